From an optimization exercise on the open Yosys and OpenROAD flow, aimed at small area, a short achievable clock period and few clock cycles; shortcuts taken in it are not production practice.
At most, simulation tests tie the RTL to the original design; equivalence was not proved.
The runs stand in the order in which they began. Some may have run side by side, so a run need not build on the results above it, and the first need not be the original design.
Some runs may be left out. An edit can pass the tests and still lose a function that they never use.
Function not checked in runs 2, 16, 18, 21, 23, 24 and 33: the RTL went through the layout flow alone.

<file path="design/flow/config.mk">
export PLATFORM = sky130hd
export DESIGN_NAME = fir_filter
export DESIGN_NICKNAME = fir_filter
export VERILOG_FILES = /design/flow/design.v
export SDC_FILE = /design/flow/constraint.sdc
export NUM_CORES = 4
export LEC_CHECK = 0
export CAP_MARGIN = 20
export CORE_MARGIN = 2
export CORE_UTILIZATION = 40
export PLACE_DENSITY = 0.6
export SLEW_MARGIN = 20
</file>
<file path="design/flow/constraint.sdc">
create_clock -name core_clock -period 11.0 [get_ports {clk}]
set_input_delay 2.2000 -clock core_clock [delete_from_list [all_inputs] [get_ports {clk}]]
set_output_delay 2.2000 -clock core_clock [all_outputs]
set_load 0.01 [all_outputs]
</file>
<file path="design/flow/design.v">
module fir_filter #(
    parameter DATA_WIDTH = 16,
    parameter TAPS = 16
)(
    input wire clk,
    input wire reset,
    input wire start_fir,                  
    input wire [1:0] filter_mode,          
    input wire [TAPS*DATA_WIDTH-1:0] input_buffer,  
    output reg signed [DATA_WIDTH-1:0] fir_output,
    output reg fir_done
);
    reg signed [DATA_WIDTH-1:0] coeffs [0:TAPS-1];
    reg [$clog2(TAPS):0] tap_ptr;
    reg signed [2*DATA_WIDTH-1:0] acc;
    reg fir_active;
    wire signed [DATA_WIDTH-1:0] sample = input_buffer[tap_ptr[$clog2(TAPS)-1:0]*DATA_WIDTH +: DATA_WIDTH];
    wire signed [2*DATA_WIDTH-1:0] acc_next = acc + sample * coeffs[tap_ptr[$clog2(TAPS)-1:0]];
    integer i;
    always @(*) begin
        case (filter_mode)
            2'b00: begin
                coeffs[0]  =  12'sd100;  coeffs[1]  =  12'sd200;
                coeffs[2]  =  12'sd400;  coeffs[3]  =  12'sd600;
                coeffs[4]  =  12'sd800;  coeffs[5]  =  12'sd1000;
                coeffs[6]  =  12'sd1200; coeffs[7]  =  12'sd1400;
                coeffs[8]  =  12'sd1400; coeffs[9]  =  12'sd1200;
                coeffs[10] =  12'sd1000; coeffs[11] =  12'sd800;
                coeffs[12] =  12'sd600;  coeffs[13] =  12'sd400;
                coeffs[14] =  12'sd200;  coeffs[15] =  12'sd100;
            end
            2'b01: begin
                coeffs[0]  = -12'sd100;  coeffs[1]  = -12'sd200;
                coeffs[2]  = -12'sd300;  coeffs[3]  = -12'sd400;
                coeffs[4]  = -12'sd500;  coeffs[5]  = -12'sd600;
                coeffs[6]  = -12'sd700;  coeffs[7]  =  12'sd808;
                coeffs[8]  =  12'sd808;  coeffs[9]  = -12'sd700;
                coeffs[10] = -12'sd600;  coeffs[11] = -12'sd500;
                coeffs[12] = -12'sd400;  coeffs[13] = -12'sd300;
                coeffs[14] = -12'sd200;  coeffs[15] = -12'sd100;
            end
            2'b10: begin
                coeffs[0]  =  12'sd0;    coeffs[1]  =  12'sd100;
                coeffs[2]  =  12'sd200;  coeffs[3]  =  12'sd400;
                coeffs[4]  =  12'sd600;  coeffs[5]  =  12'sd800;
                coeffs[6]  =  12'sd1000; coeffs[7]  = -12'sd1200;
                coeffs[8]  = -12'sd1200; coeffs[9]  =  12'sd1000;
                coeffs[10] =  12'sd800;  coeffs[11] =  12'sd600;
                coeffs[12] =  12'sd400;  coeffs[13] =  12'sd200;
                coeffs[14] =  12'sd100;  coeffs[15] =  12'sd0;
            end
            default: begin
                for (i = 0; i < TAPS; i = i + 1)
                    coeffs[i] = 12'sd0;
            end
        endcase
    end
    always @(posedge clk or posedge reset) begin
        if (reset) begin
            tap_ptr    <= 0;
            acc        <= 0;
            fir_output <= 0;
            fir_done   <= 0;
            fir_active <= 0;
        end else begin
            if (start_fir && !fir_active) begin
                fir_active <= 1;
                tap_ptr    <= 0;
                acc        <= 0;
                fir_done   <= 0;
            end else if (fir_active) begin
                acc <= acc_next;
                tap_ptr <= tap_ptr + 1;
                if (tap_ptr == TAPS - 1) begin
                    fir_output <= acc_next >>> 12;  
                    fir_done   <= 1;
                    fir_active <= 0;
                end
            end else begin
                fir_done <= 0;
            end
        end
    end
endmodule
</file>
<file path="design/flow/run.sh">
#!/bin/bash
# synth_recipe.tcl (not shown) runs the flow's synth.tcl, then flattens the netlist and writes it again
# the make line also repeats each setting of config.mk as NAME=value (left out here)
make -C /OpenROAD-flow-scripts/flow DESIGN_CONFIG=/design/flow/config.mk WORK_HOME=/design/flow/orfs CLKGATE_MAP_FILE= SYNTH_SCRIPT=/design/flow/synth_recipe.tcl finish
</file>
==> run notes, run 1 <==
- The run finished with no timing, DRC or antenna violations.
- The internal reg-to-reg setup slack is 2.00 ns.
- The post-synthesis area per instance is 9.58 um^2.
- The final routed wirelength across all metal layers is 41.7 mm.
- The final hold violation count came to 0.
- The clock arrives with 0.0132 ns of skew.
- The number of flip-flops and latches in the synthesized netlist is 49.
- From synthesis to final layout, the design area changed by 25.6%.
- The element type at the critical path start is an input pin.
- The number of nets with antenna violations after routing is 0.
- Of all cell types, the one taking the most synthesized area is fa_1.
- The global-route wire length before repair is 63.6 mm.
- The initial antenna violation count was 6.
- For the worst-skew pair, the clock arrives at the later sink with an insertion delay of 0.30 ns.
- The quantity of I/O buffers inserted on ports is 277.
- After layout, the worst setup slack is 1.11 ns.
- By area the synthesized netlist is led by fa_1 (32%), mux4_2 (12%), ha_1 (11%), dfrtp_1 (9.5%), inv_1 (8.6%).
- The number of top-level design ports is 278.
- Adding up every negative setup slack in the final design gives 0 ns.
- The worst hold path class is reg -> reg.
- Setup repair after global routing left no endpoint under its margin.
- The worst slack at placement is 0.872 ns.
- At the end of routability-driven placement, the weighted congestion stood at 0.940.
- After clock tree synthesis, the setup repair step added 0 buffers.
- The HPWL reported at the end of detailed placement is 37.0 mm.
- After clock tree synthesis, the repair step resized 0 gates.
- The first detailed-routing pass ran for 5 iterations.
- The number of DRC violations after detailed routing is 0.
- For hold timing, the worst endpoint is fir_done$_DFFE_PP0P_.
- Entering global routing, the biggest net connects 63 pins.
- After synthesis, the largest area contributor takes up 31.6% of total cell area.
- By startpoint and endpoint, the worst setup path is classified as in -> reg.
- Measured against its own limit, the worst slew margin works out to 32.0%.
- In the final routed layout, each cell accounts on average for 20.9 um.
- Global routing used 25.1% of the available tracks across all layers.
- STA classifies the critical path endpoint as a flop.
- The start point of the worst min-delay path is fir_done$_DFFE_PP0P_.
- The maximum level of the CTS H-tree is 2.
- The critical path startpoint is filter_mode[1].
- For this run, the top clock speed supported by timing is 101 MHz.
- Counting flops with a built-in enable in the synthesized netlist gives 0.
- The die outline height is 184 um.
- The number of instances on the worst hold path is 1.
- For this block, the via count after detailed routing is 10515.
- Counting cells, the worst reg-to-reg path comes to 27.
- After clock tree synthesis, the clock-pin slew on the worst setup and hold paths is 0.07 ns.
- The count of endpoints failing setup in the final report is 0.
- For this block, the initial DRC count from the detailed router was 623.
- The final net count is 2167.
- The number of CTS-inserted buffers is 5.
- The number of core rows is 65.
- Of all nets on the critical path, the largest fanout is 16.
- The count of distinct cell types in the synthesized netlist is 56.
- The dominant cell by count in the synthesized netlist is inv_1.
- Synthesis produced a netlist whose cell count is 1349.
- In this run the critical register-to-register path is captured at fir_output[14]$_DFFE_PP0P_.
- The final critical-path share of the clock period is 89.9%.
- The per-cell via count in the routed design is 5.27.
- The via count of the first global-routing pass is 11299.
- From left edge to right edge, the die measures 184 um.
- The number of slew-limit violations in the final report is 0.
- The TritonCTS clock tree is built.
- The mapped netlist covers 12900 um^2.
- STA puts the critical path data required time at 11.18 ns.
- CTS placed an instance of clkbuf_16 at the clock tree root.
- The count of synthesis-stage warnings from yosys is 2.
- The predominant post-synthesis flop cell is dfrtp_1.
- The total area inside the core boundary comes to 31700 um^2.
- The number of hold buffers added after CTS was 0.
- The die covers 33800 um^2.
- The time the final worst path needs with I/O delays and setup is 9.89 ns.
- Cells with a size suffix above 1 make up 8.54% of the layout.
- The max-capacitance violation count is 0.
- The starting density of the core is 40.7%.
- STA puts the critical path data arrival time at 10.07 ns.
- For this run, asynchronously set or reset flops after synthesis account for 100%.
- The clock sink total is 49.
- After synthesis, the most frequently instantiated cells are inv_1 (296), fa_1 (204), nor2_1 (124).
- At the pin with the least slew margin, the transition time is 1.02 ns.
- The total global routing overflow is 0.
- The sequential element share of the synthesized area is 9.49%.
- The buffer levels on the longest clock path is 2.
- The worst flop-to-flop path startpoint is tap_ptr[0]$_DFFE_PP0P_.
## through the flow
stage | hold slack [ns] | util (%) | instances | cell area, um^2
after global placement | 0.464 | 50.6 | 1985 | 16100
after floorplan | 0.470 | - | 1349 | 12900
after global routing | 0.509 | 51.1 | 1995 | 16200
final | 0.479 | 51.2 | 1997 | 16200
after CTS | 0.483 | 51.1 | 1993 | 16200
after detailed placement | 0.468 | 50.6 | 1985 | 16100
## worst max path at each step
stage | to | slack [ns] | cells past startpoint
after global placement | fir_output[14]$_DFFE_PP0P_ | 1.02 | 28
after floorplan | fir_output[14]$_DFFE_PP0P_ | 2.00 | 29
after CTS | fir_output[14]$_DFFE_PP0P_ | 1.17 | 28
after detailed placement | fir_output[14]$_DFFE_PP0P_ | 0.87 | 28
final | fir_output[14]$_DFFE_PP0P_ | 1.11 | 28
after global routing | fir_output[14]$_DFFE_PP0P_ | 0.76 | 28
## critical path, stage by stage
cell	delay (ns)
clkdlybuf4s50_1	0.53
inv_1	0.10
ha_1	0.31
nor2_1	0.13
nor2_1	0.11
a222oi_1	0.33
a32o_1	0.71
nor2_1	0.16
fa_1	0.56
inv_1	0.05
fa_1	0.46
fa_1	0.50
fa_1	0.54
inv_1	0.05
fa_1	0.48
inv_1	0.05
fa_1	0.50
inv_1	0.05
ha_1	0.34
a21o_1	0.19
a21o_1	0.17
a21o_1	0.20
nand4_1	0.12
nand3_1	0.14
o21a_1	0.26
o211a_1	0.24
or3_1	0.33
a41o_1	0.24
## layer usage
layer	track usage, %	vias to the layer above	share of wire, %
met5	0	-	0.10
met2	47.2	341	54
met4	7.39	8	3.2
li1	-	4812	-
met1	29.5	5292	38
met3	3.80	62	5.2
## logic make-up after synthesis
kind of cell,Yosys count,share of synthesized area [%]
DFF,49,9.49
AOI/OAI and AO/OA,156,8.16
muxes,111,15.2
adders and majority gates,315,42.4
and+or+nand+nor,317,11.0
xor gates and xnor gates,44,2.98
buffers and inverters,357,10.8
## final cells by class
type	instances	area [um^2]
tap	402	503
clock buffer	8	146
antenna	3	7.51
timing repair buffer	293	2900
fill	2966	15500
multi-input combinational	943	10300
sequential	49	1230
inverter	299	1120
## cells in the final DEF, fill, tap and decap left out, types with 13 or more instances in the layout
cell	netlist	layout
mux2i_1	19	18
dfrtp_1	49	44
o21ai_1	16	16
nand2b_1	37	37
xnor2_1	38	38
ha_1	111	111
inv_1	296	295
mux4_2	66	66
nor2_1	124	124
fa_1	204	204
a21oi_1	29	29
buf_4	3	15
nand2_1	99	99
o21ai_0	30	30
and2_1	13	13
a21o_1	17	17
mux2_2	26	26
clkdlybuf4s50_1	0	277
## registers in the layout, summed over array words and instances (netlist names)
| register | cells |
|---|---|
| fir_done | 1 |
| acc | 26 |
| fir_output | 16 |
| tap_ptr | 5 |
| fir_active | 1 |
Testbench counts, summed over its fixed seeds: cycles 17,416.
Power of run 1 is not shown: default switching activity piles up to over one toggle a cycle in this logic, so the estimate is an artifact.
==> inputs of run 2 (changes only) <==
==> design/flow/design.v (replaced) <==
module fir_filter #(
    parameter DATA_WIDTH = 16,
    parameter TAPS = 16
)(
    input wire clk,
    input wire reset,
    input wire start_fir,
    input wire [1:0] filter_mode,
    input wire [TAPS*DATA_WIDTH-1:0] input_buffer,
    output reg signed [DATA_WIDTH-1:0] fir_output,
    output reg fir_done
);
    wire m0 = filter_mode == 2'd0;
    wire m1 = filter_mode == 2'd1;
    wire m2 = filter_mode == 2'd2;
    wire m3 = filter_mode == 2'd3;
    wire [16:0] p0 = {input_buffer[15], input_buffer[15:0]} + {input_buffer[255], input_buffer[255:240]};
    wire [16:0] p1 = {input_buffer[31], input_buffer[31:16]} + {input_buffer[239], input_buffer[239:224]};
    wire [16:0] p2 = {input_buffer[47], input_buffer[47:32]} + {input_buffer[223], input_buffer[223:208]};
    wire [16:0] p3 = {input_buffer[63], input_buffer[63:48]} + {input_buffer[207], input_buffer[207:192]};
    wire [16:0] p4 = {input_buffer[79], input_buffer[79:64]} + {input_buffer[191], input_buffer[191:176]};
    wire [16:0] p5 = {input_buffer[95], input_buffer[95:80]} + {input_buffer[175], input_buffer[175:160]};
    wire [16:0] p6 = {input_buffer[111], input_buffer[111:96]} + {input_buffer[159], input_buffer[159:144]};
    wire [16:0] p7 = {input_buffer[127], input_buffer[127:112]} + {input_buffer[143], input_buffer[143:128]};
    wire g1;
    wire g2;
    wire g3;
    wire g4;
    wire g5;
    wire g6;
    wire g7;
    wire g8;
    wire g9;
    wire g10;
    wire g11;
    wire g12;
    wire g13;
    wire g14;
    wire g15;
    wire g16;
    wire g17;
    wire g18;
    wire g19;
    wire g20;
    wire g21;
    wire g22;
    wire g23;
    wire g24;
    wire g25;
    wire g26;
    wire g27;
    wire g28;
    wire g29;
    wire g30;
    wire g31;
    wire g32;
    wire g33;
    wire g34;
    wire g35;
    wire g36;
    wire g37;
    wire g38;
    wire g39;
    wire g40;
    wire g41;
    wire g42;
    wire g43;
    wire g44;
    wire g45;
    wire g46;
    wire g47;
    wire g48;
    wire g49;
    wire g50;
    wire g51;
    wire g52;
    wire g53;
    wire g54;
    wire g55;
    wire g56;
    wire g57;
    wire g58;
    wire g59;
    wire g60;
    wire g61;
    wire g62;
    wire g63;
    wire g64;
    wire g65;
    wire g66;
    wire g67;
    wire g68;
    wire g69;
    wire g70;
    wire g71;
    wire g72;
    wire g73;
    wire g74;
    wire g75;
    wire g76;
    wire g77;
    wire g78;
    wire g79;
    wire g80;
    wire g81;
    wire g82;
    wire g83;
    wire g84;
    wire g85;
    wire g86;
    wire g87;
    wire g88;
    wire g89;
    wire g90;
    wire g91;
    wire g92;
    wire g93;
    wire g94;
    wire g95;
    wire g96;
    wire g97;
    wire g98;
    wire g99;
    wire g100;
    wire g101;
    wire g102;
    wire g103;
    wire g104;
    wire g105;
    wire g106;
    wire g107;
    wire g108;
    wire g109;
    wire g110;
    wire g111;
    wire g112;
    wire g113;
    wire g114;
    wire g115;
    wire g116;
    wire g117;
    wire g118;
    wire g119;
    wire g120;
    wire g121;
    wire g122;
    wire g123;
    wire g124;
    wire g125;
    wire g126;
    wire g127;
    wire g128;
    wire g129;
    wire g130;
    wire g131;
    wire g132;
    wire g133;
    wire g134;
    wire g135;
    wire g136;
    wire g137;
    wire g138;
    wire g139;
    wire g140;
    wire g141;
    wire g142;
    wire g143;
    wire g144;
    wire g145;
    wire g146;
    wire g147;
    wire g148;
    wire g149;
    wire g150;
    wire g151;
    wire g152;
    wire g153;
    wire g154;
    wire g155;
    wire g156;
    wire g157;
    wire g158;
    wire g159;
    wire g160;
    wire g161;
    wire g162;
    wire g163;
    wire g164;
    wire g165;
    wire g166;
    wire g167;
    wire g168;
    wire g169;
    wire g170;
    wire g171;
    wire g172;
    wire g173;
    wire g174;
    wire g175;
    wire g176;
    wire g177;
    wire g178;
    wire g179;
    wire g180;
    wire g181;
    wire g182;
    wire g183;
    wire g184;
    wire g185;
    wire g186;
    wire g187;
    wire g188;
    wire g189;
    wire g190;
    wire g191;
    wire g192;
    wire g193;
    wire g194;
    wire g195;
    wire g196;
    wire g197;
    wire g198;
    wire g199;
    wire g200;
    wire g201;
    wire g202;
    wire g203;
    wire g204;
    wire g205;
    wire g206;
    wire g207;
    wire g208;
    wire g209;
    wire g210;
    wire g211;
    wire k212;
    wire k213;
    wire k214;
    wire k215;
    wire bs216;
    wire bc217;
    wire bs218;
    wire bc219;
    wire bs220;
    wire bc221;
    wire bs222;
    wire bc223;
    wire bs224;
    wire bc225;
    wire bs226;
    wire bc227;
    wire bs228;
    wire bc229;
    wire bs230;
    wire bc231;
    wire bs232;
    wire bc233;
    wire bs234;
    wire bc235;
    wire bs236;
    wire bc237;
    wire bs238;
    wire bc239;
    wire bs240;
    wire bc241;
    wire bs242;
    wire bc243;
    wire bs244;
    wire bc245;
    wire bs246;
    wire bc247;
    wire bs248;
    wire bc249;
    wire bs250;
    wire bc251;
    wire bs252;
    wire bc253;
    wire bs254;
    wire bc255;
    wire bs256;
    wire bc257;
    wire bs258;
    wire bc259;
    wire bs260;
    wire bc261;
    wire bs262;
    wire bc263;
    wire bs264;
    wire bc265;
    wire bs266;
    wire bc267;
    wire bs268;
    wire bc269;
    wire bs270;
    wire bc271;
    wire bs272;
    wire bc273;
    wire bs274;
    wire bc275;
    wire bs276;
    wire bc277;
    wire bs278;
    wire bc279;
    wire bs280;
    wire bc281;
    wire bs282;
    wire bc283;
    wire bs284;
    wire bc285;
    wire bs286;
    wire bc287;
    wire bs288;
    wire bc289;
    wire bs290;
    wire bc291;
    wire bs292;
    wire bc293;
    wire bs294;
    wire bc295;
    wire bs296;
    wire bc297;
    wire bs298;
    wire bc299;
    wire bs300;
    wire bc301;
    wire bs302;
    wire bc303;
    wire bs304;
    wire bc305;
    wire bs306;
    wire bc307;
    wire bs308;
    wire bc309;
    wire bs310;
    wire bc311;
    wire bs312;
    wire bc313;
    wire bs314;
    wire bc315;
    wire bs316;
    wire bc317;
    wire bs318;
    wire bc319;
    wire bs320;
    wire bc321;
    wire bs322;
    wire bc323;
    wire bs324;
    wire bc325;
    wire bs326;
    wire bc327;
    wire bs328;
    wire bc329;
    wire bs330;
    wire bc331;
    wire bs332;
    wire bc333;
    wire bs334;
    wire bc335;
    wire bs336;
    wire bc337;
    wire bs338;
    wire bc339;
    wire bs340;
    wire bc341;
    wire bs342;
    wire bc343;
    wire bs344;
    wire bc345;
    wire bs346;
    wire bc347;
    wire bs348;
    wire bc349;
    wire bs350;
    wire bc351;
    wire bs352;
    wire bc353;
    wire bs354;
    wire bc355;
    wire bs356;
    wire bc357;
    wire bs358;
    wire bc359;
    wire bs360;
    wire bc361;
    wire bs362;
    wire bc363;
    wire bs364;
    wire bc365;
    wire bs366;
    wire bc367;
    wire bs368;
    wire bc369;
    wire bs370;
    wire bc371;
    wire bs372;
    wire bc373;
    wire bs374;
    wire bc375;
    wire bs376;
    wire bc377;
    wire bs378;
    wire bc379;
    wire bs380;
    wire bc381;
    wire bs382;
    wire bc383;
    wire bs384;
    wire bc385;
    wire bs386;
    wire bc387;
    wire bs388;
    wire bc389;
    wire bs390;
    wire bc391;
    wire bs392;
    wire bc393;
    wire bs394;
    wire bc395;
    wire bs396;
    wire bc397;
    wire bs398;
    wire bc399;
    wire bs400;
    wire bc401;
    wire bs402;
    wire bc403;
    wire bs404;
    wire bc405;
    wire bs406;
    wire bc407;
    wire bs408;
    wire bc409;
    wire bs410;
    wire bc411;
    wire bs412;
    wire bc413;
    wire bs414;
    wire bc415;
    wire bs416;
    wire bc417;
    wire bs418;
    wire bc419;
    wire bs420;
    wire bc421;
    wire bs422;
    wire bc423;
    wire bs424;
    wire bc425;
    wire bs426;
    wire bc427;
    wire bs428;
    wire bc429;
    wire bs430;
    wire bc431;
    wire bs432;
    wire bc433;
    wire bs434;
    wire bc435;
    wire bs436;
    wire bc437;
    wire bs438;
    wire bc439;
    wire bs440;
    wire bc441;
    wire bs442;
    wire bc443;
    wire bs444;
    wire bc445;
    wire bs446;
    wire bc447;
    wire bs448;
    wire bc449;
    wire bs450;
    wire bc451;
    wire bs452;
    wire bc453;
    wire bs454;
    wire bc455;
    wire bs456;
    wire bc457;
    wire bs458;
    wire bc459;
    wire bs460;
    wire bc461;
    wire bs462;
    wire bc463;
    wire bs464;
    wire bc465;
    wire bs466;
    wire bc467;
    wire bs468;
    wire bc469;
    wire bs470;
    wire bc471;
    wire bs472;
    wire bc473;
    wire bs474;
    wire bc475;
    wire bs476;
    wire bc477;
    wire bs478;
    wire bc479;
    wire bs480;
    wire bc481;
    wire bs482;
    wire bc483;
    wire bs484;
    wire bc485;
    wire bs486;
    wire bc487;
    wire bs488;
    wire bc489;
    wire bs490;
    wire bc491;
    wire bs492;
    wire bc493;
    wire bs494;
    wire bc495;
    wire bs496;
    wire bc497;
    wire bs498;
    wire bc499;
    wire bs500;
    wire bc501;
    wire bs502;
    wire bc503;
    wire bs504;
    wire bc505;
    wire bs506;
    wire bc507;
    wire bs508;
    wire bc509;
    wire bs510;
    wire bc511;
    wire bs512;
    wire bc513;
    wire bs514;
    wire bc515;
    wire bs516;
    wire bc517;
    wire bs518;
    wire bc519;
    wire bs520;
    wire bc521;
    wire bs522;
    wire bc523;
    wire bs524;
    wire bc525;
    wire bs526;
    wire bc527;
    wire bs528;
    wire bc529;
    wire bs530;
    wire bc531;
    wire bs532;
    wire bc533;
    wire bs534;
    wire bc535;
    wire bs536;
    wire bc537;
    wire bs538;
    wire bc539;
    wire bs540;
    wire bc541;
    wire bs542;
    wire bc543;
    wire bs544;
    wire bc545;
    wire bs546;
    wire bc547;
    wire bs548;
    wire bc549;
    wire bs550;
    wire bc551;
    wire bs552;
    wire bc553;
    wire bs554;
    wire bc555;
    wire bs556;
    wire bc557;
    wire bs558;
    wire bc559;
    wire bs560;
    wire bc561;
    wire bs562;
    wire bc563;
    wire bs564;
    wire bc565;
    wire bs566;
    wire bc567;
    wire bs568;
    wire bc569;
    wire bs570;
    wire bc571;
    wire bs572;
    wire bc573;
    wire bs574;
    wire bc575;
    wire bs576;
    wire bc577;
    wire bs578;
    wire bc579;
    wire bs580;
    wire bc581;
    wire bs582;
    wire bc583;
    wire bs584;
    wire bc585;
    wire bs586;
    wire bc587;
    wire bs588;
    wire bc589;
    wire bs590;
    wire bc591;
    wire bs592;
    wire bc593;
    wire bs594;
    wire bc595;
    wire bs596;
    wire bc597;
    wire bs598;
    wire bc599;
    wire h600;
    wire h601;
    wire h602;
    wire h603;
    wire h604;
    wire h605;
    wire h606;
    wire h607;
    wire h608;
    wire h609;
    wire h610;
    wire h611;
    wire h612;
    wire h613;
    wire h614;
    wire h615;
    wire h616;
    wire cs617;
    wire cc618;
    wire cs619;
    wire cc620;
    wire cs621;
    wire cc622;
    wire cs623;
    wire cc624;
    wire cs625;
    wire cc626;
    wire cs627;
    wire cc628;
    wire cs629;
    wire cc630;
    wire cs631;
    wire cc632;
    wire cs633;
    wire cc634;
    wire cs635;
    wire cc636;
    wire cs637;
    wire cc638;
    wire cs639;
    wire cc640;
    wire cs641;
    wire cc642;
    wire cs643;
    wire cc644;
    wire cs645;
    wire cc646;
    wire cs647;
    wire cc648;
    wire cs649;
    wire cc650;
    wire cs651;
    wire cc652;
    wire cs653;
    wire cc654;
    wire cs655;
    wire cc656;
    wire cs657;
    wire cc658;
    wire cs659;
    wire cc660;
    wire cs661;
    wire cc662;
    wire cs663;
    wire cc664;
    wire cs665;
    wire cc666;
    wire cs667;
    wire cc668;
    wire cs669;
    wire cc670;
    wire cs671;
    wire cc672;
    wire cs673;
    wire cc674;
    wire cs675;
    wire cc676;
    wire cs677;
    wire cc678;
    wire cs679;
    wire cc680;
    wire cs681;
    wire cc682;
    wire cs683;
    wire cc684;
    wire cs685;
    wire cc686;
    wire cs687;
    wire cc688;
    wire cs689;
    wire cc690;
    wire cs691;
    wire cc692;
    wire cs693;
    wire cc694;
    wire cs695;
    wire cc696;
    wire cs697;
    wire cc698;
    wire cs699;
    wire cc700;
    wire cs701;
    wire cc702;
    wire cs703;
    wire cc704;
    wire cs705;
    wire cc706;
    wire cs707;
    wire cc708;
    wire cs709;
    wire cc710;
    wire cs711;
    wire cc712;
    wire cs713;
    wire cc714;
    wire cs715;
    wire cc716;
    wire cs717;
    wire cc718;
    wire cs719;
    wire cc720;
    wire cs721;
    wire cc722;
    wire cs723;
    wire cc724;
    wire cs725;
    wire cc726;
    wire cs727;
    wire cc728;
    wire cs729;
    wire cc730;
    wire cs731;
    wire cc732;
    wire cs733;
    wire cc734;
    wire cs735;
    wire cc736;
    wire cs737;
    wire cc738;
    wire cs739;
    wire cc740;
    wire cs741;
    wire cc742;
    wire cs743;
    wire cc744;
    wire cs745;
    wire cc746;
    wire cs747;
    wire cc748;
    wire cs749;
    wire cc750;
    wire cs751;
    wire cc752;
    wire cs753;
    wire cc754;
    wire cs755;
    wire cc756;
    wire cs757;
    wire cc758;
    wire cs759;
    wire cc760;
    wire cs761;
    wire cc762;
    wire cs763;
    wire cc764;
    wire cs765;
    wire cc766;
    wire cs767;
    wire cc768;
    wire cs769;
    wire cc770;
    wire cs771;
    wire cc772;
    wire cs773;
    wire cc774;
    wire cs775;
    wire cc776;
    wire cs777;
    wire cc778;
    wire cs779;
    wire cc780;
    wire cs781;
    wire cc782;
    wire cs783;
    wire cc784;
    wire cs785;
    wire cc786;
    wire cs787;
    wire cc788;
    wire cs789;
    wire cc790;
    wire cs791;
    wire cc792;
    wire cs793;
    wire cc794;
    wire cs795;
    wire cc796;
    wire cs797;
    wire cc798;
    wire cs799;
    wire cc800;
    wire cs801;
    wire cc802;
    wire cs803;
    wire cc804;
    wire cs805;
    wire cc806;
    wire cs807;
    wire cc808;
    wire cs809;
    wire cc810;
    wire cs811;
    wire cc812;
    wire cs813;
    wire cc814;
    wire cs815;
    wire cc816;
    wire cs817;
    wire cc818;
    wire cs819;
    wire cc820;
    wire cs821;
    wire cc822;
    wire cs823;
    wire cc824;
    wire cs825;
    wire cc826;
    wire cs827;
    wire cc828;
    wire cs829;
    wire cc830;
    wire cs831;
    wire cc832;
    wire cs833;
    wire cc834;
    wire cs835;
    wire cc836;
    wire cs837;
    wire cc838;
    wire cs839;
    wire cc840;
    wire cs841;
    wire cc842;
    wire cs843;
    wire cc844;
    wire cs845;
    wire cc846;
    wire cs847;
    wire cc848;
    wire cs849;
    wire cc850;
    wire cs851;
    wire cc852;
    wire cs853;
    wire cc854;
    assign g1 = (m0 & p0[0]) | (m1 & ~p0[0]) | (m2 & p1[0]);
    assign g2 = (m0 & p0[1]) | (m1 & ~p0[1]) | (m2 & p1[1]);
    assign g3 = (m0 & p0[2]) | (m1 & ~p0[2]) | (m2 & p1[2]);
    assign g4 = (m0 & p0[3]) | (m1 & ~p0[3]) | (m2 & p1[3]);
    assign g5 = (m0 & p0[4]) | (m1 & ~p0[4]) | (m2 & p1[4]);
    assign g6 = (m0 & p0[5]) | (m1 & ~p0[5]) | (m2 & p1[5]);
    assign g7 = (m0 & p0[6]) | (m1 & ~p0[6]) | (m2 & p1[6]);
    assign g8 = (m0 & p0[7]) | (m1 & ~p0[7]) | (m2 & p1[7]);
    assign g9 = (m0 & p0[8]) | (m1 & ~p0[8]) | (m2 & p1[8]);
    assign g10 = (m0 & p0[9]) | (m1 & ~p0[9]) | (m2 & p1[9]);
    assign g11 = (m0 & p0[10]) | (m1 & ~p0[10]) | (m2 & p1[10]);
    assign g12 = (m0 & p0[11]) | (m1 & ~p0[11]) | (m2 & p1[11]);
    assign g13 = (m0 & p0[12]) | (m1 & ~p0[12]) | (m2 & p1[12]);
    assign g14 = (m0 & p0[13]) | (m1 & ~p0[13]) | (m2 & p1[13]);
    assign g15 = (m0 & p0[14]) | (m1 & ~p0[14]) | (m2 & p1[14]);
    assign g16 = (m0 & p0[15]) | (m1 & ~p0[15]) | (m2 & p1[15]);
    assign g17 = ~((m0 & p0[16]) | (m1 & ~p0[16]) | (m2 & p1[16]));
    assign g18 = (m0 & p1[0]) | (m1 & ~p1[0]) | (m2 & p4[0]);
    assign g19 = (m0 & p1[1]) | (m1 & ~p1[1]) | (m2 & p4[1]);
    assign g20 = (m0 & p1[2]) | (m1 & ~p1[2]) | (m2 & p4[2]);
    assign g21 = (m0 & p1[3]) | (m1 & ~p1[3]) | (m2 & p4[3]);
    assign g22 = (m0 & p1[4]) | (m1 & ~p1[4]) | (m2 & p4[4]);
    assign g23 = (m0 & p1[5]) | (m1 & ~p1[5]) | (m2 & p4[5]);
    assign g24 = (m0 & p1[6]) | (m1 & ~p1[6]) | (m2 & p4[6]);
    assign g25 = (m0 & p1[7]) | (m1 & ~p1[7]) | (m2 & p4[7]);
    assign g26 = (m0 & p1[8]) | (m1 & ~p1[8]) | (m2 & p4[8]);
    assign g27 = (m0 & p1[9]) | (m1 & ~p1[9]) | (m2 & p4[9]);
    assign g28 = (m0 & p1[10]) | (m1 & ~p1[10]) | (m2 & p4[10]);
    assign g29 = (m0 & p1[11]) | (m1 & ~p1[11]) | (m2 & p4[11]);
    assign g30 = (m0 & p1[12]) | (m1 & ~p1[12]) | (m2 & p4[12]);
    assign g31 = (m0 & p1[13]) | (m1 & ~p1[13]) | (m2 & p4[13]);
    assign g32 = (m0 & p1[14]) | (m1 & ~p1[14]) | (m2 & p4[14]);
    assign g33 = (m0 & p1[15]) | (m1 & ~p1[15]) | (m2 & p4[15]);
    assign g34 = ~((m0 & p1[16]) | (m1 & ~p1[16]) | (m2 & p4[16]));
    assign g35 = (m1 & ~p4[0]);
    assign g36 = (m0 & p3[0]) | (m1 & ~p4[1]) | (m2 & p6[0]);
    assign g37 = (m0 & p3[1]) | (m1 & ~p4[2]) | (m2 & p6[1]);
    assign g38 = (m0 & p3[2]) | (m1 & ~p4[3]) | (m2 & p6[2]);
    assign g39 = (m0 & p3[3]) | (m1 & ~p4[4]) | (m2 & p6[3]);
    assign g40 = (m0 & p3[4]) | (m1 & ~p4[5]) | (m2 & p6[4]);
    assign g41 = (m0 & p3[5]) | (m1 & ~p4[6]) | (m2 & p6[5]);
    assign g42 = (m0 & p3[6]) | (m1 & ~p4[7]) | (m2 & p6[6]);
    assign g43 = (m0 & p3[7]) | (m1 & ~p4[8]) | (m2 & p6[7]);
    assign g44 = (m0 & p3[8]) | (m1 & ~p4[9]) | (m2 & p6[8]);
    assign g45 = (m0 & p3[9]) | (m1 & ~p4[10]) | (m2 & p6[9]);
    assign g46 = (m0 & p3[10]) | (m1 & ~p4[11]) | (m2 & p6[10]);
    assign g47 = (m0 & p3[11]) | (m1 & ~p4[12]) | (m2 & p6[11]);
    assign g48 = (m0 & p3[12]) | (m1 & ~p4[13]) | (m2 & p6[12]);
    assign g49 = (m0 & p3[13]) | (m1 & ~p4[14]) | (m2 & p6[13]);
    assign g50 = (m0 & p3[14]) | (m1 & ~p4[15]) | (m2 & p6[14]);
    assign g51 = (m0 & p3[15]) | (m1 & ~p4[16]) | (m2 & p6[15]);
    assign g52 = ~((m0 & p3[16]) | (m1 & ~p4[16]) | (m2 & p6[16]));
    assign g53 = (m0 & p5[0]) | (m1 & ~p5[0]) | (m2 & p2[0]);
    assign g54 = (m0 & p5[1]) | (m1 & ~p5[1]) | (m2 & p2[1]);
    assign g55 = (m0 & p5[2]) | (m1 & ~p5[2]) | (m2 & p2[2]);
    assign g56 = (m0 & p5[3]) | (m1 & ~p5[3]) | (m2 & p2[3]);
    assign g57 = (m0 & p5[4]) | (m1 & ~p5[4]) | (m2 & p2[4]);
    assign g58 = (m0 & p5[5]) | (m1 & ~p5[5]) | (m2 & p2[5]);
    assign g59 = (m0 & p5[6]) | (m1 & ~p5[6]) | (m2 & p2[6]);
    assign g60 = (m0 & p5[7]) | (m1 & ~p5[7]) | (m2 & p2[7]);
    assign g61 = (m0 & p5[8]) | (m1 & ~p5[8]) | (m2 & p2[8]);
    assign g62 = (m0 & p5[9]) | (m1 & ~p5[9]) | (m2 & p2[9]);
    assign g63 = (m0 & p5[10]) | (m1 & ~p5[10]) | (m2 & p2[10]);
    assign g64 = (m0 & p5[11]) | (m1 & ~p5[11]) | (m2 & p2[11]);
    assign g65 = (m0 & p5[12]) | (m1 & ~p5[12]) | (m2 & p2[12]);
    assign g66 = (m0 & p5[13]) | (m1 & ~p5[13]) | (m2 & p2[13]);
    assign g67 = (m0 & p5[14]) | (m1 & ~p5[14]) | (m2 & p2[14]);
    assign g68 = (m0 & p5[15]) | (m1 & ~p5[15]) | (m2 & p2[15]);
    assign g69 = ~((m0 & p5[16]) | (m1 & ~p5[16]) | (m2 & p2[16]));
    assign g70 = (m1 & p2[0]);
    assign g71 = (m0 & ~p7[0]) | (m1 & p2[1]);
    assign g72 = (m0 & ~p7[1]) | (m1 & p2[2]);
    assign g73 = (m0 & ~p7[2]) | (m1 & p2[3]);
    assign g74 = (m0 & ~p7[3]) | (m1 & p2[4]);
    assign g75 = (m0 & ~p7[4]) | (m1 & p2[5]);
    assign g76 = (m0 & ~p7[5]) | (m1 & p2[6]);
    assign g77 = (m0 & ~p7[6]) | (m1 & p2[7]);
    assign g78 = (m0 & ~p7[7]) | (m1 & p2[8]);
    assign g79 = (m0 & ~p7[8]) | (m1 & p2[9]);
    assign g80 = (m0 & ~p7[9]) | (m1 & p2[10]);
    assign g81 = (m0 & ~p7[10]) | (m1 & p2[11]);
    assign g82 = (m0 & ~p7[11]) | (m1 & p2[12]);
    assign g83 = (m0 & ~p7[12]) | (m1 & p2[13]);
    assign g84 = (m0 & ~p7[13]) | (m1 & p2[14]);
    assign g85 = (m0 & ~p7[14]) | (m1 & p2[15]);
    assign g86 = (m0 & ~p7[15]) | (m1 & p2[16]);
    assign g87 = ~((m0 & ~p7[16]) | (m1 & p2[16]));
    assign g88 = (m0 & p2[0]) | (m1 & ~p2[0]) | (m2 & p7[0]);
    assign g89 = (m0 & p2[1]) | (m1 & ~p2[1]) | (m2 & p7[1]);
    assign g90 = (m0 & p2[2]) | (m1 & ~p2[2]) | (m2 & p7[2]);
    assign g91 = (m0 & p2[3]) | (m1 & ~p2[3]) | (m2 & p7[3]);
    assign g92 = (m0 & p2[4]) | (m1 & ~p2[4]) | (m2 & p7[4]);
    assign g93 = (m0 & p2[5]) | (m1 & ~p2[5]) | (m2 & p7[5]);
    assign g94 = (m0 & p2[6]) | (m1 & ~p2[6]) | (m2 & p7[6]);
    assign g95 = (m0 & p2[7]) | (m1 & ~p2[7]) | (m2 & p7[7]);
    assign g96 = (m0 & p2[8]) | (m1 & ~p2[8]) | (m2 & p7[8]);
    assign g97 = (m0 & p2[9]) | (m1 & ~p2[9]) | (m2 & p7[9]);
    assign g98 = (m0 & p2[10]) | (m1 & ~p2[10]) | (m2 & p7[10]);
    assign g99 = (m0 & p2[11]) | (m1 & ~p2[11]) | (m2 & p7[11]);
    assign g100 = (m0 & p2[12]) | (m1 & ~p2[12]) | (m2 & p7[12]);
    assign g101 = (m0 & p2[13]) | (m1 & ~p2[13]) | (m2 & p7[13]);
    assign g102 = (m0 & p2[14]) | (m1 & ~p2[14]) | (m2 & p7[14]);
    assign g103 = (m0 & p2[15]) | (m1 & ~p2[15]) | (m2 & p7[15]);
    assign g104 = ~((m0 & p2[16]) | (m1 & ~p2[16]) | (m2 & p7[16]));
    assign g105 = (m0 & p3[0]) | (m1 & ~p3[0]) | (m2 & p3[0]);
    assign g106 = (m0 & p3[1]) | (m1 & ~p3[1]) | (m2 & p3[1]);
    assign g107 = (m0 & p3[2]) | (m1 & ~p3[2]) | (m2 & p3[2]);
    assign g108 = (m0 & p3[3]) | (m1 & ~p3[3]) | (m2 & p3[3]);
    assign g109 = (m0 & p3[4]) | (m1 & ~p3[4]) | (m2 & p3[4]);
    assign g110 = (m0 & p3[5]) | (m1 & ~p3[5]) | (m2 & p3[5]);
    assign g111 = (m0 & p3[6]) | (m1 & ~p3[6]) | (m2 & p3[6]);
    assign g112 = (m0 & p3[7]) | (m1 & ~p3[7]) | (m2 & p3[7]);
    assign g113 = (m0 & p3[8]) | (m1 & ~p3[8]) | (m2 & p3[8]);
    assign g114 = (m0 & p3[9]) | (m1 & ~p3[9]) | (m2 & p3[9]);
    assign g115 = (m0 & p3[10]) | (m1 & ~p3[10]) | (m2 & p3[10]);
    assign g116 = (m0 & p3[11]) | (m1 & ~p3[11]) | (m2 & p3[11]);
    assign g117 = (m0 & p3[12]) | (m1 & ~p3[12]) | (m2 & p3[12]);
    assign g118 = (m0 & p3[13]) | (m1 & ~p3[13]) | (m2 & p3[13]);
    assign g119 = (m0 & p3[14]) | (m1 & ~p3[14]) | (m2 & p3[14]);
    assign g120 = (m0 & p3[15]) | (m1 & ~p3[15]) | (m2 & p3[15]);
    assign g121 = ~((m0 & p3[16]) | (m1 & ~p3[16]) | (m2 & p3[16]));
    assign g122 = (m0 & p6[0]) | (m1 & ~p5[0]);
    assign g123 = (m0 & p6[1]) | (m1 & ~p5[1]);
    assign g124 = (m0 & p6[2]) | (m1 & ~p5[2]);
    assign g125 = (m0 & p6[3]) | (m1 & ~p5[3]);
    assign g126 = (m0 & p6[4]) | (m1 & ~p5[4]);
    assign g127 = (m0 & p6[5]) | (m1 & ~p5[5]);
    assign g128 = (m0 & p6[6]) | (m1 & ~p5[6]);
    assign g129 = (m0 & p6[7]) | (m1 & ~p5[7]);
    assign g130 = (m0 & p6[8]) | (m1 & ~p5[8]);
    assign g131 = (m0 & p6[9]) | (m1 & ~p5[9]);
    assign g132 = (m0 & p6[10]) | (m1 & ~p5[10]);
    assign g133 = (m0 & p6[11]) | (m1 & ~p5[11]);
    assign g134 = (m0 & p6[12]) | (m1 & ~p5[12]);
    assign g135 = (m0 & p6[13]) | (m1 & ~p5[13]);
    assign g136 = (m0 & p6[14]) | (m1 & ~p5[14]);
    assign g137 = (m0 & p6[15]) | (m1 & ~p5[15]);
    assign g138 = ~((m0 & p6[16]) | (m1 & ~p5[16]));
    assign g139 = (m1 & ~p4[0]) | (m2 & p4[0]);
    assign g140 = (m0 & p4[0]) | (m1 & ~p4[1]) | (m2 & p4[1]);
    assign g141 = (m0 & p4[1]) | (m1 & ~p4[2]) | (m2 & p4[2]);
    assign g142 = (m0 & p4[2]) | (m1 & ~p4[3]) | (m2 & p4[3]);
    assign g143 = (m0 & p4[3]) | (m1 & ~p4[4]) | (m2 & p4[4]);
    assign g144 = (m0 & p4[4]) | (m1 & ~p4[5]) | (m2 & p4[5]);
    assign g145 = (m0 & p4[5]) | (m1 & ~p4[6]) | (m2 & p4[6]);
    assign g146 = (m0 & p4[6]) | (m1 & ~p4[7]) | (m2 & p4[7]);
    assign g147 = (m0 & p4[7]) | (m1 & ~p4[8]) | (m2 & p4[8]);
    assign g148 = (m0 & p4[8]) | (m1 & ~p4[9]) | (m2 & p4[9]);
    assign g149 = (m0 & p4[9]) | (m1 & ~p4[10]) | (m2 & p4[10]);
    assign g150 = (m0 & p4[10]) | (m1 & ~p4[11]) | (m2 & p4[11]);
    assign g151 = (m0 & p4[11]) | (m1 & ~p4[12]) | (m2 & p4[12]);
    assign g152 = (m0 & p4[12]) | (m1 & ~p4[13]) | (m2 & p4[13]);
    assign g153 = (m0 & p4[13]) | (m1 & ~p4[14]) | (m2 & p4[14]);
    assign g154 = (m0 & p4[14]) | (m1 & ~p4[15]) | (m2 & p4[15]);
    assign g155 = (m0 & p4[15]) | (m1 & ~p4[16]) | (m2 & p4[16]);
    assign g156 = ~((m0 & p4[16]) | (m1 & ~p4[16]) | (m2 & p4[16]));
    assign g157 = (m0 & p5[0]) | (m1 & p7[0]) | (m2 & p5[0]);
    assign g158 = (m0 & p5[1]) | (m1 & p7[1]) | (m2 & p5[1]);
    assign g159 = (m0 & p5[2]) | (m1 & p7[2]) | (m2 & p5[2]);
    assign g160 = (m0 & p5[3]) | (m1 & p7[3]) | (m2 & p5[3]);
    assign g161 = (m0 & p5[4]) | (m1 & p7[4]) | (m2 & p5[4]);
    assign g162 = (m0 & p5[5]) | (m1 & p7[5]) | (m2 & p5[5]);
    assign g163 = (m0 & p5[6]) | (m1 & p7[6]) | (m2 & p5[6]);
    assign g164 = (m0 & p5[7]) | (m1 & p7[7]) | (m2 & p5[7]);
    assign g165 = (m0 & p5[8]) | (m1 & p7[8]) | (m2 & p5[8]);
    assign g166 = (m0 & p5[9]) | (m1 & p7[9]) | (m2 & p5[9]);
    assign g167 = (m0 & p5[10]) | (m1 & p7[10]) | (m2 & p5[10]);
    assign g168 = (m0 & p5[11]) | (m1 & p7[11]) | (m2 & p5[11]);
    assign g169 = (m0 & p5[12]) | (m1 & p7[12]) | (m2 & p5[12]);
    assign g170 = (m0 & p5[13]) | (m1 & p7[13]) | (m2 & p5[13]);
    assign g171 = (m0 & p5[14]) | (m1 & p7[14]) | (m2 & p5[14]);
    assign g172 = (m0 & p5[15]) | (m1 & p7[15]) | (m2 & p5[15]);
    assign g173 = ~((m0 & p5[16]) | (m1 & p7[16]) | (m2 & p5[16]));
    assign g174 = (m0 & p6[0]) | (m1 & ~p6[0]) | (m2 & p6[0]);
    assign g175 = (m0 & p6[1]) | (m1 & ~p6[1]) | (m2 & p6[1]);
    assign g176 = (m0 & p6[2]) | (m1 & ~p6[2]) | (m2 & p6[2]);
    assign g177 = (m0 & p6[3]) | (m1 & ~p6[3]) | (m2 & p6[3]);
    assign g178 = (m0 & p6[4]) | (m1 & ~p6[4]) | (m2 & p6[4]);
    assign g179 = (m0 & p6[5]) | (m1 & ~p6[5]) | (m2 & p6[5]);
    assign g180 = (m0 & p6[6]) | (m1 & ~p6[6]) | (m2 & p6[6]);
    assign g181 = (m0 & p6[7]) | (m1 & ~p6[7]) | (m2 & p6[7]);
    assign g182 = (m0 & p6[8]) | (m1 & ~p6[8]) | (m2 & p6[8]);
    assign g183 = (m0 & p6[9]) | (m1 & ~p6[9]) | (m2 & p6[9]);
    assign g184 = (m0 & p6[10]) | (m1 & ~p6[10]) | (m2 & p6[10]);
    assign g185 = (m0 & p6[11]) | (m1 & ~p6[11]) | (m2 & p6[11]);
    assign g186 = (m0 & p6[12]) | (m1 & ~p6[12]) | (m2 & p6[12]);
    assign g187 = (m0 & p6[13]) | (m1 & ~p6[13]) | (m2 & p6[13]);
    assign g188 = (m0 & p6[14]) | (m1 & ~p6[14]) | (m2 & p6[14]);
    assign g189 = (m0 & p6[15]) | (m1 & ~p6[15]) | (m2 & p6[15]);
    assign g190 = ~((m0 & p6[16]) | (m1 & ~p6[16]) | (m2 & p6[16]));
    assign g191 = (m1 & p6[0]);
    assign g192 = (m1 & p6[1]);
    assign g193 = (m1 & p6[2]);
    assign g194 = (m1 & p6[3]);
    assign g195 = (m0 & p7[0]) | (m1 & p6[4]) | (m2 & ~p7[0]);
    assign g196 = (m0 & p7[1]) | (m1 & p6[5]) | (m2 & ~p7[1]);
    assign g197 = (m0 & p7[2]) | (m1 & p6[6]) | (m2 & ~p7[2]);
    assign g198 = (m0 & p7[3]) | (m1 & p6[7]) | (m2 & ~p7[3]);
    assign g199 = (m0 & p7[4]) | (m1 & p6[8]) | (m2 & ~p7[4]);
    assign g200 = (m0 & p7[5]) | (m1 & p6[9]) | (m2 & ~p7[5]);
    assign g201 = (m0 & p7[6]) | (m1 & p6[10]) | (m2 & ~p7[6]);
    assign g202 = (m0 & p7[7]) | (m1 & p6[11]) | (m2 & ~p7[7]);
    assign g203 = (m0 & p7[8]) | (m1 & p6[12]) | (m2 & ~p7[8]);
    assign g204 = (m0 & p7[9]) | (m1 & p6[13]) | (m2 & ~p7[9]);
    assign g205 = (m0 & p7[10]) | (m1 & p6[14]) | (m2 & ~p7[10]);
    assign g206 = (m0 & p7[11]) | (m1 & p6[15]) | (m2 & ~p7[11]);
    assign g207 = (m0 & p7[12]) | (m1 & p6[16]) | (m2 & ~p7[12]);
    assign g208 = (m0 & p7[13]) | (m1 & p6[16]) | (m2 & ~p7[13]);
    assign g209 = (m0 & p7[14]) | (m1 & p6[16]) | (m2 & ~p7[14]);
    assign g210 = (m0 & p7[15]) | (m1 & p6[16]) | (m2 & ~p7[15]);
    assign g211 = ~((m0 & p7[16]) | (m1 & p6[16]) | (m2 & ~p7[16]));
    assign k212 = m0 | m1;
    assign k213 = m1;
    assign k214 = m1;
    assign k215 = m1 | m2;
    fir_fa u_bs216 (.a(g3), .b(g19), .c(g37), .s(bs216), .co(bc217));
    fir_fa u_bs218 (.a(g4), .b(g20), .c(g38), .s(bs218), .co(bc219));
    fir_fa u_bs220 (.a(g55), .b(g73), .c(g89), .s(bs220), .co(bc221));
    fir_ha u_bs222 (.a(g106), .b(g123), .s(bs222), .co(bc223));
    fir_fa u_bs224 (.a(g5), .b(g21), .c(g39), .s(bs224), .co(bc225));
    fir_fa u_bs226 (.a(g56), .b(g74), .c(g90), .s(bs226), .co(bc227));
    fir_fa u_bs228 (.a(g107), .b(g124), .c(g141), .s(bs228), .co(bc229));
    fir_ha u_bs230 (.a(g158), .b(g175), .s(bs230), .co(bc231));
    fir_fa u_bs232 (.a(g6), .b(g22), .c(g40), .s(bs232), .co(bc233));
    fir_fa u_bs234 (.a(g57), .b(g75), .c(g91), .s(bs234), .co(bc235));
    fir_fa u_bs236 (.a(g108), .b(g125), .c(g142), .s(bs236), .co(bc237));
    fir_ha u_bs238 (.a(g159), .b(g176), .s(bs238), .co(bc239));
    fir_fa u_bs240 (.a(g7), .b(g23), .c(g41), .s(bs240), .co(bc241));
    fir_fa u_bs242 (.a(g58), .b(g76), .c(g92), .s(bs242), .co(bc243));
    fir_fa u_bs244 (.a(g109), .b(g126), .c(g143), .s(bs244), .co(bc245));
    fir_ha u_bs246 (.a(g160), .b(g177), .s(bs246), .co(bc247));
    fir_fa u_bs248 (.a(g8), .b(g24), .c(g42), .s(bs248), .co(bc249));
    fir_fa u_bs250 (.a(g59), .b(g77), .c(g93), .s(bs250), .co(bc251));
    fir_fa u_bs252 (.a(g110), .b(g127), .c(g144), .s(bs252), .co(bc253));
    fir_ha u_bs254 (.a(g161), .b(g178), .s(bs254), .co(bc255));
    fir_fa u_bs256 (.a(g9), .b(g25), .c(g43), .s(bs256), .co(bc257));
    fir_fa u_bs258 (.a(g60), .b(g78), .c(g94), .s(bs258), .co(bc259));
    fir_fa u_bs260 (.a(g111), .b(g128), .c(g145), .s(bs260), .co(bc261));
    fir_ha u_bs262 (.a(g162), .b(g179), .s(bs262), .co(bc263));
    fir_fa u_bs264 (.a(g10), .b(g26), .c(g44), .s(bs264), .co(bc265));
    fir_fa u_bs266 (.a(g61), .b(g79), .c(g95), .s(bs266), .co(bc267));
    fir_fa u_bs268 (.a(g112), .b(g129), .c(g146), .s(bs268), .co(bc269));
    fir_ha u_bs270 (.a(g163), .b(g180), .s(bs270), .co(bc271));
    fir_fa u_bs272 (.a(g11), .b(g27), .c(g45), .s(bs272), .co(bc273));
    fir_fa u_bs274 (.a(g62), .b(g80), .c(g96), .s(bs274), .co(bc275));
    fir_fa u_bs276 (.a(g113), .b(g130), .c(g147), .s(bs276), .co(bc277));
    fir_ha u_bs278 (.a(g164), .b(g181), .s(bs278), .co(bc279));
    fir_fa u_bs280 (.a(g12), .b(g28), .c(g46), .s(bs280), .co(bc281));
    fir_fa u_bs282 (.a(g63), .b(g81), .c(g97), .s(bs282), .co(bc283));
    fir_fa u_bs284 (.a(g114), .b(g131), .c(g148), .s(bs284), .co(bc285));
    fir_ha u_bs286 (.a(g165), .b(g182), .s(bs286), .co(bc287));
    fir_fa u_bs288 (.a(g13), .b(g29), .c(g47), .s(bs288), .co(bc289));
    fir_fa u_bs290 (.a(g64), .b(g82), .c(g98), .s(bs290), .co(bc291));
    fir_fa u_bs292 (.a(g115), .b(g132), .c(g149), .s(bs292), .co(bc293));
    fir_ha u_bs294 (.a(g166), .b(g183), .s(bs294), .co(bc295));
    fir_fa u_bs296 (.a(g14), .b(g30), .c(g48), .s(bs296), .co(bc297));
    fir_fa u_bs298 (.a(g65), .b(g83), .c(g99), .s(bs298), .co(bc299));
    fir_fa u_bs300 (.a(g116), .b(g133), .c(g150), .s(bs300), .co(bc301));
    fir_ha u_bs302 (.a(g167), .b(g184), .s(bs302), .co(bc303));
    fir_fa u_bs304 (.a(g15), .b(g31), .c(g49), .s(bs304), .co(bc305));
    fir_fa u_bs306 (.a(g66), .b(g84), .c(g100), .s(bs306), .co(bc307));
    fir_fa u_bs308 (.a(g117), .b(g134), .c(g151), .s(bs308), .co(bc309));
    fir_ha u_bs310 (.a(g168), .b(g185), .s(bs310), .co(bc311));
    fir_fa u_bs312 (.a(g16), .b(g32), .c(g50), .s(bs312), .co(bc313));
    fir_fa u_bs314 (.a(g67), .b(g85), .c(g101), .s(bs314), .co(bc315));
    fir_fa u_bs316 (.a(g118), .b(g135), .c(g152), .s(bs316), .co(bc317));
    fir_ha u_bs318 (.a(g169), .b(g186), .s(bs318), .co(bc319));
    fir_fa u_bs320 (.a(g17), .b(g33), .c(g51), .s(bs320), .co(bc321));
    fir_fa u_bs322 (.a(g68), .b(g86), .c(g102), .s(bs322), .co(bc323));
    fir_fa u_bs324 (.a(g119), .b(g136), .c(g153), .s(bs324), .co(bc325));
    fir_fa u_bs326 (.a(g170), .b(g187), .c(g207), .s(bs326), .co(bc327));
    fir_fa u_bs328 (.a(g34), .b(g52), .c(g69), .s(bs328), .co(bc329));
    fir_fa u_bs330 (.a(g87), .b(g103), .c(g120), .s(bs330), .co(bc331));
    fir_fa u_bs332 (.a(g137), .b(g154), .c(g171), .s(bs332), .co(bc333));
    fir_ha u_bs334 (.a(g188), .b(g208), .s(bs334), .co(bc335));
    fir_fa u_bs336 (.a(g104), .b(g121), .c(g138), .s(bs336), .co(bc337));
    fir_ha u_bs338 (.a(g2), .b(g18), .s(bs338), .co(bc339));
    fir_fa u_bs340 (.a(g54), .b(g72), .c(g88), .s(bs340), .co(bc341));
    fir_fa u_bs342 (.a(g105), .b(g122), .c(g139), .s(bs342), .co(bc343));
    fir_fa u_bs344 (.a(g140), .b(g157), .c(g174), .s(bs344), .co(bc345));
    fir_fa u_bs346 (.a(g194), .b(k214), .c(bs218), .s(bs346), .co(bc347));
    fir_ha u_bs348 (.a(bs220), .b(bs222), .s(bs348), .co(bc349));
    fir_fa u_bs350 (.a(g195), .b(k215), .c(bs224), .s(bs350), .co(bc351));
    fir_fa u_bs352 (.a(bs226), .b(bs228), .c(bs230), .s(bs352), .co(bc353));
    fir_fa u_bs354 (.a(bc219), .b(bc221), .c(bc223), .s(bs354), .co(bc355));
    fir_fa u_bs356 (.a(g196), .b(bs232), .c(bs234), .s(bs356), .co(bc357));
    fir_fa u_bs358 (.a(bs236), .b(bs238), .c(bc225), .s(bs358), .co(bc359));
    fir_fa u_bs360 (.a(bc227), .b(bc229), .c(bc231), .s(bs360), .co(bc361));
    fir_fa u_bs362 (.a(g197), .b(bs240), .c(bs242), .s(bs362), .co(bc363));
    fir_fa u_bs364 (.a(bs244), .b(bs246), .c(bc233), .s(bs364), .co(bc365));
    fir_fa u_bs366 (.a(bc235), .b(bc237), .c(bc239), .s(bs366), .co(bc367));
    fir_fa u_bs368 (.a(g198), .b(bs248), .c(bs250), .s(bs368), .co(bc369));
    fir_fa u_bs370 (.a(bs252), .b(bs254), .c(bc241), .s(bs370), .co(bc371));
    fir_fa u_bs372 (.a(bc243), .b(bc245), .c(bc247), .s(bs372), .co(bc373));
    fir_fa u_bs374 (.a(g199), .b(bs256), .c(bs258), .s(bs374), .co(bc375));
    fir_fa u_bs376 (.a(bs260), .b(bs262), .c(bc249), .s(bs376), .co(bc377));
    fir_fa u_bs378 (.a(bc251), .b(bc253), .c(bc255), .s(bs378), .co(bc379));
    fir_fa u_bs380 (.a(g200), .b(bs264), .c(bs266), .s(bs380), .co(bc381));
    fir_fa u_bs382 (.a(bs268), .b(bs270), .c(bc257), .s(bs382), .co(bc383));
    fir_fa u_bs384 (.a(bc259), .b(bc261), .c(bc263), .s(bs384), .co(bc385));
    fir_fa u_bs386 (.a(g201), .b(bs272), .c(bs274), .s(bs386), .co(bc387));
    fir_fa u_bs388 (.a(bs276), .b(bs278), .c(bc265), .s(bs388), .co(bc389));
    fir_fa u_bs390 (.a(bc267), .b(bc269), .c(bc271), .s(bs390), .co(bc391));
    fir_fa u_bs392 (.a(g202), .b(bs280), .c(bs282), .s(bs392), .co(bc393));
    fir_fa u_bs394 (.a(bs284), .b(bs286), .c(bc273), .s(bs394), .co(bc395));
    fir_fa u_bs396 (.a(bc275), .b(bc277), .c(bc279), .s(bs396), .co(bc397));
    fir_fa u_bs398 (.a(g203), .b(bs288), .c(bs290), .s(bs398), .co(bc399));
    fir_fa u_bs400 (.a(bs292), .b(bs294), .c(bc281), .s(bs400), .co(bc401));
    fir_fa u_bs402 (.a(bc283), .b(bc285), .c(bc287), .s(bs402), .co(bc403));
    fir_fa u_bs404 (.a(g204), .b(bs296), .c(bs298), .s(bs404), .co(bc405));
    fir_fa u_bs406 (.a(bs300), .b(bs302), .c(bc289), .s(bs406), .co(bc407));
    fir_fa u_bs408 (.a(bc291), .b(bc293), .c(bc295), .s(bs408), .co(bc409));
    fir_fa u_bs410 (.a(g205), .b(bs304), .c(bs306), .s(bs410), .co(bc411));
    fir_fa u_bs412 (.a(bs308), .b(bs310), .c(bc297), .s(bs412), .co(bc413));
    fir_fa u_bs414 (.a(bc299), .b(bc301), .c(bc303), .s(bs414), .co(bc415));
    fir_fa u_bs416 (.a(g206), .b(bs312), .c(bs314), .s(bs416), .co(bc417));
    fir_fa u_bs418 (.a(bs316), .b(bs318), .c(bc305), .s(bs418), .co(bc419));
    fir_fa u_bs420 (.a(bc307), .b(bc309), .c(bc311), .s(bs420), .co(bc421));
    fir_fa u_bs422 (.a(1'b1), .b(bs320), .c(bs322), .s(bs422), .co(bc423));
    fir_fa u_bs424 (.a(bs324), .b(bs326), .c(bc313), .s(bs424), .co(bc425));
    fir_fa u_bs426 (.a(bc315), .b(bc317), .c(bc319), .s(bs426), .co(bc427));
    fir_fa u_bs428 (.a(1'b1), .b(bs328), .c(bs330), .s(bs428), .co(bc429));
    fir_fa u_bs430 (.a(bs332), .b(bs334), .c(bc321), .s(bs430), .co(bc431));
    fir_fa u_bs432 (.a(bc323), .b(bc325), .c(bc327), .s(bs432), .co(bc433));
    fir_fa u_bs434 (.a(g155), .b(g172), .c(g189), .s(bs434), .co(bc435));
    fir_fa u_bs436 (.a(g209), .b(bs336), .c(bc329), .s(bs436), .co(bc437));
    fir_fa u_bs438 (.a(bc331), .b(bc333), .c(bc335), .s(bs438), .co(bc439));
    fir_fa u_bs440 (.a(g156), .b(g173), .c(g190), .s(bs440), .co(bc441));
    fir_fa u_bs442 (.a(g36), .b(g53), .c(g71), .s(bs442), .co(bc443));
    fir_fa u_bs444 (.a(g193), .b(k213), .c(bs216), .s(bs444), .co(bc445));
    fir_ha u_bs446 (.a(bs340), .b(bs342), .s(bs446), .co(bc447));
    fir_fa u_bs448 (.a(bc217), .b(bs344), .c(bs346), .s(bs448), .co(bc449));
    fir_fa u_bs450 (.a(bs348), .b(bc341), .c(bc343), .s(bs450), .co(bc451));
    fir_fa u_bs452 (.a(bs350), .b(bs352), .c(bs354), .s(bs452), .co(bc453));
    fir_fa u_bs454 (.a(bc345), .b(bc347), .c(bc349), .s(bs454), .co(bc455));
    fir_fa u_bs456 (.a(bs356), .b(bs358), .c(bs360), .s(bs456), .co(bc457));
    fir_fa u_bs458 (.a(bc351), .b(bc353), .c(bc355), .s(bs458), .co(bc459));
    fir_fa u_bs460 (.a(bs362), .b(bs364), .c(bs366), .s(bs460), .co(bc461));
    fir_fa u_bs462 (.a(bc357), .b(bc359), .c(bc361), .s(bs462), .co(bc463));
    fir_fa u_bs464 (.a(bs368), .b(bs370), .c(bs372), .s(bs464), .co(bc465));
    fir_fa u_bs466 (.a(bc363), .b(bc365), .c(bc367), .s(bs466), .co(bc467));
    fir_fa u_bs468 (.a(bs374), .b(bs376), .c(bs378), .s(bs468), .co(bc469));
    fir_fa u_bs470 (.a(bc369), .b(bc371), .c(bc373), .s(bs470), .co(bc471));
    fir_fa u_bs472 (.a(bs380), .b(bs382), .c(bs384), .s(bs472), .co(bc473));
    fir_fa u_bs474 (.a(bc375), .b(bc377), .c(bc379), .s(bs474), .co(bc475));
    fir_fa u_bs476 (.a(bs386), .b(bs388), .c(bs390), .s(bs476), .co(bc477));
    fir_fa u_bs478 (.a(bc381), .b(bc383), .c(bc385), .s(bs478), .co(bc479));
    fir_fa u_bs480 (.a(bs392), .b(bs394), .c(bs396), .s(bs480), .co(bc481));
    fir_fa u_bs482 (.a(bc387), .b(bc389), .c(bc391), .s(bs482), .co(bc483));
    fir_fa u_bs484 (.a(bs398), .b(bs400), .c(bs402), .s(bs484), .co(bc485));
    fir_fa u_bs486 (.a(bc393), .b(bc395), .c(bc397), .s(bs486), .co(bc487));
    fir_fa u_bs488 (.a(bs404), .b(bs406), .c(bs408), .s(bs488), .co(bc489));
    fir_fa u_bs490 (.a(bc399), .b(bc401), .c(bc403), .s(bs490), .co(bc491));
    fir_fa u_bs492 (.a(bs410), .b(bs412), .c(bs414), .s(bs492), .co(bc493));
    fir_fa u_bs494 (.a(bc405), .b(bc407), .c(bc409), .s(bs494), .co(bc495));
    fir_fa u_bs496 (.a(bs416), .b(bs418), .c(bs420), .s(bs496), .co(bc497));
    fir_fa u_bs498 (.a(bc411), .b(bc413), .c(bc415), .s(bs498), .co(bc499));
    fir_fa u_bs500 (.a(bs422), .b(bs424), .c(bs426), .s(bs500), .co(bc501));
    fir_fa u_bs502 (.a(bc417), .b(bc419), .c(bc421), .s(bs502), .co(bc503));
    fir_fa u_bs504 (.a(bs428), .b(bs430), .c(bs432), .s(bs504), .co(bc505));
    fir_fa u_bs506 (.a(bc423), .b(bc425), .c(bc427), .s(bs506), .co(bc507));
    fir_fa u_bs508 (.a(bs434), .b(bs436), .c(bs438), .s(bs508), .co(bc509));
    fir_fa u_bs510 (.a(bc429), .b(bc431), .c(bc433), .s(bs510), .co(bc511));
    fir_fa u_bs512 (.a(g210), .b(bc337), .c(bs440), .s(bs512), .co(bc513));
    fir_fa u_bs514 (.a(bc435), .b(bc437), .c(bc439), .s(bs514), .co(bc515));
    fir_ha u_bs516 (.a(g1), .b(g35), .s(bs516), .co(bc517));
    fir_fa u_bs518 (.a(g192), .b(k212), .c(bs338), .s(bs518), .co(bc519));
    fir_fa u_bs520 (.a(bc339), .b(bs444), .c(bs446), .s(bs520), .co(bc521));
    fir_fa u_bs522 (.a(bs448), .b(bs450), .c(bc445), .s(bs522), .co(bc523));
    fir_fa u_bs524 (.a(bs452), .b(bs454), .c(bc449), .s(bs524), .co(bc525));
    fir_fa u_bs526 (.a(bs456), .b(bs458), .c(bc453), .s(bs526), .co(bc527));
    fir_fa u_bs528 (.a(bs460), .b(bs462), .c(bc457), .s(bs528), .co(bc529));
    fir_fa u_bs530 (.a(bs464), .b(bs466), .c(bc461), .s(bs530), .co(bc531));
    fir_fa u_bs532 (.a(bs468), .b(bs470), .c(bc465), .s(bs532), .co(bc533));
    fir_fa u_bs534 (.a(bs472), .b(bs474), .c(bc469), .s(bs534), .co(bc535));
    fir_fa u_bs536 (.a(bs476), .b(bs478), .c(bc473), .s(bs536), .co(bc537));
    fir_fa u_bs538 (.a(bs480), .b(bs482), .c(bc477), .s(bs538), .co(bc539));
    fir_fa u_bs540 (.a(bs484), .b(bs486), .c(bc481), .s(bs540), .co(bc541));
    fir_fa u_bs542 (.a(bs488), .b(bs490), .c(bc485), .s(bs542), .co(bc543));
    fir_fa u_bs544 (.a(bs492), .b(bs494), .c(bc489), .s(bs544), .co(bc545));
    fir_fa u_bs546 (.a(bs496), .b(bs498), .c(bc493), .s(bs546), .co(bc547));
    fir_fa u_bs548 (.a(bs500), .b(bs502), .c(bc497), .s(bs548), .co(bc549));
    fir_fa u_bs550 (.a(bs504), .b(bs506), .c(bc501), .s(bs550), .co(bc551));
    fir_fa u_bs552 (.a(bs508), .b(bs510), .c(bc505), .s(bs552), .co(bc553));
    fir_fa u_bs554 (.a(bs512), .b(bs514), .c(bc509), .s(bs554), .co(bc555));
    fir_fa u_bs556 (.a(g211), .b(bc441), .c(bc513), .s(bs556), .co(bc557));
    fir_ha u_bs558 (.a(g70), .b(g191), .s(bs558), .co(bc559));
    fir_fa u_bs560 (.a(bs442), .b(bs518), .c(bc517), .s(bs560), .co(bc561));
    fir_fa u_bs562 (.a(bc443), .b(bs520), .c(bc519), .s(bs562), .co(bc563));
    fir_fa u_bs564 (.a(bc447), .b(bs522), .c(bc521), .s(bs564), .co(bc565));
    fir_fa u_bs566 (.a(bc451), .b(bs524), .c(bc523), .s(bs566), .co(bc567));
    fir_fa u_bs568 (.a(bc455), .b(bs526), .c(bc525), .s(bs568), .co(bc569));
    fir_fa u_bs570 (.a(bc459), .b(bs528), .c(bc527), .s(bs570), .co(bc571));
    fir_fa u_bs572 (.a(bc463), .b(bs530), .c(bc529), .s(bs572), .co(bc573));
    fir_fa u_bs574 (.a(bc467), .b(bs532), .c(bc531), .s(bs574), .co(bc575));
    fir_fa u_bs576 (.a(bc471), .b(bs534), .c(bc533), .s(bs576), .co(bc577));
    fir_fa u_bs578 (.a(bc475), .b(bs536), .c(bc535), .s(bs578), .co(bc579));
    fir_fa u_bs580 (.a(bc479), .b(bs538), .c(bc537), .s(bs580), .co(bc581));
    fir_fa u_bs582 (.a(bc483), .b(bs540), .c(bc539), .s(bs582), .co(bc583));
    fir_fa u_bs584 (.a(bc487), .b(bs542), .c(bc541), .s(bs584), .co(bc585));
    fir_fa u_bs586 (.a(bc491), .b(bs544), .c(bc543), .s(bs586), .co(bc587));
    fir_fa u_bs588 (.a(bc495), .b(bs546), .c(bc545), .s(bs588), .co(bc589));
    fir_fa u_bs590 (.a(bc499), .b(bs548), .c(bc547), .s(bs590), .co(bc591));
    fir_fa u_bs592 (.a(bc503), .b(bs550), .c(bc549), .s(bs592), .co(bc593));
    fir_fa u_bs594 (.a(bc507), .b(bs552), .c(bc551), .s(bs594), .co(bc595));
    fir_fa u_bs596 (.a(bc511), .b(bs554), .c(bc553), .s(bs596), .co(bc597));
    fir_fa u_bs598 (.a(bc515), .b(bs556), .c(bc555), .s(bs598), .co(bc599));
    assign h600 = (m1 & p7[0]);
    assign h601 = (m1 & p7[1]);
    assign h602 = (m1 & p7[2]);
    assign h603 = (m1 & p7[3]);
    assign h604 = (m1 & p7[4]);
    assign h605 = (m1 & p7[5]);
    assign h606 = (m1 & p7[6]);
    assign h607 = (m1 & p7[7]);
    assign h608 = (m1 & p7[8]);
    assign h609 = (m1 & p7[9]);
    assign h610 = (m1 & p7[10]);
    assign h611 = (m1 & p7[11]);
    assign h612 = (m1 & p7[12]);
    assign h613 = (m1 & p7[13]);
    assign h614 = (m1 & p7[14]);
    assign h615 = (m1 & p7[15]);
    assign h616 = ~(m1 & p7[16]);
    fir_ha u_cs617 (.a(bs566), .b(bs560), .s(cs617), .co(cc618));
    fir_fa u_cs619 (.a(bs568), .b(bs562), .c(bs560), .s(cs619), .co(cc620));
    fir_fa u_cs621 (.a(bs570), .b(bs564), .c(bs562), .s(cs621), .co(cc622));
    fir_fa u_cs623 (.a(bs572), .b(bs566), .c(bs564), .s(cs623), .co(cc624));
    fir_fa u_cs625 (.a(bs574), .b(bs568), .c(bs566), .s(cs625), .co(cc626));
    fir_fa u_cs627 (.a(bs576), .b(bs570), .c(bs568), .s(cs627), .co(cc628));
    fir_fa u_cs629 (.a(bs578), .b(bs572), .c(bs570), .s(cs629), .co(cc630));
    fir_fa u_cs631 (.a(bs580), .b(bs574), .c(bs572), .s(cs631), .co(cc632));
    fir_fa u_cs633 (.a(bs582), .b(bs576), .c(bs574), .s(cs633), .co(cc634));
    fir_fa u_cs635 (.a(bs584), .b(bs578), .c(bs576), .s(cs635), .co(cc636));
    fir_fa u_cs637 (.a(bs586), .b(bs580), .c(bs578), .s(cs637), .co(cc638));
    fir_fa u_cs639 (.a(bs588), .b(bs582), .c(bs580), .s(cs639), .co(cc640));
    fir_fa u_cs641 (.a(bs590), .b(bs584), .c(bs582), .s(cs641), .co(cc642));
    fir_fa u_cs643 (.a(bs592), .b(bs586), .c(bs584), .s(cs643), .co(cc644));
    fir_ha u_cs645 (.a(bc591), .b(bc585), .s(cs645), .co(cc646));
    fir_fa u_cs647 (.a(bs594), .b(bs588), .c(bs586), .s(cs647), .co(cc648));
    fir_ha u_cs649 (.a(bc593), .b(bc587), .s(cs649), .co(cc650));
    fir_fa u_cs651 (.a(bs596), .b(bs590), .c(bs588), .s(cs651), .co(cc652));
    fir_ha u_cs653 (.a(bc595), .b(bc589), .s(cs653), .co(cc654));
    fir_fa u_cs655 (.a(bs598), .b(bs592), .c(bs590), .s(cs655), .co(cc656));
    fir_ha u_cs657 (.a(bc597), .b(bc591), .s(cs657), .co(cc658));
    fir_fa u_cs659 (.a(bc557), .b(bs594), .c(bs592), .s(cs659), .co(cc660));
    fir_ha u_cs661 (.a(bc599), .b(bc593), .s(cs661), .co(cc662));
    fir_fa u_cs663 (.a(1'b1), .b(bs596), .c(bs594), .s(cs663), .co(cc664));
    fir_ha u_cs665 (.a(1'b1), .b(bs598), .s(cs665), .co(cc666));
    fir_ha u_cs667 (.a(1'b1), .b(bc557), .s(cs667), .co(cc668));
    fir_ha u_cs669 (.a(bs564), .b(bs516), .s(cs669), .co(cc670));
    fir_fa u_cs671 (.a(bs516), .b(bc565), .c(bc559), .s(cs671), .co(cc672));
    fir_ha u_cs673 (.a(bs558), .b(h603), .s(cs673), .co(cc674));
    fir_fa u_cs675 (.a(bc567), .b(bc561), .c(bc559), .s(cs675), .co(cc676));
    fir_fa u_cs677 (.a(h604), .b(cs619), .c(cc618), .s(cs677), .co(cc678));
    fir_fa u_cs679 (.a(bc569), .b(bc563), .c(bc561), .s(cs679), .co(cc680));
    fir_fa u_cs681 (.a(h605), .b(cs621), .c(cc620), .s(cs681), .co(cc682));
    fir_fa u_cs683 (.a(bc571), .b(bc565), .c(bc563), .s(cs683), .co(cc684));
    fir_fa u_cs685 (.a(h606), .b(cs623), .c(cc622), .s(cs685), .co(cc686));
    fir_fa u_cs687 (.a(bc573), .b(bc567), .c(bc565), .s(cs687), .co(cc688));
    fir_fa u_cs689 (.a(h607), .b(cs625), .c(cc624), .s(cs689), .co(cc690));
    fir_fa u_cs691 (.a(bc575), .b(bc569), .c(bc567), .s(cs691), .co(cc692));
    fir_fa u_cs693 (.a(h608), .b(cs627), .c(cc626), .s(cs693), .co(cc694));
    fir_fa u_cs695 (.a(bc577), .b(bc571), .c(bc569), .s(cs695), .co(cc696));
    fir_fa u_cs697 (.a(h609), .b(cs629), .c(cc628), .s(cs697), .co(cc698));
    fir_fa u_cs699 (.a(bc579), .b(bc573), .c(bc571), .s(cs699), .co(cc700));
    fir_fa u_cs701 (.a(h610), .b(cs631), .c(cc630), .s(cs701), .co(cc702));
    fir_fa u_cs703 (.a(bc581), .b(bc575), .c(bc573), .s(cs703), .co(cc704));
    fir_fa u_cs705 (.a(h611), .b(cs633), .c(cc632), .s(cs705), .co(cc706));
    fir_fa u_cs707 (.a(bc583), .b(bc577), .c(bc575), .s(cs707), .co(cc708));
    fir_fa u_cs709 (.a(h612), .b(cs635), .c(cc634), .s(cs709), .co(cc710));
    fir_fa u_cs711 (.a(bc585), .b(bc579), .c(bc577), .s(cs711), .co(cc712));
    fir_fa u_cs713 (.a(h613), .b(cs637), .c(cc636), .s(cs713), .co(cc714));
    fir_fa u_cs715 (.a(bc587), .b(bc581), .c(bc579), .s(cs715), .co(cc716));
    fir_fa u_cs717 (.a(h614), .b(cs639), .c(cc638), .s(cs717), .co(cc718));
    fir_fa u_cs719 (.a(bc589), .b(bc583), .c(bc581), .s(cs719), .co(cc720));
    fir_fa u_cs721 (.a(h615), .b(cs641), .c(cc640), .s(cs721), .co(cc722));
    fir_fa u_cs723 (.a(bc583), .b(h616), .c(1'b1), .s(cs723), .co(cc724));
    fir_fa u_cs725 (.a(cs643), .b(cs645), .c(cc642), .s(cs725), .co(cc726));
    fir_fa u_cs727 (.a(bc585), .b(1'b1), .c(cs647), .s(cs727), .co(cc728));
    fir_fa u_cs729 (.a(cs649), .b(cc644), .c(cc646), .s(cs729), .co(cc730));
    fir_fa u_cs731 (.a(bc587), .b(1'b1), .c(cs651), .s(cs731), .co(cc732));
    fir_fa u_cs733 (.a(cs653), .b(cc648), .c(cc650), .s(cs733), .co(cc734));
    fir_fa u_cs735 (.a(bc589), .b(1'b1), .c(cs655), .s(cs735), .co(cc736));
    fir_fa u_cs737 (.a(cs657), .b(cc652), .c(cc654), .s(cs737), .co(cc738));
    fir_fa u_cs739 (.a(bc591), .b(1'b1), .c(cs659), .s(cs739), .co(cc740));
    fir_fa u_cs741 (.a(cs661), .b(cc656), .c(cc658), .s(cs741), .co(cc742));
    fir_fa u_cs743 (.a(bc595), .b(bc593), .c(1'b1), .s(cs743), .co(cc744));
    fir_fa u_cs745 (.a(cs663), .b(cc660), .c(cc662), .s(cs745), .co(cc746));
    fir_fa u_cs747 (.a(bs596), .b(bc597), .c(bc595), .s(cs747), .co(cc748));
    fir_fa u_cs749 (.a(1'b1), .b(cs665), .c(cc664), .s(cs749), .co(cc750));
    fir_fa u_cs751 (.a(bs598), .b(bc599), .c(bc597), .s(cs751), .co(cc752));
    fir_fa u_cs753 (.a(1'b1), .b(cs667), .c(cc666), .s(cs753), .co(cc754));
    fir_fa u_cs755 (.a(1'b1), .b(1'b1), .c(bc557), .s(cs755), .co(cc756));
    fir_fa u_cs757 (.a(bc599), .b(1'b1), .c(cc668), .s(cs757), .co(cc758));
    fir_ha u_cs759 (.a(bc563), .b(bs558), .s(cs759), .co(cc760));
    fir_fa u_cs761 (.a(cs617), .b(cs671), .c(cs673), .s(cs761), .co(cc762));
    fir_fa u_cs763 (.a(cs675), .b(cs677), .c(cc672), .s(cs763), .co(cc764));
    fir_fa u_cs765 (.a(cs679), .b(cs681), .c(cc676), .s(cs765), .co(cc766));
    fir_fa u_cs767 (.a(cs683), .b(cs685), .c(cc680), .s(cs767), .co(cc768));
    fir_fa u_cs769 (.a(cs687), .b(cs689), .c(cc684), .s(cs769), .co(cc770));
    fir_fa u_cs771 (.a(cs691), .b(cs693), .c(cc688), .s(cs771), .co(cc772));
    fir_fa u_cs773 (.a(cs695), .b(cs697), .c(cc692), .s(cs773), .co(cc774));
    fir_fa u_cs775 (.a(cs699), .b(cs701), .c(cc696), .s(cs775), .co(cc776));
    fir_fa u_cs777 (.a(cs703), .b(cs705), .c(cc700), .s(cs777), .co(cc778));
    fir_fa u_cs779 (.a(cs707), .b(cs709), .c(cc704), .s(cs779), .co(cc780));
    fir_fa u_cs781 (.a(cs711), .b(cs713), .c(cc708), .s(cs781), .co(cc782));
    fir_fa u_cs783 (.a(cs715), .b(cs717), .c(cc712), .s(cs783), .co(cc784));
    fir_fa u_cs785 (.a(cs719), .b(cs721), .c(cc716), .s(cs785), .co(cc786));
    fir_fa u_cs787 (.a(cs723), .b(cs725), .c(cc720), .s(cs787), .co(cc788));
    fir_fa u_cs789 (.a(cs727), .b(cs729), .c(cc724), .s(cs789), .co(cc790));
    fir_fa u_cs791 (.a(cs731), .b(cs733), .c(cc728), .s(cs791), .co(cc792));
    fir_fa u_cs793 (.a(cs735), .b(cs737), .c(cc732), .s(cs793), .co(cc794));
    fir_fa u_cs795 (.a(cs739), .b(cs741), .c(cc736), .s(cs795), .co(cc796));
    fir_fa u_cs797 (.a(cs743), .b(cs745), .c(cc740), .s(cs797), .co(cc798));
    fir_fa u_cs799 (.a(cs747), .b(cs749), .c(cc744), .s(cs799), .co(cc800));
    fir_fa u_cs801 (.a(cs751), .b(cs753), .c(cc748), .s(cs801), .co(cc802));
    fir_fa u_cs803 (.a(cs755), .b(cs757), .c(cc752), .s(cs803), .co(cc804));
    fir_ha u_cs805 (.a(bs560), .b(bc559), .s(cs805), .co(cc806));
    fir_fa u_cs807 (.a(bs562), .b(bc561), .c(h601), .s(cs807), .co(cc808));
    fir_fa u_cs809 (.a(h602), .b(cs669), .c(cs759), .s(cs809), .co(cc810));
    fir_fa u_cs811 (.a(cc670), .b(cs761), .c(cc760), .s(cs811), .co(cc812));
    fir_fa u_cs813 (.a(cc674), .b(cs763), .c(cc762), .s(cs813), .co(cc814));
    fir_fa u_cs815 (.a(cc678), .b(cs765), .c(cc764), .s(cs815), .co(cc816));
    fir_fa u_cs817 (.a(cc682), .b(cs767), .c(cc766), .s(cs817), .co(cc818));
    fir_fa u_cs819 (.a(cc686), .b(cs769), .c(cc768), .s(cs819), .co(cc820));
    fir_fa u_cs821 (.a(cc690), .b(cs771), .c(cc770), .s(cs821), .co(cc822));
    fir_fa u_cs823 (.a(cc694), .b(cs773), .c(cc772), .s(cs823), .co(cc824));
    fir_fa u_cs825 (.a(cc698), .b(cs775), .c(cc774), .s(cs825), .co(cc826));
    fir_fa u_cs827 (.a(cc702), .b(cs777), .c(cc776), .s(cs827), .co(cc828));
    fir_fa u_cs829 (.a(cc706), .b(cs779), .c(cc778), .s(cs829), .co(cc830));
    fir_fa u_cs831 (.a(cc710), .b(cs781), .c(cc780), .s(cs831), .co(cc832));
    fir_fa u_cs833 (.a(cc714), .b(cs783), .c(cc782), .s(cs833), .co(cc834));
    fir_fa u_cs835 (.a(cc718), .b(cs785), .c(cc784), .s(cs835), .co(cc836));
    fir_fa u_cs837 (.a(cc722), .b(cs787), .c(cc786), .s(cs837), .co(cc838));
    fir_fa u_cs839 (.a(cc726), .b(cs789), .c(cc788), .s(cs839), .co(cc840));
    fir_fa u_cs841 (.a(cc730), .b(cs791), .c(cc790), .s(cs841), .co(cc842));
    fir_fa u_cs843 (.a(cc734), .b(cs793), .c(cc792), .s(cs843), .co(cc844));
    fir_fa u_cs845 (.a(cc738), .b(cs795), .c(cc794), .s(cs845), .co(cc846));
    fir_fa u_cs847 (.a(cc742), .b(cs797), .c(cc796), .s(cs847), .co(cc848));
    fir_fa u_cs849 (.a(cc746), .b(cs799), .c(cc798), .s(cs849), .co(cc850));
    fir_fa u_cs851 (.a(cc750), .b(cs801), .c(cc800), .s(cs851), .co(cc852));
    fir_fa u_cs853 (.a(cc754), .b(cs803), .c(cc802), .s(cs853), .co(cc854));
    wire [25:0] z = {cs853, cs851, cs849, cs847, cs845, cs843, cs841, cs839, cs837, cs835, cs833, cs831, cs829, cs827, cs825, cs823, cs821, cs819, cs817, cs815, cs813, cs811, cs809, cs807, h600, bs516} + {cc852, cc850, cc848, cc846, cc844, cc842, cc840, cc838, cc836, cc834, cc832, cc830, cc828, cc826, cc824, cc822, cc820, cc818, cc816, cc814, cc812, cc810, cc808, cc806, cs805, bs558};
    always @(posedge clk or posedge reset) begin
        if (reset) fir_done <= 1'b0;
        else fir_done <= start_fir;
    end
    always @(posedge clk) fir_output <= z[25:10];
endmodule
module fir_fa (input wire a, input wire b, input wire c, output wire s, output wire co);
    assign s = a ^ b ^ c;
    assign co = (a & b) | (a & c) | (b & c);
endmodule
module fir_ha (input wire a, input wire b, output wire s, output wire co);
    assign s = a ^ b;
    assign co = a & b;
endmodule
--- a/design/flow/config.mk
+++ b/design/flow/config.mk
@@ -10,3 +10,5 @@
 export CORE_UTILIZATION = 40
 export PLACE_DENSITY = 0.6
 export SLEW_MARGIN = 20
+export SYNTH_HIERARCHICAL = 1
+export SYNTH_MINIMUM_KEEP_SIZE = 0
==> run 2 against run 1 <==
- die area grew 26%
- largest cell class unchanged
- wire length is 42% higher
- still clean on timing, DRC and antenna
- non-clock buffer count is 369 higher
==> run notes, run 2 <==
- The run finished with no timing, DRC or antenna violations.
- The number of buffers added to fix hold violations after cts is 0 (unchanged).
- The final net count is 3166 (+46%).
- The kind of cell adding the most delay to the critical path is adder cells.
- The most numerous cell type found on the critical path is fa_2.
- The pin count of the biggest net entering global routing came to 95 (+51%).
- The library cell used most frequently in the layout, excluding fill and tap cells, is buf_4.
- The portion of synthesized cell area occupied by the leading cell type is 35.3% (+3.7 points).
- The count of distinct cell types in the synthesized netlist came to 86 (+54%).
- The library cells used most frequently in the layout, excluding fill and tap cells, are buf_4 (373), clkdlybuf4s50_1 (257), fa_1 (250), nand2_1 (178), ha_1 (162).
- The element type at the critical path start is an input pin.
- The total routing resource utilization after global routing is 27.9% (+2.7 points).
- The post-route non-filler standard cell count came to 2962 (+48%).
- The CTS clock-pin slew for the worst setup and hold paths is 0.05 ns (-0.02 ns).
- The starting density of the core is 40.3% (-0.45 points).
- The number of inserted diodes is 0 (-3).
- The slew of the pin with the lowest slew margin is 0.671 ns (-0.349 ns).
- The final critical-path share of the clock period was 98.2% (+8.3 points).
- The worst slew margin relative to its limit was 55.0% (+23 points).
- The TritonCTS clock tree is built.
- The sequential element share of the synthesized area was 2.11% (-7.4 points).
- The predominant post-synthesis flop cell is dfxtp_1.
- STA classifies the critical path endpoint as a flop.
- The number of core rows is 74 (+14%).
- The detailed-route wire length per cell is 19.9 um (-4.4%).
- The final-layout setup total negative slack is 0 ns (unchanged).
- The per-cell via count in the routed design is 5.51 (+4.7%).
- The core footprint is 40600 um^2 (+28%).
- The maximum level of the CTS H-tree was 1 (-1).
- The worst-path maximum fanout was 3 (-13).
- The filler cell count in the final layout is 3693 (+25%).
- The via count of the first global-routing pass is 16941 (+50%).
- The final hold violation count is 0 (unchanged).
- The initial antenna violation count is 0 (-6).
- The time the final worst path needs with I/O delays and setup is 10.81 ns (+0.913 ns).
- The total global routing overflow is 0 (unchanged).
- The arrival time of data at the critical path endpoint is 10.98 ns (+0.91 ns).
- The dominant cell by count in the synthesized netlist is fa_1.
- The global-route wire length before repair is 91.9 mm (+45%).
- The count of synthesis-stage warnings from yosys is 7 (+5).
- The post-synthesis area per instance is 8.99 um^2 (-6.2%).
- The count of endpoints failing setup in the final report is 0 (unchanged).
- The number of flip-flops and latches in the synthesized netlist is 17 (-65%).
- The netlist area before placement is 16300 um^2 (+26%).
- The path class of the tightest hold or removal check is in -> async.
- The number of cells after detailed placement is 2928 (+48%).
- The largest registers in the layout are fir_output (16), fir_done (1).
- The count of routing violations after the opening detailed-route iteration is 884 (+42%).
- The worst setup path is of the in -> reg kind.
- The layout cell share with drive strength beyond 1 is 23.8% (+15 points).
- The via count was 16335 (+55%).
- The floorplan die width is 206 um (+12%).
- The number of nets with antenna violations after routing is 0 (unchanged).
- Ranked by total cell area, the synthesized netlist is headed by fa_1 (35%), ha_1 (14%), nand2_1 (4.1%), xnor2_1 (3.7%), a21oi_1 (3.2%).
- The number of detailed-routing iterations run before antenna repair is 6 (+1).
- The area enclosed by the die boundary is 42500 um^2 (+26%).
- The final routed wirelength across all metal layers is 59.0 mm (+42%).
- The buffer levels on the longest clock path is 2 (unchanged).
- The critical path required time was 11.17 ns (about the same).
- The fmax is 92.5 MHz (-8.4%).
- The final weighted congestion in routability-driven placement is 0.921 (-2.0%).
- The largest incremental delay on the critical path was 0.59 ns (-0.12 ns).
- The flip-flop count of the largest register after layout came to 16 (-38%).
- The post-synthesis cell count is 1818 (+35%).
- The number of top-level design ports is 278 (unchanged).
- The clock sink total is 17 (-65%).
- The share of async-settable or async-resettable flops after synthesis is 5.88% (-94 points).
- The post-synthesis to final-layout area growth is 44.5%.
- The number of slew-limit violations in the final report is 0 (unchanged).
- The HPWL reported at the end of detailed placement was 50.9 mm (+38%).
- The number of CTS-inserted buffers is 3 (-2).
- The register with the highest flop count is fir_output.
- The quantity of I/O buffers inserted on ports is 277 (unchanged).
- The die outline height was 206 um (+12%).
- The number of buffer and inverter instances along the worst setup path is 4 (-2).
- The number of flops mapped to enable cells by yosys is 0 (unchanged).
- CTS placed an instance of clkbuf_16 at the clock tree root.
- The max-capacitance violation count is 0 (unchanged).
- Counting instances in the post-synthesis netlist gives the leading cell types as fa_1 (288), ha_1 (186), nand2_1 (180).
- The number of DRC violations after detailed routing is 0 (unchanged).
- fa_1 takes more of the synthesized area than any other cell.
- The slowest library cell on the worst path is fa_2.
run 2: cell count changes after synthesis, moves of 42 or more:
cell / change
dfrtp_1: -48
a221o_1: +42
mux4_2: -66
a21oi_1: +74
nand2_1: +81
ha_1: +75
o211ai_1: +47
fa_1: +84
inv_1: -215
o21ai_0: +59
run 2: what timing repair did:
item,4_1_cts,5_1_grt
setup buffers,5,29
setup endpoints to repair,10,14
gates resized for setup,45,190
pin swaps,46,222
gates cloned,0,0
endpoints found under the hold margin,0,0
run 2: cell type report:
cell class | instances | area (um^2) | share of cell area (%)
multi-input combinational | 1664 | 16400 | 69.5
inverter | 83 | 312 | 1.32
timing repair buffer | 662 | 5800 | 24.6
sequential | 17 | 345 | 1.46
tap | 532 | 666 | 2.82
clock buffer | 4 | 78.8 | 0.334
run 2: Yosys stat by module, one instance, submodules excluded:
module      copies in the design  area (um^2)  flip-flops and latches  cells
fir_filter                     1        10300                      17   1507
fir_fa                       280         20.0                       0      1
fir_ha                        31         12.5                       0      1
run 2: routing by layer:
metal	vias to the layer above	GRT usage [%]	routed length (um)
met5	-	0	0
met4	0	5.99	1830
met3	71	2.73	2920
met2	472	50.1	29500
met1	7997	36.2	24800
li1	7795	-	-
run 2: worst paths after layout:
path | slack (ns) | from | depth (start not counted) | end
min | 2.09 | reset | 2 | fir_done$_DFF_PP0_
max in group asynchronous | 8.83 | reset | 2 | fir_done$_DFF_PP0_
max | 0.19 | input_buffer[50] | 31 | fir_output[10]$_DFF_P_
min in group core_clock | 2.40 | start_fir | 1 | fir_done$_DFF_PP0_
run 2: kinds of logic (layout without fill, tap and decap cells):
family / Yosys count / count (layout) / synth area share [%]
AOI/OAI and AO/OA: 550 / 550 / 24.0
and+or+nand+nor: 505 / 505 / 14.3
adders and majority gates: 474 / 474 / 49.5
buffers and inverters: 152 / 749 / 3.50
xor gates and xnor gates: 106 / 106 / 5.68
DFF: 17 / 17 / 2.11
muxes: 13 / 13 / 0.796
other: 1 / 16 / 0.0230
run 2: metrics by stage:
stage                     hold slack, ns  setup slack, ns  util (%)  area, um^2
after CTS                           2.08         0.000673      55.8       22600
after floorplan                     1.93            0.512         -       16400
after detailed placement            2.36           -0.551      55.0       22300
after global routing                2.11          -0.0346      58.2       23600
after global placement              2.34           -0.456      55.0       22300
final                               2.09            0.193      58.2       23600
Power of run 2 is left out for the same reason.
## Run 3: large edit since run 2, in outline
design/flow/design.v: 1436 -> 2457 lines; modules unchanged: 2
  fir_filter: edited, 1428 -> 2449 lines, shown in part
==> module fir_filter, changes in run 3, first 18 of 3425 lines <==
@@ -14,14 +14,22 @@
     wire m1 = filter_mode == 2'd1;
     wire m2 = filter_mode == 2'd2;
     wire m3 = filter_mode == 2'd3;
-    wire [16:0] p0 = {input_buffer[15], input_buffer[15:0]} + {input_buffer[255], input_buffer[255:240]};
-    wire [16:0] p1 = {input_buffer[31], input_buffer[31:16]} + {input_buffer[239], input_buffer[239:224]};
-    wire [16:0] p2 = {input_buffer[47], input_buffer[47:32]} + {input_buffer[223], input_buffer[223:208]};
-    wire [16:0] p3 = {input_buffer[63], input_buffer[63:48]} + {input_buffer[207], input_buffer[207:192]};
-    wire [16:0] p4 = {input_buffer[79], input_buffer[79:64]} + {input_buffer[191], input_buffer[191:176]};
-    wire [16:0] p5 = {input_buffer[95], input_buffer[95:80]} + {input_buffer[175], input_buffer[175:160]};
-    wire [16:0] p6 = {input_buffer[111], input_buffer[111:96]} + {input_buffer[159], input_buffer[159:144]};
-    wire [16:0] p7 = {input_buffer[127], input_buffer[127:112]} + {input_buffer[143], input_buffer[143:128]};
+    wire [15:0] x0 = input_buffer[15:0];
+    wire [15:0] x1 = input_buffer[31:16];
+    wire [15:0] x2 = input_buffer[47:32];
+    wire [15:0] x3 = input_buffer[63:48];
+    wire [15:0] x4 = input_buffer[79:64];
+    wire [15:0] x5 = input_buffer[95:80];
==> run 3 against run 2 <==
- still clean on timing, DRC and antenna
- count of clock-buffer cells in the layout is 1 lower
- wire length rose by 5.7%
- sequential share of layout area up 0.088 points
- synthesized cell count decreased by 5.8%
- sequential cell count unchanged
- core utilization is 4.9 points lower
- via count decreased by 8.3%
- area after synthesis rose by 3.3%
- first-iteration DRC count up 49%
- setup slack better by 0.047 ns
- hold slack better by 0.021 ns
- die area increased by 3.2%
- critical endpoint is now fir_output[12]$_DFF_P_
- largest cell class unchanged
==> run notes, run 3 <==
- The flip-flop count of the largest register after layout is 16 (unchanged).
- The post-synthesis cell count is 1713 (-5.8%).
- Tracing the worst setup path back leads to its startpoint at filter_mode[0].
- The number of top-level design ports is 278 (unchanged).
- The netlist area before placement is 16900 um^2 (+3.3%).
- The pin count of the biggest net entering global routing is 35 (-63%).
- The number of inserted diodes is 0 (unchanged).
- The total global routing overflow is 0 (unchanged).
- The CTS clock-pin slew for the worst setup and hold paths is 0.05 ns (about the same).
- In this run the worst setup path terminates at fir_output[12]$_DFF_P_.
- The number of flip-flops and latches in the synthesized netlist came to 17 (unchanged).
- By area the synthesized netlist is led by fa_1 (57%), nand2_1 (8.0%), o211ai_1 (4.5%), ha_1 (4.4%), a21oi_1 (2.4%).
- The worst setup path is launched from an input pin.
- Of all cell types, the one taking the most synthesized area is fa_1.
- The final weighted congestion in routability-driven placement was 0.921 (unchanged).
- The portion of synthesized cell area occupied by the leading cell type was 57.2% (+22 points).
- The total routing resource utilization after global routing was 29.2% (+1.3 points).
- The number of core rows is 75 (+1.4%).
- The filler cell count in the final layout is 3784 (+2.5%).
- The cell sitting at the root of the clock tree is a clkbuf_16.
- The capturing element type of the critical path is a flop.
- The final-layout setup total negative slack is 0 ns (unchanged).
- The arrival time of data at the critical path endpoint is 10.90 ns (-0.08 ns).
- The quantity of I/O buffers inserted on ports is 277 (unchanged).
- The initial antenna violation count came to 2 (+2).
- The layout cell share with drive strength beyond 1 is 13.5% (-10 points).
- The detailed-route wire length per cell came to 23.4 um (+17%).
- The number of buffers added to fix hold violations after cts is 0 (unchanged).
- The maximum level of the CTS H-tree is 1 (unchanged).
- The sequential element share of the synthesized area is 2.05% (-0.067 points).
- The worst slew margin relative to its limit came to 61.0% (+6.0 points).
- The HPWL reported at the end of detailed placement is 55.3 mm (+8.6%).
- The fmax is 92.9 MHz (+0.44%).
- The share of async-settable or async-resettable flops after synthesis is 5.88% (unchanged).
- The number of detailed-routing iterations run before antenna repair was 9 (+3).
- The worst hold path class is in -> async.
- The die outline height was 209 um (+1.6%).
- Compared with the post-synthesis result, the final layout area differs by 32.0%.
- The number of CTS-inserted buffers was 3 (unchanged).
- The per-cell via count in the routed design is 5.61 (+1.8%).
- The count of distinct cell types in the synthesized netlist came to 55 (-36%).
- The largest registers in the layout are fir_output (16), fir_done (1).
- The clock sink total was 17 (unchanged).
- The time the final worst path needs with I/O delays and setup was 10.76 ns (-0.0471 ns).
- The number of DRC violations after detailed routing is 0 (unchanged).
- The critical path is of the in -> reg type.
- The core footprint is 41800 um^2 (+3.0%).
- The max-capacitance violation count is 0 (unchanged).
- The via count was 14986 (-8.3%).
- TritonCTS built the clock tree.
- Leaving out fill and tap cells, the most frequent cell in the layout is fa_1.
- The via count of the first global-routing pass is 16555 (-2.3%).
- The post-synthesis area per instance is 9.85 um^2 (+9.6%).
- fir_output holds more flip-flops than any other register.
- The global-route wire length before repair came to 97.1 mm (+5.6%).
- The floorplan die width is 209 um (+1.6%).
- The number of nets with antenna violations after routing was 0 (unchanged).
- Among all cell types in the netlist, the one instantiated most often is fa_1.
- Among all flip-flop cells after synthesis, the most frequent one is dfxtp_1.
- The worst-path maximum fanout was 18 (+15).
- The final net count is 2934 (-7.3%).
- The flow ran to the end and the layout has no timing, DRC or antenna violations.
- The count of routing violations after the opening detailed-route iteration is 1319 (+49%).
- After synthesis, the most frequently instantiated cells are fa_1 (482), nand2_1 (361), o211ai_1 (102).
- The final critical-path share of the clock period is 97.8% (-0.43 points).
- The number of slew-limit violations in the final report was 0 (unchanged).
- The count of endpoints failing setup in the final report is 0 (unchanged).
- The buffer levels on the longest clock path is 2 (unchanged).
- The worst hold slack after final layout is 2.11 ns (+0.0212 ns).
- Leaving out fill and tap cells, the most frequent cells in the layout are fa_1 (472), nand2_1 (361), clkdlybuf4s50_1 (276), buf_4 (205), o211ai_1 (102).
- The number of flops mapped to enable cells by yosys is 0 (unchanged).
- The area enclosed by the die boundary is 43800 um^2 (+3.2%).
- The critical path required time is 11.14 ns (-0.03 ns).
- The final hold violation count is 0 (unchanged).
- The starting density of the core was 40.4% (+0.11 points).
- The final routed wirelength across all metal layers is 62.4 mm (+5.7%).
- The count of synthesis-stage warnings from yosys was 7 (unchanged).
- The slew of the pin with the lowest slew margin is 0.586 ns (-0.0850 ns).
-- run 3: changes by cell type in the layout (fill, tap and decap cells not counted), moves of 51 or more --
cell and delta:
o211ai_1 +54, nand2_1 +183, buf_4 -168, ha_1 -111, fa_1 +222, inv_1 -51
-- run 3: worst min path at each step --
stage / depth (start not counted) / to / from
global route: 2 / fir_done$_DFF_PP0_ / reset
floorplan: 1 / fir_done$_DFF_PP0_ / reset
CTS: 2 / fir_done$_DFF_PP0_ / reset
global placement: 2 / fir_done$_DFF_PP0_ / reset
finish: 2 / fir_done$_DFF_PP0_ / reset
detailed placement: 2 / fir_done$_DFF_PP0_ / reset
-- run 3: metal layers --
metal	routed length, um	up-vias	track usage (%)
li1	-	6670	-
met1	24500	7467	38.3
met2	31400	703	50.9
met3	4430	142	3.79
met4	2030	4	8.42
met5	18	-	0
-- run 3: modules after synthesis, one instance, submodules excluded --
module	cells	times used
fir_filter	1199	1
fir_ha	1	32
fir_fa	1	482
-- run 3: cell type report --
class / count / area (um^2) / area share (%)
Timing Repair Buffer: 503 / 4720 / 21.2
Sequential cell: 17 / 345 / 1.55
Multi-Input combinational cell: 1581 / 16400 / 73.4
Clock inverter: 1 / 5.00 / 0.0225
Tap cell: 539 / 674 / 3.03
Inverter: 26 / 98.8 / 0.444
Clock buffer: 3 / 75.1 / 0.337
-- run 3: critical path: stages --
cell and delay (ns):
clkdlybuf4s50_1 0.50, inv_2 0.08, ha_4 0.24, buf_12 0.15
nor2_4 0.14, buf_12 0.22, a21oi_1 0.11, fa_1 0.57
fa_1 0.46, fa_1 0.57, fa_1 0.46, fa_1 0.52
fa_1 0.58, fa_1 0.52, buf_4 0.19, fa_1 0.51
fa_1 0.45, fa_1 0.57, fa_1 0.44, ha_1 0.36
nand3_1 0.13, nand4bb_2 0.36, a311oi_2 0.34, a211oi_2 0.09
xnor2_1 0.13
-- run 3: repair_timing --
item	CTS	global route
gates resized for setup	8	45
pin swaps	2	30
setup buffers	0	2
setup endpoints to repair	8	14
-- run 3: kinds of logic after synthesis --
logic type                 after synthesis  synth area share, %
muxes                                    6                0.356
other                                    1               0.0222
and+or+nand+nor                        650                 17.0
xor gates and xnor gates                16                0.831
adders and majority gates              541                 61.6
AOI/OAI and AO/OA                      352                 15.1
buffers and inverters                  130                 3.01
DFF                                     17                 2.05
-- run 3: metrics by stage --
step / instance area, um^2 / setup slack [ns] / util, % / cells
floorplan: 16900 / 0.513 / - / 1728
global placement: 21900 / -0.274 / 52.5 / 2664
detailed placement: 21900 / -0.388 / 52.5 / 2664
CTS: 22000 / 0.00365 / 52.8 / 2668
global route: 22300 / -0.0260 / 53.3 / 2670
finish: 22300 / 0.240 / 53.3 / 2670
Testbench counts for the RTL of run 3, summed over its fixed seeds: cycles 1,032.
Power of run 3 is left out for the same reason.
==> inputs of run 4 (changes only) <==
--- a/design/flow/config.mk
+++ b/design/flow/config.mk
@@ -5,10 +5,11 @@
 export SDC_FILE = /design/flow/constraint.sdc
 export NUM_CORES = 4
 export LEC_CHECK = 0
-export CAP_MARGIN = 20
+export CAP_MARGIN = 0
 export CORE_MARGIN = 2
 export CORE_UTILIZATION = 40
+export GPL_TIMING_DRIVEN = 0
 export PLACE_DENSITY = 0.6
-export SLEW_MARGIN = 20
+export SLEW_MARGIN = 0
 export SYNTH_HIERARCHICAL = 1
 export SYNTH_MINIMUM_KEEP_SIZE = 0
==> run 4 against run 3 <==
- core utilization is 2.1 points lower
- sequential cell count stayed put
- critical path depth stayed put
- design area is 4.0% lower
- maximum frequency hardly changed
- synthesized cell count stayed put
- wire length is 35% higher
==> run notes, run 4 <==
- The time the final worst path needs with I/O delays and setup is 10.75 ns (-0.00672 ns).
- The final critical-path share of the clock period was 97.8% (about the same).
- The critical path start-end classification is in -> reg.
- The count of endpoints failing setup in the final report is 0 (unchanged).
- The buffer levels on the longest clock path came to 2 (unchanged).
- The number of DRC violations after detailed routing came to 0 (unchanged).
- The share of the core filled with cells is 51.2% (-2.1 points).
- The max-capacitance violation count is 0 (unchanged).
- The quantity of I/O buffers inserted on ports is 277 (unchanged).
- The worst slew margin relative to its limit is 39.1% (-22 points).
- The number of nets with antenna violations after routing was 0 (unchanged).
- The total routing resource utilization after global routing is 38.9% (+9.6 points).
- The pin count of the biggest net entering global routing came to 11 (-69%).
- The layout cell share with drive strength beyond 1 was 8.73% (-4.8 points).
- The synthesized-area fraction occupied by adder cells came to 61.6% (unchanged).
- The worst setup path is launched from an input pin.
- The clock sink total is 17 (unchanged).
- The HPWL reported at the end of detailed placement came to 69.6 mm (+26%).
- The via count of the first global-routing pass came to 16814 (+1.6%).
- The post-synthesis to final-layout area growth is 26.7%.
- The share of async-settable or async-resettable flops after synthesis came to 5.88% (unchanged).
- The final hold violation count is 0 (unchanged).
- The sequential element share of the synthesized area is 2.05% (unchanged).
- The flow ran to the end and the layout has no timing, DRC or antenna violations.
- The count of routing violations after the opening detailed-route iteration is 2152 (+63%).
- The library cell used most frequently in the layout, excluding fill and tap cells, is fa_1.
- The slowest library cell on the worst path is fa_1.
- The arrival time of data at the critical path endpoint is 10.88 ns (-0.02 ns).
- The kind of cell with the highest combined delay along the critical path is adder cells.
- The floorplan die width was 209 um (unchanged).
- The synthesized-area fraction occupied by ao, oa, aoi and oai cells came to 15.1% (unchanged).
- The area enclosed by the die boundary is 43800 um^2 (unchanged).
- In the layout the commonest cells are fa_1 (455), nand2_1 (361), clkdlybuf4s50_1 (275), o211ai_1 (102), nor2_1 (83).
- The final net count is 2819 (-3.9%).
- The slew of the pin with the lowest slew margin is 0.913 ns (+0.327 ns).
- The worst-path maximum fanout is 10 (-8).
- The cell seen most often among critical-path stages is fa_1.
- The register with the highest flop count is fir_output.
- The number of buffer and inverter instances along the worst setup path is 5 (unchanged).
- The number of flip-flops and latches in the synthesized netlist is 17 (unchanged).
- The post-synthesis share of cell area spent on and, or, nand and nor gates came to 17.0% (unchanged).
- The starting density of the core came to 40.4% (unchanged).
- The post-synthesis share of cell area spent on xor and xnor gates is 0.831% (unchanged).
- The final routed wirelength across all metal layers is 84.1 mm (+35%).
- The CTS clock-pin slew for the worst setup and hold paths is 0.05 ns (about the same).
- The fmax is 93.0 MHz (about the same).
- Among all cell types in the netlist, the one instantiated most often is fa_1.
- The critical path required time is 11.13 ns (about the same).
- The largest registers in the layout are fir_output (16), fir_done (1).
- The per-cell via count in the routed design is 6.23 (+11%).
- For this run, the leading register cell type out of synthesis is dfxtp_1.
- The initial antenna violation count is 0 (-2).
- The cell chosen for the clock root is clkbuf_16.
- The count of synthesis-stage warnings from yosys was 7 (unchanged).
- The number of CTS-inserted buffers came to 3 (unchanged).
- The biggest area contributor in the post-synthesis netlist is fa_1.
- Ranked by total cell area, the synthesized netlist is headed by fa_1 (57%), nand2_1 (8.0%), o211ai_1 (4.5%), ha_1 (4.4%), a21oi_1 (2.4%).
- TritonCTS built the clock tree.
- The number of flops mapped to enable cells by yosys was 0 (unchanged).
- The detailed-route wire length per cell came to 32.9 um (+41%).
- The count of distinct cell types in the synthesized netlist came to 55 (unchanged).
- The commonest cells after synthesis are fa_1 (482), nand2_1 (361), o211ai_1 (102).
- The largest family of logic cells by synthesized area is adder cells.
- The post-synthesis area per instance is 9.85 um^2 (unchanged).
- The path class of the tightest hold or removal check is in -> async.
- The total global routing overflow was 0 (unchanged).
- The via count came to 15925 (+6.3%).
- The final weighted congestion in routability-driven placement is 0.987 (+7.2%).
- The number of buffers added to fix hold violations after cts came to 0 (unchanged).
- The netlist area before placement is 16900 um^2 (unchanged).
- The global-route wire length before repair is 119 mm (+23%).
- The largest incremental delay on the critical path was 0.61 ns (+0.03 ns).
- The portion of synthesized cell area occupied by the leading cell type is 57.2% (unchanged).
- The core footprint is 41800 um^2 (unchanged).
- The die outline height is 209 um (unchanged).
- The number of top-level design ports was 278 (unchanged).
- The number of detailed-routing iterations run before antenna repair is 8 (-1).
- The number of slew-limit violations in the final report is 0 (unchanged).
- The number of core rows is 75 (unchanged).
- The post-synthesis cell count was 1713 (unchanged).
- STA classifies the critical path endpoint as a flop.
- The maximum level of the CTS H-tree was 1 (unchanged).
- The mux cell area share after synthesis is 0.356% (unchanged).
- The flip-flop count of the largest register after layout is 16 (unchanged).
[run 4: cell counts after synthesis]
No cell type changed its count.
[run 4: layer usage]
metal | vias to the layer above | share of wire (%) | track usage [%] | wire length (um)
met1 | 8017 | 37 | 51.2 | 31500
met3 | 265 | 13 | 11.8 | 10700
met4 | 0 | 5.8 | 18.1 | 4860
li1 | 6438 | - | - | -
met5 | - | 0 | 0 | 0
met2 | 1205 | 44 | 59.1 | 37100
[run 4: kinds of logic (layout without fill, tap and decap cells)]
family,count (synthesis),in the layout
buffers and inverters,130,418
other,1,18
xor gates and xnor gates,16,16
adders and majority gates,541,541
AOI/OAI and AO/OA,352,352
and+or+nand+nor,650,650
muxes,6,6
DFF,17,17
[run 4: cell type report]
| class | count | area, um^2 |
|---|---|---|
| Buffer | 102 | 956 |
| Inverter | 26 | 103 |
| Multi-Input combinational cell | 1581 | 16400 |
| Clock buffer | 4 | 78.8 |
| Fill cell | 3833 | 20400 |
| Timing Repair Buffer | 286 | 2860 |
| Sequential cell | 17 | 345 |
| Tap cell | 539 | 674 |
| Antenna cell | 2 | 5.00 |
[run 4: Yosys stat by module, one instance, submodules excluded]
module,cell area (um^2),cells
fir_ha,12.5,1
fir_fa,20.0,1
fir_filter,6820,1199
[run 4: path summary, 6_finish.rpt]
path / start / to / slack (ns) / depth (start not counted)
max in group asynchronous: reset / fir_done$_DFF_PP0_ / 8.82 / 2
min: reset / fir_done$_DFF_PP0_ / 2.09 / 2
max: filter_mode[0] / fir_output[12]$_DFF_P_ / 0.25 / 25
min in group core_clock: start_fir / fir_done$_DFF_PP0_ / 2.39 / 1
[run 4: per-stage QoR]
step           instances  setup TNS, ns  setup WS [ns]  hold slack [ns]  instance area [um^2]
2_1_floorplan       1728              0          0.513             1.93                 16900
3_3_place_gp        2544         -25.06          -1.76             2.34                 20400
3_5_place_dp        2544         -26.72          -1.86             2.35                 20400
4_1_cts             2552              0         0.0234             2.09                 21300
5_1_grt             2555        -0.0139        -0.0139             2.10                 21400
6_report            2557              0          0.247             2.09                 21400
[run 4: timing repair]
action / 4_1_cts / 5_1_grt
setup endpoints to repair: 16 / 14
resized for setup: 262 / 30
setup buffers: 6 / 3
pin swaps: 64 / 30
Power of run 4 is left out for the same reason.
==> inputs of run 5 (changes only) <==
==> design/flow/flow/run.sh (new file) <==
#!/bin/bash
# The standard layout (standard.sh), with smaller port buffers and power
# recovery (downsizing of gates off the critical paths) after global routing.
set -uo pipefail
bash standard.sh "BUFFER_PORTS_ARGS=-buffer_cell sky130_fd_sc_hd__buf_1" RECOVER_POWER=100 finish > standard_make.log 2>&1
==> design/flow/standard.sh (new file) <==
#!/bin/bash
# synth_recipe.tcl (not shown) runs the flow's synth.tcl, then flattens the netlist and writes it again
# the make line also repeats each setting of config.mk as NAME=value (left out here)
make -C /OpenROAD-flow-scripts/flow DESIGN_CONFIG=/design/flow/config.mk WORK_HOME=/design/flow/orfs CLKGATE_MAP_FILE= SYNTH_SCRIPT=/design/flow/synth_recipe.tcl "${@:-finish}"
removed: design/flow/run.sh
==> run 5 against run 4 <==
- largest cell class unchanged
- first-iteration DRC count fell by 0.51%
- area after synthesis did not move
- critical path depth did not move
- still clean
==> run notes, run 5 <==
- The number of detailed-routing iterations run before antenna repair was 8 (unchanged).
- The predominant post-synthesis flop cell is dfxtp_1.
- STA classifies the critical path endpoint as a flop.
- The synthesized-area fraction occupied by adder cells was 61.6% (unchanged).
- The area enclosed by the die boundary came to 43800 um^2 (unchanged).
- The number of buffer and inverter instances along the worst setup path is 5 (unchanged).
- The final critical-path share of the clock period came to 98.3% (+0.57 points).
- The count of endpoints failing setup in the final report is 0 (unchanged).
- The maximum level of the CTS H-tree came to 1 (unchanged).
- The detailed-route wire length per cell was 31.2 um (-5.3%).
- The CTS clock-pin slew for the worst setup and hold paths is 0.05 ns (about the same).
- The die outline height came to 209 um (unchanged).
- The largest incremental delay on the critical path came to 0.60 ns (about the same).
- The number of top-level design ports is 278 (unchanged).
- The final-layout setup total negative slack is 0 ns (unchanged).
- The initial antenna violation count came to 1 (+1).
- The number of core rows is 75 (unchanged).
- The cell that appears most often on the critical path is fa_1.
- The fmax is 92.5 MHz (-0.58%).
- The portion of synthesized cell area occupied by the leading cell type is 57.2% (unchanged).
- The post-synthesis share of cell area spent on and, or, nand and nor gates is 17.0% (unchanged).
- The clock sink total is 17 (unchanged).
- The flip-flop count of the largest register after layout is 16 (unchanged).
- The per-cell via count in the routed design is 6.28 (+0.78%).
- The number of inserted diodes came to 0 (-2).
- The commonest non-fill, non-tap cell in the layout is fa_1.
- The pin count of the biggest net entering global routing is 20 (+9).
- The cell sitting at the root of the clock tree is a clkbuf_16.
- The commonest cells after synthesis are fa_1 (482), nand2_1 (361), o211ai_1 (102).
- The max-capacitance violation count was 0 (unchanged).
- The slew of the pin with the lowest slew margin was 1.07 ns (+0.158 ns).
- The kind of cell with the highest combined delay along the critical path is adder cells.
- The quantity of I/O buffers inserted on ports is 277 (unchanged).
- The number of DRC violations after detailed routing is 0 (unchanged).
- The sequential element share of the synthesized area is 2.05% (unchanged).
- The starting density of the core was 40.4% (unchanged).
- The floorplan die width is 209 um (unchanged).
- The time the final worst path needs with I/O delays and setup came to 10.82 ns (+0.0626 ns).
- The number of nets with antenna violations after routing is 0 (unchanged).
- The netlist area before placement is 16900 um^2 (unchanged).
- The share of async-settable or async-resettable flops after synthesis was 5.88% (unchanged).
- The number of flip-flops and latches in the synthesized netlist is 17 (unchanged).
- Yosys attributes the largest share of cell area to fa_1 (57%), nand2_1 (8.0%), o211ai_1 (4.5%), ha_1 (4.4%), a21oi_1 (2.4%).
- The number of buffers added to fix hold violations after cts is 0 (unchanged).
- The worst hold path class is in -> async.
- The total routing resource utilization after global routing is 36.5% (-2.4 points).
- The final net count is 2812 (-0.25%).
- In the layout the commonest cells are fa_1 (466), nand2_1 (361), buf_1 (275), o211ai_1 (102), nor2_1 (84).
- The number of slew-limit violations in the final report is 0 (unchanged).
- After synthesis, the largest family of logic cells by area is adder cells.
- The HPWL reported at the end of detailed placement is 66.0 mm (-5.2%).
- The count of distinct cell types in the synthesized netlist is 55 (unchanged).
- Of all cell types, the one taking the most synthesized area is fa_1.
- The layout cell share with drive strength beyond 1 is 8.01% (-0.72 points).
- The critical path required time is 11.17 ns (+0.04 ns).
- The post-synthesis cell count is 1713 (unchanged).
- The count of routing violations after the opening detailed-route iteration is 2141 (-0.51%).
- By startpoint and endpoint, the worst setup path is classified as in -> reg.
- Yosys instantiated no cell more often than fa_1.
- The via count came to 15992 (+0.42%).
- The total global routing overflow was 0 (unchanged).
- The final weighted congestion in routability-driven placement is 1.01 (+2.7%).
- The arrival time of data at the critical path endpoint came to 10.99 ns (+0.11 ns).
- The worst-path maximum fanout was 10 (unchanged).
- The largest registers in the layout are fir_output (16), fir_done (1).
- The TritonCTS clock tree is built.
- The post-synthesis area per instance came to 9.85 um^2 (unchanged).
- The run finished with no timing, DRC or antenna violations.
- The count of synthesis-stage warnings from yosys is 7 (unchanged).
- The synthesized-area fraction occupied by ao, oa, aoi and oai cells is 15.1% (unchanged).
- The number of flops mapped to enable cells by yosys came to 0 (unchanged).
- The worst slew margin relative to its limit is 28.6% (-11 points).
- The final routed wirelength across all metal layers is 79.4 mm (-5.6%).
- The core footprint is 41800 um^2 (unchanged).
- The number of CTS-inserted buffers was 3 (unchanged).
- The global-route wire length before repair is 113 mm (-5.4%).
- The via count of the first global-routing pass was 16855 (+0.24%).
- The buffer levels on the longest clock path was 2 (unchanged).
- The element type at the critical path start is an input pin.
- fir_output holds more flip-flops than any other register.
- The post-synthesis share of cell area spent on xor and xnor gates is 0.831% (unchanged).
- The final hold violation count is 0 (unchanged).
- The mux cell area share after synthesis was 0.356% (unchanged).
- On the critical path, the stage with the largest delay is an instance of fa_1.
- From synthesis to final layout, the design area changed by 14.6%.
[run 5: layout make-up]
class,instances,area (um^2)
plain buffers,101,726
multi-input cells,1581,16300
repair buffers,280,1060
clock inverters,1,5.00
fillers,4084,22400
inverters,26,103
flip-flops and latches,17,345
well taps,539,674
clock buffers,3,75.1
[run 5: per-module statistics from Yosys (local to each module, per instance)]
module / cells / area [um^2]
fir_filter: 1199 / 6820
fir_fa: 1 / 20.0
fir_ha: 1 / 12.5
[run 5: metrics by stage]
| stage | area (um^2) | std cells | worst slack (ns) | utilization, % | hold WS, ns |
|---|---|---|---|---|---|
| global route | 19300 | 2548 | -0.0365 | 46.3 | 1.76 |
| global placement | 18600 | 2544 | -1.63 | 44.6 | 2.01 |
| floorplan | 16900 | 1728 | 0.513 | - | 1.93 |
| detailed placement | 18600 | 2544 | -1.48 | 44.6 | 2.01 |
| CTS | 19100 | 2548 | 0.000878 | 45.8 | 1.75 |
| finish | 19300 | 2548 | 0.184 | 46.3 | 1.75 |
[run 5: logic make-up after synthesis]
group | Yosys count
XOR/XNOR | 16
adder cells (fa/ha/maj) | 541
buffers and inverters | 130
AO/OA/AOI/OAI | 352
flip-flops | 17
other | 1
multiplexers | 6
AND/OR/NAND/NOR | 650
[run 5: timing repair]
action | 4_1_cts | 5_1_grt
setup endpoints to repair | 16 | 15
gates resized for setup | 186 | 84
buffers inserted | 2 | 1
hold endpoints to repair | 0 | 0
pin swaps | 12 | 32
gates cloned | 0 | 0
[run 5: how the worst max path moves through the flow]
stage	startpoint	end	slack, ns	cells after the start
floorplan	filter_mode[1]	fir_output[9]$_DFF_P_	0.51	25
global placement	filter_mode[0]	fir_output[15]$_DFF_P_	-1.63	24
detailed placement	filter_mode[1]	fir_output[15]$_DFF_P_	-1.48	26
CTS	filter_mode[1]	fir_output[12]$_DFF_P_	0.0009	26
global route	filter_mode[0]	fir_output[10]$_DFF_P_	-0.04	25
finish	filter_mode[0]	fir_output[14]$_DFF_P_	0.18	25
[run 5: per-layer routing]
layer / global-route usage (%) / share of wire (%) / vias to the layer above
li1: - / - / 6411
met1: 46.7 / 36 / 8041
met2: 55.5 / 44 / 1249
met3: 12.8 / 14 / 289
met4: 17.3 / 6.0 / 2
met5: 0 / 0.016 / -
Power of run 5 is left out for the same reason.
==> run 6: too many edits to list; what changed since run 5 <==
design/flow/design.v: 2457 -> 2429 lines; modules unchanged: 2
  fir_filter: edited, 2449 -> 2421 lines, shown in part
==> module fir_filter, changes in run 6, first 74 of 1143 lines <==
@@ -30,6 +30,52 @@
     wire [15:0] x13 = input_buffer[223:208];
     wire [15:0] x14 = input_buffer[239:224];
     wire [15:0] x15 = input_buffer[255:240];
+    reg r0_0;
+    reg r0_1;
+    reg r0_2;
+    reg r0_3;
+    reg r0_4;
+    reg r0_5;
+    reg r0_6;
+    reg r0_7;
+    reg r0_8;
+    reg r0_9;
+    reg r0_10;
+    reg r0_11;
+    reg r0_12;
+    reg r0_13;
+    reg r0_14;
+    reg r0_15;
+    reg r0_16;
+    reg r0_17;
+    reg r0_18;
+    reg r0_19;
+    reg r0_20;
+    reg r0_21;
+    reg r1_0;
+    reg r1_1;
+    reg r1_2;
+    reg r1_3;
+    reg r1_4;
+    reg r1_5;
+    reg r1_6;
+    reg r1_7;
+    reg r1_8;
+    reg r1_9;
+    reg r1_10;
+    reg r1_11;
+    reg r1_12;
+    reg r1_13;
+    reg r1_14;
+    reg r1_15;
+    reg r1_16;
+    reg r1_17;
+    reg r1_18;
+    reg r1_19;
+    reg r1_20;
+    reg r1_21;
+    reg r1_22;
+    reg [16:0] r_eg;
     wire g1;
     wire g2;
     wire g3;
@@ -1194,38 +1240,38 @@
     wire bc1162;
     wire bs1163;
     wire bc1164;
-    wire h1165;
-    wire h1166;
-    wire h1167;
-    wire h1168;
-    wire h1169;
-    wire h1170;
-    wire h1171;
-    wire h1172;
-    wire h1173;
-    wire h1174;
-    wire h1175;
-    wire h1176;
-    wire h1177;
-    wire h1178;
-    wire h1179;
-    wire h1180;
-    wire h1181;
==> run 6 against run 5 <==
- the layout now fails its checks (capacitance limit, slew limit)
- non-clock buffer count stayed put
- count of clock-buffer cells in the layout is 6 higher
- first-iteration DRC count is 4.8% higher
- largest cell class unchanged
- highest routed layer is now met4
==> run notes, run 6 <==
- The clock sink total is 63 (+46).
- The layout cell share with drive strength beyond 1 was 1.09% (-6.9 points).
- The CTS clock-pin slew for the worst setup and hold paths is 0.06 ns (about the same).
- Setup repair after global routing left no endpoint under its margin.
- The die outline height is 215 um (+2.9%).
- The library cell used most frequently in the layout, excluding fill and tap cells, is fa_1.
- The sequential element share of the synthesized area is 7.08% (+5.0 points).
- The portion of synthesized cell area occupied by the leading cell type is 51.5% (-5.7 points).
- STA classifies the critical path startpoint as an input pin.
- The total global routing overflow is 0 (unchanged).
- After synthesis, the largest family of logic cells by area is adder cells.
- fa_1 is the most common cell in the netlist.
- The max-capacitance violation count is 1 (+1).
- The synthesized-area fraction occupied by adder cells is 56.9% (-4.6 points).
- The count of synthesis-stage warnings from yosys is 7 (unchanged).
- The time the final worst path needs with I/O delays and setup is 8.59 ns (-2.23 ns).
- The number of DRC violations after detailed routing came to 0 (unchanged).
- The met3 layer wire length in the routed design came to 10.1 mm (-10%).
- The final routed wirelength across all metal layers came to 81.3 mm (+2.4%).
- On the critical path, the stage with the largest delay is an instance of clkbuf_1.
- The initial antenna violation count is 5 (+4).
- The quantity of gates resized following cts is 0 (-100%).
- The critical path start-end classification is in -> reg.
- The maximum level of the CTS H-tree is 3 (+2).
- The fmax is 116 MHz (+26%).
- The post-route non-filler standard cell count is 2708 (+6.3%).
- The number of nets with antenna violations after routing came to 0 (unchanged).
- The predominant post-synthesis flop cell is dfxtp_1.
- The area enclosed by the die boundary is 46400 um^2 (+5.9%).
- The worst slew margin relative to its limit is -3.00% (-32 points).
- The count of endpoints failing setup in the final report came to 0 (unchanged).
- The count of routing violations after the opening detailed-route iteration is 2243 (+4.8%).
- The final-layout setup total negative slack is 0 ns (unchanged).
- The number of flops mapped to enable cells by yosys came to 0 (unchanged).
- The run finished, with violations left.
- The worst-path maximum fanout is 10 (unchanged).
- The detailed-route wire length per cell is 30.0 um (-3.6%).
- The TritonCTS clock tree is built.
- The cell chosen for the clock root is clkbuf_16.
- The number of detailed-routing iterations run before antenna repair is 7 (-1).
- The worst hold path class is in -> async.
- The top cell types in the final layout, fill and taps aside, are fa_1 (460), nand2_1 (371), buf_1 (285), o211ai_1 (103), nor2_1 (98).
- The register cell area after layout is 1270 um^2 (+270%).
- The HPWL reported at the end of detailed placement came to 66.6 mm (+0.92%).
- The number of buffer and inverter instances along the worst setup path came to 6 (+1).
- The number of core rows came to 77 (+2.7%).
- The buffer levels on the longest clock path is 2 (unchanged).
- The number of stages on the worst setup path came to 16 (-36%).
- The number of top-level design ports is 278 (unchanged).
- The floorplan die width is 215 um (+2.9%).
- The top metal layer carrying routed signals is met4.
- The share of async-settable or async-resettable flops after synthesis was 1.59% (-4.3 points).
- The filler cell count in the final layout is 4335 (+6.1%).
- The synthesized-area fraction occupied by ao, oa, aoi and oai cells is 15.7% (+0.59 points).
- The starting density of the core is 40.5% (+0.050 points).
- The largest incremental delay on the critical path is 1.01 ns (+0.41 ns).
- The number of cells after detailed placement came to 2686 (+5.6%).
- The count of distinct cell types in the synthesized netlist is 54 (-1.8%).
- The register with the highest flop count is r_eg.
- The violated checks flagged are capacitance limit, slew limit.
- The via count of the first global-routing pass is 17507 (+3.9%).
- Traced cell by cell, the critical path runs through buf_1 > inv_1 > ha_1 > clkbuf_1 > clkbuf_1 > clkbuf_1 > clkbuf_1 > nand2_1 > nand3_1 > fa_1 > fa_1 > fa_1 > fa_1 > fa_1 > fa_1 > fa_1.
- The number of buffers added to fix hold violations after cts is 0 (unchanged).
- The last element of the critical path is r0_13$_DFF_P_.
- The number of slew-limit violations in the final report is 13 (+13).
- The capturing element type of the critical path is a flop.
- In this design, the largest share of critical-path delay is due to adder cells.
- The post-synthesis cell type with the largest combined area is fa_1.
- The final weighted congestion in routability-driven placement was 1.02 (+0.20%).
- The commonest cells after synthesis are fa_1 (460), nand2_1 (371), o211ai_1 (103).
- The final critical-path share of the clock period came to 78.1% (-20 points).
- The quantity of I/O buffers inserted on ports is 277 (unchanged).
- The slew of the pin with the lowest slew margin was 1.54 ns (+0.474 ns).
- The post-synthesis area per instance is 9.88 um^2 (+0.29%).
- The cell seen most often among critical-path stages is fa_1.
- The post-synthesis share of cell area spent on xor and xnor gates was 1.03% (+0.20 points).
- The netlist area before placement is 17900 um^2 (+6.0%).
- The number of setup buffers added after CTS is 0 (-2).
- By area the synthesized netlist is led by fa_1 (51%), nand2_1 (7.8%), dfxtp_1 (6.9%), ha_1 (5.5%), o211ai_1 (4.3%).
- The placement-stage cell area came to 19700 um^2 (+5.6%).
- The summed area of non-filler cells in the final layout is 20000 um^2 (+3.5%).
- The total routing resource utilization after global routing is 35.4% (-1.1 points).
- The flip-flop count of the largest register after layout came to 17 (+1).
- The final net count is 2904 (+3.3%).
- The post-synthesis share of cell area spent on and, or, nand and nor gates is 15.8% (-1.2 points).
- The mux cell area share after synthesis is 0.448% (+0.092 points).
- The number of flip-flops and latches in the synthesized netlist is 63 (+46).
- The per-cell via count in the routed design came to 6.18 (-1.5%).
- The global-route wire length before repair came to 117 mm (+3.8%).
- The footprint of the multi-input gates is 16100 um^2 (-1.6%).
- The pin count of the biggest net entering global routing came to 14 (-30%).
- The number of CTS-inserted buffers is 9 (+6).
- The post-synthesis to final-layout area growth is 11.8%.
- The worst hold slack after final layout came to 1.66 ns (-0.0927 ns).
- The core footprint is 44200 um^2 (+5.9%).
- The arrival time of data at the critical path endpoint came to 8.77 ns (-2.22 ns).
- The post-synthesis cell count came to 1811 (+5.7%).
- The final hold violation count is 0 (unchanged).
- The routed metal-1 wire length came to 30.3 mm (+6.0%).
- The critical path startpoint is filter_mode[0].
- The critical path required time came to 11.18 ns (about the same).
- The via count is 16748 (+4.7%).
- The detailed-routed wire length on met2 is 36.3 mm (+4.4%).
run 6: cell count changes after synthesis, sizes merged, moves of 14 or more:
cell / change
dfxtp: +46
a22o: +14
ha: +19
a211o: -15
and2: -26
fa: -22
run 6: layout make-up:
| type | instances | area share [%] |
|---|---|---|
| clock inverter | 7 | 0.500 |
| tap | 592 | 3.70 |
| timing repair buffer | 277 | 5.20 |
| sequential | 63 | 6.33 |
| inverter | 33 | 0.619 |
| multi-input combinational | 1617 | 80.4 |
| buffer | 104 | 2.04 |
| antenna | 6 | 0.0751 |
| clock buffer | 9 | 1.13 |
run 6: worst min-delay path by stage:
stage	to	slack (ns)	cells past startpoint
floorplan	fir_done$_DFF_PP0_	1.93	1
finish	fir_done$_DFF_PP0_	1.66	2
global placement	fir_done$_DFF_PP0_	2.01	2
global route	fir_done$_DFF_PP0_	1.66	2
detailed placement	fir_done$_DFF_PP0_	2.01	2
CTS	fir_done$_DFF_PP0_	1.65	2
run 6: per-layer routing:
| layer | track usage [%] | vias up |
|---|---|---|
| li1 | - | 6817 |
| met1 | 46.6 | 8416 |
| met2 | 54.3 | 1264 |
| met3 | 9.42 | 251 |
| met4 | 17.1 | 0 |
| met5 | 0 | - |
run 6: cell families (layout without fill, tap and decap cells):
family,Yosys count,in the layout
xor gates and xnor gates,21,21
muxes,8,8
and+or+nand+nor,651,651
adders and majority gates,538,538
AOI/OAI and AO/OA,392,392
buffers and inverters,137,430
DFF,63,63
other,1,13
run 6: per-module statistics from Yosys (local to each module, per instance):
module / flip-flops and latches / area [um^2]
fir_filter: 63 / 8260
fir_fa: 0 / 20.0
fir_ha: 0 / 12.5
run 6: stage by stage:
step	setup WS, ns	utilization (%)
final	2.41	45.2
after detailed placement	2.30	44.5
after global routing	2.34	45.2
after global placement	2.37	44.5
after CTS	2.64	45.3
after floorplan	3.88	-
Testbench counts for the RTL of run 6, summed over its fixed seeds: cycles 1,032.
Power of run 6 is left out for the same reason.
==> inputs of run 7 (changes only) <==
--- a/design/flow/config.mk
+++ b/design/flow/config.mk
@@ -5,11 +5,12 @@
 export SDC_FILE = /design/flow/constraint.sdc
 export NUM_CORES = 4
 export LEC_CHECK = 0
-export CAP_MARGIN = 0
+export CAP_MARGIN = 20
 export CORE_MARGIN = 2
 export CORE_UTILIZATION = 40
 export GPL_TIMING_DRIVEN = 0
 export PLACE_DENSITY = 0.6
-export SLEW_MARGIN = 0
+export SETUP_SLACK_MARGIN = 4.0
+export SLEW_MARGIN = 20
 export SYNTH_HIERARCHICAL = 1
 export SYNTH_MINIMUM_KEEP_SIZE = 0
==> run 7 against run 6 <==
- now clean on timing, DRC and antenna
- count of clock-buffer cells in the layout is the same
- first-iteration DRC count up 11%
- design area increased by 4.5%
- wire length is essentially flat
- die area stayed put
- area after synthesis stayed put
- largest cell class unchanged
- maximum frequency grew 0.35%
- core utilization up 2.1 points
==> run notes, run 7 <==
- The flow ran to the end and the layout has no timing, DRC or antenna violations.
- The critical path required time is 11.17 ns (about the same).
- The final hold violation count is 0 (unchanged).
- Leaving out fill and tap cells, the most frequent cells in the layout are fa_1 (448), nand2_1 (371), buf_1 (272), o211ai_1 (103), nor2_1 (97).
- The portion of synthesized cell area occupied by the leading cell type is 51.5% (unchanged).
- The netlist area before placement is 17900 um^2 (unchanged).
- The max-capacitance violation count came to 0 (-1).
- The arrival time of data at the critical path endpoint came to 8.73 ns (-0.04 ns).
- The fmax is 117 MHz (+0.35%).
- The worst hold path class is in -> async.
- The final critical-path share of the clock period is 77.8% (-0.27 points).
- The sequential element share of the synthesized area came to 7.08% (unchanged).
- The TritonCTS clock tree is built.
- The global-route wire length before repair came to 117 mm (about the same).
- The critical path goes through clkbuf_1 > clkinvlp_2 > ha_1 > clkbuf_1 > clkbuf_1 > clkbuf_1 > a222oi_1 > fa_1 > fa_1 > fa_2 > fa_1 > fa_1 > fa_1 > fa_1.
- The count of distinct cell types in the synthesized netlist was 54 (unchanged).
- The number of detailed-routing iterations run before antenna repair is 8 (+1).
- The number of DRC violations after detailed routing is 0 (unchanged).
- The final routed wirelength across all metal layers is 81.3 mm (about the same).
- The quantity of I/O buffers inserted on ports came to 277 (unchanged).
- The pin count of the biggest net entering global routing is 14 (unchanged).
- The HPWL reported at the end of detailed placement came to 66.4 mm (-0.33%).
- The slowest library cell on the worst path is clkbuf_1.
- The clock sink total was 63 (unchanged).
- After synthesis, the most frequently instantiated cells are fa_1 (460), nand2_1 (371), o211ai_1 (103).
- The total global routing overflow is 0 (unchanged).
- The number of slew-limit violations in the final report is 0 (-13).
- The number of flops mapped to enable cells by yosys is 0 (unchanged).
- The critical path start-end classification is in -> reg.
- Counting stages on the worst path, the most repeated cell is fa_1.
- The initial antenna violation count came to 3 (-2).
- The register with the highest flop count is r_eg.
- The per-cell via count in the routed design is 6.22 (+0.64%).
- The element type at the critical path start is an input pin.
- The post-synthesis to final-layout area growth is 16.9%.
- The total routing resource utilization after global routing is 35.2% (-0.15 points).
- The core footprint is 44200 um^2 (unchanged).
- The dominant cell by count in the synthesized netlist is fa_1.
- The CTS clock-pin slew for the worst setup and hold paths is 0.06 ns (about the same).
- The final weighted congestion in routability-driven placement came to 0.971 (-4.5%).
- The buffer levels on the longest clock path came to 2 (unchanged).
- The count of routing violations after the opening detailed-route iteration came to 2479 (+11%).
- The via count of the first global-routing pass is 17685 (+1.0%).
- The final-layout setup total negative slack was 0 ns (unchanged).
- In this run the clock root is driven by a clkbuf_16.
- The count of endpoints failing setup in the final report is 0 (unchanged).
- Sorting the synthesized cells by area gives the leading types as fa_1 (51%), nand2_1 (7.8%), dfxtp_1 (6.9%), ha_1 (5.5%), o211ai_1 (4.3%).
- The detailed-route wire length per cell was 29.9 um (-0.24%).
- The commonest non-fill, non-tap cell in the layout is fa_1.
- The time the final worst path needs with I/O delays and setup is 8.56 ns (-0.0300 ns).
- The die outline height was 215 um (unchanged).
- The floorplan die width is 215 um (unchanged).
- The layout cell share with drive strength beyond 1 is 7.89% (+6.8 points).
- The number of flip-flops and latches in the synthesized netlist is 63 (unchanged).
- The worst-path maximum fanout is 10 (unchanged).
- The post-synthesis cell type with the largest combined area is fa_1.
- The capturing element type of the critical path is a flop.
- The worst slew margin relative to its limit is 26.1% (+29 points).
- The number of buffers added to fix hold violations after cts was 0 (unchanged).
- The area enclosed by the die boundary is 46400 um^2 (unchanged).
- The number of core rows was 77 (unchanged).
- In the synthesized netlist the dominant register cell turns out to be dfxtp_1.
- The number of top-level design ports is 278 (unchanged).
- The maximum level of the CTS H-tree is 3 (unchanged).
- The count of synthesis-stage warnings from yosys is 7 (unchanged).
- Setup repair after global routing could not meet its margin everywhere.
- The starting density of the core is 40.5% (unchanged).
- The post-synthesis cell count is 1811 (unchanged).
- The share of async-settable or async-resettable flops after synthesis is 1.59% (unchanged).
- The flip-flop count of the largest register after layout is 17 (unchanged).
- The largest incremental delay on the critical path came to 0.79 ns (-0.22 ns).
- The number of CTS-inserted buffers is 9 (unchanged).
- The final net count is 2911 (+0.24%).
- The number of nets with antenna violations after routing was 0 (unchanged).
- The slew of the pin with the lowest slew margin is 1.11 ns (-0.436 ns).
- The via count was 16898 (+0.90%).
- The post-synthesis area per instance is 9.88 um^2 (unchanged).
## run 7: cell counts after synthesis
Identical to the previous run, type by type.
## run 7: cells by family (layout without fill, tap and decap cells)
kind of cell             Yosys count  after routing  synth area share (%)
adder cells (fa/ha/maj)          538            538                  56.9
other                              1             13                0.0210
AO/OA/AOI/OAI                    392            392                  15.7
flip-flops                        63             63                  7.08
XOR/XNOR                          21             21                  1.03
multiplexers                       8              8                 0.448
AND/OR/NAND/NOR                  651            651                  15.8
buffers and inverters            137            437                  2.97
## run 7: what timing repair did
action,4_1_cts,5_1_grt
hold endpoints to repair,0,0
cloned,0,0
buffers inserted,0,7
gates resized for setup,269,115
setup endpoints to repair,41,37
pin swaps,66,47
## run 7: layout make-up
type	count	area [um^2]
well taps	592	741
clock buffers	9	225
inverters	33	126
repair buffers	284	1100
flip-flops and latches	63	1290
fillers	4262	23300
diodes	6	15.0
multi-input cells	1617	16300
clock inverters	7	77.6
plain buffers	104	1080
## run 7: per-module statistics from Yosys, one instance, submodules excluded
| module | area (um^2) | flip-flops and latches | cells inside | copies in the design |
|---|---|---|---|---|
| fir_filter | 8260 | 63 | 1317 | 1 |
| fir_fa | 20.0 | 0 | 1 | 459 |
| fir_ha | 12.5 | 0 | 1 | 35 |
## run 7: metrics by stage
step / utilization (%) / hold WS (ns) / std cells / area, um^2 / setup WS [ns]
floorplan: - / 1.93 / 1817 / 17900 / 4.00
global route: 47.3 / 1.64 / 2711 / 20900 / 2.43
detailed placement: 44.6 / 2.01 / 2686 / 19700 / 2.41
CTS: 47.0 / 1.64 / 2702 / 20800 / 3.96
global placement: 44.6 / 2.01 / 2686 / 19700 / 2.45
finish: 47.3 / 1.65 / 2715 / 20900 / 2.44
## run 7: critical path, delay by kind of cell
family | cells | cell delay, ns
adders and majority gates | 8 | 4.11
buffers and inverters | 5 | 2.18
AOI/OAI and AO/OA | 1 | 0.23
## run 7: worst max path at each step
stage                   start            end  slack, ns  cells past startpoint
2_1_floorplan  filter_mode[1]   r0_4$_DFF_P_       4.00                     14
3_3_place_gp   filter_mode[1]  r0_13$_DFF_P_       2.45                     14
3_5_place_dp   filter_mode[1]  r0_13$_DFF_P_       2.41                     14
4_1_cts        filter_mode[1]  r0_15$_DFF_P_       3.96                     14
5_1_grt        filter_mode[1]   r0_6$_DFF_P_       2.43                     15
6_report       filter_mode[1]  r0_16$_DFF_P_       2.44                     14
## run 7: layer usage
layer	global-route usage (%)	wire, um
met4	16.3	4660
met5	0	0
met2	53.2	35700
met1	45.9	29800
met3	11.7	11100
Power of run 7 is left out for the same reason.
==> inputs of run 8 (changes only) <==
--- a/design/flow/design.v
+++ b/design/flow/design.v
@@ -51,7 +51,6 @@
     reg r0_18;
     reg r0_19;
     reg r0_20;
-    reg r0_21;
     reg r1_0;
     reg r1_1;
     reg r1_2;
@@ -74,7 +73,28 @@
     reg r1_19;
     reg r1_20;
     reg r1_21;
-    reg r1_22;
+    reg r2_0;
+    reg r2_1;
+    reg r2_2;
+    reg r2_3;
+    reg r2_4;
+    reg r2_5;
+    reg r2_6;
+    reg r2_7;
+    reg r2_8;
+    reg r2_9;
+    reg r2_10;
+    reg r2_11;
+    reg r2_12;
+    reg r2_13;
+    reg r2_14;
+    reg r2_15;
+    reg r2_16;
+    reg r2_17;
+    reg r2_18;
+    reg r2_19;
+    reg r2_20;
+    reg r2_21;
     reg [16:0] r_eg;
     wire g1;
     wire g2;
@@ -1198,50 +1218,50 @@
     wire bc1120;
     wire bs1121;
     wire bc1122;
-    wire bs1123;
-    wire bc1124;
-    wire bs1125;
-    wire bc1126;
-    wire bs1127;
-    wire bc1128;
-    wire bs1129;
-    wire bc1130;
-    wire bs1131;
-    wire bc1132;
-    wire bs1133;
-    wire bc1134;
-    wire bs1135;
-    wire bc1136;
-    wire bs1137;
-    wire bc1138;
-    wire bs1139;
-    wire bc1140;
-    wire bs1141;
-    wire bc1142;
-    wire bs1143;
-    wire bc1144;
-    wire bs1145;
-    wire bc1146;
-    wire bs1147;
-    wire bc1148;
-    wire bs1149;
-    wire bc1150;
-    wire bs1151;
-    wire bc1152;
-    wire bs1153;
-    wire bc1154;
-    wire bs1155;
-    wire bc1156;
-    wire bs1157;
-    wire bc1158;
-    wire bs1159;
-    wire bc1160;
-    wire bs1161;
-    wire bc1162;
-    wire bs1163;
-    wire bc1164;
-    wire bs1165;
-    wire bc1166;
+    wire cs1123;
+    wire cc1124;
+    wire cs1125;
+    wire cc1126;
+    wire cs1127;
+    wire cc1128;
+    wire cs1129;
+    wire cc1130;
+    wire cs1131;
+    wire cc1132;
+    wire cs1133;
+    wire cc1134;
+    wire cs1135;
+    wire cc1136;
+    wire cs1137;
+    wire cc1138;
+    wire cs1139;
+    wire cc1140;
+    wire cs1141;
+    wire cc1142;
+    wire cs1143;
+    wire cc1144;
+    wire cs1145;
+    wire cc1146;
+    wire cs1147;
+    wire cc1148;
+    wire cs1149;
+    wire cc1150;
+    wire cs1151;
+    wire cc1152;
+    wire cs1153;
+    wire cc1154;
+    wire cs1155;
+    wire cc1156;
+    wire cs1157;
+    wire cc1158;
+    wire cs1159;
+    wire cc1160;
+    wire cs1161;
+    wire cc1162;
+    wire cs1163;
+    wire cc1164;
+    wire cs1165;
+    wire cc1166;
     wire cs1167;
     wire cc1168;
     wire cs1169;
@@ -1466,6 +1486,90 @@
     wire cc1388;
     wire cs1389;
     wire cc1390;
+    wire cs1391;
+    wire cc1392;
+    wire cs1393;
+    wire cc1394;
+    wire cs1395;
+    wire cc1396;
+    wire cs1397;
+    wire cc1398;
+    wire cs1399;
+    wire cc1400;
+    wire cs1401;
+    wire cc1402;
+    wire cs1403;
+    wire cc1404;
+    wire cs1405;
+    wire cc1406;
+    wire cs1407;
+    wire cc1408;
+    wire cs1409;
+    wire cc1410;
+    wire cs1411;
+    wire cc1412;
+    wire cs1413;
+    wire cc1414;
+    wire cs1415;
+    wire cc1416;
+    wire cs1417;
+    wire cc1418;
+    wire cs1419;
+    wire cc1420;
+    wire cs1421;
+    wire cc1422;
+    wire cs1423;
+    wire cc1424;
+    wire cs1425;
+    wire cc1426;
+    wire cs1427;
+    wire cc1428;
+    wire cs1429;
+    wire cc1430;
+    wire cs1431;
+    wire cc1432;
+    wire cs1433;
+    wire cc1434;
+    wire cs1435;
+    wire cc1436;
+    wire cs1437;
+    wire cc1438;
+    wire cs1439;
+    wire cc1440;
+    wire cs1441;
+    wire cc1442;
+    wire cs1443;
+    wire cc1444;
+    wire cs1445;
+    wire cc1446;
+    wire cs1447;
+    wire cc1448;
+    wire cs1449;
+    wire cc1450;
+    wire cs1451;
+    wire cc1452;
+    wire cs1453;
+    wire cc1454;
+    wire cs1455;
+    wire cc1456;
+    wire cs1457;
+    wire cc1458;
+    wire cs1459;
+    wire cc1460;
+    wire cs1461;
+    wire cc1462;
+    wire cs1463;
+    wire cc1464;
+    wire cs1465;
+    wire cc1466;
+    wire cs1467;
+    wire cc1468;
+    wire cs1469;
+    wire cc1470;
+    wire cs1471;
+    wire cc1472;
+    wire cs1473;
+    wire cc1474;
     assign g1 = (m0 & x0[0]) | (m1 & ~x0[0]) | (m2 & x1[0]);
     assign g2 = (m0 & x0[1]) | (m1 & ~x0[1]) | (m2 & x1[1]);
     assign g3 = (m0 & x0[2]) | (m1 & ~x0[2]) | (m2 & x1[2]);
@@ -2228,193 +2332,255 @@
     fir_fa u_bs1117 (.a(bs1071), .b(bs1073), .c(bc1068), .s(bs1117), .co(bc1118));
     fir_fa u_bs1119 (.a(bs1075), .b(bs1077), .c(bc1072), .s(bs1119), .co(bc1120));
     fir_fa u_bs1121 (.a(bc1000), .b(bs1079), .c(bc1076), .s(bs1121), .co(bc1122));
-    fir_ha u_bs1123 (.a(bs889), .b(bs1001), .s(bs1123), .co(bc1124));
-    fir_fa u_bs1125 (.a(bc1002), .b(bs1083), .c(bc1082), .s(bs1125), .co(bc1126));
-    fir_fa u_bs1127 (.a(bc1006), .b(bs1085), .c(bc1084), .s(bs1127), .co(bc1128));
-    fir_fa u_bs1129 (.a(bc1010), .b(bs1087), .c(bc1086), .s(bs1129), .co(bc1130));
-    fir_fa u_bs1131 (.a(bc1014), .b(bs1089), .c(bc1088), .s(bs1131), .co(bc1132));
-    fir_fa u_bs1133 (.a(bc1018), .b(bs1091), .c(bc1090), .s(bs1133), .co(bc1134));
-    fir_fa u_bs1135 (.a(bc1022), .b(bs1093), .c(bc1092), .s(bs1135), .co(bc1136));
-    fir_fa u_bs1137 (.a(bc1026), .b(bs1095), .c(bc1094), .s(bs1137), .co(bc1138));
-    fir_fa u_bs1139 (.a(bc1030), .b(bs1097), .c(bc1096), .s(bs1139), .co(bc1140));
-    fir_fa u_bs1141 (.a(bc1034), .b(bs1099), .c(bc1098), .s(bs1141), .co(bc1142));
-    fir_fa u_bs1143 (.a(bc1038), .b(bs1101), .c(bc1100), .s(bs1143), .co(bc1144));
-    fir_fa u_bs1145 (.a(bc1042), .b(bs1103), .c(bc1102), .s(bs1145), .co(bc1146));
-    fir_fa u_bs1147 (.a(bc1046), .b(bs1105), .c(bc1104), .s(bs1147), .co(bc1148));
-    fir_fa u_bs1149 (.a(bc1050), .b(bs1107), .c(bc1106), .s(bs1149), .co(bc1150));
-    fir_fa u_bs1151 (.a(bc1054), .b(bs1109), .c(bc1108), .s(bs1151), .co(bc1152));
-    fir_fa u_bs1153 (.a(bc1058), .b(bs1111), .c(bc1110), .s(bs1153), .co(bc1154));
-    fir_fa u_bs1155 (.a(bc1062), .b(bs1113), .c(bc1112), .s(bs1155), .co(bc1156));
-    fir_fa u_bs1157 (.a(bc1066), .b(bs1115), .c(bc1114), .s(bs1157), .co(bc1158));
-    fir_fa u_bs1159 (.a(bc1070), .b(bs1117), .c(bc1116), .s(bs1159), .co(bc1160));
-    fir_fa u_bs1161 (.a(bc1074), .b(bs1119), .c(bc1118), .s(bs1161), .co(bc1162));
-    fir_fa u_bs1163 (.a(bc1078), .b(bs1121), .c(bc1120), .s(bs1163), .co(bc1164));
-    fir_fa u_bs1165 (.a(1'b1), .b(bc1080), .c(bc1122), .s(bs1165), .co(bc1166));
     wire [16:0] p7e = {x7[15], x7} + {x8[15], x8};
     wire [16:0] eg = {17{m1}} & p7e;
-    fir_ha u_cs1167 (.a(r0_4), .b(r0_1), .s(cs1167), .co(cc1168));
-    fir_fa u_cs1169 (.a(r0_5), .b(r0_2), .c(r0_1), .s(cs1169), .co(cc1170));
-    fir_fa u_cs1171 (.a(r0_6), .b(r0_3), .c(r0_2), .s(cs1171), .co(cc1172));
-    fir_fa u_cs1173 (.a(r0_7), .b(r0_4), .c(r0_3), .s(cs1173), .co(cc1174));
-    fir_fa u_cs1175 (.a(r0_8), .b(r0_5), .c(r0_4), .s(cs1175), .co(cc1176));
-    fir_fa u_cs1177 (.a(r0_9), .b(r0_6), .c(r0_5), .s(cs1177), .co(cc1178));
-    fir_fa u_cs1179 (.a(r0_10), .b(r0_7), .c(r0_6), .s(cs1179), .co(cc1180));
-    fir_fa u_cs1181 (.a(r0_11), .b(r0_8), .c(r0_7), .s(cs1181), .co(cc1182));
-    fir_fa u_cs1183 (.a(r0_12), .b(r0_9), .c(r0_8), .s(cs1183), .co(cc1184));
-    fir_fa u_cs1185 (.a(r0_13), .b(r0_10), .c(r0_9), .s(cs1185), .co(cc1186));
-    fir_fa u_cs1187 (.a(r0_14), .b(r0_11), .c(r0_10), .s(cs1187), .co(cc1188));
-    fir_fa u_cs1189 (.a(r0_15), .b(r0_12), .c(r0_11), .s(cs1189), .co(cc1190));
-    fir_fa u_cs1191 (.a(r0_16), .b(r0_13), .c(r0_12), .s(cs1191), .co(cc1192));
-    fir_fa u_cs1193 (.a(r0_17), .b(r0_14), .c(r0_13), .s(cs1193), .co(cc1194));
-    fir_ha u_cs1195 (.a(r0_18), .b(r0_15), .s(cs1195), .co(cc1196));
-    fir_ha u_cs1197 (.a(r0_19), .b(r0_16), .s(cs1197), .co(cc1198));
-    fir_ha u_cs1199 (.a(r0_20), .b(r0_17), .s(cs1199), .co(cc1200));
-    fir_ha u_cs1201 (.a(r0_21), .b(r0_18), .s(cs1201), .co(cc1202));
-    fir_ha u_cs1203 (.a(1'b1), .b(r0_19), .s(cs1203), .co(cc1204));
-    fir_ha u_cs1205 (.a(r0_3), .b(r0_0), .s(cs1205), .co(cc1206));
-    fir_fa u_cs1207 (.a(r0_0), .b(r1_4), .c(r1_1), .s(cs1207), .co(cc1208));
-    fir_ha u_cs1209 (.a(r1_0), .b(r_eg[3]), .s(cs1209), .co(cc1210));
-    fir_fa u_cs1211 (.a(r1_5), .b(r1_2), .c(r1_1), .s(cs1211), .co(cc1212));
-    fir_fa u_cs1213 (.a(r_eg[4]), .b(cs1169), .c(cc1168), .s(cs1213), .co(cc1214));
-    fir_fa u_cs1215 (.a(r1_6), .b(r1_3), .c(r1_2), .s(cs1215), .co(cc1216));
-    fir_fa u_cs1217 (.a(r_eg[5]), .b(cs1171), .c(cc1170), .s(cs1217), .co(cc1218));
-    fir_fa u_cs1219 (.a(r1_7), .b(r1_4), .c(r1_3), .s(cs1219), .co(cc1220));
-    fir_fa u_cs1221 (.a(r_eg[6]), .b(cs1173), .c(cc1172), .s(cs1221), .co(cc1222));
-    fir_fa u_cs1223 (.a(r1_8), .b(r1_5), .c(r1_4), .s(cs1223), .co(cc1224));
-    fir_fa u_cs1225 (.a(r_eg[7]), .b(cs1175), .c(cc1174), .s(cs1225), .co(cc1226));
-    fir_fa u_cs1227 (.a(r1_9), .b(r1_6), .c(r1_5), .s(cs1227), .co(cc1228));
-    fir_fa u_cs1229 (.a(r_eg[8]), .b(cs1177), .c(cc1176), .s(cs1229), .co(cc1230));
-    fir_fa u_cs1231 (.a(r1_10), .b(r1_7), .c(r1_6), .s(cs1231), .co(cc1232));
-    fir_fa u_cs1233 (.a(r_eg[9]), .b(cs1179), .c(cc1178), .s(cs1233), .co(cc1234));
-    fir_fa u_cs1235 (.a(r1_11), .b(r1_8), .c(r1_7), .s(cs1235), .co(cc1236));
-    fir_fa u_cs1237 (.a(r_eg[10]), .b(cs1181), .c(cc1180), .s(cs1237), .co(cc1238));
-    fir_fa u_cs1239 (.a(r1_12), .b(r1_9), .c(r1_8), .s(cs1239), .co(cc1240));
-    fir_fa u_cs1241 (.a(r_eg[11]), .b(cs1183), .c(cc1182), .s(cs1241), .co(cc1242));
-    fir_fa u_cs1243 (.a(r1_13), .b(r1_10), .c(r1_9), .s(cs1243), .co(cc1244));
-    fir_fa u_cs1245 (.a(r_eg[12]), .b(cs1185), .c(cc1184), .s(cs1245), .co(cc1246));
-    fir_fa u_cs1247 (.a(r1_14), .b(r1_11), .c(r1_10), .s(cs1247), .co(cc1248));
-    fir_fa u_cs1249 (.a(r_eg[13]), .b(cs1187), .c(cc1186), .s(cs1249), .co(cc1250));
-    fir_fa u_cs1251 (.a(r1_15), .b(r1_12), .c(r1_11), .s(cs1251), .co(cc1252));
-    fir_fa u_cs1253 (.a(r_eg[14]), .b(cs1189), .c(cc1188), .s(cs1253), .co(cc1254));
-    fir_fa u_cs1255 (.a(r1_16), .b(r1_13), .c(r1_12), .s(cs1255), .co(cc1256));
-    fir_fa u_cs1257 (.a(r_eg[15]), .b(cs1191), .c(cc1190), .s(cs1257), .co(cc1258));
-    fir_fa u_cs1259 (.a(r1_17), .b(r1_14), .c(r1_13), .s(cs1259), .co(cc1260));
-    fir_fa u_cs1261 (.a(~r_eg[16]), .b(cs1193), .c(cc1192), .s(cs1261), .co(cc1262));
-    fir_fa u_cs1263 (.a(r0_14), .b(r1_18), .c(r1_15), .s(cs1263), .co(cc1264));
-    fir_fa u_cs1265 (.a(r1_14), .b(cs1195), .c(cc1194), .s(cs1265), .co(cc1266));
-    fir_fa u_cs1267 (.a(r0_15), .b(r1_19), .c(r1_16), .s(cs1267), .co(cc1268));
-    fir_fa u_cs1269 (.a(r1_15), .b(cs1197), .c(cc1196), .s(cs1269), .co(cc1270));
-    fir_fa u_cs1271 (.a(r0_16), .b(r1_20), .c(r1_17), .s(cs1271), .co(cc1272));
-    fir_fa u_cs1273 (.a(r1_16), .b(cs1199), .c(cc1198), .s(cs1273), .co(cc1274));
-    fir_fa u_cs1275 (.a(r0_17), .b(r1_21), .c(r1_18), .s(cs1275), .co(cc1276));
-    fir_fa u_cs1277 (.a(r1_17), .b(cs1201), .c(cc1200), .s(cs1277), .co(cc1278));
-    fir_fa u_cs1279 (.a(r0_18), .b(r1_22), .c(r1_19), .s(cs1279), .co(cc1280));
-    fir_fa u_cs1281 (.a(r1_18), .b(cs1203), .c(cc1202), .s(cs1281), .co(cc1282));
-    fir_fa u_cs1283 (.a(r0_20), .b(r0_19), .c(r1_20), .s(cs1283), .co(cc1284));
-    fir_ha u_cs1285 (.a(r1_19), .b(cc1204), .s(cs1285), .co(cc1286));
-    fir_fa u_cs1287 (.a(1'b1), .b(r0_21), .c(r0_20), .s(cs1287), .co(cc1288));
-    fir_ha u_cs1289 (.a(r1_21), .b(r1_20), .s(cs1289), .co(cc1290));
-    fir_fa u_cs1291 (.a(1'b1), .b(1'b1), .c(r0_21), .s(cs1291), .co(cc1292));
-    fir_ha u_cs1293 (.a(r1_22), .b(r1_21), .s(cs1293), .co(cc1294));
-    fir_ha u_cs1295 (.a(r1_3), .b(r1_0), .s(cs1295), .co(cc1296));
-    fir_fa u_cs1297 (.a(cs1167), .b(cs1207), .c(cs1209), .s(cs1297), .co(cc1298));
-    fir_fa u_cs1299 (.a(cs1211), .b(cs1213), .c(cc1208), .s(cs1299), .co(cc1300));
-    fir_fa u_cs1301 (.a(cs1215), .b(cs1217), .c(cc1212), .s(cs1301), .co(cc1302));
-    fir_fa u_cs1303 (.a(cs1219), .b(cs1221), .c(cc1216), .s(cs1303), .co(cc1304));
-    fir_fa u_cs1305 (.a(cs1223), .b(cs1225), .c(cc1220), .s(cs1305), .co(cc1306));
-    fir_fa u_cs1307 (.a(cs1227), .b(cs1229), .c(cc1224), .s(cs1307), .co(cc1308));
-    fir_fa u_cs1309 (.a(cs1231), .b(cs1233), .c(cc1228), .s(cs1309), .co(cc1310));
-    fir_fa u_cs1311 (.a(cs1235), .b(cs1237), .c(cc1232), .s(cs1311), .co(cc1312));
-    fir_fa u_cs1313 (.a(cs1239), .b(cs1241), .c(cc1236), .s(cs1313), .co(cc1314));
-    fir_fa u_cs1315 (.a(cs1243), .b(cs1245), .c(cc1240), .s(cs1315), .co(cc1316));
-    fir_fa u_cs1317 (.a(cs1247), .b(cs1249), .c(cc1244), .s(cs1317), .co(cc1318));
-    fir_fa u_cs1319 (.a(cs1251), .b(cs1253), .c(cc1248), .s(cs1319), .co(cc1320));
-    fir_fa u_cs1321 (.a(cs1255), .b(cs1257), .c(cc1252), .s(cs1321), .co(cc1322));
-    fir_fa u_cs1323 (.a(cs1259), .b(cs1261), .c(cc1256), .s(cs1323), .co(cc1324));
-    fir_fa u_cs1325 (.a(cs1263), .b(cs1265), .c(cc1260), .s(cs1325), .co(cc1326));
-    fir_fa u_cs1327 (.a(cs1267), .b(cs1269), .c(cc1264), .s(cs1327), .co(cc1328));
-    fir_fa u_cs1329 (.a(cs1271), .b(cs1273), .c(cc1268), .s(cs1329), .co(cc1330));
-    fir_fa u_cs1331 (.a(cs1275), .b(cs1277), .c(cc1272), .s(cs1331), .co(cc1332));
-    fir_fa u_cs1333 (.a(cs1279), .b(cs1281), .c(cc1276), .s(cs1333), .co(cc1334));
-    fir_fa u_cs1335 (.a(cs1283), .b(cs1285), .c(cc1280), .s(cs1335), .co(cc1336));
-    fir_fa u_cs1337 (.a(cs1287), .b(cs1289), .c(cc1284), .s(cs1337), .co(cc1338));
-    fir_fa u_cs1339 (.a(cs1291), .b(cs1293), .c(cc1288), .s(cs1339), .co(cc1340));
-    fir_ha u_cs1341 (.a(r0_1), .b(r1_1), .s(cs1341), .co(cc1342));
-    fir_fa u_cs1343 (.a(r0_2), .b(r1_2), .c(r_eg[1]), .s(cs1343), .co(cc1344));
-    fir_fa u_cs1345 (.a(r_eg[2]), .b(cs1205), .c(cs1295), .s(cs1345), .co(cc1346));
-    fir_fa u_cs1347 (.a(cc1206), .b(cs1297), .c(cc1296), .s(cs1347), .co(cc1348));
-    fir_fa u_cs1349 (.a(cc1210), .b(cs1299), .c(cc1298), .s(cs1349), .co(cc1350));
-    fir_fa u_cs1351 (.a(cc1214), .b(cs1301), .c(cc1300), .s(cs1351), .co(cc1352));
-    fir_fa u_cs1353 (.a(cc1218), .b(cs1303), .c(cc1302), .s(cs1353), .co(cc1354));
-    fir_fa u_cs1355 (.a(cc1222), .b(cs1305), .c(cc1304), .s(cs1355), .co(cc1356));
-    fir_fa u_cs1357 (.a(cc1226), .b(cs1307), .c(cc1306), .s(cs1357), .co(cc1358));
-    fir_fa u_cs1359 (.a(cc1230), .b(cs1309), .c(cc1308), .s(cs1359), .co(cc1360));
-    fir_fa u_cs1361 (.a(cc1234), .b(cs1311), .c(cc1310), .s(cs1361), .co(cc1362));
-    fir_fa u_cs1363 (.a(cc1238), .b(cs1313), .c(cc1312), .s(cs1363), .co(cc1364));
-    fir_fa u_cs1365 (.a(cc1242), .b(cs1315), .c(cc1314), .s(cs1365), .co(cc1366));
-    fir_fa u_cs1367 (.a(cc1246), .b(cs1317), .c(cc1316), .s(cs1367), .co(cc1368));
-    fir_fa u_cs1369 (.a(cc1250), .b(cs1319), .c(cc1318), .s(cs1369), .co(cc1370));
-    fir_fa u_cs1371 (.a(cc1254), .b(cs1321), .c(cc1320), .s(cs1371), .co(cc1372));
-    fir_fa u_cs1373 (.a(cc1258), .b(cs1323), .c(cc1322), .s(cs1373), .co(cc1374));
-    fir_fa u_cs1375 (.a(cc1262), .b(cs1325), .c(cc1324), .s(cs1375), .co(cc1376));
-    fir_fa u_cs1377 (.a(cc1266), .b(cs1327), .c(cc1326), .s(cs1377), .co(cc1378));
-    fir_fa u_cs1379 (.a(cc1270), .b(cs1329), .c(cc1328), .s(cs1379), .co(cc1380));
-    fir_fa u_cs1381 (.a(cc1274), .b(cs1331), .c(cc1330), .s(cs1381), .co(cc1382));
-    fir_fa u_cs1383 (.a(cc1278), .b(cs1333), .c(cc1332), .s(cs1383), .co(cc1384));
-    fir_fa u_cs1385 (.a(cc1282), .b(cs1335), .c(cc1334), .s(cs1385), .co(cc1386));
-    fir_fa u_cs1387 (.a(cc1286), .b(cs1337), .c(cc1336), .s(cs1387), .co(cc1388));
-    fir_fa u_cs1389 (.a(cc1290), .b(cs1339), .c(cc1338), .s(cs1389), .co(cc1390));
-    wire [25:0] z = {cs1389, cs1387, cs1385, cs1383, cs1381, cs1379, cs1377, cs1375, cs1373, cs1371, cs1369, cs1367, cs1365, cs1363, cs1361, cs1359, cs1357, cs1355, cs1353, cs1351, cs1349, cs1347, cs1345, cs1343, r_eg[0], r0_0} + {cc1388, cc1386, cc1384, cc1382, cc1380, cc1378, cc1376, cc1374, cc1372, cc1370, cc1368, cc1366, cc1364, cc1362, cc1360, cc1358, cc1356, cc1354, cc1352, cc1350, cc1348, cc1346, cc1344, cc1342, cs1341, r1_0};
+    fir_ha u_cs1123 (.a(r0_4), .b(r0_1), .s(cs1123), .co(cc1124));
+    fir_fa u_cs1125 (.a(r0_5), .b(r0_2), .c(r0_1), .s(cs1125), .co(cc1126));
+    fir_fa u_cs1127 (.a(r0_6), .b(r0_3), .c(r0_2), .s(cs1127), .co(cc1128));
+    fir_fa u_cs1129 (.a(r0_7), .b(r0_4), .c(r0_3), .s(cs1129), .co(cc1130));
+    fir_fa u_cs1131 (.a(r0_8), .b(r0_5), .c(r0_4), .s(cs1131), .co(cc1132));
+    fir_fa u_cs1133 (.a(r0_9), .b(r0_6), .c(r0_5), .s(cs1133), .co(cc1134));
+    fir_fa u_cs1135 (.a(r0_10), .b(r0_7), .c(r0_6), .s(cs1135), .co(cc1136));
+    fir_fa u_cs1137 (.a(r0_11), .b(r0_8), .c(r0_7), .s(cs1137), .co(cc1138));
+    fir_fa u_cs1139 (.a(r0_12), .b(r0_9), .c(r0_8), .s(cs1139), .co(cc1140));
+    fir_fa u_cs1141 (.a(r0_13), .b(r0_10), .c(r0_9), .s(cs1141), .co(cc1142));
+    fir_fa u_cs1143 (.a(r0_14), .b(r0_11), .c(r0_10), .s(cs1143), .co(cc1144));
+    fir_fa u_cs1145 (.a(r0_15), .b(r0_12), .c(r0_11), .s(cs1145), .co(cc1146));
+    fir_fa u_cs1147 (.a(r0_16), .b(r0_13), .c(r0_12), .s(cs1147), .co(cc1148));
+    fir_fa u_cs1149 (.a(r0_17), .b(r0_14), .c(r0_13), .s(cs1149), .co(cc1150));
+    fir_ha u_cs1151 (.a(r0_18), .b(r0_15), .s(cs1151), .co(cc1152));
+    fir_ha u_cs1153 (.a(r0_19), .b(r0_16), .s(cs1153), .co(cc1154));
+    fir_ha u_cs1155 (.a(r0_20), .b(r0_17), .s(cs1155), .co(cc1156));
+    fir_ha u_cs1157 (.a(1'b1), .b(r0_18), .s(cs1157), .co(cc1158));
+    fir_ha u_cs1159 (.a(r0_3), .b(r0_0), .s(cs1159), .co(cc1160));
+    fir_fa u_cs1161 (.a(r0_0), .b(r1_4), .c(r1_1), .s(cs1161), .co(cc1162));
+    fir_fa u_cs1163 (.a(r1_0), .b(r2_4), .c(r2_1), .s(cs1163), .co(cc1164));
+    fir_fa u_cs1165 (.a(r1_5), .b(r1_2), .c(r1_1), .s(cs1165), .co(cc1166));
+    fir_fa u_cs1167 (.a(r2_5), .b(r2_2), .c(r2_1), .s(cs1167), .co(cc1168));
+    fir_ha u_cs1169 (.a(r_eg[4]), .b(cs1125), .s(cs1169), .co(cc1170));
+    fir_fa u_cs1171 (.a(r1_6), .b(r1_3), .c(r1_2), .s(cs1171), .co(cc1172));
+    fir_fa u_cs1173 (.a(r2_6), .b(r2_3), .c(r2_2), .s(cs1173), .co(cc1174));
+    fir_fa u_cs1175 (.a(r_eg[5]), .b(cs1127), .c(cc1126), .s(cs1175), .co(cc1176));
+    fir_fa u_cs1177 (.a(r1_7), .b(r1_4), .c(r1_3), .s(cs1177), .co(cc1178));
+    fir_fa u_cs1179 (.a(r2_7), .b(r2_4), .c(r2_3), .s(cs1179), .co(cc1180));
+    fir_fa u_cs1181 (.a(r_eg[6]), .b(cs1129), .c(cc1128), .s(cs1181), .co(cc1182));
+    fir_fa u_cs1183 (.a(r1_8), .b(r1_5), .c(r1_4), .s(cs1183), .co(cc1184));
+    fir_fa u_cs1185 (.a(r2_8), .b(r2_5), .c(r2_4), .s(cs1185), .co(cc1186));
+    fir_fa u_cs1187 (.a(r_eg[7]), .b(cs1131), .c(cc1130), .s(cs1187), .co(cc1188));
+    fir_fa u_cs1189 (.a(r1_9), .b(r1_6), .c(r1_5), .s(cs1189), .co(cc1190));
+    fir_fa u_cs1191 (.a(r2_9), .b(r2_6), .c(r2_5), .s(cs1191), .co(cc1192));
+    fir_fa u_cs1193 (.a(r_eg[8]), .b(cs1133), .c(cc1132), .s(cs1193), .co(cc1194));
+    fir_fa u_cs1195 (.a(r1_10), .b(r1_7), .c(r1_6), .s(cs1195), .co(cc1196));
+    fir_fa u_cs1197 (.a(r2_10), .b(r2_7), .c(r2_6), .s(cs1197), .co(cc1198));
+    fir_fa u_cs1199 (.a(r_eg[9]), .b(cs1135), .c(cc1134), .s(cs1199), .co(cc1200));
+    fir_fa u_cs1201 (.a(r1_11), .b(r1_8), .c(r1_7), .s(cs1201), .co(cc1202));
+    fir_fa u_cs1203 (.a(r2_11), .b(r2_8), .c(r2_7), .s(cs1203), .co(cc1204));
+    fir_fa u_cs1205 (.a(r_eg[10]), .b(cs1137), .c(cc1136), .s(cs1205), .co(cc1206));
+    fir_fa u_cs1207 (.a(r1_12), .b(r1_9), .c(r1_8), .s(cs1207), .co(cc1208));
+    fir_fa u_cs1209 (.a(r2_12), .b(r2_9), .c(r2_8), .s(cs1209), .co(cc1210));
+    fir_fa u_cs1211 (.a(r_eg[11]), .b(cs1139), .c(cc1138), .s(cs1211), .co(cc1212));
+    fir_fa u_cs1213 (.a(r1_13), .b(r1_10), .c(r1_9), .s(cs1213), .co(cc1214));
+    fir_fa u_cs1215 (.a(r2_13), .b(r2_10), .c(r2_9), .s(cs1215), .co(cc1216));
+    fir_fa u_cs1217 (.a(r_eg[12]), .b(cs1141), .c(cc1140), .s(cs1217), .co(cc1218));
+    fir_fa u_cs1219 (.a(r1_14), .b(r1_11), .c(r1_10), .s(cs1219), .co(cc1220));
+    fir_fa u_cs1221 (.a(r2_14), .b(r2_11), .c(r2_10), .s(cs1221), .co(cc1222));
+    fir_fa u_cs1223 (.a(r_eg[13]), .b(cs1143), .c(cc1142), .s(cs1223), .co(cc1224));
+    fir_fa u_cs1225 (.a(r1_15), .b(r1_12), .c(r1_11), .s(cs1225), .co(cc1226));
+    fir_fa u_cs1227 (.a(r2_15), .b(r2_12), .c(r2_11), .s(cs1227), .co(cc1228));
+    fir_fa u_cs1229 (.a(r_eg[14]), .b(cs1145), .c(cc1144), .s(cs1229), .co(cc1230));
+    fir_fa u_cs1231 (.a(r1_16), .b(r1_13), .c(r1_12), .s(cs1231), .co(cc1232));
+    fir_fa u_cs1233 (.a(r2_16), .b(r2_13), .c(r2_12), .s(cs1233), .co(cc1234));
+    fir_fa u_cs1235 (.a(r_eg[15]), .b(cs1147), .c(cc1146), .s(cs1235), .co(cc1236));
+    fir_fa u_cs1237 (.a(r1_17), .b(r1_14), .c(r1_13), .s(cs1237), .co(cc1238));
+    fir_fa u_cs1239 (.a(r2_17), .b(r2_14), .c(r2_13), .s(cs1239), .co(cc1240));
+    fir_fa u_cs1241 (.a(~r_eg[16]), .b(cs1149), .c(cc1148), .s(cs1241), .co(cc1242));
+    fir_fa u_cs1243 (.a(r0_14), .b(r1_18), .c(r1_15), .s(cs1243), .co(cc1244));
+    fir_fa u_cs1245 (.a(r1_14), .b(r2_18), .c(r2_15), .s(cs1245), .co(cc1246));
+    fir_fa u_cs1247 (.a(r2_14), .b(cs1151), .c(cc1150), .s(cs1247), .co(cc1248));
+    fir_fa u_cs1249 (.a(r0_15), .b(r1_19), .c(r1_16), .s(cs1249), .co(cc1250));
+    fir_fa u_cs1251 (.a(r1_15), .b(r2_19), .c(r2_16), .s(cs1251), .co(cc1252));
+    fir_fa u_cs1253 (.a(r2_15), .b(cs1153), .c(cc1152), .s(cs1253), .co(cc1254));
+    fir_fa u_cs1255 (.a(r0_16), .b(r1_20), .c(r1_17), .s(cs1255), .co(cc1256));
+    fir_fa u_cs1257 (.a(r1_16), .b(r2_20), .c(r2_17), .s(cs1257), .co(cc1258));
+    fir_fa u_cs1259 (.a(r2_16), .b(cs1155), .c(cc1154), .s(cs1259), .co(cc1260));
+    fir_fa u_cs1261 (.a(r0_17), .b(r1_21), .c(r1_18), .s(cs1261), .co(cc1262));
+    fir_fa u_cs1263 (.a(r1_17), .b(r2_21), .c(r2_18), .s(cs1263), .co(cc1264));
+    fir_fa u_cs1265 (.a(r2_17), .b(cs1157), .c(cc1156), .s(cs1265), .co(cc1266));
+    fir_fa u_cs1267 (.a(1'b1), .b(r0_19), .c(r0_18), .s(cs1267), .co(cc1268));
+    fir_fa u_cs1269 (.a(r1_19), .b(r1_18), .c(r2_19), .s(cs1269), .co(cc1270));
+    fir_ha u_cs1271 (.a(r2_18), .b(cc1158), .s(cs1271), .co(cc1272));
+    fir_fa u_cs1273 (.a(r0_20), .b(r0_19), .c(r1_20), .s(cs1273), .co(cc1274));
+    fir_ha u_cs1275 (.a(r1_19), .b(r2_20), .s(cs1275), .co(cc1276));
+    fir_fa u_cs1277 (.a(1'b1), .b(1'b1), .c(r0_20), .s(cs1277), .co(cc1278));
+    fir_ha u_cs1279 (.a(r1_21), .b(r1_20), .s(cs1279), .co(cc1280));
+    fir_ha u_cs1281 (.a(1'b1), .b(1'b1), .s(cs1281), .co(cc1282));
+    fir_fa u_cs1283 (.a(r1_3), .b(r1_0), .c(r2_3), .s(cs1283), .co(cc1284));
+    fir_fa u_cs1285 (.a(r2_0), .b(r_eg[3]), .c(cs1123), .s(cs1285), .co(cc1286));
+    fir_ha u_cs1287 (.a(cs1161), .b(cs1163), .s(cs1287), .co(cc1288));
+    fir_fa u_cs1289 (.a(cc1124), .b(cs1165), .c(cs1167), .s(cs1289), .co(cc1290));
+    fir_fa u_cs1291 (.a(cs1169), .b(cc1162), .c(cc1164), .s(cs1291), .co(cc1292));
+    fir_fa u_cs1293 (.a(cs1171), .b(cs1173), .c(cs1175), .s(cs1293), .co(cc1294));
+    fir_fa u_cs1295 (.a(cc1166), .b(cc1168), .c(cc1170), .s(cs1295), .co(cc1296));
+    fir_fa u_cs1297 (.a(cs1177), .b(cs1179), .c(cs1181), .s(cs1297), .co(cc1298));
+    fir_fa u_cs1299 (.a(cc1172), .b(cc1174), .c(cc1176), .s(cs1299), .co(cc1300));
+    fir_fa u_cs1301 (.a(cs1183), .b(cs1185), .c(cs1187), .s(cs1301), .co(cc1302));
+    fir_fa u_cs1303 (.a(cc1178), .b(cc1180), .c(cc1182), .s(cs1303), .co(cc1304));
+    fir_fa u_cs1305 (.a(cs1189), .b(cs1191), .c(cs1193), .s(cs1305), .co(cc1306));
+    fir_fa u_cs1307 (.a(cc1184), .b(cc1186), .c(cc1188), .s(cs1307), .co(cc1308));
+    fir_fa u_cs1309 (.a(cs1195), .b(cs1197), .c(cs1199), .s(cs1309), .co(cc1310));
+    fir_fa u_cs1311 (.a(cc1190), .b(cc1192), .c(cc1194), .s(cs1311), .co(cc1312));
+    fir_fa u_cs1313 (.a(cs1201), .b(cs1203), .c(cs1205), .s(cs1313), .co(cc1314));
+    fir_fa u_cs1315 (.a(cc1196), .b(cc1198), .c(cc1200), .s(cs1315), .co(cc1316));
+    fir_fa u_cs1317 (.a(cs1207), .b(cs1209), .c(cs1211), .s(cs1317), .co(cc1318));
+    fir_fa u_cs1319 (.a(cc1202), .b(cc1204), .c(cc1206), .s(cs1319), .co(cc1320));
+    fir_fa u_cs1321 (.a(cs1213), .b(cs1215), .c(cs1217), .s(cs1321), .co(cc1322));
+    fir_fa u_cs1323 (.a(cc1208), .b(cc1210), .c(cc1212), .s(cs1323), .co(cc1324));
+    fir_fa u_cs1325 (.a(cs1219), .b(cs1221), .c(cs1223), .s(cs1325), .co(cc1326));
+    fir_fa u_cs1327 (.a(cc1214), .b(cc1216), .c(cc1218), .s(cs1327), .co(cc1328));
+    fir_fa u_cs1329 (.a(cs1225), .b(cs1227), .c(cs1229), .s(cs1329), .co(cc1330));
+    fir_fa u_cs1331 (.a(cc1220), .b(cc1222), .c(cc1224), .s(cs1331), .co(cc1332));
+    fir_fa u_cs1333 (.a(cs1231), .b(cs1233), .c(cs1235), .s(cs1333), .co(cc1334));
+    fir_fa u_cs1335 (.a(cc1226), .b(cc1228), .c(cc1230), .s(cs1335), .co(cc1336));
+    fir_fa u_cs1337 (.a(cs1237), .b(cs1239), .c(cs1241), .s(cs1337), .co(cc1338));
+    fir_fa u_cs1339 (.a(cc1232), .b(cc1234), .c(cc1236), .s(cs1339), .co(cc1340));
+    fir_fa u_cs1341 (.a(cs1243), .b(cs1245), .c(cs1247), .s(cs1341), .co(cc1342));
+    fir_fa u_cs1343 (.a(cc1238), .b(cc1240), .c(cc1242), .s(cs1343), .co(cc1344));
+    fir_fa u_cs1345 (.a(cs1249), .b(cs1251), .c(cs1253), .s(cs1345), .co(cc1346));
+    fir_fa u_cs1347 (.a(cc1244), .b(cc1246), .c(cc1248), .s(cs1347), .co(cc1348));
+    fir_fa u_cs1349 (.a(cs1255), .b(cs1257), .c(cs1259), .s(cs1349), .co(cc1350));
+    fir_fa u_cs1351 (.a(cc1250), .b(cc1252), .c(cc1254), .s(cs1351), .co(cc1352));
+    fir_fa u_cs1353 (.a(cs1261), .b(cs1263), .c(cs1265), .s(cs1353), .co(cc1354));
+    fir_fa u_cs1355 (.a(cc1256), .b(cc1258), .c(cc1260), .s(cs1355), .co(cc1356));
+    fir_fa u_cs1357 (.a(cs1267), .b(cs1269), .c(cs1271), .s(cs1357), .co(cc1358));
+    fir_fa u_cs1359 (.a(cc1262), .b(cc1264), .c(cc1266), .s(cs1359), .co(cc1360));
+    fir_fa u_cs1361 (.a(r2_19), .b(cs1273), .c(cs1275), .s(cs1361), .co(cc1362));
+    fir_fa u_cs1363 (.a(cc1268), .b(cc1270), .c(cc1272), .s(cs1363), .co(cc1364));
+    fir_fa u_cs1365 (.a(r2_21), .b(r2_20), .c(cs1277), .s(cs1365), .co(cc1366));
+    fir_fa u_cs1367 (.a(cs1279), .b(cc1274), .c(cc1276), .s(cs1367), .co(cc1368));
+    fir_fa u_cs1369 (.a(1'b1), .b(r1_21), .c(r2_21), .s(cs1369), .co(cc1370));
+    fir_fa u_cs1371 (.a(cs1281), .b(cc1278), .c(cc1280), .s(cs1371), .co(cc1372));
+    fir_ha u_cs1373 (.a(r0_1), .b(r1_1), .s(cs1373), .co(cc1374));
+    fir_fa u_cs1375 (.a(r0_2), .b(r1_2), .c(r2_2), .s(cs1375), .co(cc1376));
+    fir_fa u_cs1377 (.a(r2_0), .b(r_eg[2]), .c(cs1159), .s(cs1377), .co(cc1378));
+    fir_fa u_cs1379 (.a(cc1160), .b(cs1285), .c(cs1287), .s(cs1379), .co(cc1380));
+    fir_fa u_cs1381 (.a(cs1289), .b(cs1291), .c(cc1286), .s(cs1381), .co(cc1382));
+    fir_fa u_cs1383 (.a(cs1293), .b(cs1295), .c(cc1290), .s(cs1383), .co(cc1384));
+    fir_fa u_cs1385 (.a(cs1297), .b(cs1299), .c(cc1294), .s(cs1385), .co(cc1386));
+    fir_fa u_cs1387 (.a(cs1301), .b(cs1303), .c(cc1298), .s(cs1387), .co(cc1388));
+    fir_fa u_cs1389 (.a(cs1305), .b(cs1307), .c(cc1302), .s(cs1389), .co(cc1390));
+    fir_fa u_cs1391 (.a(cs1309), .b(cs1311), .c(cc1306), .s(cs1391), .co(cc1392));
+    fir_fa u_cs1393 (.a(cs1313), .b(cs1315), .c(cc1310), .s(cs1393), .co(cc1394));
+    fir_fa u_cs1395 (.a(cs1317), .b(cs1319), .c(cc1314), .s(cs1395), .co(cc1396));
+    fir_fa u_cs1397 (.a(cs1321), .b(cs1323), .c(cc1318), .s(cs1397), .co(cc1398));
+    fir_fa u_cs1399 (.a(cs1325), .b(cs1327), .c(cc1322), .s(cs1399), .co(cc1400));
+    fir_fa u_cs1401 (.a(cs1329), .b(cs1331), .c(cc1326), .s(cs1401), .co(cc1402));
+    fir_fa u_cs1403 (.a(cs1333), .b(cs1335), .c(cc1330), .s(cs1403), .co(cc1404));
+    fir_fa u_cs1405 (.a(cs1337), .b(cs1339), .c(cc1334), .s(cs1405), .co(cc1406));
+    fir_fa u_cs1407 (.a(cs1341), .b(cs1343), .c(cc1338), .s(cs1407), .co(cc1408));
+    fir_fa u_cs1409 (.a(cs1345), .b(cs1347), .c(cc1342), .s(cs1409), .co(cc1410));
+    fir_fa u_cs1411 (.a(cs1349), .b(cs1351), .c(cc1346), .s(cs1411), .co(cc1412));
+    fir_fa u_cs1413 (.a(cs1353), .b(cs1355), .c(cc1350), .s(cs1413), .co(cc1414));
+    fir_fa u_cs1415 (.a(cs1357), .b(cs1359), .c(cc1354), .s(cs1415), .co(cc1416));
+    fir_fa u_cs1417 (.a(cs1361), .b(cs1363), .c(cc1358), .s(cs1417), .co(cc1418));
+    fir_fa u_cs1419 (.a(cs1365), .b(cs1367), .c(cc1362), .s(cs1419), .co(cc1420));
+    fir_fa u_cs1421 (.a(cs1369), .b(cs1371), .c(cc1366), .s(cs1421), .co(cc1422));
+    fir_ha u_cs1423 (.a(r0_0), .b(r1_0), .s(cs1423), .co(cc1424));
+    fir_fa u_cs1425 (.a(r2_1), .b(r_eg[0]), .c(cs1373), .s(cs1425), .co(cc1426));
+    fir_fa u_cs1427 (.a(r_eg[1]), .b(cs1375), .c(cc1374), .s(cs1427), .co(cc1428));
+    fir_fa u_cs1429 (.a(cs1283), .b(cs1377), .c(cc1376), .s(cs1429), .co(cc1430));
+    fir_fa u_cs1431 (.a(cc1284), .b(cs1379), .c(cc1378), .s(cs1431), .co(cc1432));
+    fir_fa u_cs1433 (.a(cc1288), .b(cs1381), .c(cc1380), .s(cs1433), .co(cc1434));
+    fir_fa u_cs1435 (.a(cc1292), .b(cs1383), .c(cc1382), .s(cs1435), .co(cc1436));
+    fir_fa u_cs1437 (.a(cc1296), .b(cs1385), .c(cc1384), .s(cs1437), .co(cc1438));
+    fir_fa u_cs1439 (.a(cc1300), .b(cs1387), .c(cc1386), .s(cs1439), .co(cc1440));
+    fir_fa u_cs1441 (.a(cc1304), .b(cs1389), .c(cc1388), .s(cs1441), .co(cc1442));
+    fir_fa u_cs1443 (.a(cc1308), .b(cs1391), .c(cc1390), .s(cs1443), .co(cc1444));
+    fir_fa u_cs1445 (.a(cc1312), .b(cs1393), .c(cc1392), .s(cs1445), .co(cc1446));
+    fir_fa u_cs1447 (.a(cc1316), .b(cs1395), .c(cc1394), .s(cs1447), .co(cc1448));
+    fir_fa u_cs1449 (.a(cc1320), .b(cs1397), .c(cc1396), .s(cs1449), .co(cc1450));
+    fir_fa u_cs1451 (.a(cc1324), .b(cs1399), .c(cc1398), .s(cs1451), .co(cc1452));
+    fir_fa u_cs1453 (.a(cc1328), .b(cs1401), .c(cc1400), .s(cs1453), .co(cc1454));
+    fir_fa u_cs1455 (.a(cc1332), .b(cs1403), .c(cc1402), .s(cs1455), .co(cc1456));
+    fir_fa u_cs1457 (.a(cc1336), .b(cs1405), .c(cc1404), .s(cs1457), .co(cc1458));
+    fir_fa u_cs1459 (.a(cc1340), .b(cs1407), .c(cc1406), .s(cs1459), .co(cc1460));
+    fir_fa u_cs1461 (.a(cc1344), .b(cs1409), .c(cc1408), .s(cs1461), .co(cc1462));
+    fir_fa u_cs1463 (.a(cc1348), .b(cs1411), .c(cc1410), .s(cs1463), .co(cc1464));
+    fir_fa u_cs1465 (.a(cc1352), .b(cs1413), .c(cc1412), .s(cs1465), .co(cc1466));
+    fir_fa u_cs1467 (.a(cc1356), .b(cs1415), .c(cc1414), .s(cs1467), .co(cc1468));
+    fir_fa u_cs1469 (.a(cc1360), .b(cs1417), .c(cc1416), .s(cs1469), .co(cc1470));
+    fir_fa u_cs1471 (.a(cc1364), .b(cs1419), .c(cc1418), .s(cs1471), .co(cc1472));
+    fir_fa u_cs1473 (.a(cc1368), .b(cs1421), .c(cc1420), .s(cs1473), .co(cc1474));
+    wire [25:0] z = {cs1473, cs1471, cs1469, cs1467, cs1465, cs1463, cs1461, cs1459, cs1457, cs1455, cs1453, cs1451, cs1449, cs1447, cs1445, cs1443, cs1441, cs1439, cs1437, cs1435, cs1433, cs1431, cs1429, cs1427, cs1425, r2_0} + {cc1472, cc1470, cc1468, cc1466, cc1464, cc1462, cc1460, cc1458, cc1456, cc1454, cc1452, cc1450, cc1448, cc1446, cc1444, cc1442, cc1440, cc1438, cc1436, cc1434, cc1432, cc1430, cc1428, cc1426, cc1424, cs1423};
     always @(posedge clk or posedge reset) begin
         if (reset) fir_done <= 1'b0;
         else fir_done <= start_fir;
     end
     always @(posedge clk) begin
-        r0_0 <= bs1081;
-        r0_1 <= bs1125;
-        r0_2 <= bs1127;
-        r0_3 <= bs1129;
-        r0_4 <= bs1131;
-        r0_5 <= bs1133;
-        r0_6 <= bs1135;
-        r0_7 <= bs1137;
-        r0_8 <= bs1139;
-        r0_9 <= bs1141;
-        r0_10 <= bs1143;
-        r0_11 <= bs1145;
-        r0_12 <= bs1147;
-        r0_13 <= bs1149;
-        r0_14 <= bs1151;
-        r0_15 <= bs1153;
-        r0_16 <= bs1155;
-        r0_17 <= bs1157;
-        r0_18 <= bs1159;
-        r0_19 <= bs1161;
-        r0_20 <= bs1163;
-        r0_21 <= bs1165;
-        r1_0 <= bs1123;
-        r1_1 <= bc1124;
-        r1_2 <= bc1126;
-        r1_3 <= bc1128;
-        r1_4 <= bc1130;
-        r1_5 <= bc1132;
-        r1_6 <= bc1134;
-        r1_7 <= bc1136;
-        r1_8 <= bc1138;
-        r1_9 <= bc1140;
-        r1_10 <= bc1142;
-        r1_11 <= bc1144;
-        r1_12 <= bc1146;
-        r1_13 <= bc1148;
-        r1_14 <= bc1150;
-        r1_15 <= bc1152;
-        r1_16 <= bc1154;
-        r1_17 <= bc1156;
-        r1_18 <= bc1158;
-        r1_19 <= bc1160;
-        r1_20 <= bc1162;
-        r1_21 <= bc1164;
-        r1_22 <= bc1166;
+        r0_0 <= bs889;
+        r0_1 <= bc1002;
+        r0_2 <= bc1006;
+        r0_3 <= bc1010;
+        r0_4 <= bc1014;
+        r0_5 <= bc1018;
+        r0_6 <= bc1022;
+        r0_7 <= bc1026;
+        r0_8 <= bc1030;
+        r0_9 <= bc1034;
+        r0_10 <= bc1038;
+        r0_11 <= bc1042;
+        r0_12 <= bc1046;
+        r0_13 <= bc1050;
+        r0_14 <= bc1054;
+        r0_15 <= bc1058;
+        r0_16 <= bc1062;
+        r0_17 <= bc1066;
+        r0_18 <= bc1070;
+        r0_19 <= bc1074;
+        r0_20 <= bc1078;
+        r1_0 <= bs1001;
+        r1_1 <= bs1083;
+        r1_2 <= bs1085;
+        r1_3 <= bs1087;
+        r1_4 <= bs1089;
+        r1_5 <= bs1091;
+        r1_6 <= bs1093;
+        r1_7 <= bs1095;
+        r1_8 <= bs1097;
+        r1_9 <= bs1099;
+        r1_10 <= bs1101;
+        r1_11 <= bs1103;
+        r1_12 <= bs1105;
+        r1_13 <= bs1107;
+        r1_14 <= bs1109;
+        r1_15 <= bs1111;
+        r1_16 <= bs1113;
+        r1_17 <= bs1115;
+        r1_18 <= bs1117;
+        r1_19 <= bs1119;
+        r1_20 <= bs1121;
+        r1_21 <= bc1080;
+        r2_0 <= bs1081;
+        r2_1 <= bc1082;
+        r2_2 <= bc1084;
+        r2_3 <= bc1086;
+        r2_4 <= bc1088;
+        r2_5 <= bc1090;
+        r2_6 <= bc1092;
+        r2_7 <= bc1094;
+        r2_8 <= bc1096;
+        r2_9 <= bc1098;
+        r2_10 <= bc1100;
+        r2_11 <= bc1102;
+        r2_12 <= bc1104;
+        r2_13 <= bc1106;
+        r2_14 <= bc1108;
+        r2_15 <= bc1110;
+        r2_16 <= bc1112;
+        r2_17 <= bc1114;
+        r2_18 <= bc1116;
+        r2_19 <= bc1118;
+        r2_20 <= bc1120;
+        r2_21 <= bc1122;
         r_eg <= eg;
     end
     always @(*) fir_output = z[25:10];
==> design/flow/config.mk (replaced) <==
export PLATFORM = sky130hd
export DESIGN_NAME = fir_filter
export DESIGN_NICKNAME = fir_filter
export VERILOG_FILES = /design/flow/design.v
export SDC_FILE = /design/flow/constraint.sdc
export NUM_CORES = 4
export LEC_CHECK = 0
export CAP_MARGIN = 0
export CORE_MARGIN = 2
export CORE_UTILIZATION = 40
export GPL_TIMING_DRIVEN = 0
export PLACE_DENSITY = 0.6
export SLEW_MARGIN = 0
export SYNTH_HIERARCHICAL = 1
export SYNTH_MINIMUM_KEEP_SIZE = 0
==> run 8 against run 7 <==
- final cell count increased by 2.7%
- maximum frequency increased by 7.6%
- core utilization is 2.5 points lower
- sequential share of layout area grew 1.7 points
- largest cell class unchanged
==> run notes, run 8 <==
- The post-synthesis cell count was 1873 (+3.4%).
- The dominant cell by count in the synthesized netlist is fa_1.
- The worst-path maximum fanout is 10 (unchanged).
- The critical path required time came to 11.21 ns (+0.04 ns).
- The number of cells after detailed placement was 2773 (+3.2%).
- The worst slew margin relative to its limit is 5.41% (-21 points).
- The HPWL reported at the end of detailed placement came to 71.8 mm (+8.1%).
- The number of buffers added to fix hold violations after cts came to 0 (unchanged).
- The arrival time of data at the critical path endpoint is 8.16 ns (-0.57 ns).
- The total global routing overflow came to 0 (unchanged).
- The critical path start-end classification is in -> reg.
- The largest incremental delay on the critical path is 1.02 ns (+0.23 ns).
- The die outline height is 223 um (+3.3%).
- The flip-flop count of the largest register after layout came to 17 (unchanged).
- The total routing resource utilization after global routing was 34.8% (-0.45 points).
- The number of setup buffers added after CTS is 0 (unchanged).
- The clock sink total is 83 (+32%).
- The predominant post-synthesis flop cell is dfxtp_1.
- The share of async-settable or async-resettable flops after synthesis was 1.20% (-0.38 points).
- The post-synthesis cell type with the largest combined area is fa_1.
- The max-capacitance violation count is 0 (unchanged).
- By instance count, the cell type seen most on the critical path is fa_1.
- The floorplan die width was 223 um (+3.3%).
- The number of top-level design ports came to 278 (unchanged).
- The final critical-path share of the clock period is 72.3% (-5.5 points).
- From synthesis to final layout, the design area changed by 11.0%.
- The capturing element type of the critical path is a flop.
- Setup repair after global routing left no endpoint under its margin.
- The netlist area before placement came to 19100 um^2 (+6.9%).
- The flow ran to the end and the layout has no timing, DRC or antenna violations.
- The number of detailed-routing iterations run before antenna repair is 8 (unchanged).
- The global-route wire length before repair is 121 mm (+3.6%).
- The core footprint is 47400 um^2 (+7.3%).
- The number of flops mapped to enable cells by yosys is 0 (unchanged).
- Sorting the synthesized cells by how often they occur yields fa_1 (502), nand2_1 (371), o211ai_1 (103).
- The count of routing violations after the opening detailed-route iteration was 2300 (-7.2%).
- The final hold violation count was 0 (unchanged).
- The slew of the pin with the lowest slew margin is 1.42 ns (+0.310 ns).
- The fmax came to 126 MHz (+7.6%).
- The buffer levels on the longest clock path is 2 (unchanged).
- The number of slew-limit violations in the final report was 0 (unchanged).
- The number of core rows is 80 (+3.9%).
- The area enclosed by the die boundary is 49600 um^2 (+6.8%).
- The via count of the first global-routing pass is 17757 (+0.41%).
- The count of endpoints failing setup in the final report is 0 (unchanged).
- The count of distinct cell types in the synthesized netlist is 54 (unchanged).
- The slowest library cell on the worst path is clkbuf_1.
- The starting density of the core is 40.3% (-0.13 points).
- The worst hold path class is in -> async.
- The element type at the critical path start is an input pin.
- The final weighted congestion in routability-driven placement was 0.993 (+2.3%).
- The maximum level of the CTS H-tree is 3 (unchanged).
- The number of CTS-inserted buffers is 9 (unchanged).
- The post-route non-filler standard cell count is 2789 (+2.7%).
- The commonest non-fill, non-tap cell in the layout is fa_1.
- The number of flip-flops and latches in the synthesized netlist is 83 (+32%).
- The final net count is 3010 (+3.4%).
- The number of nets with antenna violations after routing is 0 (unchanged).
- The detailed-route wire length per cell is 30.9 um (+3.1%).
- The portion of synthesized cell area occupied by the leading cell type is 52.5% (+1.1 points).
- TritonCTS built the clock tree.
- r_eg holds more flip-flops than any other register.
- The quantity of gates resized following cts is 0 (-100%).
- The per-cell via count in the routed design came to 6.17 (-0.82%).
- The CTS clock-pin slew for the worst setup and hold paths is 0.08 ns (+0.02 ns).
- The number of DRC violations after detailed routing is 0 (unchanged).
- The initial antenna violation count is 1 (-2).
- The top cell types in the final layout, fill and taps aside, are fa_1 (502), nand2_1 (371), buf_1 (283), o211ai_1 (103), nor2_1 (98).
- The count of synthesis-stage warnings from yosys was 7 (unchanged).
- The time the final worst path needs with I/O delays and setup was 7.95 ns (-0.603 ns).
- The post-synthesis area per instance is 10.2 um^2 (+3.4%).
- The number of inserted diodes is 0 (-6).
- The quantity of I/O buffers inserted on ports is 277 (unchanged).
- The worst hold slack after final layout is 1.63 ns (-0.0269 ns).
- The via count is 17217 (+1.9%).
- The cell chosen for the clock root is clkbuf_16.
- Yosys attributes the largest share of cell area to fa_1 (53%), dfxtp_1 (8.6%), nand2_1 (7.3%), ha_1 (5.1%), o211ai_1 (4.0%).
- The final-layout setup total negative slack is 0 ns (unchanged).
- The sequential element share of the synthesized area is 8.71% (+1.6 points).
- The layout cell share with drive strength beyond 1 was 1.06% (-6.8 points).
- The pin count of the biggest net entering global routing came to 18 (+4).
- The final routed wirelength across all metal layers is 86.1 mm (+5.9%).
- Traced cell by cell, the critical path runs through buf_1 > inv_1 > ha_1 > clkbuf_1 > clkbuf_1 > clkbuf_1 > nor2_1 > a21oi_1 > fa_1 > fa_1 > fa_1 > fa_1 > fa_1 > fa_1.
run 8: modules after synthesis (local to each module, per instance):
module | cell area (um^2) | flops+latches | cells | times used
fir_filter | 8660 | 83 | 1337 | 1
fir_fa | 20.0 | 0 | 1 | 501
fir_ha | 12.5 | 0 | 1 | 35
run 8: worst max-delay path: cells and delay by family:
family | cells | cell delay (ns)
fa+ha+maj | 7 | 3.48
simple gates | 1 | 0.12
compound gates | 1 | 0.21
buf+inv | 5 | 2.13
run 8: path summary, 6_finish.rpt:
kind / startpoint / endpoint / slack, ns / depth (start not counted)
worst max-delay path: filter_mode[1] / r1_9$_DFF_P_ / 3.05 / 14
worst min-delay path: reset / fir_done$_DFF_PP0_ / 1.63 / 2
max in group asynchronous: reset / fir_done$_DFF_PP0_ / 9.28 / 2
min in group core_clock: start_fir / fir_done$_DFF_PP0_ / 1.93 / 1
run 8: kinds of logic after synthesis:
group	Yosys count	share of synthesized area [%]
XOR/XNOR	21	0.961
multiplexers	8	0.419
AO/OA/AOI/OAI	392	14.7
adder cells (fa/ha/maj)	580	57.6
AND/OR/NAND/NOR	651	14.8
other	1	0.0196
buffers and inverters	137	2.78
flip-flops	83	8.71
run 8: area by class of cell:
class | instances | area, um^2
plain buffers | 104 | 408
clock buffers | 9 | 225
clock inverters | 7 | 70.1
fillers | 4691 | 26200
inverters | 33 | 124
multi-input cells | 1661 | 16900
flip-flops and latches | 83 | 1670
well taps | 615 | 769
repair buffers | 277 | 1040
run 8: per-stage QoR:
| step | worst slack [ns] | area [um^2] | utilization, % |
|---|---|---|---|
| 2_1_floorplan | 4.19 | 19200 | - |
| 5_1_grt | 2.76 | 21200 | 44.8 |
| 6_report | 3.05 | 21200 | 44.8 |
| 3_3_place_gp | 2.92 | 21000 | 44.2 |
| 4_1_cts | 3.22 | 21300 | 44.8 |
| 3_5_place_dp | 2.87 | 21000 | 44.2 |
run 8: per-layer routing:
| layer | routed length, um | track usage (%) | vias up |
|---|---|---|---|
| met4 | 5330 | 17.6 | 2 |
| met2 | 38500 | 53.9 | 1288 |
| met3 | 9920 | 9.02 | 277 |
| met1 | 32300 | 45.2 | 8668 |
| met5 | 13 | 0 | - |
| li1 | - | - | 6982 |
Testbench counts for the RTL of run 8, summed over its fixed seeds: cycles 1,032.
Power of run 8 is left out for the same reason.
==> inputs of run 9 (changes only) <==
==> design/flow/flow/run.sh (replaced) <==
#!/bin/bash
# The standard layout (standard.sh) with smaller port buffers (buf_1).
set -uo pipefail
bash standard.sh "BUFFER_PORTS_ARGS=-buffer_cell sky130_fd_sc_hd__buf_1" finish > standard_make.log 2>&1
--- a/design/flow/config.mk
+++ b/design/flow/config.mk
@@ -5,11 +5,12 @@
 export SDC_FILE = /design/flow/constraint.sdc
 export NUM_CORES = 4
 export LEC_CHECK = 0
-export CAP_MARGIN = 0
+export CAP_MARGIN = 20
 export CORE_MARGIN = 2
 export CORE_UTILIZATION = 40
 export GPL_TIMING_DRIVEN = 0
 export PLACE_DENSITY = 0.6
-export SLEW_MARGIN = 0
+export SETUP_SLACK_MARGIN = 4.0
+export SLEW_MARGIN = 20
 export SYNTH_HIERARCHICAL = 1
 export SYNTH_MINIMUM_KEEP_SIZE = 0
==> run 9 against run 8 <==
- highest routed layer unchanged
- die area stayed put
- critical path type is now reg -> out
- critical endpoint is now fir_output[9]
- global-route usage is 0.40 points higher
- critical path depth is 1 higher
==> run notes, run 9 <==
- The number of flops mapped to enable cells by yosys came to 0 (unchanged).
- The largest incremental delay on the critical path is 0.56 ns (-0.46 ns).
- The number of buffers added to fix hold violations after cts was 0 (unchanged).
- The final critical-path share of the clock period was 66.1% (-6.2 points).
- The final routed wirelength across all metal layers came to 87.1 mm (+1.2%).
- The final hold violation count is 0 (unchanged).
- The worst-path maximum fanout was 3 (-7).
- The max-capacitance violation count is 0 (unchanged).
- The total global routing overflow came to 0 (unchanged).
- Leaving out fill and tap cells, the most frequent cells in the layout are fa_1 (502), nand2_1 (370), buf_1 (263), o211ai_1 (103), nor2_1 (97).
- The count of distinct cell types in the synthesized netlist is 54 (unchanged).
- The placement-stage cell area was 21000 um^2 (about the same).
- The via count of the first global-routing pass is 18083 (+1.8%).
- Yosys attributes the largest share of cell area to fa_1 (53%), dfxtp_1 (8.6%), nand2_1 (7.3%), ha_1 (5.1%), o211ai_1 (4.0%).
- The post-synthesis area per instance is 10.2 um^2 (unchanged).
- The quantity of I/O buffers inserted on ports is 277 (unchanged).
- Setup repair after global routing could not meet its margin everywhere.
- The number of nets with antenna violations after routing is 0 (unchanged).
- The share of the core filled with cells came to 46.5% (+1.7 points).
- The number of CTS-inserted buffers is 9 (unchanged).
- The run finished with no timing, DRC or antenna violations.
- The core footprint was 47400 um^2 (unchanged).
- The cell seen most often among critical-path stages is fa_1.
- The portion of synthesized cell area occupied by the leading cell type came to 52.5% (unchanged).
- The element type at the critical path start is a flop.
- The final-layout setup total negative slack was 0 ns (unchanged).
- The die outline height came to 223 um (unchanged).
- The starting density of the core came to 40.3% (unchanged).
- The buffer levels on the longest clock path is 2 (unchanged).
- The tightest min-delay check is of the in -> async type.
- The number of detailed-routing iterations run before antenna repair is 8 (unchanged).
- The final weighted congestion in routability-driven placement was 0.993 (unchanged).
- The register with the most flip-flops in the final layout is r_eg.
- The HPWL reported at the end of detailed placement is 72.0 mm (+0.24%).
- The maximum level of the CTS H-tree is 3 (unchanged).
- The flip-flop count of the largest register after layout is 17 (unchanged).
- The layout cell share with drive strength beyond 1 is 9.18% (+8.1 points).
- The area enclosed by the die boundary is 49600 um^2 (unchanged).
- The total routing resource utilization after global routing is 35.2% (+0.40 points).
- The share of async-settable or async-resettable flops after synthesis was 1.20% (unchanged).
- The commonest cells after synthesis are fa_1 (502), nand2_1 (371), o211ai_1 (103).
- The via count was 17486 (+1.6%).
- The number of stages on the worst setup path is 15 (+1).
- The number of top-level design ports is 278 (unchanged).
- The tree is rooted in a clkbuf_16.
- The per-cell via count in the routed design came to 6.23 (+0.98%).
- The dominant cell by count in the synthesized netlist is fa_1.
- The largest total area in the synthesized netlist belongs to fa_1.
- The initial antenna violation count is 3 (+2).
- The most used flip-flop cell after synthesis is dfxtp_1.
- The count of routing violations after the opening detailed-route iteration came to 2557 (+11%).
- Traced cell by cell, the critical path runs through fa_1 > fa_1 > fa_1 > fa_1 > fa_1 > ha_4 > nand4_1 > or3_4 > nand4_4 > buf_6 > a221oi_4 > o31a_1 > o21ai_2 > xor2_2 > buf_2.
- The kind of cell adding the most delay to the critical path is adder cells.
- The netlist area before placement was 19100 um^2 (unchanged).
- The time the final worst path needs with I/O delays and setup was 7.27 ns (-0.683 ns).
- The summed area of non-filler cells in the final layout is 22000 um^2 (+3.8%).
- The sequential element share of the synthesized area came to 8.71% (unchanged).
- Leaving out fill and tap cells, the most frequent cell in the layout is fa_1.
- The number of flip-flops and latches in the synthesized netlist is 83 (unchanged).
- The count of synthesis-stage warnings from yosys is 7 (unchanged).
- TritonCTS built the clock tree.
- The pin count of the biggest net entering global routing is 18 (unchanged).
- The arrival time of data at the critical path endpoint came to 5.07 ns (-3.09 ns).
- The slew of the pin with the lowest slew margin is 1.09 ns (-0.324 ns).
- The area growth from synthesis to layout is 15.3%.
- The critical path required time is 8.80 ns (-2.41 ns).
- The clock sink total is 83 (unchanged).
- The capturing element type of the critical path is an output port.
- The number of slew-limit violations in the final report is 0 (unchanged).
- The number of buffer and inverter instances along the worst setup path came to 2 (-3).
- The detailed-route wire length per cell is 31.1 um (+0.61%).
- The post-synthesis cell count is 1873 (unchanged).
- The final net count is 3025 (+0.50%).
- The number of core rows came to 80 (unchanged).
- The worst slew margin relative to its limit is 27.0% (+22 points).
- The slowest library cell on the worst path is fa_1.
- The fmax was 138 MHz (+9.4%).
- The number of DRC violations after detailed routing came to 0 (unchanged).
- The CTS clock-pin slew for the worst setup and hold paths is 0.07 ns (about the same).
- The critical path is of the reg -> out type.
- The floorplan die width is 223 um (unchanged).
- The count of endpoints failing setup in the final report is 0 (unchanged).
- The global-route wire length before repair is 123 mm (+1.6%).
run 9: changes by cell type in the layout (fill, tap and decap cells not counted), moves of 16 or more:
cell | before | now
buf_1 | 283 | 263
buf_4 | 0 | 18
clkbuf_4 | 0 | 21
dfxtp_1 | 82 | 66
clkbuf_1 | 96 | 20
buf_2 | 0 | 23
clkbuf_2 | 0 | 38
run 9: cells by family (layout without fill, tap and decap cells):
kind of cell	Yosys count	after routing	synth area share, %
AO/OA/AOI/OAI	392	392	14.7
XOR/XNOR	21	21	0.961
adder cells (fa/ha/maj)	580	580	57.6
buffers and inverters	137	445	2.78
flip-flops	83	83	8.71
multiplexers	8	8	0.419
other	1	10	0.0196
AND/OR/NAND/NOR	651	651	14.8
run 9: metal layers:
metal,vias up,wire length [um],GRT usage (%),part of all wire (%)
met5,-,29,0,0.033
met4,4,5080,17.3,5.8
met3,297,9750,8.27,11
met2,1338,39200,54.7,45
met1,8833,33000,46.3,38
li1,7014,-,-,-
run 9: timing repair:
action | CTS | global route
setup buffers | 11 | 3
gates resized for setup | 207 | 68
pin swaps | 32 | 12
endpoints found under the setup margin | 60 | 46
run 9: final cells by class:
class	count	area, um^2
inverter	33	125
clock buffer	9	225
buffer	104	591
clock inverter	7	66.3
sequential	83	1700
antenna	1	2.50
tap	615	769
fill	4594	25400
multi-input combinational	1661	17300
timing repair buffer	292	1220
run 9: path summary, 6_finish.rpt:
| path | endpoint | slack [ns] | startpoint |
|---|---|---|---|
| max | fir_output[9] | 3.73 | r0_2$_DFF_P_ |
| min | fir_done$_DFF_PP0_ | 1.64 | reset |
| max in group asynchronous | fir_done$_DFF_PP0_ | 9.27 | reset |
| min in group core_clock | fir_done$_DFF_PP0_ | 1.94 | start_fir |
run 9: metrics by stage:
stage / cells / setup WS (ns) / hold WS (ns)
2_1_floorplan: 1881 / 4.19 / 1.93
3_3_place_gp: 2773 / 2.92 / 2.01
3_5_place_dp: 2774 / 2.84 / 2.01
4_1_cts: 2801 / 3.69 / 1.63
5_1_grt: 2804 / 3.54 / 1.64
6_report: 2805 / 3.73 / 1.64
run 9: Yosys stat by module, one instance, submodules excluded:
| module | cells inside | flops+latches | cell area [um^2] | times used |
|---|---|---|---|---|
| fir_fa | 1 | 0 | 20.0 | 501 |
| fir_ha | 1 | 0 | 12.5 | 35 |
| fir_filter | 1337 | 83 | 8660 | 1 |
Power of run 9 is left out for the same reason.
==> inputs of run 10 (changes only) <==
==> design/flow/design.v: back to that of run 6 <==
==> run 10 against run 9 <==
- final cell count shrank 3.3%
- largest cell class unchanged
- still clean on timing, DRC and antenna
- via count shrank 3.1%
- highest routed layer is now met4
- maximum frequency grew 4.8%
==> run notes, run 10 <==
- The core footprint is 44200 um^2 (-6.8%).
- The HPWL reported at the end of detailed placement is 66.4 mm (-7.7%).
- The count of distinct cell types in the synthesized netlist is 54 (unchanged).
- The via count is 16941 (-3.1%).
- The via count of the first global-routing pass is 17685 (-2.2%).
- The number of DRC violations after detailed routing is 0 (unchanged).
- The worst-path maximum fanout is 10 (+7).
- The slew of the pin with the lowest slew margin came to 0.877 ns (-0.218 ns).
- The number of top-level design ports came to 278 (unchanged).
- The dominant cell by count in the synthesized netlist is fa_1.
- The buffer levels on the longest clock path came to 2 (unchanged).
- The critical path required time is 11.20 ns (+2.40 ns).
- In the post-synthesis netlist, the biggest area contributors are fa_1 (51%), nand2_1 (7.8%), dfxtp_1 (6.9%), ha_1 (5.5%), o211ai_1 (4.3%).
- The number of buffers added to fix hold violations after cts is 0 (unchanged).
- The post-synthesis cell count is 1811 (-3.3%).
- The area enclosed by the die boundary was 46400 um^2 (-6.4%).
- Among all flip-flop cells after synthesis, the most frequent one is dfxtp_1.
- The TritonCTS clock tree is built.
- The final hold violation count was 0 (unchanged).
- Setup repair after global routing could not meet its margin everywhere.
- The share of async-settable or async-resettable flops after synthesis is 1.59% (+0.38 points).
- The pin count of the biggest net entering global routing is 14 (-4).
- The initial antenna violation count is 4 (+1).
- The number of slew-limit violations in the final report was 0 (unchanged).
- The number of flip-flops and latches in the synthesized netlist came to 63 (-24%).
- The total global routing overflow was 0 (unchanged).
- The capturing element type of the critical path is a flop.
- The run finished with no timing, DRC or antenna violations.
- The clock sink total is 63 (-24%).
- The floorplan die width is 215 um (-3.2%).
- The tree is rooted in a clkbuf_16.
- The critical path start-end classification is in -> reg.
- The final net count is 2911 (-3.8%).
- The detailed-route wire length per cell is 30.0 um (-3.5%).
- The post-synthesis to final-layout area growth is 17.9%.
- The global-route wire length before repair is 117 mm (-5.0%).
- The time the final worst path needs with I/O delays and setup was 6.94 ns (-0.330 ns).
- The die outline height is 215 um (-3.2%).
- The final routed wirelength across all metal layers is 81.3 mm (-6.7%).
- The number of nets with antenna violations after routing is 0 (unchanged).
- The library cell used most frequently in the layout, excluding fill and tap cells, is fa_1.
- The worst slew margin relative to its limit is 41.6% (+15 points).
- The starting density of the core came to 40.5% (+0.13 points).
- The post-synthesis area per instance was 9.88 um^2 (-3.3%).
- The quantity of I/O buffers inserted on ports is 277 (unchanged).
- The fmax was 144 MHz (+4.8%).
- The maximum level of the CTS H-tree was 3 (unchanged).
- The filler cell count in the final layout is 4227 (-8.0%).
- The final critical-path share of the clock period is 63.1% (-3.0 points).
- The number of flops mapped to enable cells by yosys is 0 (unchanged).
- The number of core rows came to 77 (-3.8%).
- The netlist area before placement was 17900 um^2 (-6.5%).
- The final-layout setup total negative slack is 0 ns (unchanged).
- The sequential element share of the synthesized area is 7.08% (-1.6 points).
- The max-capacitance violation count is 0 (unchanged).
- The layout cell share with drive strength beyond 1 is 9.21% (+0.029 points).
- The CTS clock-pin slew for the worst setup and hold paths is 0.06 ns (about the same).
- The count of routing violations after the opening detailed-route iteration was 2445 (-4.4%).
- The register cell area after layout is 1290 um^2 (-24%).
- After synthesis, the most frequently instantiated cells are fa_1 (460), nand2_1 (371), o211ai_1 (103).
- Summed over all instances, the cell type with the most area after synthesis is fa_1.
- STA classifies the critical path startpoint as an input pin.
- The arrival time of data at the critical path endpoint was 7.14 ns (+2.07 ns).
- The flip-flop count of the largest register after layout is 17 (unchanged).
- The final weighted congestion in routability-driven placement is 0.971 (-2.3%).
- The per-cell via count in the routed design is 6.24 (+0.17%).
- The count of synthesis-stage warnings from yosys is 7 (unchanged).
- The portion of synthesized cell area occupied by the leading cell type came to 51.5% (-1.1 points).
- The total routing resource utilization after global routing is 35.2% (+0.051 points).
- The footprint of the multi-input gates is 16400 um^2 (-5.6%).
- The number of CTS-inserted buffers is 9 (unchanged).
- In the layout the commonest cells are fa_1 (439), nand2_1 (371), buf_1 (277), o211ai_1 (103), nor2_1 (97).
- Ranked by flip-flop count, first place goes to r_eg.
- The count of endpoints failing setup in the final report is 0 (unchanged).
- The worst hold path class is in -> async.
- The number of detailed-routing iterations run before antenna repair is 10 (+2).
[run 10: changes by cell type in the layout (fill, tap and decap cells not counted), moves of 14 or more]
cell and change:
buf_8 +19, buf_1 +14, dfxtp_1 -20, clkbuf_8 +16
fa_2 +21, fa_1 -63, buf_2 -19, clkbuf_2 -27
[run 10: layout make-up]
| cell class | count | share of cell area [%] |
|---|---|---|
| clock inverters | 7 | 0.368 |
| inverters | 33 | 0.605 |
| diodes | 4 | 0.0475 |
| flip-flops and latches | 63 | 6.12 |
| multi-input cells | 1617 | 77.6 |
| plain buffers | 104 | 5.39 |
| repair buffers | 284 | 5.26 |
| well taps | 592 | 3.51 |
| clock buffers | 9 | 1.07 |
[run 10: path summary, 6_finish.rpt]
kind	slack, ns	endpoint	startpoint
worst max-delay path	4.06	r0_6$_DFF_P_	filter_mode[0]
worst min-delay path	1.65	fir_done$_DFF_PP0_	reset
max in group asynchronous	9.26	fir_done$_DFF_PP0_	reset
min in group core_clock	1.95	fir_done$_DFF_PP0_	start_fir
[run 10: stage by stage]
| stage | instance area (um^2) | worst slack, ns | util, % | instances | hold slack, ns |
|---|---|---|---|---|---|
| floorplan | 17900 | 4.00 | - | 1817 | 1.93 |
| global placement | 19700 | 2.45 | 44.6 | 2686 | 2.01 |
| detailed placement | 19700 | 2.41 | 44.6 | 2686 | 2.01 |
| CTS | 20800 | 3.96 | 47.0 | 2702 | 1.64 |
| global route | 21100 | 3.96 | 47.7 | 2711 | 1.64 |
| finish | 21100 | 4.06 | 47.7 | 2713 | 1.65 |
[run 10: logic make-up (layout without fill, tap and decap cells)]
family,count (synthesis),after routing,synth area share [%]
muxes,8,8,0.448
and+or+nand+nor,651,651,15.8
adders and majority gates,538,538,56.9
xor gates and xnor gates,21,21,1.03
other,1,11,0.0210
AOI/OAI and AO/OA,392,392,15.7
DFF,63,63,7.08
buffers and inverters,137,437,2.97
[run 10: timing repair]
action	4_1_cts	5_1_grt
gates cloned	0	0
pin swaps	66	47
buffers inserted	0	7
resized for setup	269	115
endpoints found under the setup margin	41	37
hold endpoints to repair	0	0
[run 10: critical path, stage by stage]
cell and delay (ns):
buf_6 0.11, inv_2 0.09, ha_4 0.16, clkbuf_8 0.16, clkinv_2 0.16, clkbuf_2 0.36, o211ai_1 0.33, fa_1 0.48
fa_1 0.52, fa_2 0.48, fa_1 0.59, fa_1 0.47, fa_1 0.55, fa_1 0.47
[run 10: routing by layer]
| metal | wire, um | global-route usage [%] | vias up |
|---|---|---|---|
| li1 | - | - | 6817 |
| met1 | 29100 | 45.9 | 8431 |
| met2 | 35600 | 53.2 | 1394 |
| met3 | 11700 | 11.7 | 299 |
| met4 | 4860 | 16.3 | 0 |
| met5 | 0 | 0 | - |
[run 10: Yosys stat by module, one instance, submodules excluded]
module	copies in the design	flip-flops and latches	cell area, um^2
fir_fa	459	0	20.0
fir_ha	35	0	12.5
fir_filter	1	63	8260
Testbench counts for the RTL of run 10, summed over its fixed seeds: cycles 1,032.
Power of run 10 is left out for the same reason.
==> inputs of run 11 (changes only) <==
--- a/design/flow/config.mk
+++ b/design/flow/config.mk
@@ -10,7 +10,7 @@
 export CORE_UTILIZATION = 40
 export GPL_TIMING_DRIVEN = 0
 export PLACE_DENSITY = 0.6
-export SETUP_SLACK_MARGIN = 4.0
+export SETUP_SLACK_MARGIN = 4.6
 export SLEW_MARGIN = 20
 export SYNTH_HIERARCHICAL = 1
 export SYNTH_MINIMUM_KEEP_SIZE = 0
==> run 11 against run 10 <==
- still clean
- die area did not move
- first-iteration DRC count fell by 11%
- non-clock buffer count rose by 35
- critical path type unchanged
- largest cell class unchanged
- highest routed layer unchanged
==> run notes, run 11 <==
- The run finished with no timing, DRC or antenna violations.
- The library cell used most frequently in the layout, excluding fill and tap cells, is fa_1.
- The critical path start-end classification is in -> reg.
- Among all cell types in the netlist, the one instantiated most often is fa_1.
- The area enclosed by the die boundary is 46400 um^2 (unchanged).
- The detailed-routed wire length on met2 is 36.4 mm (+2.2%).
- The netlist area before placement was 17900 um^2 (unchanged).
- The buffer levels on the longest clock path is 2 (unchanged).
- The worst-path maximum fanout was 10 (unchanged).
- TritonCTS built the clock tree.
- The count of routing violations after the opening detailed-route iteration is 2177 (-11%).
- The number of slew-limit violations in the final report was 0 (unchanged).
- The predominant post-synthesis flop cell is dfxtp_1.
- The clock sink total is 63 (unchanged).
- The capturing element type of the critical path is a flop.
- The total routing resource utilization after global routing is 35.7% (+0.51 points).
- The starting density of the core is 40.5% (unchanged).
- Ranked by flip-flop count, first place goes to r_eg.
- The flip-flop count of the largest register after layout is 17 (unchanged).
- The post-route non-filler standard cell count is 2745 (+1.2%).
- The initial antenna violation count is 0 (-4).
- The core footprint was 44200 um^2 (unchanged).
- The detailed-route wire length per cell is 30.1 um (+0.32%).
- The final critical-path share of the clock period is 62.4% (-0.69 points).
- The final weighted congestion in routability-driven placement is 1.01 (+4.0%).
- The worst setup path is launched from an input pin.
- The global-route wire length before repair is 119 mm (+1.2%).
- The slew of the pin with the lowest slew margin is 0.909 ns (+0.0323 ns).
- The number of flops mapped to enable cells by yosys is 0 (unchanged).
- In the layout the commonest cells are fa_1 (375), nand2_1 (371), buf_1 (261), o211ai_1 (103), nor2_1 (97).
- The critical path required time came to 11.20 ns (about the same).
- The via count is 16963 (+0.13%).
- In this run the worst setup path terminates at r0_6$_DFF_P_.
- The post-synthesis cell count is 1811 (unchanged).
- The post-synthesis area per instance is 9.88 um^2 (unchanged).
- The worst slew margin relative to its limit was 39.4% (-2.2 points).
- The sequential element share of the synthesized area is 7.08% (unchanged).
- The total global routing overflow is 0 (unchanged).
- The routed metal-1 wire length is 30.7 mm (+5.2%).
- The number of detailed-routing iterations run before antenna repair is 7 (-3).
- The worst hold path belongs to the class in -> async.
- The time the final worst path needs with I/O delays and setup was 6.87 ns (-0.0761 ns).
- The arrival time of data at the critical path endpoint is 7.07 ns (-0.07 ns).
- The fmax is 146 MHz (+1.1%).
- The pin count of the biggest net entering global routing is 13 (-1).
- The final net count is 2946 (+1.2%).
- The HPWL reported at the end of detailed placement came to 66.3 mm (-0.14%).
- The number of core rows is 77 (unchanged).
- The quantity of I/O buffers inserted on ports was 277 (unchanged).
- The count of endpoints failing setup in the final report is 0 (unchanged).
- Sorting the synthesized cells by area gives the leading types as fa_1 (51%), nand2_1 (7.8%), dfxtp_1 (6.9%), ha_1 (5.5%), o211ai_1 (4.3%).
- Counting instances in the post-synthesis netlist gives the leading cell types as fa_1 (460), nand2_1 (371), o211ai_1 (103).
- The cell chosen for the clock root is clkbuf_16.
- The number of flip-flops and latches in the synthesized netlist is 63 (unchanged).
- The portion of synthesized cell area occupied by the leading cell type came to 51.5% (unchanged).
- The met3 layer wire length in the routed design was 10.8 mm (-7.8%).
- The number of CTS-inserted buffers was 9 (unchanged).
- The max-capacitance violation count was 0 (unchanged).
- The count of synthesis-stage warnings from yosys is 7 (unchanged).
- The share of async-settable or async-resettable flops after synthesis is 1.59% (unchanged).
- The count of distinct cell types in the synthesized netlist came to 54 (unchanged).
- Setup repair after global routing could not meet its margin everywhere.
- The layout cell share with drive strength beyond 1 came to 16.2% (+7.0 points).
- The area growth from synthesis to layout is 25.2%.
- The number of DRC violations after detailed routing is 0 (unchanged).
- The floorplan die width is 215 um (unchanged).
- The number of cells after detailed placement is 2686 (unchanged).
- The share of the core filled with cells is 50.7% (+3.0 points).
- The final hold violation count came to 0 (unchanged).
- The critical path startpoint is filter_mode[0].
- The number of top-level design ports is 278 (unchanged).
- The number of nets with antenna violations after routing is 0 (unchanged).
- The final routed wirelength across all metal layers is 82.5 mm (+1.5%).
- The per-cell via count in the routed design is 6.18 (-1.0%).
- Of all cell types, the one taking the most synthesized area is fa_1.
- The top metal layer carrying routed signals is met4.
- The final-layout setup total negative slack is 0 ns (unchanged).
- The die outline height was 215 um (unchanged).
- The CTS clock-pin slew for the worst setup and hold paths is 0.06 ns (about the same).
- The maximum level of the CTS H-tree is 3 (unchanged).
- The via count of the first global-routing pass is 17923 (+1.3%).
-- run 11: metal layers --
metal,GRT usage [%],vias to the layer above
met3,11.3,262
met1,46.6,8470
met5,0,-
li1,-,6890
met4,16.2,0
met2,54.5,1341
-- run 11: final cells by class --
class	count	area, um^2
Fill cell	4110	21800
Tap cell	592	741
Clock inverter	5	63.8
Multi-Input combinational cell	1617	16900
Sequential cell	63	1290
Buffer	104	1540
Clock buffer	11	253
Antenna cell	1	2.50
Timing Repair Buffer	319	1500
Inverter	33	145
-- run 11: critical path: stages --
cell	delay, ns
buf_12	0.11
inv_8	0.04
ha_4	0.18
clkbuf_16	0.16
clkinv_2	0.16
clkbuf_4	0.30
o211ai_1	0.27
fa_2	0.50
fa_2	0.55
fa_2	0.48
fa_2	0.62
fa_2	0.45
fa_2	0.58
fa_2	0.44
-- run 11: how the worst min path moves through the flow --
stage | from | to | slack, ns | depth (start not counted)
3_5_place_dp | reset | fir_done$_DFF_PP0_ | 2.01 | 2
4_1_cts | reset | fir_done$_DFF_PP0_ | 1.64 | 2
5_1_grt | reset | fir_done$_DFF_PP0_ | 1.64 | 2
6_report | reset | fir_done$_DFF_PP0_ | 1.66 | 2
2_1_floorplan | reset | fir_done$_DFF_PP0_ | 1.93 | 1
3_3_place_gp | reset | fir_done$_DFF_PP0_ | 2.01 | 2
-- run 11: cell families (layout without fill, tap and decap cells) --
group | count (synthesis) | count (layout) | synth area share (%)
DFF | 63 | 63 | 7.08
muxes | 8 | 8 | 0.448
AOI/OAI and AO/OA | 392 | 392 | 15.7
other | 1 | 8 | 0.0210
and+or+nand+nor | 651 | 651 | 15.8
adders and majority gates | 538 | 538 | 56.9
buffers and inverters | 137 | 472 | 2.97
xor gates and xnor gates | 21 | 21 | 1.03
-- run 11: per-stage QoR --
stage | hold slack [ns] | cell area [um^2] | setup slack, ns
floorplan | 1.93 | 18300 | 4.35
global placement | 2.01 | 20100 | 3.06
detailed placement | 2.01 | 20100 | 3.03
CTS | 1.64 | 22000 | 4.15
global route | 1.64 | 22400 | 4.09
finish | 1.66 | 22400 | 4.13
-- run 11: repair_timing --
| action | CTS | global route |
|---|---|---|
| cloned | 5 | 1 |
| hold buffers | 0 | 0 |
| endpoints found under the setup margin | 56 | 51 |
| setup buffers | 23 | 13 |
| gates resized for setup | 330 | 78 |
| pin swaps | 112 | 71 |
-- run 11: modules after synthesis, one instance, submodules excluded --
module	cells inside	cell area [um^2]
fir_filter	1317	8260
fir_ha	1	12.5
fir_fa	1	20.0
Power of run 11 is left out for the same reason.
==> inputs of run 12 (changes only) <==
--- a/design/flow/config.mk
+++ b/design/flow/config.mk
@@ -10,7 +10,7 @@
 export CORE_UTILIZATION = 40
 export GPL_TIMING_DRIVEN = 0
 export PLACE_DENSITY = 0.6
-export SETUP_SLACK_MARGIN = 4.6
+export SETUP_SLACK_MARGIN = 3.5
 export SLEW_MARGIN = 20
 export SYNTH_HIERARCHICAL = 1
 export SYNTH_MINIMUM_KEEP_SIZE = 0
==> run 12 against run 11 <==
- wire length decreased by 1.5%
- via count decreased by 0.89%
- setup slack got worse by 0.57 ns
- sequential share of layout area grew 0.47 points
- global-route usage shrank 0.34 points
- synthesized cell count did not move
- critical path type unchanged
- largest cell class unchanged
==> run notes, run 12 <==
- The layout cell share with drive strength beyond 1 is 5.26% (-11 points).
- The total routing resource utilization after global routing is 35.4% (-0.34 points).
- The fmax is 135 MHz (-7.6%).
- The commonest non-fill, non-tap cell in the layout is fa_1.
- The buffer levels on the longest clock path was 2 (unchanged).
- The starting density of the core came to 40.5% (unchanged).
- The max-capacitance violation count is 0 (unchanged).
- The time the final worst path needs with I/O delays and setup is 7.43 ns (+0.567 ns).
- The number of detailed-routing iterations run before antenna repair was 9 (+2).
- The total global routing overflow is 0 (unchanged).
- The flip-flop count of the largest register after layout is 17 (unchanged).
- The post-synthesis to final-layout area growth is 13.3%.
- The pin count of the biggest net entering global routing is 14 (+1).
- For this run, the leading register cell type out of synthesis is dfxtp_1.
- The post-synthesis cell count was 1811 (unchanged).
- The via count of the first global-routing pass is 17668 (-1.4%).
- The final routed wirelength across all metal layers is 81.3 mm (-1.5%).
- The critical path start-end classification is in -> reg.
- The floorplan die width is 215 um (unchanged).
- The number of core rows is 77 (unchanged).
- The final-layout setup total negative slack is 0 ns (unchanged).
- The number of flip-flops and latches in the synthesized netlist is 63 (unchanged).
- The per-cell via count in the routed design came to 6.21 (+0.54%).
- The number of top-level design ports is 278 (unchanged).
- The share of async-settable or async-resettable flops after synthesis came to 1.59% (unchanged).
- The filler cell count in the final layout is 4299 (+4.6%).
- The die outline height is 215 um (unchanged).
- The detailed-route wire length per cell is 30.0 um (about the same).
- The final weighted congestion in routability-driven placement came to 1.02 (+0.63%).
- The number of buffers added to fix hold violations after cts came to 0 (unchanged).
- Clock tree synthesis selected as its root buffer the cell clkbuf_16.
- The maximum level of the CTS H-tree is 3 (unchanged).
- The via count is 16812 (-0.89%).
- The area enclosed by the die boundary is 46400 um^2 (unchanged).
- By count the netlist is led by fa_1 (460), nand2_1 (371), o211ai_1 (103).
- The critical path required time came to 11.20 ns (about the same).
- The worst-path maximum fanout was 10 (unchanged).
- The final critical-path share of the clock period is 67.6% (+5.2 points).
- The global-route wire length before repair was 117 mm (-1.3%).
- The final net count is 2904 (-1.4%).
- The worst hold path class is in -> async.
- The dominant cell by count in the synthesized netlist is fa_1.
- The element type at the critical path start is an input pin.
- The count of endpoints failing setup in the final report came to 0 (unchanged).
- The run finished with no timing, DRC or antenna violations.
- Setup repair after global routing could not meet its margin everywhere.
- The clock sink total is 63 (unchanged).
- The number of flops mapped to enable cells by yosys is 0 (unchanged).
- The worst hold slack after final layout is 1.66 ns (-0.00211 ns).
- The number of DRC violations after detailed routing was 0 (unchanged).
- In the layout the commonest cells are fa_1 (460), nand2_1 (371), buf_1 (280), o211ai_1 (103), nor2_1 (97).
- The arrival time of data at the critical path endpoint is 7.63 ns (+0.56 ns).
- After synthesis, the cell types taking the most area are fa_1 (51%), nand2_1 (7.8%), dfxtp_1 (6.9%), ha_1 (5.5%), o211ai_1 (4.3%).
- The TritonCTS clock tree is built.
- The sequential element share of the synthesized area is 7.08% (unchanged).
- The number of CTS-inserted buffers was 9 (unchanged).
- The register cell area after layout is 1270 um^2 (-2.1%).
- The quantity of I/O buffers inserted on ports is 277 (unchanged).
- The worst slew margin relative to its limit is 30.1% (-9.4 points).
- The count of synthesis-stage warnings from yosys was 7 (unchanged).
- The HPWL reported at the end of detailed placement is 66.6 mm (+0.41%).
- STA classifies the critical path endpoint as a flop.
- The netlist area before placement is 17900 um^2 (unchanged).
- The slew of the pin with the lowest slew margin is 1.05 ns (+0.140 ns).
- The core footprint was 44200 um^2 (unchanged).
- The footprint of the multi-input gates is 16100 um^2 (-4.4%).
- The post-synthesis area per instance came to 9.88 um^2 (unchanged).
- The count of routing violations after the opening detailed-route iteration came to 2109 (-3.1%).
- The CTS clock-pin slew for the worst setup and hold paths is 0.06 ns (about the same).
- The number of nets with antenna violations after routing was 0 (unchanged).
- The count of distinct cell types in the synthesized netlist came to 54 (unchanged).
- The portion of synthesized cell area occupied by the leading cell type is 51.5% (unchanged).
- The final hold violation count is 0 (unchanged).
- The register with the highest flop count is r_eg.
- The biggest area contributor in the post-synthesis netlist is fa_1.
- The initial antenna violation count is 3 (+3).
- The number of slew-limit violations in the final report is 0 (unchanged).
- The number of setup buffers added after CTS is 0 (-100%).
[run 12: repair_timing]
item	CTS	global route
endpoints found under the hold margin	0	0
endpoints found under the setup margin	35	28
pin swaps	0	1
gates resized for setup	122	65
[run 12: layout make-up]
type / instances / share of cell area [%]
multi-input combinational: 1617 / 79.6
sequential: 63 / 6.25
timing repair buffer: 277 / 5.13
tap: 592 / 3.65
buffer: 104 / 3.10
clock buffer: 9 / 1.11
inverter: 33 / 0.617
clock inverter: 7 / 0.494
antenna: 4 / 0.0494
[run 12: cells by family (layout without fill, tap and decap cells)]
logic type,count (synthesis),after routing,synth area share (%)
simple gates,651,651,15.8
flops,63,63,7.08
xor+xnor,21,21,1.03
buf+inv,137,430,2.97
other cells,1,11,0.0210
mux,8,8,0.448
fa+ha+maj,538,538,56.9
compound gates,392,392,15.7
[run 12: stage by stage]
stage | util (%) | cell area [um^2] | cells | setup slack (ns)
after floorplan | - | 17900 | 1817 | 3.88
after global placement | 44.5 | 19700 | 2686 | 2.37
after detailed placement | 44.5 | 19700 | 2686 | 2.30
after CTS | 45.7 | 20200 | 2702 | 3.52
after global routing | 45.8 | 20300 | 2705 | 3.46
final | 45.8 | 20300 | 2706 | 3.57
[run 12: worst max-delay path: stages]
cell             delay (ns)
buf_1                  0.12
inv_1                  0.10
ha_1                   0.24
clkbuf_2               0.22
buf_2                  0.25
clkdlybuf4s15_2        0.58
a22o_1                 0.24
fa_1                   0.45
fa_1                   0.53
fa_1                   0.58
fa_1                   0.48
fa_1                   0.57
fa_1                   0.61
fa_1                   0.45
[run 12: how the worst max path moves through the flow]
stage / start / to / slack (ns) / cells after the start
4_1_cts: filter_mode[0] / r0_12$_DFF_P_ / 3.52 / 15
3_3_place_gp: filter_mode[0] / r0_11$_DFF_P_ / 2.37 / 16
5_1_grt: filter_mode[0] / r0_11$_DFF_P_ / 3.46 / 16
6_report: filter_mode[0] / r0_6$_DFF_P_ / 3.57 / 14
2_1_floorplan: filter_mode[0] / r0_4$_DFF_P_ / 3.88 / 15
3_5_place_dp: filter_mode[0] / r0_13$_DFF_P_ / 2.30 / 16
[run 12: modules after synthesis, one instance, submodules excluded]
| module | flip-flops and latches | cells | times used | cell area, um^2 |
|---|---|---|---|---|
| fir_filter | 63 | 1317 | 1 | 8260 |
| fir_fa | 0 | 1 | 459 | 20.0 |
| fir_ha | 0 | 1 | 35 | 12.5 |
[run 12: per-layer routing]
layer / up-vias / part of all wire, % / global-route usage (%)
met5: - / 0 / 0
met4: 0 / 6.1 / 18.6
li1: 6805 / - / -
met3: 290 / 13 / 9.96
met1: 8422 / 37 / 45.5
met2: 1295 / 45 / 54.5
Power of run 12 is left out for the same reason.
==> inputs of run 13 (changes only) <==
--- a/design/flow/config.mk
+++ b/design/flow/config.mk
@@ -7,10 +7,10 @@
 export LEC_CHECK = 0
 export CAP_MARGIN = 20
 export CORE_MARGIN = 2
-export CORE_UTILIZATION = 40
+export CORE_UTILIZATION = 50
 export GPL_TIMING_DRIVEN = 0
-export PLACE_DENSITY = 0.6
-export SETUP_SLACK_MARGIN = 3.5
+export PLACE_DENSITY = 0.65
+export SETUP_SLACK_MARGIN = 4.0
 export SLEW_MARGIN = 20
 export SYNTH_HIERARCHICAL = 1
 export SYNTH_MINIMUM_KEEP_SIZE = 0
==> run 13 against run 12 <==
- area after synthesis unchanged
- global-route usage increased by 9.2 points
- critical path type unchanged
- count of clock-buffer cells in the layout increased by 1
- die area decreased by 20%
- still clean on timing, DRC and antenna
- synthesized cell count unchanged
- non-clock buffer count increased by 9
- critical path depth unchanged
- first-iteration DRC count increased by 1.0%
==> run notes, run 13 <==
- The flow ran to the end and the layout has no timing, DRC or antenna violations.
- Setup repair after global routing could not meet its margin everywhere.
- The per-cell via count in the routed design is 6.60 (+6.3%).
- The quantity of I/O buffers inserted on ports is 277 (unchanged).
- The final-layout setup total negative slack is 0 ns (unchanged).
- The global-route wire length before repair is 115 mm (-1.5%).
- The number of DRC violations after detailed routing is 0 (unchanged).
- The maximum level of the CTS H-tree is 3 (unchanged).
- The share of async-settable or async-resettable flops after synthesis is 1.59% (unchanged).
- The dominant cell by count in the synthesized netlist is fa_1.
- The filler cell count in the final layout is 3151 (-27%).
- The capturing element type of the critical path is a flop.
- The final hold violation count is 0 (unchanged).
- The sequential element share of the synthesized area was 7.08% (unchanged).
- Among all flip-flop cells after synthesis, the most frequent one is dfxtp_1.
- The core footprint is 35400 um^2 (-20%).
- The final net count is 2913 (+0.31%).
- Yosys attributes the largest share of cell area to fa_1 (51%), nand2_1 (7.8%), dfxtp_1 (6.9%), ha_1 (5.5%), o211ai_1 (4.3%).
- The layout cell share with drive strength beyond 1 is 9.16% (+3.9 points).
- The number of nets with antenna violations after routing is 0 (unchanged).
- The post-synthesis area per instance came to 9.88 um^2 (unchanged).
- The element type at the critical path start is an input pin.
- The number of detailed-routing iterations run before antenna repair is 6 (-3).
- The number of flip-flops and latches in the synthesized netlist was 63 (unchanged).
- The netlist area before placement is 17900 um^2 (unchanged).
- The buffer levels on the longest clock path came to 2 (unchanged).
- The worst slew margin relative to its limit is 34.1% (+4.1 points).
- The final routed wirelength across all metal layers is 81.9 mm (+0.74%).
- The TritonCTS clock tree is built.
- The area enclosed by the die boundary was 37300 um^2 (-20%).
- The total global routing overflow is 0 (unchanged).
- The via count came to 17065 (+1.5%).
- The clock sink total was 63 (unchanged).
- The detailed-route wire length per cell is 31.7 um (+5.5%).
- The die outline height was 193 um (-10%).
- The number of slew-limit violations in the final report was 0 (unchanged).
- The number of core rows is 69 (-10%).
- The count of endpoints failing setup in the final report was 0 (unchanged).
- The post-synthesis cell count is 1811 (unchanged).
- The portion of synthesized cell area occupied by the leading cell type is 51.5% (unchanged).
- The count of distinct cell types in the synthesized netlist is 54 (unchanged).
- The root buffer cell chosen for the clock tree is clkbuf_16.
- The number of flops mapped to enable cells by yosys is 0 (unchanged).
- The initial antenna violation count is 4 (+1).
- The worst hold slack after final layout is 1.66 ns (+0.00796 ns).
- The max-capacitance violation count was 0 (unchanged).
- The slew of the pin with the lowest slew margin was 0.988 ns (-0.0612 ns).
- The count of synthesis-stage warnings from yosys is 7 (unchanged).
- The worst-path maximum fanout is 10 (unchanged).
- The floorplan die width was 193 um (-10%).
- The via count of the first global-routing pass is 17431 (-1.3%).
- The register with the highest flop count is r_eg.
- The starting density of the core is 50.5% (+10 points).
- The number of top-level design ports was 278 (unchanged).
- The time the final worst path needs with I/O delays and setup is 7.09 ns (-0.340 ns).
- The area growth from synthesis to layout is 16.9%.
- The fmax was 141 MHz (+4.8%).
- The CTS clock-pin slew for the worst setup and hold paths was 0.06 ns (about the same).
- In the layout the commonest cells are fa_1 (445), nand2_1 (371), buf_1 (272), o211ai_1 (103), nor2_1 (97).
- Sorting the synthesized cells by how often they occur yields fa_1 (460), nand2_1 (371), o211ai_1 (103).
- The number of CTS-inserted buffers is 9 (unchanged).
- The number of buffers added to fix hold violations after cts is 0 (unchanged).
- The flip-flop count of the largest register after layout is 17 (unchanged).
- The HPWL reported at the end of detailed placement was 65.3 mm (-2.0%).
- The path class of the tightest hold or removal check is in -> async.
- The critical path required time came to 11.25 ns (+0.05 ns).
- The final weighted congestion in routability-driven placement was 1.01 (-0.73%).
- The arrival time of data at the critical path endpoint is 7.34 ns (-0.29 ns).
- The total routing resource utilization after global routing is 44.6% (+9.2 points).
- The count of routing violations after the opening detailed-route iteration is 2131 (+1.0%).
- The final critical-path share of the clock period is 64.5% (-3.1 points).
- The post-synthesis cell type with the largest combined area is fa_1.
- The library cell used most frequently in the layout, excluding fill and tap cells, is fa_1.
- The pin count of the biggest net entering global routing came to 13 (-1).
- The critical path start-end classification is in -> reg.
## run 13: worst max-delay path, cell delays in order
cell      delay [ns]
buf_8           0.11
inv_6           0.06
ha_4            0.20
inv_1           0.13
clkbuf_4        0.25
clkbuf_8        0.24
o211ai_1        0.43
fa_1            0.54
fa_1            0.48
fa_2            0.59
fa_1            0.45
fa_1            0.55
fa_1            0.44
fa_2            0.65
## run 13: per-layer routing
metal  up-vias  track usage (%)  wire length, um
met5         -            0.928               59
met4         4             23.1             4990
met3       301             19.4            12700
met2      1455             63.7            34900
met1      8466             57.6            29300
li1       6839                -                -
## run 13: per-module statistics from Yosys, one instance, submodules excluded
module      area, um^2  flip-flops and latches  cells  copies in the design
fir_fa            20.0                       0      1                   459
fir_filter        8260                      63   1317                     1
fir_ha            12.5                       0      1                    35
## run 13: worst max path at each step
stage                              start             to  slack [ns]  depth (start not counted)
after global placement    filter_mode[1]  r0_14$_DFF_P_        2.42                         14
final                     filter_mode[1]  r0_11$_DFF_P_        3.91                         14
after CTS                 filter_mode[1]  r0_14$_DFF_P_        3.96                         15
after detailed placement  filter_mode[1]  r0_14$_DFF_P_        2.36                         14
after global routing      filter_mode[0]  r0_14$_DFF_P_        3.94                         15
after floorplan           filter_mode[1]   r0_4$_DFF_P_        4.00                         14
## run 13: layout make-up
cell class	instances	area [um^2]	area share [%]
diodes	5	12.5	0.0598
plain buffers	104	1050	5.00
clock buffers	10	239	1.14
clock inverters	6	92.6	0.443
inverters	33	135	0.646
multi-input cells	1617	16400	78.3
flip-flops and latches	63	1290	6.15
well taps	461	577	2.76
repair buffers	286	1150	5.52
## run 13: cells by family (layout without fill, tap and decap cells)
logic type	Yosys count	count (layout)	synth area share (%)
other	1	12	0.0210
buffers and inverters	137	439	2.97
AO/OA/AOI/OAI	392	392	15.7
flip-flops	63	63	7.08
adder cells (fa/ha/maj)	538	538	56.9
multiplexers	8	8	0.448
XOR/XNOR	21	21	1.03
AND/OR/NAND/NOR	651	651	15.8
## run 13: timing repair
item                       in CTS  in global routing
setup endpoints to repair      42                 36
pin swaps                      42                 45
gates resized for setup       262                 88
hold endpoints to repair        0                  0
setup buffers                   0                  9
## run 13: stage by stage
step                instance area, um^2  util (%)  worst slack [ns]  instances
finish                            20900      59.1              3.91       2585
floorplan                         17900         -              4.00       1817
global placement                  19500      55.2              2.42       2555
detailed placement                19500      55.2              2.36       2555
CTS                               20600      58.2              3.96       2571
global route                      20900      59.1              3.94       2582
Power of run 13 is left out for the same reason.
==> inputs of run 14 (changes only) <==
--- a/design/flow/config.mk
+++ b/design/flow/config.mk
@@ -7,9 +7,9 @@
 export LEC_CHECK = 0
 export CAP_MARGIN = 20
 export CORE_MARGIN = 2
-export CORE_UTILIZATION = 50
+export CORE_UTILIZATION = 40
 export GPL_TIMING_DRIVEN = 0
-export PLACE_DENSITY = 0.65
+export PLACE_DENSITY = 0.75
 export SETUP_SLACK_MARGIN = 4.0
 export SLEW_MARGIN = 20
 export SYNTH_HIERARCHICAL = 1
==> run 14 against run 13 <==
- still clean
- area after synthesis did not move
- non-clock buffer count is 2 higher
- via count up 0.60%
- hold slack worse by 0.013 ns
- design area is 0.98% higher
==> run notes, run 14 <==
- The final net count is 2915 (+0.069%).
- The post-synthesis cell type with the largest combined area is fa_1.
- The final hold violation count is 0 (unchanged).
- The worst slew margin relative to its limit is 32.8% (-1.4 points).
- The library cells used most frequently in the layout, excluding fill and tap cells, are fa_1 (444), nand2_1 (370), buf_1 (273), o211ai_1 (103), nor2_1 (97).
- The die outline height is 215 um (+12%).
- The CTS clock-pin slew for the worst setup and hold paths is 0.06 ns (about the same).
- The slew of the pin with the lowest slew margin came to 1.01 ns (+0.0205 ns).
- The dominant cell by count in the synthesized netlist is fa_1.
- The global-route wire length before repair came to 118 mm (+2.3%).
- The number of buffer and inverter instances along the worst setup path was 5 (unchanged).
- In the synthesized netlist the dominant register cell turns out to be dfxtp_1.
- The critical path required time came to 11.18 ns (-0.07 ns).
- The fmax is 143 MHz (+1.2%).
- The count of routing violations after the opening detailed-route iteration is 2435 (+14%).
- The final critical-path share of the clock period is 63.7% (-0.73 points).
- The per-cell via count in the routed design is 6.32 (-4.3%).
- The number of top-level design ports is 278 (unchanged).
- The register with the highest flop count is r_eg.
- TritonCTS built the clock tree.
- On the critical path, the stage with the largest delay is an instance of fa_1.
- The count of endpoints failing setup in the final report came to 0 (unchanged).
- The final weighted congestion in routability-driven placement was 1.03 (+2.2%).
- The initial antenna violation count is 5 (+1).
- The worst hold path belongs to the class in -> async.
- The worst setup path is launched from an input pin.
- The final routed wirelength across all metal layers is 82.0 mm (+0.12%).
- The share of async-settable or async-resettable flops after synthesis was 1.59% (unchanged).
- The max-capacitance violation count came to 0 (unchanged).
- The count of synthesis-stage warnings from yosys is 7 (unchanged).
- The number of flip-flops and latches in the synthesized netlist is 63 (unchanged).
- The floorplan die width is 215 um (+12%).
- The arrival time of data at the critical path endpoint is 7.19 ns (-0.15 ns).
- The run finished with no timing, DRC or antenna violations.
- The number of nets with antenna violations after routing was 0 (unchanged).
- By count the netlist is led by fa_1 (460), nand2_1 (371), o211ai_1 (103).
- The core footprint is 44200 um^2 (+25%).
- The post-synthesis cell count was 1811 (unchanged).
- The via count is 17167 (+0.60%).
- The worst-path maximum fanout came to 10 (unchanged).
- The pin count of the biggest net entering global routing is 14 (+1).
- The number of detailed-routing iterations run before antenna repair is 7 (+1).
- The portion of synthesized cell area occupied by the leading cell type is 51.5% (unchanged).
- The HPWL reported at the end of detailed placement is 66.3 mm (+1.5%).
- The count of distinct cell types in the synthesized netlist was 54 (unchanged).
- The flip-flop count of the largest register after layout was 17 (unchanged).
- The quantity of I/O buffers inserted on ports is 277 (unchanged).
- Walking the worst path, the cells encountered are buf_4 > inv_2 > ha_1 > clkbuf_4 > buf_4 > buf_8 > nand2_1 > o211ai_1 > fa_1 > fa_2 > fa_2 > fa_1 > fa_1 > fa_1 > fa_1.
- The library cell used most frequently in the layout, excluding fill and tap cells, is fa_1.
- The final-layout setup total negative slack is 0 ns (unchanged).
- The total routing resource utilization after global routing is 35.4% (-9.3 points).
- The tree is rooted in a clkbuf_16.
- The capturing element type of the critical path is a flop.
- The number of slew-limit violations in the final report is 0 (unchanged).
- The cell seen most often among critical-path stages is fa_1.
- The number of flops mapped to enable cells by yosys is 0 (unchanged).
- Setup repair after global routing could not meet its margin everywhere.
- The time the final worst path needs with I/O delays and setup is 7.01 ns (-0.0807 ns).
- The largest incremental delay on the critical path came to 0.68 ns (+0.03 ns).
- The most critical setup path has its startpoint at filter_mode[0].
- The netlist area before placement is 17900 um^2 (unchanged).
- The sequential element share of the synthesized area is 7.08% (unchanged).
- The maximum level of the CTS H-tree is 3 (unchanged).
- The area enclosed by the die boundary is 46400 um^2 (+24%).
- The number of CTS-inserted buffers came to 9 (unchanged).
- The post-synthesis area per instance is 9.88 um^2 (unchanged).
- The critical path start-end classification is in -> reg.
- The total global routing overflow was 0 (unchanged).
- The detailed-route wire length per cell is 30.2 um (-4.7%).
- The layout cell share with drive strength beyond 1 is 9.29% (+0.13 points).
- Yosys attributes the largest share of cell area to fa_1 (51%), nand2_1 (7.8%), dfxtp_1 (6.9%), ha_1 (5.5%), o211ai_1 (4.3%).
- The cell family contributing the most delay on the critical path is adder cells.
- The number of DRC violations after detailed routing was 0 (unchanged).
- The buffer levels on the longest clock path is 2 (unchanged).
- The starting density of the core is 40.5% (-10 points).
- The number of buffers added to fix hold violations after cts came to 0 (unchanged).
- Relative to the synthesized area, the layout overhead comes to 18.0%.
- The number of core rows is 77 (+12%).
- The clock sink total is 63 (unchanged).
- The via count of the first global-routing pass was 18070 (+3.7%).
[run 14: cell types whose count changed in the layout (fill, tap and decap cells not counted), moves of 3 or more]
cell,delta
clkbuf_8,-15
buf_4,+11
clkbuf_2,-8
clkbuf_16,+5
o21ai_1,+5
buf_12,+4
buf_2,+4
clkbuf_1,+3
o21ai_0,-3
[run 14: timing repair]
| item | in CTS | in global routing |
|---|---|---|
| setup endpoints to repair | 43 | 32 |
| gates resized for setup | 253 | 102 |
| gates cloned | 0 | 1 |
| pin swaps | 68 | 41 |
| buffers inserted | 1 | 9 |
[run 14: kinds of logic after synthesis]
family                   count (synthesis)  synth area share, %
AO/OA/AOI/OAI                          392                 15.7
XOR/XNOR                                21                 1.03
adder cells (fa/ha/maj)                538                 56.9
buffers and inverters                  137                 2.97
flip-flops                              63                 7.08
multiplexers                             8                0.448
other                                    1               0.0210
AND/OR/NAND/NOR                        651                 15.8
[run 14: Yosys stat by module (local to each module, per instance)]
module	area, um^2	cells	times used	flip-flops and latches
fir_filter	8260	1317	1	63
fir_fa	20.0	1	459	0
fir_ha	12.5	1	35	0
[run 14: path summary, 6_finish.rpt]
check                                endpoint  slack, ns  cells after the start
max                             r0_14$_DFF_P_       3.99                     15
min                        fir_done$_DFF_PP0_       1.65                      2
max in group asynchronous  fir_done$_DFF_PP0_       9.26                      2
min in group core_clock    fir_done$_DFF_PP0_       1.96                      1
[run 14: stage by stage]
step / cells / utilization (%) / area (um^2) / hold slack [ns] / setup WS, ns
4_1_cts: 2703 / 47.0 / 20800 / 1.64 / 3.98
3_5_place_dp: 2686 / 44.6 / 19700 / 2.01 / 2.47
5_1_grt: 2717 / 47.7 / 21100 / 1.66 / 3.97
3_3_place_gp: 2686 / 44.6 / 19700 / 2.01 / 2.51
2_1_floorplan: 1817 / - / 17900 / 1.93 / 4.00
6_report: 2717 / 47.7 / 21100 / 1.65 / 3.99
[run 14: final cells by class]
cell class,instances,area (um^2)
clock buffers,9,225
fillers,4184,23100
inverters,33,125
clock inverters,7,100
plain buffers,104,1080
well taps,592,741
flip-flops and latches,63,1290
multi-input cells,1617,16400
repair buffers,288,1160
diodes,4,10.0
[run 14: layer usage]
| metal | vias up | GRT usage [%] | share of wire, % |
|---|---|---|---|
| li1 | 6836 | - | - |
| met1 | 8485 | 44.0 | 35 |
| met2 | 1496 | 51.6 | 43 |
| met3 | 348 | 14.9 | 16 |
| met4 | 2 | 20.3 | 6.7 |
| met5 | - | 0 | 0.016 |
Power of run 14 is left out for the same reason.
==> inputs of run 15 (changes only) <==
--- a/design/flow/config.mk
+++ b/design/flow/config.mk
@@ -8,9 +8,9 @@
 export CAP_MARGIN = 20
 export CORE_MARGIN = 2
 export CORE_UTILIZATION = 40
-export GPL_TIMING_DRIVEN = 0
-export PLACE_DENSITY = 0.75
-export SETUP_SLACK_MARGIN = 4.0
+export GPL_TIMING_DRIVEN = 1
+export PLACE_DENSITY = 0.6
+export SETUP_SLACK_MARGIN = 4.3
 export SLEW_MARGIN = 20
 export SYNTH_HIERARCHICAL = 1
 export SYNTH_MINIMUM_KEEP_SIZE = 0
==> run 15 against run 14 <==
- still clean
- wire length decreased by 15%
- area after synthesis stayed put
- die area stayed put
- design area rose by 3.3%
- via count decreased by 6.5%
- sequential cell count unchanged
==> run notes, run 15 <==
- The flow ran to the end and the layout has no timing, DRC or antenna violations.
- fa_1 is the most common cell in the netlist.
- The critical path is of the reg -> out type.
- The placement-stage cell area came to 19500 um^2 (-0.90%).
- The synthesized-area fraction occupied by adder cells was 56.9% (unchanged).
- The count of endpoints failing setup in the final report is 0 (unchanged).
- The number of DRC violations after detailed routing is 0 (unchanged).
- The post-synthesis cell count is 1811 (unchanged).
- The via count of the first global-routing pass is 16765 (-7.2%).
- From synthesis to final layout, the design area changed by 21.9%.
- The element type at the critical path start is a flop.
- The buffer levels on the longest clock path is 2 (unchanged).
- The fmax is 147 MHz (+3.0%).
- The final net count is 2901 (-0.48%).
- The layout cell share with drive strength beyond 1 is 12.1% (+2.8 points).
- The via count was 16048 (-6.5%).
- The number of flip-flops and latches in the synthesized netlist was 63 (unchanged).
- The number of detailed-routing iterations run before antenna repair is 6 (-1).
- The HPWL reported at the end of detailed placement is 47.4 mm (-29%).
- Setup repair after global routing could not meet its margin everywhere.
- The CTS clock-pin slew for the worst setup and hold paths was 0.06 ns (about the same).
- In this run the worst hold path is classified as in -> async.
- The number of CTS-inserted buffers is 9 (unchanged).
- The core footprint is 44200 um^2 (unchanged).
- The area enclosed by the die boundary is 46400 um^2 (unchanged).
- The number of buffers added to fix hold violations after cts is 0 (unchanged).
- After synthesis, the largest family of logic cells by area is adder cells.
- The die outline height came to 215 um (unchanged).
- The worst slew margin relative to its limit was 57.9% (+25 points).
- The commonest cells after synthesis are fa_1 (460), nand2_1 (371), o211ai_1 (103).
- The netlist area before placement is 17900 um^2 (unchanged).
- The predominant post-synthesis flop cell is dfxtp_1.
- The number of inserted diodes is 0 (-4).
- The max-capacitance violation count is 0 (unchanged).
- The worst-path maximum fanout was 4 (-6).
- The final weighted congestion in routability-driven placement is 0.875 (-15%).
- The footprint of the multi-input gates came to 16700 um^2 (+2.0%).
- The worst setup path is captured at an output port.
- Of all cell types, the one taking the most synthesized area is fa_1.
- The sequential element share of the synthesized area is 7.08% (unchanged).
- The filler cell count in the final layout is 4054 (-3.1%).
- The count of routing violations after the opening detailed-route iteration is 1871 (-23%).
- The slew of the pin with the lowest slew margin is 0.631 ns (-0.378 ns).
- The post-route non-filler standard cell count is 2699 (-0.66%).
- Yosys attributes the largest share of cell area to fa_1 (51%), nand2_1 (7.8%), dfxtp_1 (6.9%), ha_1 (5.5%), o211ai_1 (4.3%).
- The detailed-route wire length per cell is 25.9 um (-14%).
- The number of flops mapped to enable cells by yosys is 0 (unchanged).
- The floorplan die width is 215 um (unchanged).
- The portion of synthesized cell area occupied by the leading cell type came to 51.5% (unchanged).
- The total routing resource utilization after global routing is 29.0% (-6.4 points).
- The summed area of non-filler cells in the final layout is 21800 um^2 (+3.3%).
- The mux cell area share after synthesis came to 0.448% (unchanged).
- The largest incremental delay on the critical path is 0.57 ns (-0.11 ns).
- The number of cells after detailed placement is 2591 (-3.5%).
- The total global routing overflow is 0 (unchanged).
- The critical path required time is 8.80 ns (-2.38 ns).
- The final critical-path share of the clock period is 61.9% (-1.9 points).
- The post-synthesis share of cell area spent on and, or, nand and nor gates is 15.8% (unchanged).
- The cell sitting at the root of the clock tree is a clkbuf_16.
- The final routed wirelength across all metal layers is 69.8 mm (-15%).
- The number of nets with antenna violations after routing is 0 (unchanged).
- The pin count of the biggest net entering global routing is 103 (+89).
- The post-synthesis area per instance came to 9.88 um^2 (unchanged).
- The TritonCTS clock tree is built.
- The count of distinct cell types in the synthesized netlist is 54 (unchanged).
- The cell seen most often among critical-path stages is fa_1.
- The register cell area after layout is 1300 um^2 (+0.58%).
- The time the final worst path needs with I/O delays and setup is 6.81 ns (-0.204 ns).
- The post-synthesis share of cell area spent on xor and xnor gates is 1.03% (unchanged).
- Walking the worst path, the cells encountered are fa_1 > fa_1 > fa_1 > fa_1 > ha_4 > nand4_1 > or3_4 > nand4_4 > a31oi_4 > o41ai_4 > a41oi_2 > a21oi_2 > buf_2.
- The share of async-settable or async-resettable flops after synthesis is 1.59% (unchanged).
- The maximum level of the CTS H-tree is 3 (unchanged).
- In the layout the commonest cells are fa_1 (422), nand2_1 (369), buf_1 (265), o211ai_1 (103), nor2_1 (96).
- The final-layout setup total negative slack is 0 ns (unchanged).
- The clock sink total is 63 (unchanged).
- The number of slew-limit violations in the final report is 0 (unchanged).
- The register with the highest flop count is r_eg.
- The number of top-level design ports is 278 (unchanged).
- The starting density of the core was 40.5% (unchanged).
- The quantity of I/O buffers inserted on ports is 277 (unchanged).
- The count of synthesis-stage warnings from yosys was 7 (unchanged).
- On the critical path, the stage with the largest delay is an instance of fa_1.
- The global-route wire length before repair is 102 mm (-14%).
- The commonest non-fill, non-tap cell in the layout is fa_1.
- The synthesized-area fraction occupied by ao, oa, aoi and oai cells came to 15.7% (unchanged).
- The arrival time of data at the critical path endpoint is 4.61 ns (-2.58 ns).
- The flip-flop count of the largest register after layout was 17 (unchanged).
- The per-cell via count in the routed design was 5.95 (-5.9%).
- The initial antenna violation count is 1 (-4).
- The number of core rows came to 77 (unchanged).
- The final hold violation count was 0 (unchanged).
run 15: cell counts after synthesis:
No cell type changed its count.
run 15: layout make-up:
class / count / share of cell area [%]
tap: 592 / 3.40
multi-input combinational: 1617 / 76.6
timing repair inverter: 2 / 0.143
timing repair buffer: 376 / 11.8
sequential: 63 / 5.95
inverter: 33 / 0.700
clock inverter: 5 / 0.258
clock buffer: 11 / 1.11
run 15: stage by stage:
| stage | utilization (%) | hold WS, ns | setup slack (ns) |
|---|---|---|---|
| 6_report | 49.3 | 1.65 | 4.19 |
| 5_1_grt | 49.3 | 1.65 | 4.06 |
| 4_1_cts | 47.3 | 1.63 | 4.15 |
| 3_5_place_dp | 44.2 | 2.01 | 2.93 |
| 3_3_place_gp | 44.2 | 2.01 | 3.01 |
| 2_1_floorplan | - | 1.93 | 4.31 |
run 15: critical path: cells and delay by family (launching register included):
kind,cells,cell delay (ns)
flip-flops,1,0.34
buffers and inverters,1,0.17
adder cells (fa/ha/maj),5,2.29
AO/OA/AOI/OAI,4,0.81
AND/OR/NAND/NOR,3,0.64
run 15: logic make-up after synthesis:
kind of cell	Yosys count
buffers and inverters	137
muxes	8
DFF	63
and+or+nand+nor	651
xor gates and xnor gates	21
AOI/OAI and AO/OA	392
adders and majority gates	538
other	1
run 15: metal layers:
metal | vias up | share of wire [%] | track usage (%)
li1 | 6808 | - | -
met1 | 8021 | 38 | 38.3
met2 | 1043 | 48 | 47.8
met3 | 176 | 11 | 5.64
met4 | 0 | 3.9 | 10.1
met5 | - | 0 | 0
run 15: how the worst max path moves through the flow:
| stage | start | endpoint | slack, ns | cells past startpoint |
|---|---|---|---|---|
| 2_1_floorplan | filter_mode[1] | r0_4$_DFF_P_ | 4.31 | 14 |
| 3_3_place_gp | filter_mode[1] | r0_4$_DFF_P_ | 3.01 | 13 |
| 3_5_place_dp | filter_mode[0] | r0_11$_DFF_P_ | 2.93 | 14 |
| 4_1_cts | r0_6$_DFF_P_ | fir_output[12] | 4.15 | 13 |
| 5_1_grt | r0_6$_DFF_P_ | fir_output[12] | 4.06 | 15 |
| 6_report | r0_1$_DFF_P_ | fir_output[14] | 4.19 | 13 |
run 15: repair_timing:
item                                    CTS  global route
endpoints found under the setup margin   52            41
cloned                                   15             9
pin swaps                                39            72
resized for setup                        99           102
setup buffers                            34            34
run 15: per-module statistics from Yosys (local to each module, per instance):
| module | area, um^2 | cells |
|---|---|---|
| fir_ha | 12.5 | 1 |
| fir_fa | 20.0 | 1 |
| fir_filter | 8260 | 1317 |
Power of run 15 is left out for the same reason.
## Run 16: large edit since run 15, in outline
design/flow/design.v: 2429 -> 2450 lines; modules unchanged: 2
  fir_filter: edited, 2421 -> 2437 lines, not shown
  fir_dec: new, 5 lines
==> module fir_dec as of run 16 <==
module fir_dec (input wire [1:0] mode, output wire m0, output wire m1, output wire m2);
    assign m0 = mode == 2'd0;
    assign m1 = mode == 2'd1;
    assign m2 = mode == 2'd2;
endmodule
--- a/design/flow/config.mk
+++ b/design/flow/config.mk
@@ -10,7 +10,7 @@
 export CORE_UTILIZATION = 40
 export GPL_TIMING_DRIVEN = 1
 export PLACE_DENSITY = 0.6
-export SETUP_SLACK_MARGIN = 4.3
+export SETUP_SLACK_MARGIN = 4.0
 export SLEW_MARGIN = 20
 export SYNTH_HIERARCHICAL = 1
 export SYNTH_MINIMUM_KEEP_SIZE = 0
==> run 16 against run 15 <==
- maximum frequency decreased by 1.7%
- final cell count decreased by 3.7%
- sequential share of layout area increased by 0.30 points
- first-iteration DRC count increased by 1.9%
- area after synthesis increased by 2.0%
- global-route usage increased by 3.9 points
- design area decreased by 5.4%
- largest cell class unchanged
- synthesized cell count decreased by 2.7%
- wire length increased by 11%
==> run notes, run 16 <==
- Compared with the post-synthesis result, the final layout area differs by 13.1%.
- The top cell types in the final layout, fill and taps aside, are fa_1 (460), buf_1 (271), nand2_1 (220), nor2b_1 (112), a221o_1 (101).
- The netlist area before placement is 18300 um^2 (+2.0%).
- The number of slew-limit violations in the final report is 0 (unchanged).
- The worst-path maximum fanout came to 3 (-1).
- The via count was 16437 (+2.4%).
- The final critical-path share of the clock period is 62.9% (+1.1 points).
- The slew of the pin with the lowest slew margin came to 1.02 ns (+0.389 ns).
- The number of CTS-inserted buffers is 9 (unchanged).
- The dominant cell by count in the synthesized netlist is fa_1.
- Clock tree synthesis selected as its root buffer the cell clkbuf_16.
- The worst slew margin relative to its limit is 32.0% (-26 points).
- The flow ran to the end and the layout has no timing, DRC or antenna violations.
- The final routed wirelength across all metal layers is 77.6 mm (+11%).
- The number of core rows is 78 (+1.3%).
- Setup repair after global routing could not meet its margin everywhere.
- The quantity of I/O buffers inserted on ports is 277 (unchanged).
- The share of the core filled with cells came to 45.7% (-3.7 points).
- The summed area of non-filler cells in the final layout is 20600 um^2 (-5.4%).
- The maximum level of the CTS H-tree came to 3 (unchanged).
- The layout cell share with drive strength beyond 1 is 6.71% (-5.4 points).
- The arrival time of data at the critical path endpoint is 4.72 ns (+0.11 ns).
- The HPWL reported at the end of detailed placement was 62.0 mm (+31%).
- The die outline height is 218 um (+0.98%).
- The critical path start-end classification is reg -> out.
- The share of async-settable or async-resettable flops after synthesis is 1.59% (unchanged).
- After synthesis, the most frequently instantiated cells are fa_1 (460), nand2_1 (220), nor2b_1 (117).
- The pin count of the biggest net entering global routing is 51 (-50%).
- The number of detailed-routing iterations run before antenna repair is 6 (unchanged).
- The number of DRC violations after detailed routing is 0 (unchanged).
- The number of nets with antenna violations after routing came to 0 (unchanged).
- The final weighted congestion in routability-driven placement is 1.10 (+26%).
- The CTS clock-pin slew for the worst setup and hold paths is 0.07 ns (about the same).
- The register with the highest flop count is r_eg.
- The global-route wire length before repair is 111 mm (+9.5%).
- The core footprint came to 45200 um^2 (+2.2%).
- The worst hold path class is in -> async.
- The count of synthesis-stage warnings from yosys is 7 (unchanged).
- The flip-flop count of the largest register after layout was 17 (unchanged).
- The placement-stage cell area is 19900 um^2 (+1.7%).
- The number of top-level design ports came to 278 (unchanged).
- The post-synthesis cell type with the largest combined area is fa_1.
- The starting density of the core was 40.4% (-0.066 points).
- The portion of synthesized cell area occupied by the leading cell type came to 50.5% (-1.0 points).
- The count of routing violations after the opening detailed-route iteration is 1906 (+1.9%).
- Leaving out fill and tap cells, the most frequent cell in the layout is fa_1.
- The sequential element share of the synthesized area is 6.94% (-0.14 points).
- The fmax is 144 MHz (-1.7%).
- The via count of the first global-routing pass was 16977 (+1.3%).
- The buffer levels on the longest clock path is 2 (unchanged).
- The total routing resource utilization after global routing came to 32.9% (+3.9 points).
- The critical path required time is 8.80 ns (about the same).
- The per-cell via count in the routed design is 6.32 (+6.3%).
- TritonCTS built the clock tree.
- The count of distinct cell types in the synthesized netlist is 58 (+7.4%).
- The final-layout setup total negative slack is 0 ns (unchanged).
- Among all flip-flop cells after synthesis, the most frequent one is dfxtp_1.
- The detailed-route wire length per cell is 29.8 um (+15%).
- The number of flops mapped to enable cells by yosys was 0 (unchanged).
- The post-synthesis cell count came to 1763 (-2.7%).
- The final net count is 2790 (-3.8%).
- The floorplan die width was 218 um (+0.98%).
- The clock sink total came to 63 (unchanged).
- The total global routing overflow is 0 (unchanged).
- The number of flip-flops and latches in the synthesized netlist is 63 (unchanged).
- The count of endpoints failing setup in the final report came to 0 (unchanged).
- The max-capacitance violation count is 0 (unchanged).
- The element type at the critical path start is a flop.
- The time the final worst path needs with I/O delays and setup was 6.92 ns (+0.117 ns).
- By area the synthesized netlist is led by fa_1 (50%), dfxtp_1 (6.8%), a221o_1 (5.5%), ha_1 (5.3%), nand2_1 (4.5%).
- The capturing element type of the critical path is an output port.
- The post-synthesis area per instance came to 10.4 um^2 (+4.8%).
- The area enclosed by the die boundary is 47300 um^2 (+2.0%).
- The initial antenna violation count is 6 (+5).
- The final hold violation count is 0 (unchanged).
## run 16: kinds of logic after synthesis
| logic type | synth area share [%] |
|---|---|
| flip-flops | 6.94 |
| XOR/XNOR | 1.06 |
| buffers and inverters | 3.11 |
| other | 0.0205 |
| AO/OA/AOI/OAI | 20.1 |
| AND/OR/NAND/NOR | 12.8 |
| multiplexers | 0.329 |
| adder cells (fa/ha/maj) | 55.7 |
## run 16: repair_timing
item | 4_1_cts | 5_1_grt
gates cloned | 3 | 2
resized for setup | 41 | 39
hold buffers | 0 | 0
setup endpoints to repair | 48 | 37
hold endpoints to repair | 0 | 0
buffers inserted | 14 | 7
pin swaps | 6 | 8
## run 16: Yosys stat by module (local to each module, per instance)
module	cell area (um^2)	cells	times used	flip-flops and latches
fir_fa	20.0	1	459	0
fir_filter	8470	1245	1	63
fir_ha	12.5	1	35	0
fir_dec	18.8	3	8	0
## run 16: through the flow
| step | hold slack [ns] | std cells | worst slack [ns] |
|---|---|---|---|
| floorplan | 1.93 | 1769 | 4.11 |
| global placement | 2.01 | 2555 | 2.46 |
| detailed placement | 2.01 | 2555 | 2.38 |
| CTS | 1.62 | 2588 | 4.00 |
| global route | 1.63 | 2598 | 3.92 |
| finish | 1.63 | 2600 | 4.08 |
## run 16: routing by layer
| layer | vias to the layer above | track usage [%] | routed length (um) | part of all wire (%) |
|---|---|---|---|---|
| met2 | 1232 | 49.0 | 34100 | 44 |
| met3 | 277 | 9.30 | 9580 | 12 |
| met4 | 4 | 21.7 | 6120 | 7.9 |
| met1 | 8211 | 41.7 | 27800 | 36 |
| met5 | - | 0 | 21 | 0.027 |
| li1 | 6713 | - | - | - |
## run 16: worst paths after layout
path / startpoint / to / slack (ns) / depth (start not counted)
hold / removal: reset / fir_done$_DFF_PP0_ / 1.63 / 2
min in group core_clock: start_fir / fir_done$_DFF_PP0_ / 1.93 / 1
setup / recovery: r0_5$_DFF_P_ / fir_output[14] / 4.08 / 13
max in group asynchronous: reset / fir_done$_DFF_PP0_ / 9.28 / 2
## run 16: critical path, stage by stage, from the launching register on
cell      delay, ns
dfxtp_4        0.39
fa_1           0.57
fa_1           0.46
fa_1           0.49
fa_1           0.51
ha_4           0.29
nand3_1        0.05
or3_4          0.39
nand4b_2       0.14
a31oi_2        0.18
nor4b_4        0.41
o21ai_0        0.13
a31oi_1        0.16
clkbuf_2       0.16
## run 16: layout make-up
class                           count  area, um^2
Antenna cell                        3        7.51
Clock buffer                       11         253
Clock inverter                      5        32.5
Fill cell                        4329       24600
Inverter                           39         165
Multi-Input combinational cell   1559       16700
Sequential cell                    63        1290
Tap cell                          600         751
Timing Repair Buffer              319        1440
Timing Repair inverter              1        5.00
Power of run 16 is left out for the same reason.
==> inputs of run 17 (changes only) <==
==> design/flow/design.v: back to that of run 6 <==
==> run 17 against run 16 <==
- still clean
- sequential share of layout area increased by 0.11 points
- design area fell by 1.1%
- wire length down 18%
- hold slack improved by 0.0061 ns
- sequential cell count is the same
- global-route usage shrank 6.2 points
- final cell count rose by 1.3%
- core utilization increased by 0.50 points
- non-clock buffer count shrank 7
- area after synthesis shrank 2.0%
- critical path type is now in -> reg
- highest routed layer is now met4
==> run notes, run 17 <==
- The largest incremental delay on the critical path was 0.65 ns (+0.08 ns).
- The number of top-level design ports is 278 (unchanged).
- The worst slew margin relative to its limit is 58.1% (+26 points).
- The number of buffers added to fix hold violations after cts is 0 (unchanged).
- The pin count of the biggest net entering global routing was 79 (+55%).
- By instance count, the leading cell after synthesis is fa_1.
- The filler cell count in the final layout came to 4258 (-1.6%).
- The commonest cells after synthesis are fa_1 (460), nand2_1 (371), o211ai_1 (103).
- The post-route non-filler standard cell count came to 2633 (+1.3%).
- The worst hold path class is in -> async.
- The number of DRC violations after detailed routing is 0 (unchanged).
- The slew of the pin with the lowest slew margin is 0.629 ns (-0.391 ns).
- The slowest library cell on the worst path is fa_1.
- The capturing element type of the critical path is a flop.
- The netlist area before placement was 17900 um^2 (-2.0%).
- Walking the worst path, the cells encountered are clkbuf_2 > inv_2 > ha_4 > inv_12 > buf_8 > o211ai_1 > fa_1 > fa_1 > fa_1 > fa_1 > fa_1 > fa_1 > fa_1.
- The detailed-route wire length per cell came to 24.1 um (-19%).
- The arrival time of data at the critical path endpoint is 7.14 ns (+2.42 ns).
- The number of slew-limit violations in the final report is 0 (unchanged).
- The number of cells after detailed placement is 2591 (+1.4%).
- The number of CTS-inserted buffers was 9 (unchanged).
- The starting density of the core was 40.5% (+0.066 points).
- The share of async-settable or async-resettable flops after synthesis is 1.59% (unchanged).
- The count of distinct cell types in the synthesized netlist came to 54 (-6.9%).
- The cell chosen for the clock root is clkbuf_16.
- The time the final worst path needs with I/O delays and setup is 6.92 ns (-0.00833 ns).
- The final net count was 2835 (+1.6%).
- The number of inserted diodes is 0 (-3).
- The worst setup path is launched from an input pin.
- The via count is 15612 (-5.0%).
- The clock sink total is 63 (unchanged).
- The post-synthesis cell count is 1811 (+2.7%).
- The register with the highest flop count is r_eg.
- The count of endpoints failing setup in the final report came to 0 (unchanged).
- The commonest non-fill, non-tap cell in the layout is fa_1.
- The buffer levels on the longest clock path is 2 (unchanged).
- The final weighted congestion in routability-driven placement is 0.892 (-19%).
- The number of detailed-routing iterations run before antenna repair was 7 (+1).
- The via count of the first global-routing pass was 16129 (-5.0%).
- Among the stages of the critical path, the cell type that occurs most often is fa_1.
- The total routing resource utilization after global routing was 26.6% (-6.2 points).
- The critical path is of the in -> reg type.
- The final critical-path share of the clock period is 62.9% (-0.076 points).
- The layout cell share with drive strength beyond 1 is 5.49% (-1.2 points).
- The sequential element share of the synthesized area came to 7.08% (+0.14 points).
- Compared with the post-synthesis result, the final layout area differs by 14.1%.
- The die outline height was 215 um (-0.97%).
- Setup repair after global routing could not meet its margin everywhere.
- The number of buffer and inverter instances along the worst setup path came to 4 (+3).
- The flip-flop count of the largest register after layout came to 17 (unchanged).
- The worst-path maximum fanout is 40 (+37).
- The flow ran to the end and the layout has no timing, DRC or antenna violations.
- The share of the core filled with cells is 46.2% (+0.50 points).
- The maximum level of the CTS H-tree is 3 (unchanged).
- The TritonCTS clock tree is built.
- The kind of cell adding the most delay to the critical path is adder cells.
- The critical path required time was 11.22 ns (+2.42 ns).
- The post-synthesis area per instance came to 9.88 um^2 (-4.6%).
- The number of core rows was 77 (-1.3%).
- The number of flip-flops and latches in the synthesized netlist was 63 (unchanged).
- The portion of synthesized cell area occupied by the leading cell type was 51.5% (+1.0 points).
- The core footprint came to 44200 um^2 (-2.1%).
- The post-synthesis cell type with the largest combined area is fa_1.
- The per-cell via count in the routed design is 5.93 (-6.2%).
- The max-capacitance violation count came to 0 (unchanged).
- The count of routing violations after the opening detailed-route iteration is 1618 (-15%).
- The total global routing overflow is 0 (unchanged).
- The global-route wire length before repair came to 94.9 mm (-15%).
- In the post-synthesis netlist, the biggest area contributors are fa_1 (51%), nand2_1 (7.8%), dfxtp_1 (6.9%), ha_1 (5.5%), o211ai_1 (4.3%).
- The CTS clock-pin slew for the worst setup and hold paths came to 0.07 ns (about the same).
- The area enclosed by the die boundary is 46400 um^2 (-1.9%).
- Leaving out fill and tap cells, the most frequent cells in the layout are fa_1 (459), nand2_1 (371), buf_1 (271), o211ai_1 (103), nor2_1 (97).
- The HPWL reported at the end of detailed placement came to 48.0 mm (-23%).
- The initial antenna violation count is 1 (-5).
- The register cell area after layout is 1300 um^2 (+0.68%).
- The final routed wirelength across all metal layers is 63.5 mm (-18%).
- The fmax is 145 MHz (+0.12%).
- The number of nets with antenna violations after routing came to 0 (unchanged).
- The predominant post-synthesis flop cell is dfxtp_1.
- The final hold violation count is 0 (unchanged).
- The count of synthesis-stage warnings from yosys is 7 (unchanged).
- The floorplan die width is 215 um (-0.97%).
- The quantity of I/O buffers inserted on ports is 277 (unchanged).
- The number of flops mapped to enable cells by yosys is 0 (unchanged).
- The footprint of the multi-input gates was 16300 um^2 (-2.2%).
- The final-layout setup total negative slack is 0 ns (unchanged).
- The worst hold slack after final layout came to 1.64 ns (+0.00613 ns).
## run 17: area by class of cell
cell class              count  area share, %
multi-input cells        1617           79.9
well taps                 592           3.63
inverters                  33          0.668
clock buffers               9           1.10
repair buffers            312           7.85
flip-flops and latches     63           6.36
clock inverters             7          0.472
## run 17: routing by layer
layer / vias up / GRT usage, % / share of wire (%)
met3: 155 / 3.40 / 8.7
met1: 7871 / 35.4 / 38
met2: 927 / 45.6 / 49
met4: 0 / 8.14 / 3.5
met5: - / 0 / 0
li1: 6659 / - / -
## run 17: worst max-delay path by stage
stage | end | cells past startpoint | start
3_3_place_gp | r0_4$_DFF_P_ | 14 | filter_mode[0]
4_1_cts | fir_output[9] | 13 | r0_5$_DFF_P_
2_1_floorplan | r0_4$_DFF_P_ | 14 | filter_mode[1]
3_5_place_dp | r0_10$_DFF_P_ | 14 | filter_mode[0]
6_report | r0_5$_DFF_P_ | 13 | filter_mode[1]
5_1_grt | fir_output[14] | 13 | r0_3$_DFF_P_
## run 17: logic make-up (layout without fill, tap and decap cells)
logic type / after synthesis / in the layout / share of synthesized area, %
AOI/OAI and AO/OA: 392 / 392 / 15.7
xor gates and xnor gates: 21 / 21 / 1.03
adders and majority gates: 538 / 538 / 56.9
buffers and inverters: 137 / 361 / 2.97
DFF: 63 / 63 / 7.08
muxes: 8 / 8 / 0.448
other: 1 / 7 / 0.0210
and+or+nand+nor: 651 / 651 / 15.8
## run 17: metrics by stage
step           setup slack [ns]  cell area, um^2
2_1_floorplan              4.00            17900
3_3_place_gp               3.02            19400
3_5_place_dp               2.92            19400
4_1_cts                    4.00            20100
5_1_grt                    3.96            20400
6_report                   4.08            20400
## run 17: repair_timing
item                       in CTS  in global routing
gates cloned                    3                  5
setup endpoints to repair      43                 35
setup buffers                  11                  7
pin swaps                       5                 27
gates resized for setup        39                 51
## run 17: per-module statistics from Yosys, one instance, submodules excluded
module | area [um^2] | cells inside | flip-flops and latches
fir_filter | 8260 | 1317 | 63
fir_fa | 20.0 | 1 | 0
fir_ha | 12.5 | 1 | 0
Testbench counts for the RTL of run 17, summed over its fixed seeds: cycles 1,032.
Power of run 17 is left out for the same reason.
## Run 18: large edit since run 17, in outline
design/flow/design.v: 2429 -> 1894 lines; modules unchanged: 2
  fir_filter: edited, 2421 -> 1886 lines, shown in part
==> module fir_filter, changes in run 18, first 65 of 3515 lines <==
@@ -30,6 +30,10 @@
     wire [15:0] x13 = input_buffer[223:208];
     wire [15:0] x14 = input_buffer[239:224];
     wire [15:0] x15 = input_buffer[255:240];
+    wire [16:0] p4 = {x4[15], x4} + {x11[15], x11};
+    wire [16:0] p5 = {x5[15], x5} + {x10[15], x10};
+    wire [16:0] p6 = {x6[15], x6} + {x9[15], x9};
+    wire [16:0] p7 = {x7[15], x7} + {x8[15], x8};
     reg r0_0;
     reg r0_1;
     reg r0_2;
@@ -366,1106 +370,783 @@
     wire g288;
     wire g289;
     wire g290;
-    wire g291;
-    wire g292;
-    wire g293;
-    wire g294;
-    wire g295;
-    wire g296;
-    wire g297;
-    wire g298;
-    wire g299;
-    wire g300;
-    wire g301;
-    wire g302;
-    wire g303;
-    wire g304;
-    wire g305;
-    wire g306;
-    wire g307;
-    wire g308;
-    wire g309;
-    wire g310;
-    wire g311;
-    wire g312;
-    wire g313;
-    wire g314;
-    wire g315;
-    wire g316;
-    wire g317;
-    wire g318;
-    wire g319;
-    wire g320;
-    wire g321;
-    wire g322;
-    wire g323;
-    wire g324;
-    wire g325;
-    wire g326;
-    wire g327;
-    wire g328;
-    wire g329;
-    wire g330;
-    wire g331;
-    wire g332;
-    wire g333;
-    wire g334;
-    wire g335;
-    wire g336;
-    wire g337;
-    wire g338;
-    wire g339;
-    wire g340;
==> run 18 against run 17 <==
- still clean on timing, DRC and antenna
- global-route usage is essentially flat
- synthesized cell count down 4.0%
- die area decreased by 3.2%
- sequential share of layout area decreased by 0.14 points
- design area up 0.50%
- critical endpoint is now r0_11$_DFF_P_
- highest routed layer is now met5
==> run notes, run 18 <==
- The number of flops mapped to enable cells by yosys came to 0 (unchanged).
- The worst slack at placement is 2.55 ns (-0.374 ns).
- The via count of the first global-routing pass is 15395 (-4.6%).
- The number of CTS-inserted buffers is 9 (unchanged).
- The quantity of I/O buffers inserted on ports is 277 (unchanged).
- The final hold violation count was 0 (unchanged).
- The die outline height is 212 um (-1.6%).
- The run finished with no timing, DRC or antenna violations.
- The HPWL reported at the end of detailed placement is 49.6 mm (+3.4%).
- The worst slew margin relative to its limit is 46.9% (-11 points).
- Ranked by total cell area, the synthesized netlist is headed by fa_1 (41%), ha_1 (8.7%), dfxtp_1 (7.2%), mux2i_1 (6.4%), a21oi_1 (3.5%).
- The count of endpoints failing setup in the final report is 0 (unchanged).
- The number of core rows is 76 (-1.3%).
- The arrival time of data at the critical path endpoint is 7.44 ns (+0.30 ns).
- The critical path required time is 11.28 ns (+0.06 ns).
- The maximum level of the CTS H-tree is 3 (unchanged).
- The number of DRC violations after detailed routing is 0 (unchanged).
- The number of detailed-routing iterations run before antenna repair is 5 (-2).
- The sequential element share of the synthesized area came to 7.32% (+0.24 points).
- The slew of the pin with the lowest slew margin was 0.791 ns (+0.163 ns).
- The final net count came to 2743 (-3.2%).
- The post-synthesis to final-layout area growth is 18.5%.
- The worst setup path is captured at a flop.
- The global-route wire length before repair is 89.5 mm (-5.7%).
- The post-synthesis area per instance was 9.96 um^2 (+0.81%).
- The per-cell via count in the routed design is 5.77 (-2.7%).
- The max-capacitance violation count came to 0 (unchanged).
- The final routed wirelength across all metal layers is 59.3 mm (-6.6%).
- The cell chosen for the clock root is clkbuf_16.
- The predominant post-synthesis flop cell is dfxtp_1.
- The layout cell share with drive strength beyond 1 is 12.6% (+7.2 points).
- Counting flops per register, the top entry is r_eg.
- The element type at the critical path start is an input pin.
- The area enclosed by the die boundary came to 45000 um^2 (-3.2%).
- The post-synthesis cell count is 1738 (-4.0%).
- The flip-flop count of the largest register after layout was 17 (unchanged).
- The time the final worst path needs with I/O delays and setup is 7.16 ns (+0.247 ns).
- The floorplan die width is 212 um (-1.6%).
- The number of flip-flops and latches in the synthesized netlist is 63 (unchanged).
- The number of buffers added to fix hold violations after cts is 0 (unchanged).
- The worst path setup slack after routing came to 3.84 ns (-0.247 ns).
- The number of top-level design ports was 278 (unchanged).
- The initial antenna violation count is 4 (+3).
- The count of synthesis-stage warnings from yosys is 7 (unchanged).
- Setup repair after global routing could not meet its margin everywhere.
- Leaving out fill and tap cells, the most frequent cells in the layout are fa_1 (326), buf_1 (273), nor2_1 (123), ha_1 (115), mux2i_1 (111).
- The count of distinct cell types in the synthesized netlist is 79 (+46%).
- The worst hold slack after final layout is 1.66 ns (+0.0241 ns).
- The total routing resource utilization after global routing was 26.6% (-0.027 points).
- The worst setup path is of the in -> reg kind.
- Yosys instantiated no cell more often than fa_1.
- The via count is 14975 (-4.1%).
- The library cell used most frequently in the layout, excluding fill and tap cells, is fa_1.
- The TritonCTS clock tree is built.
- The final-layout setup total negative slack came to 0 ns (unchanged).
- The post-synthesis cell type with the largest combined area is fa_1.
- The detailed-route wire length per cell is 22.9 um (-5.2%).
- The total global routing overflow was 0 (unchanged).
- The number of slew-limit violations in the final report came to 0 (unchanged).
- The CTS clock-pin slew for the worst setup and hold paths was 0.06 ns (about the same).
- The final weighted congestion in routability-driven placement is 0.952 (+6.8%).
- The clock sink total was 63 (unchanged).
- After synthesis, the most frequently instantiated cells are fa_1 (357), nor2_1 (126), ha_1 (121).
- The fmax is 140 MHz (-3.4%).
- The netlist area before placement is 17300 um^2 (-3.3%).
- The pin count of the biggest net entering global routing came to 108 (+37%).
- The worst hold path belongs to the class in -> async.
- The final critical-path share of the clock period was 65.1% (+2.2 points).
- The number of nets with antenna violations after routing is 0 (unchanged).
- The starting density of the core is 40.4% (-0.097 points).
- The share of async-settable or async-resettable flops after synthesis is 1.59% (unchanged).
- The portion of synthesized cell area occupied by the leading cell type is 41.3% (-10 points).
- The worst-path maximum fanout is 4 (-90%).
- The count of routing violations after the opening detailed-route iteration is 1167 (-28%).
- The buffer levels on the longest clock path is 2 (unchanged).
- The core footprint is 42900 um^2 (-3.0%).
-- run 18: changes by cell type after synthesis, sizes merged, moves of 49 or more --
cell | before | now
o211ai | 103 | 12
o22ai | 1 | 92
fa | 460 | 357
o21ai | 40 | 96
mux2i | 8 | 111
nand3 | 61 | 12
nand2 | 371 | 113
-- run 18: layout make-up --
type | instances | area, um^2
Sequential cell | 63 | 1280
Fill cell | 4070 | 22400
Tap cell | 585 | 732
Inverter | 39 | 150
Antenna cell | 1 | 2.50
Clock inverter | 6 | 91.3
Multi-Input combinational cell | 1556 | 16400
Timing Repair Buffer | 335 | 1600
Clock buffer | 10 | 239
-- run 18: what timing repair did --
action | CTS | global route
setup buffers | 32 | 15
pin swaps | 39 | 45
gates resized for setup | 108 | 76
hold endpoints to repair | 0 | 0
endpoints found under the setup margin | 49 | 43
cloned | 0 | 1
-- run 18: critical path, cell delays in order --
cell	delay (ns)
buf_1	0.08
ha_2	0.19
fa_2	0.37
a211oi_4	0.35
o21bai_4	0.13
a2111oi_4	0.37
nor2_2	0.11
o311a_4	0.38
o211a_1	0.25
fa_1	0.48
fa_2	0.60
fa_2	0.44
fa_1	0.51
fa_1	0.44
fa_2	0.53
-- run 18: per-stage QoR --
| stage | util [%] | instances | instance area, um^2 |
|---|---|---|---|
| CTS | 46.8 | 2578 | 20100 |
| global route | 47.8 | 2594 | 20500 |
| finish | 47.8 | 2595 | 20500 |
| floorplan | - | 1745 | 17400 |
| detailed placement | 44.2 | 2530 | 19000 |
| global placement | 44.2 | 2530 | 19000 |
-- run 18: worst max-delay path by stage --
stage	startpoint	endpoint	slack, ns	cells after the start
6_report	input_buffer[112]	r0_11$_DFF_P_	3.84	15
5_1_grt	input_buffer[112]	r0_14$_DFF_P_	3.72	17
4_1_cts	input_buffer[64]	r0_12$_DFF_P_	3.87	19
3_5_place_dp	filter_mode[1]	r0_15$_DFF_P_	2.55	13
3_3_place_gp	filter_mode[1]	r0_15$_DFF_P_	2.59	13
2_1_floorplan	input_buffer[64]	r0_11$_DFF_P_	3.93	16
-- run 18: routing by layer --
layer,wire [um],GRT usage [%],vias up
met5,43,0,-
met4,2130,9.42,6
met3,5110,5.70,99
met2,26900,41.8,663
met1,25200,36.4,7487
li1,-,-,6720
-- run 18: per-module statistics from Yosys (local to each module, per instance) --
module	flip-flops and latches	cell area (um^2)
fir_fa	0	20.0
fir_ha	0	12.5
fir_filter	63	9830
-- run 18: cell families after synthesis --
group | Yosys count | share of synthesized area, %
other | 1 | 0.0217
buffers and inverters | 127 | 2.79
and+or+nand+nor | 359 | 9.38
muxes | 115 | 6.68
AOI/OAI and AO/OA | 509 | 19.3
DFF | 63 | 7.32
adders and majority gates | 478 | 50.0
xor gates and xnor gates | 86 | 4.50
Power of run 18 is left out for the same reason.
## Run 19: large edit since run 18, in outline
design/flow/design.v: 1894 -> 1495 lines; modules unchanged: 2
  fir_filter: edited, 1886 -> 1487 lines, shown in part
==> module fir_filter, changes in run 19, first 58 of 2182 lines <==
@@ -30,6 +30,10 @@
     wire [15:0] x13 = input_buffer[223:208];
     wire [15:0] x14 = input_buffer[239:224];
     wire [15:0] x15 = input_buffer[255:240];
+    wire [16:0] p0 = {x0[15], x0} + {x15[15], x15};
+    wire [16:0] p1 = {x1[15], x1} + {x14[15], x14};
+    wire [16:0] p2 = {x2[15], x2} + {x13[15], x13};
+    wire [16:0] p3 = {x3[15], x3} + {x12[15], x12};
     wire [16:0] p4 = {x4[15], x4} + {x11[15], x11};
     wire [16:0] p5 = {x5[15], x5} + {x10[15], x10};
     wire [16:0] p6 = {x6[15], x6} + {x9[15], x9};
@@ -291,90 +295,90 @@
     wire g209;
     wire g210;
     wire g211;
-    wire g212;
-    wire g213;
-    wire g214;
-    wire g215;
-    wire g216;
-    wire g217;
-    wire g218;
-    wire g219;
-    wire g220;
-    wire g221;
-    wire g222;
-    wire g223;
-    wire g224;
-    wire g225;
-    wire g226;
-    wire g227;
-    wire g228;
-    wire g229;
-    wire g230;
-    wire g231;
-    wire g232;
-    wire g233;
-    wire g234;
-    wire g235;
-    wire g236;
-    wire g237;
-    wire g238;
-    wire g239;
-    wire g240;
-    wire g241;
-    wire g242;
-    wire g243;
-    wire g244;
-    wire g245;
-    wire g246;
-    wire g247;
-    wire g248;
-    wire g249;
-    wire g250;
-    wire g251;
-    wire g252;
-    wire g253;
-    wire g254;
==> run 19 against run 18 <==
- area after synthesis about the same
- wire length down 1.7%
- first-iteration DRC count down 8.0%
- sequential share of layout area up 0.20 points
- core utilization down 1.2 points
- design area down 2.6%
- critical endpoint is now fir_output[12]
- via count up 4.6%
- sequential cell count unchanged
- setup slack better by 0.25 ns
- die area about the same
- final cell count up 4.9%
==> run notes, run 19 <==
- The detailed-route wire length per cell is 21.4 um (-6.3%).
- The netlist area before placement came to 17300 um^2 (about the same).
- The fmax came to 145 MHz (+3.6%).
- The total routing resource utilization after global routing is 25.5% (-1.1 points).
- The commonest non-fill, non-tap cell in the layout is buf_1.
- The global routing usage on met1 is 34.9% (-1.5 points).
- The total global routing overflow is 0 (unchanged).
- The final weighted congestion in routability-driven placement is 0.918 (-3.6%).
- The number of top-level design ports was 278 (unchanged).
- The initial antenna violation count is 0 (-4).
- The number of core rows is 76 (unchanged).
- In the layout the commonest cells are buf_1 (276), fa_1 (275), ha_1 (177), nand2_1 (170), nor2_1 (138).
- The met2 routing resource usage after global routing is 40.5% (-1.2 points).
- The TritonCTS clock tree is built.
- The maximum level of the CTS H-tree is 3 (unchanged).
- The area enclosed by the die boundary is 44900 um^2 (about the same).
- The post-synthesis cell count is 1879 (+8.1%).
- The count of routing violations after the opening detailed-route iteration is 1074 (-8.0%).
- The number of buffers added to fix hold violations after cts is 0 (unchanged).
- The via count is 15667 (+4.6%).
- The count of distinct cell types in the synthesized netlist is 90 (+14%).
- The slew of the pin with the lowest slew margin was 1.07 ns (+0.283 ns).
- The critical path required time is 8.80 ns (-2.48 ns).
- The cell chosen for the clock root is clkbuf_16.
- The layout cell share with drive strength beyond 1 is 7.44% (-5.2 points).
- The post-synthesis area per instance is 9.21 um^2 (-7.5%).
- The worst slew margin relative to its limit is 28.4% (-18 points).
- The share of async-settable or async-resettable flops after synthesis is 1.59% (unchanged).
- The buffer levels on the longest clock path is 2 (unchanged).
- The share of the core filled with cells is 46.6% (-1.2 points).
- The critical path goes through fa_1 > fa_1 > fa_1 > fa_1 > ha_4 > a211o_1 > a21oi_2 > o21ai_2 > nor4b_4 > nor3_4 > or4_1 > o311ai_1 > buf_2.
- The max-capacitance violation count is 0 (unchanged).
- The critical path start-end classification is reg -> out.
- The core footprint was 42900 um^2 (unchanged).
- The number of flops mapped to enable cells by yosys is 0 (unchanged).
- The number of CTS-inserted buffers is 9 (unchanged).
- The cell seen most often among critical-path stages is fa_1.
- The worst setup path is captured at an output port.
- The arrival time of data at the critical path endpoint is 4.71 ns (-2.73 ns).
- STA classifies the critical path startpoint as a flop.
- The filler cell count in the final layout was 4141 (+1.7%).
- The final routed wirelength across all metal layers is 58.3 mm (-1.7%).
- The portion of synthesized cell area occupied by the leading cell type is 32.4% (-8.9 points).
- The post-synthesis to final-layout area growth is 15.5%.
- The worst hold path class is in -> async.
- The largest incremental delay on the critical path is 0.58 ns (-0.02 ns).
- The number of nets with antenna violations after routing is 0 (unchanged).
- The per-cell via count in the routed design is 5.76 (-0.26%).
- On the critical path, the stage with the largest delay is an instance of fa_1.
- The time the final worst path needs with I/O delays and setup is 6.91 ns (-0.251 ns).
- The sequential element share of the synthesized area was 7.32% (about the same).
- The starting density of the core is 40.3% (about the same).
- The count of endpoints failing setup in the final report is 0 (unchanged).
- The pin count of the biggest net entering global routing is 91 (-16%).
- In the post-synthesis netlist, the biggest area contributors are fa_1 (32%), ha_1 (14%), dfxtp_1 (7.2%), nand2_1 (3.8%), a21oi_1 (3.6%).
- The number of cells after detailed placement is 2691 (+6.4%).
- The HPWL reported at the end of detailed placement is 49.2 mm (-0.92%).
- The commonest cells after synthesis are fa_1 (280), ha_1 (188), nand2_1 (173).
- The dominant cell by count in the synthesized netlist is fa_1.
- The flow ran to the end and the layout has no timing, DRC or antenna violations.
- Setup repair after global routing could not meet its margin everywhere.
- The final net count is 2860 (+4.3%).
- The floorplan die width is 212 um (about the same).
- The count of synthesis-stage warnings from yosys is 7 (unchanged).
- Ranked by flip-flop count, first place goes to r_eg.
- The number of slew-limit violations in the final report was 0 (unchanged).
- The via count of the first global-routing pass is 15544 (+0.97%).
- The clock sink total is 63 (unchanged).
- The global-route wire length before repair is 87.8 mm (-1.9%).
- The number of flip-flops and latches in the synthesized netlist came to 63 (unchanged).
- The die outline height is 212 um (about the same).
- The final critical-path share of the clock period is 62.8% (-2.3 points).
- The post-synthesis cell type with the largest combined area is fa_1.
- The post-route non-filler standard cell count is 2722 (+4.9%).
- The worst-path maximum fanout is 5 (+1).
- The quantity of I/O buffers inserted on ports is 277 (unchanged).
- The CTS clock-pin slew for the worst setup and hold paths is 0.06 ns (about the same).
- The final-layout setup total negative slack is 0 ns (unchanged).
- The global-route track usage on met3 is 5.52% (-0.18 points).
- The flip-flop count of the largest register after layout is 17 (unchanged).
- The number of detailed-routing iterations run before antenna repair is 6 (+1).
- The number of DRC violations after detailed routing is 0 (unchanged).
- The final hold violation count is 0 (unchanged).
- The busiest metal layer after global routing is met2.
- The predominant post-synthesis flop cell is dfxtp_1.
run 19: cell count changes after synthesis, sizes merged, moves of 14 or more:
cell,before,now
a21o,39,54
clkbuf,75,59
inv,36,57
nand3,12,28
nand2,113,173
ha,121,188
o21ai,96,114
nand2b,12,29
o22ai,92,10
fa,357,280
o211ai,12,41
nor2,127,141
a221o,1,41
mux2i,111,21
run 19: worst max-delay path, delay by kind of cell, from the launching register on:
family,cells,cell delay [ns]
adder cells (fa/ha/maj),5,2.27
AND/OR/NAND/NOR,3,0.96
buffers and inverters,1,0.18
flip-flops,1,0.36
AO/OA/AOI/OAI,4,0.60
run 19: layer usage:
| metal | part of all wire (%) | vias to the layer above |
|---|---|---|
| li1 | - | 7355 |
| met1 | 45 | 7640 |
| met2 | 45 | 616 |
| met3 | 7.7 | 56 |
| met4 | 3.0 | 0 |
| met5 | 0 | - |
run 19: area by class of cell:
| cell class | count | area [um^2] | share of cell area [%] |
|---|---|---|---|
| Antenna cell | 1 | 2.50 | 0.0125 |
| Clock buffer | 10 | 239 | 1.20 |
| Clock inverter | 6 | 116 | 0.582 |
| Inverter | 59 | 223 | 1.11 |
| Multi-Input combinational cell | 1698 | 16200 | 80.9 |
| Sequential cell | 63 | 1280 | 6.42 |
| Tap cell | 585 | 732 | 3.66 |
| Timing Repair Buffer | 300 | 1210 | 6.07 |
run 19: path summary, 6_finish.rpt:
path                               from                  to  slack [ns]  depth (start not counted)
min in group core_clock       start_fir  fir_done$_DFF_PP0_        1.98                          1
hold / removal                    reset  fir_done$_DFF_PP0_        1.67                          2
setup / recovery           r0_6$_DFF_P_      fir_output[12]        4.09                         13
max in group asynchronous         reset  fir_done$_DFF_PP0_        9.24                          2
run 19: logic make-up (layout without fill, tap and decap cells):
logic type / Yosys count / in the layout / synth area share (%)
buf+inv: 124 / 375 / 2.93
fa+ha+maj: 468 / 468 / 46.0
mux: 23 / 23 / 1.34
xor+xnor: 92 / 92 / 4.66
compound gates: 579 / 579 / 23.2
flops: 63 / 63 / 7.32
other cells: 1 / 8 / 0.0217
simple gates: 529 / 529 / 14.5
run 19: stage by stage:
stage               hold WS (ns)  setup WS (ns)  cell area [um^2]
finish                      1.67           4.09             20000
global route                1.70           3.98             20000
CTS                         1.67           3.96             19500
detailed placement          2.01           3.30             18900
global placement            2.01           3.29             18900
floorplan                   1.93           4.03             17300
run 19: repair_timing:
action | in CTS | in global routing
gates resized for setup | 37 | 78
pin swaps | 14 | 56
endpoints found under the setup margin | 28 | 32
setup buffers | 3 | 11
run 19: Yosys stat by module, one instance, submodules excluded:
module,flops+latches,times used,cells inside,area (um^2)
fir_filter,63,1,1574,11400
fir_fa,0,272,1,20.0
fir_ha,0,33,1,12.5
Testbench counts for the RTL of run 19, summed over its fixed seeds: cycles 1,032.
Power of run 19 is left out for the same reason.
==> inputs of run 20 (changes only) <==
--- a/design/flow/config.mk
+++ b/design/flow/config.mk
@@ -10,7 +10,7 @@
 export CORE_UTILIZATION = 40
 export GPL_TIMING_DRIVEN = 1
 export PLACE_DENSITY = 0.6
-export SETUP_SLACK_MARGIN = 4.0
+export SETUP_SLACK_MARGIN = 4.3
 export SLEW_MARGIN = 20
 export SYNTH_HIERARCHICAL = 1
 export SYNTH_MINIMUM_KEEP_SIZE = 0
==> run 20 against run 19 <==
- area after synthesis is the same
- non-clock buffer count up 41
- setup slack better by 0.024 ns
- critical path type is now in -> reg
==> run notes, run 20 <==
- The worst hold path class is in -> async.
- The arrival time of data at the critical path endpoint is 7.08 ns (+2.37 ns).
- The number of detailed-routing iterations run before antenna repair was 6 (unchanged).
- The post-synthesis to final-layout area growth is 22.1%.
- The via count of the first global-routing pass is 15865 (+2.1%).
- The max-capacitance violation count came to 0 (unchanged).
- The post-synthesis cell type with the largest combined area is fa_1.
- The post-route non-filler standard cell count was 2762 (+1.5%).
- The number of core rows was 76 (unchanged).
- The most used flip-flop cell after synthesis is dfxtp_1.
- The global-route wire length before repair is 88.9 mm (+1.3%).
- The pin count of the biggest net entering global routing is 87 (-4.4%).
- The final hold violation count is 0 (unchanged).
- The number of cells after detailed placement was 2693 (+0.074%).
- The post-synthesis share of cell area spent on xor and xnor gates is 4.66% (unchanged).
- In this design, the largest share of critical-path delay is due to adder cells.
- The count of endpoints failing setup in the final report came to 0 (unchanged).
- The slew of the pin with the lowest slew margin is 1.03 ns (-0.0488 ns).
- The per-cell via count in the routed design is 5.79 (+0.53%).
- The commonest non-fill, non-tap cell in the layout is buf_1.
- The CTS clock-pin slew for the worst setup and hold paths is 0.06 ns (about the same).
- The top cell types in the final layout, fill and taps aside, are buf_1 (264), fa_1 (246), nand2_1 (170), ha_1 (167), nor2_1 (134).
- STA classifies the critical path endpoint as a flop.
- The count of distinct cell types in the synthesized netlist is 90 (unchanged).
- The met2 routing resource usage after global routing is 42.2% (+1.7 points).
- The maximum level of the CTS H-tree is 3 (unchanged).
- The flip-flop count of the largest register after layout is 17 (unchanged).
- The number of slew-limit violations in the final report is 0 (unchanged).
- The final net count is 2901 (+1.4%).
- The number of nets with antenna violations after routing is 0 (unchanged).
- The share of async-settable or async-resettable flops after synthesis was 1.59% (unchanged).
- The number of buffers added to fix hold violations after cts is 0 (unchanged).
- After global routing, the most crowded layer is met2.
- The largest incremental delay on the critical path is 0.57 ns (about the same).
- The number of DRC violations after detailed routing is 0 (unchanged).
- The number of top-level design ports was 278 (unchanged).
- The worst slew margin relative to its limit is 31.1% (+2.8 points).
- The largest family of logic cells by synthesized area is adder cells.
- The element type at the critical path start is an input pin.
- The HPWL reported at the end of detailed placement was 48.0 mm (-2.3%).
- The number of flops mapped to enable cells by yosys was 0 (unchanged).
- The critical path goes through clkbuf_2 > ha_2 > inv_2 > fa_2 > nand3b_1 > a211o_1 > a31oi_4 > buf_12 > nor2_4 > nor2_2 > mux2_4 > a221o_1 > fa_2 > fa_2 > fa_2 > fa_1 > fa_2.
- The count of routing violations after the opening detailed-route iteration is 1311 (+22%).
- The worst-path maximum fanout is 3 (-2).
- The total routing resource utilization after global routing came to 25.7% (+0.16 points).
- The die outline height is 212 um (unchanged).
- CTS placed an instance of clkbuf_16 at the clock tree root.
- The worst hold slack after final layout is 1.67 ns (-0.00312 ns).
- The starting density of the core came to 40.3% (unchanged).
- The critical path start-end classification is in -> reg.
- The quantity of I/O buffers inserted on ports came to 277 (unchanged).
- Setup repair after global routing could not meet its margin everywhere.
- The netlist area before placement is 17300 um^2 (unchanged).
- The number of CTS-inserted buffers was 9 (unchanged).
- TritonCTS built the clock tree.
- The synthesized-area fraction occupied by ao, oa, aoi and oai cells is 23.2% (unchanged).
- The number of buffer and inverter instances along the worst setup path is 3 (+2).
- The initial antenna violation count is 0 (unchanged).
- The global-route track usage on met3 is 4.42% (-1.1 points).
- The mux cell area share after synthesis is 1.34% (unchanged).
- By instance count, the leading cell after synthesis is fa_1.
- After synthesis, the most frequently instantiated cells are fa_1 (280), ha_1 (188), nand2_1 (173).
- The final-layout setup total negative slack is 0 ns (unchanged).
- The layout cell share with drive strength beyond 1 is 15.1% (+7.6 points).
- The total global routing overflow was 0 (unchanged).
- For this design, the slowest cell found on the critical path is fa_1.
- The final critical-path share of the clock period is 62.6% (-0.22 points).
- The run finished with no timing, DRC or antenna violations.
- The cell seen most often among critical-path stages is fa_2.
- The floorplan die width is 212 um (unchanged).
- The register with the highest flop count is r_eg.
- The critical path required time is 11.20 ns (+2.40 ns).
- The core footprint came to 42900 um^2 (unchanged).
- The synthesized-area fraction occupied by adder cells came to 46.0% (unchanged).
- The post-synthesis area per instance was 9.21 um^2 (unchanged).
- The clock sink total is 63 (unchanged).
- The final routed wirelength across all metal layers is 58.6 mm (+0.50%).
- The global routing usage on met1 is 34.4% (-0.47 points).
- The filler cell count in the final layout is 4021 (-2.9%).
- The portion of synthesized cell area occupied by the leading cell type is 32.4% (unchanged).
- By area the synthesized netlist is led by fa_1 (32%), ha_1 (14%), dfxtp_1 (7.2%), nand2_1 (3.8%), a21oi_1 (3.6%).
- The sequential element share of the synthesized area is 7.32% (unchanged).
- The detailed-route wire length per cell is 21.2 um (-0.96%).
- The count of synthesis-stage warnings from yosys is 7 (unchanged).
- The buffer levels on the longest clock path is 2 (unchanged).
- The fmax is 145 MHz (+0.35%).
- The via count is 15982 (+2.0%).
- The post-synthesis cell count is 1879 (unchanged).
- The post-synthesis share of cell area spent on and, or, nand and nor gates is 14.5% (unchanged).
- The area enclosed by the die boundary is 44900 um^2 (unchanged).
- The number of inserted diodes came to 0 (-1).
- The number of flip-flops and latches in the synthesized netlist is 63 (unchanged).
- The final weighted congestion in routability-driven placement is 0.966 (+5.3%).
- The time the final worst path needs with I/O delays and setup is 6.89 ns (-0.0244 ns).
## run 20: cell counts after synthesis
Identical to the previous run, type by type.
## run 20: cell type report
cell class | count | area, um^2 | share of cell area (%)
clock inverter | 7 | 125 | 0.592
clock buffer | 9 | 225 | 1.07
sequential | 63 | 1300 | 6.14
inverter | 59 | 226 | 1.07
multi-input combinational | 1698 | 16900 | 80.1
tap | 585 | 732 | 3.47
timing repair buffer | 341 | 1590 | 7.52
## run 20: what timing repair did
item                                    in CTS  in global routing
endpoints found under the setup margin      47                 43
setup buffers                               27                 26
pin swaps                                   73                103
resized for setup                          139                164
gates cloned                                 0                  0
## run 20: kinds of logic after synthesis
family / Yosys count
AO/OA/AOI/OAI: 579
AND/OR/NAND/NOR: 529
adder cells (fa/ha/maj): 468
buffers and inverters: 124
XOR/XNOR: 92
flip-flops: 63
multiplexers: 23
other: 1
## run 20: metal layers
metal | vias to the layer above | part of all wire [%]
li1 | 7432 | -
met5 | - | 0
met2 | 627 | 47
met1 | 7851 | 42
met4 | 0 | 3.0
met3 | 72 | 7.2
## run 20: final timing paths
kind | from | end | slack, ns | cells after the start
setup / recovery | input_buffer[48] | r0_15$_DFF_P_ | 4.11 | 17
hold / removal | reset | fir_done$_DFF_PP0_ | 1.67 | 2
max in group asynchronous | reset | fir_done$_DFF_PP0_ | 9.24 | 2
min in group core_clock | start_fir | fir_done$_DFF_PP0_ | 1.97 | 1
## run 20: modules after synthesis, one instance, submodules excluded
module      flops+latches  cells inside  copies in the design  area [um^2]
fir_fa                  0             1                   272         20.0
fir_filter             63          1574                     1        11400
fir_ha                  0             1                    33         12.5
## run 20: per-stage QoR
stage / area, um^2 / utilization (%) / worst slack [ns]
finish: 21100 / 49.2 / 4.11
global route: 21100 / 49.2 / 4.03
CTS: 20100 / 47.0 / 4.11
detailed placement: 18900 / 44.2 / 3.34
global placement: 18900 / 44.1 / 3.35
floorplan: 17300 / - / 4.29
Power of run 20 is left out for the same reason.
--- run 21: outline of the changes from run 20 ---
design/flow/design.v: 1495 -> 4027 lines; modules unchanged: 2
  fir_filter: edited, 1487 -> 3998 lines, shown in part
  fir_aoi21: new, 3 lines, not shown
  fir_oai21: new, 3 lines, not shown
  fir_nand2: new, 3 lines
  fir_nor2: new, 3 lines
  fir_inv: new, 3 lines
  fir_xor2: new, 3 lines
  fir_xnor2: new, 3 lines, not shown
==> module fir_filter as of run 21, first 13 of 3998 lines <==
module fir_filter #(
    parameter DATA_WIDTH = 16,
    parameter TAPS = 16
)(
    input wire clk,
    input wire reset,
    input wire start_fir,
    input wire [1:0] filter_mode,
    input wire [TAPS*DATA_WIDTH-1:0] input_buffer,
    output reg signed [DATA_WIDTH-1:0] fir_output,
    output reg fir_done
);
    wire m0 = filter_mode == 2'd0;
==> module fir_nand2 as of run 21 <==
module fir_nand2 (input wire a, input wire b, output wire y);
    assign y = ~(a & b);
endmodule
==> module fir_nor2 as of run 21 <==
module fir_nor2 (input wire a, input wire b, output wire y);
    assign y = ~(a | b);
endmodule
==> module fir_inv as of run 21 <==
module fir_inv (input wire a, output wire y);
    assign y = ~a;
endmodule
==> module fir_xor2 as of run 21 <==
module fir_xor2 (input wire a, input wire b, output wire y);
    assign y = a ^ b;
endmodule
--- a/design/flow/config.mk
+++ b/design/flow/config.mk
@@ -10,7 +10,7 @@
 export CORE_UTILIZATION = 40
 export GPL_TIMING_DRIVEN = 1
 export PLACE_DENSITY = 0.6
-export SETUP_SLACK_MARGIN = 4.3
+export SETUP_SLACK_MARGIN = 4.5
 export SLEW_MARGIN = 20
 export SYNTH_HIERARCHICAL = 1
 export SYNTH_MINIMUM_KEEP_SIZE = 0
==> run 21 against run 20 <==
- design area grew 0.13%
- synthesized cell count rose by 13%
- first-iteration DRC count decreased by 13%
- sequential share of layout area fell by 0.073 points
- setup slack better by 0.49 ns
- count of clock-buffer cells in the layout increased by 1
- highest routed layer unchanged
==> run notes, run 21 <==
- Setup repair after global routing could not meet its margin everywhere.
- The count of endpoints failing setup in the final report is 0 (unchanged).
- After global routing, the most crowded layer is met2.
- The core footprint is 45400 um^2 (+5.8%).
- The predominant post-synthesis flop cell is dfxtp_1.
- The final net count was 3117 (+7.4%).
- The starting density of the core is 40.5% (+0.14 points).
- The number of detailed-routing iterations run before antenna repair is 6 (unchanged).
- The number of flip-flops and latches in the synthesized netlist was 63 (unchanged).
- The element type at the critical path start is an input pin.
- The sequential element share of the synthesized area is 6.89% (-0.43 points).
- The count of synthesis-stage warnings from yosys is 7 (unchanged).
- The worst slew margin relative to its limit is 36.0% (+4.9 points).
- The final critical-path share of the clock period was 58.2% (-4.4 points).
- The post-synthesis cell type with the largest combined area is fa_1.
- The cell that appears most often on the critical path is fa_1.
- The share of async-settable or async-resettable flops after synthesis is 1.59% (unchanged).
- The global routing usage on met1 is 35.5% (+1.1 points).
- The capturing element type of the critical path is a flop.
- The time the final worst path needs with I/O delays and setup was 6.40 ns (-0.489 ns).
- The area enclosed by the die boundary is 47700 um^2 (+6.1%).
- The layout cell share with drive strength beyond 1 is 18.8% (+3.8 points).
- The die outline height is 218 um (+3.0%).
- The quantity of I/O buffers inserted on ports came to 277 (unchanged).
- The flip-flop count of the largest register after layout is 17 (unchanged).
- The max-capacitance violation count was 0 (unchanged).
- The global-route track usage on met3 is 2.52% (-1.9 points).
- The maximum level of the CTS H-tree is 3 (unchanged).
- Sorting the synthesized cells by area gives the leading types as fa_1 (30%), ha_1 (14%), a21oi_2 (13%), nand2_1 (8.7%), dfxtp_1 (6.8%).
- The number of cells after detailed placement is 2953 (+9.7%).
- The most common cell in the synthesized netlist is nand2_1.
- The HPWL reported at the end of detailed placement is 53.5 mm (+11%).
- Traced cell by cell, the critical path runs through buf_1 > ha_1 > nand2_1 > nor2_2 > nand2_1 > o21ai_4 > xor2_2 > nand2_1 > o211ai_1 > fa_1 > fa_1 > fa_1 > fa_1 > fa_1.
- The slew of the pin with the lowest slew margin came to 0.953 ns (-0.0725 ns).
- The post-synthesis cell count is 2127 (+13%).
- The critical path required time is 11.21 ns (about the same).
- The final routed wirelength across all metal layers is 61.8 mm (+5.4%).
- The met2 routing resource usage after global routing is 43.8% (+1.6 points).
- The global-route wire length before repair was 95.7 mm (+7.6%).
- The worst hold path class is in -> async.
- The number of top-level design ports is 278 (unchanged).
- The kind of cell adding the most delay to the critical path is adder cells.
- The number of buffers added to fix hold violations after cts is 0 (unchanged).
- The post-synthesis to final-layout area growth is 15.1%.
- The cell chosen for the clock root is clkbuf_16.
- The portion of synthesized cell area occupied by the leading cell type is 29.6% (-2.8 points).
- The post-synthesis area per instance is 8.64 um^2 (-6.2%).
- The total global routing overflow is 0 (unchanged).
- The buffer levels on the longest clock path is 2 (unchanged).
- The CTS clock-pin slew for the worst setup and hold paths is 0.05 ns (about the same).
- The via count came to 16578 (+3.7%).
- The number of inserted diodes came to 0 (unchanged).
- The number of flops mapped to enable cells by yosys is 0 (unchanged).
- After synthesis, the most frequently instantiated cells are nand2_1 (424), fa_1 (272), a21oi_2 (270).
- The netlist area before placement came to 18400 um^2 (+6.2%).
- The clock sink total is 63 (unchanged).
- The library cell used most frequently in the layout, excluding fill and tap cells, is nand2_1.
- The number of CTS-inserted buffers is 9 (unchanged).
- The number of nets with antenna violations after routing is 0 (unchanged).
- The share of the core filled with cells is 46.6% (-2.6 points).
- The number of core rows is 78 (+2.6%).
- The number of slew-limit violations in the final report is 0 (unchanged).
- The slowest library cell on the worst path is fa_1.
- The arrival time of data at the critical path endpoint was 6.60 ns (-0.48 ns).
- The fmax was 156 MHz (+7.6%).
- The post-route non-filler standard cell count is 2989 (+8.2%).
- The floorplan die width is 218 um (+3.0%).
- The final hold violation count was 0 (unchanged).
- The critical path start-end classification is in -> reg.
- The count of distinct cell types in the synthesized netlist came to 33 (-63%).
- The per-cell via count in the routed design is 5.55 (-4.1%).
- The detailed-route wire length per cell is 20.7 um (-2.6%).
- The worst-path maximum fanout is 4 (+1).
- The pin count of the biggest net entering global routing is 79 (-9.2%).
- The largest incremental delay on the critical path was 0.61 ns (+0.04 ns).
- The initial antenna violation count is 1 (+1).
- The final weighted congestion in routability-driven placement was 1.00 (+3.6%).
- In the layout the commonest cells are nand2_1 (424), buf_1 (276), fa_1 (272), a21oi_2 (266), o21ai_1 (188).
- The number of buffer and inverter instances along the worst setup path is 1 (-2).
- The run finished with no timing, DRC or antenna violations.
- The total routing resource utilization after global routing is 25.9% (+0.17 points).
- The number of DRC violations after detailed routing is 0 (unchanged).
- The register with the highest flop count is r_eg.
- The via count of the first global-routing pass is 16779 (+5.8%).
- The count of routing violations after the opening detailed-route iteration came to 1135 (-13%).
- The final-layout setup total negative slack was 0 ns (unchanged).
- TritonCTS built the clock tree.
-- run 21: changes by cell type after synthesis, moves of 36 or more --
| cell | before | now |
|---|---|---|
| o21ai_0 | 101 | 34 |
| nand2_1 | 173 | 424 |
| xor2_1 | 31 | 95 |
| clkbuf_1 | 55 | 19 |
| nor3_1 | 37 | 0 |
| a21o_1 | 54 | 16 |
| a21oi_1 | 125 | 35 |
| a21oi_2 | 1 | 270 |
| o21ai_1 | 13 | 216 |
-- run 21: layout make-up --
cell class	instances	area, um^2
Multi-Input combinational cell	1957	17300
Inverter	47	184
Sequential cell	63	1280
Clock inverter	6	115
Fill cell	4486	24200
Timing Repair Buffer	306	1290
Clock buffer	10	239
Tap cell	600	751
-- run 21: cell families (layout without fill, tap and decap cells) --
| family | Yosys count | after routing | synth area share [%] |
|---|---|---|---|
| compound gates | 658 | 658 | 25.1 |
| simple gates | 669 | 670 | 14.6 |
| mux | 6 | 6 | 0.334 |
| flops | 63 | 63 | 6.89 |
| buf+inv | 114 | 369 | 2.96 |
| other cells | 1 | 7 | 0.0204 |
| xor+xnor | 144 | 144 | 6.86 |
| fa+ha+maj | 472 | 472 | 43.3 |
-- run 21: how the worst max path moves through the flow --
stage,depth (start not counted),slack [ns],endpoint,start
2_1_floorplan,13,4.66,r0_17$_DFF_P_,input_buffer[65]
3_3_place_gp,11,3.97,r0_15$_DFF_P_,filter_mode[1]
3_5_place_dp,14,3.84,r0_17$_DFF_P_,input_buffer[65]
4_1_cts,14,4.47,r0_17$_DFF_P_,input_buffer[17]
5_1_grt,14,4.45,r0_16$_DFF_P_,input_buffer[70]
6_report,14,4.60,r0_14$_DFF_P_,input_buffer[73]
-- run 21: repair_timing --
item	CTS	global route
buffers inserted	1	18
pin swaps	4	27
endpoints found under the setup margin	32	45
gates resized for setup	25	129
cloned	1	0
-- run 21: stage by stage --
stage	hold slack (ns)	worst slack, ns	area (um^2)
after floorplan	1.93	4.66	18400
after global placement	2.01	3.97	19900
after detailed placement	2.01	3.84	19900
after CTS	1.66	4.47	20400
after global routing	1.66	4.45	21100
final	1.67	4.60	21100
-- run 21: routing by layer --
| metal | routed length, um | up-vias |
|---|---|---|
| met2 | 28900 | 605 |
| met4 | 1980 | 0 |
| li1 | - | 7821 |
| met3 | 3740 | 95 |
| met1 | 27100 | 8057 |
| met5 | 0 | - |
-- run 21: per-module statistics from Yosys (local to each module, per instance), a selection --
| module | flops+latches | cells inside | area, um^2 | copies in the design |
|---|---|---|---|---|
| fir_ha | 0 | 1 | 12.5 | 195 |
| fir_fa | 0 | 1 | 20.0 | 272 |
| fir_nand2 | 0 | 1 | 3.75 | 216 |
| fir_xnor2 | 0 | 1 | 8.76 | 49 |
| fir_xor2 | 0 | 1 | 8.76 | 95 |
| fir_filter | 63 | 648 | 4350 | 1 |
Power of run 21 is left out for the same reason.
==> inputs of run 22 (changes only) <==
==> design/flow/design.v: back to that of run 19 <==
--- a/design/flow/config.mk
+++ b/design/flow/config.mk
@@ -10,7 +10,7 @@
 export CORE_UTILIZATION = 40
 export GPL_TIMING_DRIVEN = 1
 export PLACE_DENSITY = 0.6
-export SETUP_SLACK_MARGIN = 4.5
+export SETUP_SLACK_MARGIN = 3.8
 export SLEW_MARGIN = 20
 export SYNTH_HIERARCHICAL = 1
 export SYNTH_MINIMUM_KEEP_SIZE = 0
==> run 22 against run 21 <==
- still clean on timing, DRC and antenna
- design area down 8.1%
- global-route usage down 0.16 points
- area after synthesis down 5.8%
- sequential cell count unchanged
- synthesized cell count down 12%
- count of clock-buffer cells in the layout unchanged
- first-iteration DRC count up 1.1%
- non-clock buffer count down 14
- setup slack worse by 0.67 ns
- core utilization down 1.3 points
- sequential share of layout area up 0.48 points
==> run notes, run 22 <==
- The commonest cells after synthesis are fa_1 (280), ha_1 (188), nand2_1 (173).
- In the layout the commonest cells are fa_1 (279), buf_1 (276), ha_1 (183), nand2_1 (173), nor2_1 (140).
- The number of CTS-inserted buffers is 9 (unchanged).
- The HPWL reported at the end of detailed placement was 49.0 mm (-8.3%).
- The post-synthesis share of cell area spent on xor and xnor gates came to 4.66% (-2.2 points).
- The buffer levels on the longest clock path was 2 (unchanged).
- The number of nets with antenna violations after routing is 0 (unchanged).
- The global-route wire length before repair came to 88.8 mm (-7.2%).
- TritonCTS built the clock tree.
- The number of flops mapped to enable cells by yosys came to 0 (unchanged).
- The count of routing violations after the opening detailed-route iteration is 1147 (+1.1%).
- The sequential element share of the synthesized area was 7.32% (+0.43 points).
- The count of distinct cell types in the synthesized netlist was 90 (+170%).
- The post-synthesis to final-layout area growth is 12.3%.
- The final-layout setup total negative slack is 0 ns (unchanged).
- The count of synthesis-stage warnings from yosys came to 7 (unchanged).
- The number of DRC violations after detailed routing is 0 (unchanged).
- The via count of the first global-routing pass is 15675 (-6.6%).
- The library cell used most frequently in the layout, excluding fill and tap cells, is fa_1.
- The starting density of the core is 40.3% (-0.14 points).
- The synthesized-area fraction occupied by adder cells is 46.0% (+2.7 points).
- The die outline height is 212 um (-2.9%).
- The number of inserted diodes is 0 (unchanged).
- r_eg holds more flip-flops than any other register.
- The per-cell via count in the routed design was 5.79 (+4.4%).
- The area enclosed by the die boundary is 44900 um^2 (-5.7%).
- The slew of the pin with the lowest slew margin is 1.09 ns (+0.135 ns).
- The share of async-settable or async-resettable flops after synthesis came to 1.59% (unchanged).
- The path class of the tightest hold or removal check is in -> async.
- The number of detailed-routing iterations run before antenna repair came to 6 (unchanged).
- The count of endpoints failing setup in the final report is 0 (unchanged).
- The layout cell share with drive strength beyond 1 was 4.42% (-14 points).
- The clock sink total is 63 (unchanged).
- The dominant cell by count in the synthesized netlist is fa_1.
- The final weighted congestion in routability-driven placement is 0.941 (-6.0%).
- Setup repair after global routing could not meet its margin everywhere.
- The time the final worst path needs with I/O delays and setup is 7.06 ns (+0.666 ns).
- The final critical-path share of the clock period came to 64.2% (+6.1 points).
- The number of cells after detailed placement is 2694 (-8.8%).
- The fmax was 142 MHz (-9.4%).
- The number of core rows is 76 (-2.6%).
- The arrival time of data at the critical path endpoint is 7.26 ns (+0.66 ns).
- The synthesized-area fraction occupied by ao, oa, aoi and oai cells is 23.2% (-1.9 points).
- The worst-path maximum fanout is 5 (+1).
- The post-synthesis area per instance is 9.21 um^2 (+6.6%).
- The quantity of I/O buffers inserted on ports is 277 (unchanged).
- The critical path start-end classification is in -> reg.
- The maximum level of the CTS H-tree is 3 (unchanged).
- The via count was 15704 (-5.3%).
- STA classifies the critical path endpoint as a flop.
- The flip-flop count of the largest register after layout was 17 (unchanged).
- The number of flip-flops and latches in the synthesized netlist is 63 (unchanged).
- The total routing resource utilization after global routing is 25.7% (-0.16 points).
- The run finished with no timing, DRC or antenna violations.
- The detailed-route wire length per cell came to 21.2 um (+2.7%).
- After synthesis, the largest family of logic cells by area is adder cells.
- The number of slew-limit violations in the final report is 0 (unchanged).
- The worst slew margin relative to its limit was 27.4% (-8.5 points).
- The pin count of the biggest net entering global routing was 100 (+27%).
- The mux cell area share after synthesis came to 1.34% (+1.0 points).
- The floorplan die width was 212 um (-2.9%).
- The post-synthesis cell count is 1879 (-12%).
- Clock tree synthesis selected as its root buffer the cell clkbuf_16.
- The largest total area in the synthesized netlist belongs to fa_1.
- The CTS clock-pin slew for the worst setup and hold paths is 0.05 ns (about the same).
- The initial antenna violation count is 0 (-1).
- STA classifies the critical path startpoint as an input pin.
- The post-route non-filler standard cell count is 2713 (-9.2%).
- The post-synthesis share of cell area spent on and, or, nand and nor gates came to 14.5% (-0.080 points).
- The critical path required time is 11.20 ns (about the same).
- The number of top-level design ports was 278 (unchanged).
- The netlist area before placement is 17300 um^2 (-5.8%).
- The final net count was 2852 (-8.5%).
- The total global routing overflow was 0 (unchanged).
- For this run, the leading register cell type out of synthesis is dfxtp_1.
- The final hold violation count is 0 (unchanged).
- The core footprint was 42900 um^2 (-5.5%).
- Ranked by total cell area, the synthesized netlist is headed by fa_1 (32%), ha_1 (14%), dfxtp_1 (7.2%), nand2_1 (3.8%), a21oi_1 (3.6%).
- The portion of synthesized cell area occupied by the leading cell type is 32.4% (+2.8 points).
- The max-capacitance violation count is 0 (unchanged).
- The final routed wirelength across all metal layers is 57.6 mm (-6.8%).
run 22: cell types whose count changed in the layout (fill, tap and decap cells not counted), moves of 28 or more:
cell     delta
a21oi_2   -263
xor2_2     -30
a21o_1     +38
nor3_1     +34
xor2_1     -28
o21ai_1   -175
a21oi_1    +86
o21ai_0    +68
nand2_1   -251
run 22: logic make-up after synthesis:
group | count (synthesis)
compound gates | 579
xor+xnor | 92
fa+ha+maj | 468
buf+inv | 124
flops | 63
mux | 23
other cells | 1
simple gates | 529
run 22: stage by stage:
stage / util [%] / hold slack [ns] / worst slack, ns / instance area [um^2]
CTS: 44.9 / 1.66 / 3.77 / 19300
global placement: 44.1 / 2.01 / 3.24 / 18900
floorplan: - / 1.93 / 3.97 / 17300
finish: 45.3 / 1.67 / 3.94 / 19400
detailed placement: 44.1 / 2.01 / 3.15 / 18900
global route: 45.3 / 1.67 / 3.76 / 19400
run 22: worst paths after layout:
kind | start | endpoint | slack, ns
min | reset | fir_done$_DFF_PP0_ | 1.67
max in group asynchronous | reset | fir_done$_DFF_PP0_ | 9.24
max | input_buffer[115] | r0_17$_DFF_P_ | 3.94
min in group core_clock | start_fir | fir_done$_DFF_PP0_ | 1.97
run 22: modules after synthesis (local to each module, per instance):
| module | cells inside | area (um^2) |
|---|---|---|
| fir_ha | 1 | 12.5 |
| fir_fa | 1 | 20.0 |
| fir_filter | 1574 | 11400 |
run 22: cell type report:
| cell class | count | area [um^2] |
|---|---|---|
| Multi-Input combinational cell | 1698 | 15800 |
| Timing Repair Buffer | 292 | 1150 |
| Sequential cell | 63 | 1270 |
| Clock buffer | 10 | 239 |
| Fill cell | 4212 | 23500 |
| Inverter | 59 | 221 |
| Clock inverter | 6 | 60.1 |
| Tap cell | 585 | 732 |
run 22: routing by layer:
layer / global-route usage (%) / up-vias / part of all wire [%]
met2: 42.5 / 662 / 46
met5: 0 / - / 0
met3: 2.87 / 45 / 6.6
li1: - / 7341 / -
met4: 5.29 / 0 / 1.9
met1: 36.5 / 7656 / 45
run 22: worst max-delay path, stage by stage:
cell and delay (ns):
buf_1 0.08, ha_1 0.36, a21o_1 0.18, a21oi_1 0.33, a2111oi_4 0.15, o31ai_1 0.26
nand3_1 0.17, xnor2_1 0.64, o221ai_1 0.26, fa_1 0.59, fa_1 0.58, fa_1 0.45
fa_1 0.57, fa_1 0.42
run 22: what timing repair did:
| item | 4_1_cts | 5_1_grt |
|---|---|---|
| setup buffers | 0 | 3 |
| gates resized for setup | 7 | 30 |
| endpoints found under the setup margin | 19 | 27 |
| pin swaps | 0 | 8 |
| hold buffers | 0 | 0 |
Testbench counts for the RTL of run 22, summed over its fixed seeds: cycles 1,032.
Power of run 22 is left out for the same reason.
==> inputs of run 23 (changes only) <==
==> design/flow/design.v: back to that of run 21 <==
--- a/design/flow/config.mk
+++ b/design/flow/config.mk
@@ -10,7 +10,7 @@
 export CORE_UTILIZATION = 40
 export GPL_TIMING_DRIVEN = 1
 export PLACE_DENSITY = 0.6
-export SETUP_SLACK_MARGIN = 3.8
+export SETUP_SLACK_MARGIN = 4.8
 export SLEW_MARGIN = 20
 export SYNTH_HIERARCHICAL = 1
 export SYNTH_MINIMUM_KEEP_SIZE = 0
==> run 23 against run 22 <==
- final cell count increased by 13%
- first-iteration DRC count decreased by 3.1%
- synthesized cell count increased by 13%
- critical path depth decreased by 2
- core utilization increased by 8.3 points
- via count increased by 9.6%
- global-route usage increased by 0.90 points
- setup slack improved by 0.82 ns
- critical path type is now reg -> out
- highest routed layer unchanged
==> run notes, run 23 <==
- The flow ran to the end and the layout has no timing, DRC or antenna violations.
- The detailed-route wire length per cell is 21.6 um (+1.9%).
- The core footprint was 45400 um^2 (+5.8%).
- The count of endpoints failing setup in the final report is 0 (unchanged).
- The arrival time of data at the critical path endpoint is 4.04 ns (-3.22 ns).
- The count of synthesis-stage warnings from yosys is 7 (unchanged).
- STA classifies the critical path startpoint as a flop.
- The total routing resource utilization after global routing is 26.6% (+0.90 points).
- The cell family contributing the most delay on the critical path is adder cells.
- The post-synthesis share of cell area spent on and, or, nand and nor gates is 14.6% (+0.080 points).
- The dominant cell by count in the synthesized netlist is nand2_1.
- The netlist area before placement was 18400 um^2 (+6.2%).
- The portion of synthesized cell area occupied by the leading cell type is 29.6% (-2.8 points).
- The area enclosed by the die boundary is 47700 um^2 (+6.1%).
- The synthesized-area fraction occupied by ao, oa, aoi and oai cells was 25.1% (+1.9 points).
- The most numerous cell type found on the critical path is fa_1.
- The number of flops mapped to enable cells by yosys is 0 (unchanged).
- In the post-synthesis netlist, the biggest area contributors are fa_1 (30%), ha_1 (14%), a21oi_2 (13%), nand2_1 (8.7%), dfxtp_1 (6.8%).
- The fmax is 160 MHz (+13%).
- The global-route wire length before repair is 97.6 mm (+9.8%).
- The post-synthesis share of cell area spent on xor and xnor gates was 6.86% (+2.2 points).
- The path class of the tightest hold or removal check is in -> async.
- Setup repair after global routing could not meet its margin everywhere.
- The number of detailed-routing iterations run before antenna repair is 7 (+1).
- The count of routing violations after the opening detailed-route iteration is 1112 (-3.1%).
- The slowest library cell on the worst path is fa_1.
- The final critical-path share of the clock period came to 56.8% (-7.5 points).
- The maximum level of the CTS H-tree is 3 (unchanged).
- The number of CTS-inserted buffers is 9 (unchanged).
- In the synthesized netlist the dominant register cell turns out to be dfxtp_1.
- The count of distinct cell types in the synthesized netlist is 33 (-63%).
- The floorplan die width is 218 um (+3.0%).
- The total global routing overflow is 0 (unchanged).
- The clock sink total came to 63 (unchanged).
- The per-cell via count in the routed design is 5.62 (-2.9%).
- The flip-flop count of the largest register after layout is 17 (unchanged).
- The worst-path maximum fanout came to 4 (-1).
- The number of nets with antenna violations after routing is 0 (unchanged).
- The via count was 17210 (+9.6%).
- The commonest cells after synthesis are nand2_1 (424), fa_1 (272), a21oi_2 (270).
- The buffer levels on the longest clock path came to 2 (unchanged).
- The final routed wirelength across all metal layers is 66.2 mm (+15%).
- TritonCTS built the clock tree.
- The initial antenna violation count is 1 (+1).
- The mux cell area share after synthesis is 0.334% (-1.0 points).
- The max-capacitance violation count is 0 (unchanged).
- Ranked by flip-flop count, first place goes to r_eg.
- The CTS clock-pin slew for the worst setup and hold paths is 0.06 ns (about the same).
- The quantity of I/O buffers inserted on ports is 277 (unchanged).
- The die outline height is 218 um (+3.0%).
- The number of DRC violations after detailed routing is 0 (unchanged).
- The post-synthesis area per instance is 8.64 um^2 (-6.2%).
- The capturing element type of the critical path is an output port.
- The worst slew margin relative to its limit came to 41.6% (+14 points).
- The commonest non-fill, non-tap cell in the layout is nand2_1.
- The number of buffers added to fix hold violations after cts was 0 (unchanged).
- The pin count of the biggest net entering global routing is 76 (-24%).
- The number of core rows was 78 (+2.6%).
- The tree is rooted in a clkbuf_16.
- The signal on the critical path passes through fa_1 > fa_1 > fa_1 > fa_1 > ha_1 > nand2_1 > nor2_1 > nand2_1 > o21ai_1 > a21oi_2 > xnor2_1 > buf_2.
- The final weighted congestion in routability-driven placement is 1.00 (+6.5%).
- The library cells used most frequently in the layout, excluding fill and tap cells, are nand2_1 (378), fa_1 (270), buf_1 (255), a21oi_2 (233), o21ai_1 (102).
- The starting density of the core came to 40.5% (+0.14 points).
- The time the final worst path needs with I/O delays and setup is 6.24 ns (-0.820 ns).
- The share of async-settable or async-resettable flops after synthesis is 1.59% (unchanged).
- The largest incremental delay on the critical path is 0.52 ns (-0.12 ns).
- The critical path start-end classification is reg -> out.
- The slew of the pin with the lowest slew margin is 0.877 ns (-0.212 ns).
- The final hold violation count is 0 (unchanged).
- The number of buffer and inverter instances along the worst setup path is 1 (unchanged).
- The critical path required time is 8.80 ns (-2.40 ns).
- The number of top-level design ports is 278 (unchanged).
- The post-synthesis cell type with the largest combined area is fa_1.
- The final net count is 3187 (+12%).
- The sequential element share of the synthesized area is 6.89% (-0.43 points).
- The synthesized-area fraction occupied by adder cells is 43.3% (-2.7 points).
- The post-synthesis cell count was 2127 (+13%).
- The post-synthesis to final-layout area growth is 32.4%.
- The HPWL reported at the end of detailed placement is 54.1 mm (+10%).
- The number of slew-limit violations in the final report is 0 (unchanged).
- By area, the combinational part of the netlist is dominated by adder cells.
- The layout cell share with drive strength beyond 1 is 36.1% (+32 points).
- The number of flip-flops and latches in the synthesized netlist is 63 (unchanged).
- The via count of the first global-routing pass came to 17261 (+10%).
- The final-layout setup total negative slack came to 0 ns (unchanged).
run 23: cell count changes after synthesis, sizes merged, moves of 22 or more:
cell    before  now
nand2      173  424
a21oi      126  305
o21ai      114  250
xor2        31   95
buf          6   48
clkbuf      59   19
a21o        54   16
nor3        37    0
a221o       41   14
a211oi      24    0
o211ai      41   63
run 23: cell type report:
type                       instances  area (um^2)
clock inverter                     7          125
antenna                            3         7.51
sequential                        63         1300
timing repair buffer             376         1970
tap                              600          751
inverter                          47          185
clock buffer                       9          225
multi-input combinational       1957        19800
fill                            4098        21000
run 23: cell families after synthesis:
group	count (synthesis)
adders and majority gates	472
xor gates and xnor gates	144
DFF	63
other	1
muxes	6
and+or+nand+nor	669
buffers and inverters	114
AOI/OAI and AO/OA	658
run 23: repair_timing:
item / 4_1_cts / 5_1_grt
endpoints found under the setup margin: 54 / 50
gates cloned: 1 / 2
setup buffers: 53 / 31
pin swaps: 97 / 123
resized for setup: 249 / 420
run 23: metrics by stage:
| stage | util, % | hold slack (ns) | cell area, um^2 | cells | worst slack [ns] |
|---|---|---|---|---|---|
| 3_3_place_gp | 44.0 | 2.01 | 20000 | 2956 | 3.86 |
| 2_1_floorplan | - | 1.93 | 18400 | 2133 | 4.81 |
| 6_report | 53.6 | 1.67 | 24300 | 3062 | 4.76 |
| 4_1_cts | 48.8 | 1.66 | 22100 | 3026 | 4.76 |
| 5_1_grt | 53.6 | 1.65 | 24300 | 3059 | 4.59 |
| 3_5_place_dp | 44.0 | 2.01 | 20000 | 2956 | 3.78 |
run 23: how the worst max path moves through the flow:
stage          slack (ns)              start  cells past startpoint        endpoint
2_1_floorplan        4.81   input_buffer[33]                     13   r0_17$_DFF_P_
3_3_place_gp         3.86     filter_mode[1]                     12    r0_6$_DFF_P_
3_5_place_dp         3.78     filter_mode[1]                     12    r0_9$_DFF_P_
4_1_cts              4.76  input_buffer[100]                     13    r0_7$_DFF_P_
5_1_grt              4.59      r0_17$_DFF_P_                     12  fir_output[13]
6_report             4.76      r0_17$_DFF_P_                     12  fir_output[13]
run 23: layer usage:
layer	up-vias	wire length (um)	GRT usage, %
li1	7953	-	-
met5	-	0	0
met4	0	3310	10.2
met3	152	5290	4.57
met2	749	30300	43.6
met1	8356	27300	35.0
run 23: Yosys stat by module, one instance, submodules excluded:
module / cells inside / flops+latches
fir_fa: 1 / 0
fir_xnor2: 1 / 0
fir_inv: 1 / 0
fir_ha: 1 / 0
fir_aoi21: 1 / 0
fir_nand2: 1 / 0
fir_filter: 648 / 63
fir_xor2: 1 / 0
fir_oai21: 1 / 0
fir_nor2: 1 / 0
Power of run 23 is left out for the same reason.
## Run 24: large edit since run 23, in outline
design/flow/design.v: 4027 -> 3573 lines; modules unchanged: 9
  fir_filter: edited, 3998 -> 3544 lines, shown in part
==> module fir_filter, changes in run 24, first 53 of 6516 lines <==
@@ -113,26 +113,26 @@
     wire a0_z35;
     wire a0_n36;
     wire a0_z37;
-    wire a0_n38;
-    wire a0_q39;
-    wire a0_i40;
-    wire a0_n41;
-    wire a0_z42;
-    wire a0_n43;
-    wire a0_q44;
-    wire a0_n45;
-    wire a0_z46;
-    wire a0_n47;
-    wire a0_q48;
-    wire a0_n49;
+    wire a0_i38;
+    wire a0_i39;
+    wire a0_n40;
+    wire a0_z41;
+    wire a0_n42;
+    wire a0_q43;
+    wire a0_n44;
+    wire a0_z45;
+    wire a0_n46;
+    wire a0_z47;
+    wire a0_n48;
+    wire a0_i49;
     wire a0_q50;
-    wire a0_n51;
-    wire a0_z52;
-    wire a0_n53;
-    wire a0_q54;
-    wire a0_n55;
-    wire a0_q56;
-    wire a0_i57;
+    wire a0_i51;
+    wire a0_n52;
+    wire a0_z53;
+    wire a0_i54;
+    wire a0_i55;
+    wire a0_n56;
+    wire a0_q57;
     wire a0_n58;
     wire a0_z59;
     wire a0_n60;
@@ -141,78 +141,78 @@
     wire a0_q63;
     wire a0_n64;
     wire a0_z65;
-    wire a0_n66;
-    wire a0_q67;
+    wire a0_i66;
--- a/design/flow/config.mk
+++ b/design/flow/config.mk
@@ -10,7 +10,7 @@
 export CORE_UTILIZATION = 40
 export GPL_TIMING_DRIVEN = 1
 export PLACE_DENSITY = 0.6
-export SETUP_SLACK_MARGIN = 4.8
+export SETUP_SLACK_MARGIN = 4.5
 export SLEW_MARGIN = 20
 export SYNTH_HIERARCHICAL = 1
 export SYNTH_MINIMUM_KEEP_SIZE = 0
==> run 24 against run 23 <==
- die area down 8.0%
- via count fell by 15%
- wire length fell by 22%
- design area is 16% lower
- count of clock-buffer cells in the layout is 1 higher
- area after synthesis shrank 8.2%
- non-clock buffer count decreased by 4
- highest routed layer unchanged
==> run notes, run 24 <==
- The clock sink total came to 63 (unchanged).
- The number of buffers added to fix hold violations after cts was 0 (unchanged).
- The core footprint came to 41800 um^2 (-8.0%).
- The total global routing overflow is 0 (unchanged).
- The register with the highest flop count is r_eg.
- The number of nets with antenna violations after routing is 0 (unchanged).
- The commonest cells after synthesis are nand2_1 (315), fa_1 (272), ha_1 (200).
- The fmax was 156 MHz (-2.6%).
- The maximum level of the CTS H-tree is 3 (unchanged).
- The number of DRC violations after detailed routing was 0 (unchanged).
- The per-cell via count in the routed design was 5.26 (-6.4%).
- The sequential element share of the synthesized area is 7.50% (+0.61 points).
- The initial antenna violation count is 0 (-1).
- On the critical path, the stage with the largest delay is an instance of fa_1.
- The final routed wirelength across all metal layers is 51.8 mm (-22%).
- The die outline height was 209 um (-4.1%).
- The signal on the critical path passes through buf_1 > ha_1 > nand2_1 > o21ai_4 > a21oi_4 > buf_12 > o21ai_1 > xor2_2 > nand2_1 > o211ai_1 > fa_1 > fa_1 > fa_1 > fa_1 > fa_1.
- The worst slew margin relative to its limit is 37.4% (-4.1 points).
- The final hold violation count was 0 (unchanged).
- Setup repair after global routing could not meet its margin everywhere.
- The most used flip-flop cell after synthesis is dfxtp_1.
- The detailed-route wire length per cell was 18.7 um (-13%).
- The post-synthesis cell count is 1900 (-11%).
- The final weighted congestion in routability-driven placement was 0.927 (-7.5%).
- The post-synthesis area per instance is 8.88 um^2 (+2.8%).
- The number of core rows is 75 (-3.8%).
- The number of flip-flops and latches in the synthesized netlist is 63 (unchanged).
- The number of flops mapped to enable cells by yosys is 0 (unchanged).
- The portion of synthesized cell area occupied by the leading cell type was 32.3% (+2.6 points).
- The worst path setup slack after routing came to 4.59 ns (-0.165 ns).
- The routed metal-1 wire length came to 22.8 mm (-16%).
- The arrival time of data at the critical path endpoint came to 6.60 ns (+2.56 ns).
- The cell seen most often among critical-path stages is fa_1.
- The area enclosed by the die boundary is 43800 um^2 (-8.0%).
- The CTS clock-pin slew for the worst setup and hold paths is 0.06 ns (about the same).
- The largest incremental delay on the critical path is 0.56 ns (+0.04 ns).
- The buffer levels on the longest clock path came to 2 (unchanged).
- The pin count of the biggest net entering global routing came to 73 (-3.9%).
- The critical path required time is 11.19 ns (+2.39 ns).
- The number of slew-limit violations in the final report is 0 (unchanged).
- TritonCTS built the clock tree.
- The via count was 14565 (-15%).
- The flip-flop count of the largest register after layout was 17 (unchanged).
- The number of buffer and inverter instances along the worst setup path is 2 (+1).
- The number of top-level design ports is 278 (unchanged).
- The HPWL reported at the end of detailed placement was 42.3 mm (-22%).
- The number of CTS-inserted buffers is 9 (unchanged).
- The element type at the critical path start is an input pin.
- Tracing the worst setup path back leads to its startpoint at input_buffer[227].
- The filler cell count in the final layout was 3946 (-3.7%).
- The post-synthesis to final-layout area growth is 21.5%.
- Leaving out fill and tap cells, the most frequent cells in the layout are nand2_1 (311), buf_1 (271), fa_1 (268), ha_1 (183), inv_1 (177).
- The detailed-routed wire length on met2 is 24.9 mm (-18%).
- The count of synthesis-stage warnings from yosys was 7 (unchanged).
- The tree is rooted in a clkbuf_16.
- Broken down by cell family, the worst path's largest delay share belongs to adder cells.
- In this run the worst hold path is classified as in -> async.
- The top metal layer carrying routed signals is met4.
- The netlist area before placement came to 16900 um^2 (-8.2%).
- The worst-path maximum fanout is 7 (+3).
- The flow ran to the end and the layout has no timing, DRC or antenna violations.
- The number of stages on the worst setup path is 15 (+3).
- The quantity of I/O buffers inserted on ports is 277 (unchanged).
- The slew of the pin with the lowest slew margin is 0.939 ns (+0.0621 ns).
- The count of routing violations after the opening detailed-route iteration is 997 (-10%).
- The worst slack at placement is 3.41 ns (-0.375 ns).
- The global-route wire length before repair was 79.7 mm (-18%).
- The met3 layer wire length in the routed design is 2.54 mm (-52%).
- The time the final worst path needs with I/O delays and setup was 6.41 ns (+0.165 ns).
- The starting density of the core was 40.4% (-0.081 points).
- The commonest non-fill, non-tap cell in the layout is nand2_1.
- The total routing resource utilization after global routing came to 23.3% (-3.3 points).
- STA classifies the critical path endpoint as a flop.
- The share of async-settable or async-resettable flops after synthesis is 1.59% (unchanged).
- The max-capacitance violation count is 0 (unchanged).
- The final-layout setup total negative slack is 0 ns (unchanged).
- Ranked by total cell area, the synthesized netlist is headed by fa_1 (32%), ha_1 (15%), a21oi_2 (8.2%), dfxtp_1 (7.4%), nand2_1 (7.0%).
- The most common cell in the synthesized netlist is nand2_1.
- The number of detailed-routing iterations run before antenna repair is 5 (-2).
- The final net count is 2957 (-7.2%).
- The count of endpoints failing setup in the final report was 0 (unchanged).
- The final critical-path share of the clock period came to 58.3% (+1.5 points).
- The count of distinct cell types in the synthesized netlist is 33 (unchanged).
- The floorplan die width came to 209 um (-4.1%).
- The via count of the first global-routing pass is 14774 (-14%).
- Of all cell types, the one taking the most synthesized area is fa_1.
- The layout cell share with drive strength beyond 1 is 18.7% (-17 points).
- The critical path start-end classification is in -> reg.
-- run 24: through the flow --
stage / instances / instance area, um^2 / utilization (%) / hold slack [ns]
floorplan: 1906 / 16900 / - / 1.93
global placement: 2664 / 18300 / 43.9 / 2.01
detailed placement: 2664 / 18300 / 43.9 / 2.01
CTS: 2704 / 19300 / 46.3 / 1.65
global route: 2768 / 20500 / 49.1 / 1.65
finish: 2769 / 20500 / 49.1 / 1.66
-- run 24: layout make-up --
| class | instances | area (um^2) | share of cell area (%) |
|---|---|---|---|
| Multi-Input combinational cell | 1599 | 15600 | 76.2 |
| Timing Repair Buffer | 372 | 1940 | 9.48 |
| Sequential cell | 63 | 1290 | 6.31 |
| Inverter | 179 | 676 | 3.30 |
| Tap cell | 539 | 674 | 3.29 |
| Clock buffer | 10 | 229 | 1.12 |
| Clock inverter | 6 | 61.3 | 0.299 |
| Antenna cell | 1 | 2.50 | 0.0122 |
-- run 24: Yosys stat by module, one instance, submodules excluded, a selection --
module / flops+latches / cell area (um^2)
fir_inv: 0 / 3.75
fir_fa: 0 / 20.0
fir_nor2: 0 / 3.75
fir_aoi21: 0 / 8.76
fir_ha: 0 / 12.5
fir_nand2: 0 / 3.75
fir_filter: 63 / 4350
fir_xor2: 0 / 8.76
fir_xnor2: 0 / 8.76
-- run 24: final timing paths --
kind | to | slack (ns)
setup / recovery | r0_15$_DFF_P_ | 4.59
hold / removal | fir_done$_DFF_PP0_ | 1.66
max in group asynchronous | fir_done$_DFF_PP0_ | 9.25
min in group core_clock | fir_done$_DFF_PP0_ | 1.96
-- run 24: cells by family after synthesis --
kind of cell,Yosys count,synth area share (%)
multiplexers,6,0.363
XOR/XNOR,144,7.47
adder cells (fa/ha/maj),472,47.1
AND/OR/NAND/NOR,492,12.0
other,1,0.0222
AO/OA/AOI/OAI,476,19.4
buffers and inverters,246,6.15
flip-flops,63,7.50
-- run 24: per-layer routing --
layer	vias to the layer above	global-route usage, %
met1	7109	30.9
li1	6907	-
met3	71	2.71
met2	478	40.3
met5	-	0
met4	0	6.03
-- run 24: repair_timing --
item	in CTS	in global routing
hold endpoints to repair	0	0
endpoints found under the setup margin	44	43
buffers inserted	23	62
cloned	1	2
gates resized for setup	85	97
pin swaps	17	114
Power of run 24 is left out for the same reason.
==> inputs of run 25 (changes only) <==
--- a/design/flow/design.v
+++ b/design/flow/design.v
@@ -1892,74 +1892,74 @@
     wire fn1814;
     wire fq1815;
     wire fn1816;
-    wire fq1817;
-    wire fn1818;
-    wire fn1819;
-    wire fq1820;
+    wire fn1817;
+    wire fq1818;
+    wire fq1819;
+    wire fn1820;
     wire fq1821;
     wire fn1822;
-    wire fq1823;
+    wire fn1823;
     wire fn1824;
-    wire fn1825;
-    wire fn1826;
-    wire fn1827;
-    wire fz1828;
-    wire fi1829;
-    wire fi1830;
+    wire fq1825;
+    wire fq1826;
+    wire fq1827;
+    wire fn1828;
+    wire fn1829;
+    wire fz1830;
     wire fn1831;
-    wire fi1832;
-    wire fq1833;
-    wire fi1834;
-    wire fn1835;
-    wire fz1836;
+    wire fq1832;
+    wire fn1833;
+    wire fn1834;
+    wire fq1835;
+    wire fq1836;
     wire fn1837;
     wire fq1838;
     wire fn1839;
-    wire fi1840;
-    wire fq1841;
-    wire fi1842;
-    wire fn1843;
-    wire fz1844;
+    wire fn1840;
+    wire fn1841;
+    wire fq1842;
+    wire fq1843;
+    wire fq1844;
     wire fn1845;
     wire fq1846;
-    wire fn1847;
-    wire fz1848;
-    wire fn1849;
-    wire fi1850;
-    wire fq1851;
-    wire fi1852;
-    wire fn1853;
-    wire fq1854;
-    wire fn1855;
-    wire fz1856;
-    wire fi1857;
-    wire fi1858;
-    wire fn1859;
-    wire fq1860;
-    wire fn1861;
-    wire fq1862;
-    wire fn1863;
-    wire fz1864;
-    wire fn1865;
-    wire fq1866;
-    wire fn1867;
-    wire fq1868;
+    wire fi1847;
+    wire fn1848;
+    wire fi1849;
+    wire fn1850;
+    wire fz1851;
+    wire fn1852;
+    wire fq1853;
+    wire fn1854;
+    wire fq1855;
+    wire fn1856;
+    wire fn1857;
+    wire fq1858;
+    wire fq1859;
+    wire fn1860;
+    wire fi1861;
+    wire fn1862;
+    wire fz1863;
+    wire fn1864;
+    wire fq1865;
+    wire fn1866;
+    wire fq1867;
+    wire fn1868;
     wire fn1869;
     wire fq1870;
-    wire fn1871;
-    wire fz1872;
-    wire fn1873;
-    wire fz1874;
+    wire fq1871;
+    wire fn1872;
+    wire fq1873;
+    wire fn1874;
     wire fn1875;
-    wire fi1876;
-    wire fq1877;
-    wire fi1878;
+    wire fz1876;
+    wire fn1877;
+    wire fq1878;
     wire fn1879;
-    wire fz1880;
-    wire fi1881;
-    wire fi1882;
-    wire fn1883;
-    wire fq1884;
+    wire fq1880;
+    wire fn1881;
+    wire fq1882;
+    wire fi1883;
+    wire fn1884;
     wire fn1885;
     wire fz1886;
     wire fn1887;
@@ -1967,49 +1967,116 @@
     wire fn1889;
     wire fq1890;
     wire fn1891;
-    wire fz1892;
+    wire fq1892;
     wire fn1893;
-    wire fi1894;
-    wire fq1895;
-    wire fi1896;
-    wire fn1897;
-    wire fz1898;
-    wire fn1899;
-    wire fi1900;
+    wire fn1894;
+    wire fz1895;
+    wire fn1896;
+    wire fq1897;
+    wire fn1898;
+    wire fq1899;
+    wire fn1900;
     wire fq1901;
-    wire fi1902;
+    wire fn1902;
     wire fn1903;
-    wire fi1904;
-    wire fq1905;
-    wire fi1906;
+    wire fz1904;
+    wire fn1905;
+    wire fq1906;
     wire fn1907;
-    wire fz1908;
-    wire fi1909;
-    wire fi1910;
+    wire fq1908;
+    wire fn1909;
+    wire fq1910;
     wire fn1911;
-    wire fq1912;
-    wire fn1913;
-    wire fi1914;
-    wire fq1915;
-    wire fi1916;
+    wire fn1912;
+    wire fq1913;
+    wire fq1914;
+    wire fn1915;
+    wire fz1916;
     wire fn1917;
-    wire fz1918;
+    wire fq1918;
     wire fn1919;
     wire fq1920;
     wire fn1921;
     wire fq1922;
     wire fn1923;
-    wire fi1924;
-    wire fq1925;
-    wire fi1926;
+    wire fq1924;
+    wire fn1925;
+    wire fz1926;
     wire fn1927;
-    wire fz1928;
-    wire fi1929;
-    wire fi1930;
+    wire fq1928;
+    wire fn1929;
+    wire fq1930;
     wire fn1931;
     wire fq1932;
     wire fn1933;
-    wire fz1934;
+    wire fq1934;
+    wire fn1935;
+    wire fz1936;
+    wire fn1937;
+    wire fq1938;
+    wire fn1939;
+    wire fq1940;
+    wire fn1941;
+    wire fq1942;
+    wire fn1943;
+    wire fq1944;
+    wire fn1945;
+    wire fz1946;
+    wire fn1947;
+    wire fq1948;
+    wire fn1949;
+    wire fq1950;
+    wire fn1951;
+    wire fq1952;
+    wire fn1953;
+    wire fq1954;
+    wire fi1955;
+    wire fn1956;
+    wire fz1957;
+    wire fn1958;
+    wire fq1959;
+    wire fn1960;
+    wire fq1961;
+    wire fn1962;
+    wire fq1963;
+    wire fn1964;
+    wire fq1965;
+    wire fi1966;
+    wire fn1967;
+    wire fz1968;
+    wire fn1969;
+    wire fq1970;
+    wire fn1971;
+    wire fq1972;
+    wire fn1973;
+    wire fq1974;
+    wire fn1975;
+    wire fq1976;
+    wire fi1977;
+    wire fn1978;
+    wire fz1979;
+    wire fn1980;
+    wire fq1981;
+    wire fn1982;
+    wire fq1983;
+    wire fn1984;
+    wire fq1985;
+    wire fn1986;
+    wire fq1987;
+    wire fi1988;
+    wire fn1989;
+    wire fz1990;
+    wire fn1991;
+    wire fq1992;
+    wire fn1993;
+    wire fq1994;
+    wire fn1995;
+    wire fq1996;
+    wire fn1997;
+    wire fq1998;
+    wire fn1999;
+    wire fn2000;
+    wire fz2001;
     fir_ha u_a0_p1 (.a(x0[0]), .b(x15[0]), .s(a0_p1), .co(a0_g2));
     fir_ha u_a0_p3 (.a(x0[1]), .b(x15[1]), .s(a0_p3), .co(a0_g4));
     fir_ha u_a0_p5 (.a(x0[2]), .b(x15[2]), .s(a0_p5), .co(a0_g6));
@@ -3368,125 +3435,192 @@
     fir_aoi21 u_fn1814 (.a(fp1780), .b(fg1779), .c(fg1781), .y(fn1814));
     fir_nand2 u_fq1815 (.a(fp1780), .b(fp1778), .y(fq1815));
     fir_aoi21 u_fn1816 (.a(fp1776), .b(fg1775), .c(fg1777), .y(fn1816));
-    fir_nand2 u_fq1817 (.a(fp1776), .b(fp1774), .y(fq1817));
-    fir_aoi21 u_fn1818 (.a(fp1772), .b(fg1771), .c(fg1773), .y(fn1818));
-    fir_oai21 u_fn1819 (.a(fq1817), .b(fn1818), .c(fn1816), .y(fn1819));
-    fir_nand2 u_fq1820 (.a(fp1772), .b(fp1770), .y(fq1820));
-    fir_nor2 u_fq1821 (.a(fq1817), .b(fq1820), .y(fq1821));
+    fir_oai21 u_fn1817 (.a(fq1815), .b(fn1816), .c(fn1814), .y(fn1817));
+    fir_nand2 u_fq1818 (.a(fp1776), .b(fp1774), .y(fq1818));
+    fir_nor2 u_fq1819 (.a(fq1815), .b(fq1818), .y(fq1819));
+    fir_aoi21 u_fn1820 (.a(fp1772), .b(fg1771), .c(fg1773), .y(fn1820));
+    fir_nand2 u_fq1821 (.a(fp1772), .b(fp1770), .y(fq1821));
     fir_aoi21 u_fn1822 (.a(fp1768), .b(fg1767), .c(fg1769), .y(fn1822));
-    fir_nand2 u_fq1823 (.a(fp1768), .b(fp1766), .y(fq1823));
-    fir_aoi21 u_fn1824 (.a(fp1764), .b(fg1763), .c(fg1765), .y(fn1824));
-    fir_oai21 u_fn1825 (.a(fq1823), .b(fn1824), .c(fn1822), .y(fn1825));
-    fir_aoi21 u_fn1826 (.a(fq1821), .b(fn1825), .c(fn1819), .y(fn1826));
-    fir_oai21 u_fn1827 (.a(fq1815), .b(fn1826), .c(fn1814), .y(fn1827));
-    fir_xor2 u_fz1828 (.a(fp1782), .b(fn1827), .y(fz1828));
-    fir_inv u_fi1829 (.a(fg1783), .y(fi1829));
-    fir_inv u_fi1830 (.a(fp1782), .y(fi1830));
-    fir_oai21 u_fn1831 (.a(fi1830), .b(fn1814), .c(fi1829), .y(fn1831));
-    fir_inv u_fi1832 (.a(fn1831), .y(fi1832));
-    fir_nor2 u_fq1833 (.a(fi1830), .b(fq1815), .y(fq1833));
-    fir_inv u_fi1834 (.a(fq1833), .y(fi1834));
-    fir_oai21 u_fn1835 (.a(fi1834), .b(fn1826), .c(fi1832), .y(fn1835));
-    fir_xor2 u_fz1836 (.a(fp1784), .b(fn1835), .y(fz1836));
-    fir_aoi21 u_fn1837 (.a(fp1784), .b(fg1783), .c(fg1785), .y(fn1837));
-    fir_nand2 u_fq1838 (.a(fp1784), .b(fp1782), .y(fq1838));
-    fir_oai21 u_fn1839 (.a(fq1838), .b(fn1814), .c(fn1837), .y(fn1839));
-    fir_inv u_fi1840 (.a(fn1839), .y(fi1840));
-    fir_nor2 u_fq1841 (.a(fq1838), .b(fq1815), .y(fq1841));
-    fir_inv u_fi1842 (.a(fq1841), .y(fi1842));
-    fir_oai21 u_fn1843 (.a(fi1842), .b(fn1826), .c(fi1840), .y(fn1843));
-    fir_xor2 u_fz1844 (.a(fp1786), .b(fn1843), .y(fz1844));
-    fir_aoi21 u_fn1845 (.a(fp1786), .b(fn1839), .c(fg1787), .y(fn1845));
-    fir_nand2 u_fq1846 (.a(fp1786), .b(fq1841), .y(fq1846));
-    fir_oai21 u_fn1847 (.a(fq1846), .b(fn1826), .c(fn1845), .y(fn1847));
-    fir_xor2 u_fz1848 (.a(fp1788), .b(fn1847), .y(fz1848));
-    fir_aoi21 u_fn1849 (.a(fp1788), .b(fg1787), .c(fg1789), .y(fn1849));
-    fir_inv u_fi1850 (.a(fn1849), .y(fi1850));
-    fir_nand2 u_fq1851 (.a(fp1788), .b(fp1786), .y(fq1851));
-    fir_inv u_fi1852 (.a(fq1851), .y(fi1852));
-    fir_aoi21 u_fn1853 (.a(fi1852), .b(fn1839), .c(fi1850), .y(fn1853));
-    fir_nand2 u_fq1854 (.a(fi1852), .b(fq1841), .y(fq1854));
-    fir_oai21 u_fn1855 (.a(fq1854), .b(fn1826), .c(fn1853), .y(fn1855));
-    fir_xor2 u_fz1856 (.a(fp1790), .b(fn1855), .y(fz1856));
-    fir_inv u_fi1857 (.a(fg1791), .y(fi1857));
-    fir_inv u_fi1858 (.a(fp1790), .y(fi1858));
-    fir_oai21 u_fn1859 (.a(fi1858), .b(fn1849), .c(fi1857), .y(fn1859));
-    fir_nor2 u_fq1860 (.a(fi1858), .b(fq1851), .y(fq1860));
-    fir_aoi21 u_fn1861 (.a(fq1860), .b(fn1839), .c(fn1859), .y(fn1861));
-    fir_nand2 u_fq1862 (.a(fq1860), .b(fq1841), .y(fq1862));
-    fir_oai21 u_fn1863 (.a(fq1862), .b(fn1826), .c(fn1861), .y(fn1863));
-    fir_xor2 u_fz1864 (.a(fp1792), .b(fn1863), .y(fz1864));
-    fir_aoi21 u_fn1865 (.a(fp1792), .b(fg1791), .c(fg1793), .y(fn1865));
-    fir_nand2 u_fq1866 (.a(fp1792), .b(fp1790), .y(fq1866));
-    fir_oai21 u_fn1867 (.a(fq1866), .b(fn1849), .c(fn1865), .y(fn1867));
-    fir_nor2 u_fq1868 (.a(fq1866), .b(fq1851), .y(fq1868));
-    fir_aoi21 u_fn1869 (.a(fq1868), .b(fn1839), .c(fn1867), .y(fn1869));
-    fir_nand2 u_fq1870 (.a(fq1868), .b(fq1841), .y(fq1870));
-    fir_oai21 u_fn1871 (.a(fq1870), .b(fn1826), .c(fn1869), .y(fn1871));
-    fir_xor2 u_fz1872 (.a(fp1794), .b(fn1871), .y(fz1872));
-    fir_aoi21 u_fn1873 (.a(fp1794), .b(fn1871), .c(fg1795), .y(fn1873));
-    fir_xnor2 u_fz1874 (.a(fp1796), .b(fn1873), .y(fz1874));
-    fir_aoi21 u_fn1875 (.a(fp1796), .b(fg1795), .c(fg1797), .y(fn1875));
-    fir_inv u_fi1876 (.a(fn1875), .y(fi1876));
-    fir_nand2 u_fq1877 (.a(fp1796), .b(fp1794), .y(fq1877));
-    fir_inv u_fi1878 (.a(fq1877), .y(fi1878));
-    fir_aoi21 u_fn1879 (.a(fi1878), .b(fn1871), .c(fi1876), .y(fn1879));
-    fir_xnor2 u_fz1880 (.a(fp1798), .b(fn1879), .y(fz1880));
-    fir_inv u_fi1881 (.a(fg1799), .y(fi1881));
-    fir_inv u_fi1882 (.a(fp1798), .y(fi1882));
-    fir_oai21 u_fn1883 (.a(fi1882), .b(fn1875), .c(fi1881), .y(fn1883));
-    fir_nor2 u_fq1884 (.a(fi1882), .b(fq1877), .y(fq1884));
-    fir_aoi21 u_fn1885 (.a(fq1884), .b(fn1871), .c(fn1883), .y(fn1885));
-    fir_xnor2 u_fz1886 (.a(fp1800), .b(fn1885), .y(fz1886));
-    fir_aoi21 u_fn1887 (.a(fp1800), .b(fg1799), .c(fg1801), .y(fn1887));
-    fir_nand2 u_fq1888 (.a(fp1800), .b(fp1798), .y(fq1888));
-    fir_oai21 u_fn1889 (.a(fq1888), .b(fn1875), .c(fn1887), .y(fn1889));
-    fir_nor2 u_fq1890 (.a(fq1888), .b(fq1877), .y(fq1890));
-    fir_aoi21 u_fn1891 (.a(fq1890), .b(fn1871), .c(fn1889), .y(fn1891));
-    fir_xnor2 u_fz1892 (.a(fp1802), .b(fn1891), .y(fz1892));
-    fir_aoi21 u_fn1893 (.a(fp1802), .b(fn1889), .c(fg1803), .y(fn1893));
-    fir_inv u_fi1894 (.a(fn1893), .y(fi1894));
-    fir_nand2 u_fq1895 (.a(fp1802), .b(fq1890), .y(fq1895));
-    fir_inv u_fi1896 (.a(fq1895), .y(fi1896));
-    fir_aoi21 u_fn1897 (.a(fi1896), .b(fn1871), .c(fi1894), .y(fn1897));
-    fir_xnor2 u_fz1898 (.a(fp1804), .b(fn1897), .y(fz1898));
-    fir_aoi21 u_fn1899 (.a(fp1804), .b(fg1803), .c(fg1805), .y(fn1899));
-    fir_inv u_fi1900 (.a(fn1899), .y(fi1900));
-    fir_nand2 u_fq1901 (.a(fp1804), .b(fp1802), .y(fq1901));
-    fir_inv u_fi1902 (.a(fq1901), .y(fi1902));
-    fir_aoi21 u_fn1903 (.a(fi1902), .b(fn1889), .c(fi1900), .y(fn1903));
-    fir_inv u_fi1904 (.a(fn1903), .y(fi1904));
-    fir_nand2 u_fq1905 (.a(fi1902), .b(fq1890), .y(fq1905));
-    fir_inv u_fi1906 (.a(fq1905), .y(fi1906));
-    fir_aoi21 u_fn1907 (.a(fi1906), .b(fn1871), .c(fi1904), .y(fn1907));
-    fir_xnor2 u_fz1908 (.a(fp1806), .b(fn1907), .y(fz1908));
-    fir_inv u_fi1909 (.a(fg1807), .y(fi1909));
-    fir_inv u_fi1910 (.a(fp1806), .y(fi1910));
-    fir_oai21 u_fn1911 (.a(fi1910), .b(fn1899), .c(fi1909), .y(fn1911));
-    fir_nor2 u_fq1912 (.a(fi1910), .b(fq1901), .y(fq1912));
-    fir_aoi21 u_fn1913 (.a(fq1912), .b(fn1889), .c(fn1911), .y(fn1913));
-    fir_inv u_fi1914 (.a(fn1913), .y(fi1914));
-    fir_nand2 u_fq1915 (.a(fq1912), .b(fq1890), .y(fq1915));
-    fir_inv u_fi1916 (.a(fq1915), .y(fi1916));
-    fir_aoi21 u_fn1917 (.a(fi1916), .b(fn1871), .c(fi1914), .y(fn1917));
-    fir_xnor2 u_fz1918 (.a(fp1808), .b(fn1917), .y(fz1918));
-    fir_aoi21 u_fn1919 (.a(fp1808), .b(fg1807), .c(fg1809), .y(fn1919));
-    fir_nand2 u_fq1920 (.a(fp1808), .b(fp1806), .y(fq1920));
-    fir_oai21 u_fn1921 (.a(fq1920), .b(fn1899), .c(fn1919), .y(fn1921));
-    fir_nor2 u_fq1922 (.a(fq1920), .b(fq1901), .y(fq1922));
-    fir_aoi21 u_fn1923 (.a(fq1922), .b(fn1889), .c(fn1921), .y(fn1923));
-    fir_inv u_fi1924 (.a(fn1923), .y(fi1924));
-    fir_nand2 u_fq1925 (.a(fq1922), .b(fq1890), .y(fq1925));
-    fir_inv u_fi1926 (.a(fq1925), .y(fi1926));
-    fir_aoi21 u_fn1927 (.a(fi1926), .b(fn1871), .c(fi1924), .y(fn1927));
-    fir_xnor2 u_fz1928 (.a(fp1810), .b(fn1927), .y(fz1928));
-    fir_inv u_fi1929 (.a(fg1811), .y(fi1929));
-    fir_inv u_fi1930 (.a(fp1810), .y(fi1930));
-    fir_oai21 u_fn1931 (.a(fi1930), .b(fn1923), .c(fi1929), .y(fn1931));
-    fir_nor2 u_fq1932 (.a(fi1930), .b(fq1925), .y(fq1932));
-    fir_aoi21 u_fn1933 (.a(fq1932), .b(fn1871), .c(fn1931), .y(fn1933));
-    fir_xnor2 u_fz1934 (.a(fp1812), .b(fn1933), .y(fz1934));
-    wire [25:10] zt = {fz1934, fz1928, fz1918, fz1908, fz1898, fz1892, fz1886, fz1880, fz1874, fz1872, fz1864, fz1856, fz1848, fz1844, fz1836, fz1828};
+    fir_oai21 u_fn1823 (.a(fq1821), .b(fn1822), .c(fn1820), .y(fn1823));
+    fir_aoi21 u_fn1824 (.a(fq1819), .b(fn1823), .c(fn1817), .y(fn1824));
+    fir_nand2 u_fq1825 (.a(fp1768), .b(fp1766), .y(fq1825));
+    fir_nor2 u_fq1826 (.a(fq1821), .b(fq1825), .y(fq1826));
+    fir_nand2 u_fq1827 (.a(fq1819), .b(fq1826), .y(fq1827));
+    fir_aoi21 u_fn1828 (.a(fp1764), .b(fg1763), .c(fg1765), .y(fn1828));
+    fir_oai21 u_fn1829 (.a(fq1827), .b(fn1828), .c(fn1824), .y(fn1829));
+    fir_xor2 u_fz1830 (.a(fp1782), .b(fn1829), .y(fz1830));
+    fir_aoi21 u_fn1831 (.a(fp1782), .b(fg1781), .c(fg1783), .y(fn1831));
+    fir_nand2 u_fq1832 (.a(fp1782), .b(fp1780), .y(fq1832));
+    fir_aoi21 u_fn1833 (.a(fp1778), .b(fg1777), .c(fg1779), .y(fn1833));
+    fir_oai21 u_fn1834 (.a(fq1832), .b(fn1833), .c(fn1831), .y(fn1834));
+    fir_nand2 u_fq1835 (.a(fp1778), .b(fp1776), .y(fq1835));
+    fir_nor2 u_fq1836 (.a(fq1832), .b(fq1835), .y(fq1836));
+    fir_aoi21 u_fn1837 (.a(fp1774), .b(fg1773), .c(fg1775), .y(fn1837));
+    fir_nand2 u_fq1838 (.a(fp1774), .b(fp1772), .y(fq1838));
+    fir_aoi21 u_fn1839 (.a(fp1770), .b(fg1769), .c(fg1771), .y(fn1839));
+    fir_oai21 u_fn1840 (.a(fq1838), .b(fn1839), .c(fn1837), .y(fn1840));
+    fir_aoi21 u_fn1841 (.a(fq1836), .b(fn1840), .c(fn1834), .y(fn1841));
+    fir_nand2 u_fq1842 (.a(fp1770), .b(fp1768), .y(fq1842));
+    fir_nor2 u_fq1843 (.a(fq1838), .b(fq1842), .y(fq1843));
+    fir_nand2 u_fq1844 (.a(fq1836), .b(fq1843), .y(fq1844));
+    fir_aoi21 u_fn1845 (.a(fp1766), .b(fg1765), .c(fg1767), .y(fn1845));
+    fir_nand2 u_fq1846 (.a(fp1766), .b(fp1764), .y(fq1846));
+    fir_inv u_fi1847 (.a(fg1763), .y(fi1847));
+    fir_oai21 u_fn1848 (.a(fq1846), .b(fi1847), .c(fn1845), .y(fn1848));
+    fir_inv u_fi1849 (.a(fn1848), .y(fi1849));
+    fir_oai21 u_fn1850 (.a(fq1844), .b(fi1849), .c(fn1841), .y(fn1850));
+    fir_xor2 u_fz1851 (.a(fp1784), .b(fn1850), .y(fz1851));
+    fir_aoi21 u_fn1852 (.a(fp1784), .b(fg1783), .c(fg1785), .y(fn1852));
+    fir_nand2 u_fq1853 (.a(fp1784), .b(fp1782), .y(fq1853));
+    fir_oai21 u_fn1854 (.a(fq1853), .b(fn1814), .c(fn1852), .y(fn1854));
+    fir_nor2 u_fq1855 (.a(fq1853), .b(fq1815), .y(fq1855));
+    fir_oai21 u_fn1856 (.a(fq1818), .b(fn1820), .c(fn1816), .y(fn1856));
+    fir_aoi21 u_fn1857 (.a(fq1855), .b(fn1856), .c(fn1854), .y(fn1857));
+    fir_nor2 u_fq1858 (.a(fq1818), .b(fq1821), .y(fq1858));
+    fir_nand2 u_fq1859 (.a(fq1855), .b(fq1858), .y(fq1859));
+    fir_oai21 u_fn1860 (.a(fq1825), .b(fn1828), .c(fn1822), .y(fn1860));
+    fir_inv u_fi1861 (.a(fn1860), .y(fi1861));
+    fir_oai21 u_fn1862 (.a(fq1859), .b(fi1861), .c(fn1857), .y(fn1862));
+    fir_xor2 u_fz1863 (.a(fp1786), .b(fn1862), .y(fz1863));
+    fir_aoi21 u_fn1864 (.a(fp1786), .b(fg1785), .c(fg1787), .y(fn1864));
+    fir_nand2 u_fq1865 (.a(fp1786), .b(fp1784), .y(fq1865));
+    fir_oai21 u_fn1866 (.a(fq1865), .b(fn1831), .c(fn1864), .y(fn1866));
+    fir_nor2 u_fq1867 (.a(fq1865), .b(fq1832), .y(fq1867));
+    fir_oai21 u_fn1868 (.a(fq1835), .b(fn1837), .c(fn1833), .y(fn1868));
+    fir_aoi21 u_fn1869 (.a(fq1867), .b(fn1868), .c(fn1866), .y(fn1869));
+    fir_nor2 u_fq1870 (.a(fq1835), .b(fq1838), .y(fq1870));
+    fir_nand2 u_fq1871 (.a(fq1867), .b(fq1870), .y(fq1871));
+    fir_oai21 u_fn1872 (.a(fq1842), .b(fn1845), .c(fn1839), .y(fn1872));
+    fir_nor2 u_fq1873 (.a(fq1842), .b(fq1846), .y(fq1873));
+    fir_aoi21 u_fn1874 (.a(fq1873), .b(fg1763), .c(fn1872), .y(fn1874));
+    fir_oai21 u_fn1875 (.a(fq1871), .b(fn1874), .c(fn1869), .y(fn1875));
+    fir_xor2 u_fz1876 (.a(fp1788), .b(fn1875), .y(fz1876));
+    fir_aoi21 u_fn1877 (.a(fp1788), .b(fg1787), .c(fg1789), .y(fn1877));
+    fir_nand2 u_fq1878 (.a(fp1788), .b(fp1786), .y(fq1878));
+    fir_oai21 u_fn1879 (.a(fq1878), .b(fn1852), .c(fn1877), .y(fn1879));
+    fir_nor2 u_fq1880 (.a(fq1878), .b(fq1853), .y(fq1880));
+    fir_aoi21 u_fn1881 (.a(fq1880), .b(fn1817), .c(fn1879), .y(fn1881));
+    fir_nand2 u_fq1882 (.a(fq1880), .b(fq1819), .y(fq1882));
+    fir_inv u_fi1883 (.a(fn1828), .y(fi1883));
+    fir_aoi21 u_fn1884 (.a(fq1826), .b(fi1883), .c(fn1823), .y(fn1884));
+    fir_oai21 u_fn1885 (.a(fq1882), .b(fn1884), .c(fn1881), .y(fn1885));
+    fir_xor2 u_fz1886 (.a(fp1790), .b(fn1885), .y(fz1886));
+    fir_aoi21 u_fn1887 (.a(fp1790), .b(fg1789), .c(fg1791), .y(fn1887));
+    fir_nand2 u_fq1888 (.a(fp1790), .b(fp1788), .y(fq1888));
+    fir_oai21 u_fn1889 (.a(fq1888), .b(fn1864), .c(fn1887), .y(fn1889));
+    fir_nor2 u_fq1890 (.a(fq1888), .b(fq1865), .y(fq1890));
+    fir_aoi21 u_fn1891 (.a(fq1890), .b(fn1834), .c(fn1889), .y(fn1891));
+    fir_nand2 u_fq1892 (.a(fq1890), .b(fq1836), .y(fq1892));
+    fir_aoi21 u_fn1893 (.a(fq1843), .b(fn1848), .c(fn1840), .y(fn1893));
+    fir_oai21 u_fn1894 (.a(fq1892), .b(fn1893), .c(fn1891), .y(fn1894));
+    fir_xor2 u_fz1895 (.a(fp1792), .b(fn1894), .y(fz1895));
+    fir_aoi21 u_fn1896 (.a(fp1792), .b(fg1791), .c(fg1793), .y(fn1896));
+    fir_nand2 u_fq1897 (.a(fp1792), .b(fp1790), .y(fq1897));
+    fir_oai21 u_fn1898 (.a(fq1897), .b(fn1877), .c(fn1896), .y(fn1898));
+    fir_nor2 u_fq1899 (.a(fq1897), .b(fq1878), .y(fq1899));
+    fir_aoi21 u_fn1900 (.a(fq1899), .b(fn1854), .c(fn1898), .y(fn1900));
+    fir_nand2 u_fq1901 (.a(fq1899), .b(fq1855), .y(fq1901));
+    fir_aoi21 u_fn1902 (.a(fq1858), .b(fn1860), .c(fn1856), .y(fn1902));
+    fir_oai21 u_fn1903 (.a(fq1901), .b(fn1902), .c(fn1900), .y(fn1903));
+    fir_xor2 u_fz1904 (.a(fp1794), .b(fn1903), .y(fz1904));
+    fir_aoi21 u_fn1905 (.a(fp1794), .b(fg1793), .c(fg1795), .y(fn1905));
+    fir_nand2 u_fq1906 (.a(fp1794), .b(fp1792), .y(fq1906));
+    fir_oai21 u_fn1907 (.a(fq1906), .b(fn1887), .c(fn1905), .y(fn1907));
+    fir_nor2 u_fq1908 (.a(fq1906), .b(fq1888), .y(fq1908));
+    fir_aoi21 u_fn1909 (.a(fq1908), .b(fn1866), .c(fn1907), .y(fn1909));
+    fir_nand2 u_fq1910 (.a(fq1908), .b(fq1867), .y(fq1910));
+    fir_aoi21 u_fn1911 (.a(fq1870), .b(fn1872), .c(fn1868), .y(fn1911));
+    fir_oai21 u_fn1912 (.a(fq1910), .b(fn1911), .c(fn1909), .y(fn1912));
+    fir_nand2 u_fq1913 (.a(fq1870), .b(fq1873), .y(fq1913));
+    fir_nor2 u_fq1914 (.a(fq1910), .b(fq1913), .y(fq1914));
+    fir_aoi21 u_fn1915 (.a(fq1914), .b(fg1763), .c(fn1912), .y(fn1915));
+    fir_xnor2 u_fz1916 (.a(fp1796), .b(fn1915), .y(fz1916));
+    fir_aoi21 u_fn1917 (.a(fp1796), .b(fg1795), .c(fg1797), .y(fn1917));
+    fir_nand2 u_fq1918 (.a(fp1796), .b(fp1794), .y(fq1918));
+    fir_oai21 u_fn1919 (.a(fq1918), .b(fn1896), .c(fn1917), .y(fn1919));
+    fir_nor2 u_fq1920 (.a(fq1918), .b(fq1897), .y(fq1920));
+    fir_aoi21 u_fn1921 (.a(fq1920), .b(fn1879), .c(fn1919), .y(fn1921));
+    fir_nand2 u_fq1922 (.a(fq1920), .b(fq1880), .y(fq1922));
+    fir_oai21 u_fn1923 (.a(fq1922), .b(fn1824), .c(fn1921), .y(fn1923));
+    fir_nor2 u_fq1924 (.a(fq1922), .b(fq1827), .y(fq1924));
+    fir_aoi21 u_fn1925 (.a(fq1924), .b(fi1883), .c(fn1923), .y(fn1925));
+    fir_xnor2 u_fz1926 (.a(fp1798), .b(fn1925), .y(fz1926));
+    fir_aoi21 u_fn1927 (.a(fp1798), .b(fg1797), .c(fg1799), .y(fn1927));
+    fir_nand2 u_fq1928 (.a(fp1798), .b(fp1796), .y(fq1928));
+    fir_oai21 u_fn1929 (.a(fq1928), .b(fn1905), .c(fn1927), .y(fn1929));
+    fir_nor2 u_fq1930 (.a(fq1928), .b(fq1906), .y(fq1930));
+    fir_aoi21 u_fn1931 (.a(fq1930), .b(fn1889), .c(fn1929), .y(fn1931));
+    fir_nand2 u_fq1932 (.a(fq1930), .b(fq1890), .y(fq1932));
+    fir_oai21 u_fn1933 (.a(fq1932), .b(fn1841), .c(fn1931), .y(fn1933));
+    fir_nor2 u_fq1934 (.a(fq1932), .b(fq1844), .y(fq1934));
+    fir_aoi21 u_fn1935 (.a(fq1934), .b(fn1848), .c(fn1933), .y(fn1935));
+    fir_xnor2 u_fz1936 (.a(fp1800), .b(fn1935), .y(fz1936));
+    fir_aoi21 u_fn1937 (.a(fp1800), .b(fg1799), .c(fg1801), .y(fn1937));
+    fir_nand2 u_fq1938 (.a(fp1800), .b(fp1798), .y(fq1938));
+    fir_oai21 u_fn1939 (.a(fq1938), .b(fn1917), .c(fn1937), .y(fn1939));
+    fir_nor2 u_fq1940 (.a(fq1938), .b(fq1918), .y(fq1940));
+    fir_aoi21 u_fn1941 (.a(fq1940), .b(fn1898), .c(fn1939), .y(fn1941));
+    fir_nand2 u_fq1942 (.a(fq1940), .b(fq1899), .y(fq1942));
+    fir_oai21 u_fn1943 (.a(fq1942), .b(fn1857), .c(fn1941), .y(fn1943));
+    fir_nor2 u_fq1944 (.a(fq1942), .b(fq1859), .y(fq1944));
+    fir_aoi21 u_fn1945 (.a(fq1944), .b(fn1860), .c(fn1943), .y(fn1945));
+    fir_xnor2 u_fz1946 (.a(fp1802), .b(fn1945), .y(fz1946));
+    fir_aoi21 u_fn1947 (.a(fp1802), .b(fg1801), .c(fg1803), .y(fn1947));
+    fir_nand2 u_fq1948 (.a(fp1802), .b(fp1800), .y(fq1948));
+    fir_oai21 u_fn1949 (.a(fq1948), .b(fn1927), .c(fn1947), .y(fn1949));
+    fir_nor2 u_fq1950 (.a(fq1948), .b(fq1928), .y(fq1950));
+    fir_aoi21 u_fn1951 (.a(fq1950), .b(fn1907), .c(fn1949), .y(fn1951));
+    fir_nand2 u_fq1952 (.a(fq1950), .b(fq1908), .y(fq1952));
+    fir_oai21 u_fn1953 (.a(fq1952), .b(fn1869), .c(fn1951), .y(fn1953));
+    fir_nor2 u_fq1954 (.a(fq1952), .b(fq1871), .y(fq1954));
+    fir_inv u_fi1955 (.a(fn1874), .y(fi1955));
+    fir_aoi21 u_fn1956 (.a(fq1954), .b(fi1955), .c(fn1953), .y(fn1956));
+    fir_xnor2 u_fz1957 (.a(fp1804), .b(fn1956), .y(fz1957));
+    fir_aoi21 u_fn1958 (.a(fp1804), .b(fg1803), .c(fg1805), .y(fn1958));
+    fir_nand2 u_fq1959 (.a(fp1804), .b(fp1802), .y(fq1959));
+    fir_oai21 u_fn1960 (.a(fq1959), .b(fn1937), .c(fn1958), .y(fn1960));
+    fir_nor2 u_fq1961 (.a(fq1959), .b(fq1938), .y(fq1961));
+    fir_aoi21 u_fn1962 (.a(fq1961), .b(fn1919), .c(fn1960), .y(fn1962));
+    fir_nand2 u_fq1963 (.a(fq1961), .b(fq1920), .y(fq1963));
+    fir_oai21 u_fn1964 (.a(fq1963), .b(fn1881), .c(fn1962), .y(fn1964));
+    fir_nor2 u_fq1965 (.a(fq1963), .b(fq1882), .y(fq1965));
+    fir_inv u_fi1966 (.a(fn1884), .y(fi1966));
+    fir_aoi21 u_fn1967 (.a(fq1965), .b(fi1966), .c(fn1964), .y(fn1967));
+    fir_xnor2 u_fz1968 (.a(fp1806), .b(fn1967), .y(fz1968));
+    fir_aoi21 u_fn1969 (.a(fp1806), .b(fg1805), .c(fg1807), .y(fn1969));
+    fir_nand2 u_fq1970 (.a(fp1806), .b(fp1804), .y(fq1970));
+    fir_oai21 u_fn1971 (.a(fq1970), .b(fn1947), .c(fn1969), .y(fn1971));
+    fir_nor2 u_fq1972 (.a(fq1970), .b(fq1948), .y(fq1972));
+    fir_aoi21 u_fn1973 (.a(fq1972), .b(fn1929), .c(fn1971), .y(fn1973));
+    fir_nand2 u_fq1974 (.a(fq1972), .b(fq1930), .y(fq1974));
+    fir_oai21 u_fn1975 (.a(fq1974), .b(fn1891), .c(fn1973), .y(fn1975));
+    fir_nor2 u_fq1976 (.a(fq1974), .b(fq1892), .y(fq1976));
+    fir_inv u_fi1977 (.a(fn1893), .y(fi1977));
+    fir_aoi21 u_fn1978 (.a(fq1976), .b(fi1977), .c(fn1975), .y(fn1978));
+    fir_xnor2 u_fz1979 (.a(fp1808), .b(fn1978), .y(fz1979));
+    fir_aoi21 u_fn1980 (.a(fp1808), .b(fg1807), .c(fg1809), .y(fn1980));
+    fir_nand2 u_fq1981 (.a(fp1808), .b(fp1806), .y(fq1981));
+    fir_oai21 u_fn1982 (.a(fq1981), .b(fn1958), .c(fn1980), .y(fn1982));
+    fir_nor2 u_fq1983 (.a(fq1981), .b(fq1959), .y(fq1983));
+    fir_aoi21 u_fn1984 (.a(fq1983), .b(fn1939), .c(fn1982), .y(fn1984));
+    fir_nand2 u_fq1985 (.a(fq1983), .b(fq1940), .y(fq1985));
+    fir_oai21 u_fn1986 (.a(fq1985), .b(fn1900), .c(fn1984), .y(fn1986));
+    fir_nor2 u_fq1987 (.a(fq1985), .b(fq1901), .y(fq1987));
+    fir_inv u_fi1988 (.a(fn1902), .y(fi1988));
+    fir_aoi21 u_fn1989 (.a(fq1987), .b(fi1988), .c(fn1986), .y(fn1989));
+    fir_xnor2 u_fz1990 (.a(fp1810), .b(fn1989), .y(fz1990));
+    fir_aoi21 u_fn1991 (.a(fp1810), .b(fg1809), .c(fg1811), .y(fn1991));
+    fir_nand2 u_fq1992 (.a(fp1810), .b(fp1808), .y(fq1992));
+    fir_oai21 u_fn1993 (.a(fq1992), .b(fn1969), .c(fn1991), .y(fn1993));
+    fir_nor2 u_fq1994 (.a(fq1992), .b(fq1970), .y(fq1994));
+    fir_aoi21 u_fn1995 (.a(fq1994), .b(fn1949), .c(fn1993), .y(fn1995));
+    fir_nand2 u_fq1996 (.a(fq1994), .b(fq1950), .y(fq1996));
+    fir_oai21 u_fn1997 (.a(fq1996), .b(fn1909), .c(fn1995), .y(fn1997));
+    fir_nor2 u_fq1998 (.a(fq1996), .b(fq1910), .y(fq1998));
+    fir_oai21 u_fn1999 (.a(fq1913), .b(fi1847), .c(fn1911), .y(fn1999));
+    fir_aoi21 u_fn2000 (.a(fq1998), .b(fn1999), .c(fn1997), .y(fn2000));
+    fir_xnor2 u_fz2001 (.a(fp1812), .b(fn2000), .y(fz2001));
+    wire [25:10] zt = {fz2001, fz1990, fz1979, fz1968, fz1957, fz1946, fz1936, fz1926, fz1916, fz1904, fz1895, fz1886, fz1876, fz1863, fz1851, fz1830};
     wire [25:0] z = {zt, 10'b0};
     always @(posedge clk or posedge reset) begin
         if (reset) fir_done <= 1'b0;
==> run 25 against run 24 <==
- design area is 0.75% higher
- core utilization is 0.93 points lower
- non-clock buffer count is 28 lower
- via count is 2.7% higher
- synthesized cell count is 3.5% higher
- still clean on timing, DRC and antenna
- area after synthesis is 2.4% higher
- critical path depth is 3 higher
- global-route usage is 1.2 points higher
- critical endpoint is now r0_16$_DFF_P_
- wire length is 5.1% higher
==> run notes, run 25 <==
- The final-layout setup total negative slack is 0 ns (unchanged).
- The via count was 14952 (+2.7%).
- The element type at the critical path start is an input pin.
- The number of flip-flops and latches in the synthesized netlist is 63 (unchanged).
- The per-cell via count in the routed design was 5.24 (-0.37%).
- The time the final worst path needs with I/O delays and setup came to 6.40 ns (-0.00558 ns).
- The core footprint is 42900 um^2 (+2.7%).
- The global-route wire length before repair is 84.6 mm (+6.1%).
- The final net count is 2997 (+1.4%).
- The floorplan die width came to 212 um (+1.2%).
- The clock sink total is 63 (unchanged).
- The predominant post-synthesis flop cell is dfxtp_1.
- The cell chosen for the clock root is clkbuf_16.
- The arrival time of data at the critical path endpoint was 6.61 ns (about the same).
- The sequential element share of the synthesized area is 7.33% (-0.17 points).
- The area enclosed by the die boundary is 44900 um^2 (+2.3%).
- The total routing resource utilization after global routing is 24.5% (+1.2 points).
- The critical path start-end classification is in -> reg.
- The initial antenna violation count is 0 (unchanged).
- The max-capacitance violation count is 0 (unchanged).
- The count of distinct cell types in the synthesized netlist is 33 (unchanged).
- The worst hold path class is in -> async.
- The final critical-path share of the clock period is 58.2% (about the same).
- The number of flops mapped to enable cells by yosys is 0 (unchanged).
- The post-synthesis to final-layout area growth is 19.5%.
- The final hold violation count came to 0 (unchanged).
- The worst slew margin relative to its limit was 36.9% (-0.57 points).
- The quantity of I/O buffers inserted on ports was 277 (unchanged).
- The share of async-settable or async-resettable flops after synthesis came to 1.59% (unchanged).
- The placement-stage cell area was 18800 um^2 (+2.5%).
- The layout cell share with drive strength beyond 1 is 18.3% (-0.41 points).
- The slew of the pin with the lowest slew margin came to 0.947 ns (+0.00857 ns).
- The die outline height was 212 um (+1.2%).
- Setup repair after global routing could not meet its margin everywhere.
- The summed area of non-filler cells in the final layout was 20600 um^2 (+0.75%).
- The critical path required time is 11.20 ns (about the same).
- The netlist area before placement is 17300 um^2 (+2.4%).
- The number of core rows is 76 (+1.3%).
- The portion of synthesized cell area occupied by the leading cell type is 31.5% (-0.75 points).
- The biggest area contributor in the post-synthesis netlist is fa_1.
- The starting density of the core is 40.3% (-0.13 points).
- The number of CTS-inserted buffers is 9 (unchanged).
- The fmax was 156 MHz (about the same).
- The final routed wirelength across all metal layers is 54.5 mm (+5.1%).
- In the post-synthesis netlist, the cell with the most instances is nand2_1.
- The post-synthesis area per instance came to 8.78 um^2 (-1.1%).
- The count of synthesis-stage warnings from yosys came to 7 (unchanged).
- The number of nets with antenna violations after routing is 0 (unchanged).
- The worst-path maximum fanout is 6 (-1).
- The maximum level of the CTS H-tree is 3 (unchanged).
- The capturing element type of the critical path is a flop.
- The worst slack at placement is 3.37 ns (-0.0372 ns).
- The number of detailed-routing iterations run before antenna repair is 7 (+2).
- In the layout the commonest cells are nand2_1 (330), buf_1 (273), fa_1 (272), ha_1 (186), a21oi_2 (164).
- The number of inserted diodes is 0 (-1).
- The total global routing overflow is 0 (unchanged).
- The number of slew-limit violations in the final report is 0 (unchanged).
- The CTS clock-pin slew for the worst setup and hold paths was 0.05 ns (about the same).
- The flip-flop count of the largest register after layout was 17 (unchanged).
- The detailed-route wire length per cell came to 19.1 um (+2.0%).
- The number of DRC violations after detailed routing is 0 (unchanged).
- The final weighted congestion in routability-driven placement is 0.902 (-2.7%).
- The via count of the first global-routing pass is 15119 (+2.3%).
- The register with the highest flop count is r_eg.
- The most critical setup path has its startpoint at input_buffer[115].
- The buffer levels on the longest clock path is 2 (unchanged).
- The pin count of the biggest net entering global routing was 72 (-1.4%).
- The worst path setup slack after routing is 4.60 ns (+0.00558 ns).
- In the post-synthesis netlist, the biggest area contributors are fa_1 (32%), ha_1 (14%), a21oi_2 (9.2%), nand2_1 (7.3%), dfxtp_1 (7.2%).
- The post-synthesis cell count is 1967 (+3.5%).
- The count of routing violations after the opening detailed-route iteration came to 816 (-18%).
- The filler cell count in the final layout is 4103 (+4.0%).
- The HPWL reported at the end of detailed placement came to 45.6 mm (+7.9%).
- The run finished with no timing, DRC or antenna violations.
- The library cell used most frequently in the layout, excluding fill and tap cells, is nand2_1.
- The count of endpoints failing setup in the final report came to 0 (unchanged).
- The share of the core filled with cells is 48.1% (-0.93 points).
- The TritonCTS clock tree is built.
- After synthesis, the most frequently instantiated cells are nand2_1 (336), fa_1 (272), ha_1 (200).
- The number of top-level design ports is 278 (unchanged).
-- run 25: cell types whose count changed after synthesis, sizes merged --
cell	delta
a21oi	+24
inv	-20
nand2	+21
nor2	+20
o21ai	+22
-- run 25: routing by layer --
metal	GRT usage, %	wire, um	vias up
li1	-	-	7142
met1	35.1	25000	7264
met2	39.6	25200	488
met3	2.80	3100	58
met4	5.51	1120	0
met5	0	0	-
-- run 25: modules after synthesis (local to each module, per instance) --
module      area, um^2  flip-flops and latches  cells inside  times used
fir_fa            20.0                       0             1         272
fir_nor2          3.75                       0             1          78
fir_ha            12.5                       0             1         195
fir_nand2         3.75                       0             1         128
fir_aoi21         8.76                       0             1         182
fir_xnor2         8.76                       0             1          49
fir_oai21         5.00                       0             1         168
fir_xor2          8.76                       0             1          95
fir_filter        4350                      63           648           1
fir_inv           3.75                       0             1         152
-- run 25: logic make-up (layout without fill, tap and decap cells) --
group / after synthesis / count (layout) / synth area share (%)
buffers and inverters: 226 / 518 / 5.58
flip-flops: 63 / 63 / 7.33
AO/OA/AOI/OAI: 522 / 525 / 20.8
multiplexers: 6 / 6 / 0.355
AND/OR/NAND/NOR: 533 / 533 / 12.6
other: 1 / 7 / 0.0217
XOR/XNOR: 144 / 144 / 7.30
adder cells (fa/ha/maj): 472 / 472 / 46.0
-- run 25: stage by stage --
stage          hold WS, ns  cells
4_1_cts               1.65   2813
6_report              1.67   2853
3_5_place_dp          2.01   2775
3_3_place_gp          2.01   2775
5_1_grt               1.66   2853
2_1_floorplan         1.93   1973
-- run 25: worst max path at each step --
stage	endpoint	slack, ns	cells past startpoint
6_report	r0_16$_DFF_P_	4.60	18
3_3_place_gp	r0_12$_DFF_P_	3.45	13
2_1_floorplan	r0_16$_DFF_P_	4.51	13
4_1_cts	r0_10$_DFF_P_	4.48	13
5_1_grt	r0_16$_DFF_P_	4.47	15
3_5_place_dp	r0_10$_DFF_P_	3.37	13
-- run 25: cell type report --
cell class | instances | area, um^2 | area share (%)
Inverter | 159 | 601 | 2.91
Sequential cell | 63 | 1290 | 6.23
Timing Repair Buffer | 344 | 1700 | 8.25
Clock buffer | 9 | 225 | 1.09
Tap cell | 585 | 732 | 3.54
Clock inverter | 6 | 86.3 | 0.418
Multi-Input combinational cell | 1687 | 16000 | 77.6
-- run 25: what timing repair did --
action / CTS / global route
buffers inserted: 20 / 40
pin swaps: 20 / 49
resized for setup: 68 / 127
gates cloned: 3 / 0
hold buffers: 0 / 0
setup endpoints to repair: 36 / 47
-- run 25: worst max-delay path, cell delays in order --
cell	delay, ns
buf_1	0.08
ha_1	0.34
a21oi_2	0.19
o21ai_4	0.08
buf_12	0.15
a21oi_4	0.14
buf_12	0.14
buf_6	0.09
o21ai_2	0.06
xor2_2	0.14
buf_4	0.17
and2_1	0.20
a21o_1	0.19
fa_1	0.46
fa_1	0.53
fa_1	0.44
fa_1	0.57
fa_1	0.42
Testbench counts for the RTL of run 25, summed over its fixed seeds: cycles 1,032.
Power of run 25 is left out for the same reason.
==> inputs of run 26 (changes only) <==
--- a/design/flow/config.mk
+++ b/design/flow/config.mk
@@ -10,7 +10,7 @@
 export CORE_UTILIZATION = 40
 export GPL_TIMING_DRIVEN = 1
 export PLACE_DENSITY = 0.6
-export SETUP_SLACK_MARGIN = 4.5
+export SETUP_SLACK_MARGIN = 4.65
 export SLEW_MARGIN = 20
 export SYNTH_HIERARCHICAL = 1
 export SYNTH_MINIMUM_KEEP_SIZE = 0
==> run 26 against run 25 <==
- design area is 5.4% higher
- setup slack better by 0.046 ns
- final cell count rose by 0.70%
- critical endpoint is now r0_10$_DFF_P_
- still clean
- critical path type unchanged
- maximum frequency rose by 0.72%
==> run notes, run 26 <==
- The clock sink total is 63 (unchanged).
- The initial antenna violation count was 0 (unchanged).
- Setup repair after global routing could not meet its margin everywhere.
- The routed metal-1 wire length came to 22.2 mm (-11%).
- The kind of cell adding the most delay to the critical path is adder cells.
- The worst hold path class is in -> async.
- The global-route wire length before repair is 85.1 mm (+0.63%).
- The fmax is 157 MHz (+0.72%).
- The layout cell share with drive strength beyond 1 is 24.0% (+5.7 points).
- The number of flip-flops and latches in the synthesized netlist is 63 (unchanged).
- In the layout the commonest cells are nand2_1 (317), fa_1 (269), buf_1 (265), ha_1 (170), inv_1 (156).
- The synthesized-area fraction occupied by ao, oa, aoi and oai cells is 20.8% (unchanged).
- The per-cell via count in the routed design came to 5.24 (about the same).
- The critical path start-end classification is in -> reg.
- The via count of the first global-routing pass is 15916 (+5.3%).
- The post-synthesis cell count is 1967 (unchanged).
- The CTS clock-pin slew for the worst setup and hold paths is 0.06 ns (about the same).
- The number of DRC violations after detailed routing came to 0 (unchanged).
- The count of distinct cell types in the synthesized netlist is 33 (unchanged).
- The total routing resource utilization after global routing was 24.7% (+0.21 points).
- The final routed wirelength across all metal layers is 55.2 mm (+1.3%).
- The mux cell area share after synthesis came to 0.355% (unchanged).
- After synthesis, the cell types taking the most area are fa_1 (32%), ha_1 (14%), a21oi_2 (9.2%), nand2_1 (7.3%), dfxtp_1 (7.2%).
- The number of top-level design ports is 278 (unchanged).
- The post-synthesis share of cell area spent on xor and xnor gates is 7.30% (unchanged).
- The worst path setup slack after routing is 4.64 ns (+0.0458 ns).
- The detailed-routed wire length on met2 is 29.1 mm (+15%).
- The met3 layer wire length in the routed design is 2.29 mm (-26%).
- The register with the highest flop count is r_eg.
- The final critical-path share of the clock period is 57.8% (-0.42 points).
- Among all cell types in the netlist, the one instantiated most often is nand2_1.
- The core footprint is 42900 um^2 (unchanged).
- The number of detailed-routing iterations run before antenna repair is 5 (-2).
- The most numerous cell type found on the critical path is fa_1.
- The flip-flop count of the largest register after layout is 17 (unchanged).
- The critical path required time is 11.20 ns (about the same).
- The count of synthesis-stage warnings from yosys is 7 (unchanged).
- The worst-path maximum fanout is 5 (-1).
- The number of stages on the worst setup path is 15 (-3).
- The run finished with no timing, DRC or antenna violations.
- The cell chosen for the clock root is clkbuf_16.
- The worst slew margin relative to its limit is 44.4% (+7.5 points).
- The largest incremental delay on the critical path was 0.57 ns (about the same).
- The most used flip-flop cell after synthesis is dfxtp_1.
- The portion of synthesized cell area occupied by the leading cell type is 31.5% (unchanged).
- The HPWL reported at the end of detailed placement came to 45.0 mm (-1.5%).
- The pin count of the biggest net entering global routing is 106 (+47%).
- The number of buffer and inverter instances along the worst setup path is 2 (-3).
- The worst slack at placement is 3.79 ns (+0.419 ns).
- The floorplan die width was 212 um (unchanged).
- The share of async-settable or async-resettable flops after synthesis was 1.59% (unchanged).
- The arrival time of data at the critical path endpoint came to 6.55 ns (-0.06 ns).
- Leaving out fill and tap cells, the most frequent cell in the layout is nand2_1.
- TritonCTS built the clock tree.
- The detailed-route wire length per cell is 19.2 um (+0.56%).
- The post-synthesis to final-layout area growth is 26.0%.
- The sequential element share of the synthesized area came to 7.33% (unchanged).
- The slew of the pin with the lowest slew margin is 0.835 ns (-0.113 ns).
- The summed area of non-filler cells in the final layout was 21800 um^2 (+5.4%).
- The via count is 15060 (+0.72%).
- The time the final worst path needs with I/O delays and setup is 6.36 ns (-0.0458 ns).
- The largest family of logic cells by synthesized area is adder cells.
- The max-capacitance violation count is 0 (unchanged).
- The starting density of the core is 40.3% (unchanged).
- The number of nets with antenna violations after routing came to 0 (unchanged).
- The final net count is 3016 (+0.63%).
- After synthesis, the most frequently instantiated cells are nand2_1 (336), fa_1 (272), ha_1 (200).
- The die outline height is 212 um (unchanged).
- The number of core rows came to 76 (unchanged).
- The element type at the critical path start is an input pin.
- The buffer levels on the longest clock path is 2 (unchanged).
- The total global routing overflow is 0 (unchanged).
- The synthesized-area fraction occupied by adder cells is 46.0% (unchanged).
- The post-synthesis share of cell area spent on and, or, nand and nor gates came to 12.6% (unchanged).
- The count of routing violations after the opening detailed-route iteration is 925 (+13%).
- The number of CTS-inserted buffers was 9 (unchanged).
- The highest layer touched by signal routing is met4.
- Of all cell types, the one taking the most synthesized area is fa_1.
- Traced cell by cell, the critical path runs through buf_1 > ha_1 > a21oi_4 > o21ai_4 > buf_12 > a21oi_4 > o21ai_1 > xor2_2 > nand2_1 > o211ai_1 > fa_1 > fa_1 > fa_1 > fa_1 > fa_1.
- The slowest library cell on the worst path is fa_1.
- The maximum level of the CTS H-tree is 3 (unchanged).
- The area enclosed by the die boundary came to 44900 um^2 (unchanged).
- The final weighted congestion in routability-driven placement is 0.937 (+3.8%).
- The final hold violation count is 0 (unchanged).
- STA classifies the critical path endpoint as a flop.
- The number of flops mapped to enable cells by yosys came to 0 (unchanged).
- The number of slew-limit violations in the final report came to 0 (unchanged).
- The placement-stage cell area was 18900 um^2 (+0.45%).
- The number of inserted diodes is 0 (unchanged).
- The quantity of I/O buffers inserted on ports is 277 (unchanged).
- The post-synthesis area per instance is 8.78 um^2 (unchanged).
- The filler cell count in the final layout is 3983 (-2.9%).
- The netlist area before placement is 17300 um^2 (unchanged).
- The final-layout setup total negative slack is 0 ns (unchanged).
- The count of endpoints failing setup in the final report is 0 (unchanged).
## run 26: logic make-up (layout without fill, tap and decap cells)
kind of cell             count (synthesis)  in the layout
multiplexers                             6              6
XOR/XNOR                               144            144
AO/OA/AOI/OAI                          522            528
flip-flops                              63             63
buffers and inverters                  226            535
adder cells (fa/ha/maj)                472            472
other                                    1              7
AND/OR/NAND/NOR                        533            533
## run 26: what timing repair did
action                                 in CTS  in global routing
hold buffers                                0                  0
gates resized for setup                   135                210
buffers inserted                           42                 34
endpoints found under the hold margin       0                  0
pin swaps                                  49                128
gates cloned                                6                  0
setup endpoints to repair                  48                 46
## run 26: final cells by class
cell class / instances / area, um^2 / area share [%]
clock buffer: 9 / 225 / 1.03
clock inverter: 7 / 104 / 0.477
inverter: 159 / 604 / 2.78
multi-input combinational: 1690 / 16900 / 77.8
sequential: 63 / 1290 / 5.94
tap: 585 / 732 / 3.36
timing repair buffer: 360 / 1880 / 8.63
## run 26: final timing paths
| kind | from | end | slack [ns] |
|---|---|---|---|
| min in group core_clock | start_fir | fir_done$_DFF_PP0_ | 1.96 |
| max in group asynchronous | reset | fir_done$_DFF_PP0_ | 9.24 |
| worst min-delay path | reset | fir_done$_DFF_PP0_ | 1.67 |
| worst max-delay path | input_buffer[225] | r0_10$_DFF_P_ | 4.64 |
## run 26: per-module statistics from Yosys, one instance, submodules excluded
module | cells | times used | flip-flops and latches
fir_filter | 648 | 1 | 63
fir_nor2 | 1 | 78 | 0
fir_oai21 | 1 | 168 | 0
fir_ha | 1 | 195 | 0
fir_aoi21 | 1 | 182 | 0
fir_xor2 | 1 | 95 | 0
fir_inv | 1 | 152 | 0
fir_nand2 | 1 | 128 | 0
fir_fa | 1 | 272 | 0
fir_xnor2 | 1 | 49 | 0
## run 26: metrics by stage
step           instances  hold WS [ns]  util, %
2_1_floorplan       1973          1.93        -
4_1_cts             2839          1.67     47.6
3_3_place_gp        2775          2.02     44.0
6_report            2873          1.67     50.7
3_5_place_dp        2775          2.03     44.0
5_1_grt             2873          1.68     50.7
## run 26: metal layers
metal  GRT usage (%)  vias up
met5               0        -
met4            7.58        0
met3            3.25       94
met2            46.1      410
met1            29.3     7379
li1                -     7177
Power of run 26 is left out for the same reason.
==> inputs of run 27 (changes only) <==
--- a/design/flow/config.mk
+++ b/design/flow/config.mk
@@ -7,10 +7,10 @@
 export LEC_CHECK = 0
 export CAP_MARGIN = 20
 export CORE_MARGIN = 2
-export CORE_UTILIZATION = 40
+export CORE_UTILIZATION = 45
 export GPL_TIMING_DRIVEN = 1
-export PLACE_DENSITY = 0.6
-export SETUP_SLACK_MARGIN = 4.65
+export PLACE_DENSITY = 0.65
+export SETUP_SLACK_MARGIN = 4.5
 export SLEW_MARGIN = 20
 export SYNTH_HIERARCHICAL = 1
 export SYNTH_MINIMUM_KEEP_SIZE = 0
==> run 27 against run 26 <==
- still clean on timing, DRC and antenna
- global-route usage up 1.3 points
- count of clock-buffer cells in the layout rose by 2
- first-iteration DRC count increased by 13%
- critical path type unchanged
- highest routed layer unchanged
==> run notes, run 27 <==
- The flow ran to the end and the layout has no timing, DRC or antenna violations.
- Setup repair after global routing could not meet its margin everywhere.
- The cell seen most often among critical-path stages is fa_1.
- The time the final worst path needs with I/O delays and setup is 6.41 ns (+0.0560 ns).
- The final hold violation count came to 0 (unchanged).
- The total global routing overflow is 0 (unchanged).
- The number of core rows is 71 (-6.6%).
- The netlist area before placement was 17300 um^2 (unchanged).
- The starting density of the core was 45.7% (+5.5 points).
- The critical path required time is 11.20 ns (about the same).
- The detailed-route wire length per cell came to 18.7 um (-2.6%).
- For this run, the leading register cell type out of synthesis is dfxtp_1.
- The layout cell share with drive strength beyond 1 is 18.0% (-5.9 points).
- The number of slew-limit violations in the final report was 0 (unchanged).
- The core footprint is 37800 um^2 (-12%).
- The final critical-path share of the clock period is 58.3% (+0.51 points).
- The filler cell count in the final layout came to 3478 (-13%).
- The buffer levels on the longest clock path was 2 (unchanged).
- The global-route wire length before repair was 80.3 mm (-5.6%).
- The worst hold path class is in -> async.
- The count of routing violations after the opening detailed-route iteration is 1044 (+13%).
- The footprint of the multi-input gates is 16000 um^2 (-5.5%).
- The capturing element type of the critical path is a flop.
- The library cell used most frequently in the layout, excluding fill and tap cells, is nand2_1.
- The number of inserted diodes is 0 (unchanged).
- The largest incremental delay on the critical path is 0.58 ns (about the same).
- The clock sink total came to 63 (unchanged).
- From synthesis to final layout, the design area changed by 18.0%.
- Walking the worst path, the cells encountered are buf_1 > ha_1 > a21oi_4 > o21ai_4 > buf_12 > a21oi_4 > o21ai_2 > xor2_2 > and2_1 > a21o_1 > fa_1 > fa_1 > fa_1 > fa_1 > fa_1.
- Sorting the synthesized cells by how often they occur yields nand2_1 (336), fa_1 (272), ha_1 (200).
- The via count is 14899 (-1.1%).
- The number of flops mapped to enable cells by yosys is 0 (unchanged).
- The sequential element share of the synthesized area was 7.33% (unchanged).
- The number of top-level design ports came to 278 (unchanged).
- The floorplan die width was 200 um (-5.6%).
- The number of buffer and inverter instances along the worst setup path is 2 (unchanged).
- The fmax was 156 MHz (-0.87%).
- The kind of cell adding the most delay to the critical path is adder cells.
- The worst-path maximum fanout is 5 (unchanged).
- The maximum level of the CTS H-tree came to 3 (unchanged).
- The cell chosen for the clock root is clkbuf_16.
- The portion of synthesized cell area occupied by the leading cell type is 31.5% (unchanged).
- The share of the core filled with cells is 54.0% (+3.2 points).
- The critical path start-end classification is in -> reg.
- The post-synthesis cell count is 1967 (unchanged).
- The number of nets with antenna violations after routing is 0 (unchanged).
- The die outline height is 200 um (-5.6%).
- The arrival time of data at the critical path endpoint came to 6.61 ns (+0.06 ns).
- The post-synthesis cell type with the largest combined area is fa_1.
- The quantity of I/O buffers inserted on ports was 277 (unchanged).
- STA classifies the critical path startpoint as an input pin.
- The count of distinct cell types in the synthesized netlist is 33 (unchanged).
- The pin count of the biggest net entering global routing was 66 (-38%).
- The total routing resource utilization after global routing is 26.0% (+1.3 points).
- The final weighted congestion in routability-driven placement is 0.957 (+2.2%).
- The worst slew margin relative to its limit is 27.6% (-17 points).
- The count of synthesis-stage warnings from yosys was 7 (unchanged).
- The via count of the first global-routing pass is 15073 (-5.3%).
- The per-cell via count in the routed design was 5.38 (+2.6%).
- The final net count is 2987 (-0.96%).
- The flip-flop count of the largest register after layout is 17 (unchanged).
- The number of flip-flops and latches in the synthesized netlist is 63 (unchanged).
- The slew of the pin with the lowest slew margin is 1.09 ns (+0.251 ns).
- The CTS clock-pin slew for the worst setup and hold paths was 0.05 ns (about the same).
- TritonCTS built the clock tree.
- The count of endpoints failing setup in the final report is 0 (unchanged).
- The HPWL reported at the end of detailed placement came to 43.4 mm (-3.5%).
- The number of DRC violations after detailed routing was 0 (unchanged).
- The area enclosed by the die boundary is 40000 um^2 (-11%).
- The critical path startpoint is input_buffer[129].
- The max-capacitance violation count is 0 (unchanged).
- The top cell types in the final layout, fill and taps aside, are nand2_1 (331), buf_1 (275), fa_1 (271), ha_1 (184), a21oi_2 (166).
- The number of stages on the worst setup path is 15 (unchanged).
- By area the synthesized netlist is led by fa_1 (32%), ha_1 (14%), a21oi_2 (9.2%), nand2_1 (7.3%), dfxtp_1 (7.2%).
- The post-synthesis area per instance came to 8.78 um^2 (unchanged).
- The initial antenna violation count is 0 (unchanged).
- nand2_1 is the most common cell in the netlist.
- The share of async-settable or async-resettable flops after synthesis is 1.59% (unchanged).
- The number of buffers added to fix hold violations after cts is 0 (unchanged).
- The register cell area after layout is 1280 um^2 (-0.77%).
- The final routed wirelength across all metal layers is 51.8 mm (-6.1%).
- The number of detailed-routing iterations run before antenna repair is 5 (unchanged).
- The final-layout setup total negative slack is 0 ns (unchanged).
- The register with the highest flop count is r_eg.
- The number of CTS-inserted buffers was 9 (unchanged).
- On the critical path, the stage with the largest delay is an instance of fa_1.
[run 27: cell families (layout without fill, tap and decap cells)]
logic type,Yosys count,after routing,synth area share (%)
compound gates,522,525,20.8
xor+xnor,144,144,7.30
fa+ha+maj,472,472,46.0
buf+inv,226,508,5.58
flops,63,63,7.33
mux,6,6,0.355
other cells,1,7,0.0217
simple gates,533,534,12.6
[run 27: what timing repair did]
| action | in CTS | in global routing |
|---|---|---|
| pin swaps | 14 | 57 |
| resized for setup | 60 | 129 |
| cloned | 3 | 1 |
| setup endpoints to repair | 35 | 47 |
| buffers inserted | 7 | 42 |
[run 27: cell type report]
cell class / instances / share of cell area (%)
Inverter: 159 / 2.95
Sequential cell: 63 / 6.30
Tap cell: 511 / 3.14
Timing Repair Buffer: 333 / 7.77
Clock inverter: 5 / 0.160
Clock buffer: 11 / 1.24
Multi-Input combinational cell: 1688 / 78.4
[run 27: per-module statistics from Yosys, one instance, submodules excluded]
module,area (um^2),times used
fir_inv,3.75,152
fir_xor2,8.76,95
fir_aoi21,8.76,182
fir_nor2,3.75,78
fir_nand2,3.75,128
fir_ha,12.5,195
fir_fa,20.0,272
fir_xnor2,8.76,49
fir_filter,4350,1
fir_oai21,5.00,168
[run 27: per-layer routing]
metal	up-vias	routed length [um]	global-route usage [%]
met1	7187	23300	37.3
met3	51	3620	4.05
li1	7115	-	-
met5	-	0	0
met2	546	24100	41.2
met4	0	836	6.72
[run 27: path summary, 6_finish.rpt]
path                                      end  slack, ns
max in group asynchronous  fir_done$_DFF_PP0_       9.25
worst max-delay path            r0_16$_DFF_P_       4.59
worst min-delay path       fir_done$_DFF_PP0_       1.67
min in group core_clock    fir_done$_DFF_PP0_       1.97
[run 27: through the flow]
stage	setup slack (ns)	instances	hold WS, ns	instance area, um^2
floorplan	4.51	1973	1.93	17300
global placement	3.56	2701	2.01	18700
detailed placement	3.46	2701	2.01	18700
CTS	4.49	2727	1.66	19400
global route	4.42	2770	1.67	20400
finish	4.59	2770	1.67	20400
Power of run 27 is left out for the same reason.
==> inputs of run 28 (changes only) <==
--- a/design/flow/config.mk
+++ b/design/flow/config.mk
@@ -7,10 +7,10 @@
 export LEC_CHECK = 0
 export CAP_MARGIN = 20
 export CORE_MARGIN = 2
-export CORE_UTILIZATION = 45
+export CORE_UTILIZATION = 40
 export GPL_TIMING_DRIVEN = 1
-export PLACE_DENSITY = 0.65
-export SETUP_SLACK_MARGIN = 4.5
+export PLACE_DENSITY = 0.6
+export SETUP_SLACK_MARGIN = 4.4
 export SLEW_MARGIN = 20
 export SYNTH_HIERARCHICAL = 1
 export SYNTH_MINIMUM_KEEP_SIZE = 0
==> run 28 against run 27 <==
- die area grew 12%
- sequential cell count stayed put
- hold slack lost 0.0011 ns
- wire length increased by 3.1%
==> run notes, run 28 <==
- The via count of the first global-routing pass came to 15237 (+1.1%).
- The worst slack at placement is 3.44 ns (-0.0230 ns).
- Walking the worst path, the cells encountered are buf_1 > ha_1 > a21oi_2 > o21ai_4 > buf_12 > a21oi_2 > buf_4 > o21ai_1 > xor2_2 > o21ai_0 > fa_1 > fa_1 > fa_1 > fa_1 > fa_1.
- The number of slew-limit violations in the final report is 0 (unchanged).
- The number of inserted diodes is 0 (unchanged).
- The largest incremental delay on the critical path is 0.60 ns (+0.02 ns).
- The number of DRC violations after detailed routing is 0 (unchanged).
- The final critical-path share of the clock period is 59.0% (+0.69 points).
- The starting density of the core was 40.3% (-5.5 points).
- The detailed-routed wire length on met2 is 24.9 mm (+3.2%).
- The core footprint came to 42900 um^2 (+14%).
- The number of top-level design ports is 278 (unchanged).
- The netlist area before placement is 17300 um^2 (unchanged).
- The count of routing violations after the opening detailed-route iteration is 967 (-7.4%).
- The element type at the critical path start is an input pin.
- The summed area of non-filler cells in the final layout was 19900 um^2 (-2.4%).
- The portion of synthesized cell area occupied by the leading cell type is 31.5% (unchanged).
- The number of flops mapped to enable cells by yosys is 0 (unchanged).
- The worst hold slack after final layout is 1.66 ns (-0.00111 ns).
- The critical path start-end classification is in -> reg.
- The slowest library cell on the worst path is fa_1.
- The commonest non-fill, non-tap cell in the layout is nand2_1.
- The final hold violation count is 0 (unchanged).
- The global-route wire length before repair came to 82.9 mm (+3.2%).
- The capturing element type of the critical path is a flop.
- TritonCTS built the clock tree.
- The worst path setup slack after routing was 4.51 ns (-0.0755 ns).
- The count of distinct cell types in the synthesized netlist is 33 (unchanged).
- The layout cell share with drive strength beyond 1 is 14.2% (-3.8 points).
- The clock sink total is 63 (unchanged).
- The library cells used most frequently in the layout, excluding fill and tap cells, are nand2_1 (336), buf_1 (276), fa_1 (272), ha_1 (192), a21oi_2 (174).
- The number of core rows is 76 (+7.0%).
- The buffer levels on the longest clock path came to 2 (unchanged).
- Ranked by flip-flop count, first place goes to r_eg.
- The die outline height is 212 um (+5.9%).
- The area enclosed by the die boundary is 44900 um^2 (+12%).
- The sequential element share of the synthesized area is 7.33% (unchanged).
- The post-synthesis cell count was 1967 (unchanged).
- The slew of the pin with the lowest slew margin is 0.941 ns (-0.144 ns).
- The final net count is 2963 (-0.80%).
- The number of CTS-inserted buffers is 9 (unchanged).
- The synthesized design spends more area on one cell type than any other, namely fa_1.
- The arrival time of data at the critical path endpoint was 6.71 ns (+0.10 ns).
- The cell that appears most often on the critical path is fa_1.
- The pin count of the biggest net entering global routing is 79 (+20%).
- The via count is 14848 (-0.34%).
- The flip-flop count of the largest register after layout is 17 (unchanged).
- The final-layout setup total negative slack is 0 ns (unchanged).
- The count of endpoints failing setup in the final report is 0 (unchanged).
- The number of nets with antenna violations after routing is 0 (unchanged).
- The predominant post-synthesis flop cell is dfxtp_1.
- The worst-path maximum fanout is 5 (unchanged).
- The share of async-settable or async-resettable flops after synthesis came to 1.59% (unchanged).
- The maximum level of the CTS H-tree is 3 (unchanged).
- The post-synthesis to final-layout area growth is 15.1%.
- The quantity of I/O buffers inserted on ports is 277 (unchanged).
- The fmax came to 154 MHz (-1.2%).
- The final weighted congestion in routability-driven placement is 0.931 (-2.8%).
- The dominant cell by count in the synthesized netlist is nand2_1.
- The commonest cells after synthesis are nand2_1 (336), fa_1 (272), ha_1 (200).
- The per-cell via count in the routed design is 5.27 (-2.1%).
- The number of buffers added to fix hold violations after cts is 0 (unchanged).
- The total routing resource utilization after global routing came to 23.8% (-2.3 points).
- The met3 layer wire length in the routed design is 2.85 mm (-21%).
- The CTS clock-pin slew for the worst setup and hold paths is 0.06 ns (about the same).
- The cell chosen for the clock root is clkbuf_16.
- The count of synthesis-stage warnings from yosys is 7 (unchanged).
- The critical path required time is 11.22 ns (+0.02 ns).
- The time the final worst path needs with I/O delays and setup is 6.49 ns (+0.0755 ns).
- The total global routing overflow is 0 (unchanged).
- The floorplan die width was 212 um (+5.9%).
- The placement-stage cell area is 18800 um^2 (+0.46%).
- Routed signal wires occupy layers up through met4.
- The max-capacitance violation count was 0 (unchanged).
- The initial antenna violation count is 0 (unchanged).
- In the post-synthesis netlist, the biggest area contributors are fa_1 (32%), ha_1 (14%), a21oi_2 (9.2%), nand2_1 (7.3%), dfxtp_1 (7.2%).
- The final routed wirelength across all metal layers came to 53.4 mm (+3.1%).
- The number of detailed-routing iterations run before antenna repair is 5 (unchanged).
- The routed metal-1 wire length is 24.7 mm (+6.1%).
- The post-synthesis area per instance came to 8.78 um^2 (unchanged).
- The number of flip-flops and latches in the synthesized netlist was 63 (unchanged).
- The worst slew margin relative to its limit came to 37.3% (+9.7 points).
- The min-delay analysis places its worst path in the category in -> async.
- The flow ran to the end and the layout has no timing, DRC or antenna violations.
- Setup repair after global routing could not meet its margin everywhere.
- The HPWL reported at the end of detailed placement came to 45.4 mm (+4.6%).
- The detailed-route wire length per cell is 18.9 um (+1.3%).
## run 28: changes by cell type in the layout (fill, tap and decap cells not counted), moves of 12 or more
cell | before | now
buf_4 | 44 | 25
o21ai_1 | 138 | 150
xor2_2 | 39 | 26
xor2_1 | 56 | 69
nor2_1 | 89 | 101
o21ai_2 | 24 | 10
## run 28: kinds of logic (layout without fill, tap and decap cells)
group           count (synthesis)  in the layout  share of synthesized area [%]
simple gates                  533            533                           12.6
compound gates                522            525                           20.8
fa+ha+maj                     472            472                           46.0
buf+inv                       226            485                           5.58
xor+xnor                      144            144                           7.30
flops                          63             63                           7.33
mux                             6              6                          0.355
other cells                     1              7                         0.0217
## run 28: metal layers
| metal | vias to the layer above | track usage, % |
|---|---|---|
| met4 | 0 | 6.22 |
| met1 | 7234 | 34.6 |
| met3 | 46 | 2.34 |
| met2 | 503 | 37.8 |
| li1 | 7065 | - |
| met5 | - | 0 |
## run 28: what timing repair did
item	4_1_cts	5_1_grt
gates cloned	0	3
resized for setup	35	69
setup buffers	2	24
endpoints found under the setup margin	33	41
hold endpoints to repair	0	0
pin swaps	3	20
## run 28: through the flow
stage               util, %  std cells
finish                 46.4       2820
global route           46.4       2820
global placement       43.8       2775
detailed placement     43.8       2775
floorplan                 -       1973
CTS                    45.1       2793
## run 28: cell type report
type / count / area [um^2]
multi-input combinational: 1687 / 15600
tap: 585 / 732
clock buffer: 10 / 229
fill: 4274 / 23000
inverter: 159 / 603
sequential: 63 / 1280
timing repair buffer: 310 / 1370
clock inverter: 6 / 85.1
## run 28: modules after synthesis (local to each module, per instance)
module / cells inside / flip-flops and latches
fir_filter: 648 / 63
fir_fa: 1 / 0
fir_ha: 1 / 0
fir_aoi21: 1 / 0
fir_xnor2: 1 / 0
fir_xor2: 1 / 0
fir_oai21: 1 / 0
fir_inv: 1 / 0
fir_nand2: 1 / 0
fir_nor2: 1 / 0
## run 28: final timing paths
path / slack, ns / cells after the start / end / startpoint
setup / recovery: 4.51 / 15 / r0_10$_DFF_P_ / input_buffer[115]
hold / removal: 1.66 / 2 / fir_done$_DFF_PP0_ / reset
max in group asynchronous: 9.25 / 2 / fir_done$_DFF_PP0_ / reset
min in group core_clock: 1.96 / 1 / fir_done$_DFF_PP0_ / start_fir
## run 28: worst max-delay path, delay by kind of cell
family | cells | cell delay, ns
buffers and inverters | 3 | 0.39
xor gates and xnor gates | 1 | 0.32
adders and majority gates | 6 | 2.90
AOI/OAI and AO/OA | 5 | 0.89
Power of run 28 is left out for the same reason.
==> inputs of run 29 (changes only) <==
--- a/design/flow/config.mk
+++ b/design/flow/config.mk
@@ -7,9 +7,9 @@
 export LEC_CHECK = 0
 export CAP_MARGIN = 20
 export CORE_MARGIN = 2
-export CORE_UTILIZATION = 40
+export CORE_UTILIZATION = 45
 export GPL_TIMING_DRIVEN = 1
-export PLACE_DENSITY = 0.6
+export PLACE_DENSITY = 0.65
 export SETUP_SLACK_MARGIN = 4.4
 export SLEW_MARGIN = 20
 export SYNTH_HIERARCHICAL = 1
==> run 29 against run 28 <==
- die area shrank 11%
- critical path depth unchanged
- hold slack improved by 0.0035 ns
- still clean
- critical endpoint is now r0_16$_DFF_P_
- critical path type unchanged
==> run notes, run 29 <==
- The run finished with no timing, DRC or antenna violations.
- The pin count of the biggest net entering global routing was 66 (-16%).
- The worst path setup slack after routing is 4.50 ns (-0.00980 ns).
- The TritonCTS clock tree is built.
- The number of CTS-inserted buffers is 9 (unchanged).
- The via count of the first global-routing pass is 14553 (-4.5%).
- The number of DRC violations after detailed routing came to 0 (unchanged).
- The global-route wire length before repair came to 77.9 mm (-6.0%).
- The commonest non-fill, non-tap cell in the layout is nand2_1.
- The number of core rows came to 71 (-6.6%).
- The post-synthesis cell type with the largest combined area is fa_1.
- The CTS clock-pin slew for the worst setup and hold paths is 0.06 ns (about the same).
- The final routed wirelength across all metal layers was 50.6 mm (-5.3%).
- The number of top-level design ports is 278 (unchanged).
- The HPWL reported at the end of detailed placement is 42.8 mm (-5.6%).
- The count of routing violations after the opening detailed-route iteration is 1071 (+11%).
- The time the final worst path needs with I/O delays and setup came to 6.50 ns (+0.00980 ns).
- The die outline height was 200 um (-5.6%).
- The max-capacitance violation count is 0 (unchanged).
- The capturing element type of the critical path is a flop.
- Broken down by cell family, the worst path's largest delay share belongs to adder cells.
- The summed area of non-filler cells in the final layout was 19800 um^2 (-0.62%).
- Ranked by total cell area, the synthesized netlist is headed by fa_1 (32%), ha_1 (14%), a21oi_2 (9.2%), nand2_1 (7.3%), dfxtp_1 (7.2%).
- Setup repair after global routing could not meet its margin everywhere.
- The critical path required time is 11.20 ns (-0.02 ns).
- The placement-stage cell area was 18700 um^2 (-0.52%).
- The maximum level of the CTS H-tree was 3 (unchanged).
- The worst slack at placement was 3.43 ns (-0.00719 ns).
- The final net count is 2966 (+0.10%).
- The clock sink total came to 63 (unchanged).
- The final-layout setup total negative slack is 0 ns (unchanged).
- The share of async-settable or async-resettable flops after synthesis is 1.59% (unchanged).
- The number of flip-flops and latches in the synthesized netlist is 63 (unchanged).
- The slowest stage of the critical path is the fa_1 cell.
- The slew of the pin with the lowest slew margin is 0.979 ns (+0.0378 ns).
- The fmax is 154 MHz (-0.15%).
- The post-synthesis to final-layout area growth is 14.4%.
- The largest incremental delay on the critical path is 0.59 ns (about the same).
- The count of endpoints failing setup in the final report was 0 (unchanged).
- The worst setup path is launched from an input pin.
- For this run, the leading register cell type out of synthesis is dfxtp_1.
- The number of buffer and inverter instances along the worst setup path is 2 (-1).
- The layout cell share with drive strength beyond 1 is 13.9% (-0.29 points).
- The post-synthesis cell count was 1967 (unchanged).
- The starting density of the core was 45.7% (+5.5 points).
- The arrival time of data at the critical path endpoint was 6.70 ns (about the same).
- The number of buffers added to fix hold violations after cts is 0 (unchanged).
- The sequential element share of the synthesized area is 7.33% (unchanged).
- The count of synthesis-stage warnings from yosys was 7 (unchanged).
- The number of flops mapped to enable cells by yosys is 0 (unchanged).
- The via count is 14650 (-1.3%).
- The final critical-path share of the clock period is 59.1% (+0.089 points).
- The cell seen most often among critical-path stages is fa_1.
- The tree is rooted in a clkbuf_16.
- The detailed-route wire length per cell is 18.4 um (-2.9%).
- The critical path start-end classification is in -> reg.
- r_eg holds more flip-flops than any other register.
- The number of detailed-routing iterations run before antenna repair is 5 (unchanged).
- The worst hold path class is in -> async.
- The number of slew-limit violations in the final report is 0 (unchanged).
- The post-synthesis area per instance is 8.78 um^2 (unchanged).
- The floorplan die width is 200 um (-5.6%).
- In the layout the commonest cells are nand2_1 (336), buf_1 (276), fa_1 (272), ha_1 (195), a21oi_2 (170).
- The number of inserted diodes came to 0 (unchanged).
- The final weighted congestion in routability-driven placement is 0.891 (-4.3%).
- The per-cell via count in the routed design came to 5.33 (+1.2%).
- The count of distinct cell types in the synthesized netlist is 33 (unchanged).
- The number of nets with antenna violations after routing is 0 (unchanged).
- The area enclosed by the die boundary is 40000 um^2 (-11%).
- After synthesis, the most frequently instantiated cells are nand2_1 (336), fa_1 (272), ha_1 (200).
- The buffer levels on the longest clock path came to 2 (unchanged).
- The worst slew margin relative to its limit is 34.7% (-2.6 points).
- The total routing resource utilization after global routing is 25.2% (+1.4 points).
- The final hold violation count is 0 (unchanged).
- The worst hold slack after final layout was 1.67 ns (+0.00347 ns).
- The worst-path maximum fanout is 9 (+4).
- The core footprint is 37800 um^2 (-12%).
- The filler cell count in the final layout is 3600 (-16%).
- The critical path goes through buf_1 > ha_1 > nand2_1 > o21ai_4 > a21oi_4 > buf_12 > o21ai_1 > xor2_2 > mux2i_1 > nand2_1 > fa_1 > fa_1 > fa_1 > fa_1 > fa_1.
- The portion of synthesized cell area occupied by the leading cell type is 31.5% (unchanged).
- The netlist area before placement was 17300 um^2 (unchanged).
- The total global routing overflow is 0 (unchanged).
- The initial antenna violation count is 0 (unchanged).
- The dominant cell by count in the synthesized netlist is nand2_1.
- The quantity of I/O buffers inserted on ports is 277 (unchanged).
- The flip-flop count of the largest register after layout was 17 (unchanged).
[run 29: cell counts after synthesis]
Identical to the previous run, type by type.
[run 29: metal layers]
metal	up-vias	wire length (um)	part of all wire (%)	GRT usage [%]
met5	-	0	0	0
li1	7077	-	-	-
met2	519	23500	46	40.4
met3	38	3500	6.9	3.73
met1	7016	23000	45	36.5
met4	0	676	1.3	4.36
[run 29: final timing paths]
path | startpoint | endpoint | slack, ns | depth (start not counted)
max | input_buffer[115] | r0_16$_DFF_P_ | 4.50 | 15
min | reset | fir_done$_DFF_PP0_ | 1.67 | 2
min in group core_clock | start_fir | fir_done$_DFF_PP0_ | 1.97 | 1
max in group asynchronous | reset | fir_done$_DFF_PP0_ | 9.24 | 2
[run 29: timing repair]
action | in CTS | in global routing
hold endpoints to repair | 0 | 0
cloned | 1 | 2
buffers inserted | 4 | 25
pin swaps | 6 | 22
setup endpoints to repair | 34 | 36
resized for setup | 34 | 60
[run 29: layout make-up]
type / instances / area [um^2] / area share, %
clock buffers: 10 / 229 / 1.16
flip-flops and latches: 63 / 1270 / 6.45
inverters: 159 / 607 / 3.07
well taps: 511 / 639 / 3.24
repair buffers: 313 / 1390 / 7.01
clock inverters: 6 / 61.3 / 0.310
multi-input cells: 1687 / 15600 / 78.8
[run 29: kinds of logic (layout without fill, tap and decap cells)]
logic type,after synthesis,count (layout),share of synthesized area (%)
compound gates,522,524,20.8
mux,6,6,0.355
flops,63,63,7.33
xor+xnor,144,144,7.30
fa+ha+maj,472,472,46.0
other cells,1,7,0.0217
buf+inv,226,488,5.58
simple gates,533,534,12.6
[run 29: stage by stage]
stage,std cells,util (%)
5_1_grt,2749,52.3
6_report,2749,52.3
2_1_floorplan,1973,-
3_3_place_gp,2701,49.5
4_1_cts,2722,51.0
3_5_place_dp,2701,49.5
[run 29: per-module statistics from Yosys (local to each module, per instance)]
module      cells inside  area (um^2)  flops+latches
fir_xor2               1         8.76              0
fir_xnor2              1         8.76              0
fir_aoi21              1         8.76              0
fir_nand2              1         3.75              0
fir_oai21              1         5.00              0
fir_fa                 1         20.0              0
fir_nor2               1         3.75              0
fir_inv                1         3.75              0
fir_filter           648         4350             63
fir_ha                 1         12.5              0
Power of run 29 is left out for the same reason.
==> inputs of run 30 (changes only) <==
--- a/design/flow/config.mk
+++ b/design/flow/config.mk
@@ -7,10 +7,10 @@
 export LEC_CHECK = 0
 export CAP_MARGIN = 20
 export CORE_MARGIN = 2
-export CORE_UTILIZATION = 45
+export CORE_UTILIZATION = 40
 export GPL_TIMING_DRIVEN = 1
-export PLACE_DENSITY = 0.65
-export SETUP_SLACK_MARGIN = 4.4
+export PLACE_DENSITY = 0.6
+export SETUP_SLACK_MARGIN = 3.9
 export SLEW_MARGIN = 20
 export SYNTH_HIERARCHICAL = 1
 export SYNTH_MINIMUM_KEEP_SIZE = 0
==> run 30 against run 29 <==
- first-iteration DRC count shrank 27%
- synthesized cell count is the same
- global-route usage shrank 1.5 points
- maximum frequency shrank 6.1%
- via count shrank 0.61%
- count of clock-buffer cells in the layout is the same
- highest routed layer unchanged
==> run notes, run 30 <==
- The critical path required time was 11.21 ns (about the same).
- The number of slew-limit violations in the final report is 0 (unchanged).
- The count of endpoints failing setup in the final report is 0 (unchanged).
- The global-route wire length before repair came to 82.5 mm (+5.8%).
- The slew of the pin with the lowest slew margin was 0.935 ns (-0.0445 ns).
- The run finished with no timing, DRC or antenna violations.
- The detailed-route wire length per cell is 18.6 um (+1.1%).
- The via count is 14560 (-0.61%).
- The CTS clock-pin slew for the worst setup and hold paths is 0.05 ns (about the same).
- The floorplan die width is 212 um (+5.9%).
- The post-synthesis share of cell area spent on xor and xnor gates is 7.30% (unchanged).
- The final critical-path share of the clock period is 62.9% (+3.8 points).
- The total routing resource utilization after global routing is 23.6% (-1.5 points).
- In this run the worst hold path is classified as in -> async.
- The number of flops mapped to enable cells by yosys is 0 (unchanged).
- The number of DRC violations after detailed routing was 0 (unchanged).
- The portion of synthesized cell area occupied by the leading cell type came to 31.5% (unchanged).
- The share of async-settable or async-resettable flops after synthesis is 1.59% (unchanged).
- The time the final worst path needs with I/O delays and setup is 6.92 ns (+0.422 ns).
- The number of flip-flops and latches in the synthesized netlist was 63 (unchanged).
- The post-route non-filler standard cell count is 2791 (+1.5%).
- The count of routing violations after the opening detailed-route iteration is 779 (-27%).
- The flip-flop count of the largest register after layout is 17 (unchanged).
- The cell seen most often among critical-path stages is fa_1.
- The count of synthesis-stage warnings from yosys is 7 (unchanged).
- The number of inserted diodes is 0 (unchanged).
- The cell chosen for the clock root is clkbuf_16.
- The maximum level of the CTS H-tree was 3 (unchanged).
- Yosys instantiated no cell more often than nand2_1.
- The fmax is 145 MHz (-6.1%).
- The starting density of the core is 40.3% (-5.5 points).
- The worst slew margin relative to its limit was 37.7% (+3.0 points).
- The commonest non-fill, non-tap cell in the layout is nand2_1.
- The synthesized-area fraction occupied by adder cells came to 46.0% (unchanged).
- The final-layout setup total negative slack came to 0 ns (unchanged).
- The post-synthesis cell count is 1967 (unchanged).
- The final net count is 2934 (-1.1%).
- The sequential element share of the synthesized area came to 7.33% (unchanged).
- The count of distinct cell types in the synthesized netlist is 33 (unchanged).
- The number of setup buffers added after CTS is 0 (-4).
- The number of detailed-routing iterations run before antenna repair is 5 (unchanged).
- The worst-path maximum fanout came to 9 (unchanged).
- The predominant post-synthesis flop cell is dfxtp_1.
- STA classifies the critical path startpoint as an input pin.
- The post-synthesis area per instance is 8.78 um^2 (unchanged).
- The kind of cell adding the most delay to the critical path is adder cells.
- The number of nets with antenna violations after routing is 0 (unchanged).
- The HPWL reported at the end of detailed placement is 45.4 mm (+5.9%).
- The share of the core filled with cells is 44.7% (-7.7 points).
- The netlist area before placement was 17300 um^2 (unchanged).
- The register with the highest flop count is r_eg.
- TritonCTS built the clock tree.
- The per-cell via count in the routed design was 5.22 (-2.1%).
- Setup repair after global routing left no endpoint under its margin.
- The final hold violation count is 0 (unchanged).
- The number of cells after detailed placement came to 2775 (+2.7%).
- The post-synthesis cell type with the largest combined area is fa_1.
- The signal on the critical path passes through buf_1 > ha_1 > a21oi_2 > o21ai_2 > a21oi_2 > o21ai_1 > xor2_1 > nand2_1 > o21ai_0 > fa_1 > fa_1 > fa_1 > fa_1 > fa_1.
- The buffer levels on the longest clock path is 2 (unchanged).
- The number of top-level design ports is 278 (unchanged).
- The post-synthesis share of cell area spent on and, or, nand and nor gates is 12.6% (unchanged).
- The layout cell share with drive strength beyond 1 was 9.97% (-3.9 points).
- The initial antenna violation count is 0 (unchanged).
- The library cells used most frequently in the layout, excluding fill and tap cells, are nand2_1 (336), buf_1 (277), fa_1 (272), ha_1 (196), a21oi_2 (179).
- The quantity of I/O buffers inserted on ports is 277 (unchanged).
- By area, the combinational part of the netlist is dominated by adder cells.
- The number of core rows came to 76 (+7.0%).
- The post-synthesis to final-layout area growth is 10.9%.
- The total global routing overflow is 0 (unchanged).
- On the critical path, the stage with the largest delay is an instance of xor2_1.
- The commonest cells after synthesis are nand2_1 (336), fa_1 (272), ha_1 (200).
- The pin count of the biggest net entering global routing is 79 (+20%).
- The arrival time of data at the critical path endpoint was 7.13 ns (+0.43 ns).
- The final weighted congestion in routability-driven placement is 0.931 (+4.5%).
- Yosys attributes the largest share of cell area to fa_1 (32%), ha_1 (14%), a21oi_2 (9.2%), nand2_1 (7.3%), dfxtp_1 (7.2%).
- The clock sink total is 63 (unchanged).
- The via count of the first global-routing pass was 15134 (+4.0%).
- The die outline height is 212 um (+5.9%).
- The core footprint is 42900 um^2 (+14%).
- The area enclosed by the die boundary is 44900 um^2 (+12%).
- The largest incremental delay on the critical path is 0.59 ns (about the same).
- The synthesized-area fraction occupied by ao, oa, aoi and oai cells is 20.8% (unchanged).
- The critical path start-end classification is in -> reg.
- The final routed wirelength across all metal layers was 51.9 mm (+2.7%).
- The max-capacitance violation count is 0 (unchanged).
- The number of buffer and inverter instances along the worst setup path came to 1 (-1).
- The number of CTS-inserted buffers is 9 (unchanged).
- STA classifies the critical path endpoint as a flop.
- The worst hold slack after final layout was 1.67 ns (-0.000110 ns).
- The mux cell area share after synthesis came to 0.355% (unchanged).
## run 30: logic make-up after synthesis
logic type	Yosys count
compound gates	522
xor+xnor	144
fa+ha+maj	472
buf+inv	226
flops	63
mux	6
other cells	1
simple gates	533
## run 30: area by class of cell
cell class / count / area, um^2
inverter: 159 / 597
multi-input combinational: 1684 / 15200
tap: 585 / 732
timing repair buffer: 284 / 1090
fill: 4312 / 23700
sequential: 63 / 1270
clock inverter: 6 / 85.1
clock buffer: 10 / 229
## run 30: metrics by stage
stage          area, um^2  setup slack (ns)
2_1_floorplan       17300              4.43
3_3_place_gp        18800              3.48
3_5_place_dp        18800              3.44
4_1_cts             19100              3.91
5_1_grt             19200              3.94
6_report            19200              4.08
## run 30: path summary, 6_finish.rpt
| check | slack (ns) | end | from | cells after the start |
|---|---|---|---|---|
| setup / recovery | 4.08 | r0_11$_DFF_P_ | input_buffer[97] | 14 |
| hold / removal | 1.67 | fir_done$_DFF_PP0_ | reset | 2 |
| max in group asynchronous | 9.24 | fir_done$_DFF_PP0_ | reset | 2 |
| min in group core_clock | 1.97 | fir_done$_DFF_PP0_ | start_fir | 1 |
## run 30: metal layers
layer	vias up	global-route usage [%]	routed length, um
li1	7035	-	-
met1	7046	34.4	24700
met2	437	37.8	23700
met3	42	2.33	2580
met4	0	5.73	954
met5	-	0	0
## run 30: modules after synthesis, one instance, submodules excluded, excerpt
| module | cells inside | copies in the design | area (um^2) |
|---|---|---|---|
| fir_ha | 1 | 195 | 12.5 |
| fir_xor2 | 1 | 95 | 8.76 |
| fir_aoi21 | 1 | 182 | 8.76 |
| fir_nand2 | 1 | 128 | 3.75 |
| fir_fa | 1 | 272 | 20.0 |
| fir_nor2 | 1 | 78 | 3.75 |
| fir_oai21 | 1 | 168 | 5.00 |
| fir_filter | 648 | 1 | 4350 |
## run 30: what timing repair did
| action | CTS | global route |
|---|---|---|
| setup endpoints to repair | 5 | 18 |
| hold buffers | 0 | 0 |
| resized for setup | 3 | 8 |
Power of run 30 is left out for the same reason.
==> inputs of run 31 (changes only) <==
--- a/design/flow/config.mk
+++ b/design/flow/config.mk
@@ -10,7 +10,7 @@
 export CORE_UTILIZATION = 40
 export GPL_TIMING_DRIVEN = 1
 export PLACE_DENSITY = 0.6
-export SETUP_SLACK_MARGIN = 3.9
+export SETUP_SLACK_MARGIN = 4.1
 export SLEW_MARGIN = 20
 export SYNTH_HIERARCHICAL = 1
 export SYNTH_MINIMUM_KEEP_SIZE = 0
==> run 31 against run 30 <==
- still clean on timing, DRC and antenna
- count of clock-buffer cells in the layout is the same
- sequential share of layout area is essentially flat
- final cell count is the same
- largest cell class unchanged
- core utilization grew 0.15 points
- critical endpoint is now r0_14$_DFF_P_
- maximum frequency grew 3.3%
- critical path depth shrank 1
- design area grew 0.35%
==> run notes, run 31 <==
- The post-synthesis area per instance was 8.78 um^2 (unchanged).
- The starting density of the core came to 40.3% (unchanged).
- The slowest stage of the critical path belongs to the cell fa_1.
- The count of synthesis-stage warnings from yosys is 7 (unchanged).
- The post-synthesis share of cell area spent on xor and xnor gates is 7.30% (unchanged).
- The critical path start-end classification is in -> reg.
- Ranked by total cell area, the synthesized netlist is headed by fa_1 (32%), ha_1 (14%), a21oi_2 (9.2%), nand2_1 (7.3%), dfxtp_1 (7.2%).
- In this run the clock root is driven by a clkbuf_16.
- The core footprint is 42900 um^2 (unchanged).
- The worst slew margin relative to its limit is 36.5% (-1.2 points).
- The fmax is 149 MHz (+3.3%).
- The synthesized-area fraction occupied by adder cells is 46.0% (unchanged).
- The arrival time of data at the critical path endpoint is 6.91 ns (-0.22 ns).
- The number of flops mapped to enable cells by yosys came to 0 (unchanged).
- The number of inserted diodes is 0 (unchanged).
- The worst-path maximum fanout is 9 (unchanged).
- The number of slew-limit violations in the final report is 0 (unchanged).
- The via count of the first global-routing pass is 15155 (+0.14%).
- The per-cell via count in the routed design came to 5.24 (+0.45%).
- The via count came to 14625 (+0.45%).
- The largest incremental delay on the critical path is 0.61 ns (+0.02 ns).
- The top cell types in the final layout, fill and taps aside, are nand2_1 (336), buf_1 (277), fa_1 (272), ha_1 (196), a21oi_2 (175).
- The max-capacitance violation count came to 0 (unchanged).
- The mux cell area share after synthesis is 0.355% (unchanged).
- The biggest area contributor in the post-synthesis netlist is fa_1.
- The quantity of I/O buffers inserted on ports is 277 (unchanged).
- The number of buffers added to fix hold violations after cts came to 0 (unchanged).
- The number of core rows is 76 (unchanged).
- By area, the combinational part of the netlist is dominated by adder cells.
- The number of setup buffers added after CTS came to 0 (unchanged).
- The number of CTS-inserted buffers came to 9 (unchanged).
- The final hold violation count was 0 (unchanged).
- The final critical-path share of the clock period is 60.9% (-2.0 points).
- In the synthesized netlist, the cells that appear most often are nand2_1 (336), fa_1 (272), ha_1 (200).
- The netlist area before placement is 17300 um^2 (unchanged).
- The filler cell count in the final layout is 4317 (+0.12%).
- The time the final worst path needs with I/O delays and setup came to 6.70 ns (-0.218 ns).
- The die outline height is 212 um (unchanged).
- The share of async-settable or async-resettable flops after synthesis is 1.59% (unchanged).
- Counting stages on the worst path, the most repeated cell is fa_1.
- The count of distinct cell types in the synthesized netlist is 33 (unchanged).
- TritonCTS built the clock tree.
- The portion of synthesized cell area occupied by the leading cell type is 31.5% (unchanged).
- The critical path required time is 11.21 ns (about the same).
- The sequential element share of the synthesized area is 7.33% (unchanged).
- The clock sink total came to 63 (unchanged).
- The count of routing violations after the opening detailed-route iteration came to 848 (+8.9%).
- The final net count was 2934 (unchanged).
- The total routing resource utilization after global routing is 23.7% (+0.034 points).
- The slew of the pin with the lowest slew margin came to 0.952 ns (+0.0178 ns).
- The floorplan die width is 212 um (unchanged).
- The commonest non-fill, non-tap cell in the layout is nand2_1.
- The number of top-level design ports is 278 (unchanged).
- The buffer levels on the longest clock path is 2 (unchanged).
- The HPWL reported at the end of detailed placement is 45.4 mm (unchanged).
- The worst hold path class is in -> async.
- The CTS clock-pin slew for the worst setup and hold paths is 0.05 ns (about the same).
- The post-synthesis share of cell area spent on and, or, nand and nor gates was 12.6% (unchanged).
- The register with the highest flop count is r_eg.
- Relative to the synthesized area, the layout overhead comes to 11.3%.
- The dominant cell by count in the synthesized netlist is nand2_1.
- The flip-flop count of the largest register after layout came to 17 (unchanged).
- The run finished with no timing, DRC or antenna violations.
- The number of DRC violations after detailed routing is 0 (unchanged).
- The worst setup path is captured at a flop.
- The element type at the critical path start is an input pin.
- The number of nets with antenna violations after routing is 0 (unchanged).
- The synthesized-area fraction occupied by ao, oa, aoi and oai cells is 20.8% (unchanged).
- The number of detailed-routing iterations run before antenna repair is 5 (unchanged).
- The area enclosed by the die boundary is 44900 um^2 (unchanged).
- The pin count of the biggest net entering global routing is 79 (unchanged).
- The post-synthesis cell count is 1967 (unchanged).
- The signal on the critical path passes through buf_1 > ha_1 > a21oi_2 > o21ai_2 > a21oi_4 > o21ai_1 > xor2_1 > o21ai_0 > fa_1 > fa_1 > fa_1 > fa_1 > fa_1.
- The maximum level of the CTS H-tree is 3 (unchanged).
- The count of endpoints failing setup in the final report is 0 (unchanged).
- The number of flip-flops and latches in the synthesized netlist came to 63 (unchanged).
- The final-layout setup total negative slack came to 0 ns (unchanged).
- The worst hold slack after final layout is 1.67 ns (-0.00114 ns).
- For this run, the leading register cell type out of synthesis is dfxtp_1.
- Setup repair after global routing left no endpoint under its margin.
- The final routed wirelength across all metal layers is 52.1 mm (+0.22%).
- The total global routing overflow is 0 (unchanged).
- The detailed-route wire length per cell is 18.7 um (+0.22%).
- The layout cell share with drive strength beyond 1 is 10.2% (+0.27 points).
- The initial antenna violation count came to 0 (unchanged).
- The global-route wire length before repair is 82.6 mm (+0.13%).
- The final weighted congestion in routability-driven placement came to 0.931 (unchanged).
[run 31: stage by stage]
stage	instance area, um^2	setup slack, ns	std cells	util (%)
CTS	19200	4.07	2791	44.7
floorplan	17300	4.43	1973	-
global route	19200	4.10	2791	44.8
finish	19200	4.30	2791	44.8
detailed placement	18800	3.44	2775	43.8
global placement	18800	3.48	2775	43.8
[run 31: worst max-delay path: cells and delay by family]
kind	cells	cell delay (ns)
XOR/XNOR	1	0.53
AO/OA/AOI/OAI	5	1.19
adder cells (fa/ha/maj)	6	2.89
buffers and inverters	1	0.07
[run 31: worst max path at each step]
| stage | startpoint | end | slack [ns] | depth (start not counted) |
|---|---|---|---|---|
| finish | input_buffer[113] | r0_14$_DFF_P_ | 4.30 | 13 |
| detailed placement | input_buffer[97] | r0_12$_DFF_P_ | 3.44 | 14 |
| global placement | input_buffer[97] | r0_12$_DFF_P_ | 3.48 | 14 |
| floorplan | input_buffer[65] | r0_17$_DFF_P_ | 4.43 | 13 |
| CTS | input_buffer[33] | r0_12$_DFF_P_ | 4.07 | 14 |
| global route | input_buffer[113] | r0_16$_DFF_P_ | 4.10 | 14 |
[run 31: cells by family after synthesis]
family | after synthesis
buffers and inverters | 226
other | 1
AO/OA/AOI/OAI | 522
flip-flops | 63
adder cells (fa/ha/maj) | 472
multiplexers | 6
XOR/XNOR | 144
AND/OR/NAND/NOR | 533
[run 31: layout make-up]
| class | instances | area [um^2] | area share (%) |
|---|---|---|---|
| Clock buffer | 10 | 229 | 1.19 |
| Clock inverter | 6 | 85.1 | 0.443 |
| Inverter | 159 | 599 | 3.12 |
| Multi-Input combinational cell | 1684 | 15200 | 79.2 |
| Sequential cell | 63 | 1270 | 6.59 |
| Tap cell | 585 | 732 | 3.81 |
| Timing Repair Buffer | 284 | 1090 | 5.68 |
[run 31: Yosys stat by module, one instance, submodules excluded, excerpt]
| module | cells inside | area (um^2) | flops+latches |
|---|---|---|---|
| fir_xnor2 | 1 | 8.76 | 0 |
| fir_fa | 1 | 20.0 | 0 |
| fir_inv | 1 | 3.75 | 0 |
| fir_nor2 | 1 | 3.75 | 0 |
| fir_filter | 648 | 4350 | 63 |
| fir_xor2 | 1 | 8.76 | 0 |
[run 31: what timing repair did]
item                                    CTS  global route
gates resized for setup                  11            12
gates cloned                              0             0
pin swaps                                 0             0
endpoints found under the setup margin   20            23
[run 31: routing by layer]
metal / part of all wire (%) / GRT usage, % / routed length [um] / vias to the layer above
met5: 0 / 0 / 0 / -
met1: 46 / 34.4 / 24200 / 7046
met2: 46 / 37.9 / 23800 / 499
met3: 5.9 / 2.33 / 3070 / 49
met4: 2.0 / 5.73 / 1020 / 0
li1: - / - / - / 7031
Power of run 31 is left out for the same reason.
==> inputs of run 32 (changes only) <==
--- a/design/flow/config.mk
+++ b/design/flow/config.mk
@@ -10,7 +10,7 @@
 export CORE_UTILIZATION = 40
 export GPL_TIMING_DRIVEN = 1
 export PLACE_DENSITY = 0.6
-export SETUP_SLACK_MARGIN = 4.1
+export SETUP_SLACK_MARGIN = 4.3
 export SLEW_MARGIN = 20
 export SYNTH_HIERARCHICAL = 1
 export SYNTH_MINIMUM_KEEP_SIZE = 0
==> run 32 against run 31 <==
- sequential share of layout area is 0.079 points lower
- wire length increased by 0.45%
- critical path depth rose by 1
- first-iteration DRC count is 4.6% higher
- core utilization increased by 0.73 points
- maximum frequency up 2.6%
- still clean
- count of clock-buffer cells in the layout unchanged
- sequential cell count is the same
- setup slack gained 0.17 ns
- via count up 0.47%
==> run notes, run 32 <==
- The number of flip-flops and latches in the synthesized netlist is 63 (unchanged).
- The buffer levels on the longest clock path is 2 (unchanged).
- The global routing usage on met1 is 34.5% (+0.070 points).
- The worst slack at placement is 3.44 ns (unchanged).
- The flip-flop count of the largest register after layout is 17 (unchanged).
- The worst setup path is launched from an input pin.
- The number of buffers added to fix hold violations after cts is 0 (unchanged).
- The count of synthesis-stage warnings from yosys was 7 (unchanged).
- The number of inserted diodes is 0 (unchanged).
- By area the synthesized netlist is led by fa_1 (32%), ha_1 (14%), a21oi_2 (9.2%), nand2_1 (7.3%), dfxtp_1 (7.2%).
- The post-synthesis cell count came to 1967 (unchanged).
- The final critical-path share of the clock period was 59.4% (-1.5 points).
- The sequential element share of the synthesized area is 7.33% (unchanged).
- The slew of the pin with the lowest slew margin is 0.938 ns (-0.0143 ns).
- The worst hold path class is in -> async.
- The count of routing violations after the opening detailed-route iteration is 887 (+4.6%).
- The detailed-route wire length per cell was 18.6 um (about the same).
- The portion of synthesized cell area occupied by the leading cell type came to 31.5% (unchanged).
- The core footprint is 42900 um^2 (unchanged).
- The HPWL reported at the end of detailed placement is 45.4 mm (unchanged).
- The starting density of the core is 40.3% (unchanged).
- The total global routing overflow is 0 (unchanged).
- The number of nets with antenna violations after routing is 0 (unchanged).
- The max-capacitance violation count is 0 (unchanged).
- The via count is 14694 (+0.47%).
- The total routing resource utilization after global routing is 23.7% (+0.029 points).
- The final-layout setup total negative slack is 0 ns (unchanged).
- The critical path start-end classification is in -> reg.
- Setup repair after global routing could not meet its margin everywhere.
- The top cell types in the final layout, fill and taps aside, are nand2_1 (336), buf_1 (277), fa_1 (272), ha_1 (194), a21oi_2 (174).
- The area enclosed by the die boundary is 44900 um^2 (unchanged).
- The register cell area after layout is 1270 um^2 (+0.40%).
- In the post-synthesis netlist, the cell with the most instances is nand2_1.
- The number of DRC violations after detailed routing is 0 (unchanged).
- The flow ran to the end and the layout has no timing, DRC or antenna violations.
- The final net count is 2948 (+0.48%).
- The number of top-level design ports is 278 (unchanged).
- The count of endpoints failing setup in the final report is 0 (unchanged).
- The pin count of the biggest net entering global routing is 79 (unchanged).
- The count of distinct cell types in the synthesized netlist came to 33 (unchanged).
- The final weighted congestion in routability-driven placement is 0.931 (unchanged).
- The number of detailed-routing iterations run before antenna repair is 5 (unchanged).
- The initial antenna violation count is 0 (unchanged).
- The cell chosen for the clock root is clkbuf_16.
- The number of flops mapped to enable cells by yosys came to 0 (unchanged).
- The final routed wirelength across all metal layers is 52.3 mm (+0.45%).
- The share of async-settable or async-resettable flops after synthesis is 1.59% (unchanged).
- The footprint of the multi-input gates is 15400 um^2 (+1.2%).
- The area growth from synthesis to layout is 13.1%.
- The die outline height is 212 um (unchanged).
- The via count of the first global-routing pass is 15185 (+0.20%).
- The global-route wire length before repair came to 82.7 mm (+0.13%).
- The worst-path maximum fanout is 9 (unchanged).
- The clock sink total came to 63 (unchanged).
- The fmax is 153 MHz (+2.6%).
- The register with the highest flop count is r_eg.
- The netlist area before placement is 17300 um^2 (unchanged).
- The worst hold slack after final layout is 1.67 ns (+0.000360 ns).
- The number of core rows is 76 (unchanged).
- The post-synthesis area per instance came to 8.78 um^2 (unchanged).
- The busiest metal layer after global routing is met2.
- The commonest non-fill, non-tap cell in the layout is nand2_1.
- In the synthesized netlist the dominant register cell turns out to be dfxtp_1.
- In the synthesized netlist, the cells that appear most often are nand2_1 (336), fa_1 (272), ha_1 (200).
- The maximum level of the CTS H-tree was 3 (unchanged).
- The arrival time of data at the critical path endpoint is 6.74 ns (-0.17 ns).
- The floorplan die width is 212 um (unchanged).
- The worst path setup slack after routing is 4.47 ns (+0.167 ns).
- The number of CTS-inserted buffers is 9 (unchanged).
- The global-route track usage on met3 came to 2.42% (+0.089 points).
- The capturing element type of the critical path is a flop.
- The worst slew margin relative to its limit is 37.5% (+0.95 points).
- The per-cell via count in the routed design is 5.24 (about the same).
- The quantity of I/O buffers inserted on ports is 277 (unchanged).
- The critical path required time came to 11.21 ns (about the same).
- The time the final worst path needs with I/O delays and setup is 6.53 ns (-0.167 ns).
- The TritonCTS clock tree is built.
- The CTS clock-pin slew for the worst setup and hold paths was 0.05 ns (about the same).
- The layout cell share with drive strength beyond 1 is 12.3% (+2.0 points).
- The filler cell count in the final layout is 4296 (-0.49%).
- The largest total area in the synthesized netlist belongs to fa_1.
- The final hold violation count was 0 (unchanged).
- The number of slew-limit violations in the final report is 0 (unchanged).
- The met2 routing resource usage after global routing came to 37.7% (-0.14 points).
## run 32: cell types whose count changed in the layout (fill, tap and decap cells not counted), moves of 3 or more
cell and change:
buf_4 +11, dfxtp_1 -4, dfxtp_2 +4, nor2_1 -5
nor2_2 +5, o21ai_1 -5, o21ai_4 +3, xor2_1 -13
xor2_2 +13
## run 32: cells by family (layout without fill, tap and decap cells)
kind of cell | count (synthesis) | in the layout | synth area share (%)
AOI/OAI and AO/OA | 522 | 522 | 20.8
muxes | 6 | 6 | 0.355
other | 1 | 7 | 0.0217
and+or+nand+nor | 533 | 533 | 12.6
adders and majority gates | 472 | 472 | 46.0
buffers and inverters | 226 | 473 | 5.58
xor gates and xnor gates | 144 | 144 | 7.30
DFF | 63 | 63 | 7.33
## run 32: worst max-delay path, stage by stage
cell and delay, ns:
buf_1 0.07, ha_1 0.32, a21oi_2 0.28, o21ai_4 0.17, a21oi_4 0.36, o21ai_1 0.17, xor2_2 0.41, nand2_1 0.09
o21ai_0 0.13, fa_1 0.49, fa_1 0.58, fa_1 0.45, fa_1 0.58, fa_1 0.41
## run 32: repair_timing
item,in CTS,in global routing
endpoints found under the setup margin,25,35
gates resized for setup,24,36
pin swaps,0,11
setup buffers,0,14
hold endpoints to repair,0,0
## run 32: stage by stage
step                utilization (%)  cells  area [um^2]
floorplan                         -   1973        17300
global placement               43.8   2775        18800
detailed placement             43.8   2775        18800
CTS                            44.9   2791        19200
global route                   45.6   2805        19500
finish                         45.6   2805        19500
## run 32: layer usage
| metal | vias to the layer above | part of all wire [%] |
|---|---|---|
| met5 | - | 0 |
| met4 | 0 | 1.9 |
| met3 | 42 | 5.6 |
| met2 | 482 | 46 |
| met1 | 7130 | 47 |
| li1 | 7040 | - |
## run 32: worst max path at each step
stage	startpoint	end	slack [ns]
final	input_buffer[97]	r0_11$_DFF_P_	4.47
after global routing	r0_15$_DFF_P_	fir_output[15]	4.27
after CTS	input_buffer[97]	r0_16$_DFF_P_	4.31
after detailed placement	input_buffer[97]	r0_12$_DFF_P_	3.44
after global placement	input_buffer[97]	r0_12$_DFF_P_	3.48
after floorplan	input_buffer[65]	r0_17$_DFF_P_	4.43
## run 32: area by class of cell
class | count | area share [%]
Inverter | 159 | 3.09
Sequential cell | 63 | 6.51
Multi-Input combinational cell | 1684 | 78.8
Tap cell | 585 | 3.75
Clock buffer | 10 | 1.17
Clock inverter | 6 | 0.436
Timing Repair Buffer | 298 | 6.23
## run 32: Yosys stat by module (local to each module, per instance), excerpt
module,cells inside,flops+latches,area (um^2)
fir_oai21,1,0,5.00
fir_inv,1,0,3.75
fir_nor2,1,0,3.75
fir_fa,1,0,20.0
fir_xnor2,1,0,8.76
fir_ha,1,0,12.5
fir_xor2,1,0,8.76
fir_filter,648,63,4350
Power of run 32 is left out for the same reason.
==> inputs of run 33 (changes only) <==
==> design/flow/design.v: back to that of run 24 <==
==> run 33 against run 32 <==
- wire length decreased by 4.2%
- hold slack got worse by 0.0014 ns
- sequential share of layout area grew 0.077 points
- setup slack got worse by 0.062 ns
- count of clock-buffer cells in the layout is 2 higher
- design area decreased by 0.59%
- non-clock buffer count is 10 higher
- core utilization grew 0.95 points
- maximum frequency shrank 0.94%
- critical path depth rose by 1
==> run notes, run 33 <==
- The final-layout setup total negative slack is 0 ns (unchanged).
- The element type at the critical path start is an input pin.
- The count of synthesis-stage warnings from yosys came to 7 (unchanged).
- The sequential element share of the synthesized area is 7.50% (+0.17 points).
- The count of distinct cell types in the synthesized netlist is 33 (unchanged).
- The register with the highest flop count is r_eg.
- The area enclosed by the die boundary came to 43800 um^2 (-2.3%).
- The number of slew-limit violations in the final report is 0 (unchanged).
- The CTS clock-pin slew for the worst setup and hold paths is 0.05 ns (about the same).
- The portion of synthesized cell area occupied by the leading cell type was 32.3% (+0.75 points).
- The post-synthesis cell count is 1900 (-3.4%).
- The floorplan die width came to 209 um (-1.1%).
- The detailed-route wire length per cell is 18.5 um (-0.62%).
- The footprint of the multi-input gates is 15200 um^2 (-1.4%).
- The worst hold path class is in -> async.
- The final hold violation count was 0 (unchanged).
- The number of core rows was 75 (-1.3%).
- The share of the core filled with cells is 46.5% (+0.95 points).
- The count of endpoints failing setup in the final report is 0 (unchanged).
- Ranked by instance count, the synthesized netlist is headed by nand2_1 (315), fa_1 (272), ha_1 (200).
- The pin count of the biggest net entering global routing is 76 (-3.8%).
- The register cell area after layout came to 1280 um^2 (+0.59%).
- The total routing resource utilization after global routing is 22.4% (-1.3 points).
- The netlist area before placement is 16900 um^2 (-2.3%).
- The number of nets with antenna violations after routing was 0 (unchanged).
- The count of routing violations after the opening detailed-route iteration is 837 (-5.6%).
- The buffer levels on the longest clock path is 2 (unchanged).
- The max-capacitance violation count is 0 (unchanged).
- The initial antenna violation count is 0 (unchanged).
- The commonest non-fill, non-tap cell in the layout is nand2_1.
- The final routed wirelength across all metal layers is 50.1 mm (-4.2%).
- The final net count came to 2893 (-1.9%).
- Ranked by total cell area, the synthesized netlist is headed by fa_1 (32%), ha_1 (15%), a21oi_2 (8.2%), dfxtp_1 (7.4%), nand2_1 (7.0%).
- The number of flops mapped to enable cells by yosys is 0 (unchanged).
- The dominant cell by count in the synthesized netlist is nand2_1.
- Clock tree synthesis selected as its root buffer the cell clkbuf_16.
- The share of async-settable or async-resettable flops after synthesis is 1.59% (unchanged).
- Setup repair after global routing could not meet its margin everywhere.
- The critical path is of the in -> reg type.
- The maximum level of the CTS H-tree is 3 (unchanged).
- The placement-stage cell area is 18300 um^2 (-2.4%).
- The worst-path maximum fanout was 9 (unchanged).
- The TritonCTS clock tree is built.
- The quantity of I/O buffers inserted on ports is 277 (unchanged).
- The HPWL reported at the end of detailed placement is 42.1 mm (-7.2%).
- The via count came to 14192 (-3.4%).
- The number of buffers added to fix hold violations after cts is 0 (unchanged).
- The final weighted congestion in routability-driven placement came to 0.888 (-4.7%).
- The core footprint is 41800 um^2 (-2.6%).
- The layout cell share with drive strength beyond 1 is 13.2% (+0.96 points).
- The number of flip-flops and latches in the synthesized netlist is 63 (unchanged).
- The global-route wire length before repair is 77.5 mm (-6.3%).
- The per-cell via count in the routed design is 5.25 (+0.23%).
- The fmax is 152 MHz (-0.94%).
- The post-route non-filler standard cell count is 2703 (-3.6%).
- The run finished with no timing, DRC or antenna violations.
- The flip-flop count of the largest register after layout is 17 (unchanged).
- The time the final worst path needs with I/O delays and setup came to 6.60 ns (+0.0618 ns).
- The critical path required time is 11.20 ns (about the same).
- The arrival time of data at the critical path endpoint was 6.80 ns (+0.06 ns).
- The via count of the first global-routing pass is 14370 (-5.4%).
- The number of inserted diodes is 0 (unchanged).
- The top cell types in the final layout, fill and taps aside, are nand2_1 (315), buf_1 (273), fa_1 (272), ha_1 (194), inv_1 (178).
- The starting density of the core came to 40.4% (+0.13 points).
- Of all cell types, the one taking the most synthesized area is fa_1.
- The number of top-level design ports came to 278 (unchanged).
- The number of cells after detailed placement is 2662 (-4.1%).
- The worst slew margin relative to its limit is 31.4% (-6.1 points).
- The number of CTS-inserted buffers is 9 (unchanged).
- The total global routing overflow is 0 (unchanged).
- In the synthesized netlist the dominant register cell turns out to be dfxtp_1.
- The clock sink total is 63 (unchanged).
- The slew of the pin with the lowest slew margin is 1.03 ns (+0.0914 ns).
- The post-synthesis area per instance is 8.88 um^2 (+1.1%).
- The worst setup path is captured at a flop.
- The number of detailed-routing iterations run before antenna repair is 5 (unchanged).
- The filler cell count in the final layout is 3996 (-7.0%).
- The post-synthesis to final-layout area growth is 15.1%.
- The final critical-path share of the clock period came to 60.0% (+0.56 points).
- The summed area of non-filler cells in the final layout is 19400 um^2 (-0.59%).
- The die outline height is 209 um (-1.1%).
- The number of DRC violations after detailed routing is 0 (unchanged).
## run 33: logic make-up after synthesis
| family | count (synthesis) | synth area share [%] |
|---|---|---|
| AO/OA/AOI/OAI | 476 | 19.4 |
| XOR/XNOR | 144 | 7.47 |
| adder cells (fa/ha/maj) | 472 | 47.1 |
| buffers and inverters | 246 | 6.15 |
| flip-flops | 63 | 7.50 |
| multiplexers | 6 | 0.363 |
| other | 1 | 0.0222 |
| AND/OR/NAND/NOR | 492 | 12.0 |
## run 33: how the worst max path moves through the flow
stage                    endpoint  slack (ns)  depth (start not counted)        startpoint
floorplan           r0_17$_DFF_P_        4.43                         13  input_buffer[65]
global placement    r0_17$_DFF_P_        3.49                         14  input_buffer[65]
detailed placement  r0_17$_DFF_P_        3.47                         14  input_buffer[65]
CTS                 fir_output[9]        4.30                         13     r0_12$_DFF_P_
global route        r0_17$_DFF_P_        4.25                         16  input_buffer[81]
finish              r0_13$_DFF_P_        4.40                         15  input_buffer[81]
## run 33: layer usage
| metal | wire length (um) | vias to the layer above | track usage (%) |
|---|---|---|---|
| li1 | - | 6778 | - |
| met5 | 0 | - | 0 |
| met3 | 2430 | 44 | 2.11 |
| met4 | 732 | 0 | 4.11 |
| met2 | 24300 | 455 | 38.8 |
| met1 | 22600 | 6915 | 30.9 |
## run 33: stage by stage
stage	worst slack (ns)	hold slack (ns)
CTS	4.30	1.64
finish	4.40	1.67
floorplan	4.43	1.93
global placement	3.49	2.01
global route	4.25	1.67
detailed placement	3.47	2.01
## run 33: worst max-delay path, cell delays in order
cell and delay [ns]:
buf_1 0.07, ha_1 0.32, a21oi_2 0.26, o21ai_4 0.08
buf_12 0.14, a21oi_4 0.17, buf_12 0.15, o21ai_1 0.08
xor2_1 0.49, o21ai_0 0.21, fa_1 0.55, fa_1 0.58
fa_1 0.45, fa_1 0.58, fa_1 0.43
## run 33: modules after synthesis, one instance, submodules excluded, excerpt
module      flip-flops and latches  cell area (um^2)  times used
fir_ha                           0              12.5         195
fir_fa                           0              20.0         272
fir_nor2                         0              3.75          58
fir_xnor2                        0              8.76          49
fir_xor2                         0              8.76          95
fir_inv                          0              3.75         172
fir_filter                      63              4350           1
fir_aoi21                        0              8.76         158
fir_nand2                        0              3.75         107
## run 33: what timing repair did
item	4_1_cts	5_1_grt
cloned	0	2
resized for setup	33	66
pin swaps	3	22
setup buffers	5	19
endpoints found under the setup margin	37	35
## run 33: final cells by class
| type | count | area share [%] |
|---|---|---|
| clock buffers | 12 | 1.32 |
| repair buffers | 308 | 6.92 |
| flip-flops and latches | 63 | 6.58 |
| well taps | 539 | 3.47 |
| clock inverters | 3 | 0.0966 |
| multi-input cells | 1599 | 78.1 |
| inverters | 179 | 3.46 |
Power of run 33 is left out for the same reason.
==> inputs of run 34 (changes only) <==
==> design/flow/design.v: back to that of run 25 <==
==> design/flow/flow/run.sh (replaced) <==
#!/bin/bash
# The standard layout (standard.sh) with smaller port buffers (buf_1), and the
# AOI21 cells of the synthesized netlist started at their smallest size
# (flow/downsize.tcl, run before floorplanning).
set -uo pipefail
bash standard.sh "BUFFER_PORTS_ARGS=-buffer_cell sky130_fd_sc_hd__buf_1" "PRE_FLOORPLAN_TCL=$(pwd)/flow/downsize.tcl" finish > standard_make.log 2>&1
==> design/flow/flow/downsize.tcl (new file) <==
# Run before floorplanning: synthesis maps the AOI21 cells of the prefix adders to
# the double-strength a21oi_2; start them at a21oi_1 and let timing repair upsize
# the ones on critical paths.
set db [ord::get_db]
set block [ord::get_db_block]
set small [$db findMaster sky130_fd_sc_hd__a21oi_1]
set n 0
foreach inst [$block getInsts] {
  if {[[$inst getMaster] getName] eq "sky130_fd_sc_hd__a21oi_2"} {
    $inst swapMaster $small
    incr n
  }
}
puts "downsize.tcl: a21oi_2 -> a21oi_1 on $n instances"
==> run 34 against run 33 <==
- design area is 2.6% lower
- via count is 2.8% higher
- still clean on timing, DRC and antenna
- synthesized cell count is 3.5% higher
- largest cell class unchanged
- critical path type unchanged
- core utilization is 0.29 points lower
- hold slack better by 0.00091 ns
- die area is 1.7% lower
==> run notes, run 34 <==
- The number of buffers added to fix hold violations after cts is 0 (unchanged).
- The number of detailed-routing iterations run before antenna repair is 5 (unchanged).
- The worst-path maximum fanout is 5 (-4).
- The max-capacitance violation count is 0 (unchanged).
- The worst slack at placement came to 3.16 ns (-0.307 ns).
- The buffer levels on the longest clock path is 2 (unchanged).
- STA classifies the critical path startpoint as an input pin.
- The floorplan die width is 208 um (-0.83%).
- The layout cell share with drive strength beyond 1 was 5.08% (-8.1 points).
- The per-cell via count in the routed design is 5.30 (+0.86%).
- The number of core rows was 74 (-1.3%).
- The arrival time of data at the critical path endpoint is 6.81 ns (about the same).
- The layer flagged by global routing as most heavily used is met2.
- The critical path required time came to 11.20 ns (about the same).
- The count of endpoints failing setup in the final report is 0 (unchanged).
- Counting flops per register, the top entry is r_eg.
- The HPWL reported at the end of detailed placement is 43.9 mm (+4.1%).
- The count of synthesis-stage warnings from yosys is 7 (unchanged).
- The via count is 14590 (+2.8%).
- The initial antenna violation count is 0 (unchanged).
- The clock sink total is 63 (unchanged).
- The final-layout setup total negative slack came to 0 ns (unchanged).
- Traced cell by cell, the critical path runs through buf_1 > ha_1 > a21oi_1 > o21ai_1 > a21oi_1 > o21ai_1 > xor2_1 > a22oi_1 > o21a_1 > fa_1 > fa_1 > fa_1 > fa_1 > fa_1.
- The number of DRC violations after detailed routing came to 0 (unchanged).
- The quantity of I/O buffers inserted on ports is 277 (unchanged).
- The core footprint is 40900 um^2 (-2.0%).
- The largest incremental delay on the critical path is 0.57 ns (about the same).
- The final net count was 2953 (+2.1%).
- The CTS clock-pin slew for the worst setup and hold paths came to 0.06 ns (about the same).
- The number of inserted diodes was 0 (unchanged).
- The slew of the pin with the lowest slew margin is 0.898 ns (-0.131 ns).
- The share of the core filled with cells is 46.2% (-0.29 points).
- The filler cell count in the final layout is 4054 (+1.5%).
- The area enclosed by the die boundary is 43100 um^2 (-1.7%).
- CTS placed an instance of clkbuf_16 at the clock tree root.
- The final critical-path share of the clock period came to 60.1% (+0.10 points).
- The footprint of the multi-input gates is 14800 um^2 (-2.7%).
- The worst hold path class is in -> async.
- The die outline height is 208 um (-0.83%).
- The number of nets with antenna violations after routing was 0 (unchanged).
- The detailed-route wire length per cell came to 18.3 um (-1.2%).
- The worst hold slack after final layout is 1.67 ns (+0.000910 ns).
- TritonCTS built the clock tree.
- The number of slew-limit violations in the final report was 0 (unchanged).
- The library cell used most frequently in the layout, excluding fill and tap cells, is nand2_1.
- The final hold violation count is 0 (unchanged).
- The maximum level of the CTS H-tree is 3 (unchanged).
- The flip-flop count of the largest register after layout came to 17 (unchanged).
- The cell seen most often among critical-path stages is fa_1.
- The post-synthesis cell count is 1967 (+3.5%).
- The worst slew margin relative to its limit is 40.0% (+8.6 points).
- The starting density of the core is 40.5% (+0.13 points).
- The worst path setup slack after routing is 4.39 ns (-0.0113 ns).
- The register cell area after layout is 1280 um^2 (+0.29%).
- The global-route wire length before repair is 80.7 mm (+4.1%).
- The final routed wirelength across all metal layers is 50.4 mm (+0.67%).
- The number of top-level design ports is 278 (unchanged).
- The capturing element type of the critical path is a flop.
- In the layout the commonest cells are nand2_1 (336), buf_1 (277), fa_1 (271), a21oi_1 (196), ha_1 (195).
- The final weighted congestion in routability-driven placement is 0.890 (+0.27%).
- Setup repair after global routing could not meet its margin everywhere.
- The total routing resource utilization after global routing is 23.4% (+0.97 points).
- The global routing usage on met1 came to 32.3% (+1.3 points).
- The total global routing overflow is 0 (unchanged).
- The fmax was 151 MHz (-0.17%).
- The via count of the first global-routing pass came to 15093 (+5.0%).
- The pin count of the biggest net entering global routing is 74 (-2.6%).
- The number of CTS-inserted buffers is 9 (unchanged).
- The count of routing violations after the opening detailed-route iteration was 892 (+6.6%).
- The slowest stage of the critical path belongs to the cell fa_1.
- The global-route track usage on met3 is 2.59% (+0.48 points).
- The time the final worst path needs with I/O delays and setup came to 6.61 ns (+0.0113 ns).
- The run finished with no timing, DRC or antenna violations.
- The setup path with the least slack is of type in -> reg.
- The met2 routing resource usage after global routing is 39.0% (+0.28 points).
run 34: how the worst max path moves through the flow:
stage                     slack (ns)               from             to  cells past startpoint
after global placement          3.30   input_buffer[97]  r0_18$_DFF_P_                     13
after detailed placement        3.16   input_buffer[17]  r0_10$_DFF_P_                     14
after global routing            4.29  input_buffer[161]  r0_17$_DFF_P_                     15
after CTS                       4.29   input_buffer[17]  r0_10$_DFF_P_                     14
final                           4.39    input_buffer[9]  r0_16$_DFF_P_                     14
after floorplan                 4.35  input_buffer[113]  r0_16$_DFF_P_                     13
run 34: repair_timing:
| item | 4_1_cts | 5_1_grt |
|---|---|---|
| setup endpoints to repair | 27 | 42 |
| pin swaps | 2 | 9 |
| gates resized for setup | 27 | 50 |
| setup buffers | 4 | 14 |
run 34: worst max-delay path, delay by kind of cell:
kind | cells | cell delay, ns
AOI/OAI and AO/OA | 6 | 1.34
xor gates and xnor gates | 1 | 0.26
adders and majority gates | 6 | 2.93
buffers and inverters | 1 | 0.08
run 34: per-layer routing:
metal / vias to the layer above / share of wire, %
li1: 7068 / -
met1: 6997 / 45
met2: 453 / 47
met3: 72 / 5.5
met4: 0 / 2.7
met5: - / 0
run 34: through the flow:
step,instance area (um^2),std cells
after floorplan,16600,1973
after global placement,18000,2723
after detailed placement,18000,2723
after CTS,18500,2741
after global routing,18900,2755
final,18900,2755
run 34: area by class of cell:
type                            count  share of cell area (%)
Multi-Input combinational cell   1684                    78.1
Clock buffer                       10                    1.26
Clock inverter                      4                   0.251
Timing Repair Buffer              303                    6.93
Sequential cell                    63                    6.78
Tap cell                          532                    3.52
Inverter                          159                    3.18
Testbench counts for the RTL of run 34, summed over its fixed seeds: cycles 1,032.
Power of run 34 is left out for the same reason.
==> run 35: too many edits to list; what changed since run 34 <==
design/flow/design.v: 3707 -> 3595 lines; modules unchanged: 9
  fir_filter: edited, 3678 -> 3566 lines, shown in part
==> module fir_filter, changes in run 35, first 71 of 5484 lines <==
@@ -114,202 +114,202 @@
     wire a0_n36;
     wire a0_z37;
     wire a0_i38;
-    wire a0_i39;
-    wire a0_n40;
-    wire a0_z41;
-    wire a0_n42;
-    wire a0_q43;
-    wire a0_n44;
-    wire a0_z45;
-    wire a0_n46;
-    wire a0_z47;
-    wire a0_n48;
+    wire a0_n39;
+    wire a0_z40;
+    wire a0_n41;
+    wire a0_q42;
+    wire a0_n43;
+    wire a0_z44;
+    wire a0_n45;
+    wire a0_z46;
+    wire a0_n47;
+    wire a0_q48;
     wire a0_i49;
-    wire a0_q50;
-    wire a0_i51;
-    wire a0_n52;
-    wire a0_z53;
+    wire a0_n50;
+    wire a0_z51;
+    wire a0_i52;
+    wire a0_n53;
     wire a0_i54;
-    wire a0_i55;
+    wire a0_q55;
     wire a0_n56;
-    wire a0_q57;
+    wire a0_z57;
     wire a0_n58;
-    wire a0_z59;
+    wire a0_q59;
     wire a0_n60;
     wire a0_q61;
     wire a0_n62;
-    wire a0_q63;
-    wire a0_n64;
-    wire a0_z65;
-    wire a0_i66;
-    wire a0_i67;
-    wire a0_n68;
-    wire a0_z69;
-    wire a0_n70;
-    wire a0_q71;
+    wire a0_z63;
+    wire a0_i64;
+    wire a0_n65;
+    wire a0_z66;
+    wire a0_n67;
+    wire a0_q68;
+    wire a0_n69;
+    wire a0_z70;
+    wire a0_i71;
     wire a0_n72;
-    wire a0_z73;
-    wire a0_i74;
-    wire a0_i75;
-    wire a0_n76;
-    wire a0_i77;
+    wire a0_i73;
+    wire a0_q74;
==> run 35 against run 34 <==
- global-route usage grew 1.3 points
- sequential cell count is the same
- count of clock-buffer cells in the layout is 1 lower
- first-iteration DRC count rose by 6.1%
- highest routed layer unchanged
==> run notes, run 35 <==
- The worst setup path is launched from an input pin.
- The flip-flop count of the largest register after layout is 17 (unchanged).
- The final critical-path share of the clock period is 59.6% (-0.43 points).
- The fmax was 152 MHz (+0.72%).
- The worst-path maximum fanout is 6 (+1).
- The critical path required time is 11.21 ns (about the same).
- The number of cells after detailed placement was 2667 (-2.1%).
- The count of routing violations after the opening detailed-route iteration is 946 (+6.1%).
- The floorplan die width is 206 um (-0.62%).
- The quantity of I/O buffers inserted on ports came to 277 (unchanged).
- The number of DRC violations after detailed routing is 0 (unchanged).
- The number of nets with antenna violations after routing is 0 (unchanged).
- The total routing resource utilization after global routing is 24.7% (+1.3 points).
- The via count of the first global-routing pass is 14539 (-3.7%).
- The number of CTS-inserted buffers is 9 (unchanged).
- The library cells used most frequently in the layout, excluding fill and tap cells, are nand2_1 (344), buf_1 (277), fa_1 (272), a21oi_1 (216), ha_1 (196).
- The max-capacitance violation count is 0 (unchanged).
- The run finished with no timing, DRC or antenna violations.
- The number of slew-limit violations in the final report is 0 (unchanged).
- The CTS clock-pin slew for the worst setup and hold paths was 0.06 ns (about the same).
- The initial antenna violation count was 0 (unchanged).
- The via count came to 14388 (-1.4%).
- The per-cell via count in the routed design came to 5.34 (+0.89%).
- The final weighted congestion in routability-driven placement came to 0.914 (+2.7%).
- The count of endpoints failing setup in the final report is 0 (unchanged).
- The commonest non-fill, non-tap cell in the layout is nand2_1.
- The cell chosen for the clock root is clkbuf_16.
- The die outline height was 206 um (-0.62%).
- The slew of the pin with the lowest slew margin was 0.899 ns (+0.00130 ns).
- The number of inserted diodes came to 0 (unchanged).
- The pin count of the biggest net entering global routing is 66 (-11%).
- The worst slew margin relative to its limit is 39.9% (-0.087 points).
- Setup repair after global routing could not meet its margin everywhere.
- The final net count is 2889 (-2.2%).
- The share of the core filled with cells was 46.0% (-0.22 points).
- The buffer levels on the longest clock path is 2 (unchanged).
- TritonCTS built the clock tree.
- The layout cell share with drive strength beyond 1 is 5.55% (+0.47 points).
- The final-layout setup total negative slack is 0 ns (unchanged).
- The final routed wirelength across all metal layers is 52.0 mm (+3.2%).
- The post-route non-filler standard cell count was 2693 (-2.3%).
- The arrival time of data at the critical path endpoint is 6.77 ns (-0.04 ns).
- The global-route wire length before repair came to 81.3 mm (+0.79%).
- The number of top-level design ports is 278 (unchanged).
- The core footprint is 40600 um^2 (-0.68%).
- The number of core rows came to 74 (unchanged).
- The count of synthesis-stage warnings from yosys is 7 (unchanged).
- The worst hold slack after final layout is 1.66 ns (-0.0108 ns).
- The time the final worst path needs with I/O delays and setup was 6.56 ns (-0.0470 ns).
- The area enclosed by the die boundary is 42600 um^2 (-1.2%).
- The post-synthesis cell count was 1911 (-2.8%).
- The detailed-route wire length per cell is 19.3 um (+5.6%).
- The worst hold path class is in -> async.
- The clock sink total came to 63 (unchanged).
- The final hold violation count is 0 (unchanged).
- The worst setup path is of the in -> reg kind.
- The HPWL reported at the end of detailed placement is 44.5 mm (+1.5%).
- The maximum level of the CTS H-tree is 3 (unchanged).
- The starting density of the core is 40.3% (-0.24 points).
- The number of detailed-routing iterations run before antenna repair was 5 (unchanged).
- The total global routing overflow is 0 (unchanged).
- The capturing element type of the critical path is a flop.
- Ranked by flip-flop count, first place goes to r_eg.
==> run 35: critical path, cell delays in order <==
cell      delay (ns)
buf_1           0.07
ha_1            0.31
a21oi_2         0.09
o21ai_2         0.28
a21oi_4         0.10
buf_12          0.15
o21ai_1         0.24
xor2_2          0.28
nor2b_1         0.11
a221oi_1        0.41
fa_1            0.52
fa_1            0.48
fa_1            0.52
fa_1            0.58
fa_1            0.41
==> run 35: area by class of cell <==
cell class / instances / area [um^2]
multi-input cells: 1684 / 14800
inverters: 103 / 387
fillers: 4011 / 22000
flip-flops and latches: 63 / 1280
clock buffers: 9 / 225
clock inverters: 7 / 96.3
well taps: 532 / 666
repair buffers: 295 / 1200
==> run 35: metal layers <==
layer | track usage, % | up-vias | wire length [um]
met3 | 3.45 | 38 | 3470
met2 | 38.8 | 489 | 23100
met5 | 0 | - | 0
met1 | 36.3 | 6927 | 24700
li1 | - | 6934 | -
met4 | 4.90 | 0 | 786
==> run 35: worst paths after layout <==
kind                       slack, ns                 end             start  cells after the start
setup / recovery                4.44       r0_17$_DFF_P_  input_buffer[81]                     15
hold / removal                  1.66  fir_done$_DFF_PP0_             reset                      2
max in group asynchronous       9.26  fir_done$_DFF_PP0_             reset                      2
min in group core_clock         1.96  fir_done$_DFF_PP0_         start_fir                      1
==> run 35: stage by stage <==
stage	setup slack [ns]	area, um^2
after floorplan	4.41	16400
after global placement	3.19	17800
after detailed placement	3.13	17800
after CTS	4.30	18400
after global routing	4.27	18700
final	4.44	18700
==> run 35: repair_timing <==
action	CTS	global route
hold buffers	0	0
pin swaps	3	7
gates resized for setup	36	55
setup buffers	3	7
endpoints found under the setup margin	28	39
Testbench counts for the RTL of run 35, summed over its fixed seeds: cycles 1,032.
Power of run 35 is left out for the same reason.
==> inputs of run 36 (changes only) <==
--- a/design/flow/config.mk
+++ b/design/flow/config.mk
@@ -10,7 +10,7 @@
 export CORE_UTILIZATION = 40
 export GPL_TIMING_DRIVEN = 1
 export PLACE_DENSITY = 0.6
-export SETUP_SLACK_MARGIN = 4.3
+export SETUP_SLACK_MARGIN = 4.5
 export SLEW_MARGIN = 20
 export SYNTH_HIERARCHICAL = 1
 export SYNTH_MINIMUM_KEEP_SIZE = 0
==> run 36 against run 35 <==
- still clean
- maximum frequency up 1.8%
- hold slack better by 0.0068 ns
- critical path type unchanged
- sequential share of layout area down 0.37 points
- non-clock buffer count increased by 37
- die area unchanged
- via count up 2.2%
- first-iteration DRC count grew 0.42%
- count of clock-buffer cells in the layout is 3 higher
- critical endpoint unchanged
- design area is 6.1% higher
- sequential cell count unchanged
- largest cell class unchanged
- critical path depth is 1 higher
- final cell count grew 1.4%
==> run notes, run 36 <==
- The via count of the first global-routing pass came to 14962 (+2.9%).
- In the layout the commonest cells are nand2_1 (339), fa_1 (272), buf_1 (268), ha_1 (186), a21oi_1 (166).
- The count of routing violations after the opening detailed-route iteration was 950 (+0.42%).
- The post-synthesis cell count is 1911 (unchanged).
- The largest incremental delay on the critical path is 0.60 ns (+0.02 ns).
- The layout cell share with drive strength beyond 1 was 13.6% (+8.0 points).
- The slowest library cell on the worst path is fa_1.
- The worst slew margin relative to its limit was 36.7% (-3.2 points).
- The critical path start-end classification is in -> reg.
- Among cell families on the critical path, the largest total delay comes from adder cells.
- The final weighted congestion in routability-driven placement is 0.907 (-0.71%).
- The flip-flop count of the largest register after layout was 17 (unchanged).
- The final routed wirelength across all metal layers is 51.6 mm (-0.83%).
- The register with the highest flop count is r_eg.
- The number of buffer and inverter instances along the worst setup path is 3 (+1).
- The core footprint came to 40600 um^2 (unchanged).
- The flow ran to the end and the layout has no timing, DRC or antenna violations.
- The worst hold slack after final layout is 1.66 ns (+0.00679 ns).
- The arrival time of data at the critical path endpoint is 6.65 ns (-0.12 ns).
- The final-layout setup total negative slack is 0 ns (unchanged).
- The number of core rows came to 74 (unchanged).
- The floorplan die width came to 206 um (unchanged).
- The pin count of the biggest net entering global routing is 73 (+11%).
- The buffer levels on the longest clock path is 2 (unchanged).
- The detailed-route wire length per cell is 18.9 um (-2.2%).
- The cell sitting at the root of the clock tree is a clkbuf_16.
- The global-route wire length before repair is 79.4 mm (-2.3%).
- The number of top-level design ports is 278 (unchanged).
- The quantity of I/O buffers inserted on ports is 277 (unchanged).
- The number of nets with antenna violations after routing was 0 (unchanged).
- The number of slew-limit violations in the final report is 0 (unchanged).
- The max-capacitance violation count came to 0 (unchanged).
- The number of detailed-routing iterations run before antenna repair is 7 (+2).
- The final hold violation count is 0 (unchanged).
- The critical path required time came to 11.21 ns (about the same).
- The final net count is 2926 (+1.3%).
- The time the final worst path needs with I/O delays and setup is 6.44 ns (-0.118 ns).
- The worst hold path class is in -> async.
- The total global routing overflow is 0 (unchanged).
- The slew of the pin with the lowest slew margin came to 0.949 ns (+0.0500 ns).
- The final critical-path share of the clock period is 58.6% (-1.1 points).
- The number of CTS-inserted buffers is 9 (unchanged).
- The maximum level of the CTS H-tree is 3 (unchanged).
- The total routing resource utilization after global routing came to 24.2% (-0.50 points).
- The HPWL reported at the end of detailed placement is 43.2 mm (-3.0%).
- The clock sink total is 63 (unchanged).
- The CTS clock-pin slew for the worst setup and hold paths came to 0.05 ns (about the same).
- The cell seen most often among critical-path stages is fa_1.
- Setup repair after global routing could not meet its margin everywhere.
- The element type at the critical path start is an input pin.
- The count of synthesis-stage warnings from yosys came to 7 (unchanged).
- The worst-path maximum fanout is 5 (-1).
- The number of inserted diodes is 0 (unchanged).
- The number of DRC violations after detailed routing came to 0 (unchanged).
- The area enclosed by the die boundary is 42600 um^2 (unchanged).
- The fmax is 155 MHz (+1.8%).
- The initial antenna violation count is 1 (+1).
- The die outline height came to 206 um (unchanged).
- The count of endpoints failing setup in the final report came to 0 (unchanged).
- The per-cell via count in the routed design came to 5.39 (+0.84%).
- The TritonCTS clock tree is built.
- The critical path goes through buf_1 > ha_1 > a21oi_2 > o21ai_4 > buf_12 > a21oi_4 > inv_2 > a21oi_1 > xnor2_2 > nand2_1 > o211ai_1 > fa_1 > fa_1 > fa_1 > fa_1 > fa_1.
- The via count is 14708 (+2.2%).
- The starting density of the core is 40.3% (unchanged).
- STA classifies the critical path endpoint as a flop.
- Leaving out fill and tap cells, the most frequent cell in the layout is nand2_1.
-- run 36: repair_timing --
action / in CTS / in global routing
setup endpoints to repair: 42 / 46
hold buffers: 0 / 0
gates resized for setup: 83 / 187
hold endpoints to repair: 0 / 0
setup buffers: 14 / 32
pin swaps: 12 / 65
-- run 36: metal layers --
layer  GRT usage (%)  part of all wire, %
met1            32.9                   44
met2            41.2                   48
met3            2.22                  5.6
met4            6.66                  2.9
met5               0                    0
-- run 36: area by class of cell --
cell class | count | area (um^2)
Timing Repair Buffer | 332 | 1560
Sequential cell | 63 | 1290
Clock buffer | 12 | 246
Fill cell | 3879 | 20800
Tap cell | 532 | 666
Multi-Input combinational cell | 1684 | 15600
Inverter | 103 | 397
Clock inverter | 4 | 45.0
-- run 36: worst max path at each step --
stage | startpoint | endpoint | slack, ns | cells past startpoint
final | input_buffer[131] | r0_17$_DFF_P_ | 4.56 | 16
after global routing | r0_6$_DFF_P_ | fir_output[13] | 4.44 | 12
after CTS | input_buffer[33] | r0_17$_DFF_P_ | 4.46 | 15
after detailed placement | input_buffer[81] | r0_17$_DFF_P_ | 3.17 | 14
after global placement | input_buffer[81] | r0_17$_DFF_P_ | 3.29 | 14
after floorplan | input_buffer[33] | r0_17$_DFF_P_ | 4.50 | 14
-- run 36: metrics by stage --
| stage | setup slack, ns | util, % | instance area [um^2] | std cells |
|---|---|---|---|---|
| global placement | 3.29 | 43.9 | 17800 | 2668 |
| finish | 4.56 | 48.8 | 19800 | 2730 |
| floorplan | 4.50 | - | 16400 | 1917 |
| CTS | 4.46 | 46.0 | 18700 | 2698 |
| global route | 4.44 | 48.8 | 19800 | 2730 |
| detailed placement | 3.17 | 43.9 | 17800 | 2668 |
Power of run 36 is left out for the same reason.
==> inputs of run 37 (changes only) <==
--- a/design/flow/config.mk
+++ b/design/flow/config.mk
@@ -10,7 +10,7 @@
 export CORE_UTILIZATION = 40
 export GPL_TIMING_DRIVEN = 1
 export PLACE_DENSITY = 0.6
-export SETUP_SLACK_MARGIN = 4.5
+export SETUP_SLACK_MARGIN = 4.15
 export SLEW_MARGIN = 20
 export SYNTH_HIERARCHICAL = 1
 export SYNTH_MINIMUM_KEEP_SIZE = 0
==> run 37 against run 36 <==
- synthesized cell count stayed put
- critical path depth is 4 lower
- sequential share of layout area is 0.37 points higher
- count of clock-buffer cells in the layout is 3 lower
- hold slack worse by 0.0081 ns
- global-route usage is 0.47 points higher
- wire length is 0.47% higher
- die area stayed put
==> run notes, run 37 <==
- The buffer levels on the longest clock path is 2 (unchanged).
- The number of slew-limit violations in the final report is 0 (unchanged).
- The post-route non-filler standard cell count was 2688 (-1.5%).
- The count of endpoints failing setup in the final report is 0 (unchanged).
- The clock sink total is 63 (unchanged).
- The busiest metal layer after global routing is met2.
- The arrival time of data at the critical path endpoint is 6.88 ns (+0.23 ns).
- The post-synthesis cell count came to 1911 (unchanged).
- The worst hold path class is in -> async.
- The number of CTS-inserted buffers is 9 (unchanged).
- The worst slack at placement was 3.13 ns (-0.0361 ns).
- The fmax came to 150 MHz (-3.5%).
- The CTS clock-pin slew for the worst setup and hold paths is 0.06 ns (about the same).
- The number of top-level design ports is 278 (unchanged).
- The per-cell via count in the routed design is 5.34 (-0.91%).
- Setup repair after global routing could not meet its margin everywhere.
- The number of nets with antenna violations after routing was 0 (unchanged).
- The final routed wirelength across all metal layers was 51.8 mm (+0.47%).
- The total global routing overflow is 0 (unchanged).
- The HPWL reported at the end of detailed placement came to 44.5 mm (+3.1%).
- The placement-stage cell area was 17800 um^2 (about the same).
- The number of inserted diodes came to 0 (unchanged).
- The worst slew margin relative to its limit is 39.7% (+3.0 points).
- The capturing element type of the critical path is a flop.
- The summed area of non-filler cells in the final layout was 18500 um^2 (-6.9%).
- The time the final worst path needs with I/O delays and setup came to 6.68 ns (+0.234 ns).
- The element type at the critical path start is an input pin.
- The worst path setup slack after routing is 4.32 ns (-0.234 ns).
- The number of detailed-routing iterations run before antenna repair is 5 (-2).
- The core footprint is 40600 um^2 (unchanged).
- The final critical-path share of the clock period is 60.7% (+2.1 points).
- The total routing resource utilization after global routing is 24.7% (+0.47 points).
- The global routing usage on met1 came to 36.5% (+3.5 points).
- Ranked by flip-flop count, first place goes to r_eg.
- The via count of the first global-routing pass was 14502 (-3.1%).
- Leaving out fill and tap cells, the most frequent cell in the layout is nand2_1.
- The number of core rows was 74 (unchanged).
- The worst-path maximum fanout is 52 (+47).
- The met2 routing resource usage after global routing is 38.7% (-2.5 points).
- The pin count of the biggest net entering global routing is 66 (-9.6%).
- The cell chosen for the clock root is clkbuf_16.
- The final net count was 2884 (-1.4%).
- The critical path required time is 11.20 ns (about the same).
- The count of synthesis-stage warnings from yosys came to 7 (unchanged).
- The number of buffers added to fix hold violations after cts is 0 (unchanged).
- The detailed-route wire length per cell came to 19.3 um (+2.0%).
- The global-route wire length before repair is 81.2 mm (+2.2%).
- The count of routing violations after the opening detailed-route iteration came to 937 (-1.4%).
- The critical path is of the in -> reg type.
- The global-route track usage on met3 is 3.22% (+0.99 points).
- The floorplan die width is 206 um (unchanged).
- The via count came to 14350 (-2.4%).
- The maximum level of the CTS H-tree is 3 (unchanged).
- The signal on the critical path passes through buf_1 > inv_1 > ha_2 > buf_4 > inv_2 > buf_4 > o211ai_1 > fa_1 > fa_1 > fa_1 > fa_1 > fa_1.
- The max-capacitance violation count is 0 (unchanged).
- The final-layout setup total negative slack is 0 ns (unchanged).
- The flow ran to the end and the layout has no timing, DRC or antenna violations.
- The cell seen most often among critical-path stages is fa_1.
- In the layout the commonest cells are nand2_1 (344), buf_1 (277), fa_1 (272), a21oi_1 (231), ha_1 (196).
- The final hold violation count is 0 (unchanged).
- The starting density of the core is 40.3% (unchanged).
- The final weighted congestion in routability-driven placement is 0.914 (+0.72%).
- The slew of the pin with the lowest slew margin is 0.902 ns (-0.0476 ns).
- TritonCTS built the clock tree.
- The area enclosed by the die boundary is 42600 um^2 (unchanged).
- The die outline height came to 206 um (unchanged).
- The layout cell share with drive strength beyond 1 is 3.57% (-10 points).
- The number of DRC violations after detailed routing came to 0 (unchanged).
- The flip-flop count of the largest register after layout was 17 (unchanged).
- The largest incremental delay on the critical path is 0.62 ns (+0.02 ns).
- For this design, the slowest cell found on the critical path is fa_1.
- The quantity of I/O buffers inserted on ports is 277 (unchanged).
- The initial antenna violation count is 0 (-1).
- The number of cells after detailed placement is 2667 (-0.037%).
run 37: changes by cell type in the layout (fill, tap and decap cells not counted), moves of 17 or more:
cell     change
a21oi_1     +65
a21oi_2     -48
buf_4       -34
xnor2_1     +22
xnor2_2     -18
a21oi_4     -17
run 37: final timing paths:
check / endpoint / startpoint / slack, ns
worst max-delay path: r0_8$_DFF_P_ / filter_mode[1] / 4.32
worst min-delay path: fir_done$_DFF_PP0_ / reset / 1.65
max in group asynchronous: fir_done$_DFF_PP0_ / reset / 9.26
min in group core_clock: fir_done$_DFF_PP0_ / start_fir / 1.96
run 37: cell type report:
class / instances / area, um^2
Tap cell: 532 / 666
Multi-Input combinational cell: 1684 / 14700
Sequential cell: 63 / 1270
Timing Repair Buffer: 290 / 1150
Clock inverter: 7 / 96.3
Fill cell: 4029 / 22200
Clock buffer: 9 / 225
Inverter: 103 / 387
run 37: per-stage QoR:
step / util, % / hold slack [ns]
global placement: 43.9 / 2.01
finish: 45.4 / 1.65
CTS: 44.9 / 1.63
global route: 45.4 / 1.66
floorplan: - / 1.93
detailed placement: 43.9 / 2.01
run 37: timing repair:
| action | 4_1_cts | 5_1_grt |
|---|---|---|
| resized for setup | 19 | 32 |
| pin swaps | 0 | 3 |
| setup endpoints to repair | 27 | 27 |
| cloned | 0 | 0 |
| buffers inserted | 0 | 5 |
run 37: routing by layer:
layer  wire length [um]  vias up
met2              23000      483
li1                   -     6916
met1              25100     6915
met4                732        0
met5                  0        -
met3               3060       36
run 37: worst max-delay path: cells and delay by family:
family	cells	cell delay, ns
compound gates	1	0.29
fa+ha+maj	6	2.82
buf+inv	5	1.49
Power of run 37 is left out for the same reason.
==> inputs of run 38 (changes only) <==
--- a/design/flow/config.mk
+++ b/design/flow/config.mk
@@ -7,10 +7,10 @@
 export LEC_CHECK = 0
 export CAP_MARGIN = 20
 export CORE_MARGIN = 2
-export CORE_UTILIZATION = 40
+export CORE_UTILIZATION = 45
 export GPL_TIMING_DRIVEN = 1
-export PLACE_DENSITY = 0.6
-export SETUP_SLACK_MARGIN = 4.15
+export PLACE_DENSITY = 0.65
+export SETUP_SLACK_MARGIN = 4.3
 export SLEW_MARGIN = 20
 export SYNTH_HIERARCHICAL = 1
 export SYNTH_MINIMUM_KEEP_SIZE = 0
==> run 38 against run 37 <==
- still clean on timing, DRC and antenna
- synthesized cell count unchanged
- non-clock buffer count is 2 higher
- die area fell by 11%
- wire length is 4.5% lower
- hold slack got worse by 0.0012 ns
- maximum frequency grew 0.49%
- global-route usage rose by 1.3 points
- first-iteration DRC count is 7.9% higher
- critical path depth increased by 3
- core utilization grew 6.5 points
- setup slack better by 0.032 ns
- critical endpoint is now r0_16$_DFF_P_
==> run notes, run 38 <==
- The number of slew-limit violations in the final report is 0 (unchanged).
- The arrival time of data at the critical path endpoint is 6.86 ns (-0.02 ns).
- The final net count is 2886 (+0.069%).
- The via count is 14377 (+0.19%).
- The kind of cell adding the most delay to the critical path is adder cells.
- The critical path required time was 11.22 ns (+0.02 ns).
- The worst-path maximum fanout came to 6 (-88%).
- The worst hold slack after final layout came to 1.65 ns (-0.00124 ns).
- The commonest non-fill, non-tap cell in the layout is nand2_1.
- The run finished with no timing, DRC or antenna violations.
- The final weighted congestion in routability-driven placement came to 0.956 (+4.6%).
- The detailed-route wire length per cell is 18.9 um (-2.0%).
- The number of nets with antenna violations after routing is 0 (unchanged).
- The count of synthesis-stage warnings from yosys came to 7 (unchanged).
- The number of core rows is 69 (-6.8%).
- The area enclosed by the die boundary is 37900 um^2 (-11%).
- The die outline height is 195 um (-5.6%).
- The number of buffer and inverter instances along the worst setup path is 2 (-3).
- The count of endpoints failing setup in the final report is 0 (unchanged).
- The CTS clock-pin slew for the worst setup and hold paths is 0.06 ns (about the same).
- The library cells used most frequently in the layout, excluding fill and tap cells, are nand2_1 (344), buf_1 (277), fa_1 (272), a21oi_1 (215), ha_1 (196).
- The quantity of I/O buffers inserted on ports is 277 (unchanged).
- Traced cell by cell, the critical path runs through buf_1 > ha_1 > a21oi_2 > o21ai_2 > a21oi_4 > inv_1 > a21oi_1 > xnor2_1 > nand2_1 > o21ai_0 > fa_1 > fa_1 > fa_1 > fa_1 > fa_1.
- The count of routing violations after the opening detailed-route iteration is 1011 (+7.9%).
- The total global routing overflow is 0 (unchanged).
- The worst slew margin relative to its limit came to 35.2% (-4.6 points).
- The final-layout setup total negative slack came to 0 ns (unchanged).
- The via count of the first global-routing pass is 14373 (-0.89%).
- The summed area of non-filler cells in the final layout was 18600 um^2 (+0.45%).
- The maximum level of the CTS H-tree is 3 (unchanged).
- The number of top-level design ports is 278 (unchanged).
- The capturing element type of the critical path is a flop.
- The critical path is of the in -> reg type.
- The core footprint was 35700 um^2 (-12%).
- The fmax came to 150 MHz (+0.49%).
- The number of detailed-routing iterations run before antenna repair is 5 (unchanged).
- The max-capacitance violation count is 0 (unchanged).
- The floorplan die width was 195 um (-5.6%).
- The slowest library cell on the worst path is fa_1.
- More flip-flops sit in one register than any other, and that register is r_eg.
- The time the final worst path needs with I/O delays and setup is 6.65 ns (-0.0325 ns).
- The final critical-path share of the clock period came to 60.4% (-0.30 points).
- The final routed wirelength across all metal layers is 49.5 mm (-4.5%).
- The per-cell via count in the routed design is 5.49 (+2.8%).
- The pin count of the biggest net entering global routing is 73 (+11%).
- The clock sink total is 63 (unchanged).
- The flip-flop count of the largest register after layout came to 17 (unchanged).
- The critical path startpoint is input_buffer[97].
- The final hold violation count was 0 (unchanged).
- The number of DRC violations after detailed routing is 0 (unchanged).
- CTS placed an instance of clkbuf_16 at the clock tree root.
- The total routing resource utilization after global routing is 25.9% (+1.3 points).
- The number of CTS-inserted buffers is 9 (unchanged).
- The worst hold path class is in -> async.
- The HPWL reported at the end of detailed placement is 42.4 mm (-4.7%).
- The buffer levels on the longest clock path is 2 (unchanged).
- The number of inserted diodes is 0 (unchanged).
- The layout cell share with drive strength beyond 1 is 5.19% (+1.6 points).
- The starting density of the core was 45.8% (+5.5 points).
- TritonCTS built the clock tree.
- The largest incremental delay on the critical path is 0.59 ns (-0.03 ns).
- The post-synthesis cell count is 1911 (unchanged).
- The placement-stage cell area is 17700 um^2 (-0.54%).
- The global-route wire length before repair is 78.1 mm (-3.7%).
- The cell that appears most often on the critical path is fa_1.
- The initial antenna violation count is 0 (unchanged).
- Setup repair after global routing could not meet its margin everywhere.
- The worst setup path is launched from an input pin.
- The slew of the pin with the lowest slew margin came to 0.973 ns (+0.0707 ns).
## run 38: cell types whose count changed in the layout (fill, tap and decap cells not counted), moves of 8 or more
cell	change
xnor2_2	+8
a21oi_2	+14
xnor2_1	-8
dfxtp_2	+8
a21oi_1	-16
dfxtp_1	-8
## run 38: final cells by class
type / instances / area [um^2]
clock buffer: 10 / 239
clock inverter: 6 / 92.6
fill: 3454 / 17200
inverter: 103 / 390
multi-input combinational: 1684 / 14800
sequential: 63 / 1280
tap: 461 / 577
timing repair buffer: 292 / 1180
## run 38: repair_timing
item	CTS	global route
hold buffers	0	0
cloned	0	0
setup endpoints to repair	26	40
pin swaps	4	4
gates resized for setup	30	56
setup buffers	1	7
## run 38: final timing paths
path                                       to  slack, ns  cells past startpoint
setup / recovery                r0_16$_DFF_P_       4.35                     15
hold / removal             fir_done$_DFF_PP0_       1.65                      2
max in group asynchronous  fir_done$_DFF_PP0_       9.26                      2
min in group core_clock    fir_done$_DFF_PP0_       1.96                      1
## run 38: routing by layer
| metal | routed length [um] | track usage [%] | vias to the layer above |
|---|---|---|---|
| li1 | - | - | 6940 |
| met1 | 23600 | 38.8 | 6878 |
| met2 | 22100 | 40.8 | 525 |
| met3 | 3350 | 3.35 | 34 |
| met4 | 512 | 3.99 | 0 |
| met5 | 0 | 0 | - |
## run 38: through the flow
stage | utilization (%) | setup WS (ns) | instances
after floorplan | - | 4.41 | 1917
after global placement | 49.6 | 3.06 | 2595
after detailed placement | 49.6 | 3.09 | 2595
after CTS | 51.1 | 4.31 | 2612
after global routing | 51.9 | 4.26 | 2619
final | 51.9 | 4.35 | 2619
Power of run 38 is left out for the same reason.

[separate check: timing with driven ports]
The flow's constraints put no driver on any port. The routed layouts listed below were extracted and timed again, unchanged, in two steps. Step 1 (the two cells are an assumption about what drives the block):
set clk [get_ports {clk}]
set_driving_cell -lib_cell sky130_fd_sc_hd__clkbuf_16 $clk
set_driving_cell -lib_cell sky130_fd_sc_hd__buf_2 [delete_from_list [all_inputs] $clk]
Step 2 also shifts input and output timing later by t, the mid clock arrival at the registers, as if the neighbouring blocks saw the same clock. Slacks: ideal / step 1 / step 2; pairs: ideal / step 1.
run | t (ns) | setup slack, ns | latest minus earliest clock arrival (ns) | cell pins on the clock port's net
run 1 | 0.331 | 1.106 / 1.088 / 0.758 | 0.013 / 0.013 | 1
run 2 | 0.286 | 0.193 / 0.202 / -0.085 | 0.003 / 0.003 | 1
run 3 | 0.280 | 0.240 / 0.242 / -0.038 | 0.003 / 0.003 | 1
run 4 | 0.271 | 0.247 / 0.241 / -0.030 | 0.001 / 0.001 | 1
run 5 | 0.272 | 0.184 / 0.184 / -0.087 | 0.000 / 0.001 | 1
run 6 | 0.374 | 2.412 / 2.435 / 2.060 | 0.008 / 0.007 | 1
run 7 | 0.379 | 2.442 / 2.465 / 2.086 | 0.011 / 0.012 | 1
run 8 | 0.422 | 3.045 / 2.983 / 2.674 | 0.021 / 0.020 | 1
run 9 | 0.418 | 3.728 / 3.660 / 3.695 | 0.017 / 0.017 | 1
run 10 | 0.380 | 4.059 / 4.063 / 3.683 | 0.012 / 0.011 | 1
run 11 | 0.373 | 4.135 / 4.120 / 3.747 | 0.007 / 0.007 | 1
run 12 | 0.376 | 3.568 / 3.588 / 3.212 | 0.010 / 0.010 | 1
run 13 | 0.373 | 3.908 / 3.904 / 3.531 | 0.007 / 0.006 | 1
run 14 | 0.375 | 3.989 / 3.992 / 3.617 | 0.010 / 0.010 | 1
run 15 | 0.389 | 4.193 / 4.144 / 3.887 | 0.011 / 0.011 | 1
run 16 | 0.418 | 4.076 / 4.022 / 3.657 | 0.014 / 0.013 | 1
run 17 | 0.398 | 4.084 / 4.062 / 3.712 | 0.014 / 0.014 | 1
run 18 | 0.381 | 3.837 / 3.864 / 3.483 | 0.004 / 0.004 | 1
run 19 | 0.366 | 4.089 / 4.042 / 3.775 | 0.004 / 0.005 | 1
run 20 | 0.367 | 4.113 / 4.134 / 3.766 | 0.013 / 0.013 | 1
run 21 | 0.365 | 4.602 / 4.614 / 4.253 | 0.007 / 0.007 | 1
run 22 | 0.367 | 3.936 / 3.953 / 3.593 | 0.007 / 0.007 | 1
run 23 | 0.367 | 4.757 / 4.716 / 4.431 | 0.010 / 0.010 | 1
run 24 | 0.370 | 4.592 / 4.573 / 4.235 | 0.013 / 0.013 | 1
run 25 | 0.386 | 4.597 / 4.615 / 4.242 | 0.008 / 0.008 | 1
run 26 | 0.374 | 4.643 / 4.670 / 4.296 | 0.013 / 0.013 | 1
run 27 | 0.376 | 4.587 / 4.606 / 4.237 | 0.013 / 0.013 | 1
run 28 | 0.385 | 4.512 / 4.534 / 4.149 | 0.006 / 0.005 | 1
run 29 | 0.368 | 4.502 / 4.520 / 4.160 | 0.009 / 0.009 | 1
run 30 | 0.380 | 4.080 / 4.107 / 3.727 | 0.006 / 0.006 | 1
run 31 | 0.383 | 4.298 / 4.325 / 3.942 | 0.006 / 0.006 | 1
run 32 | 0.382 | 4.465 / 4.492 / 4.110 | 0.007 / 0.006 | 1
run 33 | 0.373 | 4.403 / 4.423 / 4.050 | 0.007 / 0.007 | 1
run 34 | 0.379 | 4.392 / 4.417 / 4.038 | 0.013 / 0.012 | 1
run 35 | 0.378 | 4.439 / 4.465 / 4.087 | 0.012 / 0.013 | 1
run 36 | 0.375 | 4.557 / 4.579 / 4.204 | 0.008 / 0.008 | 1
run 37 | 0.380 | 4.322 / 4.315 / 3.945 | 0.014 / 0.013 | 1
run 38 | 0.379 | 4.355 / 4.377 / 3.998 | 0.007 / 0.007 | 1
Met with ideal ports but missed after step 2: setup timing in run 2, run 3, run 4 and run 5. For run 16, which loses most, drivers alone change the setup slack by -0.054 ns; drivers and shift together by -0.419 ns.
